This is an optimization exercise on Yosys and OpenROAD, whose aim is small area, a short achievable clock period and few clock cycles, not a production implementation.
Only simulation tests tie the RTL to the original design; equivalence was not proved.
The runs stand in the order in which they began. Some may have run side by side, so a run need not build on the results above it, and the first need not be the original design.
The series may have gaps, and a smaller design here may also do less where the tests do not look.
No activity file was given, so power comes from the tool's default toggle rates.

==> flow/design.v <==
module adder(
    input wire [380:0] A,
    input wire [380:0] B,
    input wire clk,
    input wire reset,
    input wire start,
    output wire [380:0] S,
    output wire carry,
    output wire done
);
    reg [381:0] sum_q;
    reg done_q;
    always @(posedge clk) begin
        if (reset) done_q <= 1'b0;
        else if (start) done_q <= 1'b1;
    end
    always @(posedge clk) begin
        if (start) sum_q <= {1'b0, A} + {1'b0, B};
    end
    assign S = sum_q[380:0];
    assign carry = sum_q[381];
    assign done = done_q;
endmodule
==> flow/run.sh <==
#!/bin/bash
# synth_recipe.tcl (not shown) runs the flow's synth.tcl, then flattens the netlist and writes it again
# the make line also repeats each setting of config.mk as NAME=value (left out here)
make -C /OpenROAD-flow-scripts/flow DESIGN_CONFIG=/design/flow/config.mk WORK_HOME=/design/flow/orfs CLKGATE_MAP_FILE= SYNTH_SCRIPT=/design/flow/synth_recipe.tcl finish
==> flow/config.mk <==
export PLATFORM = sky130hd
export DESIGN_NAME = adder
export DESIGN_NICKNAME = adder
export VERILOG_FILES = /design/flow/design.v
export SDC_FILE = /design/flow/constraint.sdc
export NUM_CORES = 4
export LEC_CHECK = 0
export CAP_MARGIN = 20
export CORE_AREA = 10 10 410 410
export DIE_AREA = 0 0 420 420
export SLEW_MARGIN = 20
==> flow/constraint.sdc <==
create_clock -name core_clock -period 5.0 [get_ports {clk}]
set_input_delay 1.0000 -clock core_clock [delete_from_list [all_inputs] [get_ports {clk}]]
set_output_delay 1.0000 -clock core_clock [all_outputs]
set_load 0.01 [all_outputs]
==> results of run 1 <==
-- worst paths after layout --
kind	depth (start not counted)	startpoint	to	slack, ps
hold reg to reg	2	done_q$_SDFFE_PP0P_	done_q$_SDFFE_PP0P_	490
setup reg to reg	2	done_q$_SDFFE_PP0P_	done_q$_SDFFE_PP0P_	4440
setup / recovery	23	B[126]	sum_q[363]$_DFFE_PP_	-70
hold / removal	2	done_q$_SDFFE_PP0P_	done_q$_SDFFE_PP0P_	490
-- sequential cells by signal (all words and copies together) (netlist names) --
signal,count
done_q,1
sum_q,382
-- kinds of logic (layout without fill, tap and decap cells) --
| logic type | Yosys count | count (layout) | synth area share (%) |
|---|---|---|---|
| AND/OR/NAND/NOR | 1814 | 1814 | 20.2 |
| adder cells (fa/ha/maj) | 382 | 382 | 11.6 |
| flip-flops | 383 | 383 | 27.9 |
| AO/OA/AOI/OAI | 1986 | 1986 | 28.8 |
| buffers and inverters | 375 | 3673 | 3.47 |
| other | 0 | 51 | 0 |
| XOR/XNOR | 377 | 377 | 8.01 |
-- per-layer routing --
metal / share of wire [%] / up-vias
met5: 0.015 / -
met4: 8.8 / 10
met3: 7.0 / 758
met2: 45 / 2894
met1: 39 / 27900
li1: - / 26500
-- final cells by class --
class | instances | area [um2]
clock buffers | 57 | 1300
inverters | 146 | 548
multi-input cells | 4559 | 31400
well taps | 2072 | 2590
flip-flops and latches | 383 | 11500
fillers | 15600 | 81700
clock inverters | 36 | 420
repair buffers | 3434 | 29200
diodes | 51 | 128
-- worst register-to-register path, cell delays in order, from the launching register on --
cell	delay, ps
dfxtp_1	310
nor2_1	100
nor2_1	50
-- through the flow --
stage	hold WS [ps]	utilization, %	power [W]	setup WS (ps)	std cells
floorplan	503	-	0.00782	14.2	5317
finish	485	48.5	0.0193	-67.0	10700
global route	508	48.5	0.0199	-115	10700
detailed placement	471	45.0	0.0146	-1590	10500
CTS	484	47.0	0.0189	-5.08	10600
global placement	466	45.0	0.0147	-1500	10500
-- cells in the mapped netlist, drive strengths merged, types with 5 or more instances --
cell / instances
or2: 27
nand2b: 13
a31oi: 42
o31ai: 46
a22oi: 5
clkbuf: 215
a2111oi: 8
nand2: 641
a221oi: 22
edfxtp: 382
xnor2: 229
inv: 146
a41o: 8
a221o: 6
o21bai: 146
a21oi: 821
ha: 381
o21a: 51
a21boi: 37
a211oi: 26
and2: 13
nand4: 253
o41ai: 15
nor4: 53
and4: 24
nor2: 534
nor2b: 21
a21o: 133
o31a: 6
o221a: 5
and3: 15
nand3: 72
nor3: 110
a31o: 6
or3: 21
o21ai: 524
xor2: 148
o221ai: 17
a41oi: 8
buf: 14
o211ai: 20
-- report_power, final --
group          total, W  switching [W]  internal [W]
Clock           0.00399        0.00174       0.00225
Combinational    0.0107        0.00569       0.00497
Sequential      0.00464       0.000342       0.00429
Total            0.0193        0.00777        0.0115
-- repair_timing --
action | in CTS | in global routing
cloned | 0 | 0
endpoints found under the setup margin | 149 | 96
buffers inserted | 23 | 44
gates resized for setup | 307 | 477
pin swaps | 88 | 153
==> summary.md, run 1 <==
| Metric | Value |
|---|---|
| Global-route wire length before repair | `456000 um` |
| Area leader, netlist | `edfxtp_1` |
| Hold Violations, Final | `0` |
| Gate Count Post-Synth | `between 5k and 6k` |
| DR WL/cell | `about 32 um` |
| CTS tree | `built` |
| RSZ-0062 raised after global routing | `true` |
| Post-Place Cell Area | `71500 um2` |
| Iteration-0 DRC Markers | `around 6k` |
| Post-synthesis cell type count | `slightly above 90` |
| Die Footprint | `176000 um2` |
| P&R area growth vs syn | `86.8%` |
| GR Util All Layers | `approximately 37%` |
| Synth top area share | `around 28%` |
| Clock latency (worst-skew pair) | `between 600 and 700 ps` |
| Most Used Layer, Global Route | `met2` |
| Critical path peak fanout | `5` |
| Most used DFF post-synth | `edfxtp_1` |
| P_leak | `approximately 32 nW` |
| Peak VDD IR | `approximately 270 uV` |
| Rows | `around 150` |
| Pwr per Cell Area | `about 250 nW/um2` |
| DRT antenna net count | `0` |
| DR pass1 iterations | `6` |
| Remaining global-route overflow | `0` |
| Num CTS Buffers | `50` |
| Max stage delay on crit path | `430 ps` |
| Synth warn | `1` |
| Max Fclk | `about 200 MHz` |
| Grt met3 use | `a little under 6%` |
| Syn_nets | `6464` |
| Top cells by area, synth | `edfxtp_1 (28%), ha_1 (12%), a21oi_1 (10%), o21ai_0 (6.2%), nand2_1 (5.8%)` |
| Seq cells post-synth | `~380` |
| Final setup vio count | `4` |
| Port bufs | `approximately 1.1k` |
| Least-Margin Pin Slew | `879 ps` |
| DPL Wire Length | `around 310000 um` |
| Via-to-Cell Ratio | `between 5 and 6` |
| Outcome | `complete, but fails checks` |
| Max-cap viol count | `0` |
| Reg clk slew, reported paths | `around 60 ps` |
| Area of the core | `roughly 160000 um2` |
| Number of global-route vias before repair | `~57k` |
| Number of synthesized flops with an enable pin | `approximately 380` |
| Critical Path RT | `approximately 5400 ps` |
| Layout Cell Area excl Fill | `77000 um2` |
| # IOs | `~1.1k` |
| Delay-heaviest family, CP | `buffers and inverters` |
| Hold-fix buffers, CTS | `0` |
| Initial antenna violation count | `80` |
| Most used cell, CP | `buf_4` |
| Cell chain of the critical path | `clkdlybuf4s50_1, ha_1, buf_4, nand4_1, nor4_1, buf_4, nand4_1, buf_4, a2bb2oi_1, a22oi_2, buf_4, o311ai_2, nand2_1, a21oi_2, buf_4, o21ai_4, a31o_2, a31oi_1, buf_4, o21ai_4, a31oi_2, xnor2_2, buf_12` |
| Critical setup path kind | `input pin to flop` |
| Worst Path Arrival | `about 5500 ps` |
| Max_slew headroom | `between 40 and 50%` |
| Clock skew | `0 ps` |
| Final net count | `slightly below 10k` |
| Worst Hold Class | `flop to flop` |
| CP bufs+invs | `8` |
| Blocking Checks | `setup timing` |
| Most frequent cells in the layout | `buf_4 (2241), clkdlybuf4s50_1 (1037), a21oi_1 (723)` |
| Post-route DRC | `0` |
| Max Slew Vio Count | `0` |
| Share of cells above drive strength 1 | `33.5%` |
| Pin count of the biggest net entering global routing | `92` |
| Via count | `between 50k and 60k` |
| Leading cell type in the layout, fill and taps excluded | `buf_4` |
| Tcrit/Tclk final | `101%` |
| Clock Root Buffer | `clkbuf_16` |
| Min Tclk post-route | `5070 ps` |
| Clock buffer depth | `3` |
| FFs w/ async S/R, synth | `0%` |
| H-tree depth | `2` |
| Die height | `approximately 420 um` |
| Met1 usage | `~44%` |
| Starting density of the core | `26.0%` |
| M2 GR Usage | `between 50% and 60%` |
| Die X | `around 420 um` |
| Cell Area, Synth | `a little over 40000 um2` |
| CTS sink cnt | `383` |
| Setup TNS | `-160 ps` |
| Crit path launch type | `input pin` |
| CP endpoint kind | `flop` |
| Total wire length | `344000 um` |
| PnR worst setup slack | `-67.0 ps` |
| Syn_area_per_cell | `7.75 um2` |
| RD Place Congestion | `~1.1` |
| CP max-delay cell | `clkdlybuf4s50_1` |
| Register area share after synthesis | `27.9%` |
Testbench counts, summed over its fixed seeds: cycles 200.
## Run 2: large edit since run 1, in outline
flow/design.v: 23 -> 3564 lines; modules unchanged: 0
  adder: edited, 23 -> 3564 lines, shown in part
==> module adder, changes in run 2, first 49 of 3553 lines <==
@@ -9,4 +9,3545 @@
     output wire done
 );
+    wire [380:0] pb = A ^ B;
+    wire [380:0] gb = A & B;
+    wire [381:0] sum;
+    wire g_1 = gb[1] | (pb[1] & gb[0]);
+    wire p_1 = pb[1] & pb[0];
+    wire g_2 = gb[3] | (pb[3] & gb[2]);
+    wire p_2 = pb[3] & pb[2];
+    wire g_3 = gb[5] | (pb[5] & gb[4]);
+    wire p_3 = pb[5] & pb[4];
+    wire g_4 = gb[7] | (pb[7] & gb[6]);
+    wire p_4 = pb[7] & pb[6];
+    wire g_5 = gb[9] | (pb[9] & gb[8]);
+    wire p_5 = pb[9] & pb[8];
+    wire g_6 = gb[11] | (pb[11] & gb[10]);
+    wire p_6 = pb[11] & pb[10];
+    wire g_7 = gb[13] | (pb[13] & gb[12]);
+    wire p_7 = pb[13] & pb[12];
+    wire g_8 = gb[15] | (pb[15] & gb[14]);
+    wire p_8 = pb[15] & pb[14];
+    wire g_9 = gb[17] | (pb[17] & gb[16]);
+    wire p_9 = pb[17] & pb[16];
+    wire g_10 = gb[19] | (pb[19] & gb[18]);
+    wire p_10 = pb[19] & pb[18];
+    wire g_11 = gb[21] | (pb[21] & gb[20]);
+    wire p_11 = pb[21] & pb[20];
+    wire g_12 = gb[23] | (pb[23] & gb[22]);
+    wire p_12 = pb[23] & pb[22];
+    wire g_13 = gb[25] | (pb[25] & gb[24]);
+    wire p_13 = pb[25] & pb[24];
+    wire g_14 = gb[27] | (pb[27] & gb[26]);
+    wire p_14 = pb[27] & pb[26];
+    wire g_15 = gb[29] | (pb[29] & gb[28]);
+    wire p_15 = pb[29] & pb[28];
+    wire g_16 = gb[31] | (pb[31] & gb[30]);
+    wire p_16 = pb[31] & pb[30];
+    wire g_17 = gb[33] | (pb[33] & gb[32]);
+    wire p_17 = pb[33] & pb[32];
+    wire g_18 = gb[35] | (pb[35] & gb[34]);
+    wire p_18 = pb[35] & pb[34];
+    wire g_19 = gb[37] | (pb[37] & gb[36]);
+    wire p_19 = pb[37] & pb[36];
+    wire g_20 = gb[39] | (pb[39] & gb[38]);
+    wire p_20 = pb[39] & pb[38];
+    wire g_21 = gb[41] | (pb[41] & gb[40]);
+    wire p_21 = pb[41] & pb[40];
+    wire g_22 = gb[43] | (pb[43] & gb[42]);
==> run 2 against run 1 <==
Final area down 37%. Largest power group unchanged. Now clean on timing, DRC and antenna. Register-to-register slack worse by 70 ps. Clock power down 5.5%. Worst hold slack better by 72 ps.
==> summary.md, run 2 <==
| Metric | Value |
|---|---|
| Area of the core | `159000 um2 (unchanged)` |
| Die X | `420 um (unchanged)` |
| Global-route wire length before repair | `213000 um (was 456000 um)` |
| Reg2reg setup slack | `4370 ps (was 4440 ps)` |
| Initial antenna violation count | `31 (was 80)` |
| Number of global-route vias before repair | `28.2k (was 57.0k)` |
| Max Slew Vio Count | `0 (unchanged)` |
| P&R area growth vs syn | `79.3% (was 86.8%)` |
| Clock latency (worst-skew pair) | `630 ps (was 660 ps)` |
| Regs by FF count | `sum_q: 382 flops, done_q: 1 flops (unchanged)` |
| P_leak | `20.3 nW (was 32.3 nW)` |
| Cell count after placement | `6342 (was 10.5k)` |
| Final setup vio count | `0 (was 4)` |
| DR pass1 iterations | `5 (was 6)` |
| Sequential cell area | `11500 um2 (unchanged)` |
| Min Tclk post-route | `4900 ps (was 5070 ps)` |
| Gate Count Post-Synth | `2450 (was 5317)` |
| Final net count | `5496 (was 9721)` |
| Die Footprint | `176000 um2 (unchanged)` |
| CTS sink cnt | `383 (unchanged)` |
| Psw | `0.00438 W (was 0.00777 W)` |
| Port bufs | `1147 (unchanged)` |
| Via count | `27.2k (was 58.0k)` |
| Pwr per Cell Area | `282 nW/um2 (was 250 nW/um2)` |
| Syn_nets | `3604 (was 6464)` |
| Worst Hold Class | `flop to flop (unchanged)` |
| DR WL/cell | `24.8 um (was 32.1 um)` |
| Combinational share of power | `39.7% (was 55.3%)` |
| Cell Area, Synth | `27100 um2 (was 41200 um2)` |
| Hold Violations, Final | `0 (unchanged)` |
| M2 GR Usage | `30.9% (was 59.5%)` |
| Met1 usage | `18.8% (was 43.8%)` |
| Rows | `146 (unchanged)` |
| Reg clk slew, reported paths | `60 ps (about the same)` |
| Least-Margin Pin Slew | `980 ps (was 879 ps)` |
| Top cells by area, synth | `edfxtp_1 (42%), ha_1 (18%), xnor2_1 (6.6%), a21o_1 (3.8%), a21oi_1 (3.6%) (was edfxtp_1 (28%), ha_1 (12%), a21oi_1 (10%), o21ai_0 (6.2%), nand2_1 (5.8%))` |
| Tcrit/Tclk final | `98.0% (was 101%)` |
| Syn_area_per_cell | `11.1 um2 (was 7.75 um2)` |
| # IOs | `1148 (unchanged)` |
| Cell Count, Final, Fillers Out | `6470 (was 10.7k)` |
| DPL Wire Length | `142000 um (was 307000 um)` |
| Iteration-0 DRC Markers | `1710 (was 6026)` |
| Starting density of the core | `17.1% (was 26.0%)` |
| Outcome | `timing/DRC/antenna clean (was complete, but fails checks)` |
| Critical Path RT | `5450 ps (was 5430 ps)` |
| Multi-input gate area | `15600 um2 (was 31400 um2)` |
| Worst hold path stage count | `2 (unchanged)` |
| Cell chain of the critical path | `clkdlybuf4s50_1, ha_1, nand4_1, buf_6, nor4_4, buf_6, nand4_4, nor2_1, a211oi_4, buf_12, a211oi_4, buf_12, o21ai_2, o211ai_4, nand4_4, o21ai_4, a31oi_4, buf_12, o41ai_4, buf_4, bufbuf_16, nand4_1, o311ai_2 (was clkdlybuf4s50_1, ha_1, buf_4, nand4_1, nor4_1, buf_4, nand4_1, buf_4, a2bb2oi_1, a22oi_2, buf_4, o311ai_2, nand2_1, a21oi_2, buf_4, o21ai_4, a31o_2, a31oi_1, buf_4, o21ai_4, a31oi_2, xnor2_2, buf_12)` |
| Remaining global-route overflow | `0 (unchanged)` |
| Most used cell, CP | `buf_12 (was buf_4)` |
| Grt met3 use | `4.87% (was 5.80%)` |
| Fillcell total | `16.4k (was 15.6k)` |
| CTS tree | `built (unchanged)` |
| Sequential Power Share | `32.8% (was 24.0%)` |
| RD Place Congestion | `0.988 (was 1.08)` |
| Clock buffer depth | `3 (unchanged)` |
| Setup TNS | `0 ps (was -160 ps)` |
| RSZ-0062 raised after global routing | `true (unchanged)` |
| DRT antenna net count | `0 (unchanged)` |
| Critical path peak fanout | `5 (unchanged)` |
| Net Sw Frac | `31.9% (was 40.3%)` |
| H-tree depth | `2 (unchanged)` |
| CP endpoint kind | `flop (unchanged)` |
| Commonest cells in the synthesized netlist | `edfxtp_1 (382), ha_1 (380), nor2_1 (206) (was a21oi_1 (820), nand2_1 (641), nor2_1 (534))` |
| Leading cell type in the layout, fill and taps excluded | `clkdlybuf4s50_1 (was buf_4)` |
| Via-to-Cell Ratio | `4.21 (was 5.40)` |
| Area leader, netlist | `edfxtp_1 (unchanged)` |
| Total wire length | `160000 um (was 344000 um)` |
| FFs w/ async S/R, synth | `0% (unchanged)` |
| Clock Power Share | `27.5% (was 20.7%)` |
| GR Util All Layers | `17.0% (was 36.7%)` |
| Worst Path Arrival | `5350 ps (was 5490 ps)` |
| Clock skew | `0 ps (unchanged)` |
| Max Fclk | `204 MHz (was 197 MHz)` |
| Most Used Layer, Global Route | `met2 (unchanged)` |
| Num CTS Buffers | `54 (was 50)` |
| Share of cells above drive strength 1 | `19.5% (was 33.5%)` |
| Most common cell in the netlist | `edfxtp_1 (was a21oi_1)` |
| Reg2Reg Depth | `2 (unchanged)` |
| Post-Place Cell Area | `46300 um2 (was 71500 um2)` |
| Most frequent cells in the layout | `clkdlybuf4s50_1 (1126), buf_4 (675), edfxtp_1 (382) (was buf_4 (2241), clkdlybuf4s50_1 (1037), a21oi_1 (723))` |
| Synth top area share | `42.3% (was 27.8%)` |
| Peak VDD IR | `221 uV (was 268 uV)` |
| Most used DFF post-synth | `edfxtp_1 (unchanged)` |
| Crit path launch type | `input pin (unchanged)` |
| Clock Root Buffer | `clkbuf_16 (unchanged)` |
| Layout Cell Area excl Fill | `48600 um2 (was 77000 um2)` |
| Critical setup path kind | `input pin to flop (unchanged)` |
| Max_slew headroom | `34.7% (was 40.8%)` |
| Post-route DRC | `0 (unchanged)` |
| Largest Register | `sum_q (unchanged)` |
| Die height | `420 um (unchanged)` |
| Largest register FFs | `382 (unchanged)` |
| Synth warn | `1 (unchanged)` |
| Register area share after synthesis | `42.4% (was 27.9%)` |
| Number of synthesized flops with an enable pin | `382 (unchanged)` |
| Seq cells post-synth | `383 (unchanged)` |
| CP max-delay cell | `clkdlybuf4s50_1 (unchanged)` |
| Post-synthesis cell type count | `86 (was 92)` |
| Pin count of the biggest net entering global routing | `87 (was 92)` |
| Max stage delay on crit path | `410 ps (was 430 ps)` |
| Cell Int Power | `0.00933 W (was 0.0115 W)` |
| Max-cap viol count | `0 (unchanged)` |
[run 2: layout make-up]
class                      instances  area share, %
clock inverter                    33          0.435
timing repair buffer            1837           34.7
antenna                           14         0.0721
multi-input combinational       1984           32.2
clock buffer                      65           3.00
sequential                       383           23.7
tap                             2072           5.34
inverter                          82          0.634
[run 2: per-layer routing]
layer  share of wire, %  vias to the layer above
li1                   -                    13100
met1                 38                    13100
met2                 51                      896
met3                7.8                      173
met4                3.7                        8
met5              0.029                        -
[run 2: worst paths after layout]
path | startpoint | end
worst max-delay path | A[52] | sum_q[374]$_DFFE_PP_
worst min-delay path | done_q$_SDFFE_PP0P_ | done_q$_SDFFE_PP0P_
worst max register to register | done_q$_SDFFE_PP0P_ | done_q$_SDFFE_PP0P_
worst min register to register | done_q$_SDFFE_PP0P_ | done_q$_SDFFE_PP0P_
[run 2: kinds of logic (layout without fill, tap and decap cells)]
logic type | Yosys count | after routing | synth area share (%)
AO/OA/AOI/OAI | 657 | 657 | 16.4
XOR/XNOR | 301 | 301 | 9.73
adder cells (fa/ha/maj) | 389 | 389 | 18.2
buffers and inverters | 83 | 2017 | 1.18
flip-flops | 383 | 383 | 42.4
multiplexers | 1 | 1 | 0.0416
other | 0 | 14 | 0
AND/OR/NAND/NOR | 636 | 636 | 12.0
[run 2: repair_timing]
| item | in CTS | in global routing |
|---|---|---|
| pin swaps | 20 | 23 |
| hold buffers | 0 | 0 |
| buffers inserted | 8 | 9 |
| gates cloned | 1 | 0 |
| endpoints found under the setup margin | 114 | 68 |
| resized for setup | 40 | 36 |
[run 2: per-stage QoR]
step	power, W	hold slack, ps	util, %	worst slack [ps]
final	0.0137	557	30.6	102
after global routing	0.0144	561	30.6	-77.0
after CTS	0.0139	536	30.4	2.42
after detailed placement	0.00997	519	29.2	-1280
after global placement	0.00994	523	29.2	-1290
after floorplan	0.00642	503	-	576
[run 2: power groups by stage]
| stage | logic (W) | clock network [W] | registers, W |
|---|---|---|---|
| finish | 0.00545 | 0.00377 | 0.00449 |
| global route | 0.00584 | 0.00402 | 0.00454 |
| CTS | 0.00547 | 0.00393 | 0.00450 |
| detailed placement | 0.00541 | 0 | 0.00456 |
| global placement | 0.00538 | 0 | 0.00456 |
| floorplan | 0.00169 | 0 | 0.00472 |
[run 2: critical path, delay by kind of cell]
| family | cells | cell delay, ps |
|---|---|---|
| buffers and inverters | 8 | 1690 |
| adder cells (fa/ha/maj) | 1 | 290 |
| AO/OA/AOI/OAI | 8 | 1250 |
| AND/OR/NAND/NOR | 6 | 1060 |
Testbench counts for the RTL of run 2, summed over its fixed seeds: cycles 200.
==> inputs of run 3 (changes only) <==
==> flow/design.v (replaced) <==
module adder(
    input wire [380:0] A,
    input wire [380:0] B,
    input wire clk,
    input wire reset,
    input wire start,
    output wire [380:0] S,
    output wire carry,
    output wire done
);
    wire [380:0] pb = A ^ B;
    wire [380:0] gb = A & B;
    wire [381:0] sum;
    wire g_1 = gb[1] | (pb[1] & gb[0]);
    wire p_1 = pb[1] & pb[0];
    wire g_2 = gb[3] | (pb[3] & gb[2]);
    wire p_2 = pb[3] & pb[2];
    wire g_3 = gb[5] | (pb[5] & gb[4]);
    wire p_3 = pb[5] & pb[4];
    wire g_4 = gb[7] | (pb[7] & gb[6]);
    wire p_4 = pb[7] & pb[6];
    wire g_5 = gb[9] | (pb[9] & gb[8]);
    wire p_5 = pb[9] & pb[8];
    wire g_6 = gb[11] | (pb[11] & gb[10]);
    wire p_6 = pb[11] & pb[10];
    wire g_7 = gb[13] | (pb[13] & gb[12]);
    wire p_7 = pb[13] & pb[12];
    wire g_8 = gb[15] | (pb[15] & gb[14]);
    wire p_8 = pb[15] & pb[14];
    wire g_9 = gb[17] | (pb[17] & gb[16]);
    wire p_9 = pb[17] & pb[16];
    wire g_10 = gb[19] | (pb[19] & gb[18]);
    wire p_10 = pb[19] & pb[18];
    wire g_11 = gb[21] | (pb[21] & gb[20]);
    wire p_11 = pb[21] & pb[20];
    wire g_12 = gb[23] | (pb[23] & gb[22]);
    wire p_12 = pb[23] & pb[22];
    wire g_13 = gb[25] | (pb[25] & gb[24]);
    wire p_13 = pb[25] & pb[24];
    wire g_14 = gb[27] | (pb[27] & gb[26]);
    wire p_14 = pb[27] & pb[26];
    wire g_15 = gb[29] | (pb[29] & gb[28]);
    wire p_15 = pb[29] & pb[28];
    wire g_16 = gb[31] | (pb[31] & gb[30]);
    wire p_16 = pb[31] & pb[30];
    wire g_17 = gb[33] | (pb[33] & gb[32]);
    wire p_17 = pb[33] & pb[32];
    wire g_18 = gb[35] | (pb[35] & gb[34]);
    wire p_18 = pb[35] & pb[34];
    wire g_19 = gb[37] | (pb[37] & gb[36]);
    wire p_19 = pb[37] & pb[36];
    wire g_20 = gb[39] | (pb[39] & gb[38]);
    wire p_20 = pb[39] & pb[38];
    wire g_21 = gb[41] | (pb[41] & gb[40]);
    wire p_21 = pb[41] & pb[40];
    wire g_22 = gb[43] | (pb[43] & gb[42]);
    wire p_22 = pb[43] & pb[42];
    wire g_23 = gb[45] | (pb[45] & gb[44]);
    wire p_23 = pb[45] & pb[44];
    wire g_24 = gb[47] | (pb[47] & gb[46]);
    wire p_24 = pb[47] & pb[46];
    wire g_25 = gb[49] | (pb[49] & gb[48]);
    wire p_25 = pb[49] & pb[48];
    wire g_26 = gb[51] | (pb[51] & gb[50]);
    wire p_26 = pb[51] & pb[50];
    wire g_27 = gb[53] | (pb[53] & gb[52]);
    wire p_27 = pb[53] & pb[52];
    wire g_28 = gb[55] | (pb[55] & gb[54]);
    wire p_28 = pb[55] & pb[54];
    wire g_29 = gb[57] | (pb[57] & gb[56]);
    wire p_29 = pb[57] & pb[56];
    wire g_30 = gb[59] | (pb[59] & gb[58]);
    wire p_30 = pb[59] & pb[58];
    wire g_31 = gb[61] | (pb[61] & gb[60]);
    wire p_31 = pb[61] & pb[60];
    wire g_32 = gb[63] | (pb[63] & gb[62]);
    wire p_32 = pb[63] & pb[62];
    wire g_33 = gb[65] | (pb[65] & gb[64]);
    wire p_33 = pb[65] & pb[64];
    wire g_34 = gb[67] | (pb[67] & gb[66]);
    wire p_34 = pb[67] & pb[66];
    wire g_35 = gb[69] | (pb[69] & gb[68]);
    wire p_35 = pb[69] & pb[68];
    wire g_36 = gb[71] | (pb[71] & gb[70]);
    wire p_36 = pb[71] & pb[70];
    wire g_37 = gb[73] | (pb[73] & gb[72]);
    wire p_37 = pb[73] & pb[72];
    wire g_38 = gb[75] | (pb[75] & gb[74]);
    wire p_38 = pb[75] & pb[74];
    wire g_39 = gb[77] | (pb[77] & gb[76]);
    wire p_39 = pb[77] & pb[76];
    wire g_40 = gb[79] | (pb[79] & gb[78]);
    wire p_40 = pb[79] & pb[78];
    wire g_41 = gb[81] | (pb[81] & gb[80]);
    wire p_41 = pb[81] & pb[80];
    wire g_42 = gb[83] | (pb[83] & gb[82]);
    wire p_42 = pb[83] & pb[82];
    wire g_43 = gb[85] | (pb[85] & gb[84]);
    wire p_43 = pb[85] & pb[84];
    wire g_44 = gb[87] | (pb[87] & gb[86]);
    wire p_44 = pb[87] & pb[86];
    wire g_45 = gb[89] | (pb[89] & gb[88]);
    wire p_45 = pb[89] & pb[88];
    wire g_46 = gb[91] | (pb[91] & gb[90]);
    wire p_46 = pb[91] & pb[90];
    wire g_47 = gb[93] | (pb[93] & gb[92]);
    wire p_47 = pb[93] & pb[92];
    wire g_48 = gb[95] | (pb[95] & gb[94]);
    wire p_48 = pb[95] & pb[94];
    wire g_49 = gb[97] | (pb[97] & gb[96]);
    wire p_49 = pb[97] & pb[96];
    wire g_50 = gb[99] | (pb[99] & gb[98]);
    wire p_50 = pb[99] & pb[98];
    wire g_51 = gb[101] | (pb[101] & gb[100]);
    wire p_51 = pb[101] & pb[100];
    wire g_52 = gb[103] | (pb[103] & gb[102]);
    wire p_52 = pb[103] & pb[102];
    wire g_53 = gb[105] | (pb[105] & gb[104]);
    wire p_53 = pb[105] & pb[104];
    wire g_54 = gb[107] | (pb[107] & gb[106]);
    wire p_54 = pb[107] & pb[106];
    wire g_55 = gb[109] | (pb[109] & gb[108]);
    wire p_55 = pb[109] & pb[108];
    wire g_56 = gb[111] | (pb[111] & gb[110]);
    wire p_56 = pb[111] & pb[110];
    wire g_57 = gb[113] | (pb[113] & gb[112]);
    wire p_57 = pb[113] & pb[112];
    wire g_58 = gb[115] | (pb[115] & gb[114]);
    wire p_58 = pb[115] & pb[114];
    wire g_59 = gb[117] | (pb[117] & gb[116]);
    wire p_59 = pb[117] & pb[116];
    wire g_60 = gb[119] | (pb[119] & gb[118]);
    wire p_60 = pb[119] & pb[118];
    wire g_61 = gb[121] | (pb[121] & gb[120]);
    wire p_61 = pb[121] & pb[120];
    wire g_62 = gb[123] | (pb[123] & gb[122]);
    wire p_62 = pb[123] & pb[122];
    wire g_63 = gb[125] | (pb[125] & gb[124]);
    wire p_63 = pb[125] & pb[124];
    wire g_64 = gb[127] | (pb[127] & gb[126]);
    wire p_64 = pb[127] & pb[126];
    wire g_65 = gb[129] | (pb[129] & gb[128]);
    wire p_65 = pb[129] & pb[128];
    wire g_66 = gb[131] | (pb[131] & gb[130]);
    wire p_66 = pb[131] & pb[130];
    wire g_67 = gb[133] | (pb[133] & gb[132]);
    wire p_67 = pb[133] & pb[132];
    wire g_68 = gb[135] | (pb[135] & gb[134]);
    wire p_68 = pb[135] & pb[134];
    wire g_69 = gb[137] | (pb[137] & gb[136]);
    wire p_69 = pb[137] & pb[136];
    wire g_70 = gb[139] | (pb[139] & gb[138]);
    wire p_70 = pb[139] & pb[138];
    wire g_71 = gb[141] | (pb[141] & gb[140]);
    wire p_71 = pb[141] & pb[140];
    wire g_72 = gb[143] | (pb[143] & gb[142]);
    wire p_72 = pb[143] & pb[142];
    wire g_73 = gb[145] | (pb[145] & gb[144]);
    wire p_73 = pb[145] & pb[144];
    wire g_74 = gb[147] | (pb[147] & gb[146]);
    wire p_74 = pb[147] & pb[146];
    wire g_75 = gb[149] | (pb[149] & gb[148]);
    wire p_75 = pb[149] & pb[148];
    wire g_76 = gb[151] | (pb[151] & gb[150]);
    wire p_76 = pb[151] & pb[150];
    wire g_77 = gb[153] | (pb[153] & gb[152]);
    wire p_77 = pb[153] & pb[152];
    wire g_78 = gb[155] | (pb[155] & gb[154]);
    wire p_78 = pb[155] & pb[154];
    wire g_79 = gb[157] | (pb[157] & gb[156]);
    wire p_79 = pb[157] & pb[156];
    wire g_80 = gb[159] | (pb[159] & gb[158]);
    wire p_80 = pb[159] & pb[158];
    wire g_81 = gb[161] | (pb[161] & gb[160]);
    wire p_81 = pb[161] & pb[160];
    wire g_82 = gb[163] | (pb[163] & gb[162]);
    wire p_82 = pb[163] & pb[162];
    wire g_83 = gb[165] | (pb[165] & gb[164]);
    wire p_83 = pb[165] & pb[164];
    wire g_84 = gb[167] | (pb[167] & gb[166]);
    wire p_84 = pb[167] & pb[166];
    wire g_85 = gb[169] | (pb[169] & gb[168]);
    wire p_85 = pb[169] & pb[168];
    wire g_86 = gb[171] | (pb[171] & gb[170]);
    wire p_86 = pb[171] & pb[170];
    wire g_87 = gb[173] | (pb[173] & gb[172]);
    wire p_87 = pb[173] & pb[172];
    wire g_88 = gb[175] | (pb[175] & gb[174]);
    wire p_88 = pb[175] & pb[174];
    wire g_89 = gb[177] | (pb[177] & gb[176]);
    wire p_89 = pb[177] & pb[176];
    wire g_90 = gb[179] | (pb[179] & gb[178]);
    wire p_90 = pb[179] & pb[178];
    wire g_91 = gb[181] | (pb[181] & gb[180]);
    wire p_91 = pb[181] & pb[180];
    wire g_92 = gb[183] | (pb[183] & gb[182]);
    wire p_92 = pb[183] & pb[182];
    wire g_93 = gb[185] | (pb[185] & gb[184]);
    wire p_93 = pb[185] & pb[184];
    wire g_94 = gb[187] | (pb[187] & gb[186]);
    wire p_94 = pb[187] & pb[186];
    wire g_95 = gb[189] | (pb[189] & gb[188]);
    wire p_95 = pb[189] & pb[188];
    wire g_96 = gb[191] | (pb[191] & gb[190]);
    wire p_96 = pb[191] & pb[190];
    wire g_97 = gb[193] | (pb[193] & gb[192]);
    wire p_97 = pb[193] & pb[192];
    wire g_98 = gb[195] | (pb[195] & gb[194]);
    wire p_98 = pb[195] & pb[194];
    wire g_99 = gb[197] | (pb[197] & gb[196]);
    wire p_99 = pb[197] & pb[196];
    wire g_100 = gb[199] | (pb[199] & gb[198]);
    wire p_100 = pb[199] & pb[198];
    wire g_101 = gb[201] | (pb[201] & gb[200]);
    wire p_101 = pb[201] & pb[200];
    wire g_102 = gb[203] | (pb[203] & gb[202]);
    wire p_102 = pb[203] & pb[202];
    wire g_103 = gb[205] | (pb[205] & gb[204]);
    wire p_103 = pb[205] & pb[204];
    wire g_104 = gb[207] | (pb[207] & gb[206]);
    wire p_104 = pb[207] & pb[206];
    wire g_105 = gb[209] | (pb[209] & gb[208]);
    wire p_105 = pb[209] & pb[208];
    wire g_106 = gb[211] | (pb[211] & gb[210]);
    wire p_106 = pb[211] & pb[210];
    wire g_107 = gb[213] | (pb[213] & gb[212]);
    wire p_107 = pb[213] & pb[212];
    wire g_108 = gb[215] | (pb[215] & gb[214]);
    wire p_108 = pb[215] & pb[214];
    wire g_109 = gb[217] | (pb[217] & gb[216]);
    wire p_109 = pb[217] & pb[216];
    wire g_110 = gb[219] | (pb[219] & gb[218]);
    wire p_110 = pb[219] & pb[218];
    wire g_111 = gb[221] | (pb[221] & gb[220]);
    wire p_111 = pb[221] & pb[220];
    wire g_112 = gb[223] | (pb[223] & gb[222]);
    wire p_112 = pb[223] & pb[222];
    wire g_113 = gb[225] | (pb[225] & gb[224]);
    wire p_113 = pb[225] & pb[224];
    wire g_114 = gb[227] | (pb[227] & gb[226]);
    wire p_114 = pb[227] & pb[226];
    wire g_115 = gb[229] | (pb[229] & gb[228]);
    wire p_115 = pb[229] & pb[228];
    wire g_116 = gb[231] | (pb[231] & gb[230]);
    wire p_116 = pb[231] & pb[230];
    wire g_117 = gb[233] | (pb[233] & gb[232]);
    wire p_117 = pb[233] & pb[232];
    wire g_118 = gb[235] | (pb[235] & gb[234]);
    wire p_118 = pb[235] & pb[234];
    wire g_119 = gb[237] | (pb[237] & gb[236]);
    wire p_119 = pb[237] & pb[236];
    wire g_120 = gb[239] | (pb[239] & gb[238]);
    wire p_120 = pb[239] & pb[238];
    wire g_121 = gb[241] | (pb[241] & gb[240]);
    wire p_121 = pb[241] & pb[240];
    wire g_122 = gb[243] | (pb[243] & gb[242]);
    wire p_122 = pb[243] & pb[242];
    wire g_123 = gb[245] | (pb[245] & gb[244]);
    wire p_123 = pb[245] & pb[244];
    wire g_124 = gb[247] | (pb[247] & gb[246]);
    wire p_124 = pb[247] & pb[246];
    wire g_125 = gb[249] | (pb[249] & gb[248]);
    wire p_125 = pb[249] & pb[248];
    wire g_126 = gb[251] | (pb[251] & gb[250]);
    wire p_126 = pb[251] & pb[250];
    wire g_127 = gb[253] | (pb[253] & gb[252]);
    wire p_127 = pb[253] & pb[252];
    wire g_128 = gb[255] | (pb[255] & gb[254]);
    wire p_128 = pb[255] & pb[254];
    wire g_129 = gb[257] | (pb[257] & gb[256]);
    wire p_129 = pb[257] & pb[256];
    wire g_130 = gb[259] | (pb[259] & gb[258]);
    wire p_130 = pb[259] & pb[258];
    wire g_131 = gb[261] | (pb[261] & gb[260]);
    wire p_131 = pb[261] & pb[260];
    wire g_132 = gb[263] | (pb[263] & gb[262]);
    wire p_132 = pb[263] & pb[262];
    wire g_133 = gb[265] | (pb[265] & gb[264]);
    wire p_133 = pb[265] & pb[264];
    wire g_134 = gb[267] | (pb[267] & gb[266]);
    wire p_134 = pb[267] & pb[266];
    wire g_135 = gb[269] | (pb[269] & gb[268]);
    wire p_135 = pb[269] & pb[268];
    wire g_136 = gb[271] | (pb[271] & gb[270]);
    wire p_136 = pb[271] & pb[270];
    wire g_137 = gb[273] | (pb[273] & gb[272]);
    wire p_137 = pb[273] & pb[272];
    wire g_138 = gb[275] | (pb[275] & gb[274]);
    wire p_138 = pb[275] & pb[274];
    wire g_139 = gb[277] | (pb[277] & gb[276]);
    wire p_139 = pb[277] & pb[276];
    wire g_140 = gb[279] | (pb[279] & gb[278]);
    wire p_140 = pb[279] & pb[278];
    wire g_141 = gb[281] | (pb[281] & gb[280]);
    wire p_141 = pb[281] & pb[280];
    wire g_142 = gb[283] | (pb[283] & gb[282]);
    wire p_142 = pb[283] & pb[282];
    wire g_143 = gb[285] | (pb[285] & gb[284]);
    wire p_143 = pb[285] & pb[284];
    wire g_144 = gb[287] | (pb[287] & gb[286]);
    wire p_144 = pb[287] & pb[286];
    wire g_145 = gb[289] | (pb[289] & gb[288]);
    wire p_145 = pb[289] & pb[288];
    wire g_146 = gb[291] | (pb[291] & gb[290]);
    wire p_146 = pb[291] & pb[290];
    wire g_147 = gb[293] | (pb[293] & gb[292]);
    wire p_147 = pb[293] & pb[292];
    wire g_148 = gb[295] | (pb[295] & gb[294]);
    wire p_148 = pb[295] & pb[294];
    wire g_149 = gb[297] | (pb[297] & gb[296]);
    wire p_149 = pb[297] & pb[296];
    wire g_150 = gb[299] | (pb[299] & gb[298]);
    wire p_150 = pb[299] & pb[298];
    wire g_151 = gb[301] | (pb[301] & gb[300]);
    wire p_151 = pb[301] & pb[300];
    wire g_152 = gb[303] | (pb[303] & gb[302]);
    wire p_152 = pb[303] & pb[302];
    wire g_153 = gb[305] | (pb[305] & gb[304]);
    wire p_153 = pb[305] & pb[304];
    wire g_154 = gb[307] | (pb[307] & gb[306]);
    wire p_154 = pb[307] & pb[306];
    wire g_155 = gb[309] | (pb[309] & gb[308]);
    wire p_155 = pb[309] & pb[308];
    wire g_156 = gb[311] | (pb[311] & gb[310]);
    wire p_156 = pb[311] & pb[310];
    wire g_157 = gb[313] | (pb[313] & gb[312]);
    wire p_157 = pb[313] & pb[312];
    wire g_158 = gb[315] | (pb[315] & gb[314]);
    wire p_158 = pb[315] & pb[314];
    wire g_159 = gb[317] | (pb[317] & gb[316]);
    wire p_159 = pb[317] & pb[316];
    wire g_160 = gb[319] | (pb[319] & gb[318]);
    wire p_160 = pb[319] & pb[318];
    wire g_161 = gb[321] | (pb[321] & gb[320]);
    wire p_161 = pb[321] & pb[320];
    wire g_162 = gb[323] | (pb[323] & gb[322]);
    wire p_162 = pb[323] & pb[322];
    wire g_163 = gb[325] | (pb[325] & gb[324]);
    wire p_163 = pb[325] & pb[324];
    wire g_164 = gb[327] | (pb[327] & gb[326]);
    wire p_164 = pb[327] & pb[326];
    wire g_165 = gb[329] | (pb[329] & gb[328]);
    wire p_165 = pb[329] & pb[328];
    wire g_166 = gb[331] | (pb[331] & gb[330]);
    wire p_166 = pb[331] & pb[330];
    wire g_167 = gb[333] | (pb[333] & gb[332]);
    wire p_167 = pb[333] & pb[332];
    wire g_168 = gb[335] | (pb[335] & gb[334]);
    wire p_168 = pb[335] & pb[334];
    wire g_169 = gb[337] | (pb[337] & gb[336]);
    wire p_169 = pb[337] & pb[336];
    wire g_170 = gb[339] | (pb[339] & gb[338]);
    wire p_170 = pb[339] & pb[338];
    wire g_171 = gb[341] | (pb[341] & gb[340]);
    wire p_171 = pb[341] & pb[340];
    wire g_172 = gb[343] | (pb[343] & gb[342]);
    wire p_172 = pb[343] & pb[342];
    wire g_173 = gb[345] | (pb[345] & gb[344]);
    wire p_173 = pb[345] & pb[344];
    wire g_174 = gb[347] | (pb[347] & gb[346]);
    wire p_174 = pb[347] & pb[346];
    wire g_175 = gb[349] | (pb[349] & gb[348]);
    wire p_175 = pb[349] & pb[348];
    wire g_176 = gb[351] | (pb[351] & gb[350]);
    wire p_176 = pb[351] & pb[350];
    wire g_177 = gb[353] | (pb[353] & gb[352]);
    wire p_177 = pb[353] & pb[352];
    wire g_178 = gb[355] | (pb[355] & gb[354]);
    wire p_178 = pb[355] & pb[354];
    wire g_179 = gb[357] | (pb[357] & gb[356]);
    wire p_179 = pb[357] & pb[356];
    wire g_180 = gb[359] | (pb[359] & gb[358]);
    wire p_180 = pb[359] & pb[358];
    wire g_181 = gb[361] | (pb[361] & gb[360]);
    wire p_181 = pb[361] & pb[360];
    wire g_182 = gb[363] | (pb[363] & gb[362]);
    wire p_182 = pb[363] & pb[362];
    wire g_183 = gb[365] | (pb[365] & gb[364]);
    wire p_183 = pb[365] & pb[364];
    wire g_184 = gb[367] | (pb[367] & gb[366]);
    wire p_184 = pb[367] & pb[366];
    wire g_185 = gb[369] | (pb[369] & gb[368]);
    wire p_185 = pb[369] & pb[368];
    wire g_186 = gb[371] | (pb[371] & gb[370]);
    wire p_186 = pb[371] & pb[370];
    wire g_187 = gb[373] | (pb[373] & gb[372]);
    wire p_187 = pb[373] & pb[372];
    wire g_188 = gb[375] | (pb[375] & gb[374]);
    wire p_188 = pb[375] & pb[374];
    wire g_189 = gb[377] | (pb[377] & gb[376]);
    wire p_189 = pb[377] & pb[376];
    wire g_190 = gb[379] | (pb[379] & gb[378]);
    wire p_190 = pb[379] & pb[378];
    wire g_191 = g_2 | (p_2 & g_1);
    wire p_191 = p_2 & p_1;
    wire g_192 = g_4 | (p_4 & g_3);
    wire p_192 = p_4 & p_3;
    wire g_193 = g_6 | (p_6 & g_5);
    wire p_193 = p_6 & p_5;
    wire g_194 = g_8 | (p_8 & g_7);
    wire p_194 = p_8 & p_7;
    wire g_195 = g_10 | (p_10 & g_9);
    wire p_195 = p_10 & p_9;
    wire g_196 = g_12 | (p_12 & g_11);
    wire p_196 = p_12 & p_11;
    wire g_197 = g_14 | (p_14 & g_13);
    wire p_197 = p_14 & p_13;
    wire g_198 = g_16 | (p_16 & g_15);
    wire p_198 = p_16 & p_15;
    wire g_199 = g_18 | (p_18 & g_17);
    wire p_199 = p_18 & p_17;
    wire g_200 = g_20 | (p_20 & g_19);
    wire p_200 = p_20 & p_19;
    wire g_201 = g_22 | (p_22 & g_21);
    wire p_201 = p_22 & p_21;
    wire g_202 = g_24 | (p_24 & g_23);
    wire p_202 = p_24 & p_23;
    wire g_203 = g_26 | (p_26 & g_25);
    wire p_203 = p_26 & p_25;
    wire g_204 = g_28 | (p_28 & g_27);
    wire p_204 = p_28 & p_27;
    wire g_205 = g_30 | (p_30 & g_29);
    wire p_205 = p_30 & p_29;
    wire g_206 = g_32 | (p_32 & g_31);
    wire p_206 = p_32 & p_31;
    wire g_207 = g_34 | (p_34 & g_33);
    wire p_207 = p_34 & p_33;
    wire g_208 = g_36 | (p_36 & g_35);
    wire p_208 = p_36 & p_35;
    wire g_209 = g_38 | (p_38 & g_37);
    wire p_209 = p_38 & p_37;
    wire g_210 = g_40 | (p_40 & g_39);
    wire p_210 = p_40 & p_39;
    wire g_211 = g_42 | (p_42 & g_41);
    wire p_211 = p_42 & p_41;
    wire g_212 = g_44 | (p_44 & g_43);
    wire p_212 = p_44 & p_43;
    wire g_213 = g_46 | (p_46 & g_45);
    wire p_213 = p_46 & p_45;
    wire g_214 = g_48 | (p_48 & g_47);
    wire p_214 = p_48 & p_47;
    wire g_215 = g_50 | (p_50 & g_49);
    wire p_215 = p_50 & p_49;
    wire g_216 = g_52 | (p_52 & g_51);
    wire p_216 = p_52 & p_51;
    wire g_217 = g_54 | (p_54 & g_53);
    wire p_217 = p_54 & p_53;
    wire g_218 = g_56 | (p_56 & g_55);
    wire p_218 = p_56 & p_55;
    wire g_219 = g_58 | (p_58 & g_57);
    wire p_219 = p_58 & p_57;
    wire g_220 = g_60 | (p_60 & g_59);
    wire p_220 = p_60 & p_59;
    wire g_221 = g_62 | (p_62 & g_61);
    wire p_221 = p_62 & p_61;
    wire g_222 = g_64 | (p_64 & g_63);
    wire p_222 = p_64 & p_63;
    wire g_223 = g_66 | (p_66 & g_65);
    wire p_223 = p_66 & p_65;
    wire g_224 = g_68 | (p_68 & g_67);
    wire p_224 = p_68 & p_67;
    wire g_225 = g_70 | (p_70 & g_69);
    wire p_225 = p_70 & p_69;
    wire g_226 = g_72 | (p_72 & g_71);
    wire p_226 = p_72 & p_71;
    wire g_227 = g_74 | (p_74 & g_73);
    wire p_227 = p_74 & p_73;
    wire g_228 = g_76 | (p_76 & g_75);
    wire p_228 = p_76 & p_75;
    wire g_229 = g_78 | (p_78 & g_77);
    wire p_229 = p_78 & p_77;
    wire g_230 = g_80 | (p_80 & g_79);
    wire p_230 = p_80 & p_79;
    wire g_231 = g_82 | (p_82 & g_81);
    wire p_231 = p_82 & p_81;
    wire g_232 = g_84 | (p_84 & g_83);
    wire p_232 = p_84 & p_83;
    wire g_233 = g_86 | (p_86 & g_85);
    wire p_233 = p_86 & p_85;
    wire g_234 = g_88 | (p_88 & g_87);
    wire p_234 = p_88 & p_87;
    wire g_235 = g_90 | (p_90 & g_89);
    wire p_235 = p_90 & p_89;
    wire g_236 = g_92 | (p_92 & g_91);
    wire p_236 = p_92 & p_91;
    wire g_237 = g_94 | (p_94 & g_93);
    wire p_237 = p_94 & p_93;
    wire g_238 = g_96 | (p_96 & g_95);
    wire p_238 = p_96 & p_95;
    wire g_239 = g_98 | (p_98 & g_97);
    wire p_239 = p_98 & p_97;
    wire g_240 = g_100 | (p_100 & g_99);
    wire p_240 = p_100 & p_99;
    wire g_241 = g_102 | (p_102 & g_101);
    wire p_241 = p_102 & p_101;
    wire g_242 = g_104 | (p_104 & g_103);
    wire p_242 = p_104 & p_103;
    wire g_243 = g_106 | (p_106 & g_105);
    wire p_243 = p_106 & p_105;
    wire g_244 = g_108 | (p_108 & g_107);
    wire p_244 = p_108 & p_107;
    wire g_245 = g_110 | (p_110 & g_109);
    wire p_245 = p_110 & p_109;
    wire g_246 = g_112 | (p_112 & g_111);
    wire p_246 = p_112 & p_111;
    wire g_247 = g_114 | (p_114 & g_113);
    wire p_247 = p_114 & p_113;
    wire g_248 = g_116 | (p_116 & g_115);
    wire p_248 = p_116 & p_115;
    wire g_249 = g_118 | (p_118 & g_117);
    wire p_249 = p_118 & p_117;
    wire g_250 = g_120 | (p_120 & g_119);
    wire p_250 = p_120 & p_119;
    wire g_251 = g_122 | (p_122 & g_121);
    wire p_251 = p_122 & p_121;
    wire g_252 = g_124 | (p_124 & g_123);
    wire p_252 = p_124 & p_123;
    wire g_253 = g_126 | (p_126 & g_125);
    wire p_253 = p_126 & p_125;
    wire g_254 = g_128 | (p_128 & g_127);
    wire p_254 = p_128 & p_127;
    wire g_255 = g_130 | (p_130 & g_129);
    wire p_255 = p_130 & p_129;
    wire g_256 = g_132 | (p_132 & g_131);
    wire p_256 = p_132 & p_131;
    wire g_257 = g_134 | (p_134 & g_133);
    wire p_257 = p_134 & p_133;
    wire g_258 = g_136 | (p_136 & g_135);
    wire p_258 = p_136 & p_135;
    wire g_259 = g_138 | (p_138 & g_137);
    wire p_259 = p_138 & p_137;
    wire g_260 = g_140 | (p_140 & g_139);
    wire p_260 = p_140 & p_139;
    wire g_261 = g_142 | (p_142 & g_141);
    wire p_261 = p_142 & p_141;
    wire g_262 = g_144 | (p_144 & g_143);
    wire p_262 = p_144 & p_143;
    wire g_263 = g_146 | (p_146 & g_145);
    wire p_263 = p_146 & p_145;
    wire g_264 = g_148 | (p_148 & g_147);
    wire p_264 = p_148 & p_147;
    wire g_265 = g_150 | (p_150 & g_149);
    wire p_265 = p_150 & p_149;
    wire g_266 = g_152 | (p_152 & g_151);
    wire p_266 = p_152 & p_151;
    wire g_267 = g_154 | (p_154 & g_153);
    wire p_267 = p_154 & p_153;
    wire g_268 = g_156 | (p_156 & g_155);
    wire p_268 = p_156 & p_155;
    wire g_269 = g_158 | (p_158 & g_157);
    wire p_269 = p_158 & p_157;
    wire g_270 = g_160 | (p_160 & g_159);
    wire p_270 = p_160 & p_159;
    wire g_271 = g_162 | (p_162 & g_161);
    wire p_271 = p_162 & p_161;
    wire g_272 = g_164 | (p_164 & g_163);
    wire p_272 = p_164 & p_163;
    wire g_273 = g_166 | (p_166 & g_165);
    wire p_273 = p_166 & p_165;
    wire g_274 = g_168 | (p_168 & g_167);
    wire p_274 = p_168 & p_167;
    wire g_275 = g_170 | (p_170 & g_169);
    wire p_275 = p_170 & p_169;
    wire g_276 = g_172 | (p_172 & g_171);
    wire p_276 = p_172 & p_171;
    wire g_277 = g_174 | (p_174 & g_173);
    wire p_277 = p_174 & p_173;
    wire g_278 = g_176 | (p_176 & g_175);
    wire p_278 = p_176 & p_175;
    wire g_279 = g_178 | (p_178 & g_177);
    wire p_279 = p_178 & p_177;
    wire g_280 = g_180 | (p_180 & g_179);
    wire p_280 = p_180 & p_179;
    wire g_281 = g_182 | (p_182 & g_181);
    wire p_281 = p_182 & p_181;
    wire g_282 = g_184 | (p_184 & g_183);
    wire p_282 = p_184 & p_183;
    wire g_283 = g_186 | (p_186 & g_185);
    wire p_283 = p_186 & p_185;
    wire g_284 = g_188 | (p_188 & g_187);
    wire p_284 = p_188 & p_187;
    wire g_285 = g_190 | (p_190 & g_189);
    wire p_285 = p_190 & p_189;
    wire g_286 = g_192 | (p_192 & g_191);
    wire p_286 = p_192 & p_191;
    wire g_287 = g_194 | (p_194 & g_193);
    wire p_287 = p_194 & p_193;
    wire g_288 = g_196 | (p_196 & g_195);
    wire p_288 = p_196 & p_195;
    wire g_289 = g_198 | (p_198 & g_197);
    wire p_289 = p_198 & p_197;
    wire g_290 = g_200 | (p_200 & g_199);
    wire p_290 = p_200 & p_199;
    wire g_291 = g_202 | (p_202 & g_201);
    wire p_291 = p_202 & p_201;
    wire g_292 = g_204 | (p_204 & g_203);
    wire p_292 = p_204 & p_203;
    wire g_293 = g_206 | (p_206 & g_205);
    wire p_293 = p_206 & p_205;
    wire g_294 = g_208 | (p_208 & g_207);
    wire p_294 = p_208 & p_207;
    wire g_295 = g_210 | (p_210 & g_209);
    wire p_295 = p_210 & p_209;
    wire g_296 = g_212 | (p_212 & g_211);
    wire p_296 = p_212 & p_211;
    wire g_297 = g_214 | (p_214 & g_213);
    wire p_297 = p_214 & p_213;
    wire g_298 = g_216 | (p_216 & g_215);
    wire p_298 = p_216 & p_215;
    wire g_299 = g_218 | (p_218 & g_217);
    wire p_299 = p_218 & p_217;
    wire g_300 = g_220 | (p_220 & g_219);
    wire p_300 = p_220 & p_219;
    wire g_301 = g_222 | (p_222 & g_221);
    wire p_301 = p_222 & p_221;
    wire g_302 = g_224 | (p_224 & g_223);
    wire p_302 = p_224 & p_223;
    wire g_303 = g_226 | (p_226 & g_225);
    wire p_303 = p_226 & p_225;
    wire g_304 = g_228 | (p_228 & g_227);
    wire p_304 = p_228 & p_227;
    wire g_305 = g_230 | (p_230 & g_229);
    wire p_305 = p_230 & p_229;
    wire g_306 = g_232 | (p_232 & g_231);
    wire p_306 = p_232 & p_231;
    wire g_307 = g_234 | (p_234 & g_233);
    wire p_307 = p_234 & p_233;
    wire g_308 = g_236 | (p_236 & g_235);
    wire p_308 = p_236 & p_235;
    wire g_309 = g_238 | (p_238 & g_237);
    wire p_309 = p_238 & p_237;
    wire g_310 = g_240 | (p_240 & g_239);
    wire p_310 = p_240 & p_239;
    wire g_311 = g_242 | (p_242 & g_241);
    wire p_311 = p_242 & p_241;
    wire g_312 = g_244 | (p_244 & g_243);
    wire p_312 = p_244 & p_243;
    wire g_313 = g_246 | (p_246 & g_245);
    wire p_313 = p_246 & p_245;
    wire g_314 = g_248 | (p_248 & g_247);
    wire p_314 = p_248 & p_247;
    wire g_315 = g_250 | (p_250 & g_249);
    wire p_315 = p_250 & p_249;
    wire g_316 = g_252 | (p_252 & g_251);
    wire p_316 = p_252 & p_251;
    wire g_317 = g_254 | (p_254 & g_253);
    wire p_317 = p_254 & p_253;
    wire g_318 = g_256 | (p_256 & g_255);
    wire p_318 = p_256 & p_255;
    wire g_319 = g_258 | (p_258 & g_257);
    wire p_319 = p_258 & p_257;
    wire g_320 = g_260 | (p_260 & g_259);
    wire p_320 = p_260 & p_259;
    wire g_321 = g_262 | (p_262 & g_261);
    wire p_321 = p_262 & p_261;
    wire g_322 = g_264 | (p_264 & g_263);
    wire p_322 = p_264 & p_263;
    wire g_323 = g_266 | (p_266 & g_265);
    wire p_323 = p_266 & p_265;
    wire g_324 = g_268 | (p_268 & g_267);
    wire p_324 = p_268 & p_267;
    wire g_325 = g_270 | (p_270 & g_269);
    wire p_325 = p_270 & p_269;
    wire g_326 = g_272 | (p_272 & g_271);
    wire p_326 = p_272 & p_271;
    wire g_327 = g_274 | (p_274 & g_273);
    wire p_327 = p_274 & p_273;
    wire g_328 = g_276 | (p_276 & g_275);
    wire p_328 = p_276 & p_275;
    wire g_329 = g_278 | (p_278 & g_277);
    wire p_329 = p_278 & p_277;
    wire g_330 = g_280 | (p_280 & g_279);
    wire p_330 = p_280 & p_279;
    wire g_331 = g_282 | (p_282 & g_281);
    wire p_331 = p_282 & p_281;
    wire g_332 = g_284 | (p_284 & g_283);
    wire p_332 = p_284 & p_283;
    wire g_333 = g_287 | (p_287 & g_286);
    wire p_333 = p_287 & p_286;
    wire g_334 = g_289 | (p_289 & g_288);
    wire p_334 = p_289 & p_288;
    wire g_335 = g_291 | (p_291 & g_290);
    wire p_335 = p_291 & p_290;
    wire g_336 = g_293 | (p_293 & g_292);
    wire p_336 = p_293 & p_292;
    wire g_337 = g_295 | (p_295 & g_294);
    wire p_337 = p_295 & p_294;
    wire g_338 = g_297 | (p_297 & g_296);
    wire p_338 = p_297 & p_296;
    wire g_339 = g_299 | (p_299 & g_298);
    wire p_339 = p_299 & p_298;
    wire g_340 = g_301 | (p_301 & g_300);
    wire p_340 = p_301 & p_300;
    wire g_341 = g_303 | (p_303 & g_302);
    wire p_341 = p_303 & p_302;
    wire g_342 = g_305 | (p_305 & g_304);
    wire p_342 = p_305 & p_304;
    wire g_343 = g_307 | (p_307 & g_306);
    wire p_343 = p_307 & p_306;
    wire g_344 = g_309 | (p_309 & g_308);
    wire p_344 = p_309 & p_308;
    wire g_345 = g_311 | (p_311 & g_310);
    wire p_345 = p_311 & p_310;
    wire g_346 = g_313 | (p_313 & g_312);
    wire p_346 = p_313 & p_312;
    wire g_347 = g_315 | (p_315 & g_314);
    wire p_347 = p_315 & p_314;
    wire g_348 = g_317 | (p_317 & g_316);
    wire p_348 = p_317 & p_316;
    wire g_349 = g_319 | (p_319 & g_318);
    wire p_349 = p_319 & p_318;
    wire g_350 = g_321 | (p_321 & g_320);
    wire p_350 = p_321 & p_320;
    wire g_351 = g_323 | (p_323 & g_322);
    wire p_351 = p_323 & p_322;
    wire g_352 = g_325 | (p_325 & g_324);
    wire p_352 = p_325 & p_324;
    wire g_353 = g_327 | (p_327 & g_326);
    wire p_353 = p_327 & p_326;
    wire g_354 = g_329 | (p_329 & g_328);
    wire p_354 = p_329 & p_328;
    wire g_355 = g_331 | (p_331 & g_330);
    wire p_355 = p_331 & p_330;
    wire g_356 = g_334 | (p_334 & g_333);
    wire p_356 = p_334 & p_333;
    wire g_357 = g_336 | (p_336 & g_335);
    wire p_357 = p_336 & p_335;
    wire g_358 = g_338 | (p_338 & g_337);
    wire p_358 = p_338 & p_337;
    wire g_359 = g_340 | (p_340 & g_339);
    wire p_359 = p_340 & p_339;
    wire g_360 = g_342 | (p_342 & g_341);
    wire p_360 = p_342 & p_341;
    wire g_361 = g_344 | (p_344 & g_343);
    wire p_361 = p_344 & p_343;
    wire g_362 = g_346 | (p_346 & g_345);
    wire p_362 = p_346 & p_345;
    wire g_363 = g_348 | (p_348 & g_347);
    wire p_363 = p_348 & p_347;
    wire g_364 = g_350 | (p_350 & g_349);
    wire p_364 = p_350 & p_349;
    wire g_365 = g_352 | (p_352 & g_351);
    wire p_365 = p_352 & p_351;
    wire g_366 = g_354 | (p_354 & g_353);
    wire p_366 = p_354 & p_353;
    wire g_367 = g_357 | (p_357 & g_356);
    wire p_367 = p_357 & p_356;
    wire g_368 = g_359 | (p_359 & g_358);
    wire p_368 = p_359 & p_358;
    wire g_369 = g_361 | (p_361 & g_360);
    wire p_369 = p_361 & p_360;
    wire g_370 = g_363 | (p_363 & g_362);
    wire p_370 = p_363 & p_362;
    wire g_371 = g_365 | (p_365 & g_364);
    wire p_371 = p_365 & p_364;
    wire g_372 = g_368 | (p_368 & g_367);
    wire p_372 = p_368 & p_367;
    wire g_373 = g_370 | (p_370 & g_369);
    wire p_373 = p_370 & p_369;
    wire g_374 = g_373 | (p_373 & g_372);
    wire p_374 = p_373 & p_372;
    wire g_375 = g_369 | (p_369 & g_372);
    wire p_375 = p_369 & p_372;
    wire g_376 = g_371 | (p_371 & g_374);
    wire p_376 = p_371 & p_374;
    wire g_377 = g_358 | (p_358 & g_367);
    wire p_377 = p_358 & p_367;
    wire g_378 = g_360 | (p_360 & g_372);
    wire p_378 = p_360 & p_372;
    wire g_379 = g_362 | (p_362 & g_375);
    wire p_379 = p_362 & p_375;
    wire g_380 = g_364 | (p_364 & g_374);
    wire p_380 = p_364 & p_374;
    wire g_381 = g_366 | (p_366 & g_376);
    wire p_381 = p_366 & p_376;
    wire g_382 = g_335 | (p_335 & g_356);
    wire p_382 = p_335 & p_356;
    wire g_383 = g_337 | (p_337 & g_367);
    wire p_383 = p_337 & p_367;
    wire g_384 = g_339 | (p_339 & g_377);
    wire p_384 = p_339 & p_377;
    wire g_385 = g_341 | (p_341 & g_372);
    wire p_385 = p_341 & p_372;
    wire g_386 = g_343 | (p_343 & g_378);
    wire p_386 = p_343 & p_378;
    wire g_387 = g_345 | (p_345 & g_375);
    wire p_387 = p_345 & p_375;
    wire g_388 = g_347 | (p_347 & g_379);
    wire p_388 = p_347 & p_379;
    wire g_389 = g_349 | (p_349 & g_374);
    wire p_389 = p_349 & p_374;
    wire g_390 = g_351 | (p_351 & g_380);
    wire p_390 = p_351 & p_380;
    wire g_391 = g_353 | (p_353 & g_376);
    wire p_391 = p_353 & p_376;
    wire g_392 = g_355 | (p_355 & g_381);
    wire p_392 = p_355 & p_381;
    wire g_393 = g_288 | (p_288 & g_333);
    wire p_393 = p_288 & p_333;
    wire g_394 = g_290 | (p_290 & g_356);
    wire p_394 = p_290 & p_356;
    wire g_395 = g_292 | (p_292 & g_382);
    wire p_395 = p_292 & p_382;
    wire g_396 = g_294 | (p_294 & g_367);
    wire p_396 = p_294 & p_367;
    wire g_397 = g_296 | (p_296 & g_383);
    wire p_397 = p_296 & p_383;
    wire g_398 = g_298 | (p_298 & g_377);
    wire p_398 = p_298 & p_377;
    wire g_399 = g_300 | (p_300 & g_384);
    wire p_399 = p_300 & p_384;
    wire g_400 = g_302 | (p_302 & g_372);
    wire p_400 = p_302 & p_372;
    wire g_401 = g_304 | (p_304 & g_385);
    wire p_401 = p_304 & p_385;
    wire g_402 = g_306 | (p_306 & g_378);
    wire p_402 = p_306 & p_378;
    wire g_403 = g_308 | (p_308 & g_386);
    wire p_403 = p_308 & p_386;
    wire g_404 = g_310 | (p_310 & g_375);
    wire p_404 = p_310 & p_375;
    wire g_405 = g_312 | (p_312 & g_387);
    wire p_405 = p_312 & p_387;
    wire g_406 = g_314 | (p_314 & g_379);
    wire p_406 = p_314 & p_379;
    wire g_407 = g_316 | (p_316 & g_388);
    wire p_407 = p_316 & p_388;
    wire g_408 = g_318 | (p_318 & g_374);
    wire p_408 = p_318 & p_374;
    wire g_409 = g_320 | (p_320 & g_389);
    wire p_409 = p_320 & p_389;
    wire g_410 = g_322 | (p_322 & g_380);
    wire p_410 = p_322 & p_380;
    wire g_411 = g_324 | (p_324 & g_390);
    wire p_411 = p_324 & p_390;
    wire g_412 = g_326 | (p_326 & g_376);
    wire p_412 = p_326 & p_376;
    wire g_413 = g_328 | (p_328 & g_391);
    wire p_413 = p_328 & p_391;
    wire g_414 = g_330 | (p_330 & g_381);
    wire p_414 = p_330 & p_381;
    wire g_415 = g_332 | (p_332 & g_392);
    wire p_415 = p_332 & p_392;
    wire g_416 = g_193 | (p_193 & g_286);
    wire p_416 = p_193 & p_286;
    wire g_417 = g_195 | (p_195 & g_333);
    wire p_417 = p_195 & p_333;
    wire g_418 = g_197 | (p_197 & g_393);
    wire p_418 = p_197 & p_393;
    wire g_419 = g_199 | (p_199 & g_356);
    wire p_419 = p_199 & p_356;
    wire g_420 = g_201 | (p_201 & g_394);
    wire p_420 = p_201 & p_394;
    wire g_421 = g_203 | (p_203 & g_382);
    wire p_421 = p_203 & p_382;
    wire g_422 = g_205 | (p_205 & g_395);
    wire p_422 = p_205 & p_395;
    wire g_423 = g_207 | (p_207 & g_367);
    wire p_423 = p_207 & p_367;
    wire g_424 = g_209 | (p_209 & g_396);
    wire p_424 = p_209 & p_396;
    wire g_425 = g_211 | (p_211 & g_383);
    wire p_425 = p_211 & p_383;
    wire g_426 = g_213 | (p_213 & g_397);
    wire p_426 = p_213 & p_397;
    wire g_427 = g_215 | (p_215 & g_377);
    wire p_427 = p_215 & p_377;
    wire g_428 = g_217 | (p_217 & g_398);
    wire p_428 = p_217 & p_398;
    wire g_429 = g_219 | (p_219 & g_384);
    wire p_429 = p_219 & p_384;
    wire g_430 = g_221 | (p_221 & g_399);
    wire p_430 = p_221 & p_399;
    wire g_431 = g_223 | (p_223 & g_372);
    wire p_431 = p_223 & p_372;
    wire g_432 = g_225 | (p_225 & g_400);
    wire p_432 = p_225 & p_400;
    wire g_433 = g_227 | (p_227 & g_385);
    wire p_433 = p_227 & p_385;
    wire g_434 = g_229 | (p_229 & g_401);
    wire p_434 = p_229 & p_401;
    wire g_435 = g_231 | (p_231 & g_378);
    wire p_435 = p_231 & p_378;
    wire g_436 = g_233 | (p_233 & g_402);
    wire p_436 = p_233 & p_402;
    wire g_437 = g_235 | (p_235 & g_386);
    wire p_437 = p_235 & p_386;
    wire g_438 = g_237 | (p_237 & g_403);
    wire p_438 = p_237 & p_403;
    wire g_439 = g_239 | (p_239 & g_375);
    wire p_439 = p_239 & p_375;
    wire g_440 = g_241 | (p_241 & g_404);
    wire p_440 = p_241 & p_404;
    wire g_441 = g_243 | (p_243 & g_387);
    wire p_441 = p_243 & p_387;
    wire g_442 = g_245 | (p_245 & g_405);
    wire p_442 = p_245 & p_405;
    wire g_443 = g_247 | (p_247 & g_379);
    wire p_443 = p_247 & p_379;
    wire g_444 = g_249 | (p_249 & g_406);
    wire p_444 = p_249 & p_406;
    wire g_445 = g_251 | (p_251 & g_388);
    wire p_445 = p_251 & p_388;
    wire g_446 = g_253 | (p_253 & g_407);
    wire p_446 = p_253 & p_407;
    wire g_447 = g_255 | (p_255 & g_374);
    wire p_447 = p_255 & p_374;
    wire g_448 = g_257 | (p_257 & g_408);
    wire p_448 = p_257 & p_408;
    wire g_449 = g_259 | (p_259 & g_389);
    wire p_449 = p_259 & p_389;
    wire g_450 = g_261 | (p_261 & g_409);
    wire p_450 = p_261 & p_409;
    wire g_451 = g_263 | (p_263 & g_380);
    wire p_451 = p_263 & p_380;
    wire g_452 = g_265 | (p_265 & g_410);
    wire p_452 = p_265 & p_410;
    wire g_453 = g_267 | (p_267 & g_390);
    wire p_453 = p_267 & p_390;
    wire g_454 = g_269 | (p_269 & g_411);
    wire p_454 = p_269 & p_411;
    wire g_455 = g_271 | (p_271 & g_376);
    wire p_455 = p_271 & p_376;
    wire g_456 = g_273 | (p_273 & g_412);
    wire p_456 = p_273 & p_412;
    wire g_457 = g_275 | (p_275 & g_391);
    wire p_457 = p_275 & p_391;
    wire g_458 = g_277 | (p_277 & g_413);
    wire p_458 = p_277 & p_413;
    wire g_459 = g_279 | (p_279 & g_381);
    wire p_459 = p_279 & p_381;
    wire g_460 = g_281 | (p_281 & g_414);
    wire p_460 = p_281 & p_414;
    wire g_461 = g_283 | (p_283 & g_392);
    wire p_461 = p_283 & p_392;
    wire g_462 = g_285 | (p_285 & g_415);
    wire p_462 = p_285 & p_415;
    wire g_463 = g_3 | (p_3 & g_191);
    wire p_463 = p_3 & p_191;
    wire g_464 = g_5 | (p_5 & g_286);
    wire p_464 = p_5 & p_286;
    wire g_465 = g_7 | (p_7 & g_416);
    wire p_465 = p_7 & p_416;
    wire g_466 = g_9 | (p_9 & g_333);
    wire p_466 = p_9 & p_333;
    wire g_467 = g_11 | (p_11 & g_417);
    wire p_467 = p_11 & p_417;
    wire g_468 = g_13 | (p_13 & g_393);
    wire p_468 = p_13 & p_393;
    wire g_469 = g_15 | (p_15 & g_418);
    wire p_469 = p_15 & p_418;
    wire g_470 = g_17 | (p_17 & g_356);
    wire p_470 = p_17 & p_356;
    wire g_471 = g_19 | (p_19 & g_419);
    wire p_471 = p_19 & p_419;
    wire g_472 = g_21 | (p_21 & g_394);
    wire p_472 = p_21 & p_394;
    wire g_473 = g_23 | (p_23 & g_420);
    wire p_473 = p_23 & p_420;
    wire g_474 = g_25 | (p_25 & g_382);
    wire p_474 = p_25 & p_382;
    wire g_475 = g_27 | (p_27 & g_421);
    wire p_475 = p_27 & p_421;
    wire g_476 = g_29 | (p_29 & g_395);
    wire p_476 = p_29 & p_395;
    wire g_477 = g_31 | (p_31 & g_422);
    wire p_477 = p_31 & p_422;
    wire g_478 = g_33 | (p_33 & g_367);
    wire p_478 = p_33 & p_367;
    wire g_479 = g_35 | (p_35 & g_423);
    wire p_479 = p_35 & p_423;
    wire g_480 = g_37 | (p_37 & g_396);
    wire p_480 = p_37 & p_396;
    wire g_481 = g_39 | (p_39 & g_424);
    wire p_481 = p_39 & p_424;
    wire g_482 = g_41 | (p_41 & g_383);
    wire p_482 = p_41 & p_383;
    wire g_483 = g_43 | (p_43 & g_425);
    wire p_483 = p_43 & p_425;
    wire g_484 = g_45 | (p_45 & g_397);
    wire p_484 = p_45 & p_397;
    wire g_485 = g_47 | (p_47 & g_426);
    wire p_485 = p_47 & p_426;
    wire g_486 = g_49 | (p_49 & g_377);
    wire p_486 = p_49 & p_377;
    wire g_487 = g_51 | (p_51 & g_427);
    wire p_487 = p_51 & p_427;
    wire g_488 = g_53 | (p_53 & g_398);
    wire p_488 = p_53 & p_398;
    wire g_489 = g_55 | (p_55 & g_428);
    wire p_489 = p_55 & p_428;
    wire g_490 = g_57 | (p_57 & g_384);
    wire p_490 = p_57 & p_384;
    wire g_491 = g_59 | (p_59 & g_429);
    wire p_491 = p_59 & p_429;
    wire g_492 = g_61 | (p_61 & g_399);
    wire p_492 = p_61 & p_399;
    wire g_493 = g_63 | (p_63 & g_430);
    wire p_493 = p_63 & p_430;
    wire g_494 = g_65 | (p_65 & g_372);
    wire p_494 = p_65 & p_372;
    wire g_495 = g_67 | (p_67 & g_431);
    wire p_495 = p_67 & p_431;
    wire g_496 = g_69 | (p_69 & g_400);
    wire p_496 = p_69 & p_400;
    wire g_497 = g_71 | (p_71 & g_432);
    wire p_497 = p_71 & p_432;
    wire g_498 = g_73 | (p_73 & g_385);
    wire p_498 = p_73 & p_385;
    wire g_499 = g_75 | (p_75 & g_433);
    wire p_499 = p_75 & p_433;
    wire g_500 = g_77 | (p_77 & g_401);
    wire p_500 = p_77 & p_401;
    wire g_501 = g_79 | (p_79 & g_434);
    wire p_501 = p_79 & p_434;
    wire g_502 = g_81 | (p_81 & g_378);
    wire p_502 = p_81 & p_378;
    wire g_503 = g_83 | (p_83 & g_435);
    wire p_503 = p_83 & p_435;
    wire g_504 = g_85 | (p_85 & g_402);
    wire p_504 = p_85 & p_402;
    wire g_505 = g_87 | (p_87 & g_436);
    wire p_505 = p_87 & p_436;
    wire g_506 = g_89 | (p_89 & g_386);
    wire p_506 = p_89 & p_386;
    wire g_507 = g_91 | (p_91 & g_437);
    wire p_507 = p_91 & p_437;
    wire g_508 = g_93 | (p_93 & g_403);
    wire p_508 = p_93 & p_403;
    wire g_509 = g_95 | (p_95 & g_438);
    wire p_509 = p_95 & p_438;
    wire g_510 = g_97 | (p_97 & g_375);
    wire p_510 = p_97 & p_375;
    wire g_511 = g_99 | (p_99 & g_439);
    wire p_511 = p_99 & p_439;
    wire g_512 = g_101 | (p_101 & g_404);
    wire p_512 = p_101 & p_404;
    wire g_513 = g_103 | (p_103 & g_440);
    wire p_513 = p_103 & p_440;
    wire g_514 = g_105 | (p_105 & g_387);
    wire p_514 = p_105 & p_387;
    wire g_515 = g_107 | (p_107 & g_441);
    wire p_515 = p_107 & p_441;
    wire g_516 = g_109 | (p_109 & g_405);
    wire p_516 = p_109 & p_405;
    wire g_517 = g_111 | (p_111 & g_442);
    wire p_517 = p_111 & p_442;
    wire g_518 = g_113 | (p_113 & g_379);
    wire p_518 = p_113 & p_379;
    wire g_519 = g_115 | (p_115 & g_443);
    wire p_519 = p_115 & p_443;
    wire g_520 = g_117 | (p_117 & g_406);
    wire p_520 = p_117 & p_406;
    wire g_521 = g_119 | (p_119 & g_444);
    wire p_521 = p_119 & p_444;
    wire g_522 = g_121 | (p_121 & g_388);
    wire p_522 = p_121 & p_388;
    wire g_523 = g_123 | (p_123 & g_445);
    wire p_523 = p_123 & p_445;
    wire g_524 = g_125 | (p_125 & g_407);
    wire p_524 = p_125 & p_407;
    wire g_525 = g_127 | (p_127 & g_446);
    wire p_525 = p_127 & p_446;
    wire g_526 = g_129 | (p_129 & g_374);
    wire p_526 = p_129 & p_374;
    wire g_527 = g_131 | (p_131 & g_447);
    wire p_527 = p_131 & p_447;
    wire g_528 = g_133 | (p_133 & g_408);
    wire p_528 = p_133 & p_408;
    wire g_529 = g_135 | (p_135 & g_448);
    wire p_529 = p_135 & p_448;
    wire g_530 = g_137 | (p_137 & g_389);
    wire p_530 = p_137 & p_389;
    wire g_531 = g_139 | (p_139 & g_449);
    wire p_531 = p_139 & p_449;
    wire g_532 = g_141 | (p_141 & g_409);
    wire p_532 = p_141 & p_409;
    wire g_533 = g_143 | (p_143 & g_450);
    wire p_533 = p_143 & p_450;
    wire g_534 = g_145 | (p_145 & g_380);
    wire p_534 = p_145 & p_380;
    wire g_535 = g_147 | (p_147 & g_451);
    wire p_535 = p_147 & p_451;
    wire g_536 = g_149 | (p_149 & g_410);
    wire p_536 = p_149 & p_410;
    wire g_537 = g_151 | (p_151 & g_452);
    wire p_537 = p_151 & p_452;
    wire g_538 = g_153 | (p_153 & g_390);
    wire p_538 = p_153 & p_390;
    wire g_539 = g_155 | (p_155 & g_453);
    wire p_539 = p_155 & p_453;
    wire g_540 = g_157 | (p_157 & g_411);
    wire p_540 = p_157 & p_411;
    wire g_541 = g_159 | (p_159 & g_454);
    wire p_541 = p_159 & p_454;
    wire g_542 = g_161 | (p_161 & g_376);
    wire p_542 = p_161 & p_376;
    wire g_543 = g_163 | (p_163 & g_455);
    wire p_543 = p_163 & p_455;
    wire g_544 = g_165 | (p_165 & g_412);
    wire p_544 = p_165 & p_412;
    wire g_545 = g_167 | (p_167 & g_456);
    wire p_545 = p_167 & p_456;
    wire g_546 = g_169 | (p_169 & g_391);
    wire p_546 = p_169 & p_391;
    wire g_547 = g_171 | (p_171 & g_457);
    wire p_547 = p_171 & p_457;
    wire g_548 = g_173 | (p_173 & g_413);
    wire p_548 = p_173 & p_413;
    wire g_549 = g_175 | (p_175 & g_458);
    wire p_549 = p_175 & p_458;
    wire g_550 = g_177 | (p_177 & g_381);
    wire p_550 = p_177 & p_381;
    wire g_551 = g_179 | (p_179 & g_459);
    wire p_551 = p_179 & p_459;
    wire g_552 = g_181 | (p_181 & g_414);
    wire p_552 = p_181 & p_414;
    wire g_553 = g_183 | (p_183 & g_460);
    wire p_553 = p_183 & p_460;
    wire g_554 = g_185 | (p_185 & g_392);
    wire p_554 = p_185 & p_392;
    wire g_555 = g_187 | (p_187 & g_461);
    wire p_555 = p_187 & p_461;
    wire g_556 = g_189 | (p_189 & g_415);
    wire p_556 = p_189 & p_415;
    wire g_557 = gb[2] | (pb[2] & g_1);
    wire p_557 = pb[2] & p_1;
    wire g_558 = gb[4] | (pb[4] & g_191);
    wire p_558 = pb[4] & p_191;
    wire g_559 = gb[6] | (pb[6] & g_463);
    wire p_559 = pb[6] & p_463;
    wire g_560 = gb[8] | (pb[8] & g_286);
    wire p_560 = pb[8] & p_286;
    wire g_561 = gb[10] | (pb[10] & g_464);
    wire p_561 = pb[10] & p_464;
    wire g_562 = gb[12] | (pb[12] & g_416);
    wire p_562 = pb[12] & p_416;
    wire g_563 = gb[14] | (pb[14] & g_465);
    wire p_563 = pb[14] & p_465;
    wire g_564 = gb[16] | (pb[16] & g_333);
    wire p_564 = pb[16] & p_333;
    wire g_565 = gb[18] | (pb[18] & g_466);
    wire p_565 = pb[18] & p_466;
    wire g_566 = gb[20] | (pb[20] & g_417);
    wire p_566 = pb[20] & p_417;
    wire g_567 = gb[22] | (pb[22] & g_467);
    wire p_567 = pb[22] & p_467;
    wire g_568 = gb[24] | (pb[24] & g_393);
    wire p_568 = pb[24] & p_393;
    wire g_569 = gb[26] | (pb[26] & g_468);
    wire p_569 = pb[26] & p_468;
    wire g_570 = gb[28] | (pb[28] & g_418);
    wire p_570 = pb[28] & p_418;
    wire g_571 = gb[30] | (pb[30] & g_469);
    wire p_571 = pb[30] & p_469;
    wire g_572 = gb[32] | (pb[32] & g_356);
    wire p_572 = pb[32] & p_356;
    wire g_573 = gb[34] | (pb[34] & g_470);
    wire p_573 = pb[34] & p_470;
    wire g_574 = gb[36] | (pb[36] & g_419);
    wire p_574 = pb[36] & p_419;
    wire g_575 = gb[38] | (pb[38] & g_471);
    wire p_575 = pb[38] & p_471;
    wire g_576 = gb[40] | (pb[40] & g_394);
    wire p_576 = pb[40] & p_394;
    wire g_577 = gb[42] | (pb[42] & g_472);
    wire p_577 = pb[42] & p_472;
    wire g_578 = gb[44] | (pb[44] & g_420);
    wire p_578 = pb[44] & p_420;
    wire g_579 = gb[46] | (pb[46] & g_473);
    wire p_579 = pb[46] & p_473;
    wire g_580 = gb[48] | (pb[48] & g_382);
    wire p_580 = pb[48] & p_382;
    wire g_581 = gb[50] | (pb[50] & g_474);
    wire p_581 = pb[50] & p_474;
    wire g_582 = gb[52] | (pb[52] & g_421);
    wire p_582 = pb[52] & p_421;
    wire g_583 = gb[54] | (pb[54] & g_475);
    wire p_583 = pb[54] & p_475;
    wire g_584 = gb[56] | (pb[56] & g_395);
    wire p_584 = pb[56] & p_395;
    wire g_585 = gb[58] | (pb[58] & g_476);
    wire p_585 = pb[58] & p_476;
    wire g_586 = gb[60] | (pb[60] & g_422);
    wire p_586 = pb[60] & p_422;
    wire g_587 = gb[62] | (pb[62] & g_477);
    wire p_587 = pb[62] & p_477;
    wire g_588 = gb[64] | (pb[64] & g_367);
    wire p_588 = pb[64] & p_367;
    wire g_589 = gb[66] | (pb[66] & g_478);
    wire p_589 = pb[66] & p_478;
    wire g_590 = gb[68] | (pb[68] & g_423);
    wire p_590 = pb[68] & p_423;
    wire g_591 = gb[70] | (pb[70] & g_479);
    wire p_591 = pb[70] & p_479;
    wire g_592 = gb[72] | (pb[72] & g_396);
    wire p_592 = pb[72] & p_396;
    wire g_593 = gb[74] | (pb[74] & g_480);
    wire p_593 = pb[74] & p_480;
    wire g_594 = gb[76] | (pb[76] & g_424);
    wire p_594 = pb[76] & p_424;
    wire g_595 = gb[78] | (pb[78] & g_481);
    wire p_595 = pb[78] & p_481;
    wire g_596 = gb[80] | (pb[80] & g_383);
    wire p_596 = pb[80] & p_383;
    wire g_597 = gb[82] | (pb[82] & g_482);
    wire p_597 = pb[82] & p_482;
    wire g_598 = gb[84] | (pb[84] & g_425);
    wire p_598 = pb[84] & p_425;
    wire g_599 = gb[86] | (pb[86] & g_483);
    wire p_599 = pb[86] & p_483;
    wire g_600 = gb[88] | (pb[88] & g_397);
    wire p_600 = pb[88] & p_397;
    wire g_601 = gb[90] | (pb[90] & g_484);
    wire p_601 = pb[90] & p_484;
    wire g_602 = gb[92] | (pb[92] & g_426);
    wire p_602 = pb[92] & p_426;
    wire g_603 = gb[94] | (pb[94] & g_485);
    wire p_603 = pb[94] & p_485;
    wire g_604 = gb[96] | (pb[96] & g_377);
    wire p_604 = pb[96] & p_377;
    wire g_605 = gb[98] | (pb[98] & g_486);
    wire p_605 = pb[98] & p_486;
    wire g_606 = gb[100] | (pb[100] & g_427);
    wire p_606 = pb[100] & p_427;
    wire g_607 = gb[102] | (pb[102] & g_487);
    wire p_607 = pb[102] & p_487;
    wire g_608 = gb[104] | (pb[104] & g_398);
    wire p_608 = pb[104] & p_398;
    wire g_609 = gb[106] | (pb[106] & g_488);
    wire p_609 = pb[106] & p_488;
    wire g_610 = gb[108] | (pb[108] & g_428);
    wire p_610 = pb[108] & p_428;
    wire g_611 = gb[110] | (pb[110] & g_489);
    wire p_611 = pb[110] & p_489;
    wire g_612 = gb[112] | (pb[112] & g_384);
    wire p_612 = pb[112] & p_384;
    wire g_613 = gb[114] | (pb[114] & g_490);
    wire p_613 = pb[114] & p_490;
    wire g_614 = gb[116] | (pb[116] & g_429);
    wire p_614 = pb[116] & p_429;
    wire g_615 = gb[118] | (pb[118] & g_491);
    wire p_615 = pb[118] & p_491;
    wire g_616 = gb[120] | (pb[120] & g_399);
    wire p_616 = pb[120] & p_399;
    wire g_617 = gb[122] | (pb[122] & g_492);
    wire p_617 = pb[122] & p_492;
    wire g_618 = gb[124] | (pb[124] & g_430);
    wire p_618 = pb[124] & p_430;
    wire g_619 = gb[126] | (pb[126] & g_493);
    wire p_619 = pb[126] & p_493;
    wire g_620 = gb[128] | (pb[128] & g_372);
    wire p_620 = pb[128] & p_372;
    wire g_621 = gb[130] | (pb[130] & g_494);
    wire p_621 = pb[130] & p_494;
    wire g_622 = gb[132] | (pb[132] & g_431);
    wire p_622 = pb[132] & p_431;
    wire g_623 = gb[134] | (pb[134] & g_495);
    wire p_623 = pb[134] & p_495;
    wire g_624 = gb[136] | (pb[136] & g_400);
    wire p_624 = pb[136] & p_400;
    wire g_625 = gb[138] | (pb[138] & g_496);
    wire p_625 = pb[138] & p_496;
    wire g_626 = gb[140] | (pb[140] & g_432);
    wire p_626 = pb[140] & p_432;
    wire g_627 = gb[142] | (pb[142] & g_497);
    wire p_627 = pb[142] & p_497;
    wire g_628 = gb[144] | (pb[144] & g_385);
    wire p_628 = pb[144] & p_385;
    wire g_629 = gb[146] | (pb[146] & g_498);
    wire p_629 = pb[146] & p_498;
    wire g_630 = gb[148] | (pb[148] & g_433);
    wire p_630 = pb[148] & p_433;
    wire g_631 = gb[150] | (pb[150] & g_499);
    wire p_631 = pb[150] & p_499;
    wire g_632 = gb[152] | (pb[152] & g_401);
    wire p_632 = pb[152] & p_401;
    wire g_633 = gb[154] | (pb[154] & g_500);
    wire p_633 = pb[154] & p_500;
    wire g_634 = gb[156] | (pb[156] & g_434);
    wire p_634 = pb[156] & p_434;
    wire g_635 = gb[158] | (pb[158] & g_501);
    wire p_635 = pb[158] & p_501;
    wire g_636 = gb[160] | (pb[160] & g_378);
    wire p_636 = pb[160] & p_378;
    wire g_637 = gb[162] | (pb[162] & g_502);
    wire p_637 = pb[162] & p_502;
    wire g_638 = gb[164] | (pb[164] & g_435);
    wire p_638 = pb[164] & p_435;
    wire g_639 = gb[166] | (pb[166] & g_503);
    wire p_639 = pb[166] & p_503;
    wire g_640 = gb[168] | (pb[168] & g_402);
    wire p_640 = pb[168] & p_402;
    wire g_641 = gb[170] | (pb[170] & g_504);
    wire p_641 = pb[170] & p_504;
    wire g_642 = gb[172] | (pb[172] & g_436);
    wire p_642 = pb[172] & p_436;
    wire g_643 = gb[174] | (pb[174] & g_505);
    wire p_643 = pb[174] & p_505;
    wire g_644 = gb[176] | (pb[176] & g_386);
    wire p_644 = pb[176] & p_386;
    wire g_645 = gb[178] | (pb[178] & g_506);
    wire p_645 = pb[178] & p_506;
    wire g_646 = gb[180] | (pb[180] & g_437);
    wire p_646 = pb[180] & p_437;
    wire g_647 = gb[182] | (pb[182] & g_507);
    wire p_647 = pb[182] & p_507;
    wire g_648 = gb[184] | (pb[184] & g_403);
    wire p_648 = pb[184] & p_403;
    wire g_649 = gb[186] | (pb[186] & g_508);
    wire p_649 = pb[186] & p_508;
    wire g_650 = gb[188] | (pb[188] & g_438);
    wire p_650 = pb[188] & p_438;
    wire g_651 = gb[190] | (pb[190] & g_509);
    wire p_651 = pb[190] & p_509;
    wire g_652 = gb[192] | (pb[192] & g_375);
    wire p_652 = pb[192] & p_375;
    wire g_653 = gb[194] | (pb[194] & g_510);
    wire p_653 = pb[194] & p_510;
    wire g_654 = gb[196] | (pb[196] & g_439);
    wire p_654 = pb[196] & p_439;
    wire g_655 = gb[198] | (pb[198] & g_511);
    wire p_655 = pb[198] & p_511;
    wire g_656 = gb[200] | (pb[200] & g_404);
    wire p_656 = pb[200] & p_404;
    wire g_657 = gb[202] | (pb[202] & g_512);
    wire p_657 = pb[202] & p_512;
    wire g_658 = gb[204] | (pb[204] & g_440);
    wire p_658 = pb[204] & p_440;
    wire g_659 = gb[206] | (pb[206] & g_513);
    wire p_659 = pb[206] & p_513;
    wire g_660 = gb[208] | (pb[208] & g_387);
    wire p_660 = pb[208] & p_387;
    wire g_661 = gb[210] | (pb[210] & g_514);
    wire p_661 = pb[210] & p_514;
    wire g_662 = gb[212] | (pb[212] & g_441);
    wire p_662 = pb[212] & p_441;
    wire g_663 = gb[214] | (pb[214] & g_515);
    wire p_663 = pb[214] & p_515;
    wire g_664 = gb[216] | (pb[216] & g_405);
    wire p_664 = pb[216] & p_405;
    wire g_665 = gb[218] | (pb[218] & g_516);
    wire p_665 = pb[218] & p_516;
    wire g_666 = gb[220] | (pb[220] & g_442);
    wire p_666 = pb[220] & p_442;
    wire g_667 = gb[222] | (pb[222] & g_517);
    wire p_667 = pb[222] & p_517;
    wire g_668 = gb[224] | (pb[224] & g_379);
    wire p_668 = pb[224] & p_379;
    wire g_669 = gb[226] | (pb[226] & g_518);
    wire p_669 = pb[226] & p_518;
    wire g_670 = gb[228] | (pb[228] & g_443);
    wire p_670 = pb[228] & p_443;
    wire g_671 = gb[230] | (pb[230] & g_519);
    wire p_671 = pb[230] & p_519;
    wire g_672 = gb[232] | (pb[232] & g_406);
    wire p_672 = pb[232] & p_406;
    wire g_673 = gb[234] | (pb[234] & g_520);
    wire p_673 = pb[234] & p_520;
    wire g_674 = gb[236] | (pb[236] & g_444);
    wire p_674 = pb[236] & p_444;
    wire g_675 = gb[238] | (pb[238] & g_521);
    wire p_675 = pb[238] & p_521;
    wire g_676 = gb[240] | (pb[240] & g_388);
    wire p_676 = pb[240] & p_388;
    wire g_677 = gb[242] | (pb[242] & g_522);
    wire p_677 = pb[242] & p_522;
    wire g_678 = gb[244] | (pb[244] & g_445);
    wire p_678 = pb[244] & p_445;
    wire g_679 = gb[246] | (pb[246] & g_523);
    wire p_679 = pb[246] & p_523;
    wire g_680 = gb[248] | (pb[248] & g_407);
    wire p_680 = pb[248] & p_407;
    wire g_681 = gb[250] | (pb[250] & g_524);
    wire p_681 = pb[250] & p_524;
    wire g_682 = gb[252] | (pb[252] & g_446);
    wire p_682 = pb[252] & p_446;
    wire g_683 = gb[254] | (pb[254] & g_525);
    wire p_683 = pb[254] & p_525;
    wire g_684 = gb[256] | (pb[256] & g_374);
    wire p_684 = pb[256] & p_374;
    wire g_685 = gb[258] | (pb[258] & g_526);
    wire p_685 = pb[258] & p_526;
    wire g_686 = gb[260] | (pb[260] & g_447);
    wire p_686 = pb[260] & p_447;
    wire g_687 = gb[262] | (pb[262] & g_527);
    wire p_687 = pb[262] & p_527;
    wire g_688 = gb[264] | (pb[264] & g_408);
    wire p_688 = pb[264] & p_408;
    wire g_689 = gb[266] | (pb[266] & g_528);
    wire p_689 = pb[266] & p_528;
    wire g_690 = gb[268] | (pb[268] & g_448);
    wire p_690 = pb[268] & p_448;
    wire g_691 = gb[270] | (pb[270] & g_529);
    wire p_691 = pb[270] & p_529;
    wire g_692 = gb[272] | (pb[272] & g_389);
    wire p_692 = pb[272] & p_389;
    wire g_693 = gb[274] | (pb[274] & g_530);
    wire p_693 = pb[274] & p_530;
    wire g_694 = gb[276] | (pb[276] & g_449);
    wire p_694 = pb[276] & p_449;
    wire g_695 = gb[278] | (pb[278] & g_531);
    wire p_695 = pb[278] & p_531;
    wire g_696 = gb[280] | (pb[280] & g_409);
    wire p_696 = pb[280] & p_409;
    wire g_697 = gb[282] | (pb[282] & g_532);
    wire p_697 = pb[282] & p_532;
    wire g_698 = gb[284] | (pb[284] & g_450);
    wire p_698 = pb[284] & p_450;
    wire g_699 = gb[286] | (pb[286] & g_533);
    wire p_699 = pb[286] & p_533;
    wire g_700 = gb[288] | (pb[288] & g_380);
    wire p_700 = pb[288] & p_380;
    wire g_701 = gb[290] | (pb[290] & g_534);
    wire p_701 = pb[290] & p_534;
    wire g_702 = gb[292] | (pb[292] & g_451);
    wire p_702 = pb[292] & p_451;
    wire g_703 = gb[294] | (pb[294] & g_535);
    wire p_703 = pb[294] & p_535;
    wire g_704 = gb[296] | (pb[296] & g_410);
    wire p_704 = pb[296] & p_410;
    wire g_705 = gb[298] | (pb[298] & g_536);
    wire p_705 = pb[298] & p_536;
    wire g_706 = gb[300] | (pb[300] & g_452);
    wire p_706 = pb[300] & p_452;
    wire g_707 = gb[302] | (pb[302] & g_537);
    wire p_707 = pb[302] & p_537;
    wire g_708 = gb[304] | (pb[304] & g_390);
    wire p_708 = pb[304] & p_390;
    wire g_709 = gb[306] | (pb[306] & g_538);
    wire p_709 = pb[306] & p_538;
    wire g_710 = gb[308] | (pb[308] & g_453);
    wire p_710 = pb[308] & p_453;
    wire g_711 = gb[310] | (pb[310] & g_539);
    wire p_711 = pb[310] & p_539;
    wire g_712 = gb[312] | (pb[312] & g_411);
    wire p_712 = pb[312] & p_411;
    wire g_713 = gb[314] | (pb[314] & g_540);
    wire p_713 = pb[314] & p_540;
    wire g_714 = gb[316] | (pb[316] & g_454);
    wire p_714 = pb[316] & p_454;
    wire g_715 = gb[318] | (pb[318] & g_541);
    wire p_715 = pb[318] & p_541;
    wire g_716 = gb[320] | (pb[320] & g_376);
    wire p_716 = pb[320] & p_376;
    wire g_717 = gb[322] | (pb[322] & g_542);
    wire p_717 = pb[322] & p_542;
    wire g_718 = gb[324] | (pb[324] & g_455);
    wire p_718 = pb[324] & p_455;
    wire g_719 = gb[326] | (pb[326] & g_543);
    wire p_719 = pb[326] & p_543;
    wire g_720 = gb[328] | (pb[328] & g_412);
    wire p_720 = pb[328] & p_412;
    wire g_721 = gb[330] | (pb[330] & g_544);
    wire p_721 = pb[330] & p_544;
    wire g_722 = gb[332] | (pb[332] & g_456);
    wire p_722 = pb[332] & p_456;
    wire g_723 = gb[334] | (pb[334] & g_545);
    wire p_723 = pb[334] & p_545;
    wire g_724 = gb[336] | (pb[336] & g_391);
    wire p_724 = pb[336] & p_391;
    wire g_725 = gb[338] | (pb[338] & g_546);
    wire p_725 = pb[338] & p_546;
    wire g_726 = gb[340] | (pb[340] & g_457);
    wire p_726 = pb[340] & p_457;
    wire g_727 = gb[342] | (pb[342] & g_547);
    wire p_727 = pb[342] & p_547;
    wire g_728 = gb[344] | (pb[344] & g_413);
    wire p_728 = pb[344] & p_413;
    wire g_729 = gb[346] | (pb[346] & g_548);
    wire p_729 = pb[346] & p_548;
    wire g_730 = gb[348] | (pb[348] & g_458);
    wire p_730 = pb[348] & p_458;
    wire g_731 = gb[350] | (pb[350] & g_549);
    wire p_731 = pb[350] & p_549;
    wire g_732 = gb[352] | (pb[352] & g_381);
    wire p_732 = pb[352] & p_381;
    wire g_733 = gb[354] | (pb[354] & g_550);
    wire p_733 = pb[354] & p_550;
    wire g_734 = gb[356] | (pb[356] & g_459);
    wire p_734 = pb[356] & p_459;
    wire g_735 = gb[358] | (pb[358] & g_551);
    wire p_735 = pb[358] & p_551;
    wire g_736 = gb[360] | (pb[360] & g_414);
    wire p_736 = pb[360] & p_414;
    wire g_737 = gb[362] | (pb[362] & g_552);
    wire p_737 = pb[362] & p_552;
    wire g_738 = gb[364] | (pb[364] & g_460);
    wire p_738 = pb[364] & p_460;
    wire g_739 = gb[366] | (pb[366] & g_553);
    wire p_739 = pb[366] & p_553;
    wire g_740 = gb[368] | (pb[368] & g_392);
    wire p_740 = pb[368] & p_392;
    wire g_741 = gb[370] | (pb[370] & g_554);
    wire p_741 = pb[370] & p_554;
    wire g_742 = gb[372] | (pb[372] & g_461);
    wire p_742 = pb[372] & p_461;
    wire g_743 = gb[374] | (pb[374] & g_555);
    wire p_743 = pb[374] & p_555;
    wire g_744 = gb[376] | (pb[376] & g_415);
    wire p_744 = pb[376] & p_415;
    wire g_745 = gb[378] | (pb[378] & g_556);
    wire p_745 = pb[378] & p_556;
    wire g_746 = gb[380] | (pb[380] & g_462);
    wire p_746 = pb[380] & p_462;
    assign sum[0] = pb[0];
    assign sum[1] = pb[1] ^ gb[0];
    assign sum[2] = pb[2] ^ g_1;
    assign sum[3] = pb[3] ^ g_557;
    assign sum[4] = pb[4] ^ g_191;
    assign sum[5] = pb[5] ^ g_558;
    assign sum[6] = pb[6] ^ g_463;
    assign sum[7] = pb[7] ^ g_559;
    assign sum[8] = pb[8] ^ g_286;
    assign sum[9] = pb[9] ^ g_560;
    assign sum[10] = pb[10] ^ g_464;
    assign sum[11] = pb[11] ^ g_561;
    assign sum[12] = pb[12] ^ g_416;
    assign sum[13] = pb[13] ^ g_562;
    assign sum[14] = pb[14] ^ g_465;
    assign sum[15] = pb[15] ^ g_563;
    assign sum[16] = pb[16] ^ g_333;
    assign sum[17] = pb[17] ^ g_564;
    assign sum[18] = pb[18] ^ g_466;
    assign sum[19] = pb[19] ^ g_565;
    assign sum[20] = pb[20] ^ g_417;
    assign sum[21] = pb[21] ^ g_566;
    assign sum[22] = pb[22] ^ g_467;
    assign sum[23] = pb[23] ^ g_567;
    assign sum[24] = pb[24] ^ g_393;
    assign sum[25] = pb[25] ^ g_568;
    assign sum[26] = pb[26] ^ g_468;
    assign sum[27] = pb[27] ^ g_569;
    assign sum[28] = pb[28] ^ g_418;
    assign sum[29] = pb[29] ^ g_570;
    assign sum[30] = pb[30] ^ g_469;
    assign sum[31] = pb[31] ^ g_571;
    assign sum[32] = pb[32] ^ g_356;
    assign sum[33] = pb[33] ^ g_572;
    assign sum[34] = pb[34] ^ g_470;
    assign sum[35] = pb[35] ^ g_573;
    assign sum[36] = pb[36] ^ g_419;
    assign sum[37] = pb[37] ^ g_574;
    assign sum[38] = pb[38] ^ g_471;
    assign sum[39] = pb[39] ^ g_575;
    assign sum[40] = pb[40] ^ g_394;
    assign sum[41] = pb[41] ^ g_576;
    assign sum[42] = pb[42] ^ g_472;
    assign sum[43] = pb[43] ^ g_577;
    assign sum[44] = pb[44] ^ g_420;
    assign sum[45] = pb[45] ^ g_578;
    assign sum[46] = pb[46] ^ g_473;
    assign sum[47] = pb[47] ^ g_579;
    assign sum[48] = pb[48] ^ g_382;
    assign sum[49] = pb[49] ^ g_580;
    assign sum[50] = pb[50] ^ g_474;
    assign sum[51] = pb[51] ^ g_581;
    assign sum[52] = pb[52] ^ g_421;
    assign sum[53] = pb[53] ^ g_582;
    assign sum[54] = pb[54] ^ g_475;
    assign sum[55] = pb[55] ^ g_583;
    assign sum[56] = pb[56] ^ g_395;
    assign sum[57] = pb[57] ^ g_584;
    assign sum[58] = pb[58] ^ g_476;
    assign sum[59] = pb[59] ^ g_585;
    assign sum[60] = pb[60] ^ g_422;
    assign sum[61] = pb[61] ^ g_586;
    assign sum[62] = pb[62] ^ g_477;
    assign sum[63] = pb[63] ^ g_587;
    assign sum[64] = pb[64] ^ g_367;
    assign sum[65] = pb[65] ^ g_588;
    assign sum[66] = pb[66] ^ g_478;
    assign sum[67] = pb[67] ^ g_589;
    assign sum[68] = pb[68] ^ g_423;
    assign sum[69] = pb[69] ^ g_590;
    assign sum[70] = pb[70] ^ g_479;
    assign sum[71] = pb[71] ^ g_591;
    assign sum[72] = pb[72] ^ g_396;
    assign sum[73] = pb[73] ^ g_592;
    assign sum[74] = pb[74] ^ g_480;
    assign sum[75] = pb[75] ^ g_593;
    assign sum[76] = pb[76] ^ g_424;
    assign sum[77] = pb[77] ^ g_594;
    assign sum[78] = pb[78] ^ g_481;
    assign sum[79] = pb[79] ^ g_595;
    assign sum[80] = pb[80] ^ g_383;
    assign sum[81] = pb[81] ^ g_596;
    assign sum[82] = pb[82] ^ g_482;
    assign sum[83] = pb[83] ^ g_597;
    assign sum[84] = pb[84] ^ g_425;
    assign sum[85] = pb[85] ^ g_598;
    assign sum[86] = pb[86] ^ g_483;
    assign sum[87] = pb[87] ^ g_599;
    assign sum[88] = pb[88] ^ g_397;
    assign sum[89] = pb[89] ^ g_600;
    assign sum[90] = pb[90] ^ g_484;
    assign sum[91] = pb[91] ^ g_601;
    assign sum[92] = pb[92] ^ g_426;
    assign sum[93] = pb[93] ^ g_602;
    assign sum[94] = pb[94] ^ g_485;
    assign sum[95] = pb[95] ^ g_603;
    assign sum[96] = pb[96] ^ g_377;
    assign sum[97] = pb[97] ^ g_604;
    assign sum[98] = pb[98] ^ g_486;
    assign sum[99] = pb[99] ^ g_605;
    assign sum[100] = pb[100] ^ g_427;
    assign sum[101] = pb[101] ^ g_606;
    assign sum[102] = pb[102] ^ g_487;
    assign sum[103] = pb[103] ^ g_607;
    assign sum[104] = pb[104] ^ g_398;
    assign sum[105] = pb[105] ^ g_608;
    assign sum[106] = pb[106] ^ g_488;
    assign sum[107] = pb[107] ^ g_609;
    assign sum[108] = pb[108] ^ g_428;
    assign sum[109] = pb[109] ^ g_610;
    assign sum[110] = pb[110] ^ g_489;
    assign sum[111] = pb[111] ^ g_611;
    assign sum[112] = pb[112] ^ g_384;
    assign sum[113] = pb[113] ^ g_612;
    assign sum[114] = pb[114] ^ g_490;
    assign sum[115] = pb[115] ^ g_613;
    assign sum[116] = pb[116] ^ g_429;
    assign sum[117] = pb[117] ^ g_614;
    assign sum[118] = pb[118] ^ g_491;
    assign sum[119] = pb[119] ^ g_615;
    assign sum[120] = pb[120] ^ g_399;
    assign sum[121] = pb[121] ^ g_616;
    assign sum[122] = pb[122] ^ g_492;
    assign sum[123] = pb[123] ^ g_617;
    assign sum[124] = pb[124] ^ g_430;
    assign sum[125] = pb[125] ^ g_618;
    assign sum[126] = pb[126] ^ g_493;
    assign sum[127] = pb[127] ^ g_619;
    assign sum[128] = pb[128] ^ g_372;
    assign sum[129] = pb[129] ^ g_620;
    assign sum[130] = pb[130] ^ g_494;
    assign sum[131] = pb[131] ^ g_621;
    assign sum[132] = pb[132] ^ g_431;
    assign sum[133] = pb[133] ^ g_622;
    assign sum[134] = pb[134] ^ g_495;
    assign sum[135] = pb[135] ^ g_623;
    assign sum[136] = pb[136] ^ g_400;
    assign sum[137] = pb[137] ^ g_624;
    assign sum[138] = pb[138] ^ g_496;
    assign sum[139] = pb[139] ^ g_625;
    assign sum[140] = pb[140] ^ g_432;
    assign sum[141] = pb[141] ^ g_626;
    assign sum[142] = pb[142] ^ g_497;
    assign sum[143] = pb[143] ^ g_627;
    assign sum[144] = pb[144] ^ g_385;
    assign sum[145] = pb[145] ^ g_628;
    assign sum[146] = pb[146] ^ g_498;
    assign sum[147] = pb[147] ^ g_629;
    assign sum[148] = pb[148] ^ g_433;
    assign sum[149] = pb[149] ^ g_630;
    assign sum[150] = pb[150] ^ g_499;
    assign sum[151] = pb[151] ^ g_631;
    assign sum[152] = pb[152] ^ g_401;
    assign sum[153] = pb[153] ^ g_632;
    assign sum[154] = pb[154] ^ g_500;
    assign sum[155] = pb[155] ^ g_633;
    assign sum[156] = pb[156] ^ g_434;
    assign sum[157] = pb[157] ^ g_634;
    assign sum[158] = pb[158] ^ g_501;
    assign sum[159] = pb[159] ^ g_635;
    assign sum[160] = pb[160] ^ g_378;
    assign sum[161] = pb[161] ^ g_636;
    assign sum[162] = pb[162] ^ g_502;
    assign sum[163] = pb[163] ^ g_637;
    assign sum[164] = pb[164] ^ g_435;
    assign sum[165] = pb[165] ^ g_638;
    assign sum[166] = pb[166] ^ g_503;
    assign sum[167] = pb[167] ^ g_639;
    assign sum[168] = pb[168] ^ g_402;
    assign sum[169] = pb[169] ^ g_640;
    assign sum[170] = pb[170] ^ g_504;
    assign sum[171] = pb[171] ^ g_641;
    assign sum[172] = pb[172] ^ g_436;
    assign sum[173] = pb[173] ^ g_642;
    assign sum[174] = pb[174] ^ g_505;
    assign sum[175] = pb[175] ^ g_643;
    assign sum[176] = pb[176] ^ g_386;
    assign sum[177] = pb[177] ^ g_644;
    assign sum[178] = pb[178] ^ g_506;
    assign sum[179] = pb[179] ^ g_645;
    assign sum[180] = pb[180] ^ g_437;
    assign sum[181] = pb[181] ^ g_646;
    assign sum[182] = pb[182] ^ g_507;
    assign sum[183] = pb[183] ^ g_647;
    assign sum[184] = pb[184] ^ g_403;
    assign sum[185] = pb[185] ^ g_648;
    assign sum[186] = pb[186] ^ g_508;
    assign sum[187] = pb[187] ^ g_649;
    assign sum[188] = pb[188] ^ g_438;
    assign sum[189] = pb[189] ^ g_650;
    assign sum[190] = pb[190] ^ g_509;
    assign sum[191] = pb[191] ^ g_651;
    assign sum[192] = pb[192] ^ g_375;
    assign sum[193] = pb[193] ^ g_652;
    assign sum[194] = pb[194] ^ g_510;
    assign sum[195] = pb[195] ^ g_653;
    assign sum[196] = pb[196] ^ g_439;
    assign sum[197] = pb[197] ^ g_654;
    assign sum[198] = pb[198] ^ g_511;
    assign sum[199] = pb[199] ^ g_655;
    assign sum[200] = pb[200] ^ g_404;
    assign sum[201] = pb[201] ^ g_656;
    assign sum[202] = pb[202] ^ g_512;
    assign sum[203] = pb[203] ^ g_657;
    assign sum[204] = pb[204] ^ g_440;
    assign sum[205] = pb[205] ^ g_658;
    assign sum[206] = pb[206] ^ g_513;
    assign sum[207] = pb[207] ^ g_659;
    assign sum[208] = pb[208] ^ g_387;
    assign sum[209] = pb[209] ^ g_660;
    assign sum[210] = pb[210] ^ g_514;
    assign sum[211] = pb[211] ^ g_661;
    assign sum[212] = pb[212] ^ g_441;
    assign sum[213] = pb[213] ^ g_662;
    assign sum[214] = pb[214] ^ g_515;
    assign sum[215] = pb[215] ^ g_663;
    assign sum[216] = pb[216] ^ g_405;
    assign sum[217] = pb[217] ^ g_664;
    assign sum[218] = pb[218] ^ g_516;
    assign sum[219] = pb[219] ^ g_665;
    assign sum[220] = pb[220] ^ g_442;
    assign sum[221] = pb[221] ^ g_666;
    assign sum[222] = pb[222] ^ g_517;
    assign sum[223] = pb[223] ^ g_667;
    assign sum[224] = pb[224] ^ g_379;
    assign sum[225] = pb[225] ^ g_668;
    assign sum[226] = pb[226] ^ g_518;
    assign sum[227] = pb[227] ^ g_669;
    assign sum[228] = pb[228] ^ g_443;
    assign sum[229] = pb[229] ^ g_670;
    assign sum[230] = pb[230] ^ g_519;
    assign sum[231] = pb[231] ^ g_671;
    assign sum[232] = pb[232] ^ g_406;
    assign sum[233] = pb[233] ^ g_672;
    assign sum[234] = pb[234] ^ g_520;
    assign sum[235] = pb[235] ^ g_673;
    assign sum[236] = pb[236] ^ g_444;
    assign sum[237] = pb[237] ^ g_674;
    assign sum[238] = pb[238] ^ g_521;
    assign sum[239] = pb[239] ^ g_675;
    assign sum[240] = pb[240] ^ g_388;
    assign sum[241] = pb[241] ^ g_676;
    assign sum[242] = pb[242] ^ g_522;
    assign sum[243] = pb[243] ^ g_677;
    assign sum[244] = pb[244] ^ g_445;
    assign sum[245] = pb[245] ^ g_678;
    assign sum[246] = pb[246] ^ g_523;
    assign sum[247] = pb[247] ^ g_679;
    assign sum[248] = pb[248] ^ g_407;
    assign sum[249] = pb[249] ^ g_680;
    assign sum[250] = pb[250] ^ g_524;
    assign sum[251] = pb[251] ^ g_681;
    assign sum[252] = pb[252] ^ g_446;
    assign sum[253] = pb[253] ^ g_682;
    assign sum[254] = pb[254] ^ g_525;
    assign sum[255] = pb[255] ^ g_683;
    assign sum[256] = pb[256] ^ g_374;
    assign sum[257] = pb[257] ^ g_684;
    assign sum[258] = pb[258] ^ g_526;
    assign sum[259] = pb[259] ^ g_685;
    assign sum[260] = pb[260] ^ g_447;
    assign sum[261] = pb[261] ^ g_686;
    assign sum[262] = pb[262] ^ g_527;
    assign sum[263] = pb[263] ^ g_687;
    assign sum[264] = pb[264] ^ g_408;
    assign sum[265] = pb[265] ^ g_688;
    assign sum[266] = pb[266] ^ g_528;
    assign sum[267] = pb[267] ^ g_689;
    assign sum[268] = pb[268] ^ g_448;
    assign sum[269] = pb[269] ^ g_690;
    assign sum[270] = pb[270] ^ g_529;
    assign sum[271] = pb[271] ^ g_691;
    assign sum[272] = pb[272] ^ g_389;
    assign sum[273] = pb[273] ^ g_692;
    assign sum[274] = pb[274] ^ g_530;
    assign sum[275] = pb[275] ^ g_693;
    assign sum[276] = pb[276] ^ g_449;
    assign sum[277] = pb[277] ^ g_694;
    assign sum[278] = pb[278] ^ g_531;
    assign sum[279] = pb[279] ^ g_695;
    assign sum[280] = pb[280] ^ g_409;
    assign sum[281] = pb[281] ^ g_696;
    assign sum[282] = pb[282] ^ g_532;
    assign sum[283] = pb[283] ^ g_697;
    assign sum[284] = pb[284] ^ g_450;
    assign sum[285] = pb[285] ^ g_698;
    assign sum[286] = pb[286] ^ g_533;
    assign sum[287] = pb[287] ^ g_699;
    assign sum[288] = pb[288] ^ g_380;
    assign sum[289] = pb[289] ^ g_700;
    assign sum[290] = pb[290] ^ g_534;
    assign sum[291] = pb[291] ^ g_701;
    assign sum[292] = pb[292] ^ g_451;
    assign sum[293] = pb[293] ^ g_702;
    assign sum[294] = pb[294] ^ g_535;
    assign sum[295] = pb[295] ^ g_703;
    assign sum[296] = pb[296] ^ g_410;
    assign sum[297] = pb[297] ^ g_704;
    assign sum[298] = pb[298] ^ g_536;
    assign sum[299] = pb[299] ^ g_705;
    assign sum[300] = pb[300] ^ g_452;
    assign sum[301] = pb[301] ^ g_706;
    assign sum[302] = pb[302] ^ g_537;
    assign sum[303] = pb[303] ^ g_707;
    assign sum[304] = pb[304] ^ g_390;
    assign sum[305] = pb[305] ^ g_708;
    assign sum[306] = pb[306] ^ g_538;
    assign sum[307] = pb[307] ^ g_709;
    assign sum[308] = pb[308] ^ g_453;
    assign sum[309] = pb[309] ^ g_710;
    assign sum[310] = pb[310] ^ g_539;
    assign sum[311] = pb[311] ^ g_711;
    assign sum[312] = pb[312] ^ g_411;
    assign sum[313] = pb[313] ^ g_712;
    assign sum[314] = pb[314] ^ g_540;
    assign sum[315] = pb[315] ^ g_713;
    assign sum[316] = pb[316] ^ g_454;
    assign sum[317] = pb[317] ^ g_714;
    assign sum[318] = pb[318] ^ g_541;
    assign sum[319] = pb[319] ^ g_715;
    assign sum[320] = pb[320] ^ g_376;
    assign sum[321] = pb[321] ^ g_716;
    assign sum[322] = pb[322] ^ g_542;
    assign sum[323] = pb[323] ^ g_717;
    assign sum[324] = pb[324] ^ g_455;
    assign sum[325] = pb[325] ^ g_718;
    assign sum[326] = pb[326] ^ g_543;
    assign sum[327] = pb[327] ^ g_719;
    assign sum[328] = pb[328] ^ g_412;
    assign sum[329] = pb[329] ^ g_720;
    assign sum[330] = pb[330] ^ g_544;
    assign sum[331] = pb[331] ^ g_721;
    assign sum[332] = pb[332] ^ g_456;
    assign sum[333] = pb[333] ^ g_722;
    assign sum[334] = pb[334] ^ g_545;
    assign sum[335] = pb[335] ^ g_723;
    assign sum[336] = pb[336] ^ g_391;
    assign sum[337] = pb[337] ^ g_724;
    assign sum[338] = pb[338] ^ g_546;
    assign sum[339] = pb[339] ^ g_725;
    assign sum[340] = pb[340] ^ g_457;
    assign sum[341] = pb[341] ^ g_726;
    assign sum[342] = pb[342] ^ g_547;
    assign sum[343] = pb[343] ^ g_727;
    assign sum[344] = pb[344] ^ g_413;
    assign sum[345] = pb[345] ^ g_728;
    assign sum[346] = pb[346] ^ g_548;
    assign sum[347] = pb[347] ^ g_729;
    assign sum[348] = pb[348] ^ g_458;
    assign sum[349] = pb[349] ^ g_730;
    assign sum[350] = pb[350] ^ g_549;
    assign sum[351] = pb[351] ^ g_731;
    assign sum[352] = pb[352] ^ g_381;
    assign sum[353] = pb[353] ^ g_732;
    assign sum[354] = pb[354] ^ g_550;
    assign sum[355] = pb[355] ^ g_733;
    assign sum[356] = pb[356] ^ g_459;
    assign sum[357] = pb[357] ^ g_734;
    assign sum[358] = pb[358] ^ g_551;
    assign sum[359] = pb[359] ^ g_735;
    assign sum[360] = pb[360] ^ g_414;
    assign sum[361] = pb[361] ^ g_736;
    assign sum[362] = pb[362] ^ g_552;
    assign sum[363] = pb[363] ^ g_737;
    assign sum[364] = pb[364] ^ g_460;
    assign sum[365] = pb[365] ^ g_738;
    assign sum[366] = pb[366] ^ g_553;
    assign sum[367] = pb[367] ^ g_739;
    assign sum[368] = pb[368] ^ g_392;
    assign sum[369] = pb[369] ^ g_740;
    assign sum[370] = pb[370] ^ g_554;
    assign sum[371] = pb[371] ^ g_741;
    assign sum[372] = pb[372] ^ g_461;
    assign sum[373] = pb[373] ^ g_742;
    assign sum[374] = pb[374] ^ g_555;
    assign sum[375] = pb[375] ^ g_743;
    assign sum[376] = pb[376] ^ g_415;
    assign sum[377] = pb[377] ^ g_744;
    assign sum[378] = pb[378] ^ g_556;
    assign sum[379] = pb[379] ^ g_745;
    assign sum[380] = pb[380] ^ g_462;
    assign sum[381] = g_746;
    reg [381:0] sum_q;
    reg done_q;
    always @(posedge clk) begin
        if (reset) done_q <= 1'b0;
        else if (start) done_q <= 1'b1;
    end
    always @(posedge clk) begin
        if (start) sum_q <= sum;
    end
    assign S = sum_q[380:0];
    assign carry = sum_q[381];
    assign done = done_q;
endmodule
--- a/flow/config.mk
+++ b/flow/config.mk
@@ -6,4 +6,5 @@
 export NUM_CORES = 4
 export LEC_CHECK = 0
+export ABC_AREA = 1
 export CAP_MARGIN = 20
 export CORE_AREA = 10 10 410 410
==> run 3 against run 2 <==
First-iteration DRC count increased by 11%. Combinational power decreased by 5.7%. Non-clock buffer count decreased by 473. Maximum frequency increased by 5.2%. Critical path type unchanged. Clock skew unchanged. Worst hold slack got worse by 89 ps.
==> summary.md, run 3 <==
| Metric | Value |
|---|---|
| Outcome | `timing/DRC/antenna clean (unchanged)` |
| Post-CTS Setup Inserts | `0 (was 8)` |
| Worst Hold Class | `flop to flop (unchanged)` |
| Most common cell in the netlist | `nand2_1 (was edfxtp_1)` |
| Largest Register | `sum_q (unchanged)` |
| Hold-fix buffers, CTS | `0 (unchanged)` |
| Iteration-0 DRC Markers | `1904 (was 1710)` |
| Commonest cells in the synthesized netlist | `nand2_1 (456), inv_1 (428), edfxtp_1 (382) (was edfxtp_1 (382), ha_1 (380), nor2_1 (206))` |
| CTS sink cnt | `383 (unchanged)` |
| Syn_area_per_cell | `10.8 um2 (was 11.1 um2)` |
| # IOs | `1148 (unchanged)` |
| Area leader, netlist | `edfxtp_1 (unchanged)` |
| Post-Synth Adder-Cell Area | `29.8% (was 18.2%)` |
| Cell count after placement | `6090 (was 6342)` |
| Mux share of post-synthesis cell area | `0% (was 0.0416%)` |
| CTS tree | `built (unchanged)` |
| Worst hold path stage count | `2 (unchanged)` |
| Least-Margin Pin Slew | `729 ps (was 980 ps)` |
| Regs by FF count | `sum_q: 382 flops, done_q: 1 flops (unchanged)` |
| Compound-Gate Fraction of Synth Area | `7.00% (was 16.4%)` |
| Post-route DRC | `0 (unchanged)` |
| Most frequent cells in the layout | `clkdlybuf4s50_1 (1146), nand2_1 (456), inv_1 (428) (was clkdlybuf4s50_1 (1126), buf_4 (675), edfxtp_1 (382))` |
| Seq cells post-synth | `383 (unchanged)` |
| Global-route wire length before repair | `232000 um (was 213000 um)` |
| Share of cells above drive strength 1 | `9.84% (was 19.5%)` |
| Hold Violations, Final | `0 (unchanged)` |
| Final Util | `29.4% (was 30.6%)` |
| Total power | `0.0141 W (was 0.0137 W)` |
| Peak VDD IR | `222 uV (was 221 uV)` |
| Top cells by area, synth | `edfxtp_1 (40%), ha_1 (16%), fa_1 (13%), nand2_1 (6.0%), inv_1 (5.6%) (was edfxtp_1 (42%), ha_1 (18%), xnor2_1 (6.6%), a21o_1 (3.8%), a21oi_1 (3.6%))` |
| Simple-Gate Fraction of Synth Area | `11.8% (was 12.0%)` |
| FFs w/ async S/R, synth | `0% (unchanged)` |
| Synth warn | `1 (unchanged)` |
| Crit path launch type | `input pin (unchanged)` |
| CP Launch Point | `B[75] (was A[52])` |
| Die X | `420 um (unchanged)` |
| Register area share after synthesis | `40.0% (was 42.4%)` |
| Leading cell type in the layout, fill and taps excluded | `clkdlybuf4s50_1 (unchanged)` |
| Cell Area, Synth | `28700 um2 (was 27100 um2)` |
| Reg2Reg Depth | `2 (unchanged)` |
| Number of global-route vias before repair | `26.6k (was 28.2k)` |
| Most used DFF post-synth | `edfxtp_1 (unchanged)` |
| DPL Wire Length | `161000 um (was 142000 um)` |
| Critical setup path kind | `input pin to flop (unchanged)` |
| WHS | `468 ps (was 557 ps)` |
| Synth top area share | `39.9% (was 42.3%)` |
| Multi-input gate area | `15600 um2 (about the same)` |
| Max-cap viol count | `0 (unchanged)` |
| Worst Path Arrival | `5060 ps (was 5350 ps)` |
| P&R area growth vs syn | `62.1% (was 79.3%)` |
| H-tree depth | `2 (unchanged)` |
| DR WL/cell | `28.8 um (was 24.8 um)` |
| Clock Root Buffer | `clkbuf_16 (unchanged)` |
| Die height | `420 um (unchanged)` |
| R2R Path Start | `done_q$_SDFFE_PP0P_ (unchanged)` |
| Cell Count, Final, Fillers Out | `6230 (was 6470)` |
| RSZ-0062 raised after global routing | `false (was true)` |
| DR pass1 iterations | `6 (was 5)` |
| Max stage delay on crit path | `610 ps (was 410 ps)` |
| Min Tclk post-route | `4650 ps (was 4900 ps)` |
| Port bufs | `1147 (unchanged)` |
| Die Footprint | `176000 um2 (unchanged)` |
| Fillcell total | `16.4k (about the same)` |
| Largest register FFs | `382 (unchanged)` |
| Clock skew | `0 ps (unchanged)` |
| Via count | `25.8k (was 27.2k)` |
| Pwr per Cell Area | `303 nW/um2 (was 282 nW/um2)` |
| Area of the core | `159000 um2 (unchanged)` |
| Clock buffer depth | `3 (unchanged)` |
| Post-Place Cell Area | `44600 um2 (was 46300 um2)` |
| Tcrit/Tclk final | `93.1% (was 98.0%)` |
| Max Slew Vio Count | `0 (unchanged)` |
| RD Place Congestion | `1.01 (was 0.988)` |
| Max_slew headroom | `51.4% (was 34.7%)` |
| Total wire length | `180000 um (was 160000 um)` |
| Starting density of the core | `18.1% (was 17.1%)` |
| Rows | `146 (unchanged)` |
| Pin count of the biggest net entering global routing | `66 (was 87)` |
| Critical path peak fanout | `7 (was 5)` |
| Num CTS Buffers | `57 (was 54)` |
| CP max-delay cell | `clkdlybuf4s50_1 (unchanged)` |
| Post-synthesis cell type count | `50 (was 86)` |
| Via-to-Cell Ratio | `4.15 (was 4.21)` |
| Post-synthesis xor/xnor area fraction | `5.76% (was 9.73%)` |
| Reg clk slew, reported paths | `60 ps (about the same)` |
| Largest family of logic cells by synthesized area | `adder cells (unchanged)` |
| DRT antenna net count | `0 (unchanged)` |
| Remaining global-route overflow | `0 (unchanged)` |
| CP endpoint kind | `flop (unchanged)` |
| Syn_nets | `3989 (was 3604)` |
| Sequential cell area | `11500 um2 (unchanged)` |
| Initial antenna violation count | `72 (was 31)` |
| Layout Cell Area excl Fill | `46600 um2 (was 48600 um2)` |
| P_leak | `20.2 nW (was 20.3 nW)` |
| Gate Count Post-Synth | `2654 (was 2450)` |
| Final net count | `5412 (was 5496)` |
| Worst min-delay path startpoint | `done_q$_SDFFE_PP0P_ (unchanged)` |
| Final setup vio count | `0 (unchanged)` |
| GR Util All Layers | `19.3% (was 17.0%)` |
| CTS resizes | `0 (was 40)` |
| Clock latency (worst-skew pair) | `630 ps (about the same)` |
| Critical Path RT | `5410 ps (was 5450 ps)` |
| Number of synthesized flops with an enable pin | `382 (unchanged)` |
| Max Fclk | `215 MHz (was 204 MHz)` |
-- run 3: changes by cell type after synthesis, sizes merged, moves of 62 or more --
cell and delta:
o21ai -62, xnor2 -124, nand2 +417, inv +354
nor2 -106, a21o -101, fa +182
-- run 3: final cells by class --
cell class	instances	share of cell area [%]
multi-input combinational	1834	33.5
sequential	383	24.7
tap	2072	5.56
inverter	437	3.52
clock buffer	66	3.18
antenna	34	0.183
timing repair buffer	1364	28.4
clock inverter	40	1.03
-- run 3: path summary, 6_finish.rpt --
path	endpoint	slack, ps
max	sum_q[175]$_DFFE_PP_	350
min	done_q$_SDFFE_PP0P_	470
max reg2reg	done_q$_SDFFE_PP0P_	4460
min reg2reg	done_q$_SDFFE_PP0P_	470
-- run 3: per-layer routing --
layer | share of wire [%] | vias up | routed length [um] | GRT usage, %
met5 | 0.057 | - | 102 | 0
met4 | 3.1 | 14 | 5650 | 6.52
met3 | 8.7 | 218 | 15600 | 6.42
met2 | 48 | 1065 | 86800 | 32.4
met1 | 40 | 12700 | 71400 | 23.1
li1 | - | 11900 | - | -
-- run 3: critical path, delay by kind of cell --
| family | cells | cell delay, ps |
|---|---|---|
| xor+xnor | 1 | 170 |
| fa+ha+maj | 2 | 680 |
| buf+inv | 8 | 1650 |
| compound gates | 5 | 690 |
| simple gates | 9 | 840 |
-- run 3: stage by stage --
| stage | worst slack [ps] | setup TNS (ps) |
|---|---|---|
| floorplan | 1070 | 0 |
| global placement | -475 | -12870 |
| detailed placement | -381 | -13780 |
| CTS | 372 | 0 |
| global route | 188 | 0 |
| finish | 346 | 0 |
-- run 3: kinds of logic after synthesis --
| kind of cell | after synthesis |
|---|---|
| AO/OA/AOI/OAI | 325 |
| buffers and inverters | 437 |
| AND/OR/NAND/NOR | 750 |
| adder cells (fa/ha/maj) | 570 |
| flip-flops | 383 |
| XOR/XNOR | 189 |
-- run 3: where the power goes --
part           switching (W)  internal, W  total, W
Clock                0.00176      0.00263   0.00439
Combinational        0.00265      0.00248   0.00514
Sequential          0.000315      0.00428   0.00459
Total                0.00473      0.00939    0.0141
Testbench counts for the RTL of run 3, summed over its fixed seeds: cycles 200.
==> inputs of run 4 (changes only) <==
==> flow/flow/run.sh (new file) <==
#!/bin/bash
# Own flow: the standard layout (standard synthesis included), with every
# input and output port buffered by a plain buf_1 instead of the delay buffer
# buffer_ports picks by default. make's full output goes to flow_make.log.
set -euo pipefail
bash standard.sh "BUFFER_PORTS_ARGS=-buffer_cell sky130_fd_sc_hd__buf_1" finish > flow_make.log 2>&1
==> flow/standard.sh (new file) <==
#!/bin/bash
# synth_recipe.tcl (not shown) runs the flow's synth.tcl, then flattens the netlist and writes it again
# the make line also repeats each setting of config.mk as NAME=value (left out here)
make -C /OpenROAD-flow-scripts/flow DESIGN_CONFIG=/design/flow/config.mk WORK_HOME=/design/flow/orfs CLKGATE_MAP_FILE= SYNTH_SCRIPT=/design/flow/synth_recipe.tcl "${@:-finish}"
removed: flow/run.sh
==> run 4 against run 3 <==
Sequential cell count unchanged. Worst hold slack improved by 5.9 ps. Critical path depth shrank 7. Die area unchanged. Maximum frequency rose by 6.9%. Total power shrank 7.4%. Synthesized area did not move. Final area shrank 17%. Sequential share of layout area is 5.2 points higher. Core utilization down 5.1 points. Clock skew is the same. Via count decreased by 0.38%.
==> summary.md, run 4 <==
| Metric | Value |
|---|---|
| Outcome | `timing/DRC/antenna clean (unchanged)` |
| Critical Path RT | `5390 ps (was 5410 ps)` |
| Net Sw Frac | `36.9% (was 33.5%)` |
| FFs w/ async S/R, synth | `0% (unchanged)` |
| # IOs | `1148 (unchanged)` |
| Fillcell total | `17.3k (was 16.4k)` |
| Critical path peak fanout | `5 (was 7)` |
| Die height | `420 um (unchanged)` |
| Hold-fix buffers, CTS | `0 (unchanged)` |
| Clock latency (worst-skew pair) | `650 ps (was 630 ps)` |
| Num CTS Buffers | `57 (unchanged)` |
| Least-Margin Pin Slew | `934 ps (was 729 ps)` |
| Register area share after synthesis | `40.0% (unchanged)` |
| Met1 usage | `23.4% (was 23.1%)` |
| Min Tclk post-route | `4360 ps (was 4650 ps)` |
| Syn_nets | `3989 (unchanged)` |
| Cell Area, Synth | `28700 um2 (unchanged)` |
| Cell chain of the critical path | `buf_1, ha_1, nand2_1, nor2_1, nand2_1, nor2_2, and3b_2, and2_4, nand2_4, nand2_4, nand2_1, nand3_1, buf_12, inv_1, o21bai_1, a31oi_1, fa_1, inv_1` |
| Most common cell in the netlist | `nand2_1 (unchanged)` |
| CP Launch Point | `B[95] (was B[75])` |
| H-tree depth | `2 (unchanged)` |
| Global-route wire length before repair | `230000 um (was 232000 um)` |
| CTS tree | `built (unchanged)` |
| CTS sink cnt | `383 (unchanged)` |
| Total power | `0.0131 W (was 0.0141 W)` |
| Most used cell, CP | `nand2_1` |
| Top cells by area, synth | `edfxtp_1 (40%), ha_1 (16%), fa_1 (13%), nand2_1 (6.0%), inv_1 (5.6%) (unchanged)` |
| Clock Power Share | `33.7% (was 31.1%)` |
| R2R Path Start | `done_q$_SDFFE_PP0P_ (unchanged)` |
| Max Slew Vio Count | `0 (unchanged)` |
| Psw | `0.00482 W (was 0.00473 W)` |
| Final setup vio count | `0 (unchanged)` |
| Regs by FF count | `sum_q: 382 flops, done_q: 1 flops (unchanged)` |
| Max-cap viol count | `0 (unchanged)` |
| Critical setup path kind | `input pin to flop (unchanged)` |
| Cell Count, Final, Fillers Out | `6108 (was 6230)` |
| Share of cells above drive strength 1 | `7.48% (was 9.84%)` |
| Via-to-Cell Ratio | `4.21 (was 4.15)` |
| CP max-delay cell | `fa_1 (was clkdlybuf4s50_1)` |
| Pin count of the biggest net entering global routing | `76 (was 66)` |
| Max stage delay on crit path | `720 ps (was 610 ps)` |
| Critical path depth | `18 (was 25)` |
| Area leader, netlist | `edfxtp_1 (unchanged)` |
| GR Util All Layers | `19.2% (was 19.3%)` |
| Clock buffer depth | `3 (unchanged)` |
| Pwr per Cell Area | `339 nW/um2 (was 303 nW/um2)` |
| Sequential Power Share | `35.4% (was 32.5%)` |
| M2 GR Usage | `32.3% (was 32.4%)` |
| Max Fclk | `230 MHz (was 215 MHz)` |
| Iteration-0 DRC Markers | `1852 (was 1904)` |
| Crit path launch type | `input pin (unchanged)` |
| Worst Path Arrival | `4740 ps (was 5060 ps)` |
| Largest Register | `sum_q (unchanged)` |
| Peak VDD IR | `247 uV (was 222 uV)` |
| P_leak | `16.5 nW (was 20.2 nW)` |
| Max_slew headroom | `37.7% (was 51.4%)` |
| Die Footprint | `176000 um2 (unchanged)` |
| End of the critical path | `sum_q[170]$_DFFE_PP_ (was sum_q[175]$_DFFE_PP_)` |
| Final net count | `5298 (was 5412)` |
| Reg2Reg Depth | `2 (unchanged)` |
| Synth warn | `1 (unchanged)` |
| Most used DFF post-synth | `edfxtp_1 (unchanged)` |
| Cell Int Power | `0.00825 W (was 0.00939 W)` |
| Largest register FFs | `382 (unchanged)` |
| Hold Violations, Final | `0 (unchanged)` |
| Cell count after placement | `5976 (was 6090)` |
| Port bufs | `1147 (unchanged)` |
| Remaining global-route overflow | `0 (unchanged)` |
| RD Place Congestion | `1.09 (was 1.01)` |
| Number of global-route vias before repair | `26.6k (about the same)` |
| Combinational share of power | `30.9% (was 36.4%)` |
| R2r endpoint | `done_q$_SDFFE_PP0P_ (unchanged)` |
| Grt met3 use | `5.66% (was 6.42%)` |
| Reg clk slew, reported paths | `60 ps (about the same)` |
| Syn_area_per_cell | `10.8 um2 (unchanged)` |
| Number of synthesized flops with an enable pin | `382 (unchanged)` |
| Most Used Layer, Global Route | `met2 (unchanged)` |
| Leading cell type in the layout, fill and taps excluded | `buf_1 (was clkdlybuf4s50_1)` |
| Via count | `25.7k (was 25.8k)` |
| Clock Root Buffer | `clkbuf_16 (unchanged)` |
| DPL Wire Length | `161000 um (about the same)` |
| DRT antenna net count | `0 (unchanged)` |
| Post-CTS Setup Inserts | `0 (unchanged)` |
| Total wire length | `179000 um (was 180000 um)` |
| CTS resizes | `0 (unchanged)` |
| Reg2reg setup slack | `4440 ps (was 4460 ps)` |
| Commonest cells in the synthesized netlist | `nand2_1 (456), inv_1 (428), edfxtp_1 (382) (unchanged)` |
| Gate Count Post-Synth | `2654 (unchanged)` |
| DR pass1 iterations | `5 (was 6)` |
| Clock skew | `0 ps (unchanged)` |
| Delay-heaviest family, CP | `simple AND/OR/NAND/NOR gates (was buffers and inverters)` |
| DR WL/cell | `29.3 um (was 28.8 um)` |
| Initial antenna violation count | `76 (was 72)` |
| Die X | `420 um (unchanged)` |
| P&R area growth vs syn | `34.0% (was 62.1%)` |
| Synth top area share | `39.9% (unchanged)` |
| Starting density of the core | `18.1% (unchanged)` |
| CP endpoint kind | `flop (unchanged)` |
| RSZ-0062 raised after global routing | `false (unchanged)` |
| Tcrit/Tclk final | `87.1% (was 93.1%)` |
| Rows | `146 (unchanged)` |
| CP bufs+invs | `4 (was 8)` |
| Worst Hold Class | `flop to flop (unchanged)` |
| Most frequent cells in the layout | `buf_1 (1146), nand2_1 (456), inv_1 (428) (was clkdlybuf4s50_1 (1146), nand2_1 (456), inv_1 (428))` |
| Seq cells post-synth | `383 (unchanged)` |
| Post-route DRC | `0 (unchanged)` |
| Post-synthesis cell type count | `50 (unchanged)` |
| Area of the core | `159000 um2 (unchanged)` |
## run 4: worst min-delay path by stage
stage	start	to	slack, ps	cells past startpoint
2_1_floorplan	done_q$_SDFFE_PP0P_	done_q$_SDFFE_PP0P_	500	2
3_3_place_gp	done_q$_SDFFE_PP0P_	done_q$_SDFFE_PP0P_	450	2
4_1_cts	reset	done_q$_SDFFE_PP0P_	450	2
5_1_grt	reset	done_q$_SDFFE_PP0P_	480	2
3_5_place_dp	done_q$_SDFFE_PP0P_	done_q$_SDFFE_PP0P_	470	2
6_report	done_q$_SDFFE_PP0P_	done_q$_SDFFE_PP0P_	470	2
## run 4: worst min-delay path: stages (launching register included)
cell	delay [ps]
dfxtp_1	320
nor2_1	50
nor2_1	70
## run 4: area by class of cell
type                    count  area [um2]  share of cell area, %
clock buffers              59        1430                   3.72
flip-flops and latches    383       11500                   29.8
clock inverters            47         522                   1.35
inverters                 437        1640                   4.26
multi-input cells        1834       15600                   40.5
well taps                2072        2590                   6.73
repair buffers           1250        5170                   13.4
diodes                     26        65.1                  0.169
## run 4: power by group through the flow
stage	combinational, W	sequential, W	clock (W)
after floorplan	0.00148	0.00476	0
after global placement	0.00409	0.00470	0
after detailed placement	0.00410	0.00470	0
after CTS	0.00412	0.00464	0.00456
after global routing	0.00444	0.00467	0.00466
final	0.00404	0.00463	0.00440
## run 4: cells by family (layout without fill, tap and decap cells)
| group | after synthesis | in the layout | synth area share [%] |
|---|---|---|---|
| buf+inv | 437 | 1793 | 5.71 |
| flops | 383 | 383 | 40.0 |
| other cells | 0 | 26 | 0 |
| compound gates | 325 | 325 | 7.00 |
| fa+ha+maj | 570 | 570 | 29.8 |
| xor+xnor | 189 | 189 | 5.76 |
| simple gates | 750 | 750 | 11.8 |
## run 4: metrics by stage
stage / setup TNS, ps / setup WS, ps / util, % / hold slack (ps) / cell area [um2]
global placement: -712 / -212 / 23.0 / 453 / 36500
finish: 0 / 645 / 24.3 / 474 / 38500
global route: 0 / 393 / 24.3 / 477 / 38500
CTS: 0 / 552 / 24.2 / 445 / 38500
floorplan: 0 / 1070 / - / 503 / 28700
detailed placement: -549 / -155 / 23.0 / 467 / 36500
## run 4: per-layer routing
metal	part of all wire, %	wire (um)
met1	40	71800
met4	3.1	5560
met3	8.6	15300
met5	0.070	125
met2	48	85900
==> inputs of run 5 (changes only) <==
==> flow/design.v: back to that of run 2 <==
--- a/flow/config.mk
+++ b/flow/config.mk
@@ -6,5 +6,4 @@
 export NUM_CORES = 4
 export LEC_CHECK = 0
-export ABC_AREA = 1
 export CAP_MARGIN = 20
 export CORE_AREA = 10 10 410 410
==> run 5 against run 4 <==
Still clean. Worst setup slack got worse by 460 ps. Sequential cell count did not move. Die area unchanged. Global-route usage shrank 2.4 points. Synthesized area shrank 5.8%. Sequential power fell by 3%. Clock-buffer cell count up 2. Sequential share of layout area shrank 1.2 points. Clock power shrank 13%. Maximum frequency is 9.6% lower. Non-clock buffer count increased by 471. Via count up 5.7%. Critical path type unchanged.
==> summary.md, run 5 <==
| Metric | Value |
|---|---|
| Clock skew | `0 ps (unchanged)` |
| Clock latency (worst-skew pair) | `620 ps (was 650 ps)` |
| Total wire length | `158000 um (was 179000 um)` |
| FFs w/ async S/R, synth | `0% (unchanged)` |
| Routed wl met3 | `12500 um (was 15300 um)` |
| Share of cells above drive strength 1 | `16.6% (was 7.48%)` |
| Post-synthesis cell type count | `86 (was 50)` |
| Cell Int Power | `0.00826 W (was 0.00825 W)` |
| Most used cell, CP | `buf_4 (was nand2_1)` |
| DPL Wire Length | `140000 um (was 161000 um)` |
| Cell Count, Final, Fillers Out | `6350 (was 6108)` |
| P&R area growth vs syn | `48.3% (was 34.0%)` |
| Worst Path Arrival | `5210 ps (was 4740 ps)` |
| Post-synthesis xor/xnor area fraction | `9.73% (was 5.76%)` |
| Port bufs | `1147 (unchanged)` |
| Via count | `27.2k (was 25.7k)` |
| H-tree depth | `2 (unchanged)` |
| Mux share of post-synthesis cell area | `0.0416% (was 0%)` |
| Syn_nets | `3604 (was 3989)` |
| Compound-Gate Fraction of Synth Area | `16.4% (was 7.00%)` |
| Clock Power Share | `30.4% (was 33.7%)` |
| Max-cap viol count | `0 (unchanged)` |
| Area of the core | `159000 um2 (unchanged)` |
| Syn_area_per_cell | `11.1 um2 (was 10.8 um2)` |
| Reg clk slew, reported paths | `60 ps (about the same)` |
| Via-to-Cell Ratio | `4.29 (was 4.21)` |
| Die Footprint | `176000 um2 (unchanged)` |
| Met1 wire length | `60200 um (was 71800 um)` |
| Pin count of the biggest net entering global routing | `91 (was 76)` |
| Max_slew headroom | `48.4% (was 37.7%)` |
| Reg2reg setup slack | `4440 ps (about the same)` |
| Cell chain of the critical path | `buf_1, ha_1, fa_1, a211oi_1, nor3_1, o21ai_0, nand2_1, a22oi_2, buf_12, a211oi_4, buf_12, buf_4, o21ai_0, o211ai_1, buf_4, a21boi_1, buf_4, o21ai_1, a21o_1, a21o_1, a21oi_1, xnor2_1 (was buf_1, ha_1, nand2_1, nor2_1, nand2_1, nor2_2, and3b_2, and2_4, nand2_4, nand2_4, nand2_1, nand3_1, buf_12, inv_1, o21bai_1, a31oi_1, fa_1, inv_1)` |
| Most used DFF post-synth | `edfxtp_1 (unchanged)` |
| DR WL/cell | `24.8 um (was 29.3 um)` |
| Largest family of logic cells by synthesized area | `adder cells (unchanged)` |
| Worst Hold Class | `flop to flop (unchanged)` |
| Cell count after placement | `6233 (was 5976)` |
| Peak VDD IR | `222 uV (was 247 uV)` |
| P_leak | `16.4 nW (was 16.5 nW)` |
| Pwr per Cell Area | `315 nW/um2 (was 339 nW/um2)` |
| Tcrit/Tclk final | `96.4% (was 87.1%)` |
| Die X | `420 um (unchanged)` |
| Met2 WL | `77100 um (was 85900 um)` |
| Iteration-0 DRC Markers | `1805 (was 1852)` |
| Net Sw Frac | `34.8% (was 36.9%)` |
| Max stage delay on crit path | `460 ps (was 720 ps)` |
| # IOs | `1148 (unchanged)` |
| Most frequent cells in the layout | `buf_1 (1146), buf_4 (565), edfxtp_1 (382) (was buf_1 (1146), nand2_1 (456), inv_1 (428))` |
| Cell Area, Synth | `27100 um2 (was 28700 um2)` |
| CTS sink cnt | `383 (unchanged)` |
| Area leader, netlist | `edfxtp_1 (unchanged)` |
| Max layer used | `met5 (unchanged)` |
| Rows | `146 (unchanged)` |
| DR pass1 iterations | `6 (was 5)` |
| CP max-delay cell | `fa_1 (unchanged)` |
| Simple-Gate Fraction of Synth Area | `12.0% (was 11.8%)` |
| Largest register FFs | `382 (unchanged)` |
| Leading cell type in the layout, fill and taps excluded | `buf_1 (unchanged)` |
| CP endpoint kind | `flop (unchanged)` |
| GR Util All Layers | `16.8% (was 19.2%)` |
| Hold-fix buffers, CTS | `0 (unchanged)` |
| RSZ-0062 raised after global routing | `true (was false)` |
| Sequential Power Share | `35.6% (was 35.4%)` |
| Clock buffer depth | `3 (unchanged)` |
| Initial antenna violation count | `32 (was 76)` |
| Critical Path RT | `5390 ps (about the same)` |
| Post-Place Cell Area | `38300 um2 (was 36500 um2)` |
| Largest Register | `sum_q (unchanged)` |
| Layout Cell Area excl Fill | `40200 um2 (was 38500 um2)` |
| Synth top area share | `42.3% (was 39.9%)` |
| Combinational share of power | `34.0% (was 30.9%)` |
| CTS tree | `built (unchanged)` |
| Register area share after synthesis | `42.4% (was 40.0%)` |
| Number of synthesized flops with an enable pin | `382 (unchanged)` |
| Post-route DRC | `0 (unchanged)` |
| Regs by FF count | `sum_q: 382 flops, done_q: 1 flops (unchanged)` |
| Global-route wire length before repair | `211000 um (was 230000 um)` |
| DRT antenna net count | `0 (unchanged)` |
| Number of global-route vias before repair | `28.1k (was 26.6k)` |
| Post-Synth Adder-Cell Area | `18.2% (was 29.8%)` |
| Top cells by area, synth | `edfxtp_1 (42%), ha_1 (18%), xnor2_1 (6.6%), a21o_1 (3.8%), a21oi_1 (3.6%) (was edfxtp_1 (40%), ha_1 (16%), fa_1 (13%), nand2_1 (6.0%), inv_1 (5.6%))` |
| Final net count | `5379 (was 5298)` |
| Hold Violations, Final | `0 (unchanged)` |
| Starting density of the core | `17.1% (was 18.1%)` |
| Max Slew Vio Count | `0 (unchanged)` |
| Remaining global-route overflow | `0 (unchanged)` |
| Max Fclk | `208 MHz (was 230 MHz)` |
| Critical path peak fanout | `3 (was 5)` |
| Final setup vio count | `0 (unchanged)` |
| Least-Margin Pin Slew | `777 ps (was 934 ps)` |
| Gate Count Post-Synth | `2450 (was 2654)` |
| Crit path launch type | `input pin (unchanged)` |
| Die height | `420 um (unchanged)` |
| Most common cell in the netlist | `edfxtp_1 (was nand2_1)` |
| Num CTS Buffers | `53 (was 57)` |
| Psw | `0.00441 W (was 0.00482 W)` |
| Min Tclk post-route | `4820 ps (was 4360 ps)` |
| Seq cells post-synth | `383 (unchanged)` |
| Outcome | `timing/DRC/antenna clean (unchanged)` |
| RD Place Congestion | `1.01 (was 1.09)` |
| Synth warn | `1 (unchanged)` |
| Critical setup path kind | `input pin to flop (unchanged)` |
| Commonest cells in the synthesized netlist | `edfxtp_1 (382), ha_1 (380), nor2_1 (206) (was nand2_1 (456), inv_1 (428), edfxtp_1 (382))` |
| Clock Root Buffer | `clkbuf_16 (unchanged)` |
| WHS | `487 ps (was 474 ps)` |
## run 5: cells by family (layout without fill, tap and decap cells)
group,count (synthesis),count (layout)
xor gates and xnor gates,301,301
muxes,1,1
adders and majority gates,389,389
other,0,10
AOI/OAI and AO/OA,657,657
buffers and inverters,83,1901
and+or+nand+nor,636,636
DFF,383,383
## run 5: layer usage
layer,track usage (%),up-vias
met2,29.5,1056
met1,18.9,13000
met4,7.13,20
li1,-,12900
met3,4.68,239
met5,0,-
## run 5: critical path: cells and delay by family
family / cells / cell delay, ps
adder cells (fa/ha/maj): 2 / 680
AND/OR/NAND/NOR: 2 / 240
XOR/XNOR: 1 / 90
AO/OA/AOI/OAI: 11 / 2230
buffers and inverters: 6 / 930
## run 5: repair_timing
action / in CTS / in global routing
pin swaps: 2 / 4
setup endpoints to repair: 20 / 75
gates resized for setup: 1 / 3
buffers inserted: 6 / 3
## run 5: layout make-up
| class | count | area [um2] |
|---|---|---|
| fillers | 17200 | 119000 |
| multi-input cells | 1984 | 15300 |
| flip-flops and latches | 383 | 11500 |
| repair buffers | 1721 | 8730 |
| well taps | 2072 | 2590 |
| clock buffers | 61 | 1360 |
| clock inverters | 37 | 358 |
| inverters | 82 | 308 |
| diodes | 10 | 25.0 |
## run 5: worst paths after layout
path / start / end / cells past startpoint
worst max-delay path: A[0] / sum_q[254]$_DFFE_PP_ / 22
worst min-delay path: done_q$_SDFFE_PP0P_ / done_q$_SDFFE_PP0P_ / 2
worst max register to register: done_q$_SDFFE_PP0P_ / done_q$_SDFFE_PP0P_ / 2
worst min register to register: done_q$_SDFFE_PP0P_ / done_q$_SDFFE_PP0P_ / 2
## run 5: metrics by stage
| step | TNS [ps] | utilization (%) | worst slack, ps | total power [W] |
|---|---|---|---|---|
| detailed placement | -117780 | 24.1 | -933 | 0.00889 |
| finish | 0 | 25.3 | 181 | 0.0127 |
| CTS | 0 | 25.3 | 0.376 | 0.0129 |
| global route | -18.2 | 25.3 | -11.0 | 0.0133 |
| global placement | -109830 | 24.1 | -920 | 0.00886 |
| floorplan | 0 | - | 576 | 0.00642 |
## run 5: power by group through the flow
stage | registers (W) | clock network (W) | logic, W
after detailed placement | 0.00457 | 0 | 0.00432
after global placement | 0.00457 | 0 | 0.00429
after global routing | 0.00455 | 0.00410 | 0.00469
after floorplan | 0.00472 | 0 | 0.00169
after CTS | 0.00452 | 0.00399 | 0.00436
final | 0.00451 | 0.00385 | 0.00431
Testbench counts for the RTL of run 5, summed over its fixed seeds: cycles 200.
==> inputs of run 6 (changes only) <==
==> flow/design.v (replaced) <==
module adder(
    input wire [380:0] A,
    input wire [380:0] B,
    input wire clk,
    input wire reset,
    input wire start,
    output wire [380:0] S,
    output wire carry,
    output wire done
);
    wire [380:0] pb = A ^ B;
    wire [380:0] gb = A & B;
    wire [381:0] sum;
    wire g_1 = gb[1] | (pb[1] & gb[0]);
    wire p_1 = pb[1] & pb[0];
    wire g_2 = gb[3] | (pb[3] & gb[2]);
    wire p_2 = pb[3] & pb[2];
    wire g_3 = gb[5] | (pb[5] & gb[4]);
    wire p_3 = pb[5] & pb[4];
    wire g_4 = gb[7] | (pb[7] & gb[6]);
    wire p_4 = pb[7] & pb[6];
    wire g_5 = gb[9] | (pb[9] & gb[8]);
    wire p_5 = pb[9] & pb[8];
    wire g_6 = gb[11] | (pb[11] & gb[10]);
    wire p_6 = pb[11] & pb[10];
    wire g_7 = gb[13] | (pb[13] & gb[12]);
    wire p_7 = pb[13] & pb[12];
    wire g_8 = gb[15] | (pb[15] & gb[14]);
    wire p_8 = pb[15] & pb[14];
    wire g_9 = gb[17] | (pb[17] & gb[16]);
    wire p_9 = pb[17] & pb[16];
    wire g_10 = gb[19] | (pb[19] & gb[18]);
    wire p_10 = pb[19] & pb[18];
    wire g_11 = gb[21] | (pb[21] & gb[20]);
    wire p_11 = pb[21] & pb[20];
    wire g_12 = gb[23] | (pb[23] & gb[22]);
    wire p_12 = pb[23] & pb[22];
    wire g_13 = gb[25] | (pb[25] & gb[24]);
    wire p_13 = pb[25] & pb[24];
    wire g_14 = gb[27] | (pb[27] & gb[26]);
    wire p_14 = pb[27] & pb[26];
    wire g_15 = gb[29] | (pb[29] & gb[28]);
    wire p_15 = pb[29] & pb[28];
    wire g_16 = gb[31] | (pb[31] & gb[30]);
    wire p_16 = pb[31] & pb[30];
    wire g_17 = gb[33] | (pb[33] & gb[32]);
    wire p_17 = pb[33] & pb[32];
    wire g_18 = gb[35] | (pb[35] & gb[34]);
    wire p_18 = pb[35] & pb[34];
    wire g_19 = gb[37] | (pb[37] & gb[36]);
    wire p_19 = pb[37] & pb[36];
    wire g_20 = gb[39] | (pb[39] & gb[38]);
    wire p_20 = pb[39] & pb[38];
    wire g_21 = gb[41] | (pb[41] & gb[40]);
    wire p_21 = pb[41] & pb[40];
    wire g_22 = gb[43] | (pb[43] & gb[42]);
    wire p_22 = pb[43] & pb[42];
    wire g_23 = gb[45] | (pb[45] & gb[44]);
    wire p_23 = pb[45] & pb[44];
    wire g_24 = gb[47] | (pb[47] & gb[46]);
    wire p_24 = pb[47] & pb[46];
    wire g_25 = gb[49] | (pb[49] & gb[48]);
    wire p_25 = pb[49] & pb[48];
    wire g_26 = gb[51] | (pb[51] & gb[50]);
    wire p_26 = pb[51] & pb[50];
    wire g_27 = gb[53] | (pb[53] & gb[52]);
    wire p_27 = pb[53] & pb[52];
    wire g_28 = gb[55] | (pb[55] & gb[54]);
    wire p_28 = pb[55] & pb[54];
    wire g_29 = gb[57] | (pb[57] & gb[56]);
    wire p_29 = pb[57] & pb[56];
    wire g_30 = gb[59] | (pb[59] & gb[58]);
    wire p_30 = pb[59] & pb[58];
    wire g_31 = gb[61] | (pb[61] & gb[60]);
    wire p_31 = pb[61] & pb[60];
    wire g_32 = gb[63] | (pb[63] & gb[62]);
    wire p_32 = pb[63] & pb[62];
    wire g_33 = gb[65] | (pb[65] & gb[64]);
    wire p_33 = pb[65] & pb[64];
    wire g_34 = gb[67] | (pb[67] & gb[66]);
    wire p_34 = pb[67] & pb[66];
    wire g_35 = gb[69] | (pb[69] & gb[68]);
    wire p_35 = pb[69] & pb[68];
    wire g_36 = gb[71] | (pb[71] & gb[70]);
    wire p_36 = pb[71] & pb[70];
    wire g_37 = gb[73] | (pb[73] & gb[72]);
    wire p_37 = pb[73] & pb[72];
    wire g_38 = gb[75] | (pb[75] & gb[74]);
    wire p_38 = pb[75] & pb[74];
    wire g_39 = gb[77] | (pb[77] & gb[76]);
    wire p_39 = pb[77] & pb[76];
    wire g_40 = gb[79] | (pb[79] & gb[78]);
    wire p_40 = pb[79] & pb[78];
    wire g_41 = gb[81] | (pb[81] & gb[80]);
    wire p_41 = pb[81] & pb[80];
    wire g_42 = gb[83] | (pb[83] & gb[82]);
    wire p_42 = pb[83] & pb[82];
    wire g_43 = gb[85] | (pb[85] & gb[84]);
    wire p_43 = pb[85] & pb[84];
    wire g_44 = gb[87] | (pb[87] & gb[86]);
    wire p_44 = pb[87] & pb[86];
    wire g_45 = gb[89] | (pb[89] & gb[88]);
    wire p_45 = pb[89] & pb[88];
    wire g_46 = gb[91] | (pb[91] & gb[90]);
    wire p_46 = pb[91] & pb[90];
    wire g_47 = gb[93] | (pb[93] & gb[92]);
    wire p_47 = pb[93] & pb[92];
    wire g_48 = gb[95] | (pb[95] & gb[94]);
    wire p_48 = pb[95] & pb[94];
    wire g_49 = gb[97] | (pb[97] & gb[96]);
    wire p_49 = pb[97] & pb[96];
    wire g_50 = gb[99] | (pb[99] & gb[98]);
    wire p_50 = pb[99] & pb[98];
    wire g_51 = gb[101] | (pb[101] & gb[100]);
    wire p_51 = pb[101] & pb[100];
    wire g_52 = gb[103] | (pb[103] & gb[102]);
    wire p_52 = pb[103] & pb[102];
    wire g_53 = gb[105] | (pb[105] & gb[104]);
    wire p_53 = pb[105] & pb[104];
    wire g_54 = gb[107] | (pb[107] & gb[106]);
    wire p_54 = pb[107] & pb[106];
    wire g_55 = gb[109] | (pb[109] & gb[108]);
    wire p_55 = pb[109] & pb[108];
    wire g_56 = gb[111] | (pb[111] & gb[110]);
    wire p_56 = pb[111] & pb[110];
    wire g_57 = gb[113] | (pb[113] & gb[112]);
    wire p_57 = pb[113] & pb[112];
    wire g_58 = gb[115] | (pb[115] & gb[114]);
    wire p_58 = pb[115] & pb[114];
    wire g_59 = gb[117] | (pb[117] & gb[116]);
    wire p_59 = pb[117] & pb[116];
    wire g_60 = gb[119] | (pb[119] & gb[118]);
    wire p_60 = pb[119] & pb[118];
    wire g_61 = gb[121] | (pb[121] & gb[120]);
    wire p_61 = pb[121] & pb[120];
    wire g_62 = gb[123] | (pb[123] & gb[122]);
    wire p_62 = pb[123] & pb[122];
    wire g_63 = gb[125] | (pb[125] & gb[124]);
    wire p_63 = pb[125] & pb[124];
    wire g_64 = gb[127] | (pb[127] & gb[126]);
    wire p_64 = pb[127] & pb[126];
    wire g_65 = gb[129] | (pb[129] & gb[128]);
    wire p_65 = pb[129] & pb[128];
    wire g_66 = gb[131] | (pb[131] & gb[130]);
    wire p_66 = pb[131] & pb[130];
    wire g_67 = gb[133] | (pb[133] & gb[132]);
    wire p_67 = pb[133] & pb[132];
    wire g_68 = gb[135] | (pb[135] & gb[134]);
    wire p_68 = pb[135] & pb[134];
    wire g_69 = gb[137] | (pb[137] & gb[136]);
    wire p_69 = pb[137] & pb[136];
    wire g_70 = gb[139] | (pb[139] & gb[138]);
    wire p_70 = pb[139] & pb[138];
    wire g_71 = gb[141] | (pb[141] & gb[140]);
    wire p_71 = pb[141] & pb[140];
    wire g_72 = gb[143] | (pb[143] & gb[142]);
    wire p_72 = pb[143] & pb[142];
    wire g_73 = gb[145] | (pb[145] & gb[144]);
    wire p_73 = pb[145] & pb[144];
    wire g_74 = gb[147] | (pb[147] & gb[146]);
    wire p_74 = pb[147] & pb[146];
    wire g_75 = gb[149] | (pb[149] & gb[148]);
    wire p_75 = pb[149] & pb[148];
    wire g_76 = gb[151] | (pb[151] & gb[150]);
    wire p_76 = pb[151] & pb[150];
    wire g_77 = gb[153] | (pb[153] & gb[152]);
    wire p_77 = pb[153] & pb[152];
    wire g_78 = gb[155] | (pb[155] & gb[154]);
    wire p_78 = pb[155] & pb[154];
    wire g_79 = gb[157] | (pb[157] & gb[156]);
    wire p_79 = pb[157] & pb[156];
    wire g_80 = gb[159] | (pb[159] & gb[158]);
    wire p_80 = pb[159] & pb[158];
    wire g_81 = gb[161] | (pb[161] & gb[160]);
    wire p_81 = pb[161] & pb[160];
    wire g_82 = gb[163] | (pb[163] & gb[162]);
    wire p_82 = pb[163] & pb[162];
    wire g_83 = gb[165] | (pb[165] & gb[164]);
    wire p_83 = pb[165] & pb[164];
    wire g_84 = gb[167] | (pb[167] & gb[166]);
    wire p_84 = pb[167] & pb[166];
    wire g_85 = gb[169] | (pb[169] & gb[168]);
    wire p_85 = pb[169] & pb[168];
    wire g_86 = gb[171] | (pb[171] & gb[170]);
    wire p_86 = pb[171] & pb[170];
    wire g_87 = gb[173] | (pb[173] & gb[172]);
    wire p_87 = pb[173] & pb[172];
    wire g_88 = gb[175] | (pb[175] & gb[174]);
    wire p_88 = pb[175] & pb[174];
    wire g_89 = gb[177] | (pb[177] & gb[176]);
    wire p_89 = pb[177] & pb[176];
    wire g_90 = gb[179] | (pb[179] & gb[178]);
    wire p_90 = pb[179] & pb[178];
    wire g_91 = gb[181] | (pb[181] & gb[180]);
    wire p_91 = pb[181] & pb[180];
    wire g_92 = gb[183] | (pb[183] & gb[182]);
    wire p_92 = pb[183] & pb[182];
    wire g_93 = gb[185] | (pb[185] & gb[184]);
    wire p_93 = pb[185] & pb[184];
    wire g_94 = gb[187] | (pb[187] & gb[186]);
    wire p_94 = pb[187] & pb[186];
    wire g_95 = gb[189] | (pb[189] & gb[188]);
    wire p_95 = pb[189] & pb[188];
    wire g_96 = gb[191] | (pb[191] & gb[190]);
    wire p_96 = pb[191] & pb[190];
    wire g_97 = gb[193] | (pb[193] & gb[192]);
    wire p_97 = pb[193] & pb[192];
    wire g_98 = gb[195] | (pb[195] & gb[194]);
    wire p_98 = pb[195] & pb[194];
    wire g_99 = gb[197] | (pb[197] & gb[196]);
    wire p_99 = pb[197] & pb[196];
    wire g_100 = gb[199] | (pb[199] & gb[198]);
    wire p_100 = pb[199] & pb[198];
    wire g_101 = gb[201] | (pb[201] & gb[200]);
    wire p_101 = pb[201] & pb[200];
    wire g_102 = gb[203] | (pb[203] & gb[202]);
    wire p_102 = pb[203] & pb[202];
    wire g_103 = gb[205] | (pb[205] & gb[204]);
    wire p_103 = pb[205] & pb[204];
    wire g_104 = gb[207] | (pb[207] & gb[206]);
    wire p_104 = pb[207] & pb[206];
    wire g_105 = gb[209] | (pb[209] & gb[208]);
    wire p_105 = pb[209] & pb[208];
    wire g_106 = gb[211] | (pb[211] & gb[210]);
    wire p_106 = pb[211] & pb[210];
    wire g_107 = gb[213] | (pb[213] & gb[212]);
    wire p_107 = pb[213] & pb[212];
    wire g_108 = gb[215] | (pb[215] & gb[214]);
    wire p_108 = pb[215] & pb[214];
    wire g_109 = gb[217] | (pb[217] & gb[216]);
    wire p_109 = pb[217] & pb[216];
    wire g_110 = gb[219] | (pb[219] & gb[218]);
    wire p_110 = pb[219] & pb[218];
    wire g_111 = gb[221] | (pb[221] & gb[220]);
    wire p_111 = pb[221] & pb[220];
    wire g_112 = gb[223] | (pb[223] & gb[222]);
    wire p_112 = pb[223] & pb[222];
    wire g_113 = gb[225] | (pb[225] & gb[224]);
    wire p_113 = pb[225] & pb[224];
    wire g_114 = gb[227] | (pb[227] & gb[226]);
    wire p_114 = pb[227] & pb[226];
    wire g_115 = gb[229] | (pb[229] & gb[228]);
    wire p_115 = pb[229] & pb[228];
    wire g_116 = gb[231] | (pb[231] & gb[230]);
    wire p_116 = pb[231] & pb[230];
    wire g_117 = gb[233] | (pb[233] & gb[232]);
    wire p_117 = pb[233] & pb[232];
    wire g_118 = gb[235] | (pb[235] & gb[234]);
    wire p_118 = pb[235] & pb[234];
    wire g_119 = gb[237] | (pb[237] & gb[236]);
    wire p_119 = pb[237] & pb[236];
    wire g_120 = gb[239] | (pb[239] & gb[238]);
    wire p_120 = pb[239] & pb[238];
    wire g_121 = gb[241] | (pb[241] & gb[240]);
    wire p_121 = pb[241] & pb[240];
    wire g_122 = gb[243] | (pb[243] & gb[242]);
    wire p_122 = pb[243] & pb[242];
    wire g_123 = gb[245] | (pb[245] & gb[244]);
    wire p_123 = pb[245] & pb[244];
    wire g_124 = gb[247] | (pb[247] & gb[246]);
    wire p_124 = pb[247] & pb[246];
    wire g_125 = gb[249] | (pb[249] & gb[248]);
    wire p_125 = pb[249] & pb[248];
    wire g_126 = gb[251] | (pb[251] & gb[250]);
    wire p_126 = pb[251] & pb[250];
    wire g_127 = gb[253] | (pb[253] & gb[252]);
    wire p_127 = pb[253] & pb[252];
    wire g_128 = gb[255] | (pb[255] & gb[254]);
    wire p_128 = pb[255] & pb[254];
    wire g_129 = gb[257] | (pb[257] & gb[256]);
    wire p_129 = pb[257] & pb[256];
    wire g_130 = gb[259] | (pb[259] & gb[258]);
    wire p_130 = pb[259] & pb[258];
    wire g_131 = gb[261] | (pb[261] & gb[260]);
    wire p_131 = pb[261] & pb[260];
    wire g_132 = gb[263] | (pb[263] & gb[262]);
    wire p_132 = pb[263] & pb[262];
    wire g_133 = gb[265] | (pb[265] & gb[264]);
    wire p_133 = pb[265] & pb[264];
    wire g_134 = gb[267] | (pb[267] & gb[266]);
    wire p_134 = pb[267] & pb[266];
    wire g_135 = gb[269] | (pb[269] & gb[268]);
    wire p_135 = pb[269] & pb[268];
    wire g_136 = gb[271] | (pb[271] & gb[270]);
    wire p_136 = pb[271] & pb[270];
    wire g_137 = gb[273] | (pb[273] & gb[272]);
    wire p_137 = pb[273] & pb[272];
    wire g_138 = gb[275] | (pb[275] & gb[274]);
    wire p_138 = pb[275] & pb[274];
    wire g_139 = gb[277] | (pb[277] & gb[276]);
    wire p_139 = pb[277] & pb[276];
    wire g_140 = gb[279] | (pb[279] & gb[278]);
    wire p_140 = pb[279] & pb[278];
    wire g_141 = gb[281] | (pb[281] & gb[280]);
    wire p_141 = pb[281] & pb[280];
    wire g_142 = gb[283] | (pb[283] & gb[282]);
    wire p_142 = pb[283] & pb[282];
    wire g_143 = gb[285] | (pb[285] & gb[284]);
    wire p_143 = pb[285] & pb[284];
    wire g_144 = gb[287] | (pb[287] & gb[286]);
    wire p_144 = pb[287] & pb[286];
    wire g_145 = gb[289] | (pb[289] & gb[288]);
    wire p_145 = pb[289] & pb[288];
    wire g_146 = gb[291] | (pb[291] & gb[290]);
    wire p_146 = pb[291] & pb[290];
    wire g_147 = gb[293] | (pb[293] & gb[292]);
    wire p_147 = pb[293] & pb[292];
    wire g_148 = gb[295] | (pb[295] & gb[294]);
    wire p_148 = pb[295] & pb[294];
    wire g_149 = gb[297] | (pb[297] & gb[296]);
    wire p_149 = pb[297] & pb[296];
    wire g_150 = gb[299] | (pb[299] & gb[298]);
    wire p_150 = pb[299] & pb[298];
    wire g_151 = gb[301] | (pb[301] & gb[300]);
    wire p_151 = pb[301] & pb[300];
    wire g_152 = gb[303] | (pb[303] & gb[302]);
    wire p_152 = pb[303] & pb[302];
    wire g_153 = gb[305] | (pb[305] & gb[304]);
    wire p_153 = pb[305] & pb[304];
    wire g_154 = gb[307] | (pb[307] & gb[306]);
    wire p_154 = pb[307] & pb[306];
    wire g_155 = gb[309] | (pb[309] & gb[308]);
    wire p_155 = pb[309] & pb[308];
    wire g_156 = gb[311] | (pb[311] & gb[310]);
    wire p_156 = pb[311] & pb[310];
    wire g_157 = gb[313] | (pb[313] & gb[312]);
    wire p_157 = pb[313] & pb[312];
    wire g_158 = gb[315] | (pb[315] & gb[314]);
    wire p_158 = pb[315] & pb[314];
    wire g_159 = gb[317] | (pb[317] & gb[316]);
    wire p_159 = pb[317] & pb[316];
    wire g_160 = gb[319] | (pb[319] & gb[318]);
    wire p_160 = pb[319] & pb[318];
    wire g_161 = gb[321] | (pb[321] & gb[320]);
    wire p_161 = pb[321] & pb[320];
    wire g_162 = gb[323] | (pb[323] & gb[322]);
    wire p_162 = pb[323] & pb[322];
    wire g_163 = gb[325] | (pb[325] & gb[324]);
    wire p_163 = pb[325] & pb[324];
    wire g_164 = gb[327] | (pb[327] & gb[326]);
    wire p_164 = pb[327] & pb[326];
    wire g_165 = gb[329] | (pb[329] & gb[328]);
    wire p_165 = pb[329] & pb[328];
    wire g_166 = gb[331] | (pb[331] & gb[330]);
    wire p_166 = pb[331] & pb[330];
    wire g_167 = gb[333] | (pb[333] & gb[332]);
    wire p_167 = pb[333] & pb[332];
    wire g_168 = gb[335] | (pb[335] & gb[334]);
    wire p_168 = pb[335] & pb[334];
    wire g_169 = gb[337] | (pb[337] & gb[336]);
    wire p_169 = pb[337] & pb[336];
    wire g_170 = gb[339] | (pb[339] & gb[338]);
    wire p_170 = pb[339] & pb[338];
    wire g_171 = gb[341] | (pb[341] & gb[340]);
    wire p_171 = pb[341] & pb[340];
    wire g_172 = gb[343] | (pb[343] & gb[342]);
    wire p_172 = pb[343] & pb[342];
    wire g_173 = gb[345] | (pb[345] & gb[344]);
    wire p_173 = pb[345] & pb[344];
    wire g_174 = gb[347] | (pb[347] & gb[346]);
    wire p_174 = pb[347] & pb[346];
    wire g_175 = gb[349] | (pb[349] & gb[348]);
    wire p_175 = pb[349] & pb[348];
    wire g_176 = gb[351] | (pb[351] & gb[350]);
    wire p_176 = pb[351] & pb[350];
    wire g_177 = gb[353] | (pb[353] & gb[352]);
    wire p_177 = pb[353] & pb[352];
    wire g_178 = gb[355] | (pb[355] & gb[354]);
    wire p_178 = pb[355] & pb[354];
    wire g_179 = gb[357] | (pb[357] & gb[356]);
    wire p_179 = pb[357] & pb[356];
    wire g_180 = gb[359] | (pb[359] & gb[358]);
    wire p_180 = pb[359] & pb[358];
    wire g_181 = gb[361] | (pb[361] & gb[360]);
    wire p_181 = pb[361] & pb[360];
    wire g_182 = gb[363] | (pb[363] & gb[362]);
    wire p_182 = pb[363] & pb[362];
    wire g_183 = gb[365] | (pb[365] & gb[364]);
    wire p_183 = pb[365] & pb[364];
    wire g_184 = gb[367] | (pb[367] & gb[366]);
    wire p_184 = pb[367] & pb[366];
    wire g_185 = gb[369] | (pb[369] & gb[368]);
    wire p_185 = pb[369] & pb[368];
    wire g_186 = gb[371] | (pb[371] & gb[370]);
    wire p_186 = pb[371] & pb[370];
    wire g_187 = gb[373] | (pb[373] & gb[372]);
    wire p_187 = pb[373] & pb[372];
    wire g_188 = gb[375] | (pb[375] & gb[374]);
    wire p_188 = pb[375] & pb[374];
    wire g_189 = gb[377] | (pb[377] & gb[376]);
    wire p_189 = pb[377] & pb[376];
    wire g_190 = gb[379] | (pb[379] & gb[378]);
    wire p_190 = pb[379] & pb[378];
    wire g_191 = g_2 | (p_2 & g_1);
    wire p_191 = p_2 & p_1;
    wire g_192 = g_4 | (p_4 & g_3);
    wire p_192 = p_4 & p_3;
    wire g_193 = g_6 | (p_6 & g_5);
    wire p_193 = p_6 & p_5;
    wire g_194 = g_8 | (p_8 & g_7);
    wire p_194 = p_8 & p_7;
    wire g_195 = g_10 | (p_10 & g_9);
    wire p_195 = p_10 & p_9;
    wire g_196 = g_12 | (p_12 & g_11);
    wire p_196 = p_12 & p_11;
    wire g_197 = g_14 | (p_14 & g_13);
    wire p_197 = p_14 & p_13;
    wire g_198 = g_16 | (p_16 & g_15);
    wire p_198 = p_16 & p_15;
    wire g_199 = g_18 | (p_18 & g_17);
    wire p_199 = p_18 & p_17;
    wire g_200 = g_20 | (p_20 & g_19);
    wire p_200 = p_20 & p_19;
    wire g_201 = g_22 | (p_22 & g_21);
    wire p_201 = p_22 & p_21;
    wire g_202 = g_24 | (p_24 & g_23);
    wire p_202 = p_24 & p_23;
    wire g_203 = g_26 | (p_26 & g_25);
    wire p_203 = p_26 & p_25;
    wire g_204 = g_28 | (p_28 & g_27);
    wire p_204 = p_28 & p_27;
    wire g_205 = g_30 | (p_30 & g_29);
    wire p_205 = p_30 & p_29;
    wire g_206 = g_32 | (p_32 & g_31);
    wire p_206 = p_32 & p_31;
    wire g_207 = g_34 | (p_34 & g_33);
    wire p_207 = p_34 & p_33;
    wire g_208 = g_36 | (p_36 & g_35);
    wire p_208 = p_36 & p_35;
    wire g_209 = g_38 | (p_38 & g_37);
    wire p_209 = p_38 & p_37;
    wire g_210 = g_40 | (p_40 & g_39);
    wire p_210 = p_40 & p_39;
    wire g_211 = g_42 | (p_42 & g_41);
    wire p_211 = p_42 & p_41;
    wire g_212 = g_44 | (p_44 & g_43);
    wire p_212 = p_44 & p_43;
    wire g_213 = g_46 | (p_46 & g_45);
    wire p_213 = p_46 & p_45;
    wire g_214 = g_48 | (p_48 & g_47);
    wire p_214 = p_48 & p_47;
    wire g_215 = g_50 | (p_50 & g_49);
    wire p_215 = p_50 & p_49;
    wire g_216 = g_52 | (p_52 & g_51);
    wire p_216 = p_52 & p_51;
    wire g_217 = g_54 | (p_54 & g_53);
    wire p_217 = p_54 & p_53;
    wire g_218 = g_56 | (p_56 & g_55);
    wire p_218 = p_56 & p_55;
    wire g_219 = g_58 | (p_58 & g_57);
    wire p_219 = p_58 & p_57;
    wire g_220 = g_60 | (p_60 & g_59);
    wire p_220 = p_60 & p_59;
    wire g_221 = g_62 | (p_62 & g_61);
    wire p_221 = p_62 & p_61;
    wire g_222 = g_64 | (p_64 & g_63);
    wire p_222 = p_64 & p_63;
    wire g_223 = g_66 | (p_66 & g_65);
    wire p_223 = p_66 & p_65;
    wire g_224 = g_68 | (p_68 & g_67);
    wire p_224 = p_68 & p_67;
    wire g_225 = g_70 | (p_70 & g_69);
    wire p_225 = p_70 & p_69;
    wire g_226 = g_72 | (p_72 & g_71);
    wire p_226 = p_72 & p_71;
    wire g_227 = g_74 | (p_74 & g_73);
    wire p_227 = p_74 & p_73;
    wire g_228 = g_76 | (p_76 & g_75);
    wire p_228 = p_76 & p_75;
    wire g_229 = g_78 | (p_78 & g_77);
    wire p_229 = p_78 & p_77;
    wire g_230 = g_80 | (p_80 & g_79);
    wire p_230 = p_80 & p_79;
    wire g_231 = g_82 | (p_82 & g_81);
    wire p_231 = p_82 & p_81;
    wire g_232 = g_84 | (p_84 & g_83);
    wire p_232 = p_84 & p_83;
    wire g_233 = g_86 | (p_86 & g_85);
    wire p_233 = p_86 & p_85;
    wire g_234 = g_88 | (p_88 & g_87);
    wire p_234 = p_88 & p_87;
    wire g_235 = g_90 | (p_90 & g_89);
    wire p_235 = p_90 & p_89;
    wire g_236 = g_92 | (p_92 & g_91);
    wire p_236 = p_92 & p_91;
    wire g_237 = g_94 | (p_94 & g_93);
    wire p_237 = p_94 & p_93;
    wire g_238 = g_96 | (p_96 & g_95);
    wire p_238 = p_96 & p_95;
    wire g_239 = g_98 | (p_98 & g_97);
    wire p_239 = p_98 & p_97;
    wire g_240 = g_100 | (p_100 & g_99);
    wire p_240 = p_100 & p_99;
    wire g_241 = g_102 | (p_102 & g_101);
    wire p_241 = p_102 & p_101;
    wire g_242 = g_104 | (p_104 & g_103);
    wire p_242 = p_104 & p_103;
    wire g_243 = g_106 | (p_106 & g_105);
    wire p_243 = p_106 & p_105;
    wire g_244 = g_108 | (p_108 & g_107);
    wire p_244 = p_108 & p_107;
    wire g_245 = g_110 | (p_110 & g_109);
    wire p_245 = p_110 & p_109;
    wire g_246 = g_112 | (p_112 & g_111);
    wire p_246 = p_112 & p_111;
    wire g_247 = g_114 | (p_114 & g_113);
    wire p_247 = p_114 & p_113;
    wire g_248 = g_116 | (p_116 & g_115);
    wire p_248 = p_116 & p_115;
    wire g_249 = g_118 | (p_118 & g_117);
    wire p_249 = p_118 & p_117;
    wire g_250 = g_120 | (p_120 & g_119);
    wire p_250 = p_120 & p_119;
    wire g_251 = g_122 | (p_122 & g_121);
    wire p_251 = p_122 & p_121;
    wire g_252 = g_124 | (p_124 & g_123);
    wire p_252 = p_124 & p_123;
    wire g_253 = g_126 | (p_126 & g_125);
    wire p_253 = p_126 & p_125;
    wire g_254 = g_128 | (p_128 & g_127);
    wire p_254 = p_128 & p_127;
    wire g_255 = g_130 | (p_130 & g_129);
    wire p_255 = p_130 & p_129;
    wire g_256 = g_132 | (p_132 & g_131);
    wire p_256 = p_132 & p_131;
    wire g_257 = g_134 | (p_134 & g_133);
    wire p_257 = p_134 & p_133;
    wire g_258 = g_136 | (p_136 & g_135);
    wire p_258 = p_136 & p_135;
    wire g_259 = g_138 | (p_138 & g_137);
    wire p_259 = p_138 & p_137;
    wire g_260 = g_140 | (p_140 & g_139);
    wire p_260 = p_140 & p_139;
    wire g_261 = g_142 | (p_142 & g_141);
    wire p_261 = p_142 & p_141;
    wire g_262 = g_144 | (p_144 & g_143);
    wire p_262 = p_144 & p_143;
    wire g_263 = g_146 | (p_146 & g_145);
    wire p_263 = p_146 & p_145;
    wire g_264 = g_148 | (p_148 & g_147);
    wire p_264 = p_148 & p_147;
    wire g_265 = g_150 | (p_150 & g_149);
    wire p_265 = p_150 & p_149;
    wire g_266 = g_152 | (p_152 & g_151);
    wire p_266 = p_152 & p_151;
    wire g_267 = g_154 | (p_154 & g_153);
    wire p_267 = p_154 & p_153;
    wire g_268 = g_156 | (p_156 & g_155);
    wire p_268 = p_156 & p_155;
    wire g_269 = g_158 | (p_158 & g_157);
    wire p_269 = p_158 & p_157;
    wire g_270 = g_160 | (p_160 & g_159);
    wire p_270 = p_160 & p_159;
    wire g_271 = g_162 | (p_162 & g_161);
    wire p_271 = p_162 & p_161;
    wire g_272 = g_164 | (p_164 & g_163);
    wire p_272 = p_164 & p_163;
    wire g_273 = g_166 | (p_166 & g_165);
    wire p_273 = p_166 & p_165;
    wire g_274 = g_168 | (p_168 & g_167);
    wire p_274 = p_168 & p_167;
    wire g_275 = g_170 | (p_170 & g_169);
    wire p_275 = p_170 & p_169;
    wire g_276 = g_172 | (p_172 & g_171);
    wire p_276 = p_172 & p_171;
    wire g_277 = g_174 | (p_174 & g_173);
    wire p_277 = p_174 & p_173;
    wire g_278 = g_176 | (p_176 & g_175);
    wire p_278 = p_176 & p_175;
    wire g_279 = g_178 | (p_178 & g_177);
    wire p_279 = p_178 & p_177;
    wire g_280 = g_180 | (p_180 & g_179);
    wire p_280 = p_180 & p_179;
    wire g_281 = g_182 | (p_182 & g_181);
    wire p_281 = p_182 & p_181;
    wire g_282 = g_184 | (p_184 & g_183);
    wire p_282 = p_184 & p_183;
    wire g_283 = g_186 | (p_186 & g_185);
    wire p_283 = p_186 & p_185;
    wire g_284 = g_188 | (p_188 & g_187);
    wire p_284 = p_188 & p_187;
    wire g_285 = g_190 | (p_190 & g_189);
    wire p_285 = p_190 & p_189;
    wire g_286 = g_192 | (p_192 & g_191);
    wire p_286 = p_192 & p_191;
    wire g_287 = g_194 | (p_194 & g_193);
    wire p_287 = p_194 & p_193;
    wire g_288 = g_196 | (p_196 & g_195);
    wire p_288 = p_196 & p_195;
    wire g_289 = g_198 | (p_198 & g_197);
    wire p_289 = p_198 & p_197;
    wire g_290 = g_200 | (p_200 & g_199);
    wire p_290 = p_200 & p_199;
    wire g_291 = g_202 | (p_202 & g_201);
    wire p_291 = p_202 & p_201;
    wire g_292 = g_204 | (p_204 & g_203);
    wire p_292 = p_204 & p_203;
    wire g_293 = g_206 | (p_206 & g_205);
    wire p_293 = p_206 & p_205;
    wire g_294 = g_208 | (p_208 & g_207);
    wire p_294 = p_208 & p_207;
    wire g_295 = g_210 | (p_210 & g_209);
    wire p_295 = p_210 & p_209;
    wire g_296 = g_212 | (p_212 & g_211);
    wire p_296 = p_212 & p_211;
    wire g_297 = g_214 | (p_214 & g_213);
    wire p_297 = p_214 & p_213;
    wire g_298 = g_216 | (p_216 & g_215);
    wire p_298 = p_216 & p_215;
    wire g_299 = g_218 | (p_218 & g_217);
    wire p_299 = p_218 & p_217;
    wire g_300 = g_220 | (p_220 & g_219);
    wire p_300 = p_220 & p_219;
    wire g_301 = g_222 | (p_222 & g_221);
    wire p_301 = p_222 & p_221;
    wire g_302 = g_224 | (p_224 & g_223);
    wire p_302 = p_224 & p_223;
    wire g_303 = g_226 | (p_226 & g_225);
    wire p_303 = p_226 & p_225;
    wire g_304 = g_228 | (p_228 & g_227);
    wire p_304 = p_228 & p_227;
    wire g_305 = g_230 | (p_230 & g_229);
    wire p_305 = p_230 & p_229;
    wire g_306 = g_232 | (p_232 & g_231);
    wire p_306 = p_232 & p_231;
    wire g_307 = g_234 | (p_234 & g_233);
    wire p_307 = p_234 & p_233;
    wire g_308 = g_236 | (p_236 & g_235);
    wire p_308 = p_236 & p_235;
    wire g_309 = g_238 | (p_238 & g_237);
    wire p_309 = p_238 & p_237;
    wire g_310 = g_240 | (p_240 & g_239);
    wire p_310 = p_240 & p_239;
    wire g_311 = g_242 | (p_242 & g_241);
    wire p_311 = p_242 & p_241;
    wire g_312 = g_244 | (p_244 & g_243);
    wire p_312 = p_244 & p_243;
    wire g_313 = g_246 | (p_246 & g_245);
    wire p_313 = p_246 & p_245;
    wire g_314 = g_248 | (p_248 & g_247);
    wire p_314 = p_248 & p_247;
    wire g_315 = g_250 | (p_250 & g_249);
    wire p_315 = p_250 & p_249;
    wire g_316 = g_252 | (p_252 & g_251);
    wire p_316 = p_252 & p_251;
    wire g_317 = g_254 | (p_254 & g_253);
    wire p_317 = p_254 & p_253;
    wire g_318 = g_256 | (p_256 & g_255);
    wire p_318 = p_256 & p_255;
    wire g_319 = g_258 | (p_258 & g_257);
    wire p_319 = p_258 & p_257;
    wire g_320 = g_260 | (p_260 & g_259);
    wire p_320 = p_260 & p_259;
    wire g_321 = g_262 | (p_262 & g_261);
    wire p_321 = p_262 & p_261;
    wire g_322 = g_264 | (p_264 & g_263);
    wire p_322 = p_264 & p_263;
    wire g_323 = g_266 | (p_266 & g_265);
    wire p_323 = p_266 & p_265;
    wire g_324 = g_268 | (p_268 & g_267);
    wire p_324 = p_268 & p_267;
    wire g_325 = g_270 | (p_270 & g_269);
    wire p_325 = p_270 & p_269;
    wire g_326 = g_272 | (p_272 & g_271);
    wire p_326 = p_272 & p_271;
    wire g_327 = g_274 | (p_274 & g_273);
    wire p_327 = p_274 & p_273;
    wire g_328 = g_276 | (p_276 & g_275);
    wire p_328 = p_276 & p_275;
    wire g_329 = g_278 | (p_278 & g_277);
    wire p_329 = p_278 & p_277;
    wire g_330 = g_280 | (p_280 & g_279);
    wire p_330 = p_280 & p_279;
    wire g_331 = g_282 | (p_282 & g_281);
    wire p_331 = p_282 & p_281;
    wire g_332 = g_284 | (p_284 & g_283);
    wire p_332 = p_284 & p_283;
    wire g_333 = g_287 | (p_287 & g_286);
    wire p_333 = p_287 & p_286;
    wire g_334 = g_288 | (p_288 & g_287);
    wire p_334 = p_288 & p_287;
    wire g_335 = g_289 | (p_289 & g_288);
    wire p_335 = p_289 & p_288;
    wire g_336 = g_290 | (p_290 & g_289);
    wire p_336 = p_290 & p_289;
    wire g_337 = g_291 | (p_291 & g_290);
    wire p_337 = p_291 & p_290;
    wire g_338 = g_292 | (p_292 & g_291);
    wire p_338 = p_292 & p_291;
    wire g_339 = g_293 | (p_293 & g_292);
    wire p_339 = p_293 & p_292;
    wire g_340 = g_294 | (p_294 & g_293);
    wire p_340 = p_294 & p_293;
    wire g_341 = g_295 | (p_295 & g_294);
    wire p_341 = p_295 & p_294;
    wire g_342 = g_296 | (p_296 & g_295);
    wire p_342 = p_296 & p_295;
    wire g_343 = g_297 | (p_297 & g_296);
    wire p_343 = p_297 & p_296;
    wire g_344 = g_298 | (p_298 & g_297);
    wire p_344 = p_298 & p_297;
    wire g_345 = g_299 | (p_299 & g_298);
    wire p_345 = p_299 & p_298;
    wire g_346 = g_300 | (p_300 & g_299);
    wire p_346 = p_300 & p_299;
    wire g_347 = g_301 | (p_301 & g_300);
    wire p_347 = p_301 & p_300;
    wire g_348 = g_302 | (p_302 & g_301);
    wire p_348 = p_302 & p_301;
    wire g_349 = g_303 | (p_303 & g_302);
    wire p_349 = p_303 & p_302;
    wire g_350 = g_304 | (p_304 & g_303);
    wire p_350 = p_304 & p_303;
    wire g_351 = g_305 | (p_305 & g_304);
    wire p_351 = p_305 & p_304;
    wire g_352 = g_306 | (p_306 & g_305);
    wire p_352 = p_306 & p_305;
    wire g_353 = g_307 | (p_307 & g_306);
    wire p_353 = p_307 & p_306;
    wire g_354 = g_308 | (p_308 & g_307);
    wire p_354 = p_308 & p_307;
    wire g_355 = g_309 | (p_309 & g_308);
    wire p_355 = p_309 & p_308;
    wire g_356 = g_310 | (p_310 & g_309);
    wire p_356 = p_310 & p_309;
    wire g_357 = g_311 | (p_311 & g_310);
    wire p_357 = p_311 & p_310;
    wire g_358 = g_312 | (p_312 & g_311);
    wire p_358 = p_312 & p_311;
    wire g_359 = g_313 | (p_313 & g_312);
    wire p_359 = p_313 & p_312;
    wire g_360 = g_314 | (p_314 & g_313);
    wire p_360 = p_314 & p_313;
    wire g_361 = g_315 | (p_315 & g_314);
    wire p_361 = p_315 & p_314;
    wire g_362 = g_316 | (p_316 & g_315);
    wire p_362 = p_316 & p_315;
    wire g_363 = g_317 | (p_317 & g_316);
    wire p_363 = p_317 & p_316;
    wire g_364 = g_318 | (p_318 & g_317);
    wire p_364 = p_318 & p_317;
    wire g_365 = g_319 | (p_319 & g_318);
    wire p_365 = p_319 & p_318;
    wire g_366 = g_320 | (p_320 & g_319);
    wire p_366 = p_320 & p_319;
    wire g_367 = g_321 | (p_321 & g_320);
    wire p_367 = p_321 & p_320;
    wire g_368 = g_322 | (p_322 & g_321);
    wire p_368 = p_322 & p_321;
    wire g_369 = g_323 | (p_323 & g_322);
    wire p_369 = p_323 & p_322;
    wire g_370 = g_324 | (p_324 & g_323);
    wire p_370 = p_324 & p_323;
    wire g_371 = g_325 | (p_325 & g_324);
    wire p_371 = p_325 & p_324;
    wire g_372 = g_326 | (p_326 & g_325);
    wire p_372 = p_326 & p_325;
    wire g_373 = g_327 | (p_327 & g_326);
    wire p_373 = p_327 & p_326;
    wire g_374 = g_328 | (p_328 & g_327);
    wire p_374 = p_328 & p_327;
    wire g_375 = g_329 | (p_329 & g_328);
    wire p_375 = p_329 & p_328;
    wire g_376 = g_330 | (p_330 & g_329);
    wire p_376 = p_330 & p_329;
    wire g_377 = g_331 | (p_331 & g_330);
    wire p_377 = p_331 & p_330;
    wire g_378 = g_332 | (p_332 & g_331);
    wire p_378 = p_332 & p_331;
    wire g_379 = g_334 | (p_334 & g_286);
    wire p_379 = p_334 & p_286;
    wire g_380 = g_335 | (p_335 & g_333);
    wire p_380 = p_335 & p_333;
    wire g_381 = g_336 | (p_336 & g_334);
    wire p_381 = p_336 & p_334;
    wire g_382 = g_337 | (p_337 & g_335);
    wire p_382 = p_337 & p_335;
    wire g_383 = g_338 | (p_338 & g_336);
    wire p_383 = p_338 & p_336;
    wire g_384 = g_339 | (p_339 & g_337);
    wire p_384 = p_339 & p_337;
    wire g_385 = g_340 | (p_340 & g_338);
    wire p_385 = p_340 & p_338;
    wire g_386 = g_341 | (p_341 & g_339);
    wire p_386 = p_341 & p_339;
    wire g_387 = g_342 | (p_342 & g_340);
    wire p_387 = p_342 & p_340;
    wire g_388 = g_343 | (p_343 & g_341);
    wire p_388 = p_343 & p_341;
    wire g_389 = g_344 | (p_344 & g_342);
    wire p_389 = p_344 & p_342;
    wire g_390 = g_345 | (p_345 & g_343);
    wire p_390 = p_345 & p_343;
    wire g_391 = g_346 | (p_346 & g_344);
    wire p_391 = p_346 & p_344;
    wire g_392 = g_347 | (p_347 & g_345);
    wire p_392 = p_347 & p_345;
    wire g_393 = g_348 | (p_348 & g_346);
    wire p_393 = p_348 & p_346;
    wire g_394 = g_349 | (p_349 & g_347);
    wire p_394 = p_349 & p_347;
    wire g_395 = g_350 | (p_350 & g_348);
    wire p_395 = p_350 & p_348;
    wire g_396 = g_351 | (p_351 & g_349);
    wire p_396 = p_351 & p_349;
    wire g_397 = g_352 | (p_352 & g_350);
    wire p_397 = p_352 & p_350;
    wire g_398 = g_353 | (p_353 & g_351);
    wire p_398 = p_353 & p_351;
    wire g_399 = g_354 | (p_354 & g_352);
    wire p_399 = p_354 & p_352;
    wire g_400 = g_355 | (p_355 & g_353);
    wire p_400 = p_355 & p_353;
    wire g_401 = g_356 | (p_356 & g_354);
    wire p_401 = p_356 & p_354;
    wire g_402 = g_357 | (p_357 & g_355);
    wire p_402 = p_357 & p_355;
    wire g_403 = g_358 | (p_358 & g_356);
    wire p_403 = p_358 & p_356;
    wire g_404 = g_359 | (p_359 & g_357);
    wire p_404 = p_359 & p_357;
    wire g_405 = g_360 | (p_360 & g_358);
    wire p_405 = p_360 & p_358;
    wire g_406 = g_361 | (p_361 & g_359);
    wire p_406 = p_361 & p_359;
    wire g_407 = g_362 | (p_362 & g_360);
    wire p_407 = p_362 & p_360;
    wire g_408 = g_363 | (p_363 & g_361);
    wire p_408 = p_363 & p_361;
    wire g_409 = g_364 | (p_364 & g_362);
    wire p_409 = p_364 & p_362;
    wire g_410 = g_365 | (p_365 & g_363);
    wire p_410 = p_365 & p_363;
    wire g_411 = g_366 | (p_366 & g_364);
    wire p_411 = p_366 & p_364;
    wire g_412 = g_367 | (p_367 & g_365);
    wire p_412 = p_367 & p_365;
    wire g_413 = g_368 | (p_368 & g_366);
    wire p_413 = p_368 & p_366;
    wire g_414 = g_369 | (p_369 & g_367);
    wire p_414 = p_369 & p_367;
    wire g_415 = g_370 | (p_370 & g_368);
    wire p_415 = p_370 & p_368;
    wire g_416 = g_371 | (p_371 & g_369);
    wire p_416 = p_371 & p_369;
    wire g_417 = g_372 | (p_372 & g_370);
    wire p_417 = p_372 & p_370;
    wire g_418 = g_373 | (p_373 & g_371);
    wire p_418 = p_373 & p_371;
    wire g_419 = g_374 | (p_374 & g_372);
    wire p_419 = p_374 & p_372;
    wire g_420 = g_375 | (p_375 & g_373);
    wire p_420 = p_375 & p_373;
    wire g_421 = g_376 | (p_376 & g_374);
    wire p_421 = p_376 & p_374;
    wire g_422 = g_377 | (p_377 & g_375);
    wire p_422 = p_377 & p_375;
    wire g_423 = g_378 | (p_378 & g_376);
    wire p_423 = p_378 & p_376;
    wire g_424 = g_381 | (p_381 & g_286);
    wire p_424 = p_381 & p_286;
    wire g_425 = g_382 | (p_382 & g_333);
    wire p_425 = p_382 & p_333;
    wire g_426 = g_383 | (p_383 & g_379);
    wire p_426 = p_383 & p_379;
    wire g_427 = g_384 | (p_384 & g_380);
    wire p_427 = p_384 & p_380;
    wire g_428 = g_385 | (p_385 & g_381);
    wire p_428 = p_385 & p_381;
    wire g_429 = g_386 | (p_386 & g_382);
    wire p_429 = p_386 & p_382;
    wire g_430 = g_387 | (p_387 & g_383);
    wire p_430 = p_387 & p_383;
    wire g_431 = g_388 | (p_388 & g_384);
    wire p_431 = p_388 & p_384;
    wire g_432 = g_389 | (p_389 & g_385);
    wire p_432 = p_389 & p_385;
    wire g_433 = g_390 | (p_390 & g_386);
    wire p_433 = p_390 & p_386;
    wire g_434 = g_391 | (p_391 & g_387);
    wire p_434 = p_391 & p_387;
    wire g_435 = g_392 | (p_392 & g_388);
    wire p_435 = p_392 & p_388;
    wire g_436 = g_393 | (p_393 & g_389);
    wire p_436 = p_393 & p_389;
    wire g_437 = g_394 | (p_394 & g_390);
    wire p_437 = p_394 & p_390;
    wire g_438 = g_395 | (p_395 & g_391);
    wire p_438 = p_395 & p_391;
    wire g_439 = g_396 | (p_396 & g_392);
    wire p_439 = p_396 & p_392;
    wire g_440 = g_397 | (p_397 & g_393);
    wire p_440 = p_397 & p_393;
    wire g_441 = g_398 | (p_398 & g_394);
    wire p_441 = p_398 & p_394;
    wire g_442 = g_399 | (p_399 & g_395);
    wire p_442 = p_399 & p_395;
    wire g_443 = g_400 | (p_400 & g_396);
    wire p_443 = p_400 & p_396;
    wire g_444 = g_401 | (p_401 & g_397);
    wire p_444 = p_401 & p_397;
    wire g_445 = g_402 | (p_402 & g_398);
    wire p_445 = p_402 & p_398;
    wire g_446 = g_403 | (p_403 & g_399);
    wire p_446 = p_403 & p_399;
    wire g_447 = g_404 | (p_404 & g_400);
    wire p_447 = p_404 & p_400;
    wire g_448 = g_405 | (p_405 & g_401);
    wire p_448 = p_405 & p_401;
    wire g_449 = g_406 | (p_406 & g_402);
    wire p_449 = p_406 & p_402;
    wire g_450 = g_407 | (p_407 & g_403);
    wire p_450 = p_407 & p_403;
    wire g_451 = g_408 | (p_408 & g_404);
    wire p_451 = p_408 & p_404;
    wire g_452 = g_409 | (p_409 & g_405);
    wire p_452 = p_409 & p_405;
    wire g_453 = g_410 | (p_410 & g_406);
    wire p_453 = p_410 & p_406;
    wire g_454 = g_411 | (p_411 & g_407);
    wire p_454 = p_411 & p_407;
    wire g_455 = g_412 | (p_412 & g_408);
    wire p_455 = p_412 & p_408;
    wire g_456 = g_413 | (p_413 & g_409);
    wire p_456 = p_413 & p_409;
    wire g_457 = g_414 | (p_414 & g_410);
    wire p_457 = p_414 & p_410;
    wire g_458 = g_415 | (p_415 & g_411);
    wire p_458 = p_415 & p_411;
    wire g_459 = g_416 | (p_416 & g_412);
    wire p_459 = p_416 & p_412;
    wire g_460 = g_417 | (p_417 & g_413);
    wire p_460 = p_417 & p_413;
    wire g_461 = g_418 | (p_418 & g_414);
    wire p_461 = p_418 & p_414;
    wire g_462 = g_419 | (p_419 & g_415);
    wire p_462 = p_419 & p_415;
    wire g_463 = g_420 | (p_420 & g_416);
    wire p_463 = p_420 & p_416;
    wire g_464 = g_421 | (p_421 & g_417);
    wire p_464 = p_421 & p_417;
    wire g_465 = g_422 | (p_422 & g_418);
    wire p_465 = p_422 & p_418;
    wire g_466 = g_423 | (p_423 & g_419);
    wire p_466 = p_423 & p_419;
    wire g_467 = g_428 | (p_428 & g_286);
    wire p_467 = p_428 & p_286;
    wire g_468 = g_429 | (p_429 & g_333);
    wire p_468 = p_429 & p_333;
    wire g_469 = g_430 | (p_430 & g_379);
    wire p_469 = p_430 & p_379;
    wire g_470 = g_431 | (p_431 & g_380);
    wire p_470 = p_431 & p_380;
    wire g_471 = g_432 | (p_432 & g_424);
    wire p_471 = p_432 & p_424;
    wire g_472 = g_433 | (p_433 & g_425);
    wire p_472 = p_433 & p_425;
    wire g_473 = g_434 | (p_434 & g_426);
    wire p_473 = p_434 & p_426;
    wire g_474 = g_435 | (p_435 & g_427);
    wire p_474 = p_435 & p_427;
    wire g_475 = g_436 | (p_436 & g_428);
    wire p_475 = p_436 & p_428;
    wire g_476 = g_437 | (p_437 & g_429);
    wire p_476 = p_437 & p_429;
    wire g_477 = g_438 | (p_438 & g_430);
    wire p_477 = p_438 & p_430;
    wire g_478 = g_439 | (p_439 & g_431);
    wire p_478 = p_439 & p_431;
    wire g_479 = g_440 | (p_440 & g_432);
    wire p_479 = p_440 & p_432;
    wire g_480 = g_441 | (p_441 & g_433);
    wire p_480 = p_441 & p_433;
    wire g_481 = g_442 | (p_442 & g_434);
    wire p_481 = p_442 & p_434;
    wire g_482 = g_443 | (p_443 & g_435);
    wire p_482 = p_443 & p_435;
    wire g_483 = g_444 | (p_444 & g_436);
    wire p_483 = p_444 & p_436;
    wire g_484 = g_445 | (p_445 & g_437);
    wire p_484 = p_445 & p_437;
    wire g_485 = g_446 | (p_446 & g_438);
    wire p_485 = p_446 & p_438;
    wire g_486 = g_447 | (p_447 & g_439);
    wire p_486 = p_447 & p_439;
    wire g_487 = g_448 | (p_448 & g_440);
    wire p_487 = p_448 & p_440;
    wire g_488 = g_449 | (p_449 & g_441);
    wire p_488 = p_449 & p_441;
    wire g_489 = g_450 | (p_450 & g_442);
    wire p_489 = p_450 & p_442;
    wire g_490 = g_451 | (p_451 & g_443);
    wire p_490 = p_451 & p_443;
    wire g_491 = g_452 | (p_452 & g_444);
    wire p_491 = p_452 & p_444;
    wire g_492 = g_453 | (p_453 & g_445);
    wire p_492 = p_453 & p_445;
    wire g_493 = g_454 | (p_454 & g_446);
    wire p_493 = p_454 & p_446;
    wire g_494 = g_455 | (p_455 & g_447);
    wire p_494 = p_455 & p_447;
    wire g_495 = g_456 | (p_456 & g_448);
    wire p_495 = p_456 & p_448;
    wire g_496 = g_457 | (p_457 & g_449);
    wire p_496 = p_457 & p_449;
    wire g_497 = g_458 | (p_458 & g_450);
    wire p_497 = p_458 & p_450;
    wire g_498 = g_459 | (p_459 & g_451);
    wire p_498 = p_459 & p_451;
    wire g_499 = g_460 | (p_460 & g_452);
    wire p_499 = p_460 & p_452;
    wire g_500 = g_461 | (p_461 & g_453);
    wire p_500 = p_461 & p_453;
    wire g_501 = g_462 | (p_462 & g_454);
    wire p_501 = p_462 & p_454;
    wire g_502 = g_463 | (p_463 & g_455);
    wire p_502 = p_463 & p_455;
    wire g_503 = g_464 | (p_464 & g_456);
    wire p_503 = p_464 & p_456;
    wire g_504 = g_465 | (p_465 & g_457);
    wire p_504 = p_465 & p_457;
    wire g_505 = g_466 | (p_466 & g_458);
    wire p_505 = p_466 & p_458;
    wire g_506 = g_475 | (p_475 & g_286);
    wire p_506 = p_475 & p_286;
    wire g_507 = g_476 | (p_476 & g_333);
    wire p_507 = p_476 & p_333;
    wire g_508 = g_477 | (p_477 & g_379);
    wire p_508 = p_477 & p_379;
    wire g_509 = g_478 | (p_478 & g_380);
    wire p_509 = p_478 & p_380;
    wire g_510 = g_479 | (p_479 & g_424);
    wire p_510 = p_479 & p_424;
    wire g_511 = g_480 | (p_480 & g_425);
    wire p_511 = p_480 & p_425;
    wire g_512 = g_481 | (p_481 & g_426);
    wire p_512 = p_481 & p_426;
    wire g_513 = g_482 | (p_482 & g_427);
    wire p_513 = p_482 & p_427;
    wire g_514 = g_483 | (p_483 & g_467);
    wire p_514 = p_483 & p_467;
    wire g_515 = g_484 | (p_484 & g_468);
    wire p_515 = p_484 & p_468;
    wire g_516 = g_485 | (p_485 & g_469);
    wire p_516 = p_485 & p_469;
    wire g_517 = g_486 | (p_486 & g_470);
    wire p_517 = p_486 & p_470;
    wire g_518 = g_487 | (p_487 & g_471);
    wire p_518 = p_487 & p_471;
    wire g_519 = g_488 | (p_488 & g_472);
    wire p_519 = p_488 & p_472;
    wire g_520 = g_489 | (p_489 & g_473);
    wire p_520 = p_489 & p_473;
    wire g_521 = g_490 | (p_490 & g_474);
    wire p_521 = p_490 & p_474;
    wire g_522 = g_491 | (p_491 & g_475);
    wire p_522 = p_491 & p_475;
    wire g_523 = g_492 | (p_492 & g_476);
    wire p_523 = p_492 & p_476;
    wire g_524 = g_493 | (p_493 & g_477);
    wire p_524 = p_493 & p_477;
    wire g_525 = g_494 | (p_494 & g_478);
    wire p_525 = p_494 & p_478;
    wire g_526 = g_495 | (p_495 & g_479);
    wire p_526 = p_495 & p_479;
    wire g_527 = g_496 | (p_496 & g_480);
    wire p_527 = p_496 & p_480;
    wire g_528 = g_497 | (p_497 & g_481);
    wire p_528 = p_497 & p_481;
    wire g_529 = g_498 | (p_498 & g_482);
    wire p_529 = p_498 & p_482;
    wire g_530 = g_499 | (p_499 & g_483);
    wire p_530 = p_499 & p_483;
    wire g_531 = g_500 | (p_500 & g_484);
    wire p_531 = p_500 & p_484;
    wire g_532 = g_501 | (p_501 & g_485);
    wire p_532 = p_501 & p_485;
    wire g_533 = g_502 | (p_502 & g_486);
    wire p_533 = p_502 & p_486;
    wire g_534 = g_503 | (p_503 & g_487);
    wire p_534 = p_503 & p_487;
    wire g_535 = g_504 | (p_504 & g_488);
    wire p_535 = p_504 & p_488;
    wire g_536 = g_505 | (p_505 & g_489);
    wire p_536 = p_505 & p_489;
    wire g_537 = g_522 | (p_522 & g_286);
    wire p_537 = p_522 & p_286;
    wire g_538 = g_523 | (p_523 & g_333);
    wire p_538 = p_523 & p_333;
    wire g_539 = g_524 | (p_524 & g_379);
    wire p_539 = p_524 & p_379;
    wire g_540 = g_525 | (p_525 & g_380);
    wire p_540 = p_525 & p_380;
    wire g_541 = g_526 | (p_526 & g_424);
    wire p_541 = p_526 & p_424;
    wire g_542 = g_527 | (p_527 & g_425);
    wire p_542 = p_527 & p_425;
    wire g_543 = g_528 | (p_528 & g_426);
    wire p_543 = p_528 & p_426;
    wire g_544 = g_529 | (p_529 & g_427);
    wire p_544 = p_529 & p_427;
    wire g_545 = g_530 | (p_530 & g_467);
    wire p_545 = p_530 & p_467;
    wire g_546 = g_531 | (p_531 & g_468);
    wire p_546 = p_531 & p_468;
    wire g_547 = g_532 | (p_532 & g_469);
    wire p_547 = p_532 & p_469;
    wire g_548 = g_533 | (p_533 & g_470);
    wire p_548 = p_533 & p_470;
    wire g_549 = g_534 | (p_534 & g_471);
    wire p_549 = p_534 & p_471;
    wire g_550 = g_535 | (p_535 & g_472);
    wire p_550 = p_535 & p_472;
    wire g_551 = g_536 | (p_536 & g_473);
    wire p_551 = p_536 & p_473;
    wire g_552 = g_193 | (p_193 & g_286);
    wire p_552 = p_193 & p_286;
    wire g_553 = g_195 | (p_195 & g_333);
    wire p_553 = p_195 & p_333;
    wire g_554 = g_197 | (p_197 & g_379);
    wire p_554 = p_197 & p_379;
    wire g_555 = g_199 | (p_199 & g_380);
    wire p_555 = p_199 & p_380;
    wire g_556 = g_201 | (p_201 & g_424);
    wire p_556 = p_201 & p_424;
    wire g_557 = g_203 | (p_203 & g_425);
    wire p_557 = p_203 & p_425;
    wire g_558 = g_205 | (p_205 & g_426);
    wire p_558 = p_205 & p_426;
    wire g_559 = g_207 | (p_207 & g_427);
    wire p_559 = p_207 & p_427;
    wire g_560 = g_209 | (p_209 & g_467);
    wire p_560 = p_209 & p_467;
    wire g_561 = g_211 | (p_211 & g_468);
    wire p_561 = p_211 & p_468;
    wire g_562 = g_213 | (p_213 & g_469);
    wire p_562 = p_213 & p_469;
    wire g_563 = g_215 | (p_215 & g_470);
    wire p_563 = p_215 & p_470;
    wire g_564 = g_217 | (p_217 & g_471);
    wire p_564 = p_217 & p_471;
    wire g_565 = g_219 | (p_219 & g_472);
    wire p_565 = p_219 & p_472;
    wire g_566 = g_221 | (p_221 & g_473);
    wire p_566 = p_221 & p_473;
    wire g_567 = g_223 | (p_223 & g_474);
    wire p_567 = p_223 & p_474;
    wire g_568 = g_225 | (p_225 & g_506);
    wire p_568 = p_225 & p_506;
    wire g_569 = g_227 | (p_227 & g_507);
    wire p_569 = p_227 & p_507;
    wire g_570 = g_229 | (p_229 & g_508);
    wire p_570 = p_229 & p_508;
    wire g_571 = g_231 | (p_231 & g_509);
    wire p_571 = p_231 & p_509;
    wire g_572 = g_233 | (p_233 & g_510);
    wire p_572 = p_233 & p_510;
    wire g_573 = g_235 | (p_235 & g_511);
    wire p_573 = p_235 & p_511;
    wire g_574 = g_237 | (p_237 & g_512);
    wire p_574 = p_237 & p_512;
    wire g_575 = g_239 | (p_239 & g_513);
    wire p_575 = p_239 & p_513;
    wire g_576 = g_241 | (p_241 & g_514);
    wire p_576 = p_241 & p_514;
    wire g_577 = g_243 | (p_243 & g_515);
    wire p_577 = p_243 & p_515;
    wire g_578 = g_245 | (p_245 & g_516);
    wire p_578 = p_245 & p_516;
    wire g_579 = g_247 | (p_247 & g_517);
    wire p_579 = p_247 & p_517;
    wire g_580 = g_249 | (p_249 & g_518);
    wire p_580 = p_249 & p_518;
    wire g_581 = g_251 | (p_251 & g_519);
    wire p_581 = p_251 & p_519;
    wire g_582 = g_253 | (p_253 & g_520);
    wire p_582 = p_253 & p_520;
    wire g_583 = g_255 | (p_255 & g_521);
    wire p_583 = p_255 & p_521;
    wire g_584 = g_257 | (p_257 & g_537);
    wire p_584 = p_257 & p_537;
    wire g_585 = g_259 | (p_259 & g_538);
    wire p_585 = p_259 & p_538;
    wire g_586 = g_261 | (p_261 & g_539);
    wire p_586 = p_261 & p_539;
    wire g_587 = g_263 | (p_263 & g_540);
    wire p_587 = p_263 & p_540;
    wire g_588 = g_265 | (p_265 & g_541);
    wire p_588 = p_265 & p_541;
    wire g_589 = g_267 | (p_267 & g_542);
    wire p_589 = p_267 & p_542;
    wire g_590 = g_269 | (p_269 & g_543);
    wire p_590 = p_269 & p_543;
    wire g_591 = g_271 | (p_271 & g_544);
    wire p_591 = p_271 & p_544;
    wire g_592 = g_273 | (p_273 & g_545);
    wire p_592 = p_273 & p_545;
    wire g_593 = g_275 | (p_275 & g_546);
    wire p_593 = p_275 & p_546;
    wire g_594 = g_277 | (p_277 & g_547);
    wire p_594 = p_277 & p_547;
    wire g_595 = g_279 | (p_279 & g_548);
    wire p_595 = p_279 & p_548;
    wire g_596 = g_281 | (p_281 & g_549);
    wire p_596 = p_281 & p_549;
    wire g_597 = g_283 | (p_283 & g_550);
    wire p_597 = p_283 & p_550;
    wire g_598 = g_285 | (p_285 & g_551);
    wire p_598 = p_285 & p_551;
    wire g_599 = g_3 | (p_3 & g_191);
    wire p_599 = p_3 & p_191;
    wire g_600 = g_5 | (p_5 & g_286);
    wire p_600 = p_5 & p_286;
    wire g_601 = g_7 | (p_7 & g_552);
    wire p_601 = p_7 & p_552;
    wire g_602 = g_9 | (p_9 & g_333);
    wire p_602 = p_9 & p_333;
    wire g_603 = g_11 | (p_11 & g_553);
    wire p_603 = p_11 & p_553;
    wire g_604 = g_13 | (p_13 & g_379);
    wire p_604 = p_13 & p_379;
    wire g_605 = g_15 | (p_15 & g_554);
    wire p_605 = p_15 & p_554;
    wire g_606 = g_17 | (p_17 & g_380);
    wire p_606 = p_17 & p_380;
    wire g_607 = g_19 | (p_19 & g_555);
    wire p_607 = p_19 & p_555;
    wire g_608 = g_21 | (p_21 & g_424);
    wire p_608 = p_21 & p_424;
    wire g_609 = g_23 | (p_23 & g_556);
    wire p_609 = p_23 & p_556;
    wire g_610 = g_25 | (p_25 & g_425);
    wire p_610 = p_25 & p_425;
    wire g_611 = g_27 | (p_27 & g_557);
    wire p_611 = p_27 & p_557;
    wire g_612 = g_29 | (p_29 & g_426);
    wire p_612 = p_29 & p_426;
    wire g_613 = g_31 | (p_31 & g_558);
    wire p_613 = p_31 & p_558;
    wire g_614 = g_33 | (p_33 & g_427);
    wire p_614 = p_33 & p_427;
    wire g_615 = g_35 | (p_35 & g_559);
    wire p_615 = p_35 & p_559;
    wire g_616 = g_37 | (p_37 & g_467);
    wire p_616 = p_37 & p_467;
    wire g_617 = g_39 | (p_39 & g_560);
    wire p_617 = p_39 & p_560;
    wire g_618 = g_41 | (p_41 & g_468);
    wire p_618 = p_41 & p_468;
    wire g_619 = g_43 | (p_43 & g_561);
    wire p_619 = p_43 & p_561;
    wire g_620 = g_45 | (p_45 & g_469);
    wire p_620 = p_45 & p_469;
    wire g_621 = g_47 | (p_47 & g_562);
    wire p_621 = p_47 & p_562;
    wire g_622 = g_49 | (p_49 & g_470);
    wire p_622 = p_49 & p_470;
    wire g_623 = g_51 | (p_51 & g_563);
    wire p_623 = p_51 & p_563;
    wire g_624 = g_53 | (p_53 & g_471);
    wire p_624 = p_53 & p_471;
    wire g_625 = g_55 | (p_55 & g_564);
    wire p_625 = p_55 & p_564;
    wire g_626 = g_57 | (p_57 & g_472);
    wire p_626 = p_57 & p_472;
    wire g_627 = g_59 | (p_59 & g_565);
    wire p_627 = p_59 & p_565;
    wire g_628 = g_61 | (p_61 & g_473);
    wire p_628 = p_61 & p_473;
    wire g_629 = g_63 | (p_63 & g_566);
    wire p_629 = p_63 & p_566;
    wire g_630 = g_65 | (p_65 & g_474);
    wire p_630 = p_65 & p_474;
    wire g_631 = g_67 | (p_67 & g_567);
    wire p_631 = p_67 & p_567;
    wire g_632 = g_69 | (p_69 & g_506);
    wire p_632 = p_69 & p_506;
    wire g_633 = g_71 | (p_71 & g_568);
    wire p_633 = p_71 & p_568;
    wire g_634 = g_73 | (p_73 & g_507);
    wire p_634 = p_73 & p_507;
    wire g_635 = g_75 | (p_75 & g_569);
    wire p_635 = p_75 & p_569;
    wire g_636 = g_77 | (p_77 & g_508);
    wire p_636 = p_77 & p_508;
    wire g_637 = g_79 | (p_79 & g_570);
    wire p_637 = p_79 & p_570;
    wire g_638 = g_81 | (p_81 & g_509);
    wire p_638 = p_81 & p_509;
    wire g_639 = g_83 | (p_83 & g_571);
    wire p_639 = p_83 & p_571;
    wire g_640 = g_85 | (p_85 & g_510);
    wire p_640 = p_85 & p_510;
    wire g_641 = g_87 | (p_87 & g_572);
    wire p_641 = p_87 & p_572;
    wire g_642 = g_89 | (p_89 & g_511);
    wire p_642 = p_89 & p_511;
    wire g_643 = g_91 | (p_91 & g_573);
    wire p_643 = p_91 & p_573;
    wire g_644 = g_93 | (p_93 & g_512);
    wire p_644 = p_93 & p_512;
    wire g_645 = g_95 | (p_95 & g_574);
    wire p_645 = p_95 & p_574;
    wire g_646 = g_97 | (p_97 & g_513);
    wire p_646 = p_97 & p_513;
    wire g_647 = g_99 | (p_99 & g_575);
    wire p_647 = p_99 & p_575;
    wire g_648 = g_101 | (p_101 & g_514);
    wire p_648 = p_101 & p_514;
    wire g_649 = g_103 | (p_103 & g_576);
    wire p_649 = p_103 & p_576;
    wire g_650 = g_105 | (p_105 & g_515);
    wire p_650 = p_105 & p_515;
    wire g_651 = g_107 | (p_107 & g_577);
    wire p_651 = p_107 & p_577;
    wire g_652 = g_109 | (p_109 & g_516);
    wire p_652 = p_109 & p_516;
    wire g_653 = g_111 | (p_111 & g_578);
    wire p_653 = p_111 & p_578;
    wire g_654 = g_113 | (p_113 & g_517);
    wire p_654 = p_113 & p_517;
    wire g_655 = g_115 | (p_115 & g_579);
    wire p_655 = p_115 & p_579;
    wire g_656 = g_117 | (p_117 & g_518);
    wire p_656 = p_117 & p_518;
    wire g_657 = g_119 | (p_119 & g_580);
    wire p_657 = p_119 & p_580;
    wire g_658 = g_121 | (p_121 & g_519);
    wire p_658 = p_121 & p_519;
    wire g_659 = g_123 | (p_123 & g_581);
    wire p_659 = p_123 & p_581;
    wire g_660 = g_125 | (p_125 & g_520);
    wire p_660 = p_125 & p_520;
    wire g_661 = g_127 | (p_127 & g_582);
    wire p_661 = p_127 & p_582;
    wire g_662 = g_129 | (p_129 & g_521);
    wire p_662 = p_129 & p_521;
    wire g_663 = g_131 | (p_131 & g_583);
    wire p_663 = p_131 & p_583;
    wire g_664 = g_133 | (p_133 & g_537);
    wire p_664 = p_133 & p_537;
    wire g_665 = g_135 | (p_135 & g_584);
    wire p_665 = p_135 & p_584;
    wire g_666 = g_137 | (p_137 & g_538);
    wire p_666 = p_137 & p_538;
    wire g_667 = g_139 | (p_139 & g_585);
    wire p_667 = p_139 & p_585;
    wire g_668 = g_141 | (p_141 & g_539);
    wire p_668 = p_141 & p_539;
    wire g_669 = g_143 | (p_143 & g_586);
    wire p_669 = p_143 & p_586;
    wire g_670 = g_145 | (p_145 & g_540);
    wire p_670 = p_145 & p_540;
    wire g_671 = g_147 | (p_147 & g_587);
    wire p_671 = p_147 & p_587;
    wire g_672 = g_149 | (p_149 & g_541);
    wire p_672 = p_149 & p_541;
    wire g_673 = g_151 | (p_151 & g_588);
    wire p_673 = p_151 & p_588;
    wire g_674 = g_153 | (p_153 & g_542);
    wire p_674 = p_153 & p_542;
    wire g_675 = g_155 | (p_155 & g_589);
    wire p_675 = p_155 & p_589;
    wire g_676 = g_157 | (p_157 & g_543);
    wire p_676 = p_157 & p_543;
    wire g_677 = g_159 | (p_159 & g_590);
    wire p_677 = p_159 & p_590;
    wire g_678 = g_161 | (p_161 & g_544);
    wire p_678 = p_161 & p_544;
    wire g_679 = g_163 | (p_163 & g_591);
    wire p_679 = p_163 & p_591;
    wire g_680 = g_165 | (p_165 & g_545);
    wire p_680 = p_165 & p_545;
    wire g_681 = g_167 | (p_167 & g_592);
    wire p_681 = p_167 & p_592;
    wire g_682 = g_169 | (p_169 & g_546);
    wire p_682 = p_169 & p_546;
    wire g_683 = g_171 | (p_171 & g_593);
    wire p_683 = p_171 & p_593;
    wire g_684 = g_173 | (p_173 & g_547);
    wire p_684 = p_173 & p_547;
    wire g_685 = g_175 | (p_175 & g_594);
    wire p_685 = p_175 & p_594;
    wire g_686 = g_177 | (p_177 & g_548);
    wire p_686 = p_177 & p_548;
    wire g_687 = g_179 | (p_179 & g_595);
    wire p_687 = p_179 & p_595;
    wire g_688 = g_181 | (p_181 & g_549);
    wire p_688 = p_181 & p_549;
    wire g_689 = g_183 | (p_183 & g_596);
    wire p_689 = p_183 & p_596;
    wire g_690 = g_185 | (p_185 & g_550);
    wire p_690 = p_185 & p_550;
    wire g_691 = g_187 | (p_187 & g_597);
    wire p_691 = p_187 & p_597;
    wire g_692 = g_189 | (p_189 & g_551);
    wire p_692 = p_189 & p_551;
    wire g_693 = gb[2] | (pb[2] & g_1);
    wire p_693 = pb[2] & p_1;
    wire g_694 = gb[4] | (pb[4] & g_191);
    wire p_694 = pb[4] & p_191;
    wire g_695 = gb[6] | (pb[6] & g_599);
    wire p_695 = pb[6] & p_599;
    wire g_696 = gb[8] | (pb[8] & g_286);
    wire p_696 = pb[8] & p_286;
    wire g_697 = gb[10] | (pb[10] & g_600);
    wire p_697 = pb[10] & p_600;
    wire g_698 = gb[12] | (pb[12] & g_552);
    wire p_698 = pb[12] & p_552;
    wire g_699 = gb[14] | (pb[14] & g_601);
    wire p_699 = pb[14] & p_601;
    wire g_700 = gb[16] | (pb[16] & g_333);
    wire p_700 = pb[16] & p_333;
    wire g_701 = gb[18] | (pb[18] & g_602);
    wire p_701 = pb[18] & p_602;
    wire g_702 = gb[20] | (pb[20] & g_553);
    wire p_702 = pb[20] & p_553;
    wire g_703 = gb[22] | (pb[22] & g_603);
    wire p_703 = pb[22] & p_603;
    wire g_704 = gb[24] | (pb[24] & g_379);
    wire p_704 = pb[24] & p_379;
    wire g_705 = gb[26] | (pb[26] & g_604);
    wire p_705 = pb[26] & p_604;
    wire g_706 = gb[28] | (pb[28] & g_554);
    wire p_706 = pb[28] & p_554;
    wire g_707 = gb[30] | (pb[30] & g_605);
    wire p_707 = pb[30] & p_605;
    wire g_708 = gb[32] | (pb[32] & g_380);
    wire p_708 = pb[32] & p_380;
    wire g_709 = gb[34] | (pb[34] & g_606);
    wire p_709 = pb[34] & p_606;
    wire g_710 = gb[36] | (pb[36] & g_555);
    wire p_710 = pb[36] & p_555;
    wire g_711 = gb[38] | (pb[38] & g_607);
    wire p_711 = pb[38] & p_607;
    wire g_712 = gb[40] | (pb[40] & g_424);
    wire p_712 = pb[40] & p_424;
    wire g_713 = gb[42] | (pb[42] & g_608);
    wire p_713 = pb[42] & p_608;
    wire g_714 = gb[44] | (pb[44] & g_556);
    wire p_714 = pb[44] & p_556;
    wire g_715 = gb[46] | (pb[46] & g_609);
    wire p_715 = pb[46] & p_609;
    wire g_716 = gb[48] | (pb[48] & g_425);
    wire p_716 = pb[48] & p_425;
    wire g_717 = gb[50] | (pb[50] & g_610);
    wire p_717 = pb[50] & p_610;
    wire g_718 = gb[52] | (pb[52] & g_557);
    wire p_718 = pb[52] & p_557;
    wire g_719 = gb[54] | (pb[54] & g_611);
    wire p_719 = pb[54] & p_611;
    wire g_720 = gb[56] | (pb[56] & g_426);
    wire p_720 = pb[56] & p_426;
    wire g_721 = gb[58] | (pb[58] & g_612);
    wire p_721 = pb[58] & p_612;
    wire g_722 = gb[60] | (pb[60] & g_558);
    wire p_722 = pb[60] & p_558;
    wire g_723 = gb[62] | (pb[62] & g_613);
    wire p_723 = pb[62] & p_613;
    wire g_724 = gb[64] | (pb[64] & g_427);
    wire p_724 = pb[64] & p_427;
    wire g_725 = gb[66] | (pb[66] & g_614);
    wire p_725 = pb[66] & p_614;
    wire g_726 = gb[68] | (pb[68] & g_559);
    wire p_726 = pb[68] & p_559;
    wire g_727 = gb[70] | (pb[70] & g_615);
    wire p_727 = pb[70] & p_615;
    wire g_728 = gb[72] | (pb[72] & g_467);
    wire p_728 = pb[72] & p_467;
    wire g_729 = gb[74] | (pb[74] & g_616);
    wire p_729 = pb[74] & p_616;
    wire g_730 = gb[76] | (pb[76] & g_560);
    wire p_730 = pb[76] & p_560;
    wire g_731 = gb[78] | (pb[78] & g_617);
    wire p_731 = pb[78] & p_617;
    wire g_732 = gb[80] | (pb[80] & g_468);
    wire p_732 = pb[80] & p_468;
    wire g_733 = gb[82] | (pb[82] & g_618);
    wire p_733 = pb[82] & p_618;
    wire g_734 = gb[84] | (pb[84] & g_561);
    wire p_734 = pb[84] & p_561;
    wire g_735 = gb[86] | (pb[86] & g_619);
    wire p_735 = pb[86] & p_619;
    wire g_736 = gb[88] | (pb[88] & g_469);
    wire p_736 = pb[88] & p_469;
    wire g_737 = gb[90] | (pb[90] & g_620);
    wire p_737 = pb[90] & p_620;
    wire g_738 = gb[92] | (pb[92] & g_562);
    wire p_738 = pb[92] & p_562;
    wire g_739 = gb[94] | (pb[94] & g_621);
    wire p_739 = pb[94] & p_621;
    wire g_740 = gb[96] | (pb[96] & g_470);
    wire p_740 = pb[96] & p_470;
    wire g_741 = gb[98] | (pb[98] & g_622);
    wire p_741 = pb[98] & p_622;
    wire g_742 = gb[100] | (pb[100] & g_563);
    wire p_742 = pb[100] & p_563;
    wire g_743 = gb[102] | (pb[102] & g_623);
    wire p_743 = pb[102] & p_623;
    wire g_744 = gb[104] | (pb[104] & g_471);
    wire p_744 = pb[104] & p_471;
    wire g_745 = gb[106] | (pb[106] & g_624);
    wire p_745 = pb[106] & p_624;
    wire g_746 = gb[108] | (pb[108] & g_564);
    wire p_746 = pb[108] & p_564;
    wire g_747 = gb[110] | (pb[110] & g_625);
    wire p_747 = pb[110] & p_625;
    wire g_748 = gb[112] | (pb[112] & g_472);
    wire p_748 = pb[112] & p_472;
    wire g_749 = gb[114] | (pb[114] & g_626);
    wire p_749 = pb[114] & p_626;
    wire g_750 = gb[116] | (pb[116] & g_565);
    wire p_750 = pb[116] & p_565;
    wire g_751 = gb[118] | (pb[118] & g_627);
    wire p_751 = pb[118] & p_627;
    wire g_752 = gb[120] | (pb[120] & g_473);
    wire p_752 = pb[120] & p_473;
    wire g_753 = gb[122] | (pb[122] & g_628);
    wire p_753 = pb[122] & p_628;
    wire g_754 = gb[124] | (pb[124] & g_566);
    wire p_754 = pb[124] & p_566;
    wire g_755 = gb[126] | (pb[126] & g_629);
    wire p_755 = pb[126] & p_629;
    wire g_756 = gb[128] | (pb[128] & g_474);
    wire p_756 = pb[128] & p_474;
    wire g_757 = gb[130] | (pb[130] & g_630);
    wire p_757 = pb[130] & p_630;
    wire g_758 = gb[132] | (pb[132] & g_567);
    wire p_758 = pb[132] & p_567;
    wire g_759 = gb[134] | (pb[134] & g_631);
    wire p_759 = pb[134] & p_631;
    wire g_760 = gb[136] | (pb[136] & g_506);
    wire p_760 = pb[136] & p_506;
    wire g_761 = gb[138] | (pb[138] & g_632);
    wire p_761 = pb[138] & p_632;
    wire g_762 = gb[140] | (pb[140] & g_568);
    wire p_762 = pb[140] & p_568;
    wire g_763 = gb[142] | (pb[142] & g_633);
    wire p_763 = pb[142] & p_633;
    wire g_764 = gb[144] | (pb[144] & g_507);
    wire p_764 = pb[144] & p_507;
    wire g_765 = gb[146] | (pb[146] & g_634);
    wire p_765 = pb[146] & p_634;
    wire g_766 = gb[148] | (pb[148] & g_569);
    wire p_766 = pb[148] & p_569;
    wire g_767 = gb[150] | (pb[150] & g_635);
    wire p_767 = pb[150] & p_635;
    wire g_768 = gb[152] | (pb[152] & g_508);
    wire p_768 = pb[152] & p_508;
    wire g_769 = gb[154] | (pb[154] & g_636);
    wire p_769 = pb[154] & p_636;
    wire g_770 = gb[156] | (pb[156] & g_570);
    wire p_770 = pb[156] & p_570;
    wire g_771 = gb[158] | (pb[158] & g_637);
    wire p_771 = pb[158] & p_637;
    wire g_772 = gb[160] | (pb[160] & g_509);
    wire p_772 = pb[160] & p_509;
    wire g_773 = gb[162] | (pb[162] & g_638);
    wire p_773 = pb[162] & p_638;
    wire g_774 = gb[164] | (pb[164] & g_571);
    wire p_774 = pb[164] & p_571;
    wire g_775 = gb[166] | (pb[166] & g_639);
    wire p_775 = pb[166] & p_639;
    wire g_776 = gb[168] | (pb[168] & g_510);
    wire p_776 = pb[168] & p_510;
    wire g_777 = gb[170] | (pb[170] & g_640);
    wire p_777 = pb[170] & p_640;
    wire g_778 = gb[172] | (pb[172] & g_572);
    wire p_778 = pb[172] & p_572;
    wire g_779 = gb[174] | (pb[174] & g_641);
    wire p_779 = pb[174] & p_641;
    wire g_780 = gb[176] | (pb[176] & g_511);
    wire p_780 = pb[176] & p_511;
    wire g_781 = gb[178] | (pb[178] & g_642);
    wire p_781 = pb[178] & p_642;
    wire g_782 = gb[180] | (pb[180] & g_573);
    wire p_782 = pb[180] & p_573;
    wire g_783 = gb[182] | (pb[182] & g_643);
    wire p_783 = pb[182] & p_643;
    wire g_784 = gb[184] | (pb[184] & g_512);
    wire p_784 = pb[184] & p_512;
    wire g_785 = gb[186] | (pb[186] & g_644);
    wire p_785 = pb[186] & p_644;
    wire g_786 = gb[188] | (pb[188] & g_574);
    wire p_786 = pb[188] & p_574;
    wire g_787 = gb[190] | (pb[190] & g_645);
    wire p_787 = pb[190] & p_645;
    wire g_788 = gb[192] | (pb[192] & g_513);
    wire p_788 = pb[192] & p_513;
    wire g_789 = gb[194] | (pb[194] & g_646);
    wire p_789 = pb[194] & p_646;
    wire g_790 = gb[196] | (pb[196] & g_575);
    wire p_790 = pb[196] & p_575;
    wire g_791 = gb[198] | (pb[198] & g_647);
    wire p_791 = pb[198] & p_647;
    wire g_792 = gb[200] | (pb[200] & g_514);
    wire p_792 = pb[200] & p_514;
    wire g_793 = gb[202] | (pb[202] & g_648);
    wire p_793 = pb[202] & p_648;
    wire g_794 = gb[204] | (pb[204] & g_576);
    wire p_794 = pb[204] & p_576;
    wire g_795 = gb[206] | (pb[206] & g_649);
    wire p_795 = pb[206] & p_649;
    wire g_796 = gb[208] | (pb[208] & g_515);
    wire p_796 = pb[208] & p_515;
    wire g_797 = gb[210] | (pb[210] & g_650);
    wire p_797 = pb[210] & p_650;
    wire g_798 = gb[212] | (pb[212] & g_577);
    wire p_798 = pb[212] & p_577;
    wire g_799 = gb[214] | (pb[214] & g_651);
    wire p_799 = pb[214] & p_651;
    wire g_800 = gb[216] | (pb[216] & g_516);
    wire p_800 = pb[216] & p_516;
    wire g_801 = gb[218] | (pb[218] & g_652);
    wire p_801 = pb[218] & p_652;
    wire g_802 = gb[220] | (pb[220] & g_578);
    wire p_802 = pb[220] & p_578;
    wire g_803 = gb[222] | (pb[222] & g_653);
    wire p_803 = pb[222] & p_653;
    wire g_804 = gb[224] | (pb[224] & g_517);
    wire p_804 = pb[224] & p_517;
    wire g_805 = gb[226] | (pb[226] & g_654);
    wire p_805 = pb[226] & p_654;
    wire g_806 = gb[228] | (pb[228] & g_579);
    wire p_806 = pb[228] & p_579;
    wire g_807 = gb[230] | (pb[230] & g_655);
    wire p_807 = pb[230] & p_655;
    wire g_808 = gb[232] | (pb[232] & g_518);
    wire p_808 = pb[232] & p_518;
    wire g_809 = gb[234] | (pb[234] & g_656);
    wire p_809 = pb[234] & p_656;
    wire g_810 = gb[236] | (pb[236] & g_580);
    wire p_810 = pb[236] & p_580;
    wire g_811 = gb[238] | (pb[238] & g_657);
    wire p_811 = pb[238] & p_657;
    wire g_812 = gb[240] | (pb[240] & g_519);
    wire p_812 = pb[240] & p_519;
    wire g_813 = gb[242] | (pb[242] & g_658);
    wire p_813 = pb[242] & p_658;
    wire g_814 = gb[244] | (pb[244] & g_581);
    wire p_814 = pb[244] & p_581;
    wire g_815 = gb[246] | (pb[246] & g_659);
    wire p_815 = pb[246] & p_659;
    wire g_816 = gb[248] | (pb[248] & g_520);
    wire p_816 = pb[248] & p_520;
    wire g_817 = gb[250] | (pb[250] & g_660);
    wire p_817 = pb[250] & p_660;
    wire g_818 = gb[252] | (pb[252] & g_582);
    wire p_818 = pb[252] & p_582;
    wire g_819 = gb[254] | (pb[254] & g_661);
    wire p_819 = pb[254] & p_661;
    wire g_820 = gb[256] | (pb[256] & g_521);
    wire p_820 = pb[256] & p_521;
    wire g_821 = gb[258] | (pb[258] & g_662);
    wire p_821 = pb[258] & p_662;
    wire g_822 = gb[260] | (pb[260] & g_583);
    wire p_822 = pb[260] & p_583;
    wire g_823 = gb[262] | (pb[262] & g_663);
    wire p_823 = pb[262] & p_663;
    wire g_824 = gb[264] | (pb[264] & g_537);
    wire p_824 = pb[264] & p_537;
    wire g_825 = gb[266] | (pb[266] & g_664);
    wire p_825 = pb[266] & p_664;
    wire g_826 = gb[268] | (pb[268] & g_584);
    wire p_826 = pb[268] & p_584;
    wire g_827 = gb[270] | (pb[270] & g_665);
    wire p_827 = pb[270] & p_665;
    wire g_828 = gb[272] | (pb[272] & g_538);
    wire p_828 = pb[272] & p_538;
    wire g_829 = gb[274] | (pb[274] & g_666);
    wire p_829 = pb[274] & p_666;
    wire g_830 = gb[276] | (pb[276] & g_585);
    wire p_830 = pb[276] & p_585;
    wire g_831 = gb[278] | (pb[278] & g_667);
    wire p_831 = pb[278] & p_667;
    wire g_832 = gb[280] | (pb[280] & g_539);
    wire p_832 = pb[280] & p_539;
    wire g_833 = gb[282] | (pb[282] & g_668);
    wire p_833 = pb[282] & p_668;
    wire g_834 = gb[284] | (pb[284] & g_586);
    wire p_834 = pb[284] & p_586;
    wire g_835 = gb[286] | (pb[286] & g_669);
    wire p_835 = pb[286] & p_669;
    wire g_836 = gb[288] | (pb[288] & g_540);
    wire p_836 = pb[288] & p_540;
    wire g_837 = gb[290] | (pb[290] & g_670);
    wire p_837 = pb[290] & p_670;
    wire g_838 = gb[292] | (pb[292] & g_587);
    wire p_838 = pb[292] & p_587;
    wire g_839 = gb[294] | (pb[294] & g_671);
    wire p_839 = pb[294] & p_671;
    wire g_840 = gb[296] | (pb[296] & g_541);
    wire p_840 = pb[296] & p_541;
    wire g_841 = gb[298] | (pb[298] & g_672);
    wire p_841 = pb[298] & p_672;
    wire g_842 = gb[300] | (pb[300] & g_588);
    wire p_842 = pb[300] & p_588;
    wire g_843 = gb[302] | (pb[302] & g_673);
    wire p_843 = pb[302] & p_673;
    wire g_844 = gb[304] | (pb[304] & g_542);
    wire p_844 = pb[304] & p_542;
    wire g_845 = gb[306] | (pb[306] & g_674);
    wire p_845 = pb[306] & p_674;
    wire g_846 = gb[308] | (pb[308] & g_589);
    wire p_846 = pb[308] & p_589;
    wire g_847 = gb[310] | (pb[310] & g_675);
    wire p_847 = pb[310] & p_675;
    wire g_848 = gb[312] | (pb[312] & g_543);
    wire p_848 = pb[312] & p_543;
    wire g_849 = gb[314] | (pb[314] & g_676);
    wire p_849 = pb[314] & p_676;
    wire g_850 = gb[316] | (pb[316] & g_590);
    wire p_850 = pb[316] & p_590;
    wire g_851 = gb[318] | (pb[318] & g_677);
    wire p_851 = pb[318] & p_677;
    wire g_852 = gb[320] | (pb[320] & g_544);
    wire p_852 = pb[320] & p_544;
    wire g_853 = gb[322] | (pb[322] & g_678);
    wire p_853 = pb[322] & p_678;
    wire g_854 = gb[324] | (pb[324] & g_591);
    wire p_854 = pb[324] & p_591;
    wire g_855 = gb[326] | (pb[326] & g_679);
    wire p_855 = pb[326] & p_679;
    wire g_856 = gb[328] | (pb[328] & g_545);
    wire p_856 = pb[328] & p_545;
    wire g_857 = gb[330] | (pb[330] & g_680);
    wire p_857 = pb[330] & p_680;
    wire g_858 = gb[332] | (pb[332] & g_592);
    wire p_858 = pb[332] & p_592;
    wire g_859 = gb[334] | (pb[334] & g_681);
    wire p_859 = pb[334] & p_681;
    wire g_860 = gb[336] | (pb[336] & g_546);
    wire p_860 = pb[336] & p_546;
    wire g_861 = gb[338] | (pb[338] & g_682);
    wire p_861 = pb[338] & p_682;
    wire g_862 = gb[340] | (pb[340] & g_593);
    wire p_862 = pb[340] & p_593;
    wire g_863 = gb[342] | (pb[342] & g_683);
    wire p_863 = pb[342] & p_683;
    wire g_864 = gb[344] | (pb[344] & g_547);
    wire p_864 = pb[344] & p_547;
    wire g_865 = gb[346] | (pb[346] & g_684);
    wire p_865 = pb[346] & p_684;
    wire g_866 = gb[348] | (pb[348] & g_594);
    wire p_866 = pb[348] & p_594;
    wire g_867 = gb[350] | (pb[350] & g_685);
    wire p_867 = pb[350] & p_685;
    wire g_868 = gb[352] | (pb[352] & g_548);
    wire p_868 = pb[352] & p_548;
    wire g_869 = gb[354] | (pb[354] & g_686);
    wire p_869 = pb[354] & p_686;
    wire g_870 = gb[356] | (pb[356] & g_595);
    wire p_870 = pb[356] & p_595;
    wire g_871 = gb[358] | (pb[358] & g_687);
    wire p_871 = pb[358] & p_687;
    wire g_872 = gb[360] | (pb[360] & g_549);
    wire p_872 = pb[360] & p_549;
    wire g_873 = gb[362] | (pb[362] & g_688);
    wire p_873 = pb[362] & p_688;
    wire g_874 = gb[364] | (pb[364] & g_596);
    wire p_874 = pb[364] & p_596;
    wire g_875 = gb[366] | (pb[366] & g_689);
    wire p_875 = pb[366] & p_689;
    wire g_876 = gb[368] | (pb[368] & g_550);
    wire p_876 = pb[368] & p_550;
    wire g_877 = gb[370] | (pb[370] & g_690);
    wire p_877 = pb[370] & p_690;
    wire g_878 = gb[372] | (pb[372] & g_597);
    wire p_878 = pb[372] & p_597;
    wire g_879 = gb[374] | (pb[374] & g_691);
    wire p_879 = pb[374] & p_691;
    wire g_880 = gb[376] | (pb[376] & g_551);
    wire p_880 = pb[376] & p_551;
    wire g_881 = gb[378] | (pb[378] & g_692);
    wire p_881 = pb[378] & p_692;
    wire g_882 = gb[380] | (pb[380] & g_598);
    wire p_882 = pb[380] & p_598;
    assign sum[0] = pb[0];
    assign sum[1] = pb[1] ^ gb[0];
    assign sum[2] = pb[2] ^ g_1;
    assign sum[3] = pb[3] ^ g_693;
    assign sum[4] = pb[4] ^ g_191;
    assign sum[5] = pb[5] ^ g_694;
    assign sum[6] = pb[6] ^ g_599;
    assign sum[7] = pb[7] ^ g_695;
    assign sum[8] = pb[8] ^ g_286;
    assign sum[9] = pb[9] ^ g_696;
    assign sum[10] = pb[10] ^ g_600;
    assign sum[11] = pb[11] ^ g_697;
    assign sum[12] = pb[12] ^ g_552;
    assign sum[13] = pb[13] ^ g_698;
    assign sum[14] = pb[14] ^ g_601;
    assign sum[15] = pb[15] ^ g_699;
    assign sum[16] = pb[16] ^ g_333;
    assign sum[17] = pb[17] ^ g_700;
    assign sum[18] = pb[18] ^ g_602;
    assign sum[19] = pb[19] ^ g_701;
    assign sum[20] = pb[20] ^ g_553;
    assign sum[21] = pb[21] ^ g_702;
    assign sum[22] = pb[22] ^ g_603;
    assign sum[23] = pb[23] ^ g_703;
    assign sum[24] = pb[24] ^ g_379;
    assign sum[25] = pb[25] ^ g_704;
    assign sum[26] = pb[26] ^ g_604;
    assign sum[27] = pb[27] ^ g_705;
    assign sum[28] = pb[28] ^ g_554;
    assign sum[29] = pb[29] ^ g_706;
    assign sum[30] = pb[30] ^ g_605;
    assign sum[31] = pb[31] ^ g_707;
    assign sum[32] = pb[32] ^ g_380;
    assign sum[33] = pb[33] ^ g_708;
    assign sum[34] = pb[34] ^ g_606;
    assign sum[35] = pb[35] ^ g_709;
    assign sum[36] = pb[36] ^ g_555;
    assign sum[37] = pb[37] ^ g_710;
    assign sum[38] = pb[38] ^ g_607;
    assign sum[39] = pb[39] ^ g_711;
    assign sum[40] = pb[40] ^ g_424;
    assign sum[41] = pb[41] ^ g_712;
    assign sum[42] = pb[42] ^ g_608;
    assign sum[43] = pb[43] ^ g_713;
    assign sum[44] = pb[44] ^ g_556;
    assign sum[45] = pb[45] ^ g_714;
    assign sum[46] = pb[46] ^ g_609;
    assign sum[47] = pb[47] ^ g_715;
    assign sum[48] = pb[48] ^ g_425;
    assign sum[49] = pb[49] ^ g_716;
    assign sum[50] = pb[50] ^ g_610;
    assign sum[51] = pb[51] ^ g_717;
    assign sum[52] = pb[52] ^ g_557;
    assign sum[53] = pb[53] ^ g_718;
    assign sum[54] = pb[54] ^ g_611;
    assign sum[55] = pb[55] ^ g_719;
    assign sum[56] = pb[56] ^ g_426;
    assign sum[57] = pb[57] ^ g_720;
    assign sum[58] = pb[58] ^ g_612;
    assign sum[59] = pb[59] ^ g_721;
    assign sum[60] = pb[60] ^ g_558;
    assign sum[61] = pb[61] ^ g_722;
    assign sum[62] = pb[62] ^ g_613;
    assign sum[63] = pb[63] ^ g_723;
    assign sum[64] = pb[64] ^ g_427;
    assign sum[65] = pb[65] ^ g_724;
    assign sum[66] = pb[66] ^ g_614;
    assign sum[67] = pb[67] ^ g_725;
    assign sum[68] = pb[68] ^ g_559;
    assign sum[69] = pb[69] ^ g_726;
    assign sum[70] = pb[70] ^ g_615;
    assign sum[71] = pb[71] ^ g_727;
    assign sum[72] = pb[72] ^ g_467;
    assign sum[73] = pb[73] ^ g_728;
    assign sum[74] = pb[74] ^ g_616;
    assign sum[75] = pb[75] ^ g_729;
    assign sum[76] = pb[76] ^ g_560;
    assign sum[77] = pb[77] ^ g_730;
    assign sum[78] = pb[78] ^ g_617;
    assign sum[79] = pb[79] ^ g_731;
    assign sum[80] = pb[80] ^ g_468;
    assign sum[81] = pb[81] ^ g_732;
    assign sum[82] = pb[82] ^ g_618;
    assign sum[83] = pb[83] ^ g_733;
    assign sum[84] = pb[84] ^ g_561;
    assign sum[85] = pb[85] ^ g_734;
    assign sum[86] = pb[86] ^ g_619;
    assign sum[87] = pb[87] ^ g_735;
    assign sum[88] = pb[88] ^ g_469;
    assign sum[89] = pb[89] ^ g_736;
    assign sum[90] = pb[90] ^ g_620;
    assign sum[91] = pb[91] ^ g_737;
    assign sum[92] = pb[92] ^ g_562;
    assign sum[93] = pb[93] ^ g_738;
    assign sum[94] = pb[94] ^ g_621;
    assign sum[95] = pb[95] ^ g_739;
    assign sum[96] = pb[96] ^ g_470;
    assign sum[97] = pb[97] ^ g_740;
    assign sum[98] = pb[98] ^ g_622;
    assign sum[99] = pb[99] ^ g_741;
    assign sum[100] = pb[100] ^ g_563;
    assign sum[101] = pb[101] ^ g_742;
    assign sum[102] = pb[102] ^ g_623;
    assign sum[103] = pb[103] ^ g_743;
    assign sum[104] = pb[104] ^ g_471;
    assign sum[105] = pb[105] ^ g_744;
    assign sum[106] = pb[106] ^ g_624;
    assign sum[107] = pb[107] ^ g_745;
    assign sum[108] = pb[108] ^ g_564;
    assign sum[109] = pb[109] ^ g_746;
    assign sum[110] = pb[110] ^ g_625;
    assign sum[111] = pb[111] ^ g_747;
    assign sum[112] = pb[112] ^ g_472;
    assign sum[113] = pb[113] ^ g_748;
    assign sum[114] = pb[114] ^ g_626;
    assign sum[115] = pb[115] ^ g_749;
    assign sum[116] = pb[116] ^ g_565;
    assign sum[117] = pb[117] ^ g_750;
    assign sum[118] = pb[118] ^ g_627;
    assign sum[119] = pb[119] ^ g_751;
    assign sum[120] = pb[120] ^ g_473;
    assign sum[121] = pb[121] ^ g_752;
    assign sum[122] = pb[122] ^ g_628;
    assign sum[123] = pb[123] ^ g_753;
    assign sum[124] = pb[124] ^ g_566;
    assign sum[125] = pb[125] ^ g_754;
    assign sum[126] = pb[126] ^ g_629;
    assign sum[127] = pb[127] ^ g_755;
    assign sum[128] = pb[128] ^ g_474;
    assign sum[129] = pb[129] ^ g_756;
    assign sum[130] = pb[130] ^ g_630;
    assign sum[131] = pb[131] ^ g_757;
    assign sum[132] = pb[132] ^ g_567;
    assign sum[133] = pb[133] ^ g_758;
    assign sum[134] = pb[134] ^ g_631;
    assign sum[135] = pb[135] ^ g_759;
    assign sum[136] = pb[136] ^ g_506;
    assign sum[137] = pb[137] ^ g_760;
    assign sum[138] = pb[138] ^ g_632;
    assign sum[139] = pb[139] ^ g_761;
    assign sum[140] = pb[140] ^ g_568;
    assign sum[141] = pb[141] ^ g_762;
    assign sum[142] = pb[142] ^ g_633;
    assign sum[143] = pb[143] ^ g_763;
    assign sum[144] = pb[144] ^ g_507;
    assign sum[145] = pb[145] ^ g_764;
    assign sum[146] = pb[146] ^ g_634;
    assign sum[147] = pb[147] ^ g_765;
    assign sum[148] = pb[148] ^ g_569;
    assign sum[149] = pb[149] ^ g_766;
    assign sum[150] = pb[150] ^ g_635;
    assign sum[151] = pb[151] ^ g_767;
    assign sum[152] = pb[152] ^ g_508;
    assign sum[153] = pb[153] ^ g_768;
    assign sum[154] = pb[154] ^ g_636;
    assign sum[155] = pb[155] ^ g_769;
    assign sum[156] = pb[156] ^ g_570;
    assign sum[157] = pb[157] ^ g_770;
    assign sum[158] = pb[158] ^ g_637;
    assign sum[159] = pb[159] ^ g_771;
    assign sum[160] = pb[160] ^ g_509;
    assign sum[161] = pb[161] ^ g_772;
    assign sum[162] = pb[162] ^ g_638;
    assign sum[163] = pb[163] ^ g_773;
    assign sum[164] = pb[164] ^ g_571;
    assign sum[165] = pb[165] ^ g_774;
    assign sum[166] = pb[166] ^ g_639;
    assign sum[167] = pb[167] ^ g_775;
    assign sum[168] = pb[168] ^ g_510;
    assign sum[169] = pb[169] ^ g_776;
    assign sum[170] = pb[170] ^ g_640;
    assign sum[171] = pb[171] ^ g_777;
    assign sum[172] = pb[172] ^ g_572;
    assign sum[173] = pb[173] ^ g_778;
    assign sum[174] = pb[174] ^ g_641;
    assign sum[175] = pb[175] ^ g_779;
    assign sum[176] = pb[176] ^ g_511;
    assign sum[177] = pb[177] ^ g_780;
    assign sum[178] = pb[178] ^ g_642;
    assign sum[179] = pb[179] ^ g_781;
    assign sum[180] = pb[180] ^ g_573;
    assign sum[181] = pb[181] ^ g_782;
    assign sum[182] = pb[182] ^ g_643;
    assign sum[183] = pb[183] ^ g_783;
    assign sum[184] = pb[184] ^ g_512;
    assign sum[185] = pb[185] ^ g_784;
    assign sum[186] = pb[186] ^ g_644;
    assign sum[187] = pb[187] ^ g_785;
    assign sum[188] = pb[188] ^ g_574;
    assign sum[189] = pb[189] ^ g_786;
    assign sum[190] = pb[190] ^ g_645;
    assign sum[191] = pb[191] ^ g_787;
    assign sum[192] = pb[192] ^ g_513;
    assign sum[193] = pb[193] ^ g_788;
    assign sum[194] = pb[194] ^ g_646;
    assign sum[195] = pb[195] ^ g_789;
    assign sum[196] = pb[196] ^ g_575;
    assign sum[197] = pb[197] ^ g_790;
    assign sum[198] = pb[198] ^ g_647;
    assign sum[199] = pb[199] ^ g_791;
    assign sum[200] = pb[200] ^ g_514;
    assign sum[201] = pb[201] ^ g_792;
    assign sum[202] = pb[202] ^ g_648;
    assign sum[203] = pb[203] ^ g_793;
    assign sum[204] = pb[204] ^ g_576;
    assign sum[205] = pb[205] ^ g_794;
    assign sum[206] = pb[206] ^ g_649;
    assign sum[207] = pb[207] ^ g_795;
    assign sum[208] = pb[208] ^ g_515;
    assign sum[209] = pb[209] ^ g_796;
    assign sum[210] = pb[210] ^ g_650;
    assign sum[211] = pb[211] ^ g_797;
    assign sum[212] = pb[212] ^ g_577;
    assign sum[213] = pb[213] ^ g_798;
    assign sum[214] = pb[214] ^ g_651;
    assign sum[215] = pb[215] ^ g_799;
    assign sum[216] = pb[216] ^ g_516;
    assign sum[217] = pb[217] ^ g_800;
    assign sum[218] = pb[218] ^ g_652;
    assign sum[219] = pb[219] ^ g_801;
    assign sum[220] = pb[220] ^ g_578;
    assign sum[221] = pb[221] ^ g_802;
    assign sum[222] = pb[222] ^ g_653;
    assign sum[223] = pb[223] ^ g_803;
    assign sum[224] = pb[224] ^ g_517;
    assign sum[225] = pb[225] ^ g_804;
    assign sum[226] = pb[226] ^ g_654;
    assign sum[227] = pb[227] ^ g_805;
    assign sum[228] = pb[228] ^ g_579;
    assign sum[229] = pb[229] ^ g_806;
    assign sum[230] = pb[230] ^ g_655;
    assign sum[231] = pb[231] ^ g_807;
    assign sum[232] = pb[232] ^ g_518;
    assign sum[233] = pb[233] ^ g_808;
    assign sum[234] = pb[234] ^ g_656;
    assign sum[235] = pb[235] ^ g_809;
    assign sum[236] = pb[236] ^ g_580;
    assign sum[237] = pb[237] ^ g_810;
    assign sum[238] = pb[238] ^ g_657;
    assign sum[239] = pb[239] ^ g_811;
    assign sum[240] = pb[240] ^ g_519;
    assign sum[241] = pb[241] ^ g_812;
    assign sum[242] = pb[242] ^ g_658;
    assign sum[243] = pb[243] ^ g_813;
    assign sum[244] = pb[244] ^ g_581;
    assign sum[245] = pb[245] ^ g_814;
    assign sum[246] = pb[246] ^ g_659;
    assign sum[247] = pb[247] ^ g_815;
    assign sum[248] = pb[248] ^ g_520;
    assign sum[249] = pb[249] ^ g_816;
    assign sum[250] = pb[250] ^ g_660;
    assign sum[251] = pb[251] ^ g_817;
    assign sum[252] = pb[252] ^ g_582;
    assign sum[253] = pb[253] ^ g_818;
    assign sum[254] = pb[254] ^ g_661;
    assign sum[255] = pb[255] ^ g_819;
    assign sum[256] = pb[256] ^ g_521;
    assign sum[257] = pb[257] ^ g_820;
    assign sum[258] = pb[258] ^ g_662;
    assign sum[259] = pb[259] ^ g_821;
    assign sum[260] = pb[260] ^ g_583;
    assign sum[261] = pb[261] ^ g_822;
    assign sum[262] = pb[262] ^ g_663;
    assign sum[263] = pb[263] ^ g_823;
    assign sum[264] = pb[264] ^ g_537;
    assign sum[265] = pb[265] ^ g_824;
    assign sum[266] = pb[266] ^ g_664;
    assign sum[267] = pb[267] ^ g_825;
    assign sum[268] = pb[268] ^ g_584;
    assign sum[269] = pb[269] ^ g_826;
    assign sum[270] = pb[270] ^ g_665;
    assign sum[271] = pb[271] ^ g_827;
    assign sum[272] = pb[272] ^ g_538;
    assign sum[273] = pb[273] ^ g_828;
    assign sum[274] = pb[274] ^ g_666;
    assign sum[275] = pb[275] ^ g_829;
    assign sum[276] = pb[276] ^ g_585;
    assign sum[277] = pb[277] ^ g_830;
    assign sum[278] = pb[278] ^ g_667;
    assign sum[279] = pb[279] ^ g_831;
    assign sum[280] = pb[280] ^ g_539;
    assign sum[281] = pb[281] ^ g_832;
    assign sum[282] = pb[282] ^ g_668;
    assign sum[283] = pb[283] ^ g_833;
    assign sum[284] = pb[284] ^ g_586;
    assign sum[285] = pb[285] ^ g_834;
    assign sum[286] = pb[286] ^ g_669;
    assign sum[287] = pb[287] ^ g_835;
    assign sum[288] = pb[288] ^ g_540;
    assign sum[289] = pb[289] ^ g_836;
    assign sum[290] = pb[290] ^ g_670;
    assign sum[291] = pb[291] ^ g_837;
    assign sum[292] = pb[292] ^ g_587;
    assign sum[293] = pb[293] ^ g_838;
    assign sum[294] = pb[294] ^ g_671;
    assign sum[295] = pb[295] ^ g_839;
    assign sum[296] = pb[296] ^ g_541;
    assign sum[297] = pb[297] ^ g_840;
    assign sum[298] = pb[298] ^ g_672;
    assign sum[299] = pb[299] ^ g_841;
    assign sum[300] = pb[300] ^ g_588;
    assign sum[301] = pb[301] ^ g_842;
    assign sum[302] = pb[302] ^ g_673;
    assign sum[303] = pb[303] ^ g_843;
    assign sum[304] = pb[304] ^ g_542;
    assign sum[305] = pb[305] ^ g_844;
    assign sum[306] = pb[306] ^ g_674;
    assign sum[307] = pb[307] ^ g_845;
    assign sum[308] = pb[308] ^ g_589;
    assign sum[309] = pb[309] ^ g_846;
    assign sum[310] = pb[310] ^ g_675;
    assign sum[311] = pb[311] ^ g_847;
    assign sum[312] = pb[312] ^ g_543;
    assign sum[313] = pb[313] ^ g_848;
    assign sum[314] = pb[314] ^ g_676;
    assign sum[315] = pb[315] ^ g_849;
    assign sum[316] = pb[316] ^ g_590;
    assign sum[317] = pb[317] ^ g_850;
    assign sum[318] = pb[318] ^ g_677;
    assign sum[319] = pb[319] ^ g_851;
    assign sum[320] = pb[320] ^ g_544;
    assign sum[321] = pb[321] ^ g_852;
    assign sum[322] = pb[322] ^ g_678;
    assign sum[323] = pb[323] ^ g_853;
    assign sum[324] = pb[324] ^ g_591;
    assign sum[325] = pb[325] ^ g_854;
    assign sum[326] = pb[326] ^ g_679;
    assign sum[327] = pb[327] ^ g_855;
    assign sum[328] = pb[328] ^ g_545;
    assign sum[329] = pb[329] ^ g_856;
    assign sum[330] = pb[330] ^ g_680;
    assign sum[331] = pb[331] ^ g_857;
    assign sum[332] = pb[332] ^ g_592;
    assign sum[333] = pb[333] ^ g_858;
    assign sum[334] = pb[334] ^ g_681;
    assign sum[335] = pb[335] ^ g_859;
    assign sum[336] = pb[336] ^ g_546;
    assign sum[337] = pb[337] ^ g_860;
    assign sum[338] = pb[338] ^ g_682;
    assign sum[339] = pb[339] ^ g_861;
    assign sum[340] = pb[340] ^ g_593;
    assign sum[341] = pb[341] ^ g_862;
    assign sum[342] = pb[342] ^ g_683;
    assign sum[343] = pb[343] ^ g_863;
    assign sum[344] = pb[344] ^ g_547;
    assign sum[345] = pb[345] ^ g_864;
    assign sum[346] = pb[346] ^ g_684;
    assign sum[347] = pb[347] ^ g_865;
    assign sum[348] = pb[348] ^ g_594;
    assign sum[349] = pb[349] ^ g_866;
    assign sum[350] = pb[350] ^ g_685;
    assign sum[351] = pb[351] ^ g_867;
    assign sum[352] = pb[352] ^ g_548;
    assign sum[353] = pb[353] ^ g_868;
    assign sum[354] = pb[354] ^ g_686;
    assign sum[355] = pb[355] ^ g_869;
    assign sum[356] = pb[356] ^ g_595;
    assign sum[357] = pb[357] ^ g_870;
    assign sum[358] = pb[358] ^ g_687;
    assign sum[359] = pb[359] ^ g_871;
    assign sum[360] = pb[360] ^ g_549;
    assign sum[361] = pb[361] ^ g_872;
    assign sum[362] = pb[362] ^ g_688;
    assign sum[363] = pb[363] ^ g_873;
    assign sum[364] = pb[364] ^ g_596;
    assign sum[365] = pb[365] ^ g_874;
    assign sum[366] = pb[366] ^ g_689;
    assign sum[367] = pb[367] ^ g_875;
    assign sum[368] = pb[368] ^ g_550;
    assign sum[369] = pb[369] ^ g_876;
    assign sum[370] = pb[370] ^ g_690;
    assign sum[371] = pb[371] ^ g_877;
    assign sum[372] = pb[372] ^ g_597;
    assign sum[373] = pb[373] ^ g_878;
    assign sum[374] = pb[374] ^ g_691;
    assign sum[375] = pb[375] ^ g_879;
    assign sum[376] = pb[376] ^ g_551;
    assign sum[377] = pb[377] ^ g_880;
    assign sum[378] = pb[378] ^ g_692;
    assign sum[379] = pb[379] ^ g_881;
    assign sum[380] = pb[380] ^ g_598;
    assign sum[381] = g_882;
    reg [381:0] sum_q;
    reg done_q;
    always @(posedge clk) begin
        if (reset) done_q <= 1'b0;
        else if (start) done_q <= 1'b1;
    end
    always @(posedge clk) begin
        if (start) sum_q <= sum;
    end
    assign S = sum_q[380:0];
    assign carry = sum_q[381];
    assign done = done_q;
endmodule
==> flow/flow/run.sh (replaced) <==
#!/bin/bash
# Own flow: the standard layout through standard.sh, with two changes:
#  - ADDER_MAP_FILE is left empty, so synthesis does not pull half and full
#    adder cells out of the carry network before ABC maps it (the registers
#    and their names are those of the standard synthesis);
#  - every input and output port is buffered by a plain buf_1 instead of the
#    delay buffer buffer_ports picks by default.
# make's full output goes to flow_make.log; ORFS keeps each step's log too.
set -euo pipefail
bash standard.sh ADDER_MAP_FILE= "BUFFER_PORTS_ARGS=-buffer_cell sky130_fd_sc_hd__buf_1" finish > flow_make.log 2>&1
--- a/flow/config.mk
+++ b/flow/config.mk
@@ -6,6 +6,8 @@
 export NUM_CORES = 4
 export LEC_CHECK = 0
+export ABC_AREA = 1
 export CAP_MARGIN = 20
 export CORE_AREA = 10 10 410 410
 export DIE_AREA = 0 0 420 420
+export SETUP_SLACK_MARGIN = 1.0
 export SLEW_MARGIN = 20
==> run 6 against run 5 <==
Sequential power is 1% lower. Core utilization rose by 0.45 points. Largest power group unchanged. Critical endpoint is now sum_q[223]$_DFFE_PP_. Sequential cell count unchanged. Critical path depth decreased by 4. Synthesized cell count up 85%. Synthesized area up 17%. Global-route usage grew 3.1 points. Clock skew stayed put. Total power grew 1.1%. Via count grew 23%.
==> summary.md, run 6 <==
| Metric | Value |
|---|---|
| Outcome | `timing/DRC/antenna clean (unchanged)` |
| Share of cells above drive strength 1 | `9.53% (was 16.6%)` |
| Max_slew headroom | `41.5% (was 48.4%)` |
| CTS resizes | `0 (was 1)` |
| PnR worst setup slack | `1190 ps (was 181 ps)` |
| Via-to-Cell Ratio | `4.23 (was 4.29)` |
| Compound-Gate Fraction of Synth Area | `7.34% (was 16.4%)` |
| Clock Power Share | `33.8% (was 30.4%)` |
| End of the critical path | `sum_q[223]$_DFFE_PP_ (was sum_q[254]$_DFFE_PP_)` |
| Final net count | `6536 (was 5379)` |
| H-tree depth | `2 (unchanged)` |
| Delay-heaviest family, CP | `simple AND/OR/NAND/NOR gates (was compound AO/OA/AOI/OAI gates)` |
| Critical path peak fanout | `5 (was 3)` |
| Largest Register | `sum_q (unchanged)` |
| Area leader, netlist | `edfxtp_1 (unchanged)` |
| DPL Wire Length | `168000 um (was 140000 um)` |
| GR Util All Layers | `19.9% (was 16.8%)` |
| Num CTS Buffers | `53 (unchanged)` |
| Cell chain of the critical path | `buf_1, inv_1, nand2_1, nand2_1, nor2_1, nand3_1, nor3_2, nand2_1, nor2_4, nand2_1, nor2_1, nand2_1, nand3_2, a21oi_1, o21ai_1, nand2_1, nand3_1, nand2_1 (was buf_1, ha_1, fa_1, a211oi_1, nor3_1, o21ai_0, nand2_1, a22oi_2, buf_12, a211oi_4, buf_12, buf_4, o21ai_0, o211ai_1, buf_4, a21boi_1, buf_4, o21ai_1, a21o_1, a21o_1, a21oi_1, xnor2_1)` |
| Max Fclk | `262 MHz (was 208 MHz)` |
| Most used cell, CP | `nand2_1 (was buf_4)` |
| Layout Cell Area excl Fill | `40900 um2 (was 40200 um2)` |
| Combinational share of power | `31.4% (was 34.0%)` |
| Min Tclk post-route | `3810 ps (was 4820 ps)` |
| Least-Margin Pin Slew | `878 ps (was 777 ps)` |
| Register area share after synthesis | `36.2% (was 42.4%)` |
| Most frequent cells in the layout | `nand2_1 (1453), buf_1 (1146), inv_1 (682) (was buf_1 (1146), buf_4 (565), edfxtp_1 (382))` |
| Remaining global-route overflow | `0 (unchanged)` |
| CP endpoint kind | `flop (unchanged)` |
| Starting density of the core | `20.0% (was 17.1%)` |
| Die Footprint | `176000 um2 (unchanged)` |
| Post-Place Cell Area | `38900 um2 (was 38300 um2)` |
| Regs by FF count | `sum_q: 382 flops, done_q: 1 flops (unchanged)` |
| Clock skew | `0 ps (unchanged)` |
| Worst Path Arrival | `4230 ps (was 5210 ps)` |
| P_leak | `19.3 nW (was 16.4 nW)` |
| Total wire length | `187000 um (was 158000 um)` |
| Largest family of logic cells by synthesized area | `simple AND/OR/NAND/NOR gates (was adder cells)` |
| WHS | `478 ps (was 487 ps)` |
| R2r endpoint | `done_q$_SDFFE_PP0P_ (unchanged)` |
| Post-synthesis xor/xnor area fraction | `12.7% (was 9.73%)` |
| Post-synthesis cell type count | `42 (was 86)` |
| Pwr per Cell Area | `313 nW/um2 (was 315 nW/um2)` |
| Crit path launch type | `input pin (unchanged)` |
| Seq cells post-synth | `383 (unchanged)` |
| Psw | `0.00483 W (was 0.00441 W)` |
| Syn_area_per_cell | `6.99 um2 (was 11.1 um2)` |
| Final setup vio count | `0 (unchanged)` |
| Tcrit/Tclk final | `76.2% (was 96.4%)` |
| Mux share of post-synthesis cell area | `0% (was 0.0416%)` |
| Via count | `33.4k (was 27.2k)` |
| Number of global-route vias before repair | `32.5k (was 28.1k)` |
| CTS tree | `built (unchanged)` |
| Max Slew Vio Count | `0 (unchanged)` |
| Net Sw Frac | `37.7% (was 34.8%)` |
| Reg clk slew, reported paths | `60 ps (about the same)` |
| Top cells by area, synth | `edfxtp_1 (36%), nand2_1 (17%), inv_1 (8.1%), xor2_1 (7.9%), nor2_1 (7.5%) (was edfxtp_1 (42%), ha_1 (18%), xnor2_1 (6.6%), a21o_1 (3.8%), a21oi_1 (3.6%))` |
| Synth warn | `1 (unchanged)` |
| Post-route DRC | `0 (unchanged)` |
| Max stage delay on crit path | `460 ps (about the same)` |
| Cell Count, Final, Fillers Out | `7903 (was 6350)` |
| Clock Root Buffer | `clkbuf_16 (unchanged)` |
| R2R Path Start | `done_q$_SDFFE_PP0P_ (unchanged)` |
| Area of the core | `159000 um2 (unchanged)` |
| Die height | `420 um (unchanged)` |
| Clock latency (worst-skew pair) | `640 ps (was 620 ps)` |
| Cell Int Power | `0.00798 W (was 0.00826 W)` |
| Most common cell in the netlist | `nand2_1 (was edfxtp_1)` |
| Critical path depth | `18 (was 22)` |
| Worst Hold Class | `flop to flop (unchanged)` |
| # IOs | `1148 (unchanged)` |
| Global-route wire length before repair | `245000 um (was 211000 um)` |
| Post-Synth Adder-Cell Area | `0% (was 18.2%)` |
| Pin count of the biggest net entering global routing | `85 (was 91)` |
| Largest register FFs | `382 (unchanged)` |
| Simple-Gate Fraction of Synth Area | `34.7% (was 12.0%)` |
| Synth top area share | `36.1% (was 42.3%)` |
| Setup TNS | `0 ps (unchanged)` |
| CP bufs+invs | `2 (was 6)` |
| Commonest cells in the synthesized netlist | `nand2_1 (1453), inv_1 (682), nor2_1 (638) (was edfxtp_1 (382), ha_1 (380), nor2_1 (206))` |
| Place WS | `519 ps (was -933 ps)` |
| Rows | `146 (unchanged)` |
| DR WL/cell | `23.6 um (was 24.8 um)` |
| Number of synthesized flops with an enable pin | `382 (unchanged)` |
| CP max-delay cell | `nor3_2 (was fa_1)` |
| Peak VDD IR | `246 uV (was 222 uV)` |
| Most used DFF post-synth | `edfxtp_1 (unchanged)` |
| Cell Area, Synth | `31700 um2 (was 27100 um2)` |
| Hold Violations, Final | `0 (unchanged)` |
| Critical setup path kind | `input pin to flop (unchanged)` |
| Reg2Reg Depth | `2 (unchanged)` |
| Die X | `420 um (unchanged)` |
| Initial antenna violation count | `44 (was 32)` |
| Hold-fix buffers, CTS | `0 (unchanged)` |
| CP Launch Point | `A[171] (was A[0])` |
| Sequential Power Share | `34.8% (was 35.6%)` |
| Max-cap viol count | `0 (unchanged)` |
| Syn_nets | `5306 (was 3604)` |
| DRT antenna net count | `0 (unchanged)` |
| FFs w/ async S/R, synth | `0% (unchanged)` |
| RD Place Congestion | `1.04 (was 1.01)` |
| Reg2reg setup slack | `4450 ps (was 4440 ps)` |
| Critical Path RT | `5420 ps (was 5390 ps)` |
| P&R area growth vs syn | `28.8% (was 48.3%)` |
| CTS sink cnt | `383 (unchanged)` |
| Gate Count Post-Synth | `4541 (was 2450)` |
| Clock buffer depth | `3 (unchanged)` |
| Leading cell type in the layout, fill and taps excluded | `nand2_1 (was buf_1)` |
| Port bufs | `1147 (unchanged)` |
| Iteration-0 DRC Markers | `2423 (was 1805)` |
| Cell count after placement | `7788 (was 6233)` |
| RSZ-0062 raised after global routing | `false (was true)` |
| Post-CTS Setup Inserts | `0 (was 6)` |
| DR pass1 iterations | `8 (was 6)` |
## run 6: layout make-up
cell class              instances  area [um2]
diodes                         16        40.0
clock buffers                  60        1370
clock inverters                39         559
fillers                     17700      118000
inverters                     771        2900
multi-input cells            3387       17400
flip-flops and latches        383       11500
well taps                    2072        2590
repair buffers               1175        4580
## run 6: stage by stage
| stage | util (%) | total power [W] |
|---|---|---|
| after global placement | 24.5 | 0.00855 |
| after global routing | 25.8 | 0.0135 |
| final | 25.8 | 0.0128 |
| after detailed placement | 24.5 | 0.00856 |
| after CTS | 25.7 | 0.0130 |
| after floorplan | - | 0.00644 |
## run 6: logic make-up (layout without fill, tap and decap cells)
| family | Yosys count | in the layout |
|---|---|---|
| DFF | 383 | 383 |
| xor gates and xnor gates | 447 | 447 |
| other | 0 | 16 |
| buffers and inverters | 771 | 2045 |
| AOI/OAI and AO/OA | 398 | 398 |
| and+or+nand+nor | 2542 | 2542 |
## run 6: metal layers
layer	GRT usage [%]	up-vias	wire, um
met3	6.43	259	16900
met5	0	-	53
met1	23.0	15500	73200
met4	6.45	8	6450
li1	-	16400	-
met2	34.4	1281	90000
## run 6: how the worst min path moves through the flow
stage / startpoint / end / slack (ps) / depth (start not counted)
after detailed placement: done_q$_SDFFE_PP0P_ / done_q$_SDFFE_PP0P_ / 460 / 2
final: done_q$_SDFFE_PP0P_ / done_q$_SDFFE_PP0P_ / 480 / 2
after global placement: done_q$_SDFFE_PP0P_ / done_q$_SDFFE_PP0P_ / 450 / 2
after floorplan: done_q$_SDFFE_PP0P_ / done_q$_SDFFE_PP0P_ / 500 / 2
after global routing: reset / done_q$_SDFFE_PP0P_ / 490 / 2
after CTS: reset / done_q$_SDFFE_PP0P_ / 460 / 2
## run 6: worst register-to-register path, cell delays in order (launching register included)
cell     delay, ps
dfxtp_1        310
nor2_1         100
nor2_1          40
## run 6: power by group through the flow
| stage | clock network [W] | logic (W) | registers [W] |
|---|---|---|---|
| after floorplan | 0 | 0.00178 | 0.00466 |
| after global placement | 0 | 0.00402 | 0.00453 |
| after detailed placement | 0 | 0.00403 | 0.00453 |
| after CTS | 0.00447 | 0.00405 | 0.00447 |
| after global routing | 0.00458 | 0.00438 | 0.00450 |
| final | 0.00432 | 0.00402 | 0.00446 |
Testbench counts for the RTL of run 6, summed over its fixed seeds: cycles 200.
==> run 7: too many edits to list; what changed since run 6 <==
flow/design.v: 2172 -> 6049 lines; modules unchanged: 0
  adder: edited, 2172 -> 6028 lines, shown in part
  g_inv: new, 3 lines
  g_nand2: new, 3 lines
  g_nor2: new, 3 lines
  g_xor2: new, 3 lines
  g_xnor2: new, 3 lines
  g_a21oi: new, 3 lines
  g_o21ai: new, 3 lines
==> module adder as of run 7, first 51 of 6028 lines <==
module adder(
    input wire [380:0] A,
    input wire [380:0] B,
    input wire clk,
    input wire reset,
    input wire start,
    output wire [380:0] S,
    output wire carry,
    output wire done
);
    wire n_nand2_1;
    g_nand2 u_nand2_1 (.A(A[0]), .B(B[0]), .Y(n_nand2_1));
    wire n_nand2_2;
    g_nand2 u_nand2_2 (.A(A[1]), .B(B[1]), .Y(n_nand2_2));
    wire n_nor2_1;
    g_nor2 u_nor2_1 (.A(A[1]), .B(B[1]), .Y(n_nor2_1));
    wire n_nand2_3;
    g_nand2 u_nand2_3 (.A(A[2]), .B(B[2]), .Y(n_nand2_3));
    wire n_nor2_2;
    g_nor2 u_nor2_2 (.A(A[2]), .B(B[2]), .Y(n_nor2_2));
    wire n_nand2_4;
    g_nand2 u_nand2_4 (.A(A[3]), .B(B[3]), .Y(n_nand2_4));
    wire n_nor2_3;
    g_nor2 u_nor2_3 (.A(A[3]), .B(B[3]), .Y(n_nor2_3));
    wire n_nand2_5;
    g_nand2 u_nand2_5 (.A(A[4]), .B(B[4]), .Y(n_nand2_5));
    wire n_nor2_4;
    g_nor2 u_nor2_4 (.A(A[4]), .B(B[4]), .Y(n_nor2_4));
    wire n_nand2_6;
    g_nand2 u_nand2_6 (.A(A[5]), .B(B[5]), .Y(n_nand2_6));
    wire n_nor2_5;
    g_nor2 u_nor2_5 (.A(A[5]), .B(B[5]), .Y(n_nor2_5));
    wire n_nand2_7;
    g_nand2 u_nand2_7 (.A(A[6]), .B(B[6]), .Y(n_nand2_7));
    wire n_nor2_6;
    g_nor2 u_nor2_6 (.A(A[6]), .B(B[6]), .Y(n_nor2_6));
    wire n_nand2_8;
    g_nand2 u_nand2_8 (.A(A[7]), .B(B[7]), .Y(n_nand2_8));
    wire n_nor2_7;
    g_nor2 u_nor2_7 (.A(A[7]), .B(B[7]), .Y(n_nor2_7));
    wire n_nand2_9;
    g_nand2 u_nand2_9 (.A(A[8]), .B(B[8]), .Y(n_nand2_9));
    wire n_nor2_8;
    g_nor2 u_nor2_8 (.A(A[8]), .B(B[8]), .Y(n_nor2_8));
    wire n_nand2_10;
    g_nand2 u_nand2_10 (.A(A[9]), .B(B[9]), .Y(n_nand2_10));
    wire n_nor2_9;
    g_nor2 u_nor2_9 (.A(A[9]), .B(B[9]), .Y(n_nor2_9));
    wire n_nand2_11;
    g_nand2 u_nand2_11 (.A(A[10]), .B(B[10]), .Y(n_nand2_11));
    wire n_nor2_10;
==> module g_inv as of run 7 <==
module g_inv(input wire A, output wire Y);
    assign Y = ~A;
endmodule
==> module g_nand2 as of run 7 <==
module g_nand2(input wire A, input wire B, output wire Y);
    assign Y = ~(A & B);
endmodule
==> module g_nor2 as of run 7 <==
module g_nor2(input wire A, input wire B, output wire Y);
    assign Y = ~(A | B);
endmodule
==> module g_xor2 as of run 7 <==
module g_xor2(input wire A, input wire B, output wire X);
    assign X = A ^ B;
endmodule
==> module g_xnor2 as of run 7 <==
module g_xnor2(input wire A, input wire B, output wire Y);
    assign Y = ~(A ^ B);
endmodule
==> module g_a21oi as of run 7 <==
module g_a21oi(input wire A1, input wire A2, input wire B1, output wire Y);
    assign Y = ~((A1 & A2) | B1);
endmodule
==> module g_o21ai as of run 7 <==
module g_o21ai(input wire A1, input wire A2, input wire B1, output wire Y);
    assign Y = ~((A1 | A2) & B1);
endmodule
==> flow/flow/run.sh (replaced) <==
#!/bin/bash
# Own flow: the standard layout through standard.sh, with two changes:
#  - during synthesis, SYNTH_CANONICALIZE_TCL (flow/map_gates.tcl) turns the
#    RTL's g_* gate modules into the sky130 cells they stand for, so the carry
#    network keeps the structure the RTL gives it; everything else, the
#    registers and their names included, is the standard synthesis;
#  - every input and output port is buffered by a plain buf_1 instead of the
#    delay buffer buffer_ports picks by default.
# make's full output goes to flow_make.log; ORFS keeps each step's log too.
set -euo pipefail
here=$(pwd)
bash standard.sh "SYNTH_CANONICALIZE_TCL=$here/flow/map_gates.tcl" \
  "BUFFER_PORTS_ARGS=-buffer_cell sky130_fd_sc_hd__buf_1" finish > flow_make.log 2>&1
==> flow/flow/map_gates.tcl (new file) <==
# Turn the g_* gate modules of the RTL into the sky130 cells they stand for.
foreach {g c} {g_inv inv_1 g_nand2 nand2_1 g_nor2 nor2_1 g_xor2 xor2_1 g_xnor2 xnor2_1 g_a21oi a21oi_1 g_o21ai o21ai_1} {
  chtype -map $g sky130_fd_sc_hd__$c
}
hierarchy -top $::env(DESIGN_NAME)
--- a/flow/config.mk
+++ b/flow/config.mk
@@ -6,8 +6,7 @@
 export NUM_CORES = 4
 export LEC_CHECK = 0
-export ABC_AREA = 1
 export CAP_MARGIN = 20
 export CORE_AREA = 10 10 410 410
 export DIE_AREA = 0 0 420 420
-export SETUP_SLACK_MARGIN = 1.0
+export SETUP_SLACK_MARGIN = 1.5
 export SLEW_MARGIN = 20
==> run 7 against run 6 <==
Still clean. Clock power decreased by 4%. Sequential power increased by 2%. Global-route usage shrank 0.61 points. Clock-buffer cell count grew 3. Worst hold slack improved by 8.5 ps. Die area unchanged. Critical path type unchanged. Critical endpoint is now sum_q[269]$_DFFE_PP_.
==> summary.md, run 7 <==
| Metric | Value |
|---|---|
| Outcome | `timing/DRC/antenna clean (unchanged)` |
| Max_slew headroom | `46.0% (was 41.5%)` |
| Worst Path Arrival | `3940 ps (was 4230 ps)` |
| DRT antenna net count | `0 (unchanged)` |
| Syn_nets | `4151 (was 5306)` |
| Most used cell, CP | `nand2_1 (unchanged)` |
| Initial antenna violation count | `30 (was 44)` |
| Post-route DRC | `0 (unchanged)` |
| Worst Hold Class | `flop to flop (unchanged)` |
| Met2 WL | `89300 um (was 90000 um)` |
| GR Util All Layers | `19.3% (was 19.9%)` |
| Global-route wire length before repair | `237000 um (was 245000 um)` |
| DPL Wire Length | `162000 um (was 168000 um)` |
| H-tree depth | `2 (unchanged)` |
| Total wire length | `182000 um (was 187000 um)` |
| Iteration-0 DRC Markers | `2932 (was 2423)` |
| CP max-delay cell | `xor2_1 (was nor3_2)` |
| Clock Root Buffer | `clkbuf_16 (unchanged)` |
| Share of cells above drive strength 1 | `11.9% (was 9.53%)` |
| Regs by FF count | `sum_q: 382 flops, done_q: 1 flops (unchanged)` |
| Syn_area_per_cell | `8.18 um2 (was 6.99 um2)` |
| Routed wl met3 | `18500 um (was 16900 um)` |
| FFs w/ async S/R, synth | `0% (unchanged)` |
| P_leak | `14.2 nW (was 19.3 nW)` |
| CP endpoint kind | `flop (unchanged)` |
| Post-synthesis cell type count | `10 (was 42)` |
| Met1 wire length | `69500 um (was 73200 um)` |
| Fillcell total | `17.5k (was 17.7k)` |
| Area leader, netlist | `edfxtp_1 (unchanged)` |
| Cell chain of the critical path | `buf_1, nor2_1, nor2_1, nand2_1, nor2_4, nand2_1, nor2_2, nand2_1, nor2_2, nand2_1, o21ai_2, buf_4, inv_1, o21ai_2, inv_1, o21ai_1, xor2_1 (was buf_1, inv_1, nand2_1, nand2_1, nor2_1, nand3_1, nor3_2, nand2_1, nor2_4, nand2_1, nor2_1, nand2_1, nand3_2, a21oi_1, o21ai_1, nand2_1, nand3_1, nand2_1)` |
| Number of global-route vias before repair | `29.5k (was 32.5k)` |
| Synth top area share | `41.4% (was 36.1%)` |
| Critical path peak fanout | `3 (was 5)` |
| Via count | `30.5k (was 33.4k)` |
| Reg clk slew, reported paths | `70 ps (was 60 ps)` |
| Peak VDD IR | `247 uV (was 246 uV)` |
| Hold Violations, Final | `0 (unchanged)` |
| Leading cell type in the layout, fill and taps excluded | `buf_1 (was nand2_1)` |
| Die X | `420 um (unchanged)` |
| Largest register FFs | `382 (unchanged)` |
| Most frequent cells in the layout | `buf_1 (1126), xor2_1 (665), nor2_1 (598) (was nand2_1 (1453), buf_1 (1146), inv_1 (682))` |
| DR WL/cell | `26.4 um (was 23.6 um)` |
| RSZ-0062 raised after global routing | `true (was false)` |
| Die height | `420 um (unchanged)` |
| Die Footprint | `176000 um2 (unchanged)` |
| Remaining global-route overflow | `0 (unchanged)` |
| Largest Register | `sum_q (unchanged)` |
| RD Place Congestion | `1.05 (was 1.04)` |
| Clock latency (worst-skew pair) | `670 ps (was 640 ps)` |
| Pwr per Cell Area | `336 nW/um2 (was 313 nW/um2)` |
| Final Util | `24.7% (was 25.8%)` |
| Max Slew Vio Count | `0 (unchanged)` |
| Area of the core | `159000 um2 (unchanged)` |
| Top cells by area, synth | `edfxtp_1 (41%), xor2_1 (21%), o21ai_1 (10%), nor2_1 (9.3%), nand2_1 (7.8%) (was edfxtp_1 (36%), nand2_1 (17%), inv_1 (8.1%), xor2_1 (7.9%), nor2_1 (7.5%))` |
| CTS tree | `built (unchanged)` |
| Clock skew | `0 ps (unchanged)` |
| Critical setup path kind | `input pin to flop (unchanged)` |
| Multi-input gate area | `17100 um2 (was 17400 um2)` |
| Commonest cells in the synthesized netlist | `nor2_1 (689), xor2_1 (666), nand2_1 (574) (was nand2_1 (1453), inv_1 (682), nor2_1 (638))` |
| # IOs | `1148 (unchanged)` |
| Cell Area, Synth | `27700 um2 (was 31700 um2)` |
| Max stage delay on crit path | `300 ps (was 460 ps)` |
| Sequential cell area | `11500 um2 (unchanged)` |
| Final net count | `5535 (was 6536)` |
| Via-to-Cell Ratio | `4.42 (was 4.23)` |
| Clock buffer depth | `3 (unchanged)` |
| Num CTS Buffers | `53 (unchanged)` |
| P&R area growth vs syn | `41.8% (was 28.8%)` |
| Max Fclk | `285 MHz (was 262 MHz)` |
| DR pass1 iterations | `7 (was 8)` |
| Most common cell in the netlist | `nor2_1 (was nand2_1)` |
| Rows | `146 (unchanged)` |
| Port bufs | `1147 (unchanged)` |
| Tcrit/Tclk final | `70.2% (was 76.2%)` |
| CTS sink cnt | `383 (unchanged)` |
| Min Tclk post-route | `3510 ps (was 3810 ps)` |
| Pin count of the biggest net entering global routing | `117 (was 85)` |
| Synth warn | `1 (unchanged)` |
| Most used DFF post-synth | `edfxtp_1 (unchanged)` |
| Final setup vio count | `0 (unchanged)` |
| Number of synthesized flops with an enable pin | `382 (unchanged)` |
| Least-Margin Pin Slew | `810 ps (was 878 ps)` |
| Max layer used | `met5 (unchanged)` |
| Seq cells post-synth | `383 (unchanged)` |
| Critical Path RT | `5430 ps (was 5420 ps)` |
| Gate Count Post-Synth | `3386 (was 4541)` |
| Max-cap viol count | `0 (unchanged)` |
| Setup TNS | `0 ps (unchanged)` |
| Register area share after synthesis | `41.5% (was 36.2%)` |
| Crit path launch type | `input pin (unchanged)` |
| Starting density of the core | `17.4% (was 20.0%)` |
## run 7: cells by family after synthesis
kind of cell	count (synthesis)	share of synthesized area [%]
compound gates	883	16.0
simple gates	1263	17.1
buf+inv	96	1.30
xor+xnor	761	24.1
flops	383	41.5
## run 7: what timing repair did
action                     CTS  global route
hold buffers                 0             0
gates resized for setup    123           248
setup endpoints to repair  197           149
setup buffers                5            10
pin swaps                    5            35
## run 7: metrics by stage
step / std cells / area (um2) / hold slack, ps / setup WS [ps] / power, W
after global placement: 6772 / 35900 / 457 / 198 / 0.00889
after detailed placement: 6772 / 35900 / 465 / 207 / 0.00891
final: 6899 / 39300 / 486 / 1490 / 0.0132
after global routing: 6893 / 39200 / 511 / 1390 / 0.0138
after CTS: 6874 / 38200 / 486 / 1360 / 0.0132
after floorplan: 3386 / 27700 / 516 / 1480 / 0.00638
## run 7: layer usage
| layer | vias up | global-route usage, % |
|---|---|---|
| met1 | 14600 | 22.2 |
| met2 | 1373 | 33.6 |
| li1 | 14300 | - |
| met4 | 6 | 4.86 |
| met3 | 247 | 7.02 |
| met5 | - | 0 |
## run 7: worst paths after layout
check                                         start                    to  slack (ps)  cells after the start
worst min register to register  done_q$_SDFFE_PP0P_   done_q$_SDFFE_PP0P_         490                      1
worst max-delay path                         A[243]  sum_q[269]$_DFFE_PP_        1490                     17
worst min-delay path            done_q$_SDFFE_PP0P_   done_q$_SDFFE_PP0P_         490                      1
worst max register to register  done_q$_SDFFE_PP0P_   done_q$_SDFFE_PP0P_        4410                      1
## run 7: power by group
| group | total [W] | leakage [nW] | internal, W | switching, W |
|---|---|---|---|---|
| combinational | 0.00451 | 9.52 | 0.00143 | 0.00309 |
| clock | 0.00413 | 0.897 | 0.00249 | 0.00164 |
| sequential | 0.00454 | 3.75 | 0.00430 | 0.000239 |
| total | 0.0132 | 14.2 | 0.00821 | 0.00496 |
## run 7: area by class of cell
class                      instances  share of cell area, %
multi-input combinational       2907                   43.6
sequential                       383                   29.3
timing repair buffer            1329                   14.8
tap                             2072                   6.60
clock buffer                      63                   3.53
clock inverter                    34                   1.15
inverter                          96                  0.947
antenna                           15                 0.0956
## run 7: worst max-delay path, delay by kind of cell
family | cells | cell delay [ps]
AO/OA/AOI/OAI | 3 | 550
XOR/XNOR | 1 | 300
buffers and inverters | 4 | 470
AND/OR/NAND/NOR | 9 | 1610
Testbench counts for the RTL of run 7, summed over its fixed seeds: cycles 200.
==> inputs of run 8 (changes only) <==
==> flow/flow/run.sh (replaced) <==
#!/bin/bash
# Own flow: the standard layout through standard.sh, with three changes:
#  - during synthesis, SYNTH_CANONICALIZE_TCL (flow/map_gates.tcl) turns the
#    RTL's g_* gate modules into the sky130 cells they stand for, so the carry
#    network keeps the structure the RTL gives it; everything else, the
#    registers and their names included, is the standard synthesis;
#  - every input and output port is buffered by a plain buf_1 instead of the
#    delay buffer buffer_ports picks by default;
#  - the pins may also go on met4 (besides met2 and met3), so that the 1148
#    pins fit on the edge of a smaller die.
# make's full output goes to flow_make.log; ORFS keeps each step's log too.
set -euo pipefail
here=$(pwd)
bash standard.sh "SYNTH_CANONICALIZE_TCL=$here/flow/map_gates.tcl" \
  "BUFFER_PORTS_ARGS=-buffer_cell sky130_fd_sc_hd__buf_1" \
  "IO_PLACER_V=met2 met4" finish > flow_make.log 2>&1
--- a/flow/config.mk
+++ b/flow/config.mk
@@ -7,6 +7,6 @@
 export LEC_CHECK = 0
 export CAP_MARGIN = 20
-export CORE_AREA = 10 10 410 410
-export DIE_AREA = 0 0 420 420
+export CORE_AREA = 5 5 265 265
+export DIE_AREA = 0 0 270 270
 export SETUP_SLACK_MARGIN = 1.5
 export SLEW_MARGIN = 20
==> run 8 against run 7 <==
Worst hold slack worse by 13 ps. Global-route usage is 17 points higher. Sequential cell count stayed put. Largest power group unchanged. Synthesized area stayed put. Clock power is 22% lower. Sequential power is 0.9% lower.
==> summary.md, run 8 <==
| Metric | Value |
|---|---|
| Outcome | `timing/DRC/antenna clean (unchanged)` |
| Reg clk slew, reported paths | `60 ps (was 70 ps)` |
| Cell count after placement | `5446 (was 6772)` |
| Hold-fix buffers, CTS | `0 (unchanged)` |
| Iteration-0 DRC Markers | `2298 (was 2932)` |
| Min Tclk post-route | `3460 ps (was 3510 ps)` |
| Max Slew Vio Count | `0 (unchanged)` |
| Grt met3 use | `13.1% (was 7.02%)` |
| Global-route wire length before repair | `194000 um (was 237000 um)` |
| Die Footprint | `72900 um2 (was 176000 um2)` |
| Synth top area share | `41.4% (unchanged)` |
| Hold Violations, Final | `0 (unchanged)` |
| Area leader, netlist | `edfxtp_1 (unchanged)` |
| Commonest cells in the synthesized netlist | `nor2_1 (689), xor2_1 (666), nand2_1 (574) (unchanged)` |
| CP endpoint kind | `flop (unchanged)` |
| Combinational share of power | `33.0% (was 34.3%)` |
| Die X | `270 um (was 420 um)` |
| Clock skew | `0 ps (unchanged)` |
| Pin count of the biggest net entering global routing | `116 (was 117)` |
| Crit path launch type | `input pin (unchanged)` |
| Tcrit/Tclk final | `69.3% (was 70.2%)` |
| Remaining global-route overflow | `0 (unchanged)` |
| Clock buffer depth | `3 (unchanged)` |
| P_leak | `13.1 nW (was 14.2 nW)` |
| Final net count | `5393 (was 5535)` |
| Most frequent cells in the layout | `buf_1 (1141), xor2_1 (666), nor2_1 (626) (was buf_1 (1126), xor2_1 (665), nor2_1 (598))` |
| M2 GR Usage | `59.4% (was 33.6%)` |
| Post-synthesis cell type count | `10 (unchanged)` |
| Sequential Power Share | `39.1% (was 34.4%)` |
| Largest register FFs | `382 (unchanged)` |
| Via-to-Cell Ratio | `5.24 (was 4.42)` |
| Cell Area, Synth | `27700 um2 (unchanged)` |
| Area of the core | `67200 um2 (was 159000 um2)` |
| Most used DFF post-synth | `edfxtp_1 (unchanged)` |
| H-tree depth | `2 (unchanged)` |
| Peak VDD IR | `244 uV (was 247 uV)` |
| Post-route DRC | `0 (unchanged)` |
| DR pass1 iterations | `8 (was 7)` |
| Worst min-delay path startpoint | `done_q$_SDFFE_PP0P_ (unchanged)` |
| Syn_area_per_cell | `8.18 um2 (unchanged)` |
| Worst Path Arrival | `3800 ps (was 3940 ps)` |
| Total wire length | `141000 um (was 182000 um)` |
| P&R area growth vs syn | `29.1% (was 41.8%)` |
| Number of synthesized flops with an enable pin | `382 (unchanged)` |
| Clock Root Buffer | `clkbuf_16 (unchanged)` |
| Synth warn | `1 (unchanged)` |
| Starting density of the core | `41.2% (was 17.4%)` |
| Clock Power Share | `28.0% (was 31.3%)` |
| Cell Int Power | `0.00729 W (was 0.00821 W)` |
| CTS tree | `built (unchanged)` |
| R2R Path Start | `done_q$_SDFFE_PP0P_ (unchanged)` |
| CP Launch Point | `A[13] (was A[243])` |
| Syn_nets | `4151 (unchanged)` |
| RD Place Congestion | `1.06 (was 1.05)` |
| Max-cap viol count | `0 (unchanged)` |
| Via count | `29.4k (was 30.5k)` |
| FFs w/ async S/R, synth | `0% (unchanged)` |
| Initial antenna violation count | `84 (was 30)` |
| Gate Count Post-Synth | `3386 (unchanged)` |
| Met1 usage | `38.1% (was 22.2%)` |
| Most common cell in the netlist | `nor2_1 (unchanged)` |
| Critical Path RT | `5340 ps (was 5430 ps)` |
| Final setup vio count | `0 (unchanged)` |
| DR WL/cell | `25.2 um (was 26.4 um)` |
| Regs by FF count | `sum_q: 382 flops, done_q: 1 flops (unchanged)` |
| Number of global-route vias before repair | `27.9k (was 29.5k)` |
| Share of cells above drive strength 1 | `6.12% (was 11.9%)` |
| Worst Hold Class | `flop to flop (unchanged)` |
| RSZ-0062 raised after global routing | `true (unchanged)` |
| Cell Count, Final, Fillers Out | `5607 (was 6899)` |
| GR Util All Layers | `36.5% (was 19.3%)` |
| CTS sink cnt | `383 (unchanged)` |
| Critical setup path kind | `input pin to flop (unchanged)` |
| Max_slew headroom | `53.2% (was 46.0%)` |
| Register area share after synthesis | `41.5% (unchanged)` |
| DPL Wire Length | `124000 um (was 162000 um)` |
| DRT antenna net count | `0 (unchanged)` |
| Least-Margin Pin Slew | `698 ps (was 810 ps)` |
| Leading cell type in the layout, fill and taps excluded | `buf_1 (unchanged)` |
| Pwr per Cell Area | `322 nW/um2 (was 336 nW/um2)` |
| Port bufs | `1147 (unchanged)` |
| Most Used Layer, Global Route | `met2 (unchanged)` |
| Largest Register | `sum_q (unchanged)` |
| Net Sw Frac | `36.7% (was 37.7%)` |
| Num CTS Buffers | `48 (was 53)` |
| # IOs | `1148 (unchanged)` |
| Critical path peak fanout | `5 (was 3)` |
| Max Fclk | `289 MHz (was 285 MHz)` |
| Seq cells post-synth | `383 (unchanged)` |
| Die height | `270 um (was 420 um)` |
| Rows | `95 (was 146)` |
| Setup TNS | `0 ps (unchanged)` |
| Clock latency (worst-skew pair) | `590 ps (was 670 ps)` |
| Top cells by area, synth | `edfxtp_1 (41%), xor2_1 (21%), o21ai_1 (10%), nor2_1 (9.3%), nand2_1 (7.8%) (unchanged)` |
| Psw | `0.00423 W (was 0.00496 W)` |
## run 8: final cells by class
| cell class | count | area (um2) |
|---|---|---|
| antenna | 74 | 185 |
| inverter | 96 | 360 |
| clock buffer | 68 | 1300 |
| tap | 873 | 1090 |
| clock inverter | 14 | 67.6 |
| multi-input combinational | 2907 | 16600 |
| sequential | 383 | 11500 |
| timing repair buffer | 1192 | 4690 |
| fill | 6770 | 31400 |
## run 8: what timing repair did
action | CTS | global route
buffers inserted | 0 | 5
endpoints found under the setup margin | 117 | 110
gates resized for setup | 55 | 150
pin swaps | 0 | 7
## run 8: critical path, stage by stage
cell,delay (ps)
buf_1,120
nor2_1,160
o21ai_1,110
a21oi_1,260
o21ai_2,170
a21oi_2,210
buf_4,220
inv_1,100
a21oi_4,270
inv_1,180
a21oi_2,290
o21ai_1,180
a21oi_1,270
o21ai_1,100
xor2_1,140
## run 8: path summary, 6_finish.rpt
kind	to	slack [ps]	depth (start not counted)
setup reg to reg	done_q$_SDFFE_PP0P_	4420	1
hold / removal	done_q$_SDFFE_PP0P_	470	1
hold reg to reg	done_q$_SDFFE_PP0P_	470	1
setup / recovery	sum_q[183]$_DFFE_PP_	1540	15
## run 8: logic make-up after synthesis
logic type	synth area share, %
and+or+nand+nor	17.1
AOI/OAI and AO/OA	16.0
DFF	41.5
buffers and inverters	1.30
xor gates and xnor gates	24.1
## run 8: metal layers
metal | up-vias | wire, um | part of all wire, %
met5 | - | 193 | 0.14
met4 | 30 | 14100 | 10
met3 | 575 | 13500 | 9.6
met2 | 1420 | 64500 | 46
li1 | 14000 | - | -
met1 | 13300 | 48900 | 35
## run 8: power groups by stage
stage	logic (W)	clock network [W]	registers, W
global placement	0.00362	0	0.00455
detailed placement	0.00363	0	0.00455
finish	0.00379	0.00322	0.00450
CTS	0.00368	0.00327	0.00450
floorplan	0.00158	0	0.00479
global route	0.00407	0.00341	0.00454
## run 8: per-stage QoR
step / cell area [um2] / hold slack, ps / total power [W] / utilization [%] / setup WS [ps]
floorplan: 27700 / 516 / 0.00638 / - / 1480
global placement: 33400 / 454 / 0.00817 / 49.8 / 260
detailed placement: 33400 / 466 / 0.00818 / 49.8 / 228
CTS: 35000 / 479 / 0.0114 / 52.1 / 1470
global route: 35700 / 503 / 0.0120 / 53.2 / 1380
finish: 35700 / 473 / 0.0115 / 53.2 / 1540
==> run 9: too many edits to list; what changed since run 8 <==
flow/design.v: 6049 -> 6054 lines; modules unchanged: 7
  adder: edited, 6028 -> 6030 lines, shown in part
  g_nor2b: new, 3 lines
==> module adder, changes in run 9, first 38 of 2768 lines <==
@@ -4491,1527 +4491,1529 @@
     wire n_o21ai_573;
     g_o21ai u_o21ai_573 (.A1(n_nor2_380), .A2(n_inv_96), .B1(n_nand2_381), .Y(n_o21ai_573));
+    wire n_nor2_690;
+    g_nor2 u_nor2_690 (.A(A[0]), .B(B[0]), .Y(n_nor2_690));
+    wire n_nor2b_1;
+    g_nor2b u_nor2b_1 (.A(n_nor2_690), .B_N(n_nand2_1), .Y(n_nor2b_1));
+    wire n_nor2b_2;
+    g_nor2b u_nor2b_2 (.A(n_nor2_1), .B_N(n_nand2_2), .Y(n_nor2b_2));
+    wire n_nor2b_3;
+    g_nor2b u_nor2b_3 (.A(n_nor2_2), .B_N(n_nand2_3), .Y(n_nor2b_3));
+    wire n_nor2b_4;
+    g_nor2b u_nor2b_4 (.A(n_nor2_3), .B_N(n_nand2_4), .Y(n_nor2b_4));
+    wire n_nor2b_5;
+    g_nor2b u_nor2b_5 (.A(n_nor2_4), .B_N(n_nand2_5), .Y(n_nor2b_5));
+    wire n_nor2b_6;
+    g_nor2b u_nor2b_6 (.A(n_nor2_5), .B_N(n_nand2_6), .Y(n_nor2b_6));
+    wire n_nor2b_7;
+    g_nor2b u_nor2b_7 (.A(n_nor2_6), .B_N(n_nand2_7), .Y(n_nor2b_7));
+    wire n_nor2b_8;
+    g_nor2b u_nor2b_8 (.A(n_nor2_7), .B_N(n_nand2_8), .Y(n_nor2b_8));
+    wire n_nor2b_9;
+    g_nor2b u_nor2b_9 (.A(n_nor2_8), .B_N(n_nand2_9), .Y(n_nor2b_9));
+    wire n_nor2b_10;
+    g_nor2b u_nor2b_10 (.A(n_nor2_9), .B_N(n_nand2_10), .Y(n_nor2b_10));
+    wire n_nor2b_11;
+    g_nor2b u_nor2b_11 (.A(n_nor2_10), .B_N(n_nand2_11), .Y(n_nor2b_11));
+    wire n_nor2b_12;
+    g_nor2b u_nor2b_12 (.A(n_nor2_11), .B_N(n_nand2_12), .Y(n_nor2b_12));
+    wire n_nor2b_13;
+    g_nor2b u_nor2b_13 (.A(n_nor2_12), .B_N(n_nand2_13), .Y(n_nor2b_13));
+    wire n_nor2b_14;
+    g_nor2b u_nor2b_14 (.A(n_nor2_13), .B_N(n_nand2_14), .Y(n_nor2b_14));
+    wire n_nor2b_15;
+    g_nor2b u_nor2b_15 (.A(n_nor2_14), .B_N(n_nand2_15), .Y(n_nor2b_15));
+    wire n_nor2b_16;
+    g_nor2b u_nor2b_16 (.A(n_nor2_15), .B_N(n_nand2_16), .Y(n_nor2b_16));
+    wire n_nor2b_17;
==> module g_nor2b as of run 9 <==
module g_nor2b(input wire A, input wire B_N, output wire Y);
    assign Y = ~(A | ~B_N);
endmodule
==> flow/flow/map_gates.tcl (replaced) <==
# Turn the g_* gate modules of the RTL into the sky130 cells they stand for.
foreach {g c} {g_inv inv_1 g_nand2 nand2_1 g_nor2 nor2_1 g_nor2b nor2b_1 g_xor2 xor2_1 g_xnor2 xnor2_1 g_a21oi a21oi_1 g_o21ai o21ai_1} {
  chtype -map $g sky130_fd_sc_hd__$c
}
hierarchy -top $::env(DESIGN_NAME)
==> run 9 against run 8 <==
Critical path depth up 2. Highest routed layer unchanged. Synthesized area fell by 3.4%. Global-route usage decreased by 0.59 points. Clock skew did not move. Synthesized cell count about the same. Combinational power shrank 5%. Sequential cell count unchanged. Non-clock buffer count grew 2. First-iteration DRC count is 12% higher. Core utilization down 1.1 points. Worst hold slack barely moved. Sequential power shrank 2%. Still clean.
==> summary.md, run 9 <==
| Metric | Value |
|---|---|
| Outcome | `timing/DRC/antenna clean (unchanged)` |
| Die X | `270 um (unchanged)` |
| Most used DFF post-synth | `edfxtp_1 (unchanged)` |
| Worst hold path stage count | `1 (unchanged)` |
| Critical Path RT | `5320 ps (was 5340 ps)` |
| Worst min-delay path startpoint | `done_q$_SDFFE_PP0P_ (unchanged)` |
| Cell count after placement | `5439 (was 5446)` |
| Worst Path Arrival | `3810 ps (was 3800 ps)` |
| Least-Margin Pin Slew | `926 ps (was 698 ps)` |
| Worst Hold Class | `flop to flop (unchanged)` |
| Synth top area share | `42.9% (was 41.4%)` |
| Clock latency (worst-skew pair) | `580 ps (was 590 ps)` |
| Setup TNS | `0 ps (unchanged)` |
| Max stage delay on crit path | `260 ps (was 290 ps)` |
| Clock buffer depth | `3 (unchanged)` |
| Clock skew | `0 ps (unchanged)` |
| Tcrit/Tclk final | `69.8% (was 69.3%)` |
| Post-route DRC | `0 (unchanged)` |
| Top cells by area, synth | `edfxtp_1 (43%), o21ai_1 (11%), nor2_1 (9.7%), xor2_1 (9.3%), nor2b_1 (8.9%) (was edfxtp_1 (41%), xor2_1 (21%), o21ai_1 (10%), nor2_1 (9.3%), nand2_1 (7.8%))` |
| Max Fclk | `287 MHz (was 289 MHz)` |
| Hold Violations, Final | `0 (unchanged)` |
| Critical path peak fanout | `3 (was 5)` |
| Largest register FFs | `382 (unchanged)` |
| Reg2reg setup slack | `4420 ps (about the same)` |
| Die Footprint | `72900 um2 (unchanged)` |
| Cell Area, Synth | `26700 um2 (was 27700 um2)` |
| Seq cells post-synth | `383 (unchanged)` |
| Syn_nets | `4152 (was 4151)` |
| Crit path launch type | `input pin (unchanged)` |
| Gate Count Post-Synth | `3387 (was 3386)` |
| Worst hold endpoint | `done_q$_SDFFE_PP0P_ (unchanged)` |
| Total wire length | `140000 um (was 141000 um)` |
| Clock Root Buffer | `clkbuf_16 (unchanged)` |
| Iteration-0 DRC Markers | `2570 (was 2298)` |
| FFs w/ async S/R, synth | `0% (unchanged)` |
| Layout Cell Area excl Fill | `35000 um2 (was 35700 um2)` |
| RSZ-0062 raised after global routing | `true (unchanged)` |
| DR WL/cell | `25.0 um (was 25.2 um)` |
| DR pass1 iterations | `7 (was 8)` |
| Leading cell type in the layout, fill and taps excluded | `buf_1 (unchanged)` |
| Die height | `270 um (unchanged)` |
| Initial antenna violation count | `86 (was 84)` |
| Post-Place Cell Area | `32400 um2 (was 33400 um2)` |
| CP max-delay cell | `o21ai_2 (was a21oi_2)` |
| Area leader, netlist | `edfxtp_1 (unchanged)` |
| GR Util All Layers | `35.9% (was 36.5%)` |
| Rows | `95 (unchanged)` |
| Reg2Reg Depth | `1 (unchanged)` |
| Most common cell in the netlist | `nor2_1 (unchanged)` |
| WHS | `473 ps (about the same)` |
| Min Tclk post-route | `3490 ps (was 3460 ps)` |
| Commonest cells in the synthesized netlist | `nor2_1 (690), nand2_1 (574), o21ai_1 (573) (was nor2_1 (689), xor2_1 (666), nand2_1 (574))` |
| Peak VDD IR | `240 uV (was 244 uV)` |
| Pwr per Cell Area | `325 nW/um2 (was 322 nW/um2)` |
| Max Slew Vio Count | `0 (unchanged)` |
| CP bufs+invs | `3 (was 4)` |
| Remaining global-route overflow | `0 (unchanged)` |
| Via-to-Cell Ratio | `5.26 (was 5.24)` |
| Regs by FF count | `sum_q: 382 flops, done_q: 1 flops (unchanged)` |
| Port bufs | `1147 (unchanged)` |
| Post-synthesis cell type count | `11 (was 10)` |
| Synth warn | `1 (unchanged)` |
| Share of cells above drive strength 1 | `6.76% (was 6.12%)` |
| R2r endpoint | `done_q$_SDFFE_PP0P_ (unchanged)` |
| Final setup vio count | `0 (unchanged)` |
| Most frequent cells in the layout | `buf_1 (1144), nor2_1 (619), nand2_1 (572) (was buf_1 (1141), xor2_1 (666), nor2_1 (626))` |
| Via count | `29.5k (was 29.4k)` |
| Largest Register | `sum_q (unchanged)` |
| Hold-fix buffers, CTS | `0 (unchanged)` |
| H-tree depth | `2 (unchanged)` |
| CTS sink cnt | `383 (unchanged)` |
| Cell Count, Final, Fillers Out | `5601 (was 5607)` |
| Num CTS Buffers | `47 (was 48)` |
| P_leak | `12.3 nW (was 13.1 nW)` |
| Cell chain of the critical path | `buf_1, nor2_2, nor2_2, nand2_1, nor2_2, nand2_1, o21ai_2, a21oi_1, o21ai_1, a21oi_1, o21ai_2, buf_4, inv_1, o21ai_1, a21oi_1, o21ai_1, xor2_1 (was buf_1, nor2_1, o21ai_1, a21oi_1, o21ai_2, a21oi_2, buf_4, inv_1, a21oi_4, inv_1, a21oi_2, o21ai_1, a21oi_1, o21ai_1, xor2_1)` |
| Starting density of the core | `39.8% (was 41.2%)` |
| Area of the core | `67200 um2 (unchanged)` |
| Max-cap viol count | `0 (unchanged)` |
| Register area share after synthesis | `43.0% (was 41.5%)` |
| Final net count | `5395 (was 5393)` |
| Max_slew headroom | `38.2% (was 53.2%)` |
| Global-route wire length before repair | `190000 um (was 194000 um)` |
| R2R Path Start | `done_q$_SDFFE_PP0P_ (unchanged)` |
| DRT antenna net count | `0 (unchanged)` |
| Final Util | `52.2% (was 53.2%)` |
| Syn_area_per_cell | `7.89 um2 (was 8.18 um2)` |
| Reg clk slew, reported paths | `60 ps (about the same)` |
| # IOs | `1148 (unchanged)` |
| CTS tree | `built (unchanged)` |
| Number of synthesized flops with an enable pin | `382 (unchanged)` |
| Pin count of the biggest net entering global routing | `91 (was 116)` |
| RD Place Congestion | `1.08 (was 1.06)` |
| Number of global-route vias before repair | `27.5k (was 27.9k)` |
| Delay-heaviest family, CP | `compound AO/OA/AOI/OAI gates (unchanged)` |
| P&R area growth vs syn | `31.1% (was 29.1%)` |
| DPL Wire Length | `122000 um (was 124000 um)` |
| Critical setup path kind | `input pin to flop (unchanged)` |
| CP endpoint kind | `flop (unchanged)` |
==> run 9: metal layers <==
metal	share of wire, %	vias up	global-route usage, %
met1	35	13300	38.7
met3	9.4	605	11.9
met4	9.2	24	26.6
li1	-	14000	-
met5	0.11	-	0.0658
met2	46	1537	58.9
==> run 9: cell families after synthesis <==
family          share of synthesized area, %
compound gates                          16.6
simple gates                            26.7
flops                                   43.0
buf+inv                                 1.35
xor+xnor                                12.5
==> run 9: final cells by class <==
type / count / area (um2)
Clock buffer: 56 / 1210
Inverter: 96 / 364
Fill cell: 6722 / 32100
Antenna cell: 69 / 173
Timing Repair Buffer: 1194 / 4690
Tap cell: 873 / 1090
Multi-Input combinational cell: 2908 / 15800
Sequential cell: 383 / 11500
Clock inverter: 22 / 239
==> run 9: worst max path at each step <==
stage	slack [ps]	cells after the start	end	start
after global routing	1330	16	sum_q[375]$_DFFE_PP_	A[225]
after detailed placement	360	14	sum_q[263]$_DFFE_PP_	B[1]
after global placement	430	14	sum_q[239]$_DFFE_PP_	A[32]
final	1510	17	sum_q[295]$_DFFE_PP_	B[63]
after floorplan	1470	15	sum_q[359]$_DFFE_PP_	B[0]
after CTS	1460	18	sum_q[359]$_DFFE_PP_	A[0]
==> run 9: repair_timing <==
action / CTS / global route
gates resized for setup: 67 / 168
endpoints found under the setup margin: 125 / 105
setup buffers: 4 / 11
pin swaps: 2 / 7
==> run 9: metrics by stage <==
stage / setup WS [ps] / total power, W
2_1_floorplan: 1470 / 0.00622
3_3_place_gp: 432 / 0.00784
3_5_place_dp: 360 / 0.00786
4_1_cts: 1460 / 0.0113
5_1_grt: 1330 / 0.0119
6_report: 1510 / 0.0114
==> run 9: report_power, final <==
group / internal [W] / switching (W) / total, W / leakage (nW)
Combinational: 0.00114 / 0.00246 / 0.00360 / 7.86
Clock: 0.00197 / 0.00140 / 0.00337 / 0.713
Sequential: 0.00423 / 0.000188 / 0.00441 / 3.74
Testbench counts for the RTL of run 9, summed over its fixed seeds: cycles 200.
==> inputs of run 10 (changes only) <==
--- a/flow/config.mk
+++ b/flow/config.mk
@@ -9,4 +9,4 @@
 export CORE_AREA = 5 5 265 265
 export DIE_AREA = 0 0 270 270
-export SETUP_SLACK_MARGIN = 1.5
+export SETUP_SLACK_MARGIN = 1.8
 export SLEW_MARGIN = 20
==> run 10 against run 9 <==
Synthesized area is the same. Wire length shrank 0.46%. Die area unchanged. Cell count is 0.71% higher. Largest power group unchanged. Worst hold slack improved by 6.3 ps. First-iteration DRC count fell by 14%. Global-route usage shrank 0.48 points. Non-clock buffer count increased by 30. Clock skew did not move. Highest routed layer unchanged. Largest cell class unchanged. Via count grew 0.90%. Total power rose by 3.8%.
==> summary.md, run 10 <==
| Metric | Value |
|---|---|
| Tcrit/Tclk final | `64.4% (was 69.8%)` |
| Final net count | `5425 (was 5395)` |
| Remaining global-route overflow | `0 (unchanged)` |
| Port bufs | `1147 (unchanged)` |
| CTS sink cnt | `383 (unchanged)` |
| Post-route DRC | `0 (unchanged)` |
| Most used DFF post-synth | `edfxtp_1 (unchanged)` |
| Initial antenna violation count | `84 (was 86)` |
| CP max-delay cell | `a21oi_2 (was o21ai_2)` |
| Max stage delay on crit path | `270 ps (was 260 ps)` |
| Leading cell type in the layout, fill and taps excluded | `buf_1 (unchanged)` |
| Critical Path RT | `5340 ps (was 5320 ps)` |
| Pin count of the biggest net entering global routing | `90 (was 91)` |
| Num CTS Buffers | `47 (unchanged)` |
| Clock latency (worst-skew pair) | `590 ps (was 580 ps)` |
| Cell Int Power | `0.00760 W (was 0.00734 W)` |
| Delay-heaviest family, CP | `compound AO/OA/AOI/OAI gates (unchanged)` |
| Starting density of the core | `39.8% (unchanged)` |
| Most frequent cells in the layout | `buf_1 (1122), nand2_1 (521), nor2_1 (486) (was buf_1 (1144), nor2_1 (619), nand2_1 (572))` |
| Die Footprint | `72900 um2 (unchanged)` |
| Regs by FF count | `sum_q: 382 flops, done_q: 1 flops (unchanged)` |
| CTS tree | `built (unchanged)` |
| Outcome | `timing/DRC/antenna clean (unchanged)` |
| Total wire length | `139000 um (was 140000 um)` |
| Net Sw Frac | `35.7% (was 35.5%)` |
| Pwr per Cell Area | `318 nW/um2 (was 325 nW/um2)` |
| Syn_nets | `4152 (unchanged)` |
| Reg clk slew, reported paths | `60 ps (about the same)` |
| DPL Wire Length | `120000 um (was 122000 um)` |
| Place WS | `461 ps (was 360 ps)` |
| Largest register FFs | `382 (unchanged)` |
| Clock Power Share | `29.8% (was 29.6%)` |
| Met1 wire length | `48500 um (was 49300 um)` |
| Register area share after synthesis | `43.0% (unchanged)` |
| Hold-fix buffers, CTS | `0 (unchanged)` |
| RD Place Congestion | `1.04 (was 1.08)` |
| Met2 WL | `65500 um (was 64300 um)` |
| Gate Count Post-Synth | `3387 (unchanged)` |
| DR pass1 iterations | `8 (was 7)` |
| Synth top area share | `42.9% (unchanged)` |
| Least-Margin Pin Slew | `864 ps (was 926 ps)` |
| Final setup vio count | `0 (unchanged)` |
| P&R area growth vs syn | `39.1% (was 31.1%)` |
| Seq cells post-synth | `383 (unchanged)` |
| Critical setup path kind | `input pin to flop (unchanged)` |
| Number of global-route vias before repair | `27.7k (was 27.5k)` |
| Peak VDD IR | `255 uV (was 240 uV)` |
| Sequential Power Share | `37.5% (was 38.8%)` |
| Number of synthesized flops with an enable pin | `382 (unchanged)` |
| Min Tclk post-route | `3220 ps (was 3490 ps)` |
| Most common cell in the netlist | `nor2_1 (unchanged)` |
| Max Fclk | `310 MHz (was 287 MHz)` |
| Die height | `270 um (unchanged)` |
| Psw | `0.00422 W (was 0.00405 W)` |
| Fillcell total | `6610 (was 6722)` |
| # IOs | `1148 (unchanged)` |
| DR WL/cell | `24.7 um (was 25.0 um)` |
| FFs w/ async S/R, synth | `0% (unchanged)` |
| Syn_area_per_cell | `7.89 um2 (unchanged)` |
| Hold Violations, Final | `0 (unchanged)` |
| Largest Register | `sum_q (unchanged)` |
| Clock skew | `0 ps (unchanged)` |
| Crit path launch type | `input pin (unchanged)` |
| P_leak | `12.8 nW (was 12.3 nW)` |
| Area of the core | `67200 um2 (unchanged)` |
| Iteration-0 DRC Markers | `2221 (was 2570)` |
| CP bufs+invs | `2 (was 3)` |
| DRT antenna net count | `0 (unchanged)` |
| Top cells by area, synth | `edfxtp_1 (43%), o21ai_1 (11%), nor2_1 (9.7%), xor2_1 (9.3%), nor2b_1 (8.9%) (unchanged)` |
| Cell Area, Synth | `26700 um2 (unchanged)` |
| Cell chain of the critical path | `buf_1, nor2_1, o21ai_1, a21oi_2, o21ai_2, a21oi_2, o21ai_1, a21oi_1, o21ai_1, a21oi_2, o21ai_4, inv_1, o21ai_2, a21oi_2, o21ai_1, xor2_1 (was buf_1, nor2_2, nor2_2, nand2_1, nor2_2, nand2_1, o21ai_2, a21oi_1, o21ai_1, a21oi_1, o21ai_2, buf_4, inv_1, o21ai_1, a21oi_1, o21ai_1, xor2_1)` |
| Worst Hold Class | `flop to flop (unchanged)` |
| Rows | `95 (unchanged)` |
| Post-synthesis cell type count | `11 (unchanged)` |
| PnR worst setup slack | `1780 ps (was 1510 ps)` |
| RSZ-0062 raised after global routing | `true (unchanged)` |
| Max Slew Vio Count | `0 (unchanged)` |
| Die X | `270 um (unchanged)` |
| Critical path peak fanout | `3 (unchanged)` |
| Routed wl met3 | `13200 um (about the same)` |
| Max layer used | `met5 (unchanged)` |
| Via count | `29.7k (was 29.5k)` |
| Total power | `0.0118 W (was 0.0114 W)` |
| Clock buffer depth | `3 (unchanged)` |
| Via-to-Cell Ratio | `5.27 (was 5.26)` |
| Setup TNS | `0 ps (unchanged)` |
| Share of cells above drive strength 1 | `15.9% (was 6.76%)` |
| Worst Path Arrival | `3560 ps (was 3810 ps)` |
| Area leader, netlist | `edfxtp_1 (unchanged)` |
| CP endpoint kind | `flop (unchanged)` |
| Synth warn | `1 (unchanged)` |
| Combinational share of power | `32.7% (was 31.6%)` |
| Global-route wire length before repair | `189000 um (was 190000 um)` |
| Max_slew headroom | `42.4% (was 38.2%)` |
| GR Util All Layers | `35.4% (was 35.9%)` |
| H-tree depth | `2 (unchanged)` |
| Max-cap viol count | `0 (unchanged)` |
| Commonest cells in the synthesized netlist | `nor2_1 (690), nand2_1 (574), o21ai_1 (573) (unchanged)` |
| Clock Root Buffer | `clkbuf_16 (unchanged)` |
-- run 10: power by group through the flow --
stage / logic [W] / registers, W / clock network, W
after floorplan: 0.00154 / 0.00469 / 0
after global placement: 0.00335 / 0.00448 / 0
after detailed placement: 0.00336 / 0.00449 / 0
after CTS: 0.00356 / 0.00443 / 0.00357
after global routing: 0.00412 / 0.00447 / 0.00370
final: 0.00386 / 0.00443 / 0.00353
-- run 10: cell families after synthesis --
logic type,after synthesis,synth area share (%)
and+or+nand+nor,1645,26.7
buffers and inverters,96,1.35
xor gates and xnor gates,380,12.5
AOI/OAI and AO/OA,883,16.6
DFF,383,43.0
-- run 10: layout make-up --
| type | instances | area, um2 | area share [%] |
|---|---|---|---|
| Multi-Input combinational cell | 2908 | 17500 | 47.0 |
| Sequential cell | 383 | 11500 | 30.9 |
| Timing Repair Buffer | 1224 | 5020 | 13.5 |
| Clock buffer | 60 | 1270 | 3.41 |
| Tap cell | 873 | 1090 | 2.94 |
| Inverter | 96 | 379 | 1.02 |
| Clock inverter | 25 | 273 | 0.734 |
| Antenna cell | 72 | 180 | 0.485 |
-- run 10: path summary, 6_finish.rpt --
check	slack (ps)	start	to	cells past startpoint
setup reg to reg	4420	done_q$_SDFFE_PP0P_	done_q$_SDFFE_PP0P_	1
hold / removal	480	done_q$_SDFFE_PP0P_	done_q$_SDFFE_PP0P_	1
hold reg to reg	480	done_q$_SDFFE_PP0P_	done_q$_SDFFE_PP0P_	1
setup / recovery	1780	A[125]	sum_q[319]$_DFFE_PP_	16
-- run 10: repair_timing --
action | in CTS | in global routing
pin swaps | 20 | 83
resized for setup | 238 | 471
setup buffers | 20 | 36
setup endpoints to repair | 263 | 189
-- run 10: routing by layer --
metal	track usage (%)	vias to the layer above
li1	-	14100
met1	37.6	13500
met2	59.3	1435
met3	12.5	592
met4	23.9	28
met5	0	-
-- run 10: per-stage QoR --
step	utilization, %	cell area (um2)	hold slack (ps)	cells
3_3_place_gp	48.4	32500	454	5428
6_report	55.4	37200	480	5641
4_1_cts	52.3	35100	481	5533
3_5_place_dp	48.4	32500	466	5428
5_1_grt	55.3	37100	505	5625
2_1_floorplan	-	26900	516	3387
--- run 11: outline of the changes from run 10 ---
flow/design.v: 6054 -> 7784 lines; modules unchanged: 8
  adder: edited, 6030 -> 7742 lines, shown in part
  g_nand3: new, 3 lines
  g_nand4: new, 3 lines
  g_nor3: new, 3 lines
  g_nor4: new, 3 lines
  g_a211oi: new, 3 lines
  g_o211ai: new, 3 lines
==> module adder, changes in run 11, first 48 of 12339 lines <==
@@ -9,5250 +9,6040 @@
     output wire done
 );
+    localparam NBLK = 24;
+    localparam NB = 24;
+    reg [381:0] sum_q;
+    reg done_q, busy_q;
+    reg [4:0] cnt_q;
+    reg [NBLK-1:1] cq;               
+    wire [NBLK-1:1] cqb = {NBLK-1{busy_q}} & cq;
+    wire [NBLK-1:1] cqb_n = ~cqb;
     wire n_nand2_1;
     g_nand2 u_nand2_1 (.A(A[0]), .B(B[0]), .Y(n_nand2_1));
+    wire n_nor2_1;
+    g_nor2 u_nor2_1 (.A(A[0]), .B(B[0]), .Y(n_nor2_1));
+    wire n_nor2b_1;
+    g_nor2b u_nor2b_1 (.A(n_nor2_1), .B_N(n_nand2_1), .Y(n_nor2b_1));
     wire n_nand2_2;
     g_nand2 u_nand2_2 (.A(A[1]), .B(B[1]), .Y(n_nand2_2));
-    wire n_nor2_1;
-    g_nor2 u_nor2_1 (.A(A[1]), .B(B[1]), .Y(n_nor2_1));
+    wire n_nor2_2;
+    g_nor2 u_nor2_2 (.A(A[1]), .B(B[1]), .Y(n_nor2_2));
+    wire n_nor2b_2;
+    g_nor2b u_nor2b_2 (.A(n_nor2_2), .B_N(n_nand2_2), .Y(n_nor2b_2));
     wire n_nand2_3;
     g_nand2 u_nand2_3 (.A(A[2]), .B(B[2]), .Y(n_nand2_3));
-    wire n_nor2_2;
-    g_nor2 u_nor2_2 (.A(A[2]), .B(B[2]), .Y(n_nor2_2));
+    wire n_nor2_3;
+    g_nor2 u_nor2_3 (.A(A[2]), .B(B[2]), .Y(n_nor2_3));
+    wire n_nor2b_3;
+    g_nor2b u_nor2b_3 (.A(n_nor2_3), .B_N(n_nand2_3), .Y(n_nor2b_3));
     wire n_nand2_4;
     g_nand2 u_nand2_4 (.A(A[3]), .B(B[3]), .Y(n_nand2_4));
-    wire n_nor2_3;
-    g_nor2 u_nor2_3 (.A(A[3]), .B(B[3]), .Y(n_nor2_3));
+    wire n_nor2_4;
+    g_nor2 u_nor2_4 (.A(A[3]), .B(B[3]), .Y(n_nor2_4));
+    wire n_nor2b_4;
+    g_nor2b u_nor2b_4 (.A(n_nor2_4), .B_N(n_nand2_4), .Y(n_nor2b_4));
     wire n_nand2_5;
     g_nand2 u_nand2_5 (.A(A[4]), .B(B[4]), .Y(n_nand2_5));
-    wire n_nor2_4;
-    g_nor2 u_nor2_4 (.A(A[4]), .B(B[4]), .Y(n_nor2_4));
+    wire n_nor2_5;
+    g_nor2 u_nor2_5 (.A(A[4]), .B(B[4]), .Y(n_nor2_5));
+    wire n_nor2b_5;
==> module g_nand3 as of run 11 <==
module g_nand3(input wire A, input wire B, input wire C, output wire Y);
    assign Y = ~(A & B & C);
endmodule
==> module g_nand4 as of run 11 <==
module g_nand4(input wire A, input wire B, input wire C, input wire D, output wire Y);
    assign Y = ~(A & B & C & D);
endmodule
==> module g_nor3 as of run 11 <==
module g_nor3(input wire A, input wire B, input wire C, output wire Y);
    assign Y = ~(A | B | C);
endmodule
==> module g_nor4 as of run 11 <==
module g_nor4(input wire A, input wire B, input wire C, input wire D, output wire Y);
    assign Y = ~(A | B | C | D);
endmodule
==> module g_a211oi as of run 11 <==
module g_a211oi(input wire A1, input wire A2, input wire B1, input wire C1, output wire Y);
    assign Y = ~((A1 & A2) | B1 | C1);
endmodule
==> module g_o211ai as of run 11 <==
module g_o211ai(input wire A1, input wire A2, input wire B1, input wire C1, output wire Y);
    assign Y = ~((A1 | A2) & B1 & C1);
endmodule
==> flow/flow/map_gates.tcl (replaced) <==
# Turn the g_* gate modules of the RTL into the sky130 cells they stand for.
foreach {g c} {g_inv inv_1 g_nand2 nand2_1 g_nand3 nand3_1 g_nand4 nand4_1 g_nor2 nor2_1 g_nor3 nor3_1 g_nor4 nor4_1 g_nor2b nor2b_1 g_xor2 xor2_1 g_xnor2 xnor2_1 g_a21oi a21oi_1 g_o21ai o21ai_1 g_a211oi a211oi_1 g_o211ai o211ai_1} {
  chtype -map $g sky130_fd_sc_hd__$c
}
hierarchy -top $::env(DESIGN_NAME)
--- a/flow/config.mk
+++ b/flow/config.mk
@@ -9,4 +9,4 @@
 export CORE_AREA = 5 5 265 265
 export DIE_AREA = 0 0 270 270
-export SETUP_SLACK_MARGIN = 1.8
+export SETUP_SLACK_MARGIN = 2.3
 export SLEW_MARGIN = 20
==> run 11 against run 10 <==
First-iteration DRC count rose by 31%. Register-to-register slack got worse by 1800 ps. Synthesized cell count up 27%. Maximum frequency grew 18%. Global-route usage grew 1.7 points. Sequential cell count is 29 higher. Combinational power grew about 10%. Clock skew increased by 26 ps. Core utilization grew 5.8 points. Synthesized area is 17% higher. Critical path type unchanged. Cell count up 16%.
==> summary.md, run 11 <==
| Metric | Value |
|---|---|
| Outcome | `timing/DRC/antenna clean (unchanged)` |
| Simple-Gate Fraction of Synth Area | `27.1% (was 26.7%)` |
| CP endpoint kind | `flop (unchanged)` |
| Clock buffer depth | `3 (unchanged)` |
| Worst Hold Class | `flop to flop (unchanged)` |
| Cell Count, Final, Fillers Out | `6566 (was 5641)` |
| RSZ-0062 raised after global routing | `true (unchanged)` |
| CP bufs+invs | `4 (was 2)` |
| Commonest cells in the synthesized netlist | `nor2_1 (830), nand2_1 (728), o21ai_1 (611) (was nor2_1 (690), nand2_1 (574), o21ai_1 (573))` |
| Pin count of the biggest net entering global routing | `71 (was 90)` |
| CTS sink cnt | `412 (was 383)` |
| Via-to-Cell Ratio | `5.31 (was 5.27)` |
| Starting density of the core | `46.4% (was 39.8%)` |
| Number of global-route vias before repair | `32.2k (was 27.7k)` |
| Max-cap viol count | `0 (unchanged)` |
| Iteration-0 DRC Markers | `2908 (was 2221)` |
| Leading cell type in the layout, fill and taps excluded | `buf_1 (unchanged)` |
| # IOs | `1148 (unchanged)` |
| Hold Violations, Final | `0 (unchanged)` |
| Syn_area_per_cell | `7.24 um2 (was 7.89 um2)` |
| Regs by FF count | `sum_q: 382 flops, cq: 23 flops, cnt_q: 5 flops (was sum_q: 382 flops, done_q: 1 flops)` |
| Clock skew | `26.2 ps (was 0 ps)` |
| Most frequent cells in the layout | `buf_1 (1133), nor2_1 (692), nand2_1 (684) (was buf_1 (1122), nand2_1 (521), nor2_1 (486))` |
| P&R area growth vs syn | `31.8% (was 39.1%)` |
| Most common cell in the netlist | `nor2_1 (unchanged)` |
| Max stage delay on crit path | `340 ps (was 270 ps)` |
| Pwr per Cell Area | `311 nW/um2 (was 318 nW/um2)` |
| Critical setup path kind | `input pin to flop (unchanged)` |
| Remaining global-route overflow | `0 (unchanged)` |
| P_leak | `15.5 nW (was 12.8 nW)` |
| Global-route wire length before repair | `205000 um (was 189000 um)` |
| Max_slew headroom | `45.0% (was 42.4%)` |
| Clock Root Buffer | `clkbuf_16 (unchanged)` |
| Setup TNS | `0 ps (unchanged)` |
| Critical Path RT | `5350 ps (was 5340 ps)` |
| Peak VDD IR | `239 uV (was 255 uV)` |
| DR pass1 iterations | `8 (unchanged)` |
| Port bufs | `1147 (unchanged)` |
| Crit path launch type | `input pin (unchanged)` |
| Post-synthesis cell type count | `22 (was 11)` |
| Synth warn | `1 (unchanged)` |
| DPL Wire Length | `122000 um (was 120000 um)` |
| Max Slew Vio Count | `0 (unchanged)` |
| Total wire length | `145000 um (was 139000 um)` |
| Worst Path Arrival | `3080 ps (was 3560 ps)` |
| WHS | `534 ps (was 480 ps)` |
| Number of synthesized flops with an enable pin | `382 (unchanged)` |
| Hold-fix buffers, CTS | `0 (unchanged)` |
| Critical path peak fanout | `7 (was 3)` |
| Final Util | `61.2% (was 55.4%)` |
| Cell count after placement | `6347 (was 5428)` |
| CP max-delay cell | `o211ai_1 (was a21oi_2)` |
| Tcrit/Tclk final | `54.6% (was 64.4%)` |
| Die height | `270 um (unchanged)` |
| Top cells by area, synth | `edfxtp_1 (37%), nor2_1 (10%), o21ai_1 (9.8%), nand2_1 (8.8%), nor2b_1 (8.1%) (was edfxtp_1 (43%), o21ai_1 (11%), nor2_1 (9.7%), xor2_1 (9.3%), nor2b_1 (8.9%))` |
| Clock latency (worst-skew pair) | `610 ps (was 590 ps)` |
| Cell Area, Synth | `31200 um2 (was 26700 um2)` |
| Syn_nets | `5067 (was 4152)` |
| Min Tclk post-route | `2730 ps (was 3220 ps)` |
| Compound-Gate Fraction of Synth Area | `18.6% (was 16.6%)` |
| Largest register FFs | `382 (unchanged)` |
| Area leader, netlist | `edfxtp_1 (unchanged)` |
| Final setup vio count | `0 (unchanged)` |
| Gate Count Post-Synth | `4301 (was 3387)` |
| H-tree depth | `2 (unchanged)` |
| Largest family of logic cells by synthesized area | `simple AND/OR/NAND/NOR gates (unchanged)` |
| Most used DFF post-synth | `edfxtp_1 (unchanged)` |
| Final net count | `6339 (was 5425)` |
| Share of cells above drive strength 1 | `10.5% (was 15.9%)` |
| Post-Synth Adder-Cell Area | `0.0402% (was 0%)` |
| Synth top area share | `36.8% (was 42.9%)` |
| DR WL/cell | `22.1 um (was 24.7 um)` |
| FFs w/ async S/R, synth | `0% (unchanged)` |
| Cell chain of the critical path | `buf_1, nor2_2, nor2_2, nand2_1, o21ai_1, buf_4, a21oi_2, o211ai_1, buf_6, clkinvlp_4, o21ai_1, xor2_1 (was buf_1, nor2_1, o21ai_1, a21oi_2, o21ai_2, a21oi_2, o21ai_1, a21oi_1, o21ai_1, a21oi_2, o21ai_4, inv_1, o21ai_2, a21oi_2, o21ai_1, xor2_1)` |
| Area of the core | `67200 um2 (unchanged)` |
| Register area share after synthesis | `38.7% (was 43.0%)` |
| Die Footprint | `72900 um2 (unchanged)` |
| Post-synthesis xor/xnor area fraction | `10.8% (was 12.5%)` |
| Reg clk slew, reported paths | `60 ps (about the same)` |
| Initial antenna violation count | `97 (was 84)` |
| DRT antenna net count | `0 (unchanged)` |
| Rows | `95 (unchanged)` |
| Max Fclk | `366 MHz (was 310 MHz)` |
| GR Util All Layers | `37.1% (was 35.4%)` |
| Num CTS Buffers | `51 (was 47)` |
| Via count | `34.8k (was 29.7k)` |
| Delay-heaviest family, CP | `compound AO/OA/AOI/OAI gates (unchanged)` |
| Seq cells post-synth | `412 (was 383)` |
| Largest Register | `sum_q (unchanged)` |
| CTS tree | `built (unchanged)` |
| Mux share of post-synthesis cell area | `0.0321% (was 0%)` |
| RD Place Congestion | `1.02 (was 1.04)` |
| Least-Margin Pin Slew | `826 ps (was 864 ps)` |
| Post-route DRC | `0 (unchanged)` |
| Die X | `270 um (unchanged)` |
run 11: cell count changes in the layout (fill, tap and decap cells not counted), moves of 23 or more:
cell | previous run | this run
xnor2_1 | 93 | 191
xor2_1 | 284 | 192
a21oi_1 | 127 | 430
a21oi_2 | 167 | 41
nand2_1 | 521 | 684
o21ai_2 | 79 | 118
nor2_4 | 74 | 21
dfxtp_1 | 1 | 29
nor2_1 | 486 | 692
inv_1 | 82 | 358
o21ai_0 | 0 | 23
run 11: routing by layer:
layer  up-vias  wire length, um  global-route usage (%)
met5         -              240                       0
met4        36            14300                    30.7
met3       624            14000                    13.1
met2      1658            67700                    61.2
met1     15600            48900                    37.8
li1      16900                -                       -
run 11: area by class of cell:
cell class	count	area, um2
diodes	80	200
clock buffers	77	1560
clock inverters	16	124
fillers	6380	26100
inverters	377	1440
multi-input cells	3509	19600
flip-flops and latches	412	12100
well taps	873	1090
repair buffers	1222	4970
run 11: kinds of logic (layout without fill, tap and decap cells):
family | after synthesis | after routing
AOI/OAI and AO/OA | 1148 | 1148
xor gates and xnor gates | 384 | 384
adders and majority gates | 1 | 1
buffers and inverters | 381 | 1692
DFF | 412 | 412
muxes | 1 | 1
other | 0 | 80
and+or+nand+nor | 1974 | 1975
run 11: worst paths after layout:
kind | slack, ps | startpoint | cells after the start | endpoint
worst max-delay path | 2270 | B[20] | 12 | sum_q[54]$_DFFE_PP_
worst max register to register | 2660 | busy_q$_SDFFE_PP0P_ | 2 | sum_q[145]$_DFFE_PP_
worst min register to register | 530 | cnt_q[4]$_SDFFE_PP0P_ | 2 | cnt_q[4]$_SDFFE_PP0P_
worst min-delay path | 530 | cnt_q[4]$_SDFFE_PP0P_ | 2 | cnt_q[4]$_SDFFE_PP0P_
run 11: where the power goes:
part	leakage, nW	switching [W]	total (W)	internal [W]
combinational	10.6	0.00283	0.00426	0.00143
sequential	4.05	0.000203	0.00471	0.00451
clock	0.833	0.00158	0.00382	0.00224
total	15.5	0.00461	0.0128	0.00818
run 11: worst reg2reg max path, cell delays in order (launching register included):
cell	delay, ps
dfxtp_2	810
or2_4	670
buf_12	430
run 11: what timing repair did:
action	4_1_cts	5_1_grt
resized for setup	37	127
buffers inserted	2	42
cloned	0	2
pin swaps	4	30
endpoints found under the setup margin	141	268
run 11: metrics by stage:
step	power, W	area [um2]	worst slack (ps)
after floorplan	0.00722	32600	680
after global placement	0.00878	38300	1150
after detailed placement	0.00881	38300	1080
after CTS	0.0127	40100	2270
after global routing	0.0134	41000	2210
final	0.0128	41100	2270
Testbench counts for the RTL of run 11, summed over its fixed seeds: cycles 200.
--- run 12: outline of the changes from run 11 ---
flow/design.v: 7784 -> 8389 lines; modules unchanged: 14
  adder: edited, 7742 -> 8341 lines, shown in part
  g_a31o: new, 3 lines
  g_a21o: new, 3 lines
==> module adder, changes in run 12, first 34 of 3214 lines <==
@@ -17,4 +17,9 @@
     wire [NBLK-1:1] cqb = {NBLK-1{busy_q}} & cq;
     wire [NBLK-1:1] cqb_n = ~cqb;
+    wire last = cnt_q == NB - 1;
+    wire e_start = start & ~reset;
+    wire keep_done = ~reset & ~start & ((busy_q & last) | (done_q & ~busy_q));
+    wire keep_busy = ~reset & ~start & busy_q & ~last;
+    wire done_d, busy_d;
     wire n_nand2_1;
     g_nand2 u_nand2_1 (.A(A[0]), .B(B[0]), .Y(n_nand2_1));
@@ -6078,1463 +6083,2059 @@
     g_xor2 u_xor2_9 (.A(n_nor2b_17), .B(n_nand2_689), .X(n_xor2_9));
     wire n_inv_333;
-    g_inv u_inv_333 (.A(n_nand2_689), .Y(n_inv_333));
-    wire n_o21ai_452;
-    g_o21ai u_o21ai_452 (.A1(n_nor2_17), .A2(n_inv_333), .B1(n_nand2_17), .Y(n_o21ai_452));
-    wire n_xor2_10;
-    g_xor2 u_xor2_10 (.A(n_nor2b_18), .B(n_o21ai_452), .X(n_xor2_10));
+    g_inv u_inv_333 (.A(n_nor2_17), .Y(n_inv_333));
+    wire n_inv_334;
+    g_inv u_inv_334 (.A(n_nand2_17), .Y(n_inv_334));
     wire n_a21oi_308;
-    g_a21oi u_a21oi_308 (.A1(n_nor2_401), .A2(n_nand2_689), .B1(n_o21ai_20), .Y(n_a21oi_308));
+    g_a21oi u_a21oi_308 (.A1(n_inv_333), .A2(n_nand2_689), .B1(n_inv_334), .Y(n_a21oi_308));
     wire n_xnor2_8;
-    g_xnor2 u_xnor2_8 (.A(n_nor2b_19), .B(n_a21oi_308), .Y(n_xnor2_8));
+    g_xnor2 u_xnor2_8 (.A(n_nor2b_18), .B(n_a21oi_308), .Y(n_xnor2_8));
     wire n_a21oi_309;
-    g_a21oi u_a21oi_309 (.A1(n_nor2_409), .A2(n_nand2_689), .B1(n_o21ai_28), .Y(n_a21oi_309));
+    g_a21oi u_a21oi_309 (.A1(n_nor2_401), .A2(n_nand2_689), .B1(n_o21ai_20), .Y(n_a21oi_309));
     wire n_xnor2_9;
-    g_xnor2 u_xnor2_9 (.A(n_nor2b_20), .B(n_a21oi_309), .Y(n_xnor2_9));
+    g_xnor2 u_xnor2_9 (.A(n_nor2b_19), .B(n_a21oi_309), .Y(n_xnor2_9));
     wire n_a21oi_310;
==> module g_a31o as of run 12 <==
module g_a31o(input wire A1, input wire A2, input wire A3, input wire B1, output wire X);
    assign X = (A1 & A2 & A3) | B1;
endmodule
==> module g_a21o as of run 12 <==
module g_a21o(input wire A1, input wire A2, input wire B1, output wire X);
    assign X = (A1 & A2) | B1;
endmodule
==> flow/flow/map_gates.tcl (replaced) <==
# Turn the g_* gate modules of the RTL into the sky130 cells they stand for.
foreach {g c} {g_inv inv_1 g_nand2 nand2_1 g_nand3 nand3_1 g_nand4 nand4_1 g_nor2 nor2_1 g_nor3 nor3_1 g_nor4 nor4_1 g_nor2b nor2b_1 g_xor2 xor2_1 g_xnor2 xnor2_1 g_a21oi a21oi_1 g_o21ai o21ai_1 g_a211oi a211oi_1 g_o211ai o211ai_1 g_a31o a31o_1 g_a21o a21o_1} {
  chtype -map $g sky130_fd_sc_hd__$c
}
hierarchy -top $::env(DESIGN_NAME)
--- a/flow/config.mk
+++ b/flow/config.mk
@@ -9,4 +9,4 @@
 export CORE_AREA = 5 5 265 265
 export DIE_AREA = 0 0 270 270
-export SETUP_SLACK_MARGIN = 2.3
+export SETUP_SLACK_MARGIN = 2.5
 export SLEW_MARGIN = 20
==> run 12 against run 11 <==
Sequential cell count is the same. Combinational power grew 2%. Core utilization grew 2.4 points.
==> summary.md, run 12 <==
| Metric | Value |
|---|---|
| Regs by FF count | `sum_q: 382 flops, cq: 23 flops, cnt_q: 5 flops (unchanged)` |
| Critical path peak fanout | `17 (was 7)` |
| Min Tclk post-route | `2490 ps (was 2730 ps)` |
| Post-Synth Adder-Cell Area | `0.0387% (was 0.0402%)` |
| Post-synthesis xor/xnor area fraction | `10.3% (was 10.8%)` |
| Largest register FFs | `382 (unchanged)` |
| Place WS | `1480 ps (was 1080 ps)` |
| Number of synthesized flops with an enable pin | `382 (unchanged)` |
| Num CTS Buffers | `52 (was 51)` |
| Hold Violations, Final | `0 (unchanged)` |
| Gate Count Post-Synth | `4601 (was 4301)` |
| Peak VDD IR | `216 uV (was 239 uV)` |
| Largest Register | `sum_q (unchanged)` |
| Largest family of logic cells by synthesized area | `simple AND/OR/NAND/NOR gates (unchanged)` |
| Critical setup path kind | `input pin to flop (unchanged)` |
| Grt met3 use | `13.4% (was 13.1%)` |
| Port bufs | `1147 (unchanged)` |
| Max_slew headroom | `47.3% (was 45.0%)` |
| Most used DFF post-synth | `edfxtp_1 (unchanged)` |
| Via count | `36.2k (was 34.8k)` |
| Iteration-0 DRC Markers | `2884 (was 2908)` |
| DR WL/cell | `21.4 um (was 22.1 um)` |
| Syn_area_per_cell | `7.02 um2 (was 7.24 um2)` |
| Commonest cells in the synthesized netlist | `nor2_1 (831), nand2_1 (726), inv_1 (674) (was nor2_1 (830), nand2_1 (728), o21ai_1 (611))` |
| Share of cells above drive strength 1 | `10.3% (was 10.5%)` |
| Area leader, netlist | `edfxtp_1 (unchanged)` |
| P&R area growth vs syn | `32.1% (was 31.8%)` |
| Pin count of the biggest net entering global routing | `55 (was 71)` |
| GR Util All Layers | `37.8% (was 37.1%)` |
| Most frequent cells in the layout | `buf_1 (1126), nand2_1 (676), inv_1 (674) (was buf_1 (1133), nor2_1 (692), nand2_1 (684))` |
| Worst Path Arrival | `2840 ps (was 3080 ps)` |
| Max Slew Vio Count | `0 (unchanged)` |
| Critical Path RT | `5350 ps (about the same)` |
| Most Used Layer, Global Route | `met2 (unchanged)` |
| Leading cell type in the layout, fill and taps excluded | `buf_1 (unchanged)` |
| Setup TNS | `0 ps (unchanged)` |
| Syn_nets | `5367 (was 5067)` |
| Die X | `270 um (unchanged)` |
| Met1 usage | `38.9% (was 37.8%)` |
| Final net count | `6673 (was 6339)` |
| Total wire length | `148000 um (was 145000 um)` |
| Post-synthesis cell type count | `28 (was 22)` |
| Total power | `0.0128 W (about the same)` |
| Initial antenna violation count | `121 (was 97)` |
| Clock skew | `11.5 ps (was 26.2 ps)` |
| Final setup vio count | `0 (unchanged)` |
| Post-Place Cell Area | `39300 um2 (was 38300 um2)` |
| Clock Root Buffer | `clkbuf_16 (unchanged)` |
| Mux share of post-synthesis cell area | `0.101% (was 0.0321%)` |
| Die Footprint | `72900 um2 (unchanged)` |
| Pwr per Cell Area | `301 nW/um2 (was 311 nW/um2)` |
| CTS tree | `built (unchanged)` |
| Post-route DRC | `0 (unchanged)` |
| Rows | `95 (unchanged)` |
| H-tree depth | `2 (unchanged)` |
| Hold-fix buffers, CTS | `0 (unchanged)` |
| Outcome | `timing/DRC/antenna clean (unchanged)` |
| DRT antenna net count | `0 (unchanged)` |
| Clock latency (worst-skew pair) | `610 ps (about the same)` |
| DPL Wire Length | `123000 um (was 122000 um)` |
| M2 GR Usage | `61.2% (about the same)` |
| Synth top area share | `35.5% (was 36.8%)` |
| Via-to-Cell Ratio | `5.24 (was 5.31)` |
| Top cells by area, synth | `edfxtp_1 (35%), a21oi_1 (10%), nor2_1 (9.7%), xnor2_1 (9.5%), nand2_1 (8.4%) (was edfxtp_1 (37%), nor2_1 (10%), o21ai_1 (9.8%), nand2_1 (8.8%), nor2b_1 (8.1%))` |
| Cell Area, Synth | `32300 um2 (was 31200 um2)` |
| PnR worst setup slack | `2510 ps (was 2270 ps)` |
| Crit path launch type | `input pin (unchanged)` |
| DR pass1 iterations | `6 (was 8)` |
| Max Fclk | `402 MHz (was 366 MHz)` |
| Synth warn | `1 (unchanged)` |
| Seq cells post-synth | `412 (unchanged)` |
| Final Util | `63.6% (was 61.2%)` |
| Number of global-route vias before repair | `33.1k (was 32.2k)` |
| CTS sink cnt | `412 (unchanged)` |
| Simple-Gate Fraction of Synth Area | `26.2% (was 27.1%)` |
| Most common cell in the netlist | `nor2_1 (unchanged)` |
| Reg clk slew, reported paths | `60 ps (about the same)` |
| Starting density of the core | `48.1% (was 46.4%)` |
| P_leak | `17.6 nW (was 15.5 nW)` |
| Max-cap viol count | `0 (unchanged)` |
| RSZ-0062 raised after global routing | `true (unchanged)` |
| Tcrit/Tclk final | `49.8% (was 54.6%)` |
| Area of the core | `67200 um2 (unchanged)` |
| Die height | `270 um (unchanged)` |
| Worst Hold Class | `flop to flop (unchanged)` |
| Clock buffer depth | `3 (unchanged)` |
| Remaining global-route overflow | `0 (unchanged)` |
| Layout Cell Area excl Fill | `42700 um2 (was 41100 um2)` |
| RD Place Congestion | `1.03 (was 1.02)` |
| Least-Margin Pin Slew | `790 ps (was 826 ps)` |
| # IOs | `1148 (unchanged)` |
| CP endpoint kind | `flop (unchanged)` |
| FFs w/ async S/R, synth | `0% (unchanged)` |
| Register area share after synthesis | `37.4% (was 38.7%)` |
| Global-route wire length before repair | `209000 um (was 205000 um)` |
| Compound-Gate Fraction of Synth Area | `18.0% (was 18.6%)` |
## run 12: changes by cell type after synthesis, sizes merged, moves of 2 or more
cell and change:
o21ai -161, xor2 -162, inv +297, mux2 +2, xnor2 +159, nor2b +3
nand2 -2, a21oi +159
## run 12: path summary, 6_finish.rpt
kind | startpoint | end | slack (ps) | cells after the start
max | A[327] | sum_q[350]$_DFFE_PP_ | 2510 | 11
min | cnt_q[0]$_SDFFE_PP0P_ | cnt_q[0]$_SDFFE_PP0P_ | 540 | 2
max reg2reg | busy_q$_DFF_P_ | sum_q[131]$_DFFE_PP_ | 2750 | 2
min reg2reg | cnt_q[0]$_SDFFE_PP0P_ | cnt_q[0]$_SDFFE_PP0P_ | 540 | 2
## run 12: repair_timing
action,CTS,global route
cloned,1,3
setup endpoints to repair,334,355
setup buffers,5,64
pin swaps,6,43
resized for setup,49,211
## run 12: cell families after synthesis
| kind of cell | after synthesis |
|---|---|
| and+or+nand+nor | 1976 |
| AOI/OAI and AO/OA | 1150 |
| buffers and inverters | 678 |
| DFF | 412 |
| xor gates and xnor gates | 381 |
| muxes | 3 |
| adders and majority gates | 1 |
## run 12: layer usage
layer / routed length, um / vias to the layer above / share of wire [%]
met3: 15100 / 666 / 10
li1: - / 17600 / -
met1: 49500 / 16200 / 33
met2: 67900 / 1712 / 46
met4: 15600 / 34 / 11
met5: 249 / - / 0.17
## run 12: metrics by stage
| stage | std cells | hold WS [ps] |
|---|---|---|
| after global routing | 6910 | 587 |
| after CTS | 6755 | 541 |
| final | 6920 | 541 |
| after global placement | 6653 | 514 |
| after detailed placement | 6653 | 535 |
| after floorplan | 4601 | 487 |
## run 12: layout make-up
cell class                 instances  area, um2
fill                            6366      24500
multi-input combinational       3512      19800
sequential                       412      12100
clock buffer                      72       1450
clock inverter                    24        235
antenna                           98        245
tap                              873       1090
inverter                         674       2530
timing repair buffer            1255       5300
## run 12: worst max-delay path: stages
cell,delay (ps)
buf_1,140
nor2_1,100
nor2_1,220
nand2_1,150
nor2_1,210
buf_4,190
nand2_1,90
o211ai_1,250
buf_6,240
a21oi_1,110
xnor2_1,140
## run 12: report_power, final
| part | switching, W | total (W) | internal (W) |
|---|---|---|---|
| logic | 0.00280 | 0.00434 | 0.00154 |
| clock network | 0.00160 | 0.00387 | 0.00226 |
| registers | 0.000186 | 0.00464 | 0.00445 |
| total | 0.00459 | 0.0128 | 0.00826 |
Testbench counts for the RTL of run 12, summed over its fixed seeds: cycles 200.

## static timing again, ports no longer ideal
How much do the figures lean on ideal ports? The routed layouts below were timed once more, with nothing changed but the port constraints. Step 1, drivers: a clkbuf_16 drives clk and a buf_2 each remaining input, both assumed. Step 2 also shifts input and output timing later by t, the mid clock arrival at the registers, as if the neighbouring blocks saw the same clock. Three values: no drivers, after step 1, after step 2; two values: the first two.
run	t (ns)	setup slack, ns	worst register clock-pin slew, ns
run 1	0.752	-0.067 / -0.093 / -0.845	0.08 / 0.08
run 2	0.698	0.102 / 0.115 / -0.583	0.07 / 0.07
run 3	0.710	0.346 / 0.382 / -0.328	0.07 / 0.07
run 4	0.722	0.645 / 0.663 / -0.059	0.07 / 0.07
run 5	0.707	0.181 / 0.232 / -0.475	0.07 / 0.07
run 6	0.738	1.189 / 1.237 / 0.499	0.07 / 0.07
run 7	0.724	1.491 / 1.499 / 0.776	0.07 / 0.07
run 8	0.659	1.536 / 1.572 / 0.913	0.06 / 0.06
run 9	0.637	1.510 / 1.497 / 0.860	0.06 / 0.06
run 10	0.652	1.779 / 1.790 / 1.138	0.06 / 0.06
run 11	0.666	2.271 / 2.316 / 1.650	0.07 / 0.07
run 12	0.671	2.509 / 2.522 / 1.851	0.06 / 0.06
With both steps, setup timing fails in run 2, run 3, run 4 and run 5, where it was met with ideal ports. For run 1, which loses most, drivers alone change the setup slack by -0.026 ns; drivers and shift together by -0.778 ns.
